From an optimization exercise on the open Yosys and OpenROAD flow, aimed at a short achievable clock period and few clock cycles; shortcuts taken in it are not production practice. In this exercise RTL edits were held to simulation tests only and were not proved equivalent to the original. The runs stand in the order in which they began. Some may have run side by side, so a run need not build on the results above it, and the first need not be the original design. Not every run is shown, and edits may drop behaviour that the tests do not exercise.

$ cat flow/run.sh
#!/bin/bash
# synth_recipe.tcl (not shown) runs the flow's synth.tcl, then flattens the netlist and writes it again
# the make line also repeats each setting of config.mk as NAME=value (left out here)
make -C /OpenROAD-flow-scripts/flow DESIGN_CONFIG=/design/flow/config.mk WORK_HOME=/design/flow/orfs CLKGATE_MAP_FILE= SYNTH_SCRIPT=/design/flow/synth_recipe.tcl finish
$ cat flow/config.mk
export PLATFORM = sky130hd
export DESIGN_NAME = cpu
export DESIGN_NICKNAME = cpu
export VERILOG_FILES = /design/flow/design.v
export SDC_FILE = /design/flow/constraint.sdc
export NUM_CORES = 4
export LEC_CHECK = 0
export CAP_MARGIN = 20
export CELL_PAD_IN_SITES_GLOBAL_PLACEMENT = 2
export CORE_MARGIN = 2
export CORE_UTILIZATION = 25
export PLACE_DENSITY = 0.4
export SLEW_MARGIN = 20
$ cat flow/constraint.sdc
create_clock -name core_clock -period 11.0 [get_ports {clk}]
set_input_delay 2.2000 -clock core_clock [delete_from_list [all_inputs] [get_ports {clk}]]
set_output_delay 2.2000 -clock core_clock [all_outputs]
set_load 0.01 [all_outputs]
$ cat flow/design.v
module alu(
    input [5:0]  i_mnemonic,
    input [31:0] i_src1,
    input [31:0] i_src2,
    output logic [31:0] o_ALUout
);
    always_comb begin
        unique case (i_mnemonic)
            6'b000001, 6'b001011: begin
                o_ALUout = i_src1 + i_src2;
            end
            6'b000010: begin
                o_ALUout = i_src1 - i_src2;
            end
            6'b000011, 6'b010001: begin
                o_ALUout = i_src1 << i_src2[4:0];
            end
            6'b000100, 6'b001100: begin
                o_ALUout = ($signed(i_src1) < $signed(i_src2)) ? 32'b1 : 32'b0;
            end
            6'b000101, 6'b001101: begin
                o_ALUout = ($unsigned(i_src1) < $unsigned(i_src2)) ? 32'b1 : 32'b0;
            end
            6'b000110, 6'b001110: begin
                o_ALUout = i_src1 ^ i_src2;
            end
            6'b000111, 6'b010010: begin
                o_ALUout = i_src1 >> i_src2[4:0];
            end
            6'b001000, 6'b010011: begin
                o_ALUout = $signed(i_src1) >>> i_src2[4:0];
            end
            6'b001001, 6'b001111: begin
                o_ALUout = i_src1 | i_src2;
            end
            6'b001010, 6'b010000: begin
                o_ALUout = i_src1 & i_src2;
            end
            6'b011111: begin
                o_ALUout = i_src1 + 32'd4;
            end
            6'b011110: begin
                o_ALUout = i_src1 + 32'd4;
            end
            6'b010100, 6'b010101, 6'b010110, 6'b011000, 6'b010111: begin
                o_ALUout = i_src1 + i_src2;
            end
            6'b011001, 6'b011010, 6'b011011: begin
                o_ALUout = i_src1 + i_src2;
            end
            6'b011101: begin
                o_ALUout = i_src1 + i_src2;
            end
            6'b011100: begin
                o_ALUout = i_src2;
            end
            default: begin
                o_ALUout = 32'b0;
            end
        endcase
    end
endmodule
module bju(
    input [5:0]  i_mnemonic,
    input [31:0] i_src1,
    input [31:0] i_src2,
    input [31:0] i_fw_rs1_data,
    input [31:0] i_imm,
    input [31:0] i_pc,
    output logic o_branch,
    output logic [31:0] o_branch_addr
);
    always_comb begin
        unique case (i_mnemonic)
            6'b100000: begin
                o_branch = (i_src1 == i_src2) ? 1'b1 : 1'b0;
                o_branch_addr = i_pc + i_imm;
            end
            6'b100001: begin
                o_branch = (i_src1 != i_src2) ? 1'b1 : 1'b0;
                o_branch_addr = i_pc + i_imm;
            end
            6'b100010: begin
                o_branch = ($signed(i_src1) < $signed(i_src2)) ? 1'b1 : 1'b0;
                o_branch_addr = i_pc + i_imm;
            end
            6'b100011: begin
                o_branch = ($signed(i_src1) >= $signed(i_src2)) ? 1'b1: 1'b0;
                o_branch_addr = i_pc + i_imm;
            end
            6'b100100: begin
                o_branch = ($unsigned(i_src1) < $unsigned(i_src2)) ? 1'b1 : 1'b0;
                o_branch_addr = i_pc + i_imm;
            end
            6'b100101: begin
                o_branch = ($unsigned(i_src1) >= $unsigned(i_src2)) ? 1'b1 : 1'b0;
                o_branch_addr = i_pc + i_imm;
            end 
            6'b011110: begin
                o_branch = 1'b1;
                o_branch_addr = i_pc + i_imm;
            end
            6'b011111: begin
                o_branch = 1'b1;
                o_branch_addr = i_imm + i_fw_rs1_data;
            end
            default: begin
                o_branch = 1'b0;
                o_branch_addr = 32'b0;
            end
        endcase
    end
endmodule
module forward(
    input           [ 4:0]  i_wb_rd_addr,
    input           [31:0]  i_wb_rd_data,
    input                   i_wb_rd_wr,
    input           [ 4:0]  i_mem_rd_addr,
    input           [31:0]  i_mem_rd_data,
    input                   i_mem_rd_wr,
    input           [ 4:0]  i_rs1_addr,
    input           [31:0]  i_rs1_data,
    input           [ 4:0]  i_rs2_addr,
    input           [31:0]  i_rs2_data,
    output  logic           forward_detect,
    output  logic   [31:0]  o_rs1_data,
    output  logic   [31:0]  o_rs2_data
);
    always_comb begin
        if (i_mem_rd_wr && (i_mem_rd_addr == i_rs1_addr) && i_rs1_addr != 5'b0) begin
            o_rs1_data = i_mem_rd_data;
        end else if (i_wb_rd_wr && (i_wb_rd_addr == i_rs1_addr) && i_rs1_addr != 5'b0) begin
            o_rs1_data = i_wb_rd_data;
        end else begin
            o_rs1_data = i_rs1_data;
        end
    end
    always_comb begin
        if (i_mem_rd_wr && (i_mem_rd_addr == i_rs2_addr) && i_rs2_addr != 5'b0) begin
            o_rs2_data = i_mem_rd_data;
        end else if (i_wb_rd_wr && (i_wb_rd_addr == i_rs2_addr) && i_rs2_addr != 5'b0) begin
            o_rs2_data = i_wb_rd_data;
        end else begin
            o_rs2_data = i_rs2_data;
        end
    end
endmodule
module id_ex(
    input                   clk,
    input                   rst,
    input           [ 5:0]  i_mnemonic,
    input           [31:0]  i_rs1_data,
    input           [31:0]  i_rs2_data,
    input           [ 4:0]  i_rd_addr,
    input                   i_rd_wr,
    input           [31:0]  i_imm,
    input                   i_ALUsrc1,
    input                   i_ALUsrc2,
    input           [31:0]  i_pc,
    input           [ 4:0]  i_rs1_addr,
    input           [ 4:0]  i_rs2_addr,
    input                   i_flush,
    input                   i_DM_OE,
    input                   i_ex_stall,
    output  logic   [ 5:0]  o_mnemonic,
    output  logic   [31:0]  o_rs1_data,
    output  logic   [31:0]  o_rs2_data,
    output  logic   [ 4:0]  o_rd_addr,
    output  logic           o_rd_wr,
    output  logic   [31:0]  o_imm,
    output  logic           o_ALUsrc1,
    output  logic           o_ALUsrc2,
    output  logic   [31:0]  o_pc,
    output  logic   [ 4:0]  o_rs1_addr,
    output  logic   [ 4:0]  o_rs2_addr,
    output  logic           o_DM_OE
);
    always_ff @(posedge clk, posedge rst) begin
        if (rst) begin
            o_mnemonic  <= 'd0;
            o_rs1_data  <= 'd0;
            o_rs2_data  <= 'd0;
            o_rd_addr   <= 'd0;
            o_rd_wr     <= 'd0;
            o_imm       <= 'd0;
            o_ALUsrc1   <= 'd0;
            o_ALUsrc2   <= 'd0;
            o_pc        <= 'd0;
            o_rs1_addr  <= 'd0;
            o_rs2_addr  <= 'd0;
            o_DM_OE     <= 'd0;
        end else if (i_flush || i_ex_stall) begin
            o_mnemonic  <= 'd0;
            o_rs1_data  <= 'd0;
            o_rs2_data  <= 'd0;
            o_rd_addr   <= 'd0;
            o_rd_wr     <= 'd0;
            o_imm       <= 'd0;
            o_ALUsrc1   <= 'd0;
            o_ALUsrc2   <= 'd0;
            o_pc        <= 'd0;
            o_rs1_addr  <= 'd0;
            o_rs2_addr  <= 'd0;
            o_DM_OE     <= 'd0;
        end else begin
            o_mnemonic  <= i_mnemonic;
            o_rs1_data  <= i_rs1_data;
            o_rs2_data  <= i_rs2_data;
            o_rd_addr   <= i_rd_addr;
            o_rd_wr     <= i_rd_wr;
            o_imm       <= i_imm;
            o_ALUsrc1   <= i_ALUsrc1;
            o_ALUsrc2   <= i_ALUsrc2;
            o_pc        <= i_pc;
            o_rs1_addr  <= i_rs1_addr;
            o_rs2_addr  <= i_rs2_addr;
            o_DM_OE     <= i_DM_OE;
        end
    end
endmodule
module exu(
    input                   clk,
    input                   rst,
    input           [ 4:0]  i_wb_rd_addr,
    input           [31:0]  i_wb_rd_data,
    input                   i_wb_rd_wr,
    input           [ 4:0]  i_mem_rd_addr,
    input           [31:0]  i_mem_rd_data,
    input                   i_mem_rd_wr,
    input           [ 5:0]  i_mnemonic,
    input           [31:0]  i_rs1_data,
    input           [31:0]  i_rs2_data,
    input           [ 4:0]  i_rd_addr,
    input                   i_rd_wr,
    input           [31:0]  i_imm,
    input                   i_ALUsrc1,
    input                   i_ALUsrc2,
    input           [31:0]  i_pc,
    input           [ 4:0]  i_rs1_addr,
    input           [ 4:0]  i_rs2_addr,
    input                   i_flush,
    input                   i_DM_OE,
    output  logic   [ 5:0]  o_mnemonic,
    output  logic   [ 4:0]  o_rd_addr,
    output  logic   [31:0]  o_ALUout,
    output  logic           o_rd_wr,
    output  logic   [31:0]  o_rs2_data,
    output  logic           o_flush,
    output  logic   [31:0]  o_branch_addr,
    output  logic           o_ex_stall
);
    logic [5:0] mnemonic;
    logic [31:0] rs1_data, rs2_data;
    logic [4:0] rd_addr, rs1_addr, rs2_addr;
    logic rd_wr, ALUsrc1, ALUsrc2;
    logic [31:0] imm;
    logic [31:0] ALUout;
    logic [31:0] src1, src2;
    logic [31:0] pc;
    logic branch, DM_OE;
    logic [31:0] fw_rs1_data, fw_rs2_data;
    logic [63:0] rdinst, rdcycle;
    id_ex id_ex0(
        .clk            (clk            ),
        .rst            (rst            ),
        .i_mnemonic     (i_mnemonic     ),
        .i_rs1_data     (i_rs1_data     ),
        .i_rs2_data     (i_rs2_data     ),
        .i_rd_addr      (i_rd_addr      ),
        .i_rd_wr        (i_rd_wr        ),
        .i_imm          (i_imm          ),
        .i_ALUsrc1      (i_ALUsrc1      ),
        .i_ALUsrc2      (i_ALUsrc2      ),
        .i_pc           (i_pc           ),
        .i_rs1_addr     (i_rs1_addr     ),
        .i_rs2_addr     (i_rs2_addr     ),
        .i_flush        (i_flush        ),
        .i_DM_OE        (i_DM_OE        ),
        .i_ex_stall     (o_ex_stall     ),
        .o_mnemonic     (mnemonic       ),
        .o_rs1_data     (rs1_data       ),
        .o_rs2_data     (rs2_data       ),
        .o_rd_addr      (rd_addr        ),
        .o_rd_wr        (rd_wr          ),
        .o_imm          (imm            ),
        .o_ALUsrc1      (ALUsrc1        ),
        .o_ALUsrc2      (ALUsrc2        ),
        .o_pc           (pc             ),
        .o_rs1_addr     (rs1_addr       ),
        .o_rs2_addr     (rs2_addr       ),
        .o_DM_OE        (DM_OE          )
    );
    forward forward0(   
        .i_wb_rd_addr   (i_wb_rd_addr   ),
        .i_wb_rd_data   (i_wb_rd_data   ),
        .i_wb_rd_wr     (i_wb_rd_wr     ),
        .i_mem_rd_addr  (i_mem_rd_addr  ),
        .i_mem_rd_data  (i_mem_rd_data  ),
        .i_mem_rd_wr    (i_mem_rd_wr    ),
        .i_rs1_addr     (rs1_addr       ),
        .i_rs1_data     (rs1_data       ),
        .i_rs2_addr     (rs2_addr       ),
        .i_rs2_data     (rs2_data       ),
        .o_rs1_data     (fw_rs1_data    ),
        .o_rs2_data     (fw_rs2_data    )
    );
    assign src1 = ALUsrc1 ? fw_rs1_data : pc;
    assign src2 = ALUsrc2 ? fw_rs2_data : imm;
    alu alu0(
        .i_mnemonic     (mnemonic       ),
        .i_src1         (src1           ),
        .i_src2         (src2           ),
        .o_ALUout       (ALUout         )
    );
    bju bju0(
        .i_mnemonic     (mnemonic       ),
        .i_src1         (src1           ),
        .i_src2         (src2           ),
        .i_fw_rs1_data  (fw_rs1_data    ),
        .i_imm          (imm            ),
        .i_pc           (pc             ),
        .o_branch       (branch         ),
        .o_branch_addr  (o_branch_addr  )
    );
    assign o_mnemonic   = mnemonic;
    assign o_rd_addr    = rd_addr;
    assign o_rd_wr      = rd_wr;
    assign o_rs2_data   = fw_rs2_data;
    assign o_ALUout     = ALUout;
    assign o_flush      = branch;
    always_comb begin
        if (DM_OE) begin
            o_ex_stall = (i_rs1_addr == rd_addr) || (i_rs2_addr == rd_addr);
        end else begin
            o_ex_stall = 1'b0;
        end
    end
endmodule
module if_id(
    input                   clk,
    input                   rst,
    input           [31:0]  i_pc,
    input           [31:0]  i_inst,
    output  logic   [31:0]  o_pc,
    output  logic   [31:0]  o_inst
);
    always_ff @(posedge clk, posedge rst) begin
        if (rst) begin
            o_pc <= 'd0;
        end else begin
            o_pc <= i_pc;
        end
    end
    assign o_inst = i_inst;
endmodule
module regs(
    input                   clk,
    input                   rst,
    input                   i_rd_wr,
    input           [ 4:0]  i_rd_addr,
    input           [ 4:0]  i_rs1_addr,
    input           [ 4:0]  i_rs2_addr,
    input           [31:0]  i_rd_data,
    output  logic   [31:0]  o_rs1_data,
    output  logic   [31:0]  o_rs2_data
);
    logic [31:0] rf [0:31];
    always_ff @(posedge clk, posedge rst) begin
        if (rst) begin
            for (int i = 0; i < 32; i++) begin
                rf[i] <= 'd0;
            end
        end else if (i_rd_wr) begin
            rf[i_rd_addr] <= i_rd_data;
        end else begin
            rf[i_rd_addr] <= rf[i_rd_addr];
        end
    end
    always_comb begin
        if (i_rs1_addr == 5'b0) begin
            o_rs1_data = 'd0;
        end else if (i_rd_wr && i_rd_addr == i_rs1_addr) begin
            o_rs1_data = i_rd_data;
        end else begin
            o_rs1_data = rf[i_rs1_addr];
        end
    end
    always_comb begin
        if (i_rs2_addr == 5'b0) begin
            o_rs2_data = 32'b0;
        end else if (i_rd_wr && i_rd_addr == i_rs2_addr) begin
            o_rs2_data = i_rd_data;
        end else begin
            o_rs2_data = rf[i_rs2_addr];
        end
    end
endmodule
module control(
    input           [31:0]  clk,
    input           [31:0]  i_inst,
    output  logic           o_rd_wr,
    output  logic   [31:0]  o_imm,
    output  logic           o_ALUsrc1,
    output  logic           o_ALUsrc2,
    output  logic   [ 5:0]  o_mnemonic,
    output  logic           o_DM_OE,
    output  logic   [ 4:0]  o_rd_addr,
    output  logic   [ 4:0]  o_rs1_addr,
    output  logic   [ 4:0]  o_rs2_addr
);
    logic [6:0] opcode;
    logic [2:0] funct3;
    assign opcode = i_inst[6:0];
    assign funct3 = i_inst[14:12];
    assign o_rd_addr  = i_inst[11:7];
    assign o_rs1_addr = i_inst[19:15];
    assign o_rs2_addr = i_inst[24:20];
    always_comb begin
        unique case (opcode)
            7'b0110011: begin
                o_rd_wr     = 1'b1;
                o_imm       = 32'b0;
                o_ALUsrc1   = 1'b1;
                o_ALUsrc2   = 1'b1;
                o_DM_OE     = 1'b0;
                unique case (funct3)
                    3'b000: o_mnemonic = i_inst[30] ? 6'b000010 : 6'b000001;
                    3'b001: o_mnemonic = 6'b000011;
                    3'b010: o_mnemonic = 6'b000100;
                    3'b011: o_mnemonic = 6'b000101;
                    3'b100: o_mnemonic = 6'b000110;
                    3'b101: o_mnemonic = i_inst[30] ? 6'b001000 : 6'b000111; 
                    3'b110: o_mnemonic = 6'b001001;
                    3'b111: o_mnemonic = 6'b001010;
                    default:o_mnemonic = 6'b000000;
                endcase
            end
            7'b0010011: begin
                o_rd_wr     = 1'b1;
                o_imm       = signed'(i_inst[31:20]);
                o_ALUsrc1   = 1'b1;
                o_ALUsrc2   = 1'b0;
                o_DM_OE     = 1'b0;
                unique case (funct3)
                    3'b000: o_mnemonic = 6'b001011;
                    3'b010: o_mnemonic = 6'b001100;
                    3'b011: o_mnemonic = 6'b001101;
                    3'b100: o_mnemonic = 6'b001110;
                    3'b110: o_mnemonic = 6'b001111;
                    3'b111: o_mnemonic = 6'b010000;
                    3'b001: o_mnemonic = 6'b010001;
                    3'b101: o_mnemonic = i_inst[30] ? 6'b010011 : 6'b010010; 
                    default:o_mnemonic = 6'b000000;
                endcase
            end
            7'b0000011: begin
                o_rd_wr     = 1'b1;
                o_imm       = signed'(i_inst[31:20]);
                o_ALUsrc1   = 1'b1;
                o_ALUsrc2   = 1'b0;
                o_DM_OE     = 1'b1;
                unique case (funct3)
                    3'b000: o_mnemonic = 6'b010100;
                    3'b001: o_mnemonic = 6'b010101;
                    3'b010: o_mnemonic = 6'b010110;
                    3'b100: o_mnemonic = 6'b010111;
                    3'b101: o_mnemonic = 6'b011000;
                    default:o_mnemonic = 6'b000000;
                endcase
            end
            7'b0100011: begin
                o_rd_wr     = 1'b0;
                o_imm       = signed'({i_inst[31:25], i_inst[11:7]});
                o_ALUsrc1   = 1'b1;
                o_ALUsrc2   = 1'b0;
                o_DM_OE     = 1'b0;
                unique case (funct3)
                    3'b000: o_mnemonic = 6'b011001;
                    3'b001: o_mnemonic = 6'b011010;
                    3'b010: o_mnemonic = 6'b011011;
                    default:o_mnemonic = 6'b000000;
                endcase
            end
            7'b0110111: begin
                o_rd_wr     = 1'b1;
                o_imm       = {i_inst[31:12], 12'b0};
                o_mnemonic  = 6'b011100;
                o_ALUsrc1   = 1'b0;
                o_ALUsrc2   = 1'b0;
                o_DM_OE     = 1'b0;
            end
            7'b0010111: begin
                o_rd_wr     = 1'b1;
                o_imm       = {i_inst[31:12], 12'b0};
                o_mnemonic  = 6'b011101;
                o_ALUsrc1   = 1'b0;
                o_ALUsrc2   = 1'b0;
                o_DM_OE     = 1'b0;
            end
            7'b1101111: begin
                o_rd_wr     = 1'b1;
                o_imm       = signed'({i_inst[31], i_inst[19:12], i_inst[20], i_inst[30:21], 1'b0});
                o_mnemonic  = 6'b011110;
                o_ALUsrc1   = 1'b0;
                o_ALUsrc2   = 1'b0;
                o_DM_OE     = 1'b0;
            end
            7'b1100111: begin
                o_rd_wr     = 1'b1;
                o_imm       = signed'({i_inst[31:20]});
                o_mnemonic  = 6'b011111;
                o_ALUsrc1   = 1'b0;
                o_ALUsrc2   = 1'b0;
                o_DM_OE     = 1'b0;
            end
            7'b1100011: begin
                o_rd_wr     = 1'b0;
                o_imm       = signed'({i_inst[31], i_inst[7], i_inst[30:25], i_inst[11:8], 1'b0});
                o_ALUsrc1   = 1'b1;
                o_ALUsrc2   = 1'b1;
                o_DM_OE     = 1'b0;
                unique case (funct3)
                    3'b000: o_mnemonic = 6'b100000;
                    3'b001: o_mnemonic = 6'b100001;
                    3'b100: o_mnemonic = 6'b100010;
                    3'b101: o_mnemonic = 6'b100011;
                    3'b110: o_mnemonic = 6'b100100;
                    3'b111: o_mnemonic = 6'b100101;
                    default:o_mnemonic = 6'b000000;
                endcase
            end
            default: begin
                o_mnemonic  = 6'b000000;
                o_rd_wr     = 1'b0;
                o_imm       = 32'b0;
                o_ALUsrc1   = 1'b0;
                o_ALUsrc2   = 1'b0;
                o_DM_OE     = 1'b0;
            end
        endcase
    end
endmodule
module idu(
    input                   clk,
    input                   rst,
    input           [31:0]  i_pc,
    input           [31:0]  i_inst,
    input           [31:0]  i_rd_data,
    input           [ 4:0]  i_rd_addr,
    input                   i_rd_wr,
    output  logic   [ 5:0]  o_mnemonic,
    output  logic   [31:0]  o_rs1_data,
    output  logic   [31:0]  o_rs2_data,
    output  logic   [ 4:0]  o_rd_addr,
    output  logic   [ 4:0]  o_rs1_addr,
    output  logic   [ 4:0]  o_rs2_addr,
    output  logic           o_rd_wr,
    output  logic   [31:0]  o_imm,
    output  logic           o_ALUsrc1,
    output  logic           o_ALUsrc2,
    output  logic           o_DM_OE,
    output  logic   [31:0]  o_pc
);
    logic [31:0] inst;
    if_id if_id0(
        .clk            (clk        ),
        .rst            (rst        ),
        .i_pc           (i_pc       ),
        .i_inst         (i_inst     ),
        .o_pc           (o_pc       ),
        .o_inst         (inst       )
    );
    control control0(
        .i_inst         (inst       ),
        .o_rd_wr        (o_rd_wr    ),
        .o_imm          (o_imm      ),
        .o_ALUsrc1      (o_ALUsrc1  ),
        .o_ALUsrc2      (o_ALUsrc2  ),
        .o_mnemonic     (o_mnemonic ),
        .o_DM_OE        (o_DM_OE    ),
        .o_rd_addr      (o_rd_addr  ),
        .o_rs1_addr     (o_rs1_addr ),
        .o_rs2_addr     (o_rs2_addr )
    );
    regs regs0(
        .clk            (clk        ),
        .rst            (rst        ),
        .i_rd_wr        (i_rd_wr    ),
        .i_rd_addr      (i_rd_addr  ),
        .i_rd_data      (i_rd_data  ),
        .i_rs1_addr     (o_rs1_addr ),
        .i_rs2_addr     (o_rs2_addr ),
        .o_rs1_data     (o_rs1_data ),
        .o_rs2_data     (o_rs2_data )
    );
endmodule
module ifu(
    input                   clk,
    input                   rst,
    input           [31:0]  i_inst,
    input           [31:0]  i_branch_addr,
    input                   i_flush,
    input                   i_ex_stall,
    output  logic   [31:0]  o_IM_addr,
    output  logic   [31:0]  o_inst
);
    logic [31:0] pc;
    always_ff @(posedge clk, posedge rst) begin
        if (rst) begin
            pc <= 'd0;
        end else begin
            if (i_flush == 'd1) begin
                pc <= i_branch_addr + 'd4;
            end else if (i_ex_stall == 1'd1) begin
                pc <= pc;
            end else begin
                pc <= pc + 'd4;
            end
        end
    end
    assign o_inst   = i_inst;
    always_comb begin
        if (i_flush == 1'b1) begin
            o_IM_addr = i_branch_addr;
        end else if (i_ex_stall) begin
            o_IM_addr = pc -'d4;
        end else begin
            o_IM_addr = pc;
        end
    end
endmodule
module ex_mem(
    input                   clk,
    input                   rst,
    input                   i_rd_wr,
    input           [ 4:0]  i_rd_addr,
    input           [ 5:0]  i_mnemonic,
    input           [31:0]  i_ALUout,
    input           [31:0]  i_rs2_data,
    output  logic           o_rd_wr,
    output  logic   [ 4:0]  o_rd_addr,
    output  logic   [ 5:0]  o_mnemonic,
    output  logic   [31:0]  o_ALUout,
    output  logic   [31:0]  o_rs2_data
);
    always_ff @(posedge clk, posedge rst) begin
        if (rst) begin
            o_rd_wr     <= 'd0;
            o_rd_addr   <= 'd0;
            o_mnemonic  <= 'd0;
            o_ALUout    <= 'd0;
            o_rs2_data  <= 'd0;
        end else begin
            o_rd_wr     <= i_rd_wr;
            o_rd_addr   <= i_rd_addr;
            o_mnemonic  <= i_mnemonic;
            o_ALUout    <= i_ALUout;
            o_rs2_data  <= i_rs2_data;
        end
    end
endmodule
module store(
    input           [ 5:0]  i_mnemonic,
    input           [31:0]  i_ALUout,
    input           [31:0]  i_rs2_data,
    output  logic           o_DM_CS,
    output  logic   [ 3:0]  o_DM_WEB,
    output  logic   [31:0]  o_DM_addr,
    output  logic   [31:0]  o_DM_DI
);
    assign o_DM_addr = i_ALUout;
    always_comb begin
        unique case (i_mnemonic) 
            6'b011011: begin
                o_DM_CS     = 1'b1;
                o_DM_DI     = i_rs2_data;
                o_DM_WEB    = 4'b0000;
            end
            6'b011001: begin
                o_DM_CS     = 1'b1;
                o_DM_DI     = {4{i_rs2_data[7:0]}};
                unique case (i_ALUout[1:0])
                    2'b00: o_DM_WEB = 4'b1110;
                    2'b01: o_DM_WEB = 4'b1101;
                    2'b10: o_DM_WEB = 4'b1011;
                    2'b11: o_DM_WEB = 4'b0111;
                endcase
            end
            6'b011010: begin
                o_DM_CS     = 1'b1;
                o_DM_DI     = {2{i_rs2_data[15:0]}};
                o_DM_WEB    = i_ALUout[1] ? 4'b0011 : 4'b1100;
            end
            6'b010110, 6'b010100, 6'b010111, 6'b010101, 6'b011000: begin
                o_DM_CS     = 1'b1;
                o_DM_DI     = 32'b0;
                o_DM_WEB    = 4'b1111;
            end
            default: begin
                o_DM_CS     = 1'b0;
                o_DM_DI     = 32'b0;
                o_DM_WEB    = 4'b1111;
            end
        endcase
    end
endmodule
module memu(
    input                   clk,
    input                   rst,
    input           [ 5:0]  i_mnemonic,
    input           [ 4:0]  i_rd_addr,
    input           [31:0]  i_ALUout,
    input                   i_rd_wr,
    input           [31:0]  i_rs2_data,
    output  logic   [ 5:0]  o_mnemonic,
    output  logic   [ 4:0]  o_rd_addr,
    output  logic   [31:0]  o_ALUout,
    output  logic           o_rd_wr,
    output  logic           o_DM_CS,
    output  logic   [ 3:0]  o_DM_WEB,
    output  logic   [31:0]  o_DM_addr,
    output  logic   [31:0]  o_DM_DI
);
    logic [5:0] mnemonic;
    logic [31:0] rs2_data;
    logic [31:0] ALUout;
    ex_mem ex_mem0(
        .clk        (clk        ),
        .rst        (rst        ),
        .i_mnemonic (i_mnemonic ),
        .i_rd_addr  (i_rd_addr  ),
        .i_ALUout   (i_ALUout   ),
        .i_rd_wr    (i_rd_wr    ),
        .i_rs2_data (i_rs2_data ),
        .o_mnemonic (mnemonic   ),
        .o_rd_addr  (o_rd_addr  ),
        .o_ALUout   (ALUout     ),
        .o_rd_wr    (o_rd_wr    ),
        .o_rs2_data (rs2_data   )
    );
    store store0(
        .i_mnemonic (mnemonic   ),
        .i_ALUout   (ALUout     ),
        .i_rs2_data (rs2_data   ),
        .o_DM_CS    (o_DM_CS    ),
        .o_DM_WEB   (o_DM_WEB   ),
        .o_DM_addr  (o_DM_addr  ),
        .o_DM_DI    (o_DM_DI    )
    );
    assign o_ALUout   = ALUout;
    assign o_mnemonic = mnemonic;
endmodule
module mem_wb(
    input                   clk,
    input                   rst,
    input           [ 5:0]  i_mnemonic,
    input           [ 4:0]  i_rd_addr,
    input           [31:0]  i_ALUout,
    input                   i_rd_wr,
    output  logic   [ 5:0]  o_mnemonic,
    output  logic   [ 4:0]  o_rd_addr,
    output  logic   [31:0]  o_ALUout,
    output  logic           o_rd_wr
);
    always_ff @(posedge clk, posedge rst) begin
        if (rst) begin
            o_rd_addr   <= 'd0;
            o_ALUout    <= 'd0;
            o_rd_wr     <= 'd0;
            o_mnemonic  <= 'd0;
        end else begin
            o_rd_addr   <= i_rd_addr;
            o_ALUout    <= i_ALUout;
            o_rd_wr     <= i_rd_wr;
            o_mnemonic  <= i_mnemonic;
        end
    end
endmodule
module load(
    input           [ 5:0]  i_mnemonic,
    input           [31:0]  i_ALUout,
    input           [31:0]  i_DM_DI,
    output  logic   [31:0]  o_rd_data,
    output  logic           o_DM_OE
);
    always_comb begin
        unique case (i_mnemonic)
            6'b010110: begin
                o_DM_OE     = 1'b1;
                o_rd_data   = i_DM_DI;
            end
            6'b010101: begin
                o_DM_OE     = 1'b1;
                o_rd_data   = i_ALUout[1] ? signed'(i_DM_DI[31:16]) : signed'(i_DM_DI[15:0]);
            end
            6'b010100: begin
                o_DM_OE = 1'b1;
                unique case (i_ALUout[1:0])
                    2'b00: o_rd_data = signed'(i_DM_DI[ 7: 0]);
                    2'b01: o_rd_data = signed'(i_DM_DI[15: 8]);
                    2'b10: o_rd_data = signed'(i_DM_DI[23:16]);
                    2'b11: o_rd_data = signed'(i_DM_DI[31:24]);
                endcase
            end
            6'b011000: begin
                o_DM_OE = 1'b1;
                o_rd_data = i_ALUout[1] ? i_DM_DI[31:16] : i_DM_DI[15:0];
            end
            6'b010111: begin
                o_DM_OE = 1'b1;
                unique case (i_ALUout[1:0])
                    2'b00: o_rd_data = i_DM_DI[ 7: 0];
                    2'b01: o_rd_data = i_DM_DI[15: 8];
                    2'b10: o_rd_data = i_DM_DI[23:16];
                    2'b11: o_rd_data = i_DM_DI[31:24];
                endcase
            end
            default: begin
                o_DM_OE = 1'b0;
                o_rd_data = i_ALUout;
            end
        endcase
    end
endmodule
module wbu(
    input                   clk,
    input                   rst,
    input           [ 5:0]  i_mnemonic,
    input           [ 4:0]  i_rd_addr,
    input           [31:0]  i_ALUout,
    input                   i_rd_wr,
    input           [31:0]  i_DM_DI,
    output  logic   [ 4:0]  o_rd_addr,
    output  logic   [31:0]  o_rd_data,
    output  logic           o_rd_wr,
    output  logic           o_DM_OE
);
    logic load_inst;
    logic [31:0] ALUout;
    logic [5:0] mnemonic;
    mem_wb mem_wb0(
        .clk        (clk        ),
        .rst        (rst        ),
        .i_rd_addr  (i_rd_addr  ),
        .i_ALUout   (i_ALUout   ),
        .i_rd_wr    (i_rd_wr    ),
        .i_mnemonic (i_mnemonic ),
        .o_rd_addr  (o_rd_addr  ),
        .o_ALUout   (ALUout     ),
        .o_rd_wr    (o_rd_wr    ),
        .o_mnemonic (mnemonic   )
    );
    load load0(
        .i_mnemonic (mnemonic   ),
        .i_ALUout   (ALUout     ),
        .i_DM_DI    (i_DM_DI    ),
        .o_rd_data  (o_rd_data  ),
        .o_DM_OE    (o_DM_OE    )
    );
endmodule
module cpu(
    input clk,
    input rst,
    input [31:0] i_IM_inst,
    input [31:0] i_DM_DI,
    output logic [31:0] o_IM_addr,
    output logic        o_DM_CS,
    output logic [3:0]  o_DM_WEB,
    output logic [31:0] o_DM_addr,
    output logic [31:0] o_DM_DI
);
    logic [31:0] if_inst;
    logic [5:0]  id_mnemonic;
    logic [31:0] id_pc, id_rs1_data, id_rs2_data, id_imm;
    logic [4:0]  id_rd_addr, id_rs1_addr, id_rs2_addr;
    logic        id_rd_wr, id_ALUsrc1, id_ALUsrc2, id_DM_OE;
    logic [5:0]  ex_mnemonic;
    logic [4:0]  ex_rd_addr;
    logic [31:0] ex_ALUout, ex_rs2_data, ex_branch_addr;
    logic        ex_rd_wr, ex_flush, ex_stall;
    logic [4:0]  mem_rd_addr;
    logic [31:0] mem_ALUout;
    logic        mem_rd_wr;
    logic [5:0]  mem_mnemonic;
    logic [4:0]  wb_rd_addr;
    logic [31:0] wb_rd_data;
    logic        wb_rd_wr;
    ifu ifu0(
        .clk(clk),
        .rst(rst),
        .i_inst(i_IM_inst),
        .i_flush(ex_flush),
        .i_branch_addr(ex_branch_addr),
        .i_ex_stall(ex_stall),
        .o_inst(if_inst),
        .o_IM_addr(o_IM_addr)
    );
    idu idu0(
        .clk(clk),
        .rst(rst),
        .i_pc(o_IM_addr),
        .i_inst(if_inst),
        .i_rd_data(wb_rd_data),
        .i_rd_addr(wb_rd_addr),
        .i_rd_wr(wb_rd_wr),
        .o_mnemonic(id_mnemonic),
        .o_rs1_data(id_rs1_data),
        .o_rs2_data(id_rs2_data),
        .o_rd_addr(id_rd_addr),
        .o_rd_wr(id_rd_wr),
        .o_imm(id_imm),
        .o_ALUsrc1(id_ALUsrc1),
        .o_ALUsrc2(id_ALUsrc2),
        .o_pc(id_pc),
        .o_rs1_addr(id_rs1_addr),
        .o_rs2_addr(id_rs2_addr),
        .o_DM_OE(id_DM_OE)
    );
    exu exu0(
        .clk(clk),
        .rst(rst),
        .i_wb_rd_addr(wb_rd_addr),
        .i_wb_rd_data(wb_rd_data),
        .i_wb_rd_wr(wb_rd_wr),
        .i_mem_rd_addr(mem_rd_addr),
        .i_mem_rd_data(mem_ALUout),
        .i_mem_rd_wr(mem_rd_wr),
        .i_mnemonic(id_mnemonic),
        .i_rs1_data(id_rs1_data),
        .i_rs2_data(id_rs2_data),
        .i_rd_addr(id_rd_addr),
        .i_rd_wr(id_rd_wr),
        .i_imm(id_imm),
        .i_ALUsrc1(id_ALUsrc1),
        .i_ALUsrc2(id_ALUsrc2),
        .i_pc(id_pc),
        .i_rs1_addr(id_rs1_addr),
        .i_rs2_addr(id_rs2_addr),
        .i_flush(ex_flush),
        .i_DM_OE(id_DM_OE),
        .o_mnemonic(ex_mnemonic),
        .o_rd_addr(ex_rd_addr),
        .o_ALUout(ex_ALUout),
        .o_rd_wr(ex_rd_wr),
        .o_rs2_data(ex_rs2_data),
        .o_flush(ex_flush),
        .o_branch_addr(ex_branch_addr),
        .o_ex_stall(ex_stall)
    );
    memu memu0(
        .clk(clk),
        .rst(rst),
        .i_mnemonic(ex_mnemonic),
        .i_rd_addr(ex_rd_addr),
        .i_ALUout(ex_ALUout),
        .i_rd_wr(ex_rd_wr),
        .i_rs2_data(ex_rs2_data),
        .o_mnemonic(mem_mnemonic),
        .o_rd_addr(mem_rd_addr),
        .o_ALUout(mem_ALUout),
        .o_rd_wr(mem_rd_wr),
        .o_DM_CS(o_DM_CS),
        .o_DM_WEB(o_DM_WEB),
        .o_DM_addr(o_DM_addr),
        .o_DM_DI(o_DM_DI)
    );
    wbu wbu0(
        .clk(clk),
        .rst(rst),
        .i_mnemonic(mem_mnemonic),
        .i_rd_addr(mem_rd_addr),
        .i_ALUout(mem_ALUout),
        .i_rd_wr(mem_rd_wr),
        .i_DM_DI(i_DM_DI),
        .o_rd_addr(wb_rd_addr),
        .o_rd_data(wb_rd_data),
        .o_rd_wr(wb_rd_wr),
        .o_DM_OE()
    );
endmodule
==> results of run 1 <==
==> sequential cells by signal (all words and copies together) (netlist names), 6 cells and up <==
name                      count
memu0.ex_mem0.o_ALUout       32
wbu0.mem_wb0.o_ALUout        32
exu0.id_ex0.o_imm            32
exu0.id_ex0.o_mnemonic        6
ifu0.pc                      32
wbu0.mem_wb0.o_mnemonic       6
memu0.ex_mem0.o_rs2_data     32
idu0.if_id0.o_pc             32
exu0.id_ex0.o_pc             32
memu0.ex_mem0.o_mnemonic      6
idu0.regs0.rf              1024
exu0.id_ex0.o_rs1_data       32
exu0.id_ex0.o_rs2_data       32
==> cell type report <==
| cell class | count | share of cell area [%] |
|---|---|---|
| Clock inverter | 66 | 0.873 |
| Timing Repair Buffer | 735 | 6.65 |
| Clock buffer | 270 | 5.62 |
| Tap cell | 4346 | 5.53 |
| Inverter | 135 | 0.522 |
| Sequential cell | 1361 | 34.7 |
| Multi-Input combinational cell | 7245 | 46.1 |
| Antenna cell | 30 | 0.0764 |
==> worst max-delay path, stage by stage <==
cell	delay [ns]
clkdlybuf4s50_1	0.51
mux4_2	0.70
a221oi_2	0.49
nor2_1	0.20
mux2i_1	0.17
o21ai_0	0.11
mux2i_1	0.54
inv_1	0.10
ha_1	0.34
nor4bb_1	0.32
buf_4	0.20
nand4_1	0.15
nor4_2	0.25
buf_4	0.15
xnor2_1	0.05
o31ai_1	0.27
o21ai_1	0.14
mux2_2	0.42
nand2_4	0.14
buf_12	0.18
buf_4	0.18
nand2_1	0.08
nand2_1	0.10
clkdlybuf4s50_1	0.56
==> per-stage QoR <==
stage | instances | area [um^2]
6_report | 14188 | 98300
5_1_grt | 14162 | 98200
4_1_cts | 14158 | 98100
3_5_place_dp | 13822 | 91800
3_3_place_gp | 13821 | 91700
2_1_floorplan | 9652 | 82200
==> layout by cell type (no fill, tap or decap), types with 31 or more instances in the layout <==
master	Yosys	routed
a211oi_1	70	70
a21o_1	72	72
a21oi_1	1298	1260
a21oi_2	0	36
a221oi_1	353	349
a222oi_1	65	65
a22o_1	311	311
a22oi_1	724	724
a31oi_1	41	41
and2_1	32	32
and3_1	80	80
buf_12	0	48
buf_4	2	521
clkbuf_1	830	35
clkbuf_16	0	192
clkbuf_8	0	43
clkdlybuf4s50_1	0	166
dfrtp_1	1361	1357
ha_1	131	131
inv_1	118	116
mux2i_1	172	170
nand2_1	525	521
nand2b_1	39	39
nand3_1	161	160
nand4_1	253	253
nor2_1	1479	1388
nor2_4	0	90
nor3_1	190	178
nor4_1	54	43
o211ai_1	31	31
o21ai_0	393	389
o21ai_1	32	31
o221ai_1	33	33
o22ai_1	47	47
o32ai_1	36	36
xnor2_1	137	137
xor2_1	47	47
==> worst paths after layout <==
kind | to | startpoint | cells after the start
max in group asynchronous | idu0.regs0.rf[16][16]$_DFFE_PP0N_ | rst | 4
setup / recovery | o_IM_addr[0] | i_DM_DI[7] | 24
min in group asynchronous | wbu0.mem_wb0.o_ALUout[5]$_DFF_PP0_ | rst | 2
setup reg to reg | ifu0.pc[30]$_DFFE_PP0P_ | wbu0.mem_wb0.o_mnemonic[1]$_DFF_PP0_ | 30
hold reg to reg | memu0.ex_mem0.o_rd_wr$_DFF_PP0_ | exu0.id_ex0.o_rd_wr$_DFF_PP0_ | 0
hold / removal | memu0.ex_mem0.o_rd_wr$_DFF_PP0_ | exu0.id_ex0.o_rd_wr$_DFF_PP0_ | 0
==> cells by family (layout without fill, tap and decap cells) <==
logic type,after synthesis,after routing
mux,204,204
fa+ha+maj,134,134
other cells,0,30
flops,1361,1361
buf+inv,1046,1206
compound gates,3758,3758
xor+xnor,184,184
simple gates,2965,2965
==> metal layers <==
layer / global-route usage [%] / vias to the layer above
li1: - / 36323
met1: 46.2 / 46767
met3: 8.47 / 1675
met4: 21.0 / 10
met2: 56.9 / 5671
met5: 0 / -
==> cell usage after synthesis (all sizes together) (15+ instances only) <==
cell and instances:
nor2 1479, dfrtp 1361, a21oi 1298, clkbuf 830
a22oi 724, nand2 525, o21ai 426, a221oi 367
a22o 311, nand4 253, nor3 191, mux2i 172
nand3 163, xnor2 137, inv 133, ha 131
buf 81, and3 80, a21o 72, a211oi 70
a222oi 65, nor4 55, o22ai 47, xor2 47
a31oi 44, nand2b 39, o32ai 36, o221ai 33
and2 32, o211ai 31, or3 30, nor2b 26
mux2 23, a211o 21, o21a 20, o31ai 20
a311oi 19, a31o 19, a2111oi 18, a221o 18
o21bai 18, or2 17, nor3b 15
==> flow_results.xml, run 1 <==
<?xml version="1.0" encoding="UTF-8"?>
<metrics>
  <group name="run_status">
    <metric name="status" unit="">complete, no violations</metric>
  </group>
  <group name="clock_tree">
    <metric name="clock_insertion_delay_worst_skew" unit="ns">0.95</metric>
    <metric name="cts_repair_resizes" unit="">0</metric>
    <metric name="root_cell_of_the_clock_tree" unit="">clkbuf_16</metric>
    <metric name="cts_post_setup_buffers_inserted" unit="">0</metric>
    <metric name="cts_max_path_buffers" unit="">4</metric>
    <metric name="cts_buf_count" unit="">188</metric>
    <metric name="tritoncts" unit="">done</metric>
    <metric name="cts.hold.buffers_added" unit="">0</metric>
    <metric name="worst_setup_hold_path_clk_slew" unit="ns">0.05</metric>
    <metric name="cts_max_level" unit="">4</metric>
    <metric name="clock_sinks" unit="">1361</metric>
  </group>
  <group name="routing">
    <metric name="wirelength_met1" unit="um">256000</metric>
    <metric name="highest_metal_used" unit="">met5</metric>
    <metric name="ant_nets" unit="">0</metric>
    <metric name="drt_first_pass_iters" unit="">9</metric>
    <metric name="detailroute.via_count" unit="">90446</metric>
    <metric name="wl_per_cell" unit="um">44.2</metric>
    <metric name="drt_first_iter_violations" unit="">12160</metric>
    <metric name="detail_route.vias_per_cell" unit="">6.37</metric>
    <metric name="residual_drc_count" unit="">0</metric>
    <metric name="met2RoutedLength" unit="um">279000</metric>
    <metric name="met3_routed_length" unit="um">50600</metric>
    <metric name="wirelength" unit="um">628000</metric>
  </group>
  <group name="global_route">
    <metric name="grt_pass1_vias" unit="">85221</metric>
    <metric name="gr_overflow_total" unit="">0</metric>
    <metric name="track_usage" unit="%">36.5</metric>
    <metric name="grt_max_degree" unit="">146</metric>
    <metric name="number_of_antenna_violations_at_the_first_check_in_global_routing" unit="">43</metric>
    <metric name="wire_length_of_the_first_global_routing_pass" unit="um">830000</metric>
  </group>
  <group name="cells_and_area">
    <metric name="areaGrowthSynthToFinish" unit="%">19.5</metric>
    <metric name="multiInputGateArea" unit="um^2">45300</metric>
    <metric name="post_route_cells_drive_above_1_share" unit="%">11.9</metric>
    <metric name="finished_core_util" unit="%">30.0</metric>
    <metric name="layout.nets" unit="">9866</metric>
    <metric name="layout.filler_cells" unit="">34814</metric>
    <metric name="seq_area" unit="um^2">34100</metric>
  </group>
  <group name="timing">
    <metric name="hold_viol" unit="">0</metric>
    <metric name="setup_total_negative_slack" unit="ns">0</metric>
    <metric name="slew_viols_final" unit="">0</metric>
    <metric name="slew-limit-headroom" unit="%">9.73</metric>
    <metric name="ratio_of_final_minimum_period_to_clock_period" unit="%">98.0</metric>
    <metric name="clock.fmax" unit="GHz">0.0927</metric>
    <metric name="hold_ws" unit="ns">0.355</metric>
    <metric name="grt_setup_unrepaired" unit="">false</metric>
    <metric name="report.final.setup_viol" unit="">0</metric>
    <metric name="setup_ws" unit="ns">0.217</metric>
    <metric name="period_needed" unit="ns">10.78</metric>
    <metric name="timing.clock.skew" unit="ns">0.111</metric>
    <metric name="max_slew.worst_pin.slew" unit="ns">1.35</metric>
  </group>
  <group name="synthesis">
    <metric name="synth_top_area_cell" unit="">dfrtp_1</metric>
    <metric name="yosys_register_bits" unit="">1361</metric>
    <metric name="ys_async_sr_fraction" unit="%">100</metric>
    <metric name="post_synthesis_sequential_area_ratio" unit="%">41.4</metric>
    <metric name="synth_top_area_share" unit="%">41.4</metric>
    <metric name="synth_enable_flop_cells" unit="">0</metric>
    <metric name="synthesis.area" unit="um^2">82200</metric>
    <metric name="dominant_combinational_cell_family_by_area_after_synthesis" unit="">compound AO/OA/AOI/OAI gates</metric>
    <metric name="synthesis.area_per_instance" unit="um^2">8.52</metric>
    <metric name="post_synth_xor_area_fraction" unit="%">1.96</metric>
    <metric name="synthSimpleGateAreaFrac" unit="%">16.2</metric>
    <metric name="synth_cell_types" unit="">103</metric>
    <metric name="synth-compound-area-share" unit="%">30.9</metric>
    <metric name="postSynthCellCount" unit="">9652</metric>
    <metric name="synth_mux_area_share" unit="%">2.66</metric>
    <metric name="ys.warnings.count" unit="">14</metric>
    <metric name="post_synth_fa_ha_maj_area_fraction" unit="%">2.07</metric>
    <metric name="synth.area.top_cells" unit="">dfrtp_1 (41%), a21oi_1 (7.9%), nor2_1 (6.8%), a22oi_1 (6.6%), clkbuf_1 (3.8%)</metric>
    <metric name="synthFlopType" unit="">dfrtp_1</metric>
  </group>
  <group name="die">
    <metric name="design.core.area" unit="um^2">327000</metric>
    <metric name="fp.dieArea" unit="um^2">333000</metric>
    <metric name="num_rows" unit="">210</metric>
    <metric name="floorplan.initialDensity" unit="%">25.1</metric>
    <metric name="floorplan.die.width" unit="um">577</metric>
    <metric name="y_dimension_of_the_die" unit="um">577</metric>
    <metric name="boundaryPins" unit="">167</metric>
  </group>
  <group name="setup_path">
    <metric name="crit_required" unit="ns">8.80</metric>
    <metric name="crit_arrival" unit="ns">8.58</metric>
    <metric name="reg2reg_setup_slack" unit="ns">2.27</metric>
    <metric name="timing.critical_path.to_type" unit="">output pin</metric>
    <metric name="start_kind" unit="">primary input</metric>
    <metric name="setup.worst_path.class" unit="">primary input to output pin</metric>
    <metric name="timing.critical_path.fanout_max" unit="">27</metric>
  </group>
  <group name="placement">
    <metric name="count_of_port_buffers_added_during_placement" unit="">166</metric>
    <metric name="pre_cts_slack" unit="ns">0.111</metric>
    <metric name="dp.final_hpwl" unit="um">415000</metric>
    <metric name="gpl.final_weighted_congestion" unit="">0.924</metric>
  </group>
  <group name="hold_path">
    <metric name="min-delay-path-class" unit="">flop to flop</metric>
  </group>
  <group name="run">
    <metric name="max-cap-violations" unit="">0</metric>
  </group>
</metrics>
Testbench counts, summed over its fixed seeds: cycles 338,767.
Power of run 1 is not shown: the default activity estimate is doubtful for this run.
==> run 2: changes to the inputs <==
==> flow/design.v (replaced) <==
module cpu(
    input clk,
    input rst,
    input [31:0] i_IM_inst,
    input [31:0] i_DM_DI,
    output logic [31:0] o_IM_addr,
    output logic        o_DM_CS,
    output logic [3:0]  o_DM_WEB,
    output logic [31:0] o_DM_addr,
    output logic [31:0] o_DM_DI
);
    localparam BI = 3;
    localparam NB = 1 << BI;
    logic        stall, redirect;
    logic [31:2] redirect_pc;
    logic [31:2] pc_f;
    assign o_IM_addr = {pc_f, 2'b00};
    logic              btb_v   [NB];
    logic [1:0]        btb_ctr [NB];
    logic [31:2+BI]    btb_tag [NB];
    logic [31:2]       btb_tgt [NB];
    logic [BI-1:0] f_idx;
    logic          f_hit, f_pred;
    logic [1:0]    f_ctr;
    logic [31:2]   f_next;
    assign f_idx  = pc_f[2+BI-1:2];
    assign f_hit  = btb_v[f_idx] && (btb_tag[f_idx] == pc_f[31:2+BI]);
    assign f_ctr  = btb_ctr[f_idx];
    assign f_pred = f_hit && f_ctr[1];
    assign f_next = f_pred ? btb_tgt[f_idx] : pc_f + 30'd1;
    logic        d_valid, d_pred, d_hit, d_use_skid;
    logic [1:0]  d_ctr;
    logic [31:2] d_pc;
    logic [31:0] d_skid;
    logic [31:0] d_inst;
    always_ff @(posedge clk, posedge rst) begin
        if (rst) begin
            pc_f       <= '0;
            d_valid    <= 1'b0;
            d_use_skid <= 1'b0;
        end else if (redirect) begin
            pc_f       <= redirect_pc;
            d_valid    <= 1'b0;
            d_use_skid <= 1'b0;
        end else if (stall) begin
            d_use_skid <= 1'b1;
        end else begin
            pc_f       <= f_next;
            d_valid    <= 1'b1;
            d_use_skid <= 1'b0;
        end
    end
    always_ff @(posedge clk) begin
        if (stall) d_skid <= d_inst;
        if (!stall && !redirect) begin
            d_pc   <= pc_f;
            d_pred <= f_pred;
            d_hit  <= f_hit;
            d_ctr  <= f_ctr;
        end
    end
    assign d_inst = d_use_skid ? d_skid : i_IM_inst;
    logic [6:0] d_op;
    logic [4:0] d_rd, d_rs1, d_rs2;
    logic [2:0] d_f3;
    assign d_op  = d_inst[6:0];
    assign d_rd  = d_inst[11:7];
    assign d_f3  = d_inst[14:12];
    assign d_rs1 = d_inst[19:15];
    assign d_rs2 = d_inst[24:20];
    logic d_is_op, d_is_opi, d_is_ld, d_is_st, d_is_br, d_is_jal, d_is_jalr, d_is_lui, d_is_auipc;
    assign d_is_op    = d_op == 7'b0110011;
    assign d_is_opi   = d_op == 7'b0010011;
    assign d_is_ld    = d_op == 7'b0000011;
    assign d_is_st    = d_op == 7'b0100011;
    assign d_is_br    = d_op == 7'b1100011;
    assign d_is_jal   = d_op == 7'b1101111;
    assign d_is_jalr  = d_op == 7'b1100111;
    assign d_is_lui   = d_op == 7'b0110111;
    assign d_is_auipc = d_op == 7'b0010111;
    logic [31:0] d_imm;
    always_comb begin
        if (d_is_st)
            d_imm = {{20{d_inst[31]}}, d_inst[31:25], d_inst[11:7]};
        else if (d_is_br)
            d_imm = {{19{d_inst[31]}}, d_inst[31], d_inst[7], d_inst[30:25], d_inst[11:8], 1'b0};
        else if (d_is_lui || d_is_auipc)
            d_imm = {d_inst[31:12], 12'b0};
        else if (d_is_jal)
            d_imm = {{11{d_inst[31]}}, d_inst[31], d_inst[19:12], d_inst[20], d_inst[30:21], 1'b0};
        else
            d_imm = {{20{d_inst[31]}}, d_inst[31:20]};
    end
    logic d_alu;       
    assign d_alu = d_is_op || d_is_opi;
    logic d_wr, d_use1, d_use2;
    assign d_wr   = (d_rd != 5'd0) && (d_alu || d_is_ld || d_is_lui || d_is_auipc || d_is_jal || d_is_jalr);
    assign d_use1 = d_alu || d_is_ld || d_is_st || d_is_br || d_is_jalr;
    assign d_use2 = d_is_op || d_is_st || d_is_br;
    logic d_sel_add, d_sel_slt, d_sel_sltu, d_sel_xor, d_sel_or, d_sel_and, d_sel_sll, d_sel_sr, d_sel_imm, d_sel_link;
    assign d_sel_add  = (d_alu && d_f3 == 3'b000) || d_is_auipc;
    assign d_sel_slt  = d_alu && d_f3 == 3'b010;
    assign d_sel_sltu = d_alu && d_f3 == 3'b011;
    assign d_sel_xor  = d_alu && d_f3 == 3'b100;
    assign d_sel_or   = d_alu && d_f3 == 3'b110;
    assign d_sel_and  = d_alu && d_f3 == 3'b111;
    assign d_sel_sll  = d_alu && d_f3 == 3'b001;
    assign d_sel_sr   = d_alu && d_f3 == 3'b101;
    assign d_sel_imm  = d_is_lui;
    assign d_sel_link = d_is_jal || d_is_jalr;
    logic [31:0] rf [1:31];
    logic        w_wr;
    logic [4:0]  w_rd;
    logic [31:0] wb_data;
    logic [31:0] d_rs1v, d_rs2v;
    always_comb begin
        if (d_rs1 == 5'd0)                 d_rs1v = 32'd0;
        else if (w_wr && w_rd == d_rs1)    d_rs1v = wb_data;
        else                               d_rs1v = rf[d_rs1];
        if (d_rs2 == 5'd0)                 d_rs2v = 32'd0;
        else if (w_wr && w_rd == d_rs2)    d_rs2v = wb_data;
        else                               d_rs2v = rf[d_rs2];
    end
    always_ff @(posedge clk, posedge rst) begin
        if (rst) begin
            for (int i = 1; i < 32; i++) rf[i] <= 32'd0;
        end else if (w_wr) begin
            rf[w_rd] <= wb_data;
        end
    end
    logic        e_valid;
    logic [31:2] e_pc;
    logic [31:0] e_imm, e_rs1v, e_rs2v;
    logic [4:0]  e_rs1, e_rs2, e_rd;
    logic [2:0]  e_f3;
    logic        e_wr, e_use1, e_use2, e_is_ld, e_is_st, e_is_br, e_is_jal, e_is_jalr;
    logic        e_a_pc, e_b_imm, e_sub, e_sra, e_pred, e_hit;
    logic [1:0]  e_ctr;
    logic        e_sel_add, e_sel_slt, e_sel_sltu, e_sel_xor, e_sel_or, e_sel_and, e_sel_sll, e_sel_sr, e_sel_imm, e_sel_link;
    logic        m_wr, m_ld;
    logic [4:0]  m_rd;
    logic [31:0] m_res;
    logic        w_ld;
    logic [31:0] w_res;
    logic m_fw1, m_fw2, w_fw1, w_fw2;
    assign m_fw1 = m_wr && m_rd == e_rs1;
    assign m_fw2 = m_wr && m_rd == e_rs2;
    assign w_fw1 = w_wr && w_rd == e_rs1;
    assign w_fw2 = w_wr && w_rd == e_rs2;
    logic haz1, haz2;
    assign haz1  = e_use1 && (m_fw1 ? m_ld : (w_fw1 && w_ld));
    assign haz2  = e_use2 && (m_fw2 ? m_ld : (w_fw2 && w_ld));
    assign stall = e_valid && (haz1 || haz2);
    logic [31:0] a_fw, b_fw;
    assign a_fw = m_fw1 ? m_res : w_fw1 ? w_res : e_rs1v;
    assign b_fw = m_fw2 ? m_res : w_fw2 ? w_res : e_rs2v;
    logic [31:0] op_a, op_b, sum;
    assign op_a = e_a_pc  ? {e_pc, 2'b00} : a_fw;
    assign op_b = e_b_imm ? e_imm : b_fw;
    assign sum  = op_a + (e_sub ? ~op_b : op_b) + {31'd0, e_sub};
    logic eq, lt, ltu;
    assign eq  = a_fw == op_b;
    assign lt  = $signed(a_fw) < $signed(op_b);
    assign ltu = a_fw < op_b;
    logic [31:0] sll_r, sr_r;
    assign sll_r = a_fw << op_b[4:0];
    assign sr_r  = 32'($signed({e_sra & a_fw[31], a_fw}) >>> op_b[4:0]);
    logic [31:2] e_pc4, e_tgt;
    assign e_pc4 = e_pc + 30'd1;
    assign e_tgt = e_pc + e_imm[31:2];
    logic [31:0] res;
    assign res = ({32{e_sel_add }} & sum)
               | ({32{e_sel_slt }} & {31'd0, lt})
               | ({32{e_sel_sltu}} & {31'd0, ltu})
               | ({32{e_sel_xor }} & (a_fw ^ op_b))
               | ({32{e_sel_or  }} & (a_fw | op_b))
               | ({32{e_sel_and }} & (a_fw & op_b))
               | ({32{e_sel_sll }} & sll_r)
               | ({32{e_sel_sr  }} & sr_r)
               | ({32{e_sel_imm }} & e_imm)
               | ({32{e_sel_link}} & {e_pc4, 2'b00})
               | ({32{e_is_ld | e_is_st}} & sum);
    logic cond, taken;
    assign cond  = e_f3[2] ? (e_f3[1] ? ltu : lt) : eq;
    assign taken = e_is_jal || (e_is_br && (cond ^ e_f3[0]));
    assign redirect = e_valid && !stall &&
                      (e_is_jalr || (taken != e_pred));
    assign redirect_pc = e_is_jalr ? sum[31:2] : taken ? e_tgt : e_pc4;
    logic e_go;        
    assign e_go = e_valid && !stall;
    always_ff @(posedge clk, posedge rst) begin
        if (rst) begin
            e_valid <= 1'b0;
        end else if (redirect) begin
            e_valid <= 1'b0;
        end else if (!stall) begin
            e_valid <= d_valid;
        end
    end
    always_ff @(posedge clk) begin
        if (!stall) begin
            e_pc       <= d_pc;
            e_imm      <= d_imm;
            e_rs1v     <= d_rs1v;
            e_rs2v     <= d_rs2v;
            e_rs1      <= d_rs1;
            e_rs2      <= d_rs2;
            e_rd       <= d_rd;
            e_f3       <= d_f3;
            e_wr       <= d_wr;
            e_use1     <= d_use1;
            e_use2     <= d_use2;
            e_is_ld    <= d_is_ld;
            e_is_st    <= d_is_st;
            e_is_br    <= d_is_br;
            e_is_jal   <= d_is_jal;
            e_is_jalr  <= d_is_jalr;
            e_a_pc     <= d_is_auipc;
            e_b_imm    <= !(d_is_op || d_is_br);
            e_sub      <= d_is_op && d_f3 == 3'b000 && d_inst[30];
            e_sra      <= d_inst[30];
            e_pred     <= d_pred;
            e_hit      <= d_hit;
            e_ctr      <= d_ctr;
            e_sel_add  <= d_sel_add;
            e_sel_slt  <= d_sel_slt;
            e_sel_sltu <= d_sel_sltu;
            e_sel_xor  <= d_sel_xor;
            e_sel_or   <= d_sel_or;
            e_sel_and  <= d_sel_and;
            e_sel_sll  <= d_sel_sll;
            e_sel_sr   <= d_sel_sr;
            e_sel_imm  <= d_sel_imm;
            e_sel_link <= d_sel_link;
        end else begin
            if (m_fw1) begin
                if (!m_ld) e_rs1v <= m_res;
            end else if (w_fw1) begin
                e_rs1v <= wb_data;
            end
            if (m_fw2) begin
                if (!m_ld) e_rs2v <= m_res;
            end else if (w_fw2) begin
                e_rs2v <= wb_data;
            end
        end
    end
    logic [BI-1:0] e_idx;
    assign e_idx = e_pc[2+BI-1:2];
    always_ff @(posedge clk, posedge rst) begin
        if (rst) begin
            for (int i = 0; i < NB; i++) begin
                btb_v[i]   <= 1'b0;
                btb_ctr[i] <= 2'b00;
            end
        end else if (e_go && (e_is_br || e_is_jal)) begin
            if (e_hit) begin
                if (taken && e_ctr != 2'b11)       btb_ctr[e_idx] <= e_ctr + 2'd1;
                else if (!taken && e_ctr != 2'b00) btb_ctr[e_idx] <= e_ctr - 2'd1;
            end else if (taken) begin
                btb_v[e_idx]   <= 1'b1;
                btb_ctr[e_idx] <= 2'b10;
            end
        end
    end
    always_ff @(posedge clk) begin
        if (e_go && (e_is_br || e_is_jal) && !e_hit && taken) begin
            btb_tag[e_idx] <= e_pc[31:2+BI];
            btb_tgt[e_idx] <= e_tgt;
        end
    end
    logic [2:0]  m_f3;
    logic [3:0]  e_web;
    logic [31:0] e_sdata;
    always_comb begin
        case (e_f3[1:0])
            2'b00:   e_web = ~(4'b0001 << sum[1:0]);
            2'b01:   e_web = sum[1] ? 4'b0011 : 4'b1100;
            default: e_web = 4'b0000;
        endcase
        case (e_f3[1:0])
            2'b00:   e_sdata = {4{b_fw[7:0]}};
            2'b01:   e_sdata = {2{b_fw[15:0]}};
            default: e_sdata = b_fw;
        endcase
    end
    always_ff @(posedge clk, posedge rst) begin
        if (rst) begin
            m_wr     <= 1'b0;
            o_DM_CS  <= 1'b0;
            o_DM_WEB <= 4'hf;
        end else begin
            m_wr     <= e_go && e_wr;
            o_DM_CS  <= e_go && (e_is_ld || e_is_st);
            o_DM_WEB <= (e_go && e_is_st) ? e_web : 4'hf;
        end
    end
    always_ff @(posedge clk) begin
        m_ld    <= e_is_ld;
        m_rd    <= e_rd;
        m_res   <= res;
        m_f3    <= e_f3;
        o_DM_DI <= e_sdata;
    end
    assign o_DM_addr = m_res;
    logic [2:0] w_f3;
    always_ff @(posedge clk, posedge rst) begin
        if (rst) w_wr <= 1'b0;
        else     w_wr <= m_wr;
    end
    always_ff @(posedge clk) begin
        w_ld  <= m_ld;
        w_rd  <= m_rd;
        w_res <= m_res;
        w_f3  <= m_f3;
    end
    logic [31:0] ld_sh, ld_val;
    assign ld_sh = i_DM_DI >> {w_res[1:0], 3'b000};
    always_comb begin
        case (w_f3)
            3'b000:  ld_val = {{24{ld_sh[7]}}, ld_sh[7:0]};
            3'b001:  ld_val = {{16{ld_sh[15]}}, ld_sh[15:0]};
            3'b100:  ld_val = {24'd0, ld_sh[7:0]};
            3'b101:  ld_val = {16'd0, ld_sh[15:0]};
            default: ld_val = i_DM_DI;
        endcase
    end
    assign wb_data = w_ld ? ld_val : w_res;
endmodule
==> flow_results.xml, run 2 <==
<?xml version="1.0" encoding="UTF-8"?>
<metrics>
  <group name="synthesis">
    <metric name="synth_enable_flop_cells" unit="">692</metric>
    <metric name="synth_most_common_cell" unit="">nand2_1</metric>
    <metric name="synth_top_area_share" unit="%">28.3</metric>
    <metric name="postSynthCellCount" unit="">9047</metric>
    <metric name="yosys_register_bits" unit="">1862</metric>
    <metric name="synth.area.top_cells" unit="">dfrtp_1 (28%), edfxtp_1 (22%), o21ai_0 (6.9%), nand2_1 (6.0%), a22oi_1 (3.8%)</metric>
    <metric name="post_synthesis_sequential_area_ratio" unit="%">53.2</metric>
    <metric name="synthFlopType" unit="">dfrtp_1</metric>
    <metric name="synthesis.area" unit="um^2">93100</metric>
    <metric name="synthesis.area_per_instance" unit="um^2">10.3</metric>
    <metric name="ys_async_sr_fraction" unit="%">56.7</metric>
    <metric name="synth.cells.most_frequent" unit="">nand2_1 (1493), o21ai_0 (1275), dfrtp_1 (1052)</metric>
    <metric name="ys.warnings.count" unit="">4</metric>
    <metric name="synth_cell_types" unit="">92</metric>
    <metric name="synth_top_area_cell" unit="">dfrtp_1</metric>
  </group>
  <group name="setup_path">
    <metric name="timing.critical_path.to_type" unit="">flop</metric>
    <metric name="critical_path.max_stage_delay" unit="ns">0.90</metric>
    <metric name="crit_required" unit="ns">11.84</metric>
    <metric name="setup.worst_path.class" unit="">flop to flop</metric>
    <metric name="timing.critical_path.cells" unit="">xnor2_1, and4_1, a22oi_2, a221o_1, mux2i_2, buf_4, ha_1, nor4b_1, a31oi_1, a21boi_0, o41ai_1, and3_1, a21oi_1, or4_1, a31oi_4, buf_4, o211a_2, clkinv_2, a32o_1, a211oi_1</metric>
    <metric name="start_kind" unit="">flop</metric>
    <metric name="timing.critical_path.fanout_max" unit="">45</metric>
    <metric name="critical_r2r_capture" unit="">pc_f[8]$_DFFE_PP0N_</metric>
    <metric name="worst_path_most_repeated_cell" unit="">buf_4</metric>
    <metric name="critical-path-slowest-cell" unit="">clkinv_2</metric>
    <metric name="timing.rr.start" unit="">w_rd[3]$_DFF_P_</metric>
    <metric name="reg2reg_setup_slack" unit="ns">2.35</metric>
    <metric name="timing.reg2reg.worst_path_depth" unit="">20</metric>
    <metric name="crit_arrival" unit="ns">9.49</metric>
  </group>
  <group name="global_route">
    <metric name="grt_most_used_layer" unit="">met2</metric>
    <metric name="grt_pass1_vias" unit="">78655</metric>
    <metric name="grt_use_met1" unit="%">41.8</metric>
    <metric name="globalRouteMet3Util" unit="%">4.30</metric>
    <metric name="wire_length_of_the_first_global_routing_pass" unit="um">804000</metric>
    <metric name="track_usage" unit="%">31.6</metric>
    <metric name="gr_overflow_total" unit="">0</metric>
    <metric name="globalRouteMet2Util" unit="%">51.4</metric>
    <metric name="number_of_antenna_violations_at_the_first_check_in_global_routing" unit="">69</metric>
    <metric name="grt_max_degree" unit="">118</metric>
  </group>
  <group name="clock_tree">
    <metric name="root_cell_of_the_clock_tree" unit="">clkbuf_16</metric>
    <metric name="cts_post_setup_buffers_inserted" unit="">0</metric>
    <metric name="cts.hold.buffers_added" unit="">0</metric>
    <metric name="clock_insertion_delay_worst_skew" unit="ns">1.00</metric>
    <metric name="clock_sinks" unit="">1862</metric>
    <metric name="cts_repair_resizes" unit="">0</metric>
    <metric name="cts_max_level" unit="">4</metric>
    <metric name="cts_max_path_buffers" unit="">4</metric>
    <metric name="tritoncts" unit="">done</metric>
    <metric name="worst_setup_hold_path_clk_slew" unit="ns">0.06</metric>
    <metric name="cts_buf_count" unit="">238</metric>
  </group>
  <group name="die">
    <metric name="floorplan.initialDensity" unit="%">25.1</metric>
    <metric name="floorplan.die.width" unit="um">614</metric>
    <metric name="fp.dieArea" unit="um^2">377000</metric>
    <metric name="boundaryPins" unit="">167</metric>
    <metric name="y_dimension_of_the_die" unit="um">614</metric>
    <metric name="num_rows" unit="">224</metric>
    <metric name="design.core.area" unit="um^2">371000</metric>
  </group>
  <group name="routing">
    <metric name="residual_drc_count" unit="">0</metric>
    <metric name="ant_nets" unit="">0</metric>
    <metric name="detailroute.via_count" unit="">81233</metric>
    <metric name="wl_per_cell" unit="um">43.1</metric>
    <metric name="drt_first_pass_iters" unit="">10</metric>
    <metric name="detail_route.vias_per_cell" unit="">5.70</metric>
    <metric name="drt_first_iter_violations" unit="">9597</metric>
    <metric name="wirelength" unit="um">614000</metric>
  </group>
  <group name="placement">
    <metric name="dp.cells" unit="">13793</metric>
    <metric name="count_of_port_buffers_added_during_placement" unit="">164</metric>
    <metric name="gpl.final_weighted_congestion" unit="">0.913</metric>
    <metric name="dp.final_hpwl" unit="um">401000</metric>
  </group>
  <group name="cells_and_area">
    <metric name="post_route_cells_drive_above_1_share" unit="%">12.8</metric>
    <metric name="areaGrowthSynthToFinish" unit="%">18.8</metric>
    <metric name="max_flop_register" unit="">rf</metric>
    <metric name="layout.filler_cells" unit="">38563</metric>
    <metric name="layout.nets" unit="">9299</metric>
    <metric name="layout_commonest_cell" unit="">nand2_1</metric>
    <metric name="finished_core_util" unit="%">29.8</metric>
    <metric name="flip_flop_count_of_the_largest_register_after_layout" unit="">992</metric>
    <metric name="post_layout_nonfiller_instances" unit="">14244</metric>
    <metric name="largestRegisters" unit="">rf x992, btb_tgt x240, btb_tag x216</metric>
    <metric name="layout_common_cells" unit="">nand2_1 (1470), o21ai_0 (1264), dfrtp_1 (1048)</metric>
  </group>
  <group name="timing">
    <metric name="timing.clock.skew" unit="ns">0.136</metric>
    <metric name="slew-limit-headroom" unit="%">4.56</metric>
    <metric name="hold_viol" unit="">0</metric>
    <metric name="period_needed" unit="ns">8.65</metric>
    <metric name="grt_setup_unrepaired" unit="">false</metric>
    <metric name="setup_total_negative_slack" unit="ns">0</metric>
    <metric name="report.final.setup_viol" unit="">0</metric>
    <metric name="slew_viols_final" unit="">0</metric>
    <metric name="max_slew.worst_pin.slew" unit="ns">1.42</metric>
    <metric name="ratio_of_final_minimum_period_to_clock_period" unit="%">78.6</metric>
    <metric name="clock.fmax" unit="GHz">0.116</metric>
  </group>
  <group name="hold_path">
    <metric name="holdPathEnd" unit="">w_f3[1]$_DFF_P_</metric>
    <metric name="min-delay-path-class" unit="">flop to flop</metric>
    <metric name="hold_path_depth" unit="">0</metric>
    <metric name="hp-start" unit="">m_f3[1]$_DFF_P_</metric>
  </group>
  <group name="run">
    <metric name="max-cap-violations" unit="">0</metric>
  </group>
  <group name="run_status">
    <metric name="status" unit="">complete, no violations</metric>
  </group>
</metrics>
## run 2: area by class of cell
type | instances | area (um^2) | share of cell area (%)
sequential | 1862 | 49500 | 44.8
clock buffer | 341 | 6850 | 6.19
tap | 4972 | 6220 | 5.63
inverter | 164 | 626 | 0.566
timing repair buffer | 519 | 4800 | 4.34
antenna | 15 | 37.5 | 0.0339
clock inverter | 91 | 1050 | 0.948
multi-input combinational | 6280 | 41500 | 37.5
## run 2: worst max-delay path by stage
stage	cells past startpoint	slack, ns	to	startpoint
after CTS	20	2.78	pc_f[8]$_DFFE_PP0N_	w_rd[3]$_DFF_P_
after detailed placement	19	2.77	btb_tgt[0][29]$_DFFE_PP_	w_rd[2]$_DFF_P_
after floorplan	1	-5.76	btb_ctr[0][0]$_DFFE_PP0P_	rst
final	20	2.35	pc_f[8]$_DFFE_PP0N_	w_rd[3]$_DFF_P_
after global placement	19	2.79	btb_tgt[2][29]$_DFFE_PP_	w_rd[2]$_DFF_P_
after global routing	20	1.86	pc_f[8]$_DFFE_PP0N_	w_rd[3]$_DFF_P_
## run 2: stage by stage
| stage | instance area [um^2] | hold slack [ns] | setup slack (ns) |
|---|---|---|---|
| finish | 111000 | 0.327 | 2.35 |
| global route | 111000 | 0.338 | 1.86 |
| CTS | 110000 | 0.328 | 2.78 |
| detailed placement | 103000 | 0.317 | 2.77 |
| global placement | 102000 | 0.312 | 2.79 |
| floorplan | 93100 | 0.310 | -5.76 |
## run 2: layer usage
metal | wire, um | vias to the layer above
li1 | - | 33982
met1 | 264000 | 42585
met2 | 285000 | 3651
met3 | 32900 | 1011
met4 | 31200 | 4
met5 | 20 | -
## run 2: cells by family (layout without fill, tap and decap cells)
group,Yosys count,count (layout),share of synthesized area [%]
xor+xnor,182,182,1.71
mux,442,442,6.48
compound gates,3023,3023,21.1
simple gates,2463,2463,11.5
flops,1862,1862,53.2
other cells,1,17,0.00403
buf+inv,906,1115,3.72
fa+ha+maj,168,168,2.27
## run 2: critical path, delay by kind of cell (launching register included)
kind | cells | cell delay [ns]
muxes | 1 | 0.11
xor gates and xnor gates | 1 | 0.15
DFF | 1 | 0.84
AOI/OAI and AO/OA | 10 | 4.00
adders and majority gates | 1 | 0.34
buffers and inverters | 3 | 1.41
and+or+nand+nor | 4 | 1.61
Testbench counts for the RTL of run 2, summed over its fixed seeds: cycles 317,963.
Power of run 2 is not shown: the default activity estimate is doubtful for this run.
==> run 3: changes to the inputs <==
--- a/flow/design.v
+++ b/flow/design.v
@@ -1 +1,30 @@
+module ks_add #(parameter int W = 32) (
+    input  [W-1:0] a,
+    input  [W-1:0] b,
+    input          cin,
+    output [W-1:0] s,
+    output         cout
+);
+    localparam int N = W + 1;
+    localparam int L = (N > 32) ? 6 : (N > 16) ? 5 : (N > 8) ? 4 : (N > 4) ? 3 : 2;
+    logic [(L+1)*N-1:0] g, p;
+    assign g[N-1:0] = {a & b, cin};
+    assign p[N-1:0] = {a ^ b, 1'b0};
+    genvar l, i;
+    generate
+        for (l = 0; l < L; l++) begin : lv
+            for (i = 0; i < N; i++) begin : bt
+                if (i >= (1 << l)) begin : pre
+                    assign g[(l+1)*N+i] = g[l*N+i] | (p[l*N+i] & g[l*N+i-(1<<l)]);
+                    assign p[(l+1)*N+i] = p[l*N+i] & p[l*N+i-(1<<l)];
+                end else begin : pass
+                    assign g[(l+1)*N+i] = g[l*N+i];
+                    assign p[(l+1)*N+i] = p[l*N+i];
+                end
+            end
+        end
+    endgenerate
+    assign s    = p[N-1:1] ^ g[L*N+N-2:L*N];
+    assign cout = g[L*N+N-1];
+endmodule
 module cpu(
@@ -13,4 +42,6 @@
     localparam NB = 1 << BI;
-    logic        stall, redirect;
+    logic        stall, redirect, e_go;
     logic [31:2] redirect_pc;
+    logic        m_jalr;
+    logic [31:2] m_jtgt;
     logic [31:2] pc_f;
@@ -24,3 +55,3 @@
     logic [1:0]    f_ctr;
-    logic [31:2]   f_next;
+    logic [31:2]   f_inc, f_next;
     assign f_idx  = pc_f[2+BI-1:2];
@@ -29,3 +60,4 @@
     assign f_pred = f_hit && f_ctr[1];
-    assign f_next = f_pred ? btb_tgt[f_idx] : pc_f + 30'd1;
+    ks_add #(30) f_add (.a(pc_f), .b(30'd0), .cin(1'b1), .s(f_inc), .cout());
+    assign f_next = f_pred ? btb_tgt[f_idx] : f_inc;
     logic        d_valid, d_pred, d_hit, d_use_skid;
@@ -40,2 +72,6 @@
             d_use_skid <= 1'b0;
+        end else if (m_jalr) begin
+            pc_f       <= m_jtgt;
+            d_valid    <= 1'b0;
+            d_use_skid <= 1'b0;
         end else if (redirect) begin
@@ -54,3 +90,3 @@
         if (stall) d_skid <= d_inst;
-        if (!stall && !redirect) begin
+        if (!stall) begin
             d_pc   <= pc_f;
@@ -99,13 +135,2 @@
     assign d_use2 = d_is_op || d_is_st || d_is_br;
-    logic d_sel_add, d_sel_slt, d_sel_sltu, d_sel_xor, d_sel_or, d_sel_and, d_sel_sll, d_sel_sr, d_sel_imm, d_sel_link;
-    assign d_sel_add  = (d_alu && d_f3 == 3'b000) || d_is_auipc;
-    assign d_sel_slt  = d_alu && d_f3 == 3'b010;
-    assign d_sel_sltu = d_alu && d_f3 == 3'b011;
-    assign d_sel_xor  = d_alu && d_f3 == 3'b100;
-    assign d_sel_or   = d_alu && d_f3 == 3'b110;
-    assign d_sel_and  = d_alu && d_f3 == 3'b111;
-    assign d_sel_sll  = d_alu && d_f3 == 3'b001;
-    assign d_sel_sr   = d_alu && d_f3 == 3'b101;
-    assign d_sel_imm  = d_is_lui;
-    assign d_sel_link = d_is_jal || d_is_jalr;
     logic [31:0] rf [1:31];
@@ -114,11 +139,2 @@
     logic [31:0] wb_data;
-    logic [31:0] d_rs1v, d_rs2v;
-    always_comb begin
-        if (d_rs1 == 5'd0)                 d_rs1v = 32'd0;
-        else if (w_wr && w_rd == d_rs1)    d_rs1v = wb_data;
-        else                               d_rs1v = rf[d_rs1];
-        if (d_rs2 == 5'd0)                 d_rs2v = 32'd0;
-        else if (w_wr && w_rd == d_rs2)    d_rs2v = wb_data;
-        else                               d_rs2v = rf[d_rs2];
-    end
     always_ff @(posedge clk, posedge rst) begin
@@ -130,36 +146,38 @@
     end
-    logic        e_valid;
+    logic        e_valid, e_wr, e_is_ld;
+    logic [4:0]  e_rd;
+    logic        m_wr, m_ld;
+    logic [4:0]  m_rd;
+    logic d_sm1, d_sw1, d_sx1, d_sm2, d_sw2, d_sx2;
+    assign d_sm1 = e_valid && e_wr && e_rd == d_rs1;
+    assign d_sw1 = !d_sm1 && m_wr && m_rd == d_rs1;
+    assign d_sx1 = !d_sm1 && !d_sw1 && w_wr && w_rd == d_rs1;
+    assign d_sm2 = e_valid && e_wr && e_rd == d_rs2;
+    assign d_sw2 = !d_sm2 && m_wr && m_rd == d_rs2;
+    assign d_sx2 = !d_sm2 && !d_sw2 && w_wr && w_rd == d_rs2;
     logic [31:2] e_pc;
     logic [31:0] e_imm, e_rs1v, e_rs2v;
-    logic [4:0]  e_rs1, e_rs2, e_rd;
     logic [2:0]  e_f3;
-    logic        e_wr, e_use1, e_use2, e_is_ld, e_is_st, e_is_br, e_is_jal, e_is_jalr;
-    logic        e_a_pc, e_b_imm, e_sub, e_sra, e_pred, e_hit;
+    logic        e_is_st, e_is_br, e_is_jal, e_is_jalr;
+    logic        e_a_pc, e_b_imm, e_sub, e_sra, e_pred, e_hit, e_brx, e_omis;
     logic [1:0]  e_ctr;
     logic        e_sel_add, e_sel_slt, e_sel_sltu, e_sel_xor, e_sel_or, e_sel_and, e_sel_sll, e_sel_sr, e_sel_imm, e_sel_link;
-    logic        m_wr, m_ld;
-    logic [4:0]  m_rd;
-    logic [31:0] m_res;
+    logic        e_sm1, e_sw1, e_sx1, e_sr1, e_hm1, e_hw1;
+    logic        e_sm2, e_sw2, e_sx2, e_sr2, e_hm2, e_hw2;
+    logic [31:0] m_res, w_res, x_res;
     logic        w_ld;
-    logic [31:0] w_res;
-    logic m_fw1, m_fw2, w_fw1, w_fw2;
-    assign m_fw1 = m_wr && m_rd == e_rs1;
-    assign m_fw2 = m_wr && m_rd == e_rs2;
-    assign w_fw1 = w_wr && w_rd == e_rs1;
-    assign w_fw2 = w_wr && w_rd == e_rs2;
-    logic haz1, haz2;
-    assign haz1  = e_use1 && (m_fw1 ? m_ld : (w_fw1 && w_ld));
-    assign haz2  = e_use2 && (m_fw2 ? m_ld : (w_fw2 && w_ld));
-    assign stall = e_valid && (haz1 || haz2);
+    assign stall = e_valid && (e_hm1 || e_hw1 || e_hm2 || e_hw2);
+    assign e_go  = e_valid && !stall;
     logic [31:0] a_fw, b_fw;
-    assign a_fw = m_fw1 ? m_res : w_fw1 ? w_res : e_rs1v;
-    assign b_fw = m_fw2 ? m_res : w_fw2 ? w_res : e_rs2v;
+    assign a_fw = ({32{e_sm1}} & m_res) | ({32{e_sw1}} & w_res) | ({32{e_sx1}} & x_res) | ({32{e_sr1}} & e_rs1v);
+    assign b_fw = ({32{e_sm2}} & m_res) | ({32{e_sw2}} & w_res) | ({32{e_sx2}} & x_res) | ({32{e_sr2}} & e_rs2v);
     logic [31:0] op_a, op_b, sum;
+    logic        cout;
     assign op_a = e_a_pc  ? {e_pc, 2'b00} : a_fw;
     assign op_b = e_b_imm ? e_imm : b_fw;
-    assign sum  = op_a + (e_sub ? ~op_b : op_b) + {31'd0, e_sub};
+    ks_add #(32) e_add (.a(op_a), .b(e_sub ? ~op_b : op_b), .cin(e_sub), .s(sum), .cout(cout));
     logic eq, lt, ltu;
     assign eq  = a_fw == op_b;
-    assign lt  = $signed(a_fw) < $signed(op_b);
-    assign ltu = a_fw < op_b;
+    assign ltu = !cout;
+    assign lt  = ltu ^ a_fw[31] ^ op_b[31];
     logic [31:0] sll_r, sr_r;
@@ -168,4 +186,4 @@
     logic [31:2] e_pc4, e_tgt;
-    assign e_pc4 = e_pc + 30'd1;
-    assign e_tgt = e_pc + e_imm[31:2];
+    ks_add #(30) e_inc (.a(e_pc), .b(30'd0), .cin(1'b1), .s(e_pc4), .cout());
+    ks_add #(30) e_tad (.a(e_pc), .b(e_imm[31:2]), .cin(1'b0), .s(e_tgt), .cout());
     logic [31:0] res;
@@ -180,4 +198,3 @@
                | ({32{e_sel_imm }} & e_imm)
-               | ({32{e_sel_link}} & {e_pc4, 2'b00})
-               | ({32{e_is_ld | e_is_st}} & sum);
+               | ({32{e_sel_link}} & {e_pc4, 2'b00});
     logic cond, taken;
@@ -185,7 +202,4 @@
     assign taken = e_is_jal || (e_is_br && (cond ^ e_f3[0]));
-    assign redirect = e_valid && !stall &&
-                      (e_is_jalr || (taken != e_pred));
-    assign redirect_pc = e_is_jalr ? sum[31:2] : taken ? e_tgt : e_pc4;
-    logic e_go;        
-    assign e_go = e_valid && !stall;
+    assign redirect    = e_go && (e_is_br ? (cond ^ e_brx) : e_omis);
+    assign redirect_pc = e_pred ? e_pc4 : e_tgt;
     always_ff @(posedge clk, posedge rst) begin
@@ -193,3 +207,3 @@
             e_valid <= 1'b0;
-        end else if (redirect) begin
+        end else if (m_jalr || redirect) begin
             e_valid <= 1'b0;
@@ -203,6 +217,4 @@
             e_imm      <= d_imm;
-            e_rs1v     <= d_rs1v;
-            e_rs2v     <= d_rs2v;
-            e_rs1      <= d_rs1;
-            e_rs2      <= d_rs2;
+            e_rs1v     <= (d_rs1 == 5'd0) ? 32'd0 : rf[d_rs1];
+            e_rs2v     <= (d_rs2 == 5'd0) ? 32'd0 : rf[d_rs2];
             e_rd       <= d_rd;
@@ -210,4 +222,2 @@
             e_wr       <= d_wr;
-            e_use1     <= d_use1;
-            e_use2     <= d_use2;
             e_is_ld    <= d_is_ld;
@@ -219,32 +229,65 @@
             e_b_imm    <= !(d_is_op || d_is_br);
-            e_sub      <= d_is_op && d_f3 == 3'b000 && d_inst[30];
+            e_sub      <= d_is_br || (d_alu && (d_f3 == 3'b010 || d_f3 == 3'b011))
+                          || (d_is_op && d_f3 == 3'b000 && d_inst[30]);
             e_sra      <= d_inst[30];
             e_pred     <= d_pred;
+            e_brx      <= d_pred ^ d_f3[0];
+            e_omis     <= d_is_jalr || (d_is_jal ? !d_pred : d_pred);
             e_hit      <= d_hit;
             e_ctr      <= d_ctr;
-            e_sel_add  <= d_sel_add;
-            e_sel_slt  <= d_sel_slt;
-            e_sel_sltu <= d_sel_sltu;
-            e_sel_xor  <= d_sel_xor;
-            e_sel_or   <= d_sel_or;
-            e_sel_and  <= d_sel_and;
-            e_sel_sll  <= d_sel_sll;
-            e_sel_sr   <= d_sel_sr;
-            e_sel_imm  <= d_sel_imm;
-            e_sel_link <= d_sel_link;
+            e_sel_add  <= (d_alu && d_f3 == 3'b000) || d_is_auipc || d_is_ld || d_is_st;
+            e_sel_slt  <= d_alu && d_f3 == 3'b010;
+            e_sel_sltu <= d_alu && d_f3 == 3'b011;
+            e_sel_xor  <= d_alu && d_f3 == 3'b100;
+            e_sel_or   <= d_alu && d_f3 == 3'b110;
+            e_sel_and  <= d_alu && d_f3 == 3'b111;
+            e_sel_sll  <= d_alu && d_f3 == 3'b001;
+            e_sel_sr   <= d_alu && d_f3 == 3'b101;
+            e_sel_imm  <= d_is_lui;
+            e_sel_link <= d_is_jal || d_is_jalr;
+            e_sm1      <= d_sm1;
+            e_sw1      <= d_sw1;
+            e_sx1      <= d_sx1;
+            e_sr1      <= !(d_sm1 || d_sw1 || d_sx1);
+            e_hm1      <= d_use1 && d_sm1 && e_is_ld;
+            e_hw1      <= d_use1 && d_sw1 && m_ld;
+            e_sm2      <= d_sm2;
+            e_sw2      <= d_sw2;
+            e_sx2      <= d_sx2;
+            e_sr2      <= !(d_sm2 || d_sw2 || d_sx2);
+            e_hm2      <= d_use2 && d_sm2 && e_is_ld;
+            e_hw2      <= d_use2 && d_sw2 && m_ld;
         end else begin
-            if (m_fw1) begin
-                if (!m_ld) e_rs1v <= m_res;
-            end else if (w_fw1) begin
-                e_rs1v <= wb_data;
-            end
-            if (m_fw2) begin
-                if (!m_ld) e_rs2v <= m_res;
-            end else if (w_fw2) begin
-                e_rs2v <= wb_data;
-            end
+            if (!e_hm1) e_rs1v <= e_sw1 ? wb_data : a_fw;
+            if (!e_hm2) e_rs2v <= e_sw2 ? wb_data : b_fw;
+            e_sm1 <= 1'b0;
+            e_sx1 <= 1'b0;
+            e_sw1 <= e_hm1;
+            e_hw1 <= e_hm1;
+            e_hm1 <= 1'b0;
+            e_sr1 <= !e_hm1;
+            e_sm2 <= 1'b0;
+            e_sx2 <= 1'b0;
+            e_sw2 <= e_hm2;
+            e_hw2 <= e_hm2;
+            e_hm2 <= 1'b0;
+            e_sr2 <= !e_hm2;
         end
     end
-    logic [BI-1:0] e_idx;
-    assign e_idx = e_pc[2+BI-1:2];
+    logic          u_go, u_hit, u_taken;
+    logic [1:0]    u_ctr;
+    logic [31:2]   u_pc, u_tgt;
+    logic [BI-1:0] u_idx;
+    assign u_idx = u_pc[2+BI-1:2];
+    always_ff @(posedge clk, posedge rst) begin
+        if (rst) u_go <= 1'b0;
+        else     u_go <= e_go && (e_is_br || e_is_jal);
+    end
+    always_ff @(posedge clk) begin
+        u_hit   <= e_hit;
+        u_taken <= taken;
+        u_ctr   <= e_ctr;
+        u_pc    <= e_pc;
+        u_tgt   <= e_tgt;
+    end
     always_ff @(posedge clk, posedge rst) begin
@@ -255,9 +298,9 @@
             end
-        end else if (e_go && (e_is_br || e_is_jal)) begin
-            if (e_hit) begin
-                if (taken && e_ctr != 2'b11)       btb_ctr[e_idx] <= e_ctr + 2'd1;
-                else if (!taken && e_ctr != 2'b00) btb_ctr[e_idx] <= e_ctr - 2'd1;
-            end else if (taken) begin
-                btb_v[e_idx]   <= 1'b1;
-                btb_ctr[e_idx] <= 2'b10;
+        end else if (u_go) begin
+            if (u_hit) begin
+                if (u_taken && u_ctr != 2'b11)       btb_ctr[u_idx] <= u_ctr + 2'd1;
+                else if (!u_taken && u_ctr != 2'b00) btb_ctr[u_idx] <= u_ctr - 2'd1;
+            end else if (u_taken) begin
+                btb_v[u_idx]   <= 1'b1;
+                btb_ctr[u_idx] <= 2'b10;
             end
@@ -266,5 +309,5 @@
     always_ff @(posedge clk) begin
-        if (e_go && (e_is_br || e_is_jal) && !e_hit && taken) begin
-            btb_tag[e_idx] <= e_pc[31:2+BI];
-            btb_tgt[e_idx] <= e_tgt;
+        if (u_go && !u_hit && u_taken) begin
+            btb_tag[u_idx] <= u_pc[31:2+BI];
+            btb_tgt[u_idx] <= u_tgt;
         end
@@ -289,2 +332,3 @@
             m_wr     <= 1'b0;
+            m_jalr   <= 1'b0;
             o_DM_CS  <= 1'b0;
@@ -293,2 +337,3 @@
             m_wr     <= e_go && e_wr;
+            m_jalr   <= e_go && e_is_jalr;
             o_DM_CS  <= e_go && (e_is_ld || e_is_st);
@@ -302,5 +347,6 @@
         m_f3    <= e_f3;
+        m_jtgt  <= sum[31:2];
         o_DM_DI <= e_sdata;
+        if (e_go && (e_is_ld || e_is_st)) o_DM_addr <= sum;
     end
-    assign o_DM_addr = m_res;
     logic [2:0] w_f3;
@@ -315,2 +361,3 @@
         w_f3  <= m_f3;
+        x_res <= wb_data;
     end
==> flow/flow/run.sh (new file) <==
#!/bin/bash
# The standard layout, with timing repair aiming 6.8 ns below the clock
# period (the clock, constraints and synthesis are the standard ones).
bash standard.sh SETUP_SLACK_MARGIN=6.8 finish > flow.log 2>&1
==> flow/standard.sh (new file) <==
#!/bin/bash
# synth_recipe.tcl (not shown) runs the flow's synth.tcl, then flattens the netlist and writes it again
# the make line also repeats each setting of config.mk as NAME=value (left out here)
make -C /OpenROAD-flow-scripts/flow DESIGN_CONFIG=/design/flow/config.mk WORK_HOME=/design/flow/orfs CLKGATE_MAP_FILE= SYNTH_SCRIPT=/design/flow/synth_recipe.tcl "${@:-finish}"
--- a/flow/config.mk
+++ b/flow/config.mk
@@ -7,2 +7,3 @@
 export LEC_CHECK = 0
+export ABC_CLOCK_PERIOD_IN_PS = 4000
 export CAP_MARGIN = 20
@@ -10,4 +11,4 @@
 export CORE_MARGIN = 2
-export CORE_UTILIZATION = 25
-export PLACE_DENSITY = 0.4
+export CORE_UTILIZATION = 40
+export PLACE_DENSITY = 0.55
 export SLEW_MARGIN = 20
removed: flow/run.sh
==> flow_results.xml, run 3 <==
<?xml version="1.0" encoding="UTF-8"?>
<metrics>
  <group name="timing">
    <metric name="ratio_of_final_minimum_period_to_clock_period" unit="%">46.8</metric>
    <metric name="clock.fmax" unit="GHz">0.194</metric>
    <metric name="report.final.setup_viol" unit="">0</metric>
    <metric name="grt_setup_unrepaired" unit="">true</metric>
    <metric name="max_slew.worst_pin.slew" unit="ns">1.22</metric>
    <metric name="hold_viol" unit="">0</metric>
    <metric name="slew-limit-headroom" unit="%">18.5</metric>
    <metric name="timing.clock.skew" unit="ns">0.127</metric>
    <metric name="period_needed" unit="ns">5.15</metric>
    <metric name="slew_viols_final" unit="">0</metric>
    <metric name="setup_ws" unit="ns">5.85</metric>
    <metric name="setup_total_negative_slack" unit="ns">0</metric>
  </group>
  <group name="cells_and_area">
    <metric name="areaGrowthSynthToFinish" unit="%">23.3</metric>
    <metric name="layout_commonest_cell" unit="">nand2_1</metric>
    <metric name="flip_flop_count_of_the_largest_register_after_layout" unit="">992</metric>
    <metric name="post_route_cells_drive_above_1_share" unit="%">19.0</metric>
    <metric name="max_flop_register" unit="">rf</metric>
    <metric name="layout.nets" unit="">9786</metric>
    <metric name="layout_common_cells" unit="">nand2_1 (1385), o21ai_0 (1231), dfrtp_1 (1035)</metric>
    <metric name="post_layout_nonfiller_instances" unit="">12979</metric>
    <metric name="largestRegisters" unit="">rf x992, btb_tgt x240, btb_tag x216</metric>
  </group>
  <group name="clock_tree">
    <metric name="cts_buf_count" unit="">216</metric>
    <metric name="cts_max_path_buffers" unit="">3</metric>
    <metric name="root_cell_of_the_clock_tree" unit="">clkbuf_16</metric>
    <metric name="clock_sinks" unit="">2024</metric>
    <metric name="worst_setup_hold_path_clk_slew" unit="ns">0.06</metric>
    <metric name="clock_insertion_delay_worst_skew" unit="ns">0.97</metric>
    <metric name="tritoncts" unit="">done</metric>
    <metric name="cts_max_level" unit="">4</metric>
  </group>
  <group name="global_route">
    <metric name="grt_max_degree" unit="">156</metric>
    <metric name="gr_overflow_total" unit="">0</metric>
    <metric name="number_of_antenna_violations_at_the_first_check_in_global_routing" unit="">48</metric>
    <metric name="track_usage" unit="%">42.3</metric>
    <metric name="grt_pass1_vias" unit="">80796</metric>
    <metric name="wire_length_of_the_first_global_routing_pass" unit="um">710000</metric>
  </group>
  <group name="die">
    <metric name="floorplan.die.width" unit="um">495</metric>
    <metric name="fp.dieArea" unit="um^2">245000</metric>
    <metric name="num_rows" unit="">180</metric>
    <metric name="design.core.area" unit="um^2">240000</metric>
    <metric name="y_dimension_of_the_die" unit="um">495</metric>
    <metric name="boundaryPins" unit="">167</metric>
    <metric name="floorplan.initialDensity" unit="%">40.1</metric>
  </group>
  <group name="synthesis">
    <metric name="synth_top_area_share" unit="%">27.4</metric>
    <metric name="synth.area.top_cells" unit="">dfrtp_1 (27%), edfxtp_1 (22%), o21ai_0 (6.7%), nand2_1 (5.7%), dfxtp_1 (5.2%)</metric>
    <metric name="post_synth_fa_ha_maj_area_fraction" unit="%">1.75</metric>
    <metric name="postSynthCellCount" unit="">9248</metric>
    <metric name="synth_mux_area_share" unit="%">5.79</metric>
    <metric name="synth_cell_types" unit="">92</metric>
    <metric name="synth_most_common_cell" unit="">nand2_1</metric>
    <metric name="synth-compound-area-share" unit="%">20.9</metric>
    <metric name="ys_async_sr_fraction" unit="%">52.3</metric>
    <metric name="synth_top_area_cell" unit="">dfrtp_1</metric>
    <metric name="synth_enable_flop_cells" unit="">714</metric>
    <metric name="synth.cells.most_frequent" unit="">nand2_1 (1471), o21ai_0 (1291), dfrtp_1 (1054)</metric>
    <metric name="synthesis.area_per_instance" unit="um^2">10.4</metric>
    <metric name="post_synthesis_sequential_area_ratio" unit="%">55.0</metric>
    <metric name="synthesis.area" unit="um^2">96200</metric>
    <metric name="yosys_register_bits" unit="">2024</metric>
    <metric name="dominant_combinational_cell_family_by_area_after_synthesis" unit="">compound AO/OA/AOI/OAI gates</metric>
    <metric name="synthFlopType" unit="">dfrtp_1</metric>
    <metric name="synthSimpleGateAreaFrac" unit="%">11.1</metric>
    <metric name="post_synth_xor_area_fraction" unit="%">1.79</metric>
    <metric name="ys.warnings.count" unit="">4</metric>
  </group>
  <group name="hold_path">
    <metric name="min-delay-path-class" unit="">flop to flop</metric>
  </group>
  <group name="routing">
    <metric name="residual_drc_count" unit="">0</metric>
    <metric name="drt_first_pass_iters" unit="">9</metric>
    <metric name="wirelength" unit="um">539000</metric>
    <metric name="detailroute.via_count" unit="">86972</metric>
    <metric name="wl_per_cell" unit="um">41.5</metric>
    <metric name="ant_nets" unit="">0</metric>
    <metric name="detail_route.vias_per_cell" unit="">6.70</metric>
    <metric name="drt_first_iter_violations" unit="">13731</metric>
  </group>
  <group name="setup_path">
    <metric name="crit_required" unit="ns">11.78</metric>
    <metric name="crit_arrival" unit="ns">5.93</metric>
    <metric name="critical_path.max_stage_delay" unit="ns">0.48</metric>
    <metric name="crit_family" unit="">simple AND/OR/NAND/NOR gates</metric>
    <metric name="timing.critical_path.fanout_max" unit="">32</metric>
    <metric name="setup.worst_path.class" unit="">flop to flop</metric>
    <metric name="worst_path_most_repeated_cell" unit="">buf_12</metric>
    <metric name="critical-path-slowest-cell" unit="">a2111o_1</metric>
    <metric name="critical_path_buf_inv_count" unit="">3</metric>
    <metric name="start_kind" unit="">flop</metric>
    <metric name="timing.critical_path.to_type" unit="">flop</metric>
    <metric name="timing.critical_path.cells" unit="">buf_4, a22oi_1, nand2_2, mux2_2, ha_1, and4_1, and2_2, o311ai_4, buf_12, a2111o_1, and4b_1, or3_4, buf_12, or4_4, o221ai_2, a221oi_1</metric>
  </group>
  <group name="run">
    <metric name="max-cap-violations" unit="">0</metric>
  </group>
  <group name="placement">
    <metric name="dp.cells" unit="">12163</metric>
    <metric name="dp.final_hpwl" unit="um">344000</metric>
    <metric name="gpl.final_weighted_congestion" unit="">1.00</metric>
    <metric name="pre_cts_slack" unit="ns">3.76</metric>
    <metric name="count_of_port_buffers_added_during_placement" unit="">164</metric>
  </group>
  <group name="run_status">
    <metric name="status" unit="">complete, no violations</metric>
  </group>
</metrics>
-- run 3: changes by cell type in the layout (fill, tap and decap cells not counted), moves of 48 or more --
| cell | previous run | this run |
|---|---|---|
| mux2_2 | 123 | 75 |
| dfxtp_1 | 113 | 246 |
| buf_4 | 321 | 457 |
| ha_1 | 166 | 115 |
| buf_12 | 23 | 102 |
| buf_6 | 1 | 76 |
| nand2_1 | 1470 | 1385 |
-- run 3: worst paths after layout --
path,startpoint,slack [ns],cells after the start,end
worst max-delay path,e_sr1$_DFF_P_,5.85,16,pc_f[15]$_DFFE_PP0N_
worst min-delay path,m_f3[1]$_DFF_P_,0.33,0,w_f3[1]$_DFF_P_
worst max register to register,e_sr1$_DFF_P_,5.85,16,pc_f[15]$_DFFE_PP0N_
worst min register to register,m_f3[1]$_DFF_P_,0.33,0,w_f3[1]$_DFF_P_
max in group asynchronous,rst,7.03,5,rf[9][22]$_DFFE_PP0P_
min in group asynchronous,rst,1.86,3,pc_f[10]$_DFFE_PP0N_
-- run 3: area by class of cell --
type                       count  area (um^2)
inverter                     159          631
tap                         3185         3990
timing repair buffer         869         9610
clock buffer                 325         6390
antenna                       22         55.1
sequential                  2024        53000
multi-input combinational   6314        43800
fill                       21818       121000
clock inverter                79         1180
timing repair inverter         2         15.0
-- run 3: metrics by stage --
| step | hold slack, ns | util [%] | area (um^2) |
|---|---|---|---|
| global placement | 0.312 | 42.7 | 103000 |
| detailed placement | 0.313 | 42.8 | 103000 |
| CTS | 0.327 | 48.1 | 115000 |
| floorplan | 0.310 | - | 96300 |
| finish | 0.326 | 49.5 | 119000 |
| global route | 0.331 | 49.5 | 119000 |
-- run 3: what timing repair did --
action,in CTS,in global routing
pin swaps,140,172
hold buffers,0,0
setup endpoints to repair,545,382
gates cloned,22,27
gates resized for setup,653,356
setup buffers,212,128
endpoints found under the hold margin,0,0
-- run 3: metal layers --
metal  part of all wire [%]  vias up  global-route usage [%]
met1                     38    43359                    53.3
met3                     10     2020                    9.66
met5                  0.035        -                       0
met2                     43     6272                    64.1
met4                    9.1       30                    29.9
li1                       -    35291                       -
-- run 3: kinds of logic after synthesis --
logic type,after synthesis
adders and majority gates,134
and+or+nand+nor,2472
xor gates and xnor gates,197
muxes,408
buffers and inverters,915
DFF,2024
other,1
AOI/OAI and AO/OA,3097
Testbench counts for the RTL of run 3, summed over its fixed seeds: cycles 318,971.
Power of run 3 is not shown: the default activity estimate is doubtful for this run.
==> run 4: changes to the inputs <==
==> flow/design.v (replaced) <==
module ks_add #(parameter int W = 32) (
    input  [W-1:0] a,
    input  [W-1:0] b,
    input          cin,
    output [W-1:0] s,
    output         cout
);
    localparam int N = W + 1;
    localparam int L = (N > 32) ? 6 : (N > 16) ? 5 : (N > 8) ? 4 : (N > 4) ? 3 : 2;
    logic [(L+1)*N-1:0] g, p;
    assign g[N-1:0] = {a & b, cin};
    assign p[N-1:0] = {a ^ b, 1'b0};
    genvar l, i;
    generate
        for (l = 0; l < L; l++) begin : lv
            for (i = 0; i < N; i++) begin : bt
                if (i >= (1 << l)) begin : pre
                    assign g[(l+1)*N+i] = g[l*N+i] | (p[l*N+i] & g[l*N+i-(1<<l)]);
                    assign p[(l+1)*N+i] = p[l*N+i] & p[l*N+i-(1<<l)];
                end else begin : pass
                    assign g[(l+1)*N+i] = g[l*N+i];
                    assign p[(l+1)*N+i] = p[l*N+i];
                end
            end
        end
    endgenerate
    assign s    = p[N-1:1] ^ g[L*N+N-2:L*N];
    assign cout = g[L*N+N-1];
endmodule
module cpu(
    input clk,
    input rst,
    input [31:0] i_IM_inst,
    input [31:0] i_DM_DI,
    output logic [31:0] o_IM_addr,
    output logic        o_DM_CS,
    output logic [3:0]  o_DM_WEB,
    output logic [31:0] o_DM_addr,
    output logic [31:0] o_DM_DI
);
    localparam BI = 3;
    localparam NB = 1 << BI;
    logic        stall, redirect;
    logic [31:2] redirect_pc;
    logic        m_jalr;
    logic [31:2] m_jtgt;
    logic [31:2] pc_f;
    assign o_IM_addr = {pc_f, 2'b00};
    logic              btb_v   [NB];
    logic [1:0]        btb_ctr [NB];
    logic [31:2+BI]    btb_tag [NB];
    logic [31:2]       btb_tgt [NB];
    logic [NB-1:0] f_sel;
    logic          f_hit, f_pred;
    logic [1:0]    f_ctr;
    logic [31:2]   f_tgt, f_inc, f_next;
    always_comb begin
        f_hit = 1'b0;
        f_ctr = 2'b00;
        f_tgt = '0;
        for (int i = 0; i < NB; i++) begin
            f_sel[i] = btb_v[i] && pc_f[2+BI-1:2] == i[BI-1:0] && btb_tag[i] == pc_f[31:2+BI];
            f_hit    = f_hit | f_sel[i];
            f_ctr    = f_ctr | ({2{f_sel[i]}} & btb_ctr[i]);
            f_tgt    = f_tgt | ({30{f_sel[i]}} & btb_tgt[i]);
        end
    end
    assign f_pred = f_hit && f_ctr[1];
    ks_add #(30) f_add (.a(pc_f), .b(30'd0), .cin(1'b1), .s(f_inc), .cout());
    assign f_next = f_pred ? f_tgt : f_inc;
    logic        d_valid, d_pred, d_hit, d_use_skid;
    logic [1:0]  d_ctr;
    logic [31:2] d_pc;
    logic [31:0] d_skid;
    logic [31:0] d_inst;
    always_ff @(posedge clk) begin
        if (rst)           pc_f <= '0;
        else if (redirect) pc_f <= redirect_pc;
        else if (m_jalr)   pc_f <= m_jtgt;
        else if (!stall)   pc_f <= f_next;
    end
    always_ff @(posedge clk, posedge rst) begin
        if (rst) begin
            d_valid    <= 1'b0;
            d_use_skid <= 1'b0;
        end else begin
            d_valid    <= !redirect && !m_jalr && (d_valid || !stall);
            d_use_skid <= stall && !redirect;
        end
    end
    always_ff @(posedge clk) begin
        d_skid <= d_inst;
        if (!stall) begin
            d_pc   <= pc_f;
            d_pred <= f_pred;
            d_hit  <= f_hit;
            d_ctr  <= f_ctr;
        end
    end
    assign d_inst = d_use_skid ? d_skid : i_IM_inst;
    logic [6:0] d_op;
    logic [4:0] d_rd, d_rs1, d_rs2;
    logic [2:0] d_f3;
    assign d_op  = d_inst[6:0];
    assign d_rd  = d_inst[11:7];
    assign d_f3  = d_inst[14:12];
    assign d_rs1 = d_inst[19:15];
    assign d_rs2 = d_inst[24:20];
    logic d_is_op, d_is_opi, d_is_ld, d_is_st, d_is_br, d_is_jal, d_is_jalr, d_is_lui, d_is_auipc;
    assign d_is_op    = d_op == 7'b0110011;
    assign d_is_opi   = d_op == 7'b0010011;
    assign d_is_ld    = d_op == 7'b0000011;
    assign d_is_st    = d_op == 7'b0100011;
    assign d_is_br    = d_op == 7'b1100011;
    assign d_is_jal   = d_op == 7'b1101111;
    assign d_is_jalr  = d_op == 7'b1100111;
    assign d_is_lui   = d_op == 7'b0110111;
    assign d_is_auipc = d_op == 7'b0010111;
    logic [31:0] d_imm;
    always_comb begin
        if (d_is_st)
            d_imm = {{20{d_inst[31]}}, d_inst[31:25], d_inst[11:7]};
        else if (d_is_br)
            d_imm = {{19{d_inst[31]}}, d_inst[31], d_inst[7], d_inst[30:25], d_inst[11:8], 1'b0};
        else if (d_is_lui || d_is_auipc)
            d_imm = {d_inst[31:12], 12'b0};
        else if (d_is_jal)
            d_imm = {{11{d_inst[31]}}, d_inst[31], d_inst[19:12], d_inst[20], d_inst[30:21], 1'b0};
        else
            d_imm = {{20{d_inst[31]}}, d_inst[31:20]};
    end
    logic d_alu;       
    assign d_alu = d_is_op || d_is_opi;
    logic d_wr, d_use1, d_use2, d_bimm;
    assign d_wr   = (d_rd != 5'd0) && (d_alu || d_is_ld || d_is_lui || d_is_auipc || d_is_jal || d_is_jalr);
    assign d_use1 = d_alu || d_is_ld || d_is_st || d_is_br || d_is_jalr;
    assign d_use2 = d_is_op || d_is_st || d_is_br;
    assign d_bimm = !(d_is_op || d_is_br);
    logic [31:0] rf [1:31];
    logic [31:1] rf_ok;
    logic        w_wr;
    logic [4:0]  w_rd;
    logic [31:0] wb_data;
    always_ff @(posedge clk) begin
        if (w_wr) rf[w_rd] <= wb_data;
    end
    always_ff @(posedge clk, posedge rst) begin
        if (rst)       rf_ok <= '0;
        else if (w_wr) rf_ok[w_rd] <= 1'b1;
    end
    logic [31:0] rfz;
    assign rfz = {rf_ok, 1'b0};
    logic        e_valid, e_wr, e_is_ld;
    logic [4:0]  e_rd;
    logic        m_wr, m_ld;
    logic [4:0]  m_rd;
    logic [31:0] res, m_res, w_res;
    logic        w_ld;
    logic d_sm1, d_sw1, d_sx1, d_sm2, d_sw2, d_sx2;
    assign d_sm1 = e_valid && e_wr && e_rd == d_rs1;
    assign d_sw1 = !d_sm1 && m_wr && m_rd == d_rs1;
    assign d_sx1 = !d_sm1 && !d_sw1 && w_wr && w_rd == d_rs1;
    assign d_sm2 = e_valid && e_wr && e_rd == d_rs2;
    assign d_sw2 = !d_sm2 && m_wr && m_rd == d_rs2;
    assign d_sx2 = !d_sm2 && !d_sw2 && w_wr && w_rd == d_rs2;
    assign stall = d_valid && ((d_use1 && ((d_sm1 && e_is_ld) || (d_sw1 && m_ld)))
                            || (d_use2 && ((d_sm2 && e_is_ld) || (d_sw2 && m_ld))));
    logic [31:0] d_fw1, d_fw2;
    always_comb begin
        if (d_sm1)             d_fw1 = res;
        else if (d_sw1)        d_fw1 = m_res;
        else if (d_sx1)        d_fw1 = wb_data;
        else if (!rfz[d_rs1])  d_fw1 = 32'd0;
        else                   d_fw1 = rf[d_rs1];
        if (d_sm2)             d_fw2 = res;
        else if (d_sw2)        d_fw2 = m_res;
        else if (d_sx2)        d_fw2 = wb_data;
        else if (!rfz[d_rs2])  d_fw2 = 32'd0;
        else                   d_fw2 = rf[d_rs2];
    end
    logic [31:2] e_pc;
    logic [31:0] e_imm, e_a, e_b, e_sd;    
    logic [2:0]  e_f3;
    logic        e_is_st, e_is_br, e_is_jal, e_is_jalr;
    logic        e_a_pc, e_sub, e_sra, e_pred, e_hit, e_brx, e_omis;
    logic [1:0]  e_ctr;
    logic        e_sel_add, e_sel_slt, e_sel_sltu, e_sel_xor, e_sel_or, e_sel_and, e_sel_sll, e_sel_sr, e_sel_imm, e_sel_link;
    logic [31:0] sum, diff;
    logic        dcout;
    ks_add #(32) e_add (.a(e_a), .b(e_b),  .cin(1'b0), .s(sum),  .cout());
    ks_add #(32) e_sbb (.a(e_a), .b(~e_b), .cin(1'b1), .s(diff), .cout(dcout));
    logic eq, lt, ltu;
    assign eq  = e_a == e_b;
    assign ltu = !dcout;
    assign lt  = ltu ^ e_a[31] ^ e_b[31];
    logic [31:0] sll_r, sr_r;
    assign sll_r = e_a << e_b[4:0];
    assign sr_r  = 32'($signed({e_sra & e_a[31], e_a}) >>> e_b[4:0]);
    logic [31:2] e_pc4, e_tgt;
    ks_add #(30) e_inc (.a(e_pc), .b(30'd0), .cin(1'b1), .s(e_pc4), .cout());
    ks_add #(30) e_tad (.a(e_pc), .b(e_imm[31:2]), .cin(1'b0), .s(e_tgt), .cout());
    assign res = ({32{e_sel_add }} & sum)
               | ({32{e_sub     }} & diff)
               | ({32{e_a_pc    }} & {e_tgt, 2'b00})
               | ({32{e_sel_slt }} & {31'd0, lt})
               | ({32{e_sel_sltu}} & {31'd0, ltu})
               | ({32{e_sel_xor }} & (e_a ^ e_b))
               | ({32{e_sel_or  }} & (e_a | e_b))
               | ({32{e_sel_and }} & (e_a & e_b))
               | ({32{e_sel_sll }} & sll_r)
               | ({32{e_sel_sr  }} & sr_r)
               | ({32{e_sel_imm }} & e_b)
               | ({32{e_sel_link}} & {e_pc4, 2'b00});
    logic cond, taken;
    assign cond  = e_f3[2] ? (e_f3[1] ? ltu : lt) : eq;
    assign taken = e_is_jal || (e_is_br && (cond ^ e_f3[0]));
    assign redirect    = e_valid && (e_is_br ? (cond ^ e_brx) : e_omis);
    assign redirect_pc = e_pred ? e_pc4 : e_tgt;
    always_ff @(posedge clk, posedge rst) begin
        if (rst) e_valid <= 1'b0;
        else     e_valid <= d_valid && !stall && !redirect && !m_jalr;
    end
    always_ff @(posedge clk) begin
        e_pc       <= d_pc;
        e_imm      <= d_imm;
        e_a        <= d_fw1;
        e_b        <= d_bimm ? d_imm : d_fw2;
        e_sd       <= d_fw2;
        e_rd       <= d_rd;
        e_f3       <= d_f3;
        e_wr       <= d_wr;
        e_is_ld    <= d_is_ld;
        e_is_st    <= d_is_st;
        e_is_br    <= d_is_br;
        e_is_jal   <= d_is_jal;
        e_is_jalr  <= d_is_jalr;
        e_a_pc     <= d_is_auipc;
        e_sub      <= d_is_op && d_f3 == 3'b000 && d_inst[30];
        e_sra      <= d_inst[30];
        e_pred     <= d_pred;
        e_brx      <= d_pred ^ d_f3[0];
        e_omis     <= d_is_jalr || (d_is_jal ? !d_pred : d_pred);
        e_hit      <= d_hit;
        e_ctr      <= d_ctr;
        e_sel_add  <= (d_is_opi && d_f3 == 3'b000) || (d_is_op && d_f3 == 3'b000 && !d_inst[30])
                      || d_is_ld || d_is_st;
        e_sel_slt  <= d_alu && d_f3 == 3'b010;
        e_sel_sltu <= d_alu && d_f3 == 3'b011;
        e_sel_xor  <= d_alu && d_f3 == 3'b100;
        e_sel_or   <= d_alu && d_f3 == 3'b110;
        e_sel_and  <= d_alu && d_f3 == 3'b111;
        e_sel_sll  <= d_alu && d_f3 == 3'b001;
        e_sel_sr   <= d_alu && d_f3 == 3'b101;
        e_sel_imm  <= d_is_lui;
        e_sel_link <= d_is_jal || d_is_jalr;
    end
    logic          u_go, u_hit, u_taken;
    logic [1:0]    u_ctr;
    logic [31:2]   u_pc, u_tgt;
    logic [BI-1:0] u_idx;
    assign u_idx = u_pc[2+BI-1:2];
    always_ff @(posedge clk, posedge rst) begin
        if (rst) u_go <= 1'b0;
        else     u_go <= e_valid && (e_is_br || e_is_jal);
    end
    always_ff @(posedge clk) begin
        u_hit   <= e_hit;
        u_taken <= taken;
        u_ctr   <= e_ctr;
        u_pc    <= e_pc;
        u_tgt   <= e_tgt;
    end
    always_ff @(posedge clk, posedge rst) begin
        if (rst) begin
            for (int i = 0; i < NB; i++) begin
                btb_v[i]   <= 1'b0;
                btb_ctr[i] <= 2'b00;
            end
        end else if (u_go) begin
            if (u_hit) begin
                if (u_taken && u_ctr != 2'b11)       btb_ctr[u_idx] <= u_ctr + 2'd1;
                else if (!u_taken && u_ctr != 2'b00) btb_ctr[u_idx] <= u_ctr - 2'd1;
            end else if (u_taken) begin
                btb_v[u_idx]   <= 1'b1;
                btb_ctr[u_idx] <= 2'b10;
            end
        end
    end
    always_ff @(posedge clk) begin
        if (u_go && !u_hit && u_taken) begin
            btb_tag[u_idx] <= u_pc[31:2+BI];
            btb_tgt[u_idx] <= u_tgt;
        end
    end
    logic [2:0]  m_f3;
    logic [3:0]  e_web;
    logic [31:0] e_sdata;
    always_comb begin
        case (e_f3[1:0])
            2'b00:   e_web = ~(4'b0001 << sum[1:0]);
            2'b01:   e_web = sum[1] ? 4'b0011 : 4'b1100;
            default: e_web = 4'b0000;
        endcase
        case (e_f3[1:0])
            2'b00:   e_sdata = {4{e_sd[7:0]}};
            2'b01:   e_sdata = {2{e_sd[15:0]}};
            default: e_sdata = e_sd;
        endcase
    end
    always_ff @(posedge clk, posedge rst) begin
        if (rst) begin
            m_wr    <= 1'b0;
            m_jalr  <= 1'b0;
            o_DM_CS <= 1'b0;
        end else begin
            m_wr    <= e_valid && e_wr;
            m_jalr  <= e_valid && e_is_jalr;
            o_DM_CS <= e_valid && (e_is_ld || e_is_st);
        end
    end
    always_ff @(posedge clk) begin
        o_DM_WEB  <= (e_valid && e_is_st) ? e_web : 4'hf;
        m_ld      <= e_is_ld;
        m_rd      <= e_rd;
        m_res     <= res;
        m_f3      <= e_f3;
        m_jtgt    <= sum[31:2];
        o_DM_DI   <= e_sdata;
        o_DM_addr <= sum;
    end
    logic [2:0] w_f3;
    always_ff @(posedge clk, posedge rst) begin
        if (rst) w_wr <= 1'b0;
        else     w_wr <= m_wr;
    end
    always_ff @(posedge clk) begin
        w_ld  <= m_ld;
        w_rd  <= m_rd;
        w_res <= m_res;
        w_f3  <= m_f3;
    end
    logic [31:0] ld_sh, ld_val;
    assign ld_sh = i_DM_DI >> {w_res[1:0], 3'b000};
    always_comb begin
        case (w_f3)
            3'b000:  ld_val = {{24{ld_sh[7]}}, ld_sh[7:0]};
            3'b001:  ld_val = {{16{ld_sh[15]}}, ld_sh[15:0]};
            3'b100:  ld_val = {24'd0, ld_sh[7:0]};
            3'b101:  ld_val = {16'd0, ld_sh[15:0]};
            default: ld_val = i_DM_DI;
        endcase
    end
    assign wb_data = w_ld ? ld_val : w_res;
endmodule
==> flow/flow/run.sh (replaced) <==
#!/bin/bash
# The standard layout (standard synthesis, clock and constraints), with
# timing repair asked to leave 7 ns of setup slack at the design's period.
bash standard.sh SETUP_SLACK_MARGIN=7 finish > flow.log 2>&1
--- a/flow/config.mk
+++ b/flow/config.mk
@@ -11,4 +11,4 @@
 export CORE_MARGIN = 2
-export CORE_UTILIZATION = 40
-export PLACE_DENSITY = 0.55
+export CORE_UTILIZATION = 30
+export PLACE_DENSITY = 0.5
 export SLEW_MARGIN = 20
==> flow_results.xml, run 4 <==
<?xml version="1.0" encoding="UTF-8"?>
<metrics>
  <group name="run_status">
    <metric name="status" unit="">complete, no violations</metric>
  </group>
  <group name="cells_and_area">
    <metric name="post_route_cells_drive_above_1_share" unit="%">20.6</metric>
    <metric name="post_layout_nonfiller_instances" unit="">14694</metric>
    <metric name="flip_flop_count_of_the_largest_register_after_layout" unit="">992</metric>
    <metric name="areaGrowthSynthToFinish" unit="%">29.5</metric>
    <metric name="layout.nets" unit="">10350</metric>
    <metric name="layout_commonest_cell" unit="">nand2_1</metric>
    <metric name="layout_common_cells" unit="">nand2_1 (2248), edfxtp_1 (1482), nand3_1 (974)</metric>
    <metric name="max_flop_register" unit="">rf</metric>
    <metric name="largestRegisters" unit="">rf x992, btb_tgt x240, btb_tag x216</metric>
    <metric name="layout.filler_cells" unit="">31775</metric>
  </group>
  <group name="timing">
    <metric name="hold_viol" unit="">0</metric>
    <metric name="report.final.setup_viol" unit="">0</metric>
    <metric name="grt_setup_unrepaired" unit="">true</metric>
    <metric name="timing.clock.skew" unit="ns">0.0952</metric>
    <metric name="slew-limit-headroom" unit="%">14.8</metric>
    <metric name="setup_ws" unit="ns">6.62</metric>
    <metric name="max_slew.worst_pin.slew" unit="ns">1.26</metric>
    <metric name="slew_viols_final" unit="">0</metric>
    <metric name="setup_total_negative_slack" unit="ns">0</metric>
    <metric name="ratio_of_final_minimum_period_to_clock_period" unit="%">39.8</metric>
    <metric name="clock.fmax" unit="GHz">0.228</metric>
    <metric name="period_needed" unit="ns">4.38</metric>
  </group>
  <group name="routing">
    <metric name="detailroute.via_count" unit="">85229</metric>
    <metric name="drt_first_iter_violations" unit="">8835</metric>
    <metric name="residual_drc_count" unit="">0</metric>
    <metric name="drt_first_pass_iters" unit="">7</metric>
    <metric name="wirelength_met1" unit="um">233000</metric>
    <metric name="ant_nets" unit="">0</metric>
    <metric name="wl_per_cell" unit="um">38.9</metric>
    <metric name="detail_route.vias_per_cell" unit="">5.80</metric>
    <metric name="highest_metal_used" unit="">met5</metric>
    <metric name="met3_routed_length" unit="um">33700</metric>
    <metric name="wirelength" unit="um">572000</metric>
    <metric name="met2RoutedLength" unit="um">274000</metric>
  </group>
  <group name="die">
    <metric name="design.core.area" unit="um^2">327000</metric>
    <metric name="floorplan.initialDensity" unit="%">30.1</metric>
    <metric name="y_dimension_of_the_die" unit="um">577</metric>
    <metric name="floorplan.die.width" unit="um">577</metric>
    <metric name="boundaryPins" unit="">167</metric>
    <metric name="num_rows" unit="">210</metric>
    <metric name="fp.dieArea" unit="um^2">333000</metric>
  </group>
  <group name="clock_tree">
    <metric name="cts_max_level" unit="">4</metric>
    <metric name="root_cell_of_the_clock_tree" unit="">clkbuf_16</metric>
    <metric name="cts.hold.buffers_added" unit="">0</metric>
    <metric name="clock_sinks" unit="">2000</metric>
    <metric name="clock_insertion_delay_worst_skew" unit="ns">1.00</metric>
    <metric name="tritoncts" unit="">done</metric>
    <metric name="worst_setup_hold_path_clk_slew" unit="ns">0.06</metric>
    <metric name="cts_buf_count" unit="">242</metric>
    <metric name="cts_max_path_buffers" unit="">4</metric>
  </group>
  <group name="global_route">
    <metric name="number_of_antenna_violations_at_the_first_check_in_global_routing" unit="">47</metric>
    <metric name="gr_overflow_total" unit="">0</metric>
    <metric name="wire_length_of_the_first_global_routing_pass" unit="um">749000</metric>
    <metric name="grt_max_degree" unit="">69</metric>
    <metric name="track_usage" unit="%">32.9</metric>
    <metric name="grt_pass1_vias" unit="">81517</metric>
  </group>
  <group name="synthesis">
    <metric name="ys.warnings.count" unit="">3</metric>
    <metric name="synth.cells.most_frequent" unit="">nand2_1 (2283), edfxtp_1 (1482), nand3_1 (1002)</metric>
    <metric name="synthFlopType" unit="">edfxtp_1</metric>
    <metric name="synthesis.area_per_instance" unit="um^2">10.3</metric>
    <metric name="synth_top_area_share" unit="%">45.2</metric>
    <metric name="yosys_register_bits" unit="">2000</metric>
    <metric name="synth_cell_types" unit="">104</metric>
    <metric name="ys_async_sr_fraction" unit="%">3.15</metric>
    <metric name="synth_most_common_cell" unit="">nand2_1</metric>
    <metric name="synthesis.area" unit="um^2">98400</metric>
    <metric name="synth_enable_flop_cells" unit="">1482</metric>
    <metric name="synth.area.top_cells" unit="">edfxtp_1 (45%), dfxtp_1 (9.3%), nand2_1 (8.7%), nand3_1 (5.1%), a311oi_1 (3.0%)</metric>
    <metric name="synth_top_area_cell" unit="">edfxtp_1</metric>
    <metric name="post_synthesis_sequential_area_ratio" unit="%">56.1</metric>
    <metric name="postSynthCellCount" unit="">9597</metric>
  </group>
  <group name="hold_path">
    <metric name="min-delay-path-class" unit="">flop to flop</metric>
    <metric name="hold_path_depth" unit="">0</metric>
    <metric name="holdPathEnd" unit="">e_pc[8]$_DFF_P_</metric>
    <metric name="hp-start" unit="">d_pc[8]$_DFFE_PN_</metric>
  </group>
  <group name="setup_path">
    <metric name="timing.reg2reg.worst_path_depth" unit="">14</metric>
    <metric name="worst_path_most_repeated_cell" unit="">buf_6</metric>
    <metric name="timing.rr.start" unit="">e_a[10]$_DFF_P_</metric>
    <metric name="crit_arrival" unit="ns">5.18</metric>
    <metric name="timing.critical_path.to_type" unit="">flop</metric>
    <metric name="timing.critical_path.cells" unit="">buf_6, mux2i_4, buf_12, buf_16, inv_16, buf_6, bufbuf_16, nand2_1, and3_1, a311oi_1, a311oi_2, a21oi_1, a21o_2, a221oi_4, o31ai_2, mux2_2</metric>
    <metric name="setup.worst_path.class" unit="">primary input to flop</metric>
    <metric name="crit_family" unit="">compound AO/OA/AOI/OAI gates</metric>
    <metric name="critical-path-slowest-cell" unit="">a221oi_4</metric>
    <metric name="timing.critical_path.fanout_max" unit="">8</metric>
    <metric name="critical_path_buf_inv_count" unit="">6</metric>
    <metric name="crit_required" unit="ns">11.80</metric>
    <metric name="reg2reg_setup_slack" unit="ns">6.83</metric>
    <metric name="critical_r2r_capture" unit="">e_b[17]$_DFF_P_</metric>
    <metric name="start_kind" unit="">primary input</metric>
    <metric name="critical_path.max_stage_delay" unit="ns">0.36</metric>
  </group>
  <group name="placement">
    <metric name="dp.final_hpwl" unit="um">317000</metric>
    <metric name="dp.cells" unit="">13685</metric>
    <metric name="gpl.final_weighted_congestion" unit="">0.869</metric>
    <metric name="count_of_port_buffers_added_during_placement" unit="">164</metric>
    <metric name="pre_cts_slack" unit="ns">4.02</metric>
  </group>
  <group name="run">
    <metric name="max-cap-violations" unit="">0</metric>
  </group>
</metrics>
[run 4: worst max-delay path by stage]
| stage | start | end | slack [ns] | cells after the start |
|---|---|---|---|---|
| 5_1_grt | i_IM_inst[21] | e_b[6]$_DFF_P_ | 6.58 | 16 |
| 3_5_place_dp | i_IM_inst[19] | e_a[6]$_DFF_P_ | 4.02 | 12 |
| 2_1_floorplan | i_DM_DI[23] | e_a[19]$_DFF_P_ | 6.45 | 10 |
| 3_3_place_gp | i_IM_inst[20] | e_b[18]$_DFF_P_ | 4.01 | 14 |
| 4_1_cts | i_IM_inst[21] | e_b[2]$_DFF_P_ | 6.72 | 17 |
| 6_report | i_IM_inst[21] | e_b[6]$_DFF_P_ | 6.62 | 16 |
[run 4: layer usage]
layer,up-vias,global-route usage [%]
li1,36431,-
met1,44248,41.6
met2,3604,55.5
met3,934,4.50
met4,12,15.3
met5,-,0
[run 4: layout make-up]
| type | count | area [um^2] | area share (%) |
|---|---|---|---|
| diodes | 18 | 45.0 | 0.0354 |
| clock buffers | 330 | 6740 | 5.29 |
| clock inverters | 108 | 955 | 0.749 |
| inverters | 201 | 963 | 0.756 |
| multi-input cells | 6687 | 44000 | 34.6 |
| flip-flops and latches | 2000 | 55400 | 43.5 |
| well taps | 4346 | 5440 | 4.27 |
| repair buffers | 980 | 13500 | 10.6 |
| repair inverters | 24 | 328 | 0.257 |
[run 4: kinds of logic (layout without fill, tap and decap cells)]
family,after synthesis,count (layout),synth area share [%]
simple gates,4257,4259,19.0
flops,2000,2000,56.1
compound gates,1659,1660,12.3
buf+inv,914,1643,3.94
xor+xnor,362,362,3.22
mux,256,256,3.56
fa+ha+maj,148,148,1.90
other cells,1,20,0.00381
[run 4: worst register-to-register path, stage by stage (launching register included)]
cell and delay (ns):
dfxtp_2 0.38, buf_12 0.17, inv_1 0.08, ha_2 0.37
a21oi_1 0.24, o21ai_0 0.18, o21ai_1 0.32, o31ai_4 0.16
a221oi_4 0.52, buf_4 0.22, nor2_1 0.04, a211o_1 0.29
a221o_1 0.51, o21a_1 0.28, mux2_2 0.26
[run 4: repair_timing]
action                     4_1_cts  5_1_grt
buffers inserted               287      105
pin swaps                      203      191
resized for setup             1220      284
gates cloned                   127       34
setup endpoints to repair      624      239
[run 4: metrics by stage]
step / util (%) / area [um^2] / hold WS (ns)
6_report: 39.0 / 127000 / 0.320
5_1_grt: 39.0 / 127000 / 0.322
4_1_cts: 38.0 / 124000 / 0.310
3_5_place_dp: 32.4 / 106000 / 0.313
3_3_place_gp: 32.3 / 106000 / 0.314
2_1_floorplan: - / 99300 / 0.310
Testbench counts for the RTL of run 4, summed over its fixed seeds: cycles 318,971.
Power of run 4 is not shown: the default activity estimate is doubtful for this run.
==> run 5: changes to the inputs <==
--- a/flow/design.v
+++ b/flow/design.v
@@ -44,4 +44,2 @@
     logic [31:2] redirect_pc;
-    logic        m_jalr;
-    logic [31:2] m_jtgt;
     logic [31:2] pc_f;
@@ -72,3 +70,3 @@
     logic [1:0]  d_ctr;
-    logic [31:2] d_pc;
+    logic [31:2] d_pc, d_ptgt;
     logic [31:0] d_skid;
@@ -78,3 +76,2 @@
         else if (redirect) pc_f <= redirect_pc;
-        else if (m_jalr)   pc_f <= m_jtgt;
         else if (!stall)   pc_f <= f_next;
@@ -86,3 +83,3 @@
         end else begin
-            d_valid    <= !redirect && !m_jalr && (d_valid || !stall);
+            d_valid    <= !redirect && (d_valid || !stall);
             d_use_skid <= stall && !redirect;
@@ -95,2 +92,3 @@
             d_pred <= f_pred;
+            d_ptgt <= f_tgt;
             d_hit  <= f_hit;
@@ -140,7 +138,7 @@
     logic [31:1] rf_ok;
-    logic        w_wr;
-    logic [4:0]  w_rd;
-    logic [31:0] wb_data;
+    logic        w_wr, x_wr;
+    logic [4:0]  w_rd, x_rd;
+    logic [31:0] wb_data, x_res;
     always_ff @(posedge clk) begin
-        if (w_wr) rf[w_rd] <= wb_data;
+        if (x_wr) rf[x_rd] <= x_res;
     end
@@ -148,3 +146,3 @@
         if (rst)       rf_ok <= '0;
-        else if (w_wr) rf_ok[w_rd] <= 1'b1;
+        else if (x_wr) rf_ok[x_rd] <= 1'b1;
     end
@@ -158,3 +156,3 @@
     logic        w_ld;
-    logic d_sm1, d_sw1, d_sx1, d_sm2, d_sw2, d_sx2;
+    logic d_sm1, d_sw1, d_sx1, d_sy1, d_sm2, d_sw2, d_sx2, d_sy2;
     assign d_sm1 = e_valid && e_wr && e_rd == d_rs1;
@@ -165,17 +163,17 @@
     assign d_sx2 = !d_sm2 && !d_sw2 && w_wr && w_rd == d_rs2;
+    assign d_sy1 = !d_sm1 && !d_sw1 && !d_sx1 && x_wr && x_rd == d_rs1;
+    assign d_sy2 = !d_sm2 && !d_sw2 && !d_sx2 && x_wr && x_rd == d_rs2;
     assign stall = d_valid && ((d_use1 && ((d_sm1 && e_is_ld) || (d_sw1 && m_ld)))
                             || (d_use2 && ((d_sm2 && e_is_ld) || (d_sw2 && m_ld))));
-    logic [31:0] d_fw1, d_fw2;
-    always_comb begin
-        if (d_sm1)             d_fw1 = res;
-        else if (d_sw1)        d_fw1 = m_res;
-        else if (d_sx1)        d_fw1 = wb_data;
-        else if (!rfz[d_rs1])  d_fw1 = 32'd0;
-        else                   d_fw1 = rf[d_rs1];
-        if (d_sm2)             d_fw2 = res;
-        else if (d_sw2)        d_fw2 = m_res;
-        else if (d_sx2)        d_fw2 = wb_data;
-        else if (!rfz[d_rs2])  d_fw2 = 32'd0;
-        else                   d_fw2 = rf[d_rs2];
-    end
+    logic        d_sr1, d_sr2;
+    logic [31:0] d_fw1, d_fw2, d_opb;
+    assign d_sr1 = !(d_sm1 || d_sw1 || d_sx1 || d_sy1) && rfz[d_rs1];
+    assign d_sr2 = !(d_sm2 || d_sw2 || d_sx2 || d_sy2) && rfz[d_rs2];
+    assign d_fw1 = ({32{d_sm1}} & res) | ({32{d_sw1}} & m_res) | ({32{d_sx1}} & wb_data)
+                 | ({32{d_sy1}} & x_res) | ({32{d_sr1}} & rf[d_rs1]);
+    assign d_fw2 = ({32{d_sm2}} & res) | ({32{d_sw2}} & m_res) | ({32{d_sx2}} & wb_data)
+                 | ({32{d_sy2}} & x_res) | ({32{d_sr2}} & rf[d_rs2]);
+    assign d_opb = ({32{d_sm2 && !d_bimm}} & res) | ({32{d_sw2 && !d_bimm}} & m_res)
+                 | ({32{d_sx2 && !d_bimm}} & wb_data) | ({32{d_sy2 && !d_bimm}} & x_res)
+                 | ({32{d_sr2 && !d_bimm}} & rf[d_rs2]) | ({32{d_bimm}} & d_imm);
     logic [31:2] e_pc;
@@ -184,3 +182,5 @@
     logic        e_is_st, e_is_br, e_is_jal, e_is_jalr;
-    logic        e_a_pc, e_sub, e_sra, e_pred, e_hit, e_brx, e_omis;
+    logic        e_a_pc, e_sub, e_sra, e_pred, e_hit, e_omis;
+    logic        e_req, e_rne, e_rlt, e_rge, e_rltu, e_rgeu, e_rjalr;
+    logic [31:2] e_ptgt;
     logic [1:0]  e_ctr;
@@ -216,7 +216,16 @@
     assign taken = e_is_jal || (e_is_br && (cond ^ e_f3[0]));
-    assign redirect    = e_valid && (e_is_br ? (cond ^ e_brx) : e_omis);
-    assign redirect_pc = e_pred ? e_pc4 : e_tgt;
+    logic [31:0] jc, jk, jcy;
+    logic [1:0]  jlo;
+    logic        jalr_ok;
+    assign jlo     = e_a[1:0] + e_b[1:0];
+    assign jc      = {e_ptgt, jlo};
+    assign jk      = e_a ^ e_b ^ jc;
+    assign jcy     = (e_a & e_b) | ((e_a | e_b) & ~jc);
+    assign jalr_ok = e_pred && jk == {jcy[30:0], 1'b0};
+    assign redirect    = e_valid && ((e_req && eq) || (e_rne && !eq) || (e_rlt && lt) || (e_rge && !lt)
+                                     || (e_rltu && ltu) || (e_rgeu && !ltu) || (e_rjalr && !jalr_ok) || e_omis);
+    assign redirect_pc = e_is_jalr ? sum[31:2] : e_pred ? e_pc4 : e_tgt;
     always_ff @(posedge clk, posedge rst) begin
         if (rst) e_valid <= 1'b0;
-        else     e_valid <= d_valid && !stall && !redirect && !m_jalr;
+        else     e_valid <= d_valid && !stall && !redirect;
     end
@@ -226,3 +235,3 @@
         e_a        <= d_fw1;
-        e_b        <= d_bimm ? d_imm : d_fw2;
+        e_b        <= d_opb;
         e_sd       <= d_fw2;
@@ -240,4 +249,11 @@
         e_pred     <= d_pred;
-        e_brx      <= d_pred ^ d_f3[0];
-        e_omis     <= d_is_jalr || (d_is_jal ? !d_pred : d_pred);
+        e_ptgt     <= d_ptgt;
+        e_omis     <= !d_is_br && !d_is_jalr && (d_is_jal ? !d_pred : d_pred);
+        e_rjalr    <= d_is_jalr;
+        e_req      <= d_is_br && d_f3[2:1] == 2'b00 && (d_f3[0] == d_pred);
+        e_rne      <= d_is_br && d_f3[2:1] == 2'b00 && (d_f3[0] != d_pred);
+        e_rlt      <= d_is_br && d_f3[2:1] == 2'b10 && (d_f3[0] == d_pred);
+        e_rge      <= d_is_br && d_f3[2:1] == 2'b10 && (d_f3[0] != d_pred);
+        e_rltu     <= d_is_br && d_f3[2:1] == 2'b11 && (d_f3[0] == d_pred);
+        e_rgeu     <= d_is_br && d_f3[2:1] == 2'b11 && (d_f3[0] != d_pred);
         e_hit      <= d_hit;
@@ -256,3 +272,3 @@
     end
-    logic          u_go, u_hit, u_taken;
+    logic          u_go, u_hit, u_taken, u_jalr;
     logic [1:0]    u_ctr;
@@ -263,3 +279,3 @@
         if (rst) u_go <= 1'b0;
-        else     u_go <= e_valid && (e_is_br || e_is_jal);
+        else     u_go <= e_valid && (e_is_br || e_is_jal || e_is_jalr);
     end
@@ -267,6 +283,7 @@
         u_hit   <= e_hit;
-        u_taken <= taken;
+        u_taken <= taken || e_is_jalr;
+        u_jalr  <= e_is_jalr;
         u_ctr   <= e_ctr;
         u_pc    <= e_pc;
-        u_tgt   <= e_tgt;
+        u_tgt   <= e_is_jalr ? sum[31:2] : e_tgt;
     end
@@ -289,3 +306,3 @@
     always_ff @(posedge clk) begin
-        if (u_go && !u_hit && u_taken) begin
+        if (u_go && ((!u_hit && u_taken) || u_jalr)) begin
             btb_tag[u_idx] <= u_pc[31:2+BI];
@@ -312,3 +329,2 @@
             m_wr    <= 1'b0;
-            m_jalr  <= 1'b0;
             o_DM_CS <= 1'b0;
@@ -316,3 +332,2 @@
             m_wr    <= e_valid && e_wr;
-            m_jalr  <= e_valid && e_is_jalr;
             o_DM_CS <= e_valid && (e_is_ld || e_is_st);
@@ -326,3 +341,2 @@
         m_f3      <= e_f3;
-        m_jtgt    <= sum[31:2];
         o_DM_DI   <= e_sdata;
@@ -332,4 +346,9 @@
     always_ff @(posedge clk, posedge rst) begin
-        if (rst) w_wr <= 1'b0;
-        else     w_wr <= m_wr;
+        if (rst) begin
+            w_wr <= 1'b0;
+            x_wr <= 1'b0;
+        end else begin
+            w_wr <= m_wr;
+            x_wr <= w_wr;
+        end
     end
@@ -340,2 +359,4 @@
         w_f3  <= m_f3;
+        x_rd  <= w_rd;
+        x_res <= wb_data;
     end
==> flow/flow/run.sh (replaced) <==
#!/bin/bash
# The standard layout (standard synthesis, clock and constraints), with
# timing repair asked to leave 7 ns of setup slack at the design's period,
# and plain buffers (buf_4) rather than delay cells on the ports.
bash standard.sh SETUP_SLACK_MARGIN=7 "BUFFER_PORTS_ARGS=-buffer_cell sky130_fd_sc_hd__buf_4" finish > flow.log 2>&1
--- a/flow/config.mk
+++ b/flow/config.mk
@@ -7,3 +7,3 @@
 export LEC_CHECK = 0
-export ABC_CLOCK_PERIOD_IN_PS = 4000
+export ABC_CLOCK_PERIOD_IN_PS = 3000
 export CAP_MARGIN = 20
==> flow_results.xml, run 5 <==
<?xml version="1.0" encoding="UTF-8"?>
<metrics>
  <group name="setup_path">
    <metric name="timing.critical_path.cells" unit="">buf_4, mux2i_4, buf_12, inv_16, buf_16, buf_16, mux4_2, a211oi_1, a311oi_1, a31oi_2, o211ai_1, mux2_2</metric>
    <metric name="timing.reg2reg.worst_path_depth" unit="">14</metric>
    <metric name="crit_arrival" unit="ns">5.09</metric>
    <metric name="critical-path-slowest-cell" unit="">buf_16</metric>
    <metric name="worst_path_most_repeated_cell" unit="">buf_16</metric>
    <metric name="timing.critical_path.fanout_max" unit="">52</metric>
    <metric name="critical_path.max_stage_delay" unit="ns">0.37</metric>
    <metric name="setup.worst_path.class" unit="">primary input to flop</metric>
    <metric name="timing.critical_path.to_type" unit="">flop</metric>
    <metric name="start_kind" unit="">primary input</metric>
    <metric name="crit_required" unit="ns">11.80</metric>
  </group>
  <group name="timing">
    <metric name="report.final.setup_viol" unit="">0</metric>
    <metric name="grt_setup_unrepaired" unit="">true</metric>
    <metric name="setup_total_negative_slack" unit="ns">0</metric>
    <metric name="ratio_of_final_minimum_period_to_clock_period" unit="%">39.0</metric>
    <metric name="period_needed" unit="ns">4.29</metric>
    <metric name="hold_viol" unit="">0</metric>
    <metric name="slew_viols_final" unit="">0</metric>
    <metric name="timing.clock.skew" unit="ns">0.127</metric>
    <metric name="slew-limit-headroom" unit="%">10.6</metric>
    <metric name="clock.fmax" unit="GHz">0.233</metric>
    <metric name="max_slew.worst_pin.slew" unit="ns">1.33</metric>
  </group>
  <group name="cells_and_area">
    <metric name="post_route_cells_drive_above_1_share" unit="%">23.4</metric>
    <metric name="multiInputGateArea" unit="um^2">45200</metric>
    <metric name="layout_common_cells" unit="">nand2_1 (1554), edfxtp_1 (1512), nand3_1 (603)</metric>
    <metric name="max_flop_register" unit="">rf</metric>
    <metric name="areaGrowthSynthToFinish" unit="%">25.4</metric>
    <metric name="layout_commonest_cell" unit="">nand2_1</metric>
    <metric name="largestRegisters" unit="">rf x992, btb_tgt x240, btb_tag x216</metric>
    <metric name="layout.filler_cells" unit="">32788</metric>
    <metric name="seq_area" unit="um^2">57700</metric>
    <metric name="layout.nets" unit="">9615</metric>
    <metric name="flip_flop_count_of_the_largest_register_after_layout" unit="">992</metric>
  </group>
  <group name="die">
    <metric name="floorplan.initialDensity" unit="%">30.1</metric>
    <metric name="design.core.area" unit="um^2">340000</metric>
    <metric name="num_rows" unit="">214</metric>
    <metric name="floorplan.die.width" unit="um">588</metric>
    <metric name="fp.dieArea" unit="um^2">346000</metric>
    <metric name="y_dimension_of_the_die" unit="um">588</metric>
    <metric name="boundaryPins" unit="">167</metric>
  </group>
  <group name="synthesis">
    <metric name="synthFlopType" unit="">edfxtp_1</metric>
    <metric name="postSynthCellCount" unit="">8896</metric>
    <metric name="synthesis.area" unit="um^2">102000</metric>
    <metric name="synth_top_area_cell" unit="">edfxtp_1</metric>
    <metric name="post_synthesis_sequential_area_ratio" unit="%">56.2</metric>
    <metric name="synth.area.top_cells" unit="">edfxtp_1 (44%), dfxtp_1 (10%), mux4_2 (6.6%), nand2_1 (5.7%), nand3_1 (3.1%)</metric>
    <metric name="synth_top_area_share" unit="%">44.3</metric>
    <metric name="synth_enable_flop_cells" unit="">1512</metric>
    <metric name="ys.warnings.count" unit="">3</metric>
    <metric name="synth_most_common_cell" unit="">nand2_1</metric>
    <metric name="ys_async_sr_fraction" unit="%">3.00</metric>
    <metric name="synth_cell_types" unit="">104</metric>
    <metric name="synthesis.area_per_instance" unit="um^2">11.5</metric>
    <metric name="synth.cells.most_frequent" unit="">nand2_1 (1565), edfxtp_1 (1512), nand3_1 (627)</metric>
    <metric name="yosys_register_bits" unit="">2103</metric>
  </group>
  <group name="hold_path">
    <metric name="hold_path_depth" unit="">0</metric>
    <metric name="min-delay-path-class" unit="">flop to flop</metric>
  </group>
  <group name="clock_tree">
    <metric name="cts_buf_count" unit="">244</metric>
    <metric name="clock_sinks" unit="">2103</metric>
    <metric name="root_cell_of_the_clock_tree" unit="">clkbuf_16</metric>
    <metric name="clock_insertion_delay_worst_skew" unit="ns">1.00</metric>
    <metric name="tritoncts" unit="">done</metric>
    <metric name="worst_setup_hold_path_clk_slew" unit="ns">0.07</metric>
    <metric name="cts_max_level" unit="">4</metric>
    <metric name="cts_max_path_buffers" unit="">4</metric>
    <metric name="cts.hold.buffers_added" unit="">0</metric>
  </group>
  <group name="run_status">
    <metric name="status" unit="">complete, no violations</metric>
  </group>
  <group name="global_route">
    <metric name="track_usage" unit="%">31.2</metric>
    <metric name="number_of_antenna_violations_at_the_first_check_in_global_routing" unit="">47</metric>
    <metric name="gr_overflow_total" unit="">0</metric>
    <metric name="grt_max_degree" unit="">72</metric>
    <metric name="grt_pass1_vias" unit="">79585</metric>
    <metric name="wire_length_of_the_first_global_routing_pass" unit="um">739000</metric>
  </group>
  <group name="routing">
    <metric name="met2RoutedLength" unit="um">268000</metric>
    <metric name="highest_metal_used" unit="">met5</metric>
    <metric name="wl_per_cell" unit="um">39.6</metric>
    <metric name="drt_first_iter_violations" unit="">9948</metric>
    <metric name="wirelength_met1" unit="um">232000</metric>
    <metric name="ant_nets" unit="">0</metric>
    <metric name="met3_routed_length" unit="um">32500</metric>
    <metric name="residual_drc_count" unit="">0</metric>
    <metric name="detailroute.via_count" unit="">82676</metric>
    <metric name="drt_first_pass_iters" unit="">10</metric>
    <metric name="detail_route.vias_per_cell" unit="">5.84</metric>
    <metric name="wirelength" unit="um">561000</metric>
  </group>
  <group name="placement">
    <metric name="gpl.final_weighted_congestion" unit="">0.918</metric>
    <metric name="dp.final_hpwl" unit="um">342000</metric>
    <metric name="count_of_port_buffers_added_during_placement" unit="">164</metric>
  </group>
  <group name="run">
    <metric name="max-cap-violations" unit="">0</metric>
  </group>
</metrics>
[run 5: final cells by class]
type | count | area share (%)
repair inverters | 14 | 0.138
clock inverters | 124 | 0.807
clock buffers | 331 | 5.47
inverters | 228 | 0.821
multi-input cells | 5932 | 35.2
diodes | 39 | 0.0760
well taps | 4536 | 4.42
flip-flops and latches | 2103 | 44.9
repair buffers | 850 | 8.17
[run 5: kinds of logic after synthesis]
family          share of synthesized area [%]
flops                                    56.2
fa+ha+maj                                2.38
compound gates                           12.1
simple gates                             13.9
buf+inv                                  3.55
xor+xnor                                 3.46
other cells                           0.00366
mux                                      8.43
[run 5: layer usage]
layer | vias to the layer above | track usage [%]
met5 | - | 0
met4 | 14 | 13.8
met3 | 749 | 3.90
met2 | 3513 | 51.9
met1 | 43616 | 40.5
li1 | 34784 | -
[run 5: critical path, delay by kind of cell]
family,cells,cell delay [ns]
AOI/OAI and AO/OA,4,0.90
buffers and inverters,5,0.91
muxes,3,0.76
[run 5: metrics by stage]
step | hold slack, ns | util (%) | setup WS, ns | instances | instance area (um^2)
5_1_grt | 0.277 | 37.8 | 6.73 | 14147 | 128000
3_5_place_dp | 0.312 | 32.4 | 4.37 | 13302 | 110000
3_3_place_gp | 0.310 | 32.3 | 4.38 | 13294 | 110000
2_1_floorplan | 0.310 | - | 6.62 | 8897 | 103000
4_1_cts | 0.250 | 37.0 | 6.80 | 14003 | 126000
6_report | 0.255 | 37.8 | 6.71 | 14157 | 128000
[run 5: repair_timing]
action                                  CTS  global route
endpoints found under the setup margin  300           168
pin swaps                               118           113
endpoints found under the hold margin     0             0
buffers inserted                        165            96
cloned                                   81            18
resized for setup                       796           315
[run 5: final timing paths]
path | start | slack, ns | endpoint
setup / recovery | i_IM_inst[21] | 6.71 | e_b[7]$_DFF_P_
hold / removal | d_ptgt[11]$_DFFE_PN_ | 0.25 | e_ptgt[11]$_DFF_P_
setup reg to reg | e_b[15]$_DFF_P_ | 6.86 | e_b[26]$_DFF_P_
hold reg to reg | d_ptgt[11]$_DFFE_PN_ | 0.25 | e_ptgt[11]$_DFF_P_
max in group asynchronous | rst | 8.18 | rf_ok[21]$_DFFE_PP0P_
min in group asynchronous | rst | 1.48 | e_valid$_DFF_PP0_
Testbench counts for the RTL of run 5, summed over its fixed seeds: cycles 316,783.
Power of run 5 is not shown: the default activity estimate is doubtful for this run.
==> run 6: changes to the inputs <==
--- a/flow/design.v
+++ b/flow/design.v
@@ -71,2 +71,5 @@
     logic [31:2] d_pc, d_ptgt;
+    logic        dn_pred, dn_hit, ds_pred, ds_hit;
+    logic [1:0]  dn_ctr, ds_ctr;
+    logic [31:2] dn_pc, dn_ptgt, ds_pc, ds_ptgt;
     logic [31:0] d_skid;
@@ -89,11 +92,19 @@
         d_skid <= d_inst;
-        if (!stall) begin
-            d_pc   <= pc_f;
-            d_pred <= f_pred;
-            d_ptgt <= f_tgt;
-            d_hit  <= f_hit;
-            d_ctr  <= f_ctr;
-        end
+        dn_pc   <= pc_f;
+        dn_pred <= f_pred;
+        dn_ptgt <= f_tgt;
+        dn_hit  <= f_hit;
+        dn_ctr  <= f_ctr;
+        ds_pc   <= d_pc;
+        ds_pred <= d_pred;
+        ds_ptgt <= d_ptgt;
+        ds_hit  <= d_hit;
+        ds_ctr  <= d_ctr;
     end
     assign d_inst = d_use_skid ? d_skid : i_IM_inst;
+    assign d_pc   = d_use_skid ? ds_pc   : dn_pc;
+    assign d_pred = d_use_skid ? ds_pred : dn_pred;
+    assign d_ptgt = d_use_skid ? ds_ptgt : dn_ptgt;
+    assign d_hit  = d_use_skid ? ds_hit  : dn_hit;
+    assign d_ctr  = d_use_skid ? ds_ctr  : dn_ctr;
     logic [6:0] d_op;
@@ -165,4 +176,7 @@
     assign d_sy2 = !d_sm2 && !d_sw2 && !d_sx2 && x_wr && x_rd == d_rs2;
-    assign stall = d_valid && ((d_use1 && ((d_sm1 && e_is_ld) || (d_sw1 && m_ld)))
-                            || (d_use2 && ((d_sm2 && e_is_ld) || (d_sw2 && m_ld))));
+    logic e_ldw, m_ldw;
+    assign e_ldw = e_valid && e_wr && e_is_ld;
+    assign m_ldw = m_wr && m_ld;
+    assign stall = d_valid && ((d_use1 && ((e_ldw && e_rd == d_rs1) || (m_ldw && m_rd == d_rs1)))
+                            || (d_use2 && ((e_ldw && e_rd == d_rs2) || (m_ldw && m_rd == d_rs2))));
     logic        d_sr1, d_sr2;
==> flow_results.xml, run 6 <==
<?xml version="1.0" encoding="UTF-8"?>
<metrics>
  <group name="synthesis">
    <metric name="synthesis.area" unit="um^2">101000</metric>
    <metric name="ys_async_sr_fraction" unit="%">3.00</metric>
    <metric name="synth.cells.most_frequent" unit="">edfxtp_1 (1511), nand2_1 (1121), dfxtp_1 (529)</metric>
    <metric name="synth_enable_flop_cells" unit="">1511</metric>
    <metric name="synth.area.top_cells" unit="">edfxtp_1 (45%), dfxtp_1 (11%), mux4_2 (10%), nand2_1 (4.2%), xnor2_1 (2.4%)</metric>
    <metric name="synth_cell_types" unit="">105</metric>
    <metric name="synth_top_area_cell" unit="">edfxtp_1</metric>
    <metric name="synthFlopType" unit="">edfxtp_1</metric>
    <metric name="synthesis.area_per_instance" unit="um^2">12.6</metric>
    <metric name="yosys_register_bits" unit="">2103</metric>
    <metric name="synth_most_common_cell" unit="">edfxtp_1</metric>
    <metric name="post_synthesis_sequential_area_ratio" unit="%">57.2</metric>
    <metric name="postSynthCellCount" unit="">8009</metric>
    <metric name="ys.warnings.count" unit="">3</metric>
    <metric name="synth_top_area_share" unit="%">45.1</metric>
  </group>
  <group name="clock_tree">
    <metric name="cts_buf_count" unit="">262</metric>
    <metric name="tritoncts" unit="">done</metric>
    <metric name="clock_sinks" unit="">2103</metric>
    <metric name="cts_max_level" unit="">5</metric>
    <metric name="clock_insertion_delay_worst_skew" unit="ns">0.94</metric>
    <metric name="worst_setup_hold_path_clk_slew" unit="ns">0.05</metric>
    <metric name="cts_max_path_buffers" unit="">4</metric>
    <metric name="root_cell_of_the_clock_tree" unit="">clkbuf_16</metric>
  </group>
  <group name="die">
    <metric name="fp.dieArea" unit="um^2">340000</metric>
    <metric name="floorplan.initialDensity" unit="%">30.1</metric>
    <metric name="floorplan.die.width" unit="um">583</metric>
    <metric name="y_dimension_of_the_die" unit="um">583</metric>
    <metric name="boundaryPins" unit="">167</metric>
    <metric name="num_rows" unit="">212</metric>
    <metric name="design.core.area" unit="um^2">334000</metric>
  </group>
  <group name="cells_and_area">
    <metric name="max_flop_register" unit="">rf</metric>
    <metric name="layout_commonest_cell" unit="">edfxtp_1</metric>
    <metric name="seq_area" unit="um^2">57600</metric>
    <metric name="layout.nets" unit="">8797</metric>
    <metric name="layout_common_cells" unit="">edfxtp_1 (1511), nand2_1 (1099), buf_4 (553)</metric>
    <metric name="layout.filler_cells" unit="">31940</metric>
    <metric name="multiInputGateArea" unit="um^2">43400</metric>
    <metric name="post_route_cells_drive_above_1_share" unit="%">26.2</metric>
    <metric name="largestRegisters" unit="">rf x992, btb_tgt x240, btb_tag x216</metric>
    <metric name="flip_flop_count_of_the_largest_register_after_layout" unit="">992</metric>
    <metric name="areaGrowthSynthToFinish" unit="%">25.3</metric>
  </group>
  <group name="routing">
    <metric name="wl_per_cell" unit="um">39.3</metric>
    <metric name="ant_nets" unit="">0</metric>
    <metric name="met3_routed_length" unit="um">28300</metric>
    <metric name="drt_first_pass_iters" unit="">7</metric>
    <metric name="drt_first_iter_violations" unit="">7939</metric>
    <metric name="detailroute.via_count" unit="">75897</metric>
    <metric name="residual_drc_count" unit="">0</metric>
    <metric name="wirelength" unit="um">517000</metric>
    <metric name="met2RoutedLength" unit="um">255000</metric>
    <metric name="detail_route.vias_per_cell" unit="">5.76</metric>
    <metric name="highest_metal_used" unit="">met5</metric>
    <metric name="wirelength_met1" unit="um">210000</metric>
  </group>
  <group name="setup_path">
    <metric name="timing.critical_path.cells" unit="">buf_6, mux2i_4, buf_12, buf_16, xnor2_4, nor4_4, buf_4, buf_6, nand3_4, buf_12, and2_4, buf_12, a222oi_1, nand2_1, mux2_4</metric>
    <metric name="crit_arrival" unit="ns">5.00</metric>
    <metric name="critical-path-slowest-cell" unit="">a222oi_1</metric>
    <metric name="worst_path_most_repeated_cell" unit="">buf_12</metric>
    <metric name="crit_required" unit="ns">11.78</metric>
    <metric name="timing.critical_path.fanout_max" unit="">8</metric>
    <metric name="timing.critical_path.to_type" unit="">flop</metric>
    <metric name="start_kind" unit="">primary input</metric>
    <metric name="critical_path.max_stage_delay" unit="ns">0.51</metric>
    <metric name="setup.worst_path.class" unit="">primary input to flop</metric>
  </group>
  <group name="global_route">
    <metric name="wire_length_of_the_first_global_routing_pass" unit="um">682000</metric>
    <metric name="track_usage" unit="%">29.3</metric>
    <metric name="number_of_antenna_violations_at_the_first_check_in_global_routing" unit="">43</metric>
    <metric name="grt_pass1_vias" unit="">74394</metric>
    <metric name="grt_max_degree" unit="">73</metric>
    <metric name="gr_overflow_total" unit="">0</metric>
  </group>
  <group name="timing">
    <metric name="timing.clock.skew" unit="ns">0.0506</metric>
    <metric name="grt_setup_unrepaired" unit="">true</metric>
    <metric name="max_slew.worst_pin.slew" unit="ns">1.29</metric>
    <metric name="slew_viols_final" unit="">0</metric>
    <metric name="hold_viol" unit="">0</metric>
    <metric name="period_needed" unit="ns">4.22</metric>
    <metric name="setup_total_negative_slack" unit="ns">0</metric>
    <metric name="clock.fmax" unit="GHz">0.237</metric>
    <metric name="ratio_of_final_minimum_period_to_clock_period" unit="%">38.3</metric>
    <metric name="report.final.setup_viol" unit="">0</metric>
    <metric name="slew-limit-headroom" unit="%">13.7</metric>
  </group>
  <group name="placement">
    <metric name="count_of_port_buffers_added_during_placement" unit="">164</metric>
    <metric name="dp.final_hpwl" unit="um">314000</metric>
    <metric name="gpl.final_weighted_congestion" unit="">0.889</metric>
  </group>
  <group name="run">
    <metric name="max-cap-violations" unit="">0</metric>
  </group>
  <group name="hold_path">
    <metric name="min-delay-path-class" unit="">flop to flop</metric>
  </group>
  <group name="run_status">
    <metric name="status" unit="">complete, no violations</metric>
  </group>
</metrics>
[run 6: cell count changes in the layout (fill, tap and decap cells not counted), sizes merged, moves of 33 or more]
cell    before   now
a22oi      135    86
a311oi     274   223
a31oi       68    23
clkbuf     341   383
clkinv     106    73
mux4       302   445
nand2     1568  1121
nand3      628   339
nor4       114    73
xnor2      167   276
xor2       237   128
[run 6: kinds of logic (layout without fill, tap and decap cells)]
family                   Yosys count  after routing  share of synthesized area (%)
AO/OA/AOI/OAI                   1489           1489                           10.8
XOR/XNOR                         404            404                           3.52
adder cells (fa/ha/maj)          176            176                           2.42
buffers and inverters            796           1539                           3.30
flip-flops                      2103           2103                           57.2
multiplexers                     613            613                           11.8
other                              1             27                        0.00373
AND/OR/NAND/NOR                 2427           2428                           11.0
[run 6: worst max-delay path, delay by kind of cell]
family                    cells  cell delay, ns
AOI/OAI and AO/OA             1            0.51
buffers and inverters         7            1.00
and+or+nand+nor               4            0.74
xor gates and xnor gates      1            0.07
muxes                         2            0.44
[run 6: final timing paths]
kind	from	to	slack (ns)	depth (start not counted)
worst max-delay path	i_IM_inst[20]	e_b[3]$_DFF_P_	6.78	15
worst min-delay path	m_f3[1]$_DFF_P_	w_f3[1]$_DFF_P_	0.32	0
worst max register to register	e_a[23]$_DFF_P_	e_a[30]$_DFF_P_	6.87	15
worst min register to register	m_f3[1]$_DFF_P_	w_f3[1]$_DFF_P_	0.32	0
max in group asynchronous	rst	d_use_skid$_DFF_PP0_	8.10	3
min in group asynchronous	rst	btb_v[4]$_DFFE_PP0P_	1.65	2
[run 6: routing by layer]
layer | global-route usage, % | vias up
met5 | 0 | -
met3 | 3.55 | 749
met2 | 50.4 | 2896
met4 | 11.7 | 20
li1 | - | 31854
met1 | 37.5 | 40378
[run 6: cell type report]
type / count / share of cell area (%)
Sequential cell: 2103 / 45.7
Timing Repair Buffer: 814 / 7.67
Timing Repair inverter: 20 / 0.282
Clock inverter: 93 / 0.837
Clock buffer: 370 / 5.77
Antenna cell: 25 / 0.0496
Tap cell: 4387 / 4.35
Inverter: 242 / 0.901
Multi-Input combinational cell: 5112 / 34.4
[run 6: stage by stage]
step                hold slack (ns)  setup slack [ns]  util [%]  cell area (um^2)  instances
floorplan                     0.310              6.57         -            101000       8010
finish                        0.325              6.78      37.8            126000      13166
CTS                           0.321              6.87      37.1            124000      13050
global placement              0.314              4.17      32.3            108000      12293
global route                  0.329              6.72      37.8            126000      13148
detailed placement            0.314              4.18      32.4            108000      12297
[run 6: timing repair]
action	CTS	global route
buffers inserted	219	71
setup endpoints to repair	226	132
gates cloned	71	19
resized for setup	721	227
hold buffers	0	0
pin swaps	114	89
Testbench counts for the RTL of run 6, summed over its fixed seeds: cycles 316,783.
Power of run 6 is not shown: the default activity estimate is doubtful for this run.
==> run 7: changes to the inputs <==
--- a/flow/config.mk
+++ b/flow/config.mk
@@ -11,4 +11,4 @@
 export CORE_MARGIN = 2
-export CORE_UTILIZATION = 30
-export PLACE_DENSITY = 0.5
+export CORE_UTILIZATION = 45
+export PLACE_DENSITY = 0.62
 export SLEW_MARGIN = 20
==> flow_results.xml, run 7 <==
<?xml version="1.0" encoding="UTF-8"?>
<metrics>
  <group name="synthesis">
    <metric name="synth-compound-area-share" unit="%">10.8</metric>
    <metric name="synth_enable_flop_cells" unit="">1511</metric>
    <metric name="synth_top_area_cell" unit="">edfxtp_1</metric>
    <metric name="ys.warnings.count" unit="">3</metric>
    <metric name="post_synth_xor_area_fraction" unit="%">3.52</metric>
    <metric name="synth.area.top_cells" unit="">edfxtp_1 (45%), dfxtp_1 (11%), mux4_2 (10%), nand2_1 (4.2%), xnor2_1 (2.4%)</metric>
    <metric name="synth_mux_area_share" unit="%">11.8</metric>
    <metric name="synthSimpleGateAreaFrac" unit="%">11.0</metric>
    <metric name="synthesis.area_per_instance" unit="um^2">12.6</metric>
    <metric name="post_synth_fa_ha_maj_area_fraction" unit="%">2.42</metric>
    <metric name="synth_most_common_cell" unit="">edfxtp_1</metric>
    <metric name="synth_top_area_share" unit="%">45.1</metric>
    <metric name="synthFlopType" unit="">edfxtp_1</metric>
    <metric name="ys_async_sr_fraction" unit="%">3.00</metric>
    <metric name="synth_cell_types" unit="">105</metric>
    <metric name="postSynthCellCount" unit="">8009</metric>
    <metric name="synth.cells.most_frequent" unit="">edfxtp_1 (1511), nand2_1 (1121), dfxtp_1 (529)</metric>
    <metric name="post_synthesis_sequential_area_ratio" unit="%">57.2</metric>
    <metric name="yosys_register_bits" unit="">2103</metric>
    <metric name="dominant_combinational_cell_family_by_area_after_synthesis" unit="">multiplexers</metric>
    <metric name="synthesis.area" unit="um^2">101000</metric>
  </group>
  <group name="clock_tree">
    <metric name="cts_buf_count" unit="">218</metric>
    <metric name="cts_max_path_buffers" unit="">3</metric>
    <metric name="worst_setup_hold_path_clk_slew" unit="ns">0.06</metric>
    <metric name="clock_insertion_delay_worst_skew" unit="ns">0.90</metric>
    <metric name="root_cell_of_the_clock_tree" unit="">clkbuf_16</metric>
    <metric name="cts_max_level" unit="">4</metric>
    <metric name="clock_sinks" unit="">2103</metric>
    <metric name="tritoncts" unit="">done</metric>
    <metric name="cts.hold.buffers_added" unit="">0</metric>
  </group>
  <group name="run_status">
    <metric name="status" unit="">complete, no violations</metric>
  </group>
  <group name="routing">
    <metric name="met2RoutedLength" unit="um">209000</metric>
    <metric name="detail_route.vias_per_cell" unit="">6.61</metric>
    <metric name="wirelength_met1" unit="um">166000</metric>
    <metric name="wirelength" unit="um">448000</metric>
    <metric name="met3_routed_length" unit="um">40700</metric>
    <metric name="detailroute.via_count" unit="">76671</metric>
    <metric name="residual_drc_count" unit="">0</metric>
    <metric name="ant_nets" unit="">0</metric>
    <metric name="drt_first_pass_iters" unit="">10</metric>
    <metric name="highest_metal_used" unit="">met5</metric>
    <metric name="wl_per_cell" unit="um">38.6</metric>
    <metric name="drt_first_iter_violations" unit="">10335</metric>
  </group>
  <group name="cells_and_area">
    <metric name="layout_common_cells" unit="">edfxtp_1 (1511), nand2_1 (1110), buf_4 (519)</metric>
    <metric name="areaGrowthSynthToFinish" unit="%">20.6</metric>
    <metric name="max_flop_register" unit="">rf</metric>
    <metric name="layout.cell_area.non_filler" unit="um^2">121000</metric>
    <metric name="layout.filler_cells" unit="">18555</metric>
    <metric name="multiInputGateArea" unit="um^2">43000</metric>
    <metric name="seq_area" unit="um^2">57700</metric>
    <metric name="largestRegisters" unit="">rf x992, btb_tgt x240, btb_tag x216</metric>
    <metric name="layout.nets" unit="">8663</metric>
    <metric name="post_route_cells_drive_above_1_share" unit="%">24.6</metric>
    <metric name="flip_flop_count_of_the_largest_register_after_layout" unit="">992</metric>
    <metric name="layout_commonest_cell" unit="">edfxtp_1</metric>
  </group>
  <group name="global_route">
    <metric name="wire_length_of_the_first_global_routing_pass" unit="um">601000</metric>
    <metric name="number_of_antenna_violations_at_the_first_check_in_global_routing" unit="">40</metric>
    <metric name="gr_overflow_total" unit="">0</metric>
    <metric name="grt_max_degree" unit="">92</metric>
    <metric name="track_usage" unit="%">38.0</metric>
    <metric name="grt_pass1_vias" unit="">72825</metric>
  </group>
  <group name="timing">
    <metric name="hold_viol" unit="">0</metric>
    <metric name="report.final.setup_viol" unit="">0</metric>
    <metric name="period_needed" unit="ns">4.42</metric>
    <metric name="grt_setup_unrepaired" unit="">true</metric>
    <metric name="slew_viols_final" unit="">0</metric>
    <metric name="clock.fmax" unit="GHz">0.226</metric>
    <metric name="setup_total_negative_slack" unit="ns">0</metric>
    <metric name="slew-limit-headroom" unit="%">12.4</metric>
    <metric name="timing.clock.skew" unit="ns">0.0993</metric>
    <metric name="ratio_of_final_minimum_period_to_clock_period" unit="%">40.2</metric>
    <metric name="max_slew.worst_pin.slew" unit="ns">1.30</metric>
  </group>
  <group name="die">
    <metric name="floorplan.initialDensity" unit="%">45.2</metric>
    <metric name="boundaryPins" unit="">167</metric>
    <metric name="num_rows" unit="">173</metric>
    <metric name="design.core.area" unit="um^2">222000</metric>
    <metric name="fp.dieArea" unit="um^2">227000</metric>
    <metric name="y_dimension_of_the_die" unit="um">477</metric>
    <metric name="floorplan.die.width" unit="um">477</metric>
  </group>
  <group name="run">
    <metric name="max-cap-violations" unit="">0</metric>
  </group>
  <group name="setup_path">
    <metric name="timing.critical_path.cells" unit="">buf_6, mux2i_4, buf_12, xnor2_4, nor4_4, and3_4, buf_12, nor4b_4, buf_4, buf_12, a222oi_1, o211ai_1, mux2_4</metric>
    <metric name="critical_path.max_stage_delay" unit="ns">0.73</metric>
    <metric name="critical_r2r_capture" unit="">e_b[15]$_DFF_P_</metric>
    <metric name="timing.reg2reg.worst_path_depth" unit="">14</metric>
    <metric name="worst_path_most_repeated_cell" unit="">buf_12</metric>
    <metric name="timing.critical_path.to_type" unit="">flop</metric>
    <metric name="setup.worst_path.class" unit="">primary input to flop</metric>
    <metric name="crit_arrival" unit="ns">5.16</metric>
    <metric name="crit_family" unit="">compound AO/OA/AOI/OAI gates</metric>
    <metric name="critical-path-slowest-cell" unit="">a222oi_1</metric>
    <metric name="crit_required" unit="ns">11.74</metric>
    <metric name="critical_path_buf_inv_count" unit="">5</metric>
    <metric name="timing.critical_path.fanout_max" unit="">5</metric>
    <metric name="critPathLaunch" unit="">i_IM_inst[22]</metric>
    <metric name="start_kind" unit="">primary input</metric>
    <metric name="reg2reg_setup_slack" unit="ns">6.82</metric>
    <metric name="timing.rr.start" unit="">e_b[1]$_DFF_P_</metric>
  </group>
  <group name="hold_path">
    <metric name="min-delay-path-class" unit="">flop to flop</metric>
    <metric name="hold_path_depth" unit="">0</metric>
    <metric name="holdPathEnd" unit="">w_f3[2]$_DFF_P_</metric>
    <metric name="hp-start" unit="">m_f3[2]$_DFF_P_</metric>
  </group>
  <group name="placement">
    <metric name="count_of_port_buffers_added_during_placement" unit="">164</metric>
    <metric name="place_area" unit="um^2">106000</metric>
    <metric name="gpl.final_weighted_congestion" unit="">0.968</metric>
    <metric name="dp.final_hpwl" unit="um">275000</metric>
  </group>
</metrics>
==> run 7: kinds of logic after synthesis <==
| family | after synthesis |
|---|---|
| buffers and inverters | 796 |
| AOI/OAI and AO/OA | 1489 |
| muxes | 613 |
| other | 1 |
| xor gates and xnor gates | 404 |
| adders and majority gates | 176 |
| and+or+nand+nor | 2427 |
| DFF | 2103 |
==> run 7: layer usage <==
metal	vias to the layer above	track usage, %
met2	4603	61.1
met5	-	0
met4	24	21.8
met3	1171	7.14
met1	39263	48.3
li1	31610	-
==> run 7: area by class of cell <==
class / instances / area share, %
diodes: 15 / 0.0309
clock buffers: 295 / 4.99
clock inverters: 119 / 1.21
inverters: 242 / 0.920
multi-input cells: 5111 / 35.4
flip-flops and latches: 2103 / 47.5
well taps: 2975 / 3.07
repair buffers: 729 / 6.62
repair inverters: 16 / 0.177
==> run 7: worst max-delay path by stage <==
stage | cells after the start | end | slack (ns)
after floorplan | 13 | e_b[19]$_DFF_P_ | 6.57
after global placement | 11 | e_a[12]$_DFF_P_ | 3.78
after detailed placement | 11 | e_a[30]$_DFF_P_ | 4.29
after CTS | 13 | e_b[9]$_DFF_P_ | 6.78
after global routing | 13 | e_b[9]$_DFF_P_ | 6.64
final | 13 | e_b[9]$_DFF_P_ | 6.58
==> run 7: repair_timing <==
action,CTS,global route
pin swaps,73,88
setup endpoints to repair,195,133
setup buffers,148,90
resized for setup,627,225
cloned,49,15
==> run 7: worst register-to-register path, delay by kind of cell (launching register included) <==
kind	cells	cell delay [ns]
AO/OA/AOI/OAI	8	2.42
XOR/XNOR	1	0.21
adder cells (fa/ha/maj)	1	0.27
buffers and inverters	3	0.47
flip-flops	1	0.40
multiplexers	1	0.30
==> run 7: through the flow <==
step / std cells / hold WS [ns] / util [%] / worst slack (ns)
floorplan: 8010 / 0.310 / - / 6.57
global placement: 10857 / 0.315 / 47.6 / 3.78
detailed placement: 10874 / 0.317 / 47.8 / 4.29
CTS: 11485 / 0.333 / 53.6 / 6.78
global route: 11593 / 0.341 / 54.6 / 6.64
finish: 11605 / 0.332 / 54.6 / 6.58
Power of run 7 is not shown: the default activity estimate is doubtful for this run.
==> run 8: changes to the inputs <==
--- a/flow/design.v
+++ b/flow/design.v
@@ -68,9 +68,12 @@
     assign f_next = f_pred ? f_tgt : f_inc;
-    logic        d_valid, d_pred, d_hit, d_use_skid;
+    logic        i_valid, i_pred, i_hit, i_use_skid;
+    logic [1:0]  i_ctr;
+    logic [31:2] i_pc, i_ptgt;
+    logic [31:0] i_inst, i_skid;
+    logic        in_pred, in_hit, is_pred, is_hit;
+    logic [1:0]  in_ctr, is_ctr;
+    logic [31:2] in_pc, in_ptgt, is_pc, is_ptgt;
+    logic        d_valid, d_pred, d_hit;
     logic [1:0]  d_ctr;
     logic [31:2] d_pc, d_ptgt;
-    logic        dn_pred, dn_hit, ds_pred, ds_hit;
-    logic [1:0]  dn_ctr, ds_ctr;
-    logic [31:2] dn_pc, dn_ptgt, ds_pc, ds_ptgt;
-    logic [31:0] d_skid;
     logic [31:0] d_inst;
@@ -83,7 +86,9 @@
         if (rst) begin
+            i_valid    <= 1'b0;
+            i_use_skid <= 1'b0;
             d_valid    <= 1'b0;
-            d_use_skid <= 1'b0;
         end else begin
-            d_valid    <= !redirect && (d_valid || !stall);
-            d_use_skid <= stall && !redirect;
+            i_valid    <= !redirect && (i_valid || !stall);
+            i_use_skid <= stall && !redirect;
+            d_valid    <= !redirect && (stall ? d_valid : i_valid);
         end
@@ -91,20 +96,28 @@
     always_ff @(posedge clk) begin
-        d_skid <= d_inst;
-        dn_pc   <= pc_f;
-        dn_pred <= f_pred;
-        dn_ptgt <= f_tgt;
-        dn_hit  <= f_hit;
-        dn_ctr  <= f_ctr;
-        ds_pc   <= d_pc;
-        ds_pred <= d_pred;
-        ds_ptgt <= d_ptgt;
-        ds_hit  <= d_hit;
-        ds_ctr  <= d_ctr;
+        i_skid  <= i_inst;
+        in_pc   <= pc_f;
+        in_pred <= f_pred;
+        in_ptgt <= f_tgt;
+        in_hit  <= f_hit;
+        in_ctr  <= f_ctr;
+        is_pc   <= i_pc;
+        is_pred <= i_pred;
+        is_ptgt <= i_ptgt;
+        is_hit  <= i_hit;
+        is_ctr  <= i_ctr;
+        if (!stall) begin
+            d_inst <= i_inst;
+            d_pc   <= i_pc;
+            d_pred <= i_pred;
+            d_ptgt <= i_ptgt;
+            d_hit  <= i_hit;
+            d_ctr  <= i_ctr;
+        end
     end
-    assign d_inst = d_use_skid ? d_skid : i_IM_inst;
-    assign d_pc   = d_use_skid ? ds_pc   : dn_pc;
-    assign d_pred = d_use_skid ? ds_pred : dn_pred;
-    assign d_ptgt = d_use_skid ? ds_ptgt : dn_ptgt;
-    assign d_hit  = d_use_skid ? ds_hit  : dn_hit;
-    assign d_ctr  = d_use_skid ? ds_ctr  : dn_ctr;
+    assign i_inst = i_use_skid ? i_skid  : i_IM_inst;
+    assign i_pc   = i_use_skid ? is_pc   : in_pc;
+    assign i_pred = i_use_skid ? is_pred : in_pred;
+    assign i_ptgt = i_use_skid ? is_ptgt : in_ptgt;
+    assign i_hit  = i_use_skid ? is_hit  : in_hit;
+    assign i_ctr  = i_use_skid ? is_ctr  : in_ctr;
     logic [6:0] d_op;
--- a/flow/config.mk
+++ b/flow/config.mk
@@ -11,4 +11,4 @@
 export CORE_MARGIN = 2
-export CORE_UTILIZATION = 45
-export PLACE_DENSITY = 0.62
+export CORE_UTILIZATION = 30
+export PLACE_DENSITY = 0.5
 export SLEW_MARGIN = 20
==> flow_results.xml, run 8 <==
<?xml version="1.0" encoding="UTF-8"?>
<metrics>
  <group name="routing">
    <metric name="detailroute.via_count" unit="">67353</metric>
    <metric name="ant_nets" unit="">0</metric>
    <metric name="wl_per_cell" unit="um">36.1</metric>
    <metric name="detail_route.vias_per_cell" unit="">5.50</metric>
    <metric name="drt_first_pass_iters" unit="">9</metric>
    <metric name="drt_first_iter_violations" unit="">6483</metric>
    <metric name="residual_drc_count" unit="">0</metric>
    <metric name="wirelength" unit="um">443000</metric>
  </group>
  <group name="timing">
    <metric name="max_slew.worst_pin.slew" unit="ns">1.14</metric>
    <metric name="clock.fmax" unit="GHz">0.249</metric>
    <metric name="report.final.setup_viol" unit="">0</metric>
    <metric name="grt_setup_unrepaired" unit="">true</metric>
    <metric name="slew_viols_final" unit="">0</metric>
    <metric name="ratio_of_final_minimum_period_to_clock_period" unit="%">36.5</metric>
    <metric name="setup_total_negative_slack" unit="ns">0</metric>
    <metric name="hold_viol" unit="">0</metric>
    <metric name="hold_ws" unit="ns">0.323</metric>
    <metric name="timing.clock.skew" unit="ns">0.0533</metric>
    <metric name="slew-limit-headroom" unit="%">23.5</metric>
    <metric name="period_needed" unit="ns">4.02</metric>
  </group>
  <group name="setup_path">
    <metric name="critPathLaunch" unit="">e_b[12]$_DFF_P_</metric>
    <metric name="timing.reg2reg.worst_path_depth" unit="">13</metric>
    <metric name="critical_r2r_capture" unit="">e_b[30]$_DFF_P_</metric>
    <metric name="timing.critical_path.fanout_max" unit="">12</metric>
    <metric name="crit_required" unit="ns">11.79</metric>
    <metric name="timing.critical_path.to_type" unit="">flop</metric>
    <metric name="reg2reg_setup_slack" unit="ns">6.98</metric>
    <metric name="timing.rr.start" unit="">e_b[12]$_DFF_P_</metric>
    <metric name="crit_arrival" unit="ns">4.80</metric>
    <metric name="start_kind" unit="">flop</metric>
    <metric name="setup.worst_path.class" unit="">flop to flop</metric>
  </group>
  <group name="cells_and_area">
    <metric name="layout.nets" unit="">7686</metric>
    <metric name="post_route_cells_drive_above_1_share" unit="%">27.6</metric>
    <metric name="max_flop_register" unit="">rf</metric>
    <metric name="areaGrowthSynthToFinish" unit="%">18.8</metric>
    <metric name="layout_commonest_cell" unit="">edfxtp_1</metric>
    <metric name="layout.cell_area.non_filler" unit="um^2">123000</metric>
    <metric name="largestRegisters" unit="">rf x992, btb_tgt x240, btb_tag x216</metric>
    <metric name="flip_flop_count_of_the_largest_register_after_layout" unit="">992</metric>
    <metric name="layout_common_cells" unit="">edfxtp_1 (1544), mux4_2 (651), dfxtp_1 (605)</metric>
  </group>
  <group name="hold_path">
    <metric name="hp-start" unit="">e_hit$_DFF_P_</metric>
    <metric name="hold_path_depth" unit="">0</metric>
    <metric name="min-delay-path-class" unit="">flop to flop</metric>
    <metric name="holdPathEnd" unit="">u_hit$_DFF_P_</metric>
  </group>
  <group name="synthesis">
    <metric name="ys.warnings.count" unit="">3</metric>
    <metric name="synth.area.top_cells" unit="">edfxtp_1 (45%), mux4_2 (14%), dfxtp_1 (13%), xnor2_1 (2.4%), mux2_2 (2.0%)</metric>
    <metric name="post_synth_fa_ha_maj_area_fraction" unit="%">2.35</metric>
    <metric name="synth-compound-area-share" unit="%">8.46</metric>
    <metric name="synth_most_common_cell" unit="">edfxtp_1</metric>
    <metric name="synth_mux_area_share" unit="%">18.1</metric>
    <metric name="synth.cells.most_frequent" unit="">edfxtp_1 (1544), dfxtp_1 (676), mux4_2 (651)</metric>
    <metric name="synth_top_area_share" unit="%">44.7</metric>
    <metric name="synthSimpleGateAreaFrac" unit="%">5.90</metric>
    <metric name="post_synth_xor_area_fraction" unit="%">3.33</metric>
    <metric name="ys_async_sr_fraction" unit="%">2.80</metric>
    <metric name="synth_top_area_cell" unit="">edfxtp_1</metric>
    <metric name="synthesis.area" unit="um^2">104000</metric>
    <metric name="synth_enable_flop_cells" unit="">1544</metric>
    <metric name="synthesis.area_per_instance" unit="um^2">14.6</metric>
    <metric name="synthFlopType" unit="">edfxtp_1</metric>
    <metric name="dominant_combinational_cell_family_by_area_after_synthesis" unit="">multiplexers</metric>
    <metric name="post_synthesis_sequential_area_ratio" unit="%">59.3</metric>
    <metric name="synth_cell_types" unit="">98</metric>
    <metric name="yosys_register_bits" unit="">2284</metric>
    <metric name="postSynthCellCount" unit="">7127</metric>
  </group>
  <group name="die">
    <metric name="design.core.area" unit="um^2">344000</metric>
    <metric name="num_rows" unit="">215</metric>
    <metric name="floorplan.die.width" unit="um">592</metric>
    <metric name="floorplan.initialDensity" unit="%">30.2</metric>
    <metric name="fp.dieArea" unit="um^2">351000</metric>
    <metric name="y_dimension_of_the_die" unit="um">592</metric>
    <metric name="boundaryPins" unit="">167</metric>
  </group>
  <group name="global_route">
    <metric name="wire_length_of_the_first_global_routing_pass" unit="um">598000</metric>
    <metric name="track_usage" unit="%">24.8</metric>
    <metric name="grt_pass1_vias" unit="">67452</metric>
    <metric name="number_of_antenna_violations_at_the_first_check_in_global_routing" unit="">24</metric>
    <metric name="grt_max_degree" unit="">87</metric>
    <metric name="gr_overflow_total" unit="">0</metric>
  </group>
  <group name="clock_tree">
    <metric name="cts_buf_count" unit="">278</metric>
    <metric name="tritoncts" unit="">done</metric>
    <metric name="worst_setup_hold_path_clk_slew" unit="ns">0.06</metric>
    <metric name="cts_max_level" unit="">5</metric>
    <metric name="clock_sinks" unit="">2284</metric>
    <metric name="cts.hold.buffers_added" unit="">0</metric>
    <metric name="clock_insertion_delay_worst_skew" unit="ns">0.91</metric>
    <metric name="root_cell_of_the_clock_tree" unit="">clkbuf_16</metric>
    <metric name="cts_max_path_buffers" unit="">4</metric>
  </group>
  <group name="run_status">
    <metric name="status" unit="">complete, no violations</metric>
  </group>
  <group name="placement">
    <metric name="count_of_port_buffers_added_during_placement" unit="">164</metric>
    <metric name="place_area" unit="um^2">111000</metric>
    <metric name="gpl.final_weighted_congestion" unit="">0.891</metric>
    <metric name="dp.final_hpwl" unit="um">293000</metric>
  </group>
  <group name="run">
    <metric name="max-cap-violations" unit="">0</metric>
  </group>
</metrics>
[run 8: cell count changes after synthesis, sizes merged, moves of 46 or more]
| cell | previous run | this run |
|---|---|---|
| nand3 | 339 | 88 |
| dfxtp | 529 | 676 |
| and3 | 105 | 38 |
| buf | 237 | 159 |
| mux2 | 80 | 185 |
| mux2i | 88 | 198 |
| a311oi | 223 | 19 |
| a211oi | 89 | 32 |
| mux4 | 445 | 651 |
| o221ai | 11 | 57 |
| nand2 | 1121 | 362 |
[run 8: final cells by class]
cell class,instances,area [um^2]
diodes,23,57.6
clock buffers,360,7650
clock inverters,147,1260
fillers,32698,220000
inverters,215,836
multi-input cells,4149,41400
flip-flops and latches,2284,61700
well taps,4557,5700
repair buffers,516,4690
[run 8: layer usage]
metal | part of all wire, % | global-route usage [%] | vias to the layer above
met5 | 0.0016 | 0 | -
met4 | 3.9 | 8.48 | 2
met3 | 4.6 | 2.62 | 558
met2 | 50 | 43.0 | 2182
met1 | 42 | 32.2 | 35987
li1 | - | - | 28624
[run 8: how the worst max path moves through the flow]
| stage | endpoint | slack, ns | cells after the start |
|---|---|---|---|
| 2_1_floorplan | e_b[10]$_DFF_P_ | 6.90 | 10 |
| 3_3_place_gp | pc_f[31]$_SDFFE_PP0N_ | 5.59 | 11 |
| 3_5_place_dp | e_b[24]$_DFF_P_ | 5.52 | 14 |
| 4_1_cts | e_b[0]$_DFF_P_ | 6.95 | 7 |
| 5_1_grt | e_b[21]$_DFF_P_ | 6.98 | 13 |
| 6_report | e_b[30]$_DFF_P_ | 6.98 | 13 |
[run 8: logic make-up (layout without fill, tap and decap cells)]
group | after synthesis | count (layout)
AOI/OAI and AO/OA | 1235 | 1236
and+or+nand+nor | 1306 | 1306
other | 1 | 25
xor gates and xnor gates | 395 | 395
muxes | 1034 | 1034
adders and majority gates | 176 | 176
DFF | 2284 | 2284
buffers and inverters | 696 | 1238
[run 8: critical path: stages (launching register included)]
cell and delay (ns):
dfxtp_2 0.47, inv_1 0.15, ha_4 0.34, nor4_4 0.36
and3_4 0.25, nand2_1 0.07, o211a_4 0.29, buf_4 0.15
o22a_1 0.27, o211ai_1 0.45, mux2i_1 0.14, or4_4 0.48
a21o_1 0.22, mux2_2 0.26
[run 8: what timing repair did]
| action | in CTS | in global routing |
|---|---|---|
| endpoints found under the hold margin | 0 | 0 |
| resized for setup | 322 | 106 |
| pin swaps | 28 | 28 |
| setup buffers | 49 | 56 |
| gates cloned | 6 | 2 |
| endpoints found under the setup margin | 257 | 98 |
[run 8: through the flow]
step                std cells  setup slack, ns  utilization (%)
floorplan                7128             6.90                -
global placement        11608             5.59             32.4
detailed placement      11608             5.52             32.4
CTS                     12170             6.95             35.6
global route            12241             6.98             35.9
finish                  12251             6.98             35.9
Testbench counts for the RTL of run 8, summed over its fixed seeds: cycles 327,403.
Power of run 8 is not shown: the default activity estimate is doubtful for this run.
==> run 9: changes to the inputs <==
--- a/flow/design.v
+++ b/flow/design.v
@@ -44,4 +44,4 @@
     logic [31:2] redirect_pc;
-    logic [31:2] pc_f;
-    assign o_IM_addr = {pc_f, 2'b00};
+    logic [31:2] pc_f, pc_o;
+    assign o_IM_addr = {pc_o, 2'b00};
     logic              btb_v   [NB];
@@ -79,2 +79,31 @@
     logic [31:0] d_inst;
+    logic        e_valid, e_wr, e_is_ld;
+    logic [4:0]  e_rd;
+    logic        m_wr, m_ld;
+    logic [4:0]  m_rd;
+    logic        w_wr, x_wr;
+    logic [4:0]  w_rd, x_rd;
+    logic        d_wr;
+    logic [4:0]  d_rd;
+    logic [4:0]  i_rs1, i_rs2;
+    logic        p_m1, p_w1, p_x1, p_y1, p_m2, p_w2, p_x2, p_y2;
+    logic [31:1] i_oh1, i_oh2;
+    assign i_rs1 = i_inst[19:15];
+    assign i_rs2 = i_inst[24:20];
+    assign p_m1 = d_valid && d_wr && d_rd == i_rs1;
+    assign p_w1 = !p_m1 && e_valid && e_wr && e_rd == i_rs1;
+    assign p_x1 = !p_m1 && !p_w1 && m_wr && m_rd == i_rs1;
+    assign p_y1 = !p_m1 && !p_w1 && !p_x1 && w_wr && w_rd == i_rs1;
+    assign p_m2 = d_valid && d_wr && d_rd == i_rs2;
+    assign p_w2 = !p_m2 && e_valid && e_wr && e_rd == i_rs2;
+    assign p_x2 = !p_m2 && !p_w2 && m_wr && m_rd == i_rs2;
+    assign p_y2 = !p_m2 && !p_w2 && !p_x2 && w_wr && w_rd == i_rs2;
+    always_comb begin
+        for (int i = 1; i < 32; i++) begin
+            i_oh1[i] = i_rs1 == i[4:0];
+            i_oh2[i] = i_rs2 == i[4:0];
+        end
+    end
+    logic        d_sm1, d_sw1, d_sx1, d_sy1, d_sm2, d_sw2, d_sx2, d_sy2;
+    logic [31:1] d_oh1, d_oh2;
     always_ff @(posedge clk) begin
@@ -85,2 +114,7 @@
     always_ff @(posedge clk, posedge rst) begin
+        if (rst)           pc_o <= '0;
+        else if (redirect) pc_o <= redirect_pc;
+        else if (!stall)   pc_o <= f_next;
+    end
+    always_ff @(posedge clk, posedge rst) begin
         if (rst) begin
@@ -114,2 +148,21 @@
             d_ctr  <= i_ctr;
+            d_oh1  <= i_oh1;
+            d_oh2  <= i_oh2;
+            d_sm1  <= p_m1;
+            d_sw1  <= p_w1;
+            d_sx1  <= p_x1;
+            d_sy1  <= p_y1;
+            d_sm2  <= p_m2;
+            d_sw2  <= p_w2;
+            d_sx2  <= p_x2;
+            d_sy2  <= p_y2;
+        end else begin
+            d_sm1  <= 1'b0;
+            d_sw1  <= d_sm1;
+            d_sx1  <= d_sw1;
+            d_sy1  <= d_sx1;
+            d_sm2  <= 1'b0;
+            d_sw2  <= d_sm2;
+            d_sx2  <= d_sw2;
+            d_sy2  <= d_sx2;
         end
@@ -123,3 +176,3 @@
     logic [6:0] d_op;
-    logic [4:0] d_rd, d_rs1, d_rs2;
+    logic [4:0] d_rs1, d_rs2;
     logic [2:0] d_f3;
@@ -155,3 +208,3 @@
     assign d_alu = d_is_op || d_is_opi;
-    logic d_wr, d_use1, d_use2, d_bimm;
+    logic d_use1, d_use2, d_bimm;
     assign d_wr   = (d_rd != 5'd0) && (d_alu || d_is_ld || d_is_lui || d_is_auipc || d_is_jal || d_is_jalr);
@@ -162,4 +215,2 @@
     logic [31:1] rf_ok;
-    logic        w_wr, x_wr;
-    logic [4:0]  w_rd, x_rd;
     logic [31:0] wb_data, x_res;
@@ -172,37 +223,28 @@
     end
-    logic [31:0] rfz;
-    assign rfz = {rf_ok, 1'b0};
-    logic        e_valid, e_wr, e_is_ld;
-    logic [4:0]  e_rd;
-    logic        m_wr, m_ld;
-    logic [4:0]  m_rd;
     logic [31:0] res, m_res, w_res;
     logic        w_ld;
-    logic d_sm1, d_sw1, d_sx1, d_sy1, d_sm2, d_sw2, d_sx2, d_sy2;
-    assign d_sm1 = e_valid && e_wr && e_rd == d_rs1;
-    assign d_sw1 = !d_sm1 && m_wr && m_rd == d_rs1;
-    assign d_sx1 = !d_sm1 && !d_sw1 && w_wr && w_rd == d_rs1;
-    assign d_sm2 = e_valid && e_wr && e_rd == d_rs2;
-    assign d_sw2 = !d_sm2 && m_wr && m_rd == d_rs2;
-    assign d_sx2 = !d_sm2 && !d_sw2 && w_wr && w_rd == d_rs2;
-    assign d_sy1 = !d_sm1 && !d_sw1 && !d_sx1 && x_wr && x_rd == d_rs1;
-    assign d_sy2 = !d_sm2 && !d_sw2 && !d_sx2 && x_wr && x_rd == d_rs2;
-    logic e_ldw, m_ldw;
-    assign e_ldw = e_valid && e_wr && e_is_ld;
-    assign m_ldw = m_wr && m_ld;
-    assign stall = d_valid && ((d_use1 && ((e_ldw && e_rd == d_rs1) || (m_ldw && m_rd == d_rs1)))
-                            || (d_use2 && ((e_ldw && e_rd == d_rs2) || (m_ldw && m_rd == d_rs2))));
+    assign stall = d_valid && ((d_use1 && ((d_sm1 && e_is_ld) || (d_sw1 && m_ld)))
+                            || (d_use2 && ((d_sm2 && e_is_ld) || (d_sw2 && m_ld))));
     logic        d_sr1, d_sr2;
-    logic [31:0] d_fw1, d_fw2, d_opb;
-    assign d_sr1 = !(d_sm1 || d_sw1 || d_sx1 || d_sy1) && rfz[d_rs1];
-    assign d_sr2 = !(d_sm2 || d_sw2 || d_sx2 || d_sy2) && rfz[d_rs2];
+    logic [31:0] d_rf1, d_rf2, d_fw1, d_fw2, d_opb;
+    always_comb begin
+        d_rf1 = 32'd0;
+        d_rf2 = 32'd0;
+        for (int i = 1; i < 32; i++) begin
+            d_rf1 = d_rf1 | ({32{d_oh1[i] && rf_ok[i]}} & rf[i]);
+            d_rf2 = d_rf2 | ({32{d_oh2[i] && rf_ok[i]}} & rf[i]);
+        end
+    end
+    assign d_sr1 = !(d_sm1 || d_sw1 || d_sx1 || d_sy1);
+    assign d_sr2 = !(d_sm2 || d_sw2 || d_sx2 || d_sy2);
     assign d_fw1 = ({32{d_sm1}} & res) | ({32{d_sw1}} & m_res) | ({32{d_sx1}} & wb_data)
-                 | ({32{d_sy1}} & x_res) | ({32{d_sr1}} & rf[d_rs1]);
+                 | ({32{d_sy1}} & x_res) | ({32{d_sr1}} & d_rf1);
     assign d_fw2 = ({32{d_sm2}} & res) | ({32{d_sw2}} & m_res) | ({32{d_sx2}} & wb_data)
-                 | ({32{d_sy2}} & x_res) | ({32{d_sr2}} & rf[d_rs2]);
+                 | ({32{d_sy2}} & x_res) | ({32{d_sr2}} & d_rf2);
     assign d_opb = ({32{d_sm2 && !d_bimm}} & res) | ({32{d_sw2 && !d_bimm}} & m_res)
                  | ({32{d_sx2 && !d_bimm}} & wb_data) | ({32{d_sy2 && !d_bimm}} & x_res)
-                 | ({32{d_sr2 && !d_bimm}} & rf[d_rs2]) | ({32{d_bimm}} & d_imm);
+                 | ({32{d_sr2 && !d_bimm}} & d_rf2) | ({32{d_bimm}} & d_imm);
     logic [31:2] e_pc;
     logic [31:0] e_imm, e_a, e_b, e_sd;    
+    logic [31:0] e_ca, e_cb;               
     logic [2:0]  e_f3;
@@ -218,6 +260,10 @@
     ks_add #(32) e_sbb (.a(e_a), .b(~e_b), .cin(1'b1), .s(diff), .cout(dcout));
-    logic eq, lt, ltu;
-    assign eq  = e_a == e_b;
-    assign ltu = !dcout;
-    assign lt  = ltu ^ e_a[31] ^ e_b[31];
+    logic slt, sltu;
+    assign sltu = !dcout;
+    assign slt  = sltu ^ e_a[31] ^ e_b[31];
+    logic eq, lt, ltu, bcout;
+    ks_add #(32) e_cmp (.a(e_ca), .b(~e_cb), .cin(1'b1), .s(), .cout(bcout));
+    assign eq  = e_ca == e_cb;
+    assign ltu = !bcout;
+    assign lt  = ltu ^ e_ca[31] ^ e_cb[31];
     logic [31:0] sll_r, sr_r;
@@ -231,4 +277,4 @@
                | ({32{e_a_pc    }} & {e_tgt, 2'b00})
-               | ({32{e_sel_slt }} & {31'd0, lt})
-               | ({32{e_sel_sltu}} & {31'd0, ltu})
+               | ({32{e_sel_slt }} & {31'd0, slt})
+               | ({32{e_sel_sltu}} & {31'd0, sltu})
                | ({32{e_sel_xor }} & (e_a ^ e_b))
@@ -264,2 +310,4 @@
         e_sd       <= d_fw2;
+        e_ca       <= d_is_br ? d_fw1 : 32'd0;
+        e_cb       <= d_is_br ? d_fw2 : 32'd0;
         e_rd       <= d_rd;
==> flow/flow/run.sh (replaced) <==
#!/bin/bash
# The standard layout (standard synthesis, clock and constraints), with
# timing repair asked to leave 7.4 ns of setup slack at the design's period,
# and plain buffers (buf_4) rather than delay cells on the ports.
bash standard.sh SETUP_SLACK_MARGIN=7.4 "BUFFER_PORTS_ARGS=-buffer_cell sky130_fd_sc_hd__buf_4" finish > flow.log 2>&1
==> flow_results.xml, run 9 <==
<?xml version="1.0" encoding="UTF-8"?>
<metrics>
  <group name="synthesis">
    <metric name="synth_top_area_cell" unit="">edfxtp_1</metric>
    <metric name="ys.warnings.count" unit="">3</metric>
    <metric name="ys_async_sr_fraction" unit="%">3.86</metric>
    <metric name="yosys_register_bits" unit="">2438</metric>
    <metric name="synthFlopType" unit="">edfxtp_1</metric>
    <metric name="synth.area.top_cells" unit="">edfxtp_1 (46%), dfxtp_1 (14%), a221oi_1 (3.4%), a22o_1 (3.4%), xnor2_1 (2.6%)</metric>
    <metric name="synth_enable_flop_cells" unit="">1606</metric>
    <metric name="synth_cell_types" unit="">98</metric>
    <metric name="synth_most_common_cell" unit="">edfxtp_1</metric>
    <metric name="synth.cells.most_frequent" unit="">edfxtp_1 (1606), dfxtp_1 (738), nor2_1 (468)</metric>
    <metric name="post_synthesis_sequential_area_ratio" unit="%">61.8</metric>
    <metric name="postSynthCellCount" unit="">8308</metric>
    <metric name="synthesis.area_per_instance" unit="um^2">12.7</metric>
    <metric name="synthesis.area" unit="um^2">106000</metric>
    <metric name="synth_top_area_share" unit="%">45.6</metric>
  </group>
  <group name="setup_path">
    <metric name="timing.critical_path.cells" unit="">buf_12, fa_1, xor2_2, nand4_1, nor4_2, buf_4, nand4_1, a211oi_2, nand3b_1, buf_6, buf_6, buf_6, o31a_4, a211o_1, a31oi_1</metric>
    <metric name="critical_path.max_stage_delay" unit="ns">0.54</metric>
    <metric name="setup.worst_path.class" unit="">flop to flop</metric>
    <metric name="crit_arrival" unit="ns">4.79</metric>
    <metric name="critical_r2r_capture" unit="">pc_f[11]$_SDFFE_PP0N_</metric>
    <metric name="start_kind" unit="">flop</metric>
    <metric name="reg2reg_setup_slack" unit="ns">7.02</metric>
    <metric name="timing.critical_path.fanout_max" unit="">5</metric>
    <metric name="worst_path_most_repeated_cell" unit="">buf_6</metric>
    <metric name="crit_family" unit="">compound AO/OA/AOI/OAI gates</metric>
    <metric name="crit_required" unit="ns">11.81</metric>
    <metric name="critical_path_buf_inv_count" unit="">5</metric>
    <metric name="timing.rr.start" unit="">e_a[15]$_DFF_P_</metric>
    <metric name="timing.critical_path.to_type" unit="">flop</metric>
    <metric name="critical-path-slowest-cell" unit="">fa_1</metric>
    <metric name="timing.reg2reg.worst_path_depth" unit="">15</metric>
  </group>
  <group name="timing">
    <metric name="hold_viol" unit="">0</metric>
    <metric name="clock.fmax" unit="GHz">0.251</metric>
    <metric name="slew_viols_final" unit="">0</metric>
    <metric name="setup_total_negative_slack" unit="ns">0</metric>
    <metric name="max_slew.worst_pin.slew" unit="ns">1.20</metric>
    <metric name="grt_setup_unrepaired" unit="">true</metric>
    <metric name="report.final.setup_viol" unit="">0</metric>
    <metric name="slew-limit-headroom" unit="%">19.8</metric>
    <metric name="setup_ws" unit="ns">7.02</metric>
    <metric name="ratio_of_final_minimum_period_to_clock_period" unit="%">36.2</metric>
    <metric name="period_needed" unit="ns">3.98</metric>
    <metric name="hold_ws" unit="ns">0.323</metric>
    <metric name="timing.clock.skew" unit="ns">0.0547</metric>
  </group>
  <group name="clock_tree">
    <metric name="cts_max_level" unit="">5</metric>
    <metric name="tritoncts" unit="">done</metric>
    <metric name="cts_buf_count" unit="">289</metric>
    <metric name="cts_max_path_buffers" unit="">4</metric>
    <metric name="clock_sinks" unit="">2438</metric>
    <metric name="root_cell_of_the_clock_tree" unit="">clkbuf_16</metric>
    <metric name="clock_insertion_delay_worst_skew" unit="ns">0.94</metric>
    <metric name="cts.hold.buffers_added" unit="">0</metric>
    <metric name="worst_setup_hold_path_clk_slew" unit="ns">0.06</metric>
  </group>
  <group name="placement">
    <metric name="dp.final_hpwl" unit="um">384000</metric>
    <metric name="pre_cts_slack" unit="ns">5.66</metric>
    <metric name="gpl.final_weighted_congestion" unit="">0.913</metric>
    <metric name="count_of_port_buffers_added_during_placement" unit="">164</metric>
  </group>
  <group name="die">
    <metric name="fp.dieArea" unit="um^2">357000</metric>
    <metric name="floorplan.die.width" unit="um">598</metric>
    <metric name="num_rows" unit="">218</metric>
    <metric name="floorplan.initialDensity" unit="%">30.1</metric>
    <metric name="boundaryPins" unit="">167</metric>
    <metric name="design.core.area" unit="um^2">352000</metric>
    <metric name="y_dimension_of_the_die" unit="um">598</metric>
  </group>
  <group name="routing">
    <metric name="ant_nets" unit="">0</metric>
    <metric name="wirelength" unit="um">598000</metric>
    <metric name="drt_first_pass_iters" unit="">7</metric>
    <metric name="residual_drc_count" unit="">0</metric>
    <metric name="detail_route.vias_per_cell" unit="">6.12</metric>
    <metric name="detailroute.via_count" unit="">84269</metric>
    <metric name="drt_first_iter_violations" unit="">11982</metric>
    <metric name="wl_per_cell" unit="um">43.4</metric>
  </group>
  <group name="global_route">
    <metric name="grt_max_degree" unit="">116</metric>
    <metric name="number_of_antenna_violations_at_the_first_check_in_global_routing" unit="">47</metric>
    <metric name="gr_overflow_total" unit="">0</metric>
    <metric name="wire_length_of_the_first_global_routing_pass" unit="um">780000</metric>
    <metric name="grt_pass1_vias" unit="">81440</metric>
    <metric name="track_usage" unit="%">32.4</metric>
  </group>
  <group name="cells_and_area">
    <metric name="layout_commonest_cell" unit="">edfxtp_1</metric>
    <metric name="areaGrowthSynthToFinish" unit="%">25.4</metric>
    <metric name="layout_common_cells" unit="">edfxtp_1 (1606), dfxtp_1 (596), buf_4 (547)</metric>
    <metric name="flip_flop_count_of_the_largest_register_after_layout" unit="">992</metric>
    <metric name="largestRegisters" unit="">rf x992, btb_tgt x240, btb_tag x216</metric>
    <metric name="post_route_cells_drive_above_1_share" unit="%">25.7</metric>
    <metric name="layout.nets" unit="">9161</metric>
    <metric name="max_flop_register" unit="">rf</metric>
    <metric name="layout.filler_cells" unit="">33708</metric>
  </group>
  <group name="run">
    <metric name="max-cap-violations" unit="">0</metric>
  </group>
  <group name="hold_path">
    <metric name="holdPathEnd" unit="">e_pc[24]$_DFF_P_</metric>
    <metric name="hp-start" unit="">d_pc[24]$_DFFE_PN_</metric>
    <metric name="min-delay-path-class" unit="">flop to flop</metric>
    <metric name="hold_path_depth" unit="">0</metric>
  </group>
  <group name="run_status">
    <metric name="status" unit="">complete, no violations</metric>
  </group>
</metrics>
[run 9: cell count changes in the layout (fill, tap and decap cells not counted), sizes merged, moves of 62 or more]
cell    change
a221oi    +321
a22o      +368
a22oi     +251
and2      +108
buf       +313
dfxtp      +62
edfxtp     +62
mux2i     -122
mux4      -584
nand3     +135
nand4     +139
[run 9: repair_timing]
action / 4_1_cts / 5_1_grt
resized for setup: 931 / 334
buffers inserted: 196 / 137
pin swaps: 130 / 163
cloned: 23 / 3
hold endpoints to repair: 0 / 0
endpoints found under the setup margin: 522 / 283
[run 9: final cells by class]
class	instances	area, um^2	share of cell area (%)
inverters	266	1050	0.790
diodes	22	55.1	0.0415
clock inverters	154	1680	1.27
well taps	4620	5780	4.36
repair buffers	836	8790	6.62
clock buffers	372	7950	5.99
flip-flops and latches	2438	65700	49.5
multi-input cells	5056	41700	31.4
[run 9: cell families after synthesis]
| logic type | Yosys count | synth area share, % |
|---|---|---|
| DFF | 2438 | 61.8 |
| AOI/OAI and AO/OA | 2315 | 16.7 |
| and+or+nand+nor | 1805 | 8.43 |
| buffers and inverters | 818 | 3.02 |
| xor gates and xnor gates | 417 | 3.46 |
| muxes | 306 | 3.88 |
| adders and majority gates | 208 | 2.68 |
| other | 1 | 0.00355 |
[run 9: worst max-delay path by stage]
stage	from	endpoint	slack, ns	depth (start not counted)
final	e_a[15]$_DFF_P_	pc_f[11]$_SDFFE_PP0N_	7.02	15
after global routing	e_a[15]$_DFF_P_	pc_f[6]$_SDFFE_PP0N_	6.98	17
after CTS	e_a[15]$_DFF_P_	pc_f[6]$_SDFFE_PP0N_	7.07	17
after detailed placement	e_a[8]$_DFF_P_	e_b[22]$_DFF_P_	5.66	12
after global placement	e_a[8]$_DFF_P_	e_b[22]$_DFF_P_	5.67	12
after floorplan	i_DM_DI[31]	e_b[13]$_DFF_P_	6.80	9
[run 9: metal layers]
layer	global-route usage (%)	wire length [um]	up-vias
li1	-	-	33745
met1	40.7	233000	43946
met2	53.0	279000	5194
met3	5.50	46900	1360
met4	17.8	38400	24
met5	0	177	-
[run 9: through the flow]
stage          instances  util (%)  cell area, um^2
2_1_floorplan       8309         -           106000
3_3_place_gp       12854      32.4           114000
3_5_place_dp       12857      32.4           114000
4_1_cts            13602      36.9           130000
5_1_grt            13744      37.7           133000
6_report           13764      37.7           133000
Testbench counts for the RTL of run 9, summed over its fixed seeds: cycles 327,403.
Power of run 9 is not shown: the default activity estimate is doubtful for this run.
==> run 10: changes to the inputs <==
--- a/flow/design.v
+++ b/flow/design.v
@@ -42,4 +42,4 @@
     localparam NB = 1 << BI;
-    logic        stall, redirect;
-    logic [31:2] redirect_pc;
+    logic        stall, redirect, m_redir, kill, e_go;
+    logic [31:2] redirect_pc, m_jtgt;
     logic [31:2] pc_f, pc_o;
@@ -110,2 +110,3 @@
         if (rst)           pc_f <= '0;
+        else if (m_redir)  pc_f <= m_jtgt;
         else if (redirect) pc_f <= redirect_pc;
@@ -115,2 +116,3 @@
         if (rst)           pc_o <= '0;
+        else if (m_redir)  pc_o <= m_jtgt;
         else if (redirect) pc_o <= redirect_pc;
@@ -124,5 +126,5 @@
         end else begin
-            i_valid    <= !redirect && (i_valid || !stall);
-            i_use_skid <= stall && !redirect;
-            d_valid    <= !redirect && (stall ? d_valid : i_valid);
+            i_valid    <= !kill && (i_valid || !stall);
+            i_use_skid <= stall && !kill;
+            d_valid    <= !kill && (stall ? d_valid : i_valid);
         end
@@ -289,16 +291,21 @@
     assign taken = e_is_jal || (e_is_br && (cond ^ e_f3[0]));
-    logic [31:0] jc, jk, jcy;
-    logic [1:0]  jlo;
-    logic        jalr_ok;
-    assign jlo     = e_a[1:0] + e_b[1:0];
-    assign jc      = {e_ptgt, jlo};
-    assign jk      = e_a ^ e_b ^ jc;
-    assign jcy     = (e_a & e_b) | ((e_a | e_b) & ~jc);
-    assign jalr_ok = e_pred && jk == {jcy[30:0], 1'b0};
-    assign redirect    = e_valid && ((e_req && eq) || (e_rne && !eq) || (e_rlt && lt) || (e_rge && !lt)
-                                     || (e_rltu && ltu) || (e_rgeu && !ltu) || (e_rjalr && !jalr_ok) || e_omis);
+    logic        m_jchk;
+    logic [31:2] m_ptgt;
+    assign m_redir = m_jchk && m_jtgt != m_ptgt;
+    assign e_go    = e_valid && !m_redir;
+    assign kill    = redirect || m_redir;
+    assign redirect    = e_go && ((e_req && eq) || (e_rne && !eq) || (e_rlt && lt) || (e_rge && !lt)
+                                  || (e_rltu && ltu) || (e_rgeu && !ltu) || (e_rjalr && !e_pred) || e_omis);
     assign redirect_pc = e_is_jalr ? sum[31:2] : e_pred ? e_pc4 : e_tgt;
     always_ff @(posedge clk, posedge rst) begin
+        if (rst) m_jchk <= 1'b0;
+        else     m_jchk <= e_go && e_is_jalr && e_pred;
+    end
+    always_ff @(posedge clk) begin
+        m_jtgt <= sum[31:2];
+        m_ptgt <= e_ptgt;
+    end
+    always_ff @(posedge clk, posedge rst) begin
         if (rst) e_valid <= 1'b0;
-        else     e_valid <= d_valid && !stall && !redirect;
+        else     e_valid <= d_valid && !stall && !kill;
     end
@@ -354,3 +361,3 @@
         if (rst) u_go <= 1'b0;
-        else     u_go <= e_valid && (e_is_br || e_is_jal || e_is_jalr);
+        else     u_go <= e_go && (e_is_br || e_is_jal || e_is_jalr);
     end
@@ -406,4 +413,4 @@
         end else begin
-            m_wr    <= e_valid && e_wr;
-            o_DM_CS <= e_valid && (e_is_ld || e_is_st);
+            m_wr    <= e_go && e_wr;
+            o_DM_CS <= e_go && (e_is_ld || e_is_st);
         end
@@ -411,3 +418,3 @@
     always_ff @(posedge clk) begin
-        o_DM_WEB  <= (e_valid && e_is_st) ? e_web : 4'hf;
+        o_DM_WEB  <= (e_go && e_is_st) ? e_web : 4'hf;
         m_ld      <= e_is_ld;
==> flow_results.xml, run 10 <==
<?xml version="1.0" encoding="UTF-8"?>
<metrics>
  <group name="cells_and_area">
    <metric name="max_flop_register" unit="">rf</metric>
    <metric name="areaGrowthSynthToFinish" unit="%">24.9</metric>
    <metric name="layout_common_cells" unit="">edfxtp_1 (1606), dfxtp_1 (617), buf_4 (544)</metric>
    <metric name="post_route_cells_drive_above_1_share" unit="%">25.8</metric>
    <metric name="largestRegisters" unit="">rf x992, btb_tgt x240, btb_tag x216</metric>
    <metric name="layout.nets" unit="">8936</metric>
    <metric name="layout_commonest_cell" unit="">edfxtp_1</metric>
    <metric name="layout.cell_area.non_filler" unit="um^2">130000</metric>
    <metric name="layout.filler_cells" unit="">33132</metric>
    <metric name="finished_core_util" unit="%">37.6</metric>
    <metric name="flip_flop_count_of_the_largest_register_after_layout" unit="">992</metric>
  </group>
  <group name="die">
    <metric name="num_rows" unit="">216</metric>
    <metric name="floorplan.die.width" unit="um">593</metric>
    <metric name="y_dimension_of_the_die" unit="um">593</metric>
    <metric name="design.core.area" unit="um^2">346000</metric>
    <metric name="boundaryPins" unit="">167</metric>
    <metric name="fp.dieArea" unit="um^2">352000</metric>
    <metric name="floorplan.initialDensity" unit="%">30.1</metric>
  </group>
  <group name="run_status">
    <metric name="status" unit="">complete, no violations</metric>
  </group>
  <group name="synthesis">
    <metric name="ys.warnings.count" unit="">3</metric>
    <metric name="synth-compound-area-share" unit="%">16.3</metric>
    <metric name="synth_most_common_cell" unit="">edfxtp_1</metric>
    <metric name="yosys_register_bits" unit="">2469</metric>
    <metric name="synth_enable_flop_cells" unit="">1606</metric>
    <metric name="ys_async_sr_fraction" unit="%">3.85</metric>
    <metric name="post_synth_fa_ha_maj_area_fraction" unit="%">2.16</metric>
    <metric name="synthFlopType" unit="">edfxtp_1</metric>
    <metric name="postSynthCellCount" unit="">8119</metric>
    <metric name="synthSimpleGateAreaFrac" unit="%">8.02</metric>
    <metric name="synth.area.top_cells" unit="">edfxtp_1 (46%), dfxtp_1 (15%), a221oi_1 (3.6%), a22o_1 (3.3%), a22oi_1 (2.5%)</metric>
    <metric name="synthesis.area_per_instance" unit="um^2">12.8</metric>
    <metric name="synth_top_area_share" unit="%">46.3</metric>
    <metric name="post_synth_xor_area_fraction" unit="%">3.56</metric>
    <metric name="synth.cells.most_frequent" unit="">edfxtp_1 (1606), dfxtp_1 (768), nor2_1 (480)</metric>
    <metric name="synth_cell_types" unit="">95</metric>
    <metric name="synth_top_area_cell" unit="">edfxtp_1</metric>
    <metric name="dominant_combinational_cell_family_by_area_after_synthesis" unit="">compound AO/OA/AOI/OAI gates</metric>
    <metric name="post_synthesis_sequential_area_ratio" unit="%">63.3</metric>
    <metric name="synth_mux_area_share" unit="%">3.75</metric>
    <metric name="synthesis.area" unit="um^2">104000</metric>
  </group>
  <group name="clock_tree">
    <metric name="worst_setup_hold_path_clk_slew" unit="ns">0.06</metric>
    <metric name="cts.hold.buffers_added" unit="">0</metric>
    <metric name="cts_max_level" unit="">5</metric>
    <metric name="clock_insertion_delay_worst_skew" unit="ns">0.95</metric>
    <metric name="tritoncts" unit="">done</metric>
    <metric name="cts_max_path_buffers" unit="">4</metric>
    <metric name="cts_buf_count" unit="">289</metric>
    <metric name="root_cell_of_the_clock_tree" unit="">clkbuf_16</metric>
    <metric name="clock_sinks" unit="">2469</metric>
  </group>
  <group name="timing">
    <metric name="slew_viols_final" unit="">0</metric>
    <metric name="grt_setup_unrepaired" unit="">true</metric>
    <metric name="timing.clock.skew" unit="ns">0.0797</metric>
    <metric name="hold_viol" unit="">0</metric>
    <metric name="slew-limit-headroom" unit="%">19.3</metric>
    <metric name="max_slew.worst_pin.slew" unit="ns">1.21</metric>
    <metric name="setup_total_negative_slack" unit="ns">0</metric>
    <metric name="clock.fmax" unit="GHz">0.261</metric>
    <metric name="report.final.setup_viol" unit="">0</metric>
    <metric name="ratio_of_final_minimum_period_to_clock_period" unit="%">34.8</metric>
    <metric name="period_needed" unit="ns">3.83</metric>
  </group>
  <group name="routing">
    <metric name="detail_route.vias_per_cell" unit="">6.04</metric>
    <metric name="detailroute.via_count" unit="">81675</metric>
    <metric name="drt_first_pass_iters" unit="">9</metric>
    <metric name="residual_drc_count" unit="">0</metric>
    <metric name="wirelength" unit="um">589000</metric>
    <metric name="wl_per_cell" unit="um">43.6</metric>
    <metric name="ant_nets" unit="">0</metric>
    <metric name="drt_first_iter_violations" unit="">11355</metric>
  </group>
  <group name="setup_path">
    <metric name="crit_arrival" unit="ns">4.59</metric>
    <metric name="crit_required" unit="ns">11.76</metric>
    <metric name="timing.critical_path.cells" unit="">buf_12, inv_2, ha_4, a21o_1, a211oi_2, a21oi_2, o41ai_4, a31oi_4, xnor2_2, a221oi_2, o211ai_1, buf_4, a221o_1, mux2_4</metric>
    <metric name="timing.critical_path.fanout_max" unit="">8</metric>
    <metric name="timing.critical_path.to_type" unit="">flop</metric>
    <metric name="critical_path.max_stage_delay" unit="ns">0.60</metric>
    <metric name="setup.worst_path.class" unit="">flop to flop</metric>
    <metric name="start_kind" unit="">flop</metric>
    <metric name="critical-path-slowest-cell" unit="">o41ai_4</metric>
  </group>
  <group name="run">
    <metric name="max-cap-violations" unit="">0</metric>
  </group>
  <group name="global_route">
    <metric name="grt_pass1_vias" unit="">78804</metric>
    <metric name="gr_overflow_total" unit="">0</metric>
    <metric name="number_of_antenna_violations_at_the_first_check_in_global_routing" unit="">38</metric>
    <metric name="track_usage" unit="%">32.5</metric>
    <metric name="grt_max_degree" unit="">61</metric>
    <metric name="wire_length_of_the_first_global_routing_pass" unit="um">766000</metric>
  </group>
  <group name="placement">
    <metric name="place_area" unit="um^2">112000</metric>
    <metric name="gpl.final_weighted_congestion" unit="">0.882</metric>
    <metric name="count_of_port_buffers_added_during_placement" unit="">164</metric>
    <metric name="dp.final_hpwl" unit="um">375000</metric>
  </group>
  <group name="hold_path">
    <metric name="min-delay-path-class" unit="">flop to flop</metric>
  </group>
</metrics>
[run 10: area by class of cell]
class | count | area (um^2) | share of cell area, %
Inverter | 223 | 937 | 0.720
Tap cell | 4578 | 5730 | 4.40
Timing Repair Buffer | 824 | 8240 | 6.33
Clock buffer | 384 | 8090 | 6.21
Clock inverter | 139 | 1390 | 1.07
Antenna cell | 20 | 50.0 | 0.0384
Timing Repair inverter | 2 | 17.5 | 0.0135
Multi-Input combinational cell | 4882 | 39400 | 30.2
Sequential cell | 2469 | 66400 | 51.0
[run 10: path summary, 6_finish.rpt]
check                           cells after the start  slack, ns                   end               start
worst min-delay path                                0       0.31    m_ptgt[15]$_DFF_P_  e_ptgt[15]$_DFF_P_
worst max-delay path                               14       7.17       e_b[25]$_DFF_P_     e_a[10]$_DFF_P_
worst max register to register                     14       7.17       e_b[25]$_DFF_P_     e_a[10]$_DFF_P_
worst min register to register                      0       0.31    m_ptgt[15]$_DFF_P_  e_ptgt[15]$_DFF_P_
max in group asynchronous                           3       8.45  i_use_skid$_DFF_PP0_                 rst
min in group asynchronous                           3       1.82  btb_v[6]$_DFFE_PP0P_                 rst
[run 10: stage by stage]
| stage | hold WS [ns] | instances | setup slack (ns) |
|---|---|---|---|
| after CTS | 0.317 | 13395 | 7.16 |
| after global placement | 0.311 | 12632 | 5.19 |
| after floorplan | 0.310 | 8120 | 6.64 |
| after detailed placement | 0.312 | 12633 | 5.24 |
| final | 0.314 | 13521 | 7.17 |
| after global routing | 0.328 | 13509 | 7.10 |
[run 10: routing by layer]
layer,GRT usage (%),vias to the layer above,share of wire [%]
met5,0,-,0.024
met4,16.7,14,6.4
met3,6.31,1408,8.0
met2,52.5,4947,46
met1,41.3,42539,40
li1,-,32767,-
[run 10: timing repair]
item,4_1_cts,5_1_grt
endpoints found under the setup margin,514,279
endpoints found under the hold margin,0,0
gates cloned,17,5
pin swaps,144,170
buffers inserted,222,101
gates resized for setup,913,321
[run 10: cells by family (layout without fill, tap and decap cells)]
group | Yosys count | in the layout
AOI/OAI and AO/OA | 2249 | 2249
xor gates and xnor gates | 424 | 424
adders and majority gates | 179 | 179
buffers and inverters | 771 | 1572
DFF | 2469 | 2469
muxes | 291 | 291
other | 1 | 22
and+or+nand+nor | 1735 | 1737
[run 10: critical path, delay by kind of cell, from the launching register on]
| family | cells | cell delay [ns] |
|---|---|---|
| AO/OA/AOI/OAI | 8 | 2.19 |
| adder cells (fa/ha/maj) | 1 | 0.24 |
| buffers and inverters | 3 | 0.41 |
| multiplexers | 1 | 0.27 |
| flip-flops | 1 | 0.35 |
| XOR/XNOR | 1 | 0.18 |
Testbench counts for the RTL of run 10, summed over its fixed seeds: cycles 327,403.
Power of run 10 is not shown: the default activity estimate is doubtful for this run.
==> run 11: changes to the inputs <==
==> flow/flow/run.sh (replaced) <==
#!/bin/bash
# The standard layout (standard synthesis, clock and constraints), with
# timing repair asked to leave 7.7 ns of setup slack at the design's period,
# and plain buffers (buf_4) rather than delay cells on the ports.
bash standard.sh SETUP_SLACK_MARGIN=7.7 "BUFFER_PORTS_ARGS=-buffer_cell sky130_fd_sc_hd__buf_4" finish > flow.log 2>&1
==> flow_results.xml, run 11 <==
<?xml version="1.0" encoding="UTF-8"?>
<metrics>
  <group name="global_route">
    <metric name="wire_length_of_the_first_global_routing_pass" unit="um">777000</metric>
    <metric name="grt_max_degree" unit="">72</metric>
    <metric name="number_of_antenna_violations_at_the_first_check_in_global_routing" unit="">35</metric>
    <metric name="gr_overflow_total" unit="">0</metric>
    <metric name="track_usage" unit="%">33.0</metric>
    <metric name="grt_pass1_vias" unit="">79686</metric>
  </group>
  <group name="timing">
    <metric name="grt_setup_unrepaired" unit="">true</metric>
    <metric name="ratio_of_final_minimum_period_to_clock_period" unit="%">34.4</metric>
    <metric name="hold_viol" unit="">0</metric>
    <metric name="slew_viols_final" unit="">0</metric>
    <metric name="slew-limit-headroom" unit="%">19.2</metric>
    <metric name="setup_ws" unit="ns">7.22</metric>
    <metric name="report.final.setup_viol" unit="">0</metric>
    <metric name="clock.fmax" unit="GHz">0.264</metric>
    <metric name="timing.clock.skew" unit="ns">0.0639</metric>
    <metric name="max_slew.worst_pin.slew" unit="ns">1.21</metric>
    <metric name="period_needed" unit="ns">3.78</metric>
    <metric name="setup_total_negative_slack" unit="ns">0</metric>
  </group>
  <group name="routing">
    <metric name="detailroute.via_count" unit="">83744</metric>
    <metric name="residual_drc_count" unit="">0</metric>
    <metric name="wirelength" unit="um">600000</metric>
    <metric name="ant_nets" unit="">0</metric>
    <metric name="wl_per_cell" unit="um">43.4</metric>
    <metric name="drt_first_iter_violations" unit="">12067</metric>
    <metric name="detail_route.vias_per_cell" unit="">6.05</metric>
    <metric name="drt_first_pass_iters" unit="">10</metric>
  </group>
  <group name="setup_path">
    <metric name="crit_family" unit="">flip-flops</metric>
    <metric name="timing.critical_path.cells" unit="">buf_6</metric>
    <metric name="timing.critical_path.to_type" unit="">output pin</metric>
    <metric name="critical_path_buf_inv_count" unit="">1</metric>
    <metric name="setup.worst_path.class" unit="">flop to output pin</metric>
    <metric name="crit_required" unit="ns">8.80</metric>
    <metric name="start_kind" unit="">flop</metric>
    <metric name="crit_arrival" unit="ns">1.58</metric>
    <metric name="critical-path-slowest-cell" unit="">dfrtp_2</metric>
    <metric name="critical_path.max_stage_delay" unit="ns">0.49</metric>
    <metric name="timing.critical_path.fanout_max" unit="">1</metric>
  </group>
  <group name="synthesis">
    <metric name="ys.warnings.count" unit="">3</metric>
    <metric name="synthesis.area" unit="um^2">104000</metric>
    <metric name="synthesis.area_per_instance" unit="um^2">12.8</metric>
    <metric name="synth_top_area_cell" unit="">edfxtp_1</metric>
    <metric name="yosys_register_bits" unit="">2469</metric>
    <metric name="synth_enable_flop_cells" unit="">1606</metric>
    <metric name="synthFlopType" unit="">edfxtp_1</metric>
    <metric name="synth_most_common_cell" unit="">edfxtp_1</metric>
    <metric name="postSynthCellCount" unit="">8119</metric>
    <metric name="synth.area.top_cells" unit="">edfxtp_1 (46%), dfxtp_1 (15%), a221oi_1 (3.6%), a22o_1 (3.3%), a22oi_1 (2.5%)</metric>
    <metric name="ys_async_sr_fraction" unit="%">3.85</metric>
    <metric name="synth_top_area_share" unit="%">46.3</metric>
    <metric name="synth_cell_types" unit="">95</metric>
    <metric name="post_synthesis_sequential_area_ratio" unit="%">63.3</metric>
    <metric name="synth.cells.most_frequent" unit="">edfxtp_1 (1606), dfxtp_1 (768), nor2_1 (480)</metric>
  </group>
  <group name="clock_tree">
    <metric name="clock_insertion_delay_worst_skew" unit="ns">0.93</metric>
    <metric name="clock_sinks" unit="">2469</metric>
    <metric name="tritoncts" unit="">done</metric>
    <metric name="cts_max_level" unit="">5</metric>
    <metric name="cts_buf_count" unit="">296</metric>
    <metric name="worst_setup_hold_path_clk_slew" unit="ns">0.06</metric>
    <metric name="root_cell_of_the_clock_tree" unit="">clkbuf_16</metric>
    <metric name="cts_max_path_buffers" unit="">4</metric>
  </group>
  <group name="placement">
    <metric name="dp.final_hpwl" unit="um">375000</metric>
    <metric name="count_of_port_buffers_added_during_placement" unit="">164</metric>
    <metric name="pre_cts_slack" unit="ns">5.42</metric>
    <metric name="gpl.final_weighted_congestion" unit="">0.891</metric>
  </group>
  <group name="cells_and_area">
    <metric name="max_flop_register" unit="">rf</metric>
    <metric name="areaGrowthSynthToFinish" unit="%">31.1</metric>
    <metric name="layout_commonest_cell" unit="">edfxtp_1</metric>
    <metric name="post_route_cells_drive_above_1_share" unit="%">31.5</metric>
    <metric name="finished_core_util" unit="%">39.5</metric>
    <metric name="flip_flop_count_of_the_largest_register_after_layout" unit="">992</metric>
    <metric name="layout_common_cells" unit="">edfxtp_1 (1606), buf_4 (695), dfxtp_1 (592)</metric>
    <metric name="layout.nets" unit="">9242</metric>
    <metric name="largestRegisters" unit="">rf x992, btb_tgt x240, btb_tag x216</metric>
  </group>
  <group name="die">
    <metric name="floorplan.die.width" unit="um">593</metric>
    <metric name="y_dimension_of_the_die" unit="um">593</metric>
    <metric name="num_rows" unit="">216</metric>
    <metric name="boundaryPins" unit="">167</metric>
    <metric name="floorplan.initialDensity" unit="%">30.1</metric>
    <metric name="fp.dieArea" unit="um^2">352000</metric>
    <metric name="design.core.area" unit="um^2">346000</metric>
  </group>
  <group name="run_status">
    <metric name="status" unit="">complete, no violations</metric>
  </group>
  <group name="hold_path">
    <metric name="min-delay-path-class" unit="">flop to flop</metric>
  </group>
  <group name="run">
    <metric name="max-cap-violations" unit="">0</metric>
  </group>
</metrics>
[run 11: cell counts after synthesis]
Identical to the previous run, type by type.
[run 11: worst paths after layout]
check | from | cells after the start | end | slack [ns]
max | o_DM_CS$_DFF_PP0_ | 1 | o_DM_CS | 7.22
min | e_hit$_DFF_P_ | 0 | u_hit$_DFF_P_ | 0.32
max reg2reg | e_b[0]$_DFF_P_ | 12 | e_b[20]$_DFF_P_ | 7.26
min reg2reg | e_hit$_DFF_P_ | 0 | u_hit$_DFF_P_ | 0.32
max in group asynchronous | rst | 4 | rf_ok[13]$_DFFE_PP0P_ | 8.31
min in group asynchronous | rst | 2 | btb_ctr[3][1]$_DFFE_PP0P_ | 1.73
[run 11: cell type report]
class	instances	area (um^2)
clock inverter	114	1050
multi-input combinational	4881	41700
timing repair buffer	1120	12100
fill	32790	209000
inverter	223	963
sequential	2469	66400
tap	4578	5730
clock buffer	417	8550
timing repair inverter	6	73.8
antenna	24	60.1
[run 11: metrics by stage]
stage	std cells	cell area, um^2	hold WS, ns
final	13832	137000	0.325
after global routing	13812	137000	0.328
after CTS	13592	132000	0.325
after detailed placement	12623	112000	0.312
after global placement	12621	112000	0.311
after floorplan	8120	105000	0.310
[run 11: cell families (layout without fill, tap and decap cells)]
kind of cell	count (synthesis)	count (layout)	synth area share [%]
fa+ha+maj	179	179	2.16
xor+xnor	424	424	3.56
other cells	1	26	0.00360
compound gates	2249	2249	16.3
buf+inv	771	1880	2.91
mux	291	291	3.75
flops	2469	2469	63.3
simple gates	1735	1736	8.02
[run 11: per-layer routing]
metal  vias up  wire length (um)  track usage [%]
li1      33408                 -                -
met1     43667            239000             42.7
met2      5245            271000             52.6
met3      1414             49000             6.06
met4        10             40000             17.4
met5         -                58                0
[run 11: worst reg2reg max path, stage by stage, from the launching register on]
cell and delay [ns]:
dfxtp_4 0.47, buf_16 0.15, buf_12 0.11, mux2i_2 0.37, mux2_2 0.28, nand2_1 0.06, o211ai_1 0.13, o21ai_1 0.15
o21ai_0 0.65, nand3_1 0.16, a221o_2 0.45, a221o_1 0.38, mux2_2 0.27
[run 11: timing repair]
item	CTS	global route
gates resized for setup	1458	493
endpoints found under the setup margin	971	411
pin swaps	295	256
hold buffers	0	0
setup buffers	407	207
gates cloned	31	8
Power of run 11 is not shown: the default activity estimate is doubtful for this run.
==> run 12: changes to the inputs <==
==> flow/flow/run.sh (replaced) <==
#!/bin/bash
# The standard layout (standard synthesis, clock and constraints), with
# timing repair asked to leave 8.0 ns of setup slack at the design's period,
# and plain buffers (buf_4) rather than delay cells on the ports.
bash standard.sh SETUP_SLACK_MARGIN=8.0 "BUFFER_PORTS_ARGS=-buffer_cell sky130_fd_sc_hd__buf_4" finish > flow.log 2>&1
==> flow_results.xml, run 12 <==
<?xml version="1.0" encoding="UTF-8"?>
<metrics>
  <group name="run_status">
    <metric name="status" unit="">complete, no violations</metric>
  </group>
  <group name="cells_and_area">
    <metric name="post_route_cells_drive_above_1_share" unit="%">33.3</metric>
    <metric name="layout_commonest_cell" unit="">edfxtp_1</metric>
    <metric name="seq_area" unit="um^2">66400</metric>
    <metric name="post_layout_nonfiller_instances" unit="">13974</metric>
    <metric name="layout.filler_cells" unit="">32654</metric>
    <metric name="layout.nets" unit="">9360</metric>
    <metric name="layout_common_cells" unit="">edfxtp_1 (1606), buf_4 (676), dfxtp_1 (603)</metric>
    <metric name="max_flop_register" unit="">rf</metric>
    <metric name="flip_flop_count_of_the_largest_register_after_layout" unit="">992</metric>
    <metric name="multiInputGateArea" unit="um^2">42200</metric>
    <metric name="largestRegisters" unit="">rf x992, btb_tgt x240, btb_tag x216</metric>
    <metric name="areaGrowthSynthToFinish" unit="%">33.2</metric>
  </group>
  <group name="hold_path">
    <metric name="hold_path_depth" unit="">0</metric>
    <metric name="min-delay-path-class" unit="">flop to flop</metric>
  </group>
  <group name="timing">
    <metric name="ratio_of_final_minimum_period_to_clock_period" unit="%">35.3</metric>
    <metric name="report.final.setup_viol" unit="">0</metric>
    <metric name="slew-limit-headroom" unit="%">21.1</metric>
    <metric name="period_needed" unit="ns">3.88</metric>
    <metric name="max_slew.worst_pin.slew" unit="ns">1.18</metric>
    <metric name="hold_viol" unit="">0</metric>
    <metric name="timing.clock.skew" unit="ns">0.0623</metric>
    <metric name="grt_setup_unrepaired" unit="">true</metric>
    <metric name="clock.fmax" unit="GHz">0.258</metric>
    <metric name="setup_total_negative_slack" unit="ns">0</metric>
    <metric name="slew_viols_final" unit="">0</metric>
  </group>
  <group name="global_route">
    <metric name="wire_length_of_the_first_global_routing_pass" unit="um">780000</metric>
    <metric name="number_of_antenna_violations_at_the_first_check_in_global_routing" unit="">60</metric>
    <metric name="track_usage" unit="%">33.1</metric>
    <metric name="gr_overflow_total" unit="">0</metric>
    <metric name="grt_max_degree" unit="">69</metric>
    <metric name="grt_pass1_vias" unit="">80849</metric>
  </group>
  <group name="routing">
    <metric name="residual_drc_count" unit="">0</metric>
    <metric name="drt_first_iter_violations" unit="">12421</metric>
    <metric name="wirelength" unit="um">600000</metric>
    <metric name="drt_first_pass_iters" unit="">9</metric>
    <metric name="detailroute.via_count" unit="">84825</metric>
    <metric name="detail_route.vias_per_cell" unit="">6.07</metric>
    <metric name="ant_nets" unit="">0</metric>
    <metric name="wl_per_cell" unit="um">43.0</metric>
  </group>
  <group name="synthesis">
    <metric name="synth_most_common_cell" unit="">edfxtp_1</metric>
    <metric name="synth_top_area_share" unit="%">46.3</metric>
    <metric name="synth_top_area_cell" unit="">edfxtp_1</metric>
    <metric name="post_synthesis_sequential_area_ratio" unit="%">63.3</metric>
    <metric name="synthesis.area_per_instance" unit="um^2">12.8</metric>
    <metric name="synth.cells.most_frequent" unit="">edfxtp_1 (1606), dfxtp_1 (768), nor2_1 (480)</metric>
    <metric name="ys.warnings.count" unit="">3</metric>
    <metric name="synth-compound-area-share" unit="%">16.3</metric>
    <metric name="post_synth_xor_area_fraction" unit="%">3.56</metric>
    <metric name="postSynthCellCount" unit="">8119</metric>
    <metric name="synth_mux_area_share" unit="%">3.75</metric>
    <metric name="synth.area.top_cells" unit="">edfxtp_1 (46%), dfxtp_1 (15%), a221oi_1 (3.6%), a22o_1 (3.3%), a22oi_1 (2.5%)</metric>
    <metric name="synthFlopType" unit="">edfxtp_1</metric>
    <metric name="synthesis.area" unit="um^2">104000</metric>
    <metric name="yosys_register_bits" unit="">2469</metric>
    <metric name="dominant_combinational_cell_family_by_area_after_synthesis" unit="">compound AO/OA/AOI/OAI gates</metric>
    <metric name="synth_enable_flop_cells" unit="">1606</metric>
    <metric name="synthSimpleGateAreaFrac" unit="%">8.02</metric>
    <metric name="synth_cell_types" unit="">95</metric>
    <metric name="post_synth_fa_ha_maj_area_fraction" unit="%">2.16</metric>
    <metric name="ys_async_sr_fraction" unit="%">3.85</metric>
  </group>
  <group name="run">
    <metric name="max-cap-violations" unit="">0</metric>
  </group>
  <group name="setup_path">
    <metric name="setup.worst_path.class" unit="">flop to flop</metric>
    <metric name="timing.critical_path.fanout_max" unit="">4</metric>
    <metric name="crit_arrival" unit="ns">4.67</metric>
    <metric name="crit_required" unit="ns">11.79</metric>
    <metric name="timing.reg2reg.worst_path_depth" unit="">16</metric>
    <metric name="timing.critical_path.to_type" unit="">flop</metric>
    <metric name="start_kind" unit="">flop</metric>
  </group>
  <group name="die">
    <metric name="y_dimension_of_the_die" unit="um">593</metric>
    <metric name="floorplan.die.width" unit="um">593</metric>
    <metric name="num_rows" unit="">216</metric>
    <metric name="boundaryPins" unit="">167</metric>
    <metric name="fp.dieArea" unit="um^2">352000</metric>
    <metric name="design.core.area" unit="um^2">346000</metric>
    <metric name="floorplan.initialDensity" unit="%">30.1</metric>
  </group>
  <group name="clock_tree">
    <metric name="root_cell_of_the_clock_tree" unit="">clkbuf_16</metric>
    <metric name="cts_max_level" unit="">5</metric>
    <metric name="cts_max_path_buffers" unit="">4</metric>
    <metric name="worst_setup_hold_path_clk_slew" unit="ns">0.06</metric>
    <metric name="tritoncts" unit="">done</metric>
    <metric name="clock_insertion_delay_worst_skew" unit="ns">0.96</metric>
    <metric name="clock_sinks" unit="">2469</metric>
    <metric name="cts_buf_count" unit="">292</metric>
  </group>
  <group name="placement">
    <metric name="count_of_port_buffers_added_during_placement" unit="">164</metric>
    <metric name="gpl.final_weighted_congestion" unit="">0.878</metric>
    <metric name="dp.cells" unit="">12601</metric>
    <metric name="dp.final_hpwl" unit="um">369000</metric>
  </group>
</metrics>
## run 12: cell types whose count changed in the layout (fill, tap and decap cells not counted), moves of 15 or more
cell       delta
buf_12       +18
o21ai_0      -16
buf_6       +103
buf_4        -19
nand2_2      +39
nand2_1      -50
o21ai_2      +17
inv_1        -15
and2_2       -15
and2_4       +22
diode_2      +18
clkbuf_16    -15
## run 12: cell families after synthesis
kind of cell,Yosys count
adder cells (fa/ha/maj),179
flip-flops,2469
buffers and inverters,771
other,1
multiplexers,291
AO/OA/AOI/OAI,2249
AND/OR/NAND/NOR,1735
XOR/XNOR,424
## run 12: final timing paths
kind / startpoint / end / slack, ns
worst max-delay path: e_b[0]$_DFF_P_ / e_b[20]$_DFF_P_ / 7.12
min in group asynchronous: rst / pc_o[8]$_DFFE_PP0P_ / 1.58
max in group asynchronous: rst / rf_ok[1]$_DFFE_PP0P_ / 8.16
worst min register to register: e_ptgt[24]$_DFF_P_ / m_ptgt[24]$_DFF_P_ / 0.32
worst max register to register: e_b[0]$_DFF_P_ / e_b[20]$_DFF_P_ / 7.12
worst min-delay path: e_ptgt[24]$_DFF_P_ / m_ptgt[24]$_DFF_P_ / 0.32
## run 12: repair_timing
item | in CTS | in global routing
hold buffers | 0 | 0
cloned | 49 | 6
resized for setup | 1749 | 407
setup buffers | 596 | 146
endpoints found under the setup margin | 1531 | 646
pin swaps | 367 | 243
## run 12: worst max-delay path, cell delays in order (launching register included)
cell and delay [ns]:
dfxtp_4 0.36, buf_16 0.14, ha_4 0.16, fa_2 0.43, a211oi_4 0.24, o211ai_1 0.10
buf_4 0.17, a21oi_4 0.20, o211ai_1 0.11, buf_4 0.18, a21o_1 0.20, mux2i_1 0.13
nand2_1 0.07, nand3_1 0.09, a221o_2 0.44, a221o_1 0.42, mux2_4 0.29
## run 12: metrics by stage
stage,worst slack [ns],cell area [um^2],util (%),hold slack (ns)
6_report,7.12,139000,40.1,0.324
5_1_grt,7.04,139000,40.1,0.315
4_1_cts,7.07,136000,39.2,0.322
3_5_place_dp,5.57,112000,32.5,0.312
3_3_place_gp,5.51,112000,32.5,0.311
2_1_floorplan,6.64,105000,-,0.310
## run 12: cell type report
cell class,count,area share [%]
clock inverter,148,1.10
sequential,2469,47.8
tap,4578,4.13
timing repair inverter,18,0.174
multi-input combinational,4883,30.4
inverter,223,0.729
clock buffer,385,5.87
timing repair buffer,1228,9.71
antenna,42,0.0757
## run 12: layer usage
metal | vias up | track usage, % | wire [um]
met5 | - | 0.0271 | 38
met4 | 6 | 17.8 | 38800
met3 | 1396 | 5.77 | 48000
met2 | 5421 | 52.8 | 274000
met1 | 44280 | 42.8 | 239000
li1 | 33722 | - | -
Power of run 12 is not shown: the default activity estimate is doubtful for this run.
==> run 13: changes to the inputs <==
==> flow/flow/run.sh (replaced) <==
#!/bin/bash
# The standard layout (standard synthesis, clock and constraints), with
# timing repair asked to leave 7.7 ns of setup slack at the design's period,
# and plain buffers (buf_4) rather than delay cells on the ports.
bash standard.sh SETUP_SLACK_MARGIN=7.7 "BUFFER_PORTS_ARGS=-buffer_cell sky130_fd_sc_hd__buf_4" finish > flow.log 2>&1
--- a/flow/config.mk
+++ b/flow/config.mk
@@ -7,3 +7,3 @@
 export LEC_CHECK = 0
-export ABC_CLOCK_PERIOD_IN_PS = 3000
+export ABC_CLOCK_PERIOD_IN_PS = 2000
 export CAP_MARGIN = 20
==> flow_results.xml, run 13 <==
<?xml version="1.0" encoding="UTF-8"?>
<metrics>
  <group name="setup_path">
    <metric name="cp_num_cells" unit="">1</metric>
    <metric name="critical_r2r_capture" unit="">e_b[20]$_DFF_P_</metric>
    <metric name="crit_arrival" unit="ns">1.58</metric>
    <metric name="critPathLaunch" unit="">o_DM_CS$_DFF_PP0_</metric>
    <metric name="critical_path.max_stage_delay" unit="ns">0.49</metric>
    <metric name="start_kind" unit="">flop</metric>
    <metric name="timing.reg2reg.worst_path_depth" unit="">12</metric>
    <metric name="timing.rr.start" unit="">e_b[0]$_DFF_P_</metric>
    <metric name="setup.worst_path.class" unit="">flop to output pin</metric>
    <metric name="crit_family" unit="">flip-flops</metric>
    <metric name="timing.critical_path.cells" unit="">buf_6</metric>
    <metric name="critical-path-slowest-cell" unit="">dfrtp_2</metric>
    <metric name="crit_required" unit="ns">8.80</metric>
    <metric name="timing.critical_path.to_type" unit="">output pin</metric>
    <metric name="timing.critical_path.to" unit="">o_DM_CS</metric>
    <metric name="timing.critical_path.fanout_max" unit="">1</metric>
    <metric name="critical_path_buf_inv_count" unit="">1</metric>
    <metric name="reg2reg_setup_slack" unit="ns">7.26</metric>
  </group>
  <group name="cells_and_area">
    <metric name="layout_common_cells" unit="">edfxtp_1 (1606), buf_4 (695), dfxtp_1 (592)</metric>
    <metric name="layout_commonest_cell" unit="">edfxtp_1</metric>
    <metric name="layout.filler_cells" unit="">32790</metric>
    <metric name="max_flop_register" unit="">rf</metric>
    <metric name="layout.nets" unit="">9242</metric>
    <metric name="largestRegisters" unit="">rf x992, btb_tgt x240, btb_tag x216</metric>
    <metric name="areaGrowthSynthToFinish" unit="%">31.1</metric>
    <metric name="flip_flop_count_of_the_largest_register_after_layout" unit="">992</metric>
    <metric name="post_route_cells_drive_above_1_share" unit="%">31.5</metric>
  </group>
  <group name="clock_tree">
    <metric name="cts_max_path_buffers" unit="">4</metric>
    <metric name="root_cell_of_the_clock_tree" unit="">clkbuf_16</metric>
    <metric name="worst_setup_hold_path_clk_slew" unit="ns">0.06</metric>
    <metric name="clock_insertion_delay_worst_skew" unit="ns">0.93</metric>
    <metric name="cts_max_level" unit="">5</metric>
    <metric name="cts.hold.buffers_added" unit="">0</metric>
    <metric name="clock_sinks" unit="">2469</metric>
    <metric name="cts_buf_count" unit="">296</metric>
    <metric name="tritoncts" unit="">done</metric>
  </group>
  <group name="timing">
    <metric name="slew-limit-headroom" unit="%">19.2</metric>
    <metric name="hold_viol" unit="">0</metric>
    <metric name="setup_total_negative_slack" unit="ns">0</metric>
    <metric name="timing.clock.skew" unit="ns">0.0639</metric>
    <metric name="report.final.setup_viol" unit="">0</metric>
    <metric name="period_needed" unit="ns">3.78</metric>
    <metric name="grt_setup_unrepaired" unit="">true</metric>
    <metric name="max_slew.worst_pin.slew" unit="ns">1.21</metric>
    <metric name="clock.fmax" unit="GHz">0.264</metric>
    <metric name="ratio_of_final_minimum_period_to_clock_period" unit="%">34.4</metric>
    <metric name="slew_viols_final" unit="">0</metric>
  </group>
  <group name="routing">
    <metric name="ant_nets" unit="">0</metric>
    <metric name="residual_drc_count" unit="">0</metric>
    <metric name="drt_first_iter_violations" unit="">12067</metric>
    <metric name="detail_route.vias_per_cell" unit="">6.05</metric>
    <metric name="detailroute.via_count" unit="">83744</metric>
    <metric name="wirelength" unit="um">600000</metric>
    <metric name="wl_per_cell" unit="um">43.4</metric>
    <metric name="drt_first_pass_iters" unit="">10</metric>
  </group>
  <group name="hold_path">
    <metric name="min-delay-path-class" unit="">flop to flop</metric>
  </group>
  <group name="global_route">
    <metric name="track_usage" unit="%">33.0</metric>
    <metric name="number_of_antenna_violations_at_the_first_check_in_global_routing" unit="">35</metric>
    <metric name="wire_length_of_the_first_global_routing_pass" unit="um">777000</metric>
    <metric name="gr_overflow_total" unit="">0</metric>
    <metric name="grt_pass1_vias" unit="">79686</metric>
    <metric name="grt_max_degree" unit="">72</metric>
  </group>
  <group name="synthesis">
    <metric name="synthFlopType" unit="">edfxtp_1</metric>
    <metric name="ys.warnings.count" unit="">3</metric>
    <metric name="yosys_register_bits" unit="">2469</metric>
    <metric name="synth_most_common_cell" unit="">edfxtp_1</metric>
    <metric name="synthesis.area" unit="um^2">104000</metric>
    <metric name="synth.area.top_cells" unit="">edfxtp_1 (46%), dfxtp_1 (15%), a221oi_1 (3.6%), a22o_1 (3.3%), a22oi_1 (2.5%)</metric>
    <metric name="ys_async_sr_fraction" unit="%">3.85</metric>
    <metric name="synth.cells.most_frequent" unit="">edfxtp_1 (1606), dfxtp_1 (768), nor2_1 (480)</metric>
    <metric name="synth_top_area_cell" unit="">edfxtp_1</metric>
    <metric name="post_synthesis_sequential_area_ratio" unit="%">63.3</metric>
    <metric name="synth_top_area_share" unit="%">46.3</metric>
    <metric name="synth_cell_types" unit="">95</metric>
    <metric name="postSynthCellCount" unit="">8119</metric>
    <metric name="synthesis.area_per_instance" unit="um^2">12.8</metric>
    <metric name="synth_enable_flop_cells" unit="">1606</metric>
  </group>
  <group name="die">
    <metric name="floorplan.die.width" unit="um">593</metric>
    <metric name="floorplan.initialDensity" unit="%">30.1</metric>
    <metric name="y_dimension_of_the_die" unit="um">593</metric>
    <metric name="fp.dieArea" unit="um^2">352000</metric>
    <metric name="boundaryPins" unit="">167</metric>
    <metric name="design.core.area" unit="um^2">346000</metric>
    <metric name="num_rows" unit="">216</metric>
  </group>
  <group name="placement">
    <metric name="gpl.final_weighted_congestion" unit="">0.891</metric>
    <metric name="count_of_port_buffers_added_during_placement" unit="">164</metric>
    <metric name="dp.final_hpwl" unit="um">375000</metric>
  </group>
  <group name="run">
    <metric name="max-cap-violations" unit="">0</metric>
  </group>
  <group name="run_status">
    <metric name="status" unit="">complete, no violations</metric>
  </group>
</metrics>
## run 13: changes by cell type in the layout (fill, tap and decap cells not counted), sizes merged
cell      previous run  this run
bufinv              24        14
diode               42        24
inv                237       224
clkinvlp            18        13
buf               1210      1101
bufbuf              16        12
nor2               482       481
clkinv             110        92
clkbuf             387       424
nor2b               34        33
## run 13: cell type report
cell class                 count  area (um^2)  share of cell area, %
sequential                  2469        66400                   48.6
inverter                     223          963                  0.705
antenna                       24         60.1                 0.0440
tap                         4578         5730                   4.19
timing repair buffer        1120        12100                   8.84
clock inverter               114         1050                  0.769
multi-input combinational   4881        41700                   30.5
timing repair inverter         6         73.8                 0.0540
clock buffer                 417         8550                   6.26
## run 13: cells by family (layout without fill, tap and decap cells)
family / count (synthesis) / count (layout) / synth area share, %
other: 1 / 26 / 0.00360
and+or+nand+nor: 1735 / 1736 / 8.02
AOI/OAI and AO/OA: 2249 / 2249 / 16.3
buffers and inverters: 771 / 1880 / 2.91
adders and majority gates: 179 / 179 / 2.16
xor gates and xnor gates: 424 / 424 / 3.56
DFF: 2469 / 2469 / 63.3
muxes: 291 / 291 / 3.75
## run 13: through the flow
step	instance area (um^2)	cells	setup slack (ns)	hold WS, ns	util, %
3_3_place_gp	112000	12621	5.51	0.311	32.5
6_report	137000	13832	7.22	0.325	39.5
3_5_place_dp	112000	12623	5.42	0.312	32.5
2_1_floorplan	105000	8120	6.64	0.310	-
5_1_grt	137000	13812	7.20	0.328	39.5
4_1_cts	132000	13592	7.16	0.325	38.3
## run 13: timing repair
| action | in CTS | in global routing |
|---|---|---|
| gates resized for setup | 1458 | 493 |
| endpoints found under the setup margin | 971 | 411 |
| cloned | 31 | 8 |
| pin swaps | 295 | 256 |
| buffers inserted | 407 | 207 |
## run 13: routing by layer
metal	routed length (um)	global-route usage (%)
met5	58	0
met3	49000	6.06
met2	271000	52.6
met4	40000	17.4
met1	239000	42.7
## run 13: how the worst min path moves through the flow
| stage | cells after the start | from | to | slack [ns] |
|---|---|---|---|---|
| 5_1_grt | 0 | d_pc[15]$_DFFE_PN_ | e_pc[15]$_DFF_P_ | 0.33 |
| 4_1_cts | 0 | e_ptgt[21]$_DFF_P_ | m_ptgt[21]$_DFF_P_ | 0.32 |
| 6_report | 0 | e_hit$_DFF_P_ | u_hit$_DFF_P_ | 0.32 |
| 2_1_floorplan | 0 | e_ptgt[10]$_DFF_P_ | m_ptgt[10]$_DFF_P_ | 0.31 |
| 3_3_place_gp | 0 | e_ptgt[3]$_DFF_P_ | m_ptgt[3]$_DFF_P_ | 0.31 |
| 3_5_place_dp | 0 | e_ptgt[17]$_DFF_P_ | m_ptgt[17]$_DFF_P_ | 0.31 |
Power of run 13 is not shown: the default activity estimate is doubtful for this run.
==> run 14: changes to the inputs <==
--- a/flow/design.v
+++ b/flow/design.v
@@ -48,2 +48,6 @@
     logic [1:0]        btb_ctr [NB];
+    logic              btb_pt  [NB];       
+    logic [3:0]        btb_cur [NB];       
+    logic [3:0]        btb_trip[NB];       
+    logic              btb_conf[NB];       
     logic [31:2+BI]    btb_tag [NB];
@@ -51,3 +55,3 @@
     logic [NB-1:0] f_sel;
-    logic          f_hit, f_pred;
+    logic          f_hit, f_pred, f_pt;
     logic [1:0]    f_ctr;
@@ -57,2 +61,3 @@
         f_ctr = 2'b00;
+        f_pt  = 1'b0;
         f_tgt = '0;
@@ -62,2 +67,3 @@
             f_ctr    = f_ctr | ({2{f_sel[i]}} & btb_ctr[i]);
+            f_pt     = f_pt | (f_sel[i] && btb_pt[i]);
             f_tgt    = f_tgt | ({30{f_sel[i]}} & btb_tgt[i]);
@@ -65,3 +71,3 @@
     end
-    assign f_pred = f_hit && f_ctr[1];
+    assign f_pred = f_pt;
     ks_add #(30) f_add (.a(pc_f), .b(30'd0), .cin(1'b1), .s(f_inc), .cout());
@@ -371,2 +377,23 @@
     end
+    logic [1:0] u_ctr_n;
+    logic [3:0] u_cur, u_trip, u_cur_n, u_trip_n;
+    logic       u_conf, u_conf_n;
+    always_comb begin
+        u_cur  = btb_cur[u_idx];
+        u_trip = btb_trip[u_idx];
+        u_conf = btb_conf[u_idx];
+        if (u_taken)
+            u_ctr_n = (u_ctr == 2'b11) ? 2'b11 : u_ctr + 2'd1;
+        else
+            u_ctr_n = (u_ctr == 2'b00) ? 2'b00 : u_ctr - 2'd1;
+        if (u_taken) begin
+            u_cur_n  = (u_cur == 4'd15) ? 4'd15 : u_cur + 4'd1;
+            u_trip_n = u_trip;
+            u_conf_n = u_conf;
+        end else begin
+            u_cur_n  = 4'd0;
+            u_trip_n = u_cur;
+            u_conf_n = u_cur == u_trip && u_cur != 4'd15;
+        end
+    end
     always_ff @(posedge clk, posedge rst) begin
@@ -374,4 +401,8 @@
             for (int i = 0; i < NB; i++) begin
-                btb_v[i]   <= 1'b0;
-                btb_ctr[i] <= 2'b00;
+                btb_v[i]    <= 1'b0;
+                btb_ctr[i]  <= 2'b00;
+                btb_pt[i]   <= 1'b0;
+                btb_cur[i]  <= 4'd0;
+                btb_trip[i] <= 4'd0;
+                btb_conf[i] <= 1'b0;
             end
@@ -379,7 +410,14 @@
             if (u_hit) begin
-                if (u_taken && u_ctr != 2'b11)       btb_ctr[u_idx] <= u_ctr + 2'd1;
-                else if (!u_taken && u_ctr != 2'b00) btb_ctr[u_idx] <= u_ctr - 2'd1;
+                btb_ctr[u_idx]  <= u_ctr_n;
+                btb_cur[u_idx]  <= u_cur_n;
+                btb_trip[u_idx] <= u_trip_n;
+                btb_conf[u_idx] <= u_conf_n;
+                btb_pt[u_idx]   <= u_ctr_n[1] && !(u_conf_n && u_cur_n == u_trip_n);
             end else if (u_taken) begin
-                btb_v[u_idx]   <= 1'b1;
-                btb_ctr[u_idx] <= 2'b10;
+                btb_v[u_idx]    <= 1'b1;
+                btb_ctr[u_idx]  <= 2'b10;
+                btb_cur[u_idx]  <= 4'd1;
+                btb_trip[u_idx] <= 4'd0;
+                btb_conf[u_idx] <= 1'b0;
+                btb_pt[u_idx]   <= 1'b1;
             end
--- a/flow/config.mk
+++ b/flow/config.mk
@@ -7,3 +7,3 @@
 export LEC_CHECK = 0
-export ABC_CLOCK_PERIOD_IN_PS = 2000
+export ABC_CLOCK_PERIOD_IN_PS = 3000
 export CAP_MARGIN = 20
==> flow_results.xml, run 14 <==
<?xml version="1.0" encoding="UTF-8"?>
<metrics>
  <group name="run_status">
    <metric name="status" unit="">complete, no violations</metric>
  </group>
  <group name="die">
    <metric name="y_dimension_of_the_die" unit="um">613</metric>
    <metric name="boundaryPins" unit="">167</metric>
    <metric name="floorplan.die.width" unit="um">613</metric>
    <metric name="num_rows" unit="">223</metric>
    <metric name="fp.dieArea" unit="um^2">376000</metric>
    <metric name="design.core.area" unit="um^2">369000</metric>
    <metric name="floorplan.initialDensity" unit="%">30.1</metric>
  </group>
  <group name="placement">
    <metric name="dp.final_hpwl" unit="um">415000</metric>
    <metric name="pre_cts_slack" unit="ns">5.44</metric>
    <metric name="count_of_port_buffers_added_during_placement" unit="">164</metric>
    <metric name="gpl.final_weighted_congestion" unit="">0.902</metric>
    <metric name="dp.cells" unit="">13862</metric>
  </group>
  <group name="setup_path">
    <metric name="crit_required" unit="ns">11.78</metric>
    <metric name="reg2reg_setup_slack" unit="ns">7.20</metric>
    <metric name="critical_path_buf_inv_count" unit="">1</metric>
    <metric name="crit_arrival" unit="ns">4.68</metric>
    <metric name="crit_family" unit="">multiplexers</metric>
    <metric name="timing.critical_path.to_type" unit="">flop</metric>
    <metric name="critical_r2r_capture" unit="">e_b[14]$_DFF_P_</metric>
    <metric name="start_kind" unit="">primary input</metric>
    <metric name="critical_path.max_stage_delay" unit="ns">0.50</metric>
    <metric name="timing.critical_path.cells" unit="">buf_6, mux4_2, a31o_4, a21oi_4, a21oi_4, mux2_4, a221oi_4, nor4bb_4, a22oi_2, mux2_4</metric>
    <metric name="timing.critical_path.fanout_max" unit="">3</metric>
    <metric name="cp_num_cells" unit="">10</metric>
    <metric name="timing.reg2reg.worst_path_depth" unit="">10</metric>
    <metric name="critical-path-slowest-cell" unit="">mux4_2</metric>
    <metric name="setup.worst_path.class" unit="">primary input to flop</metric>
    <metric name="timing.rr.start" unit="">rf_ok[29]$_DFFE_PP0P_</metric>
  </group>
  <group name="clock_tree">
    <metric name="clock_insertion_delay_worst_skew" unit="ns">0.96</metric>
    <metric name="cts.hold.buffers_added" unit="">0</metric>
    <metric name="worst_setup_hold_path_clk_slew" unit="ns">0.06</metric>
    <metric name="clock_sinks" unit="">2549</metric>
    <metric name="cts_max_level" unit="">5</metric>
    <metric name="cts_buf_count" unit="">305</metric>
    <metric name="cts_max_path_buffers" unit="">4</metric>
    <metric name="root_cell_of_the_clock_tree" unit="">clkbuf_16</metric>
    <metric name="tritoncts" unit="">done</metric>
  </group>
  <group name="routing">
    <metric name="met2RoutedLength" unit="um">277000</metric>
    <metric name="drt_first_iter_violations" unit="">13870</metric>
    <metric name="ant_nets" unit="">0</metric>
    <metric name="wirelength" unit="um">649000</metric>
    <metric name="wirelength_met1" unit="um">275000</metric>
    <metric name="drt_first_pass_iters" unit="">8</metric>
    <metric name="highest_metal_used" unit="">met5</metric>
    <metric name="wl_per_cell" unit="um">42.8</metric>
    <metric name="residual_drc_count" unit="">0</metric>
    <metric name="met3_routed_length" unit="um">61700</metric>
    <metric name="detail_route.vias_per_cell" unit="">6.14</metric>
    <metric name="detailroute.via_count" unit="">93265</metric>
  </group>
  <group name="timing">
    <metric name="slew_viols_final" unit="">0</metric>
    <metric name="hold_ws" unit="ns">0.272</metric>
    <metric name="timing.clock.skew" unit="ns">0.0823</metric>
    <metric name="period_needed" unit="ns">3.90</metric>
    <metric name="hold_viol" unit="">0</metric>
    <metric name="setup_ws" unit="ns">7.10</metric>
    <metric name="slew-limit-headroom" unit="%">16.9</metric>
    <metric name="report.final.setup_viol" unit="">0</metric>
    <metric name="grt_setup_unrepaired" unit="">true</metric>
    <metric name="setup_total_negative_slack" unit="ns">0</metric>
    <metric name="max_slew.worst_pin.slew" unit="ns">1.25</metric>
    <metric name="ratio_of_final_minimum_period_to_clock_period" unit="%">35.5</metric>
    <metric name="clock.fmax" unit="GHz">0.256</metric>
  </group>
  <group name="synthesis">
    <metric name="synthFlopType" unit="">edfxtp_1</metric>
    <metric name="ys_async_sr_fraction" unit="%">6.87</metric>
    <metric name="synthesis.area_per_instance" unit="um^2">12.4</metric>
    <metric name="yosys_register_bits" unit="">2549</metric>
    <metric name="postSynthCellCount" unit="">8998</metric>
    <metric name="synthesis.area" unit="um^2">111000</metric>
    <metric name="synth_enable_flop_cells" unit="">1606</metric>
    <metric name="synth_top_area_cell" unit="">edfxtp_1</metric>
    <metric name="synth_cell_types" unit="">110</metric>
    <metric name="synth.cells.most_frequent" unit="">edfxtp_1 (1606), dfxtp_1 (768), nand2_1 (577)</metric>
    <metric name="ys.warnings.count" unit="">7</metric>
    <metric name="synth.area.top_cells" unit="">edfxtp_1 (43%), dfxtp_1 (14%), dfrtp_1 (3.9%), a22o_1 (3.3%), a221oi_1 (3.2%)</metric>
    <metric name="post_synthesis_sequential_area_ratio" unit="%">61.1</metric>
    <metric name="synth_top_area_share" unit="%">43.4</metric>
    <metric name="synth_most_common_cell" unit="">edfxtp_1</metric>
  </group>
  <group name="cells_and_area">
    <metric name="layout_common_cells" unit="">edfxtp_1 (1606), buf_4 (740), dfxtp_1 (591)</metric>
    <metric name="max_flop_register" unit="">rf</metric>
    <metric name="post_route_cells_drive_above_1_share" unit="%">31.6</metric>
    <metric name="layout.nets" unit="">10196</metric>
    <metric name="layout_commonest_cell" unit="">edfxtp_1</metric>
    <metric name="largestRegisters" unit="">rf x992, btb_tgt x240, btb_tag x216</metric>
    <metric name="areaGrowthSynthToFinish" unit="%">31.8</metric>
    <metric name="post_layout_nonfiller_instances" unit="">15181</metric>
    <metric name="flip_flop_count_of_the_largest_register_after_layout" unit="">992</metric>
  </group>
  <group name="global_route">
    <metric name="wire_length_of_the_first_global_routing_pass" unit="um">848000</metric>
    <metric name="grt_max_degree" unit="">67</metric>
    <metric name="gr_overflow_total" unit="">0</metric>
    <metric name="number_of_antenna_violations_at_the_first_check_in_global_routing" unit="">62</metric>
    <metric name="grt_pass1_vias" unit="">88647</metric>
    <metric name="track_usage" unit="%">33.4</metric>
  </group>
  <group name="run">
    <metric name="max-cap-violations" unit="">0</metric>
  </group>
  <group name="hold_path">
    <metric name="hp-start" unit="">d_pc[25]$_DFFE_PN_</metric>
    <metric name="hold_path_depth" unit="">0</metric>
    <metric name="min-delay-path-class" unit="">flop to flop</metric>
    <metric name="holdPathEnd" unit="">e_pc[25]$_DFF_P_</metric>
  </group>
</metrics>
## run 14: metal layers
| layer | global-route usage, % | vias to the layer above |
|---|---|---|
| li1 | - | 37119 |
| met1 | 46.5 | 48973 |
| met2 | 49.5 | 5885 |
| met3 | 7.35 | 1254 |
| met4 | 15.3 | 34 |
| met5 | 0.258 | - |
## run 14: how the worst max path moves through the flow
stage	startpoint	slack (ns)	end
final	i_DM_DI[31]	7.10	e_b[14]$_DFF_P_
after detailed placement	e_b[1]$_DFF_P_	5.44	e_b[9]$_DFF_P_
after global routing	i_DM_DI[31]	7.06	e_b[14]$_DFF_P_
after CTS	i_DM_DI[31]	7.12	e_b[14]$_DFF_P_
after global placement	e_b[1]$_DFF_P_	5.39	e_b[9]$_DFF_P_
after floorplan	i_DM_DI[31]	6.69	e_b[14]$_DFF_P_
## run 14: cells by family after synthesis
| kind of cell | Yosys count | share of synthesized area, % |
|---|---|---|
| other | 1 | 0.00337 |
| xor gates and xnor gates | 404 | 3.18 |
| muxes | 321 | 3.97 |
| buffers and inverters | 884 | 3.13 |
| and+or+nand+nor | 2176 | 9.70 |
| adders and majority gates | 182 | 2.06 |
| AOI/OAI and AO/OA | 2481 | 16.8 |
| DFF | 2549 | 61.1 |
## run 14: area by class of cell
class	instances	area (um^2)
Clock buffer	411	8400
Multi-Input combinational cell	5567	47300
Timing Repair inverter	1	8.76
Timing Repair Buffer	1252	13600
Fill cell	34996	222000
Tap cell	4950	6190
Clock inverter	146	1420
Sequential cell	2549	68400
Antenna cell	31	77.6
Inverter	274	1160
## run 14: stage by stage
stage	cell area, um^2	utilization (%)
global route	146000	39.7
CTS	142000	38.6
floorplan	112000	-
global placement	120000	32.5
finish	147000	39.7
detailed placement	120000	32.5
## run 14: worst reg2reg max path, delay by kind of cell (launching register included)
| kind | cells | cell delay [ns] |
|---|---|---|
| and+or+nand+nor | 4 | 1.42 |
| AOI/OAI and AO/OA | 3 | 0.78 |
| buffers and inverters | 2 | 0.71 |
| DFF | 1 | 0.45 |
| muxes | 1 | 0.31 |
## run 14: repair_timing
action,in CTS,in global routing
pin swaps,316,277
buffers inserted,505,187
gates resized for setup,1666,537
cloned,32,5
endpoints found under the setup margin,1100,399
Testbench counts for the RTL of run 14, summed over its fixed seeds: cycles 323,908.
Power of run 14 is not shown: the default activity estimate is doubtful for this run.
==> run 15: changes to the inputs <==
--- a/flow/design.v
+++ b/flow/design.v
@@ -232,3 +232,2 @@
     logic [31:0] res, m_res, w_res;
-    logic        w_ld;
     assign stall = d_valid && ((d_use1 && ((d_sm1 && e_is_ld) || (d_sw1 && m_ld)))
@@ -464,3 +463,28 @@
     end
-    logic [2:0] w_f3;
+    logic       m_isb, m_ish, m_isw, m_sx;
+    logic [1:0] m_a;
+    logic [3:0] w_b0, w_sg;
+    logic [1:0] w_b1;
+    logic       w_b1sg, w_hw, w_hsg, w_nl;
+    assign m_isb = m_f3[1:0] == 2'b00;
+    assign m_ish = m_f3[1:0] == 2'b01;
+    assign m_isw = !m_isb && !m_ish;
+    assign m_sx  = !m_f3[2];
+    assign m_a   = m_res[1:0];
+    always_ff @(posedge clk) begin
+        w_nl    <= !m_ld;
+        w_b0[0] <= m_ld && (m_isw || (m_isb && m_a == 2'd0) || (m_ish && !m_a[1]));
+        w_b0[1] <= m_ld && m_isb && m_a == 2'd1;
+        w_b0[2] <= m_ld && ((m_isb && m_a == 2'd2) || (m_ish && m_a[1]));
+        w_b0[3] <= m_ld && m_isb && m_a == 2'd3;
+        w_b1[0] <= m_ld && (m_isw || (m_ish && !m_a[1]));
+        w_b1[1] <= m_ld && m_ish && m_a[1];
+        w_b1sg  <= m_ld && m_isb && m_sx;
+        w_hw    <= m_ld && m_isw;
+        w_hsg   <= m_ld && !m_isw && m_sx;
+        w_sg[0] <= m_isb && m_a == 2'd0;
+        w_sg[1] <= (m_isb && m_a == 2'd1) || (m_ish && !m_a[1]);
+        w_sg[2] <= m_isb && m_a == 2'd2;
+        w_sg[3] <= (m_isb && m_a == 2'd3) || (m_ish && m_a[1]);
+    end
     always_ff @(posedge clk, posedge rst) begin
@@ -475,6 +499,4 @@
     always_ff @(posedge clk) begin
-        w_ld  <= m_ld;
         w_rd  <= m_rd;
         w_res <= m_res;
-        w_f3  <= m_f3;
         x_rd  <= w_rd;
@@ -482,14 +504,11 @@
     end
-    logic [31:0] ld_sh, ld_val;
-    assign ld_sh = i_DM_DI >> {w_res[1:0], 3'b000};
-    always_comb begin
-        case (w_f3)
-            3'b000:  ld_val = {{24{ld_sh[7]}}, ld_sh[7:0]};
-            3'b001:  ld_val = {{16{ld_sh[15]}}, ld_sh[15:0]};
-            3'b100:  ld_val = {24'd0, ld_sh[7:0]};
-            3'b101:  ld_val = {16'd0, ld_sh[15:0]};
-            default: ld_val = i_DM_DI;
-        endcase
-    end
-    assign wb_data = w_ld ? ld_val : w_res;
+    logic       sg;
+    assign sg = (w_sg[0] & i_DM_DI[7]) | (w_sg[1] & i_DM_DI[15]) | (w_sg[2] & i_DM_DI[23]) | (w_sg[3] & i_DM_DI[31]);
+    assign wb_data[7:0]   = ({8{w_b0[0]}} & i_DM_DI[7:0]) | ({8{w_b0[1]}} & i_DM_DI[15:8])
+                          | ({8{w_b0[2]}} & i_DM_DI[23:16]) | ({8{w_b0[3]}} & i_DM_DI[31:24])
+                          | ({8{w_nl}} & w_res[7:0]);
+    assign wb_data[15:8]  = ({8{w_b1[0]}} & i_DM_DI[15:8]) | ({8{w_b1[1]}} & i_DM_DI[31:24])
+                          | ({8{w_b1sg && sg}}) | ({8{w_nl}} & w_res[15:8]);
+    assign wb_data[31:16] = ({16{w_hw}} & i_DM_DI[31:16]) | ({16{w_hsg && sg}})
+                          | ({16{w_nl}} & w_res[31:16]);
 endmodule
==> flow_results.xml, run 15 <==
<?xml version="1.0" encoding="UTF-8"?>
<metrics>
  <group name="synthesis">
    <metric name="synth_mux_area_share" unit="%">3.78</metric>
    <metric name="synth-compound-area-share" unit="%">16.5</metric>
    <metric name="synthFlopType" unit="">edfxtp_1</metric>
    <metric name="synthSimpleGateAreaFrac" unit="%">7.88</metric>
    <metric name="dominant_combinational_cell_family_by_area_after_synthesis" unit="">compound AO/OA/AOI/OAI gates</metric>
    <metric name="synth.area.top_cells" unit="">edfxtp_1 (45%), dfxtp_1 (14%), dfrtp_1 (4.1%), a221oi_1 (3.9%), a22o_1 (3.6%)</metric>
    <metric name="ys_async_sr_fraction" unit="%">6.84</metric>
    <metric name="synthesis.area" unit="um^2">108000</metric>
    <metric name="postSynthCellCount" unit="">8347</metric>
    <metric name="ys.warnings.count" unit="">7</metric>
    <metric name="synth_cell_types" unit="">102</metric>
    <metric name="synth.cells.most_frequent" unit="">edfxtp_1 (1606), dfxtp_1 (778), nand2_1 (526)</metric>
    <metric name="synthesis.area_per_instance" unit="um^2">12.9</metric>
    <metric name="yosys_register_bits" unit="">2559</metric>
    <metric name="synth_most_common_cell" unit="">edfxtp_1</metric>
    <metric name="post_synth_fa_ha_maj_area_fraction" unit="%">2.12</metric>
    <metric name="post_synth_xor_area_fraction" unit="%">3.51</metric>
    <metric name="synth_top_area_share" unit="%">44.8</metric>
    <metric name="synth_enable_flop_cells" unit="">1606</metric>
    <metric name="synth_top_area_cell" unit="">edfxtp_1</metric>
    <metric name="post_synthesis_sequential_area_ratio" unit="%">63.4</metric>
  </group>
  <group name="global_route">
    <metric name="grt_max_degree" unit="">113</metric>
    <metric name="number_of_antenna_violations_at_the_first_check_in_global_routing" unit="">51</metric>
    <metric name="track_usage" unit="%">30.8</metric>
    <metric name="gr_overflow_total" unit="">0</metric>
    <metric name="wire_length_of_the_first_global_routing_pass" unit="um">760000</metric>
    <metric name="grt_pass1_vias" unit="">80436</metric>
  </group>
  <group name="cells_and_area">
    <metric name="post_layout_nonfiller_instances" unit="">14017</metric>
    <metric name="flip_flop_count_of_the_largest_register_after_layout" unit="">992</metric>
    <metric name="layout_common_cells" unit="">edfxtp_1 (1606), dfxtp_1 (635), buf_4 (582)</metric>
    <metric name="layout_commonest_cell" unit="">edfxtp_1</metric>
    <metric name="post_route_cells_drive_above_1_share" unit="%">27.6</metric>
    <metric name="max_flop_register" unit="">rf</metric>
    <metric name="largestRegisters" unit="">rf x992, btb_tgt x240, btb_tag x216</metric>
    <metric name="areaGrowthSynthToFinish" unit="%">26.5</metric>
    <metric name="layout.nets" unit="">9243</metric>
  </group>
  <group name="die">
    <metric name="design.core.area" unit="um^2">356000</metric>
    <metric name="floorplan.initialDensity" unit="%">30.2</metric>
    <metric name="floorplan.die.width" unit="um">603</metric>
    <metric name="y_dimension_of_the_die" unit="um">603</metric>
    <metric name="boundaryPins" unit="">167</metric>
    <metric name="fp.dieArea" unit="um^2">363000</metric>
    <metric name="num_rows" unit="">219</metric>
  </group>
  <group name="timing">
    <metric name="clock.fmax" unit="GHz">0.261</metric>
    <metric name="slew-limit-headroom" unit="%">17.6</metric>
    <metric name="grt_setup_unrepaired" unit="">true</metric>
    <metric name="slew_viols_final" unit="">0</metric>
    <metric name="hold_ws" unit="ns">0.307</metric>
    <metric name="setup_total_negative_slack" unit="ns">0</metric>
    <metric name="ratio_of_final_minimum_period_to_clock_period" unit="%">34.8</metric>
    <metric name="report.final.setup_viol" unit="">0</metric>
    <metric name="max_slew.worst_pin.slew" unit="ns">1.24</metric>
    <metric name="period_needed" unit="ns">3.83</metric>
    <metric name="timing.clock.skew" unit="ns">0.0770</metric>
    <metric name="hold_viol" unit="">0</metric>
  </group>
  <group name="run">
    <metric name="max-cap-violations" unit="">0</metric>
  </group>
  <group name="setup_path">
    <metric name="critical_path.max_stage_delay" unit="ns">0.43</metric>
    <metric name="timing.critical_path.cells" unit="">buf_12, clkinv_16, ha_4, o21ba_4, o2111ai_4, a211oi_4, or3_4, a21oi_4, a41oi_4, buf_6, a221o_1, a211oi_4, buf_12, o221ai_4, mux2_4</metric>
    <metric name="critical_path_buf_inv_count" unit="">4</metric>
    <metric name="timing.critical_path.to_type" unit="">flop</metric>
    <metric name="timing.critical_path.fanout_max" unit="">5</metric>
    <metric name="timing.rr.start" unit="">e_b[1]$_DFF_P_</metric>
    <metric name="critical-path-slowest-cell" unit="">or3_4</metric>
    <metric name="setup.worst_path.class" unit="">flop to flop</metric>
    <metric name="crit_family" unit="">compound AO/OA/AOI/OAI gates</metric>
    <metric name="start_kind" unit="">flop</metric>
    <metric name="crit_required" unit="ns">11.76</metric>
    <metric name="critPathLaunch" unit="">e_b[1]$_DFF_P_</metric>
    <metric name="crit_arrival" unit="ns">4.59</metric>
  </group>
  <group name="routing">
    <metric name="wirelength" unit="um">579000</metric>
    <metric name="ant_nets" unit="">0</metric>
    <metric name="drt_first_pass_iters" unit="">10</metric>
    <metric name="wl_per_cell" unit="um">41.3</metric>
    <metric name="drt_first_iter_violations" unit="">13251</metric>
    <metric name="detailroute.via_count" unit="">84281</metric>
    <metric name="detail_route.vias_per_cell" unit="">6.01</metric>
    <metric name="residual_drc_count" unit="">0</metric>
  </group>
  <group name="clock_tree">
    <metric name="clock_insertion_delay_worst_skew" unit="ns">0.95</metric>
    <metric name="root_cell_of_the_clock_tree" unit="">clkbuf_16</metric>
    <metric name="cts_max_level" unit="">5</metric>
    <metric name="clock_sinks" unit="">2559</metric>
    <metric name="tritoncts" unit="">done</metric>
    <metric name="cts_max_path_buffers" unit="">4</metric>
    <metric name="worst_setup_hold_path_clk_slew" unit="ns">0.07</metric>
    <metric name="cts.hold.buffers_added" unit="">0</metric>
    <metric name="cts_buf_count" unit="">306</metric>
  </group>
  <group name="placement">
    <metric name="dp.final_hpwl" unit="um">363000</metric>
    <metric name="dp.cells" unit="">12963</metric>
    <metric name="gpl.final_weighted_congestion" unit="">0.883</metric>
    <metric name="count_of_port_buffers_added_during_placement" unit="">164</metric>
  </group>
  <group name="hold_path">
    <metric name="min-delay-path-class" unit="">flop to flop</metric>
    <metric name="hp-start" unit="">d_pc[6]$_DFFE_PN_</metric>
  </group>
  <group name="run_status">
    <metric name="status" unit="">complete, no violations</metric>
  </group>
</metrics>
[run 15: cell types whose count changed after synthesis, moves of 53 or more]
cell / delta
a21oi_1: -55
a221oi_1: +70
a222oi_1: +78
a22oi_1: -146
inv_1: -70
nand3_1: -86
nand4_1: -76
nor3_1: -57
o21ai_0: -53
[run 15: final cells by class]
type                    instances  area (um^2)
inverters                     209          947
flip-flops and latches       2559        68500
repair inverters               10          163
multi-input cells            5009        41500
clock buffers                 419         8610
repair buffers                902         8790
diodes                         15         37.5
clock inverters               143         1550
well taps                    4751         5940
fillers                     33990       220000
[run 15: worst reg2reg max path, stage by stage, from the launching register on]
cell,delay [ns]
dfxtp_4,0.36
buf_12,0.15
clkinv_16,0.08
ha_4,0.28
o21ba_4,0.22
o2111ai_4,0.25
a211oi_4,0.14
or3_4,0.44
a21oi_4,0.25
a41oi_4,0.19
buf_6,0.17
a221o_1,0.33
a211oi_4,0.25
buf_12,0.17
o221ai_4,0.12
mux2_4,0.29
[run 15: layer usage]
layer	vias up	part of all wire [%]	track usage [%]
li1	33918	-	-
met1	44120	43	43.3
met2	5173	43	46.0
met3	1066	9.0	6.58
met4	4	4.5	11.9
met5	-	0.0043	0
[run 15: through the flow]
step / worst slack [ns] / utilization, % / area, um^2
4_1_cts: 7.16 / 37.4 / 133000
3_5_place_dp: 5.37 / 32.4 / 115000
5_1_grt: 7.12 / 38.2 / 136000
3_3_place_gp: 5.34 / 32.3 / 115000
2_1_floorplan: 5.06 / - / 108000
6_report: 7.17 / 38.2 / 136000
[run 15: repair_timing]
action,CTS,global route
setup endpoints to repair,1145,592
gates cloned,24,4
setup buffers,315,133
pin swaps,231,175
resized for setup,1159,336
[run 15: logic make-up (layout without fill, tap and decap cells)]
group	after synthesis	in the layout
flops	2559	2559
compound gates	2297	2297
simple gates	1776	1780
buf+inv	784	1683
xor+xnor	431	431
mux	318	318
fa+ha+maj	181	181
other cells	1	17
[run 15: worst paths after layout]
check,slack (ns),endpoint,cells past startpoint
min in group asynchronous,1.52,pc_o[12]$_DFFE_PP0P_,2
hold reg to reg,0.31,e_pc[6]$_DFF_P_,0
hold / removal,0.31,e_pc[6]$_DFF_P_,0
setup / recovery,7.17,e_b[27]$_DFF_P_,15
max in group asynchronous,7.90,btb_ctr[3][1]$_DFFE_PP0P_,4
setup reg to reg,7.17,e_b[27]$_DFF_P_,15
Testbench counts for the RTL of run 15, summed over its fixed seeds: cycles 323,908.
Power of run 15 is not shown: the default activity estimate is doubtful for this run.
==> run 16: changes to the inputs <==
--- a/flow/design.v
+++ b/flow/design.v
@@ -48,6 +48,2 @@
     logic [1:0]        btb_ctr [NB];
-    logic              btb_pt  [NB];       
-    logic [3:0]        btb_cur [NB];       
-    logic [3:0]        btb_trip[NB];       
-    logic              btb_conf[NB];       
     logic [31:2+BI]    btb_tag [NB];
@@ -55,3 +51,3 @@
     logic [NB-1:0] f_sel;
-    logic          f_hit, f_pred, f_pt;
+    logic          f_hit, f_pred;
     logic [1:0]    f_ctr;
@@ -61,3 +57,2 @@
         f_ctr = 2'b00;
-        f_pt  = 1'b0;
         f_tgt = '0;
@@ -67,3 +62,2 @@
             f_ctr    = f_ctr | ({2{f_sel[i]}} & btb_ctr[i]);
-            f_pt     = f_pt | (f_sel[i] && btb_pt[i]);
             f_tgt    = f_tgt | ({30{f_sel[i]}} & btb_tgt[i]);
@@ -71,3 +65,3 @@
     end
-    assign f_pred = f_pt;
+    assign f_pred = f_hit && f_ctr[1];
     ks_add #(30) f_add (.a(pc_f), .b(30'd0), .cin(1'b1), .s(f_inc), .cout());
@@ -376,23 +370,2 @@
     end
-    logic [1:0] u_ctr_n;
-    logic [3:0] u_cur, u_trip, u_cur_n, u_trip_n;
-    logic       u_conf, u_conf_n;
-    always_comb begin
-        u_cur  = btb_cur[u_idx];
-        u_trip = btb_trip[u_idx];
-        u_conf = btb_conf[u_idx];
-        if (u_taken)
-            u_ctr_n = (u_ctr == 2'b11) ? 2'b11 : u_ctr + 2'd1;
-        else
-            u_ctr_n = (u_ctr == 2'b00) ? 2'b00 : u_ctr - 2'd1;
-        if (u_taken) begin
-            u_cur_n  = (u_cur == 4'd15) ? 4'd15 : u_cur + 4'd1;
-            u_trip_n = u_trip;
-            u_conf_n = u_conf;
-        end else begin
-            u_cur_n  = 4'd0;
-            u_trip_n = u_cur;
-            u_conf_n = u_cur == u_trip && u_cur != 4'd15;
-        end
-    end
     always_ff @(posedge clk, posedge rst) begin
@@ -400,8 +373,4 @@
             for (int i = 0; i < NB; i++) begin
-                btb_v[i]    <= 1'b0;
-                btb_ctr[i]  <= 2'b00;
-                btb_pt[i]   <= 1'b0;
-                btb_cur[i]  <= 4'd0;
-                btb_trip[i] <= 4'd0;
-                btb_conf[i] <= 1'b0;
+                btb_v[i]   <= 1'b0;
+                btb_ctr[i] <= 2'b00;
             end
@@ -409,14 +378,7 @@
             if (u_hit) begin
-                btb_ctr[u_idx]  <= u_ctr_n;
-                btb_cur[u_idx]  <= u_cur_n;
-                btb_trip[u_idx] <= u_trip_n;
-                btb_conf[u_idx] <= u_conf_n;
-                btb_pt[u_idx]   <= u_ctr_n[1] && !(u_conf_n && u_cur_n == u_trip_n);
+                if (u_taken && u_ctr != 2'b11)       btb_ctr[u_idx] <= u_ctr + 2'd1;
+                else if (!u_taken && u_ctr != 2'b00) btb_ctr[u_idx] <= u_ctr - 2'd1;
             end else if (u_taken) begin
-                btb_v[u_idx]    <= 1'b1;
-                btb_ctr[u_idx]  <= 2'b10;
-                btb_cur[u_idx]  <= 4'd1;
-                btb_trip[u_idx] <= 4'd0;
-                btb_conf[u_idx] <= 1'b0;
-                btb_pt[u_idx]   <= 1'b1;
+                btb_v[u_idx]   <= 1'b1;
+                btb_ctr[u_idx] <= 2'b10;
             end
==> flow_results.xml, run 16 <==
<?xml version="1.0" encoding="UTF-8"?>
<metrics>
  <group name="run_status">
    <metric name="status" unit="">complete, no violations</metric>
  </group>
  <group name="die">
    <metric name="y_dimension_of_the_die" unit="um">595</metric>
    <metric name="boundaryPins" unit="">167</metric>
    <metric name="floorplan.die.width" unit="um">595</metric>
    <metric name="floorplan.initialDensity" unit="%">30.2</metric>
    <metric name="fp.dieArea" unit="um^2">354000</metric>
    <metric name="design.core.area" unit="um^2">347000</metric>
    <metric name="num_rows" unit="">216</metric>
  </group>
  <group name="setup_path">
    <metric name="critical-path-slowest-cell" unit="">a311o_2</metric>
    <metric name="critical_path_buf_inv_count" unit="">4</metric>
    <metric name="critical_path.max_stage_delay" unit="ns">0.43</metric>
    <metric name="timing.critical_path.cells" unit="">buf_16, ha_4, fa_2, a211oi_2, o21bai_2, o211ai_1, buf_4, a21oi_4, a311o_2, buf_6, a211oi_4, xnor2_4, a211oi_4, buf_6, o21ai_4, mux2_2</metric>
    <metric name="start_kind" unit="">flop</metric>
    <metric name="critPathLaunch" unit="">e_b[0]$_DFF_P_</metric>
    <metric name="setup.worst_path.class" unit="">flop to flop</metric>
    <metric name="crit_required" unit="ns">11.77</metric>
    <metric name="timing.rr.start" unit="">e_b[0]$_DFF_P_</metric>
    <metric name="crit_family" unit="">compound AO/OA/AOI/OAI gates</metric>
    <metric name="timing.critical_path.fanout_max" unit="">4</metric>
    <metric name="crit_arrival" unit="ns">4.57</metric>
    <metric name="timing.critical_path.to_type" unit="">flop</metric>
  </group>
  <group name="cells_and_area">
    <metric name="areaGrowthSynthToFinish" unit="%">26.7</metric>
    <metric name="layout_commonest_cell" unit="">edfxtp_1</metric>
    <metric name="layout_common_cells" unit="">edfxtp_1 (1606), dfxtp_1 (617), buf_4 (603)</metric>
    <metric name="largestRegisters" unit="">rf x992, btb_tgt x240, btb_tag x216</metric>
    <metric name="max_flop_register" unit="">rf</metric>
    <metric name="post_route_cells_drive_above_1_share" unit="%">28.8</metric>
    <metric name="layout.nets" unit="">8930</metric>
    <metric name="flip_flop_count_of_the_largest_register_after_layout" unit="">992</metric>
  </group>
  <group name="global_route">
    <metric name="grt_pass1_vias" unit="">79817</metric>
    <metric name="number_of_antenna_violations_at_the_first_check_in_global_routing" unit="">46</metric>
    <metric name="grt_max_degree" unit="">67</metric>
    <metric name="wire_length_of_the_first_global_routing_pass" unit="um">764000</metric>
    <metric name="track_usage" unit="%">31.9</metric>
    <metric name="gr_overflow_total" unit="">0</metric>
  </group>
  <group name="synthesis">
    <metric name="postSynthCellCount" unit="">8025</metric>
    <metric name="synth.area.top_cells" unit="">edfxtp_1 (46%), dfxtp_1 (15%), a221oi_1 (3.8%), a22o_1 (3.7%), xnor2_1 (2.8%)</metric>
    <metric name="synth_cell_types" unit="">102</metric>
    <metric name="ys.warnings.count" unit="">3</metric>
    <metric name="post_synthesis_sequential_area_ratio" unit="%">63.2</metric>
    <metric name="yosys_register_bits" unit="">2479</metric>
    <metric name="synth_top_area_share" unit="%">46.1</metric>
    <metric name="synth_enable_flop_cells" unit="">1606</metric>
    <metric name="synthesis.area_per_instance" unit="um^2">13.0</metric>
    <metric name="synthFlopType" unit="">edfxtp_1</metric>
    <metric name="synth.cells.most_frequent" unit="">edfxtp_1 (1606), dfxtp_1 (778), a221oi_1 (460)</metric>
    <metric name="synthesis.area" unit="um^2">105000</metric>
    <metric name="ys_async_sr_fraction" unit="%">3.83</metric>
    <metric name="synth_most_common_cell" unit="">edfxtp_1</metric>
    <metric name="synth_top_area_cell" unit="">edfxtp_1</metric>
  </group>
  <group name="timing">
    <metric name="report.final.setup_viol" unit="">0</metric>
    <metric name="slew_viols_final" unit="">0</metric>
    <metric name="ratio_of_final_minimum_period_to_clock_period" unit="%">34.6</metric>
    <metric name="hold_viol" unit="">0</metric>
    <metric name="slew-limit-headroom" unit="%">20.0</metric>
    <metric name="setup_total_negative_slack" unit="ns">0</metric>
    <metric name="period_needed" unit="ns">3.80</metric>
    <metric name="max_slew.worst_pin.slew" unit="ns">1.20</metric>
    <metric name="clock.fmax" unit="GHz">0.263</metric>
    <metric name="grt_setup_unrepaired" unit="">true</metric>
    <metric name="timing.clock.skew" unit="ns">0.0760</metric>
  </group>
  <group name="clock_tree">
    <metric name="worst_setup_hold_path_clk_slew" unit="ns">0.06</metric>
    <metric name="cts_max_path_buffers" unit="">4</metric>
    <metric name="root_cell_of_the_clock_tree" unit="">clkbuf_16</metric>
    <metric name="cts_max_level" unit="">5</metric>
    <metric name="clock_insertion_delay_worst_skew" unit="ns">0.93</metric>
    <metric name="cts_buf_count" unit="">292</metric>
    <metric name="clock_sinks" unit="">2479</metric>
    <metric name="cts.hold.buffers_added" unit="">0</metric>
    <metric name="tritoncts" unit="">done</metric>
  </group>
  <group name="routing">
    <metric name="detailroute.via_count" unit="">82339</metric>
    <metric name="detail_route.vias_per_cell" unit="">6.09</metric>
    <metric name="drt_first_iter_violations" unit="">11758</metric>
    <metric name="wirelength" unit="um">584000</metric>
    <metric name="drt_first_pass_iters" unit="">9</metric>
    <metric name="residual_drc_count" unit="">0</metric>
    <metric name="wl_per_cell" unit="um">43.2</metric>
    <metric name="ant_nets" unit="">0</metric>
  </group>
  <group name="placement">
    <metric name="count_of_port_buffers_added_during_placement" unit="">164</metric>
    <metric name="gpl.final_weighted_congestion" unit="">0.905</metric>
    <metric name="dp.final_hpwl" unit="um">371000</metric>
  </group>
  <group name="hold_path">
    <metric name="hp-start" unit="">d_pc[26]$_DFFE_PN_</metric>
    <metric name="min-delay-path-class" unit="">flop to flop</metric>
  </group>
  <group name="run">
    <metric name="max-cap-violations" unit="">0</metric>
  </group>
</metrics>
[run 16: cell count changes after synthesis, moves of 23 or more]
cell and delta:
dfrtp_1 -80, xnor2_1 +44, mux2_2 -23, clkbuf_1 -35, nand2_1 -103, xor2_1 -50
nand4_1 +28, o21ai_0 -79, a21oi_1 -35, a22oi_1 +30, nor2_1 -37
[run 16: cell type report]
| type | instances | area [um^2] |
|---|---|---|
| antenna | 20 | 50.0 |
| clock buffer | 378 | 8060 |
| clock inverter | 156 | 1540 |
| fill | 33054 | 214000 |
| inverter | 207 | 898 |
| multi-input combinational | 4784 | 40700 |
| sequential | 2479 | 66600 |
| tap | 4578 | 5730 |
| timing repair buffer | 911 | 8940 |
| timing repair inverter | 10 | 151 |
[run 16: per-stage QoR]
stage,cells,utilization [%],cell area [um^2],hold WS [ns],setup WS (ns)
floorplan,8026,-,105000,0.310,7.05
global placement,12488,32.4,112000,0.311,5.02
detailed placement,12491,32.4,112000,0.312,5.56
CTS,13373,37.5,130000,0.303,7.16
global route,13512,38.2,133000,0.316,7.13
finish,13523,38.2,133000,0.316,7.20
[run 16: worst paths after layout]
check	endpoint	slack, ns	cells after the start
setup / recovery	e_b[30]$_DFF_P_	7.20	16
hold / removal	e_pc[26]$_DFF_P_	0.32	0
setup reg to reg	e_b[30]$_DFF_P_	7.20	16
hold reg to reg	e_pc[26]$_DFF_P_	0.32	0
max in group asynchronous	rf_ok[1]$_DFFE_PP0P_	8.06	3
min in group asynchronous	pc_o[9]$_DFFE_PP0P_	1.76	2
[run 16: cells by family (layout without fill, tap and decap cells)]
logic type / count (synthesis) / count (layout) / synth area share (%)
AO/OA/AOI/OAI: 2192 / 2192 / 16.5
XOR/XNOR: 425 / 425 / 3.56
adder cells (fa/ha/maj): 179 / 179 / 2.15
buffers and inverters: 771 / 1662 / 2.93
flip-flops: 2479 / 2479 / 63.2
multiplexers: 287 / 287 / 3.75
other: 1 / 22 / 0.00358
AND/OR/NAND/NOR: 1691 / 1699 / 7.90
[run 16: worst reg2reg max path, cell delays in order, from the launching register on]
cell      delay [ns]
dfxtp_4         0.40
buf_16          0.16
ha_4            0.16
fa_2            0.35
a211oi_2        0.22
o21bai_2        0.12
o211ai_1        0.17
buf_4           0.18
a21oi_4         0.07
a311o_2         0.43
buf_6           0.15
a211oi_4        0.30
xnor2_4         0.18
a211oi_4        0.24
buf_6           0.18
o21ai_4         0.09
mux2_2          0.29
[run 16: timing repair]
item / in CTS / in global routing
pin swaps: 270 / 169
hold endpoints to repair: 0 / 0
endpoints found under the setup margin: 1119 / 439
gates resized for setup: 1156 / 328
setup buffers: 317 / 124
cloned: 31 / 6
[run 16: routing by layer]
layer  vias up  global-route usage (%)  wire length (um)
li1      32970                       -                 -
met1     43065                    40.4            231000
met2      4911                    51.7            272000
met3      1379                    5.75             45400
met4        14                    16.7             36000
met5         -                       0               100
Testbench counts for the RTL of run 16, summed over its fixed seeds: cycles 327,403.
Power of run 16 is not shown: the default activity estimate is doubtful for this run.
==> run 17: changes to the inputs <==
--- a/flow/design.v
+++ b/flow/design.v
@@ -48,2 +48,6 @@
     logic [1:0]        btb_ctr [NB];
+    logic              btb_pt  [NB];       
+    logic [3:0]        btb_cur [NB];       
+    logic [3:0]        btb_trip[NB];       
+    logic              btb_conf[NB];       
     logic [31:2+BI]    btb_tag [NB];
@@ -51,3 +55,3 @@
     logic [NB-1:0] f_sel;
-    logic          f_hit, f_pred;
+    logic          f_hit, f_pred, f_pt;
     logic [1:0]    f_ctr;
@@ -57,2 +61,3 @@
         f_ctr = 2'b00;
+        f_pt  = 1'b0;
         f_tgt = '0;
@@ -62,2 +67,3 @@
             f_ctr    = f_ctr | ({2{f_sel[i]}} & btb_ctr[i]);
+            f_pt     = f_pt | (f_sel[i] && btb_pt[i]);
             f_tgt    = f_tgt | ({30{f_sel[i]}} & btb_tgt[i]);
@@ -65,3 +71,3 @@
     end
-    assign f_pred = f_hit && f_ctr[1];
+    assign f_pred = f_pt;
     ks_add #(30) f_add (.a(pc_f), .b(30'd0), .cin(1'b1), .s(f_inc), .cout());
@@ -303,4 +309,6 @@
     always_ff @(posedge clk) begin
-        m_jtgt <= sum[31:2];
-        m_ptgt <= e_ptgt;
+        if (e_is_jalr) begin
+            m_jtgt <= sum[31:2];
+            m_ptgt <= e_ptgt;
+        end
     end
@@ -370,2 +378,23 @@
     end
+    logic [1:0] u_ctr_n;
+    logic [3:0] u_cur, u_trip, u_cur_n, u_trip_n;
+    logic       u_conf, u_conf_n;
+    always_comb begin
+        u_cur  = btb_cur[u_idx];
+        u_trip = btb_trip[u_idx];
+        u_conf = btb_conf[u_idx];
+        if (u_taken)
+            u_ctr_n = (u_ctr == 2'b11) ? 2'b11 : u_ctr + 2'd1;
+        else
+            u_ctr_n = (u_ctr == 2'b00) ? 2'b00 : u_ctr - 2'd1;
+        if (u_taken) begin
+            u_cur_n  = (u_cur == 4'd15) ? 4'd15 : u_cur + 4'd1;
+            u_trip_n = u_trip;
+            u_conf_n = u_conf;
+        end else begin
+            u_cur_n  = 4'd0;
+            u_trip_n = u_cur;
+            u_conf_n = u_cur == u_trip && u_cur != 4'd15;
+        end
+    end
     always_ff @(posedge clk, posedge rst) begin
@@ -373,4 +402,8 @@
             for (int i = 0; i < NB; i++) begin
-                btb_v[i]   <= 1'b0;
-                btb_ctr[i] <= 2'b00;
+                btb_v[i]    <= 1'b0;
+                btb_ctr[i]  <= 2'b00;
+                btb_pt[i]   <= 1'b0;
+                btb_cur[i]  <= 4'd0;
+                btb_trip[i] <= 4'd0;
+                btb_conf[i] <= 1'b0;
             end
@@ -378,7 +411,14 @@
             if (u_hit) begin
-                if (u_taken && u_ctr != 2'b11)       btb_ctr[u_idx] <= u_ctr + 2'd1;
-                else if (!u_taken && u_ctr != 2'b00) btb_ctr[u_idx] <= u_ctr - 2'd1;
+                btb_ctr[u_idx]  <= u_ctr_n;
+                btb_cur[u_idx]  <= u_cur_n;
+                btb_trip[u_idx] <= u_trip_n;
+                btb_conf[u_idx] <= u_conf_n;
+                btb_pt[u_idx]   <= u_ctr_n[1] && !(u_conf_n && u_cur_n == u_trip_n);
             end else if (u_taken) begin
-                btb_v[u_idx]   <= 1'b1;
-                btb_ctr[u_idx] <= 2'b10;
+                btb_v[u_idx]    <= 1'b1;
+                btb_ctr[u_idx]  <= 2'b10;
+                btb_cur[u_idx]  <= 4'd1;
+                btb_trip[u_idx] <= 4'd0;
+                btb_conf[u_idx] <= 1'b0;
+                btb_pt[u_idx]   <= 1'b1;
             end
==> flow_results.xml, run 17 <==
<?xml version="1.0" encoding="UTF-8"?>
<metrics>
  <group name="synthesis">
    <metric name="synth_most_common_cell" unit="">edfxtp_1</metric>
    <metric name="synthFlopType" unit="">edfxtp_1</metric>
    <metric name="synth_top_area_share" unit="%">45.7</metric>
    <metric name="synthesis.area_per_instance" unit="um^2">13.0</metric>
    <metric name="synth_top_area_cell" unit="">edfxtp_1</metric>
    <metric name="synthesis.area" unit="um^2">110000</metric>
    <metric name="postSynthCellCount" unit="">8430</metric>
    <metric name="post_synthesis_sequential_area_ratio" unit="%">63.3</metric>
    <metric name="ys.warnings.count" unit="">7</metric>
    <metric name="ys_async_sr_fraction" unit="%">6.76</metric>
    <metric name="synth_enable_flop_cells" unit="">1666</metric>
    <metric name="synth.area.top_cells" unit="">edfxtp_1 (46%), dfxtp_1 (14%), dfrtp_1 (4.0%), a221oi_1 (3.7%), a22o_1 (3.5%)</metric>
    <metric name="synth_cell_types" unit="">105</metric>
    <metric name="yosys_register_bits" unit="">2589</metric>
    <metric name="synth.cells.most_frequent" unit="">edfxtp_1 (1666), dfxtp_1 (748), nand2_1 (522)</metric>
  </group>
  <group name="cells_and_area">
    <metric name="areaGrowthSynthToFinish" unit="%">27.8</metric>
    <metric name="post_route_cells_drive_above_1_share" unit="%">29.8</metric>
    <metric name="layout.nets" unit="">9386</metric>
    <metric name="max_flop_register" unit="">rf</metric>
    <metric name="largestRegisters" unit="">rf x992, btb_tgt x240, btb_tag x216</metric>
    <metric name="layout.filler_cells" unit="">34460</metric>
    <metric name="layout.cell_area.non_filler" unit="um^2">140000</metric>
    <metric name="layout_common_cells" unit="">edfxtp_1 (1666), buf_4 (638), dfxtp_1 (600)</metric>
    <metric name="finished_core_util" unit="%">38.6</metric>
    <metric name="flip_flop_count_of_the_largest_register_after_layout" unit="">992</metric>
    <metric name="layout_commonest_cell" unit="">edfxtp_1</metric>
  </group>
  <group name="routing">
    <metric name="drt_first_pass_iters" unit="">9</metric>
    <metric name="wirelength" unit="um">594000</metric>
    <metric name="drt_first_iter_violations" unit="">12867</metric>
    <metric name="residual_drc_count" unit="">0</metric>
    <metric name="detail_route.vias_per_cell" unit="">6.04</metric>
    <metric name="ant_nets" unit="">0</metric>
    <metric name="wl_per_cell" unit="um">41.8</metric>
    <metric name="detailroute.via_count" unit="">85871</metric>
  </group>
  <group name="timing">
    <metric name="timing.clock.skew" unit="ns">0.0864</metric>
    <metric name="slew_viols_final" unit="">0</metric>
    <metric name="max_slew.worst_pin.slew" unit="ns">1.22</metric>
    <metric name="report.final.setup_viol" unit="">0</metric>
    <metric name="slew-limit-headroom" unit="%">18.8</metric>
    <metric name="period_needed" unit="ns">3.76</metric>
    <metric name="setup_total_negative_slack" unit="ns">0</metric>
    <metric name="ratio_of_final_minimum_period_to_clock_period" unit="%">34.2</metric>
    <metric name="clock.fmax" unit="GHz">0.266</metric>
    <metric name="hold_viol" unit="">0</metric>
    <metric name="grt_setup_unrepaired" unit="">true</metric>
  </group>
  <group name="die">
    <metric name="fp.dieArea" unit="um^2">370000</metric>
    <metric name="floorplan.initialDensity" unit="%">30.2</metric>
    <metric name="boundaryPins" unit="">167</metric>
    <metric name="y_dimension_of_the_die" unit="um">608</metric>
    <metric name="num_rows" unit="">221</metric>
    <metric name="design.core.area" unit="um^2">363000</metric>
    <metric name="floorplan.die.width" unit="um">608</metric>
  </group>
  <group name="run">
    <metric name="max-cap-violations" unit="">0</metric>
  </group>
  <group name="setup_path">
    <metric name="timing.critical_path.fanout_max" unit="">2</metric>
    <metric name="crit_arrival" unit="ns">1.56</metric>
    <metric name="start_kind" unit="">flop</metric>
    <metric name="critical_path.max_stage_delay" unit="ns">0.49</metric>
    <metric name="timing.critical_path.cells" unit="">buf_6</metric>
    <metric name="crit_required" unit="ns">8.80</metric>
    <metric name="critical-path-slowest-cell" unit="">dfrtp_2</metric>
    <metric name="setup.worst_path.class" unit="">flop to output pin</metric>
    <metric name="reg2reg_setup_slack" unit="ns">7.42</metric>
    <metric name="timing.critical_path.to_type" unit="">output pin</metric>
    <metric name="critical_path_buf_inv_count" unit="">1</metric>
    <metric name="crit_family" unit="">flip-flops</metric>
  </group>
  <group name="clock_tree">
    <metric name="clock_sinks" unit="">2589</metric>
    <metric name="worst_setup_hold_path_clk_slew" unit="ns">0.06</metric>
    <metric name="cts_buf_count" unit="">306</metric>
    <metric name="cts_max_level" unit="">5</metric>
    <metric name="clock_insertion_delay_worst_skew" unit="ns">0.96</metric>
    <metric name="root_cell_of_the_clock_tree" unit="">clkbuf_16</metric>
    <metric name="cts_max_path_buffers" unit="">4</metric>
    <metric name="tritoncts" unit="">done</metric>
  </group>
  <group name="global_route">
    <metric name="track_usage" unit="%">31.0</metric>
    <metric name="grt_pass1_vias" unit="">83175</metric>
    <metric name="wire_length_of_the_first_global_routing_pass" unit="um">783000</metric>
    <metric name="number_of_antenna_violations_at_the_first_check_in_global_routing" unit="">32</metric>
    <metric name="gr_overflow_total" unit="">0</metric>
    <metric name="grt_max_degree" unit="">81</metric>
  </group>
  <group name="run_status">
    <metric name="status" unit="">complete, no violations</metric>
  </group>
  <group name="hold_path">
    <metric name="min-delay-path-class" unit="">flop to flop</metric>
  </group>
  <group name="placement">
    <metric name="dp.final_hpwl" unit="um">383000</metric>
    <metric name="place_area" unit="um^2">118000</metric>
    <metric name="count_of_port_buffers_added_during_placement" unit="">164</metric>
    <metric name="gpl.final_weighted_congestion" unit="">0.917</metric>
  </group>
</metrics>
## run 17: changes by cell type in the layout (fill, tap and decap cells not counted), moves of 17 or more
| cell | change |
|---|---|
| o21a_1 | +19 |
| o21ai_0 | +62 |
| dfxtp_1 | -17 |
| mux2i_1 | +17 |
| nand4_1 | -17 |
| nand3_1 | -27 |
| xnor2_1 | -19 |
| o21ai_2 | +26 |
| nand2_1 | +93 |
| buf_8 | +18 |
| edfxtp_1 | +60 |
| a21oi_2 | +22 |
| buf_4 | +35 |
| dfrtp_1 | +77 |
## run 17: worst paths after layout
kind / start / end / depth (start not counted)
worst max-delay path: pc_o[12]$_DFFE_PP0P_ / o_IM_addr[12] / 1
worst min-delay path: d_pc[30]$_DFFE_PN_ / e_pc[30]$_DFF_P_ / 0
worst max register to register: e_b[0]$_DFF_P_ / e_cb[15]$_SDFF_PN0_ / 14
worst min register to register: d_pc[30]$_DFFE_PN_ / e_pc[30]$_DFF_P_ / 0
max in group asynchronous: rst / btb_pt[3]$_DFFE_PP0P_ / 4
min in group asynchronous: rst / pc_o[19]$_DFFE_PP0P_ / 2
## run 17: what timing repair did
action,CTS,global route
resized for setup,1268,445
cloned,26,2
pin swaps,221,254
buffers inserted,338,140
hold endpoints to repair,0,0
setup endpoints to repair,1263,472
hold buffers,0,0
## run 17: stage by stage
stage | hold WS (ns) | cells | worst slack [ns]
floorplan | 0.310 | 8431 | 6.89
global placement | 0.313 | 13113 | 5.47
detailed placement | 0.312 | 13120 | 5.79
CTS | 0.325 | 14044 | 7.18
global route | 0.338 | 14193 | 7.21
finish | 0.313 | 14209 | 7.24
## run 17: logic make-up after synthesis
family                     after synthesis  share of synthesized area, %
AOI/OAI and AO/OA                     2333                          16.5
xor gates and xnor gates               432                          3.45
adders and majority gates              181                          2.08
buffers and inverters                  816                          3.02
DFF                                   2589                          63.3
muxes                                  294                          3.70
other                                    1                       0.00342
and+or+nand+nor                       1784                          7.88
## run 17: cell type report
| class | instances | area, um^2 | share of cell area [%] |
|---|---|---|---|
| Timing Repair inverter | 3 | 31.3 | 0.0223 |
| Clock inverter | 155 | 1710 | 1.22 |
| Clock buffer | 405 | 8430 | 6.02 |
| Antenna cell | 23 | 57.6 | 0.0411 |
| Sequential cell | 2589 | 69700 | 49.8 |
| Tap cell | 4794 | 6000 | 4.28 |
| Inverter | 218 | 953 | 0.681 |
| Timing Repair Buffer | 994 | 10000 | 7.15 |
| Multi-Input combinational cell | 5028 | 43200 | 30.8 |
## run 17: per-layer routing
metal	vias to the layer above	GRT usage [%]	part of all wire, %
met3	1268	5.52	8.1
li1	34481	-	-
met5	-	0	0.0062
met4	6	15.6	5.9
met2	5095	48.2	45
met1	45021	41.5	41
Testbench counts for the RTL of run 17, summed over its fixed seeds: cycles 323,908.
Power of run 17 is not shown: the default activity estimate is doubtful for this run.
==> run 18: changes to the inputs <==
--- a/flow/config.mk
+++ b/flow/config.mk
@@ -11,4 +11,4 @@
 export CORE_MARGIN = 2
-export CORE_UTILIZATION = 30
-export PLACE_DENSITY = 0.5
+export CORE_UTILIZATION = 25
+export PLACE_DENSITY = 0.45
 export SLEW_MARGIN = 20
==> flow_results.xml, run 18 <==
<?xml version="1.0" encoding="UTF-8"?>
<metrics>
  <group name="setup_path">
    <metric name="critical-path-slowest-cell" unit="">dfrtp_2</metric>
    <metric name="critical_path.max_stage_delay" unit="ns">0.51</metric>
    <metric name="setup.worst_path.class" unit="">flop to output pin</metric>
    <metric name="critical_path_buf_inv_count" unit="">1</metric>
    <metric name="crit_required" unit="ns">8.80</metric>
    <metric name="timing.critical_path.to_type" unit="">output pin</metric>
    <metric name="crit_family" unit="">flip-flops</metric>
    <metric name="timing.critical_path.fanout_max" unit="">2</metric>
    <metric name="critPathLaunch" unit="">pc_o[25]$_DFFE_PP0P_</metric>
    <metric name="start_kind" unit="">flop</metric>
    <metric name="critical_r2r_capture" unit="">e_b[14]$_DFF_P_</metric>
    <metric name="cp_num_cells" unit="">1</metric>
    <metric name="timing.critical_path.to" unit="">o_IM_addr[25]</metric>
    <metric name="timing.critical_path.cells" unit="">buf_6</metric>
    <metric name="timing.reg2reg.worst_path_depth" unit="">15</metric>
    <metric name="crit_arrival" unit="ns">1.64</metric>
    <metric name="reg2reg_setup_slack" unit="ns">7.23</metric>
    <metric name="timing.rr.start" unit="">e_b[0]$_DFF_P_</metric>
  </group>
  <group name="die">
    <metric name="boundaryPins" unit="">167</metric>
    <metric name="num_rows" unit="">243</metric>
    <metric name="design.core.area" unit="um^2">437000</metric>
    <metric name="floorplan.initialDensity" unit="%">25.1</metric>
    <metric name="fp.dieArea" unit="um^2">444000</metric>
    <metric name="y_dimension_of_the_die" unit="um">666</metric>
    <metric name="floorplan.die.width" unit="um">666</metric>
  </group>
  <group name="timing">
    <metric name="report.final.setup_viol" unit="">0</metric>
    <metric name="slew-limit-headroom" unit="%">14.8</metric>
    <metric name="slew_viols_final" unit="">0</metric>
    <metric name="setup_total_negative_slack" unit="ns">0</metric>
    <metric name="grt_setup_unrepaired" unit="">true</metric>
    <metric name="clock.fmax" unit="GHz">0.261</metric>
    <metric name="ratio_of_final_minimum_period_to_clock_period" unit="%">34.9</metric>
    <metric name="max_slew.worst_pin.slew" unit="ns">1.27</metric>
    <metric name="hold_ws" unit="ns">0.326</metric>
    <metric name="timing.clock.skew" unit="ns">0.0825</metric>
    <metric name="period_needed" unit="ns">3.84</metric>
    <metric name="hold_viol" unit="">0</metric>
  </group>
  <group name="cells_and_area">
    <metric name="finished_core_util" unit="%">32.4</metric>
    <metric name="flip_flop_count_of_the_largest_register_after_layout" unit="">992</metric>
    <metric name="largestRegisters" unit="">rf x992, btb_tgt x240, btb_tag x216</metric>
    <metric name="layout.nets" unit="">9373</metric>
    <metric name="multiInputGateArea" unit="um^2">43100</metric>
    <metric name="layout_common_cells" unit="">edfxtp_1 (1666), buf_4 (597), dfxtp_1 (579)</metric>
    <metric name="layout.filler_cells" unit="">43193</metric>
    <metric name="max_flop_register" unit="">rf</metric>
    <metric name="seq_area" unit="um^2">69800</metric>
    <metric name="layout_commonest_cell" unit="">edfxtp_1</metric>
    <metric name="areaGrowthSynthToFinish" unit="%">29.2</metric>
    <metric name="post_route_cells_drive_above_1_share" unit="%">30.0</metric>
    <metric name="layout.cell_area.non_filler" unit="um^2">142000</metric>
  </group>
  <group name="placement">
    <metric name="count_of_port_buffers_added_during_placement" unit="">164</metric>
    <metric name="gpl.final_weighted_congestion" unit="">0.883</metric>
    <metric name="place_area" unit="um^2">119000</metric>
    <metric name="dp.final_hpwl" unit="um">409000</metric>
  </group>
  <group name="synthesis">
    <metric name="post_synth_fa_ha_maj_area_fraction" unit="%">2.08</metric>
    <metric name="synth.area.top_cells" unit="">edfxtp_1 (46%), dfxtp_1 (14%), dfrtp_1 (4.0%), a221oi_1 (3.7%), a22o_1 (3.5%)</metric>
    <metric name="synthesis.area" unit="um^2">110000</metric>
    <metric name="ys.warnings.count" unit="">7</metric>
    <metric name="ys_async_sr_fraction" unit="%">6.76</metric>
    <metric name="synth-compound-area-share" unit="%">16.5</metric>
    <metric name="post_synthesis_sequential_area_ratio" unit="%">63.3</metric>
    <metric name="synth_cell_types" unit="">105</metric>
    <metric name="yosys_register_bits" unit="">2589</metric>
    <metric name="synthesis.area_per_instance" unit="um^2">13.0</metric>
    <metric name="synthFlopType" unit="">edfxtp_1</metric>
    <metric name="post_synth_xor_area_fraction" unit="%">3.45</metric>
    <metric name="postSynthCellCount" unit="">8430</metric>
    <metric name="synth.cells.most_frequent" unit="">edfxtp_1 (1666), dfxtp_1 (748), nand2_1 (522)</metric>
    <metric name="synth_top_area_cell" unit="">edfxtp_1</metric>
    <metric name="synth_top_area_share" unit="%">45.7</metric>
    <metric name="synthSimpleGateAreaFrac" unit="%">7.88</metric>
    <metric name="dominant_combinational_cell_family_by_area_after_synthesis" unit="">compound AO/OA/AOI/OAI gates</metric>
    <metric name="synth_mux_area_share" unit="%">3.70</metric>
    <metric name="synth_most_common_cell" unit="">edfxtp_1</metric>
    <metric name="synth_enable_flop_cells" unit="">1666</metric>
  </group>
  <group name="hold_path">
    <metric name="min-delay-path-class" unit="">flop to flop</metric>
    <metric name="hp-start" unit="">e_ctr[0]$_DFF_P_</metric>
  </group>
  <group name="clock_tree">
    <metric name="cts_max_path_buffers" unit="">4</metric>
    <metric name="root_cell_of_the_clock_tree" unit="">clkbuf_16</metric>
    <metric name="cts_max_level" unit="">5</metric>
    <metric name="clock_insertion_delay_worst_skew" unit="ns">0.98</metric>
    <metric name="clock_sinks" unit="">2589</metric>
    <metric name="cts_buf_count" unit="">308</metric>
    <metric name="tritoncts" unit="">done</metric>
    <metric name="worst_setup_hold_path_clk_slew" unit="ns">0.06</metric>
  </group>
  <group name="run_status">
    <metric name="status" unit="">complete, no violations</metric>
  </group>
  <group name="routing">
    <metric name="drt_first_pass_iters" unit="">9</metric>
    <metric name="wirelength" unit="um">627000</metric>
    <metric name="detail_route.vias_per_cell" unit="">5.65</metric>
    <metric name="residual_drc_count" unit="">0</metric>
    <metric name="wl_per_cell" unit="um">41.4</metric>
    <metric name="ant_nets" unit="">0</metric>
    <metric name="detailroute.via_count" unit="">85632</metric>
    <metric name="drt_first_iter_violations" unit="">11595</metric>
  </group>
  <group name="run">
    <metric name="max-cap-violations" unit="">0</metric>
  </group>
  <group name="global_route">
    <metric name="grt_max_degree" unit="">136</metric>
    <metric name="track_usage" unit="%">27.3</metric>
    <metric name="wire_length_of_the_first_global_routing_pass" unit="um">819000</metric>
    <metric name="gr_overflow_total" unit="">0</metric>
    <metric name="number_of_antenna_violations_at_the_first_check_in_global_routing" unit="">56</metric>
    <metric name="grt_pass1_vias" unit="">83269</metric>
  </group>
</metrics>
==> run 18: cell counts after synthesis <==
No cell type changed its count.
==> run 18: worst min-delay path by stage <==
stage,slack (ns),depth (start not counted),to
floorplan,0.31,0,u_ctr[0]$_DFF_P_
global route,0.33,0,u_hit$_DFF_P_
CTS,0.33,0,u_ctr[0]$_DFF_P_
detailed placement,0.32,0,u_hit$_DFF_P_
global placement,0.31,0,u_hit$_DFF_P_
finish,0.33,0,u_ctr[0]$_DFF_P_
==> run 18: metrics by stage <==
step           instances  setup slack [ns]
6_report           15150              7.16
3_5_place_dp       14102              5.56
3_3_place_gp       14093              5.01
2_1_floorplan       8431              6.89
4_1_cts            15007              7.06
5_1_grt            15142              7.13
==> run 18: layout make-up <==
cell class / instances / area share, %
Clock inverter: 141 / 1.11
Multi-Input combinational cell: 5027 / 30.5
Clock buffer: 425 / 6.11
Tap cell: 5757 / 5.09
Timing Repair Buffer: 982 / 7.24
Timing Repair inverter: 1 / 0.00619
Sequential cell: 2589 / 49.3
Antenna cell: 10 / 0.0177
Inverter: 218 / 0.666
==> run 18: what timing repair did <==
| item | 4_1_cts | 5_1_grt |
|---|---|---|
| endpoints found under the setup margin | 1189 | 459 |
| hold buffers | 0 | 0 |
| setup buffers | 311 | 131 |
| resized for setup | 1345 | 388 |
| cloned | 28 | 2 |
| pin swaps | 254 | 217 |
==> run 18: per-layer routing <==
metal / up-vias / routed length, um / track usage, %
li1: 34491 / - / -
met2: 4538 / 279000 / 42.7
met4: 12 / 35300 / 12.6
met3: 1156 / 45800 / 4.45
met5: - / 92 / 0
met1: 45435 / 266000 / 36.9
==> run 18: kinds of logic (layout without fill, tap and decap cells) <==
kind of cell,Yosys count,count (layout)
AND/OR/NAND/NOR,1784,1785
flip-flops,2589,2589
buffers and inverters,816,1767
AO/OA/AOI/OAI,2333,2333
multiplexers,294,294
adder cells (fa/ha/maj),181,181
other,1,12
XOR/XNOR,432,432
Power of run 18 is not shown: the default activity estimate is doubtful for this run.
==> run 19: changes to the inputs <==
==> flow/flow/run.sh (replaced) <==
#!/bin/bash
# The standard layout (standard synthesis, clock and constraints), with
# timing repair asked to leave 7.85 ns of setup slack at the design's period,
# and plain buffers (buf_4) rather than delay cells on the ports.
bash standard.sh SETUP_SLACK_MARGIN=7.85 "BUFFER_PORTS_ARGS=-buffer_cell sky130_fd_sc_hd__buf_4" finish > flow.log 2>&1
--- a/flow/config.mk
+++ b/flow/config.mk
@@ -11,4 +11,4 @@
 export CORE_MARGIN = 2
-export CORE_UTILIZATION = 25
-export PLACE_DENSITY = 0.45
+export CORE_UTILIZATION = 30
+export PLACE_DENSITY = 0.5
 export SLEW_MARGIN = 20
==> flow_results.xml, run 19 <==
<?xml version="1.0" encoding="UTF-8"?>
<metrics>
  <group name="routing">
    <metric name="drt_first_pass_iters" unit="">10</metric>
    <metric name="wirelength" unit="um">603000</metric>
    <metric name="detailroute.via_count" unit="">86707</metric>
    <metric name="detail_route.vias_per_cell" unit="">6.06</metric>
    <metric name="drt_first_iter_violations" unit="">13200</metric>
    <metric name="ant_nets" unit="">0</metric>
    <metric name="wl_per_cell" unit="um">42.1</metric>
    <metric name="residual_drc_count" unit="">0</metric>
  </group>
  <group name="setup_path">
    <metric name="critical_path.max_stage_delay" unit="ns">0.51</metric>
    <metric name="critical_path_buf_inv_count" unit="">1</metric>
    <metric name="crit_family" unit="">flip-flops</metric>
    <metric name="reg2reg_setup_slack" unit="ns">7.37</metric>
    <metric name="timing.rr.start" unit="">e_b[0]$_DFF_P_</metric>
    <metric name="timing.reg2reg.worst_path_depth" unit="">16</metric>
    <metric name="setup.worst_path.class" unit="">flop to output pin</metric>
    <metric name="timing.critical_path.fanout_max" unit="">2</metric>
    <metric name="critical_r2r_capture" unit="">pc_f[20]$_SDFFE_PP0P_</metric>
    <metric name="crit_required" unit="ns">8.80</metric>
    <metric name="critical-path-slowest-cell" unit="">dfrtp_2</metric>
    <metric name="crit_arrival" unit="ns">1.59</metric>
    <metric name="timing.critical_path.cells" unit="">buf_6</metric>
    <metric name="start_kind" unit="">flop</metric>
    <metric name="timing.critical_path.to_type" unit="">output pin</metric>
  </group>
  <group name="clock_tree">
    <metric name="clock_insertion_delay_worst_skew" unit="ns">0.98</metric>
    <metric name="cts.hold.buffers_added" unit="">0</metric>
    <metric name="root_cell_of_the_clock_tree" unit="">clkbuf_16</metric>
    <metric name="clock_sinks" unit="">2589</metric>
    <metric name="cts_buf_count" unit="">307</metric>
    <metric name="worst_setup_hold_path_clk_slew" unit="ns">0.06</metric>
    <metric name="tritoncts" unit="">done</metric>
    <metric name="cts_max_level" unit="">5</metric>
    <metric name="cts_max_path_buffers" unit="">4</metric>
  </group>
  <group name="synthesis">
    <metric name="ys_async_sr_fraction" unit="%">6.76</metric>
    <metric name="synth_most_common_cell" unit="">edfxtp_1</metric>
    <metric name="postSynthCellCount" unit="">8430</metric>
    <metric name="synth_cell_types" unit="">105</metric>
    <metric name="synth_top_area_cell" unit="">edfxtp_1</metric>
    <metric name="yosys_register_bits" unit="">2589</metric>
    <metric name="post_synthesis_sequential_area_ratio" unit="%">63.3</metric>
    <metric name="synthesis.area_per_instance" unit="um^2">13.0</metric>
    <metric name="synth.cells.most_frequent" unit="">edfxtp_1 (1666), dfxtp_1 (748), nand2_1 (522)</metric>
    <metric name="synth.area.top_cells" unit="">edfxtp_1 (46%), dfxtp_1 (14%), dfrtp_1 (4.0%), a221oi_1 (3.7%), a22o_1 (3.5%)</metric>
    <metric name="synth_top_area_share" unit="%">45.7</metric>
    <metric name="synthesis.area" unit="um^2">110000</metric>
    <metric name="synthFlopType" unit="">edfxtp_1</metric>
    <metric name="ys.warnings.count" unit="">7</metric>
    <metric name="synth_enable_flop_cells" unit="">1666</metric>
  </group>
  <group name="placement">
    <metric name="count_of_port_buffers_added_during_placement" unit="">164</metric>
    <metric name="gpl.final_weighted_congestion" unit="">0.937</metric>
    <metric name="dp.final_hpwl" unit="um">380000</metric>
  </group>
  <group name="die">
    <metric name="num_rows" unit="">221</metric>
    <metric name="floorplan.die.width" unit="um">608</metric>
    <metric name="fp.dieArea" unit="um^2">370000</metric>
    <metric name="y_dimension_of_the_die" unit="um">608</metric>
    <metric name="boundaryPins" unit="">167</metric>
    <metric name="design.core.area" unit="um^2">363000</metric>
    <metric name="floorplan.initialDensity" unit="%">30.2</metric>
  </group>
  <group name="timing">
    <metric name="slew-limit-headroom" unit="%">12.4</metric>
    <metric name="setup_total_negative_slack" unit="ns">0</metric>
    <metric name="clock.fmax" unit="GHz">0.264</metric>
    <metric name="period_needed" unit="ns">3.79</metric>
    <metric name="timing.clock.skew" unit="ns">0.102</metric>
    <metric name="report.final.setup_viol" unit="">0</metric>
    <metric name="grt_setup_unrepaired" unit="">true</metric>
    <metric name="slew_viols_final" unit="">0</metric>
    <metric name="ratio_of_final_minimum_period_to_clock_period" unit="%">34.5</metric>
    <metric name="hold_viol" unit="">0</metric>
    <metric name="max_slew.worst_pin.slew" unit="ns">1.31</metric>
  </group>
  <group name="hold_path">
    <metric name="min-delay-path-class" unit="">flop to flop</metric>
    <metric name="holdPathEnd" unit="">u_ctr[1]$_DFF_P_</metric>
    <metric name="hp-start" unit="">e_ctr[1]$_DFF_P_</metric>
    <metric name="hold_path_depth" unit="">0</metric>
  </group>
  <group name="global_route">
    <metric name="grt_pass1_vias" unit="">83534</metric>
    <metric name="track_usage" unit="%">31.4</metric>
    <metric name="grt_max_degree" unit="">129</metric>
    <metric name="gr_overflow_total" unit="">0</metric>
    <metric name="number_of_antenna_violations_at_the_first_check_in_global_routing" unit="">51</metric>
    <metric name="wire_length_of_the_first_global_routing_pass" unit="um">792000</metric>
  </group>
  <group name="run">
    <metric name="max-cap-violations" unit="">0</metric>
  </group>
  <group name="cells_and_area">
    <metric name="layout.nets" unit="">9463</metric>
    <metric name="largestRegisters" unit="">rf x992, btb_tgt x240, btb_tag x216</metric>
    <metric name="layout_commonest_cell" unit="">edfxtp_1</metric>
    <metric name="areaGrowthSynthToFinish" unit="%">29.0</metric>
    <metric name="layout.filler_cells" unit="">34291</metric>
    <metric name="multiInputGateArea" unit="um^2">43500</metric>
    <metric name="max_flop_register" unit="">rf</metric>
    <metric name="post_route_cells_drive_above_1_share" unit="%">30.7</metric>
    <metric name="seq_area" unit="um^2">69700</metric>
    <metric name="layout_common_cells" unit="">edfxtp_1 (1666), buf_4 (635), dfxtp_1 (601)</metric>
    <metric name="flip_flop_count_of_the_largest_register_after_layout" unit="">992</metric>
  </group>
  <group name="run_status">
    <metric name="status" unit="">complete, no violations</metric>
  </group>
</metrics>
[run 19: cell counts after synthesis]
No cell type changed its count.
[run 19: metrics by stage]
stage                     worst slack [ns]  hold WS (ns)  utilization, %  cell area, um^2  instances
after CTS                             7.14         0.320            38.0           138000      14096
final                                 7.21         0.324            38.9           141000      14303
after global placement                4.83         0.315            32.4           118000      13112
after detailed placement              5.62         0.312            32.4           118000      13120
after floorplan                       7.05         0.310               -           110000       8431
after global routing                  7.18         0.326            38.9           141000      14290
[run 19: metal layers]
metal / global-route usage [%] / vias up / wire length [um]
met3: 7.12 / 1257 / 57100
li1: - / 34659 / -
met2: 48.7 / 5404 / 267000
met4: 13.6 / 28 / 31500
met5: 0.245 / - / 308
met1: 42.1 / 45359 / 247000
[run 19: worst max-delay path by stage]
stage	startpoint	cells after the start	to
CTS	pc_o[9]$_DFFE_PP0P_	1	o_IM_addr[9]
global route	pc_o[9]$_DFFE_PP0P_	1	o_IM_addr[9]
detailed placement	e_b[3]$_DFF_P_	13	e_b[25]$_DFF_P_
global placement	e_b[3]$_DFF_P_	12	e_b[12]$_DFF_P_
finish	pc_o[9]$_DFFE_PP0P_	1	o_IM_addr[9]
floorplan	i_DM_DI[7]	10	e_b[23]$_DFF_P_
[run 19: cells by family after synthesis]
kind of cell / synth area share, %
AND/OR/NAND/NOR: 7.88
flip-flops: 63.3
other: 0.00342
adder cells (fa/ha/maj): 2.08
buffers and inverters: 3.02
XOR/XNOR: 3.45
AO/OA/AOI/OAI: 16.5
multiplexers: 3.70
[run 19: final cells by class]
class,count,area share [%]
timing repair inverter,3,0.0239
multi-input combinational,5032,30.8
timing repair buffer,1066,7.96
clock buffer,430,6.07
antenna,44,0.0779
tap,4794,4.24
inverter,218,0.682
clock inverter,127,0.858
sequential,2589,49.3
[run 19: what timing repair did]
action                     in CTS  in global routing
setup endpoints to repair    1302                551
cloned                         41                  2
pin swaps                     290                278
buffers inserted              378                159
gates resized for setup      1412                426
Power of run 19 is not shown: the default activity estimate is doubtful for this run.
==> run 20: changes to the inputs <==
==> flow/flow/run.sh (replaced) <==
#!/bin/bash
# The standard layout (standard synthesis, clock and constraints), with
# timing repair asked to leave 7.7 ns of setup slack at the design's period,
# and plain buffers (buf_4) rather than delay cells on the ports.
bash standard.sh SETUP_SLACK_MARGIN=7.7 "BUFFER_PORTS_ARGS=-buffer_cell sky130_fd_sc_hd__buf_4" finish > flow.log 2>&1
--- a/flow/config.mk
+++ b/flow/config.mk
@@ -11,4 +11,4 @@
 export CORE_MARGIN = 2
-export CORE_UTILIZATION = 30
-export PLACE_DENSITY = 0.5
+export CORE_UTILIZATION = 33
+export PLACE_DENSITY = 0.52
 export SLEW_MARGIN = 20
==> flow_results.xml, run 20 <==
<?xml version="1.0" encoding="UTF-8"?>
<metrics>
  <group name="run_status">
    <metric name="status" unit="">complete, no violations</metric>
  </group>
  <group name="cells_and_area">
    <metric name="max_flop_register" unit="">rf</metric>
    <metric name="flip_flop_count_of_the_largest_register_after_layout" unit="">992</metric>
    <metric name="areaGrowthSynthToFinish" unit="%">27.6</metric>
    <metric name="post_route_cells_drive_above_1_share" unit="%">29.9</metric>
    <metric name="largestRegisters" unit="">rf x992, btb_tgt x240, btb_tag x216</metric>
    <metric name="layout_commonest_cell" unit="">edfxtp_1</metric>
    <metric name="layout.nets" unit="">9442</metric>
    <metric name="layout.filler_cells" unit="">30629</metric>
    <metric name="layout_common_cells" unit="">edfxtp_1 (1666), buf_4 (671), dfxtp_1 (576)</metric>
  </group>
  <group name="synthesis">
    <metric name="synth.cells.most_frequent" unit="">edfxtp_1 (1666), dfxtp_1 (748), nand2_1 (522)</metric>
    <metric name="ys_async_sr_fraction" unit="%">6.76</metric>
    <metric name="synth_enable_flop_cells" unit="">1666</metric>
    <metric name="synth.area.top_cells" unit="">edfxtp_1 (46%), dfxtp_1 (14%), dfrtp_1 (4.0%), a221oi_1 (3.7%), a22o_1 (3.5%)</metric>
    <metric name="yosys_register_bits" unit="">2589</metric>
    <metric name="synth_top_area_share" unit="%">45.7</metric>
    <metric name="synthesis.area_per_instance" unit="um^2">13.0</metric>
    <metric name="synthesis.area" unit="um^2">110000</metric>
    <metric name="synthFlopType" unit="">edfxtp_1</metric>
    <metric name="synth_top_area_cell" unit="">edfxtp_1</metric>
    <metric name="synth_most_common_cell" unit="">edfxtp_1</metric>
    <metric name="ys.warnings.count" unit="">7</metric>
    <metric name="post_synthesis_sequential_area_ratio" unit="%">63.3</metric>
    <metric name="postSynthCellCount" unit="">8430</metric>
    <metric name="synth_cell_types" unit="">105</metric>
  </group>
  <group name="timing">
    <metric name="slew-limit-headroom" unit="%">17.5</metric>
    <metric name="setup_total_negative_slack" unit="ns">0</metric>
    <metric name="hold_viol" unit="">0</metric>
    <metric name="hold_ws" unit="ns">0.310</metric>
    <metric name="max_slew.worst_pin.slew" unit="ns">1.24</metric>
    <metric name="ratio_of_final_minimum_period_to_clock_period" unit="%">34.4</metric>
    <metric name="setup_ws" unit="ns">7.22</metric>
    <metric name="slew_viols_final" unit="">0</metric>
    <metric name="grt_setup_unrepaired" unit="">true</metric>
    <metric name="period_needed" unit="ns">3.78</metric>
    <metric name="report.final.setup_viol" unit="">0</metric>
    <metric name="clock.fmax" unit="GHz">0.264</metric>
    <metric name="timing.clock.skew" unit="ns">0.0861</metric>
  </group>
  <group name="global_route">
    <metric name="globalRouteMet3Util" unit="%">8.41</metric>
    <metric name="grt_pass1_vias" unit="">83082</metric>
    <metric name="gr_overflow_total" unit="">0</metric>
    <metric name="number_of_antenna_violations_at_the_first_check_in_global_routing" unit="">56</metric>
    <metric name="grt_max_degree" unit="">80</metric>
    <metric name="wire_length_of_the_first_global_routing_pass" unit="um">779000</metric>
    <metric name="grt_use_met1" unit="%">45.8</metric>
    <metric name="globalRouteMet2Util" unit="%">51.6</metric>
    <metric name="grt_most_used_layer" unit="">met2</metric>
    <metric name="track_usage" unit="%">34.1</metric>
  </group>
  <group name="setup_path">
    <metric name="crit_arrival" unit="ns">1.58</metric>
    <metric name="crit_required" unit="ns">8.80</metric>
    <metric name="critical_path.max_stage_delay" unit="ns">0.48</metric>
    <metric name="critical-path-slowest-cell" unit="">dfrtp_2</metric>
    <metric name="timing.critical_path.cells" unit="">buf_6</metric>
    <metric name="critical_path_buf_inv_count" unit="">1</metric>
    <metric name="setup.worst_path.class" unit="">flop to output pin</metric>
    <metric name="timing.critical_path.fanout_max" unit="">2</metric>
    <metric name="crit_family" unit="">flip-flops</metric>
    <metric name="critPathLaunch" unit="">pc_o[26]$_DFFE_PP0P_</metric>
    <metric name="start_kind" unit="">flop</metric>
    <metric name="timing.critical_path.to_type" unit="">output pin</metric>
    <metric name="timing.rr.start" unit="">e_b[0]$_DFF_P_</metric>
  </group>
  <group name="clock_tree">
    <metric name="cts_max_level" unit="">5</metric>
    <metric name="clock_insertion_delay_worst_skew" unit="ns">0.97</metric>
    <metric name="tritoncts" unit="">done</metric>
    <metric name="worst_setup_hold_path_clk_slew" unit="ns">0.06</metric>
    <metric name="clock_sinks" unit="">2589</metric>
    <metric name="cts_buf_count" unit="">305</metric>
    <metric name="root_cell_of_the_clock_tree" unit="">clkbuf_16</metric>
    <metric name="cts_max_path_buffers" unit="">4</metric>
    <metric name="cts.hold.buffers_added" unit="">0</metric>
  </group>
  <group name="die">
    <metric name="y_dimension_of_the_die" unit="um">580</metric>
    <metric name="floorplan.die.width" unit="um">580</metric>
    <metric name="floorplan.initialDensity" unit="%">33.2</metric>
    <metric name="design.core.area" unit="um^2">331000</metric>
    <metric name="boundaryPins" unit="">167</metric>
    <metric name="fp.dieArea" unit="um^2">337000</metric>
    <metric name="num_rows" unit="">211</metric>
  </group>
  <group name="hold_path">
    <metric name="min-delay-path-class" unit="">flop to flop</metric>
    <metric name="hp-start" unit="">d_pc[18]$_DFFE_PN_</metric>
  </group>
  <group name="routing">
    <metric name="ant_nets" unit="">0</metric>
    <metric name="detailroute.via_count" unit="">87240</metric>
    <metric name="drt_first_pass_iters" unit="">10</metric>
    <metric name="detail_route.vias_per_cell" unit="">6.31</metric>
    <metric name="residual_drc_count" unit="">0</metric>
    <metric name="wl_per_cell" unit="um">43.0</metric>
    <metric name="wirelength" unit="um">595000</metric>
    <metric name="drt_first_iter_violations" unit="">13000</metric>
  </group>
  <group name="placement">
    <metric name="dp.final_hpwl" unit="um">373000</metric>
    <metric name="pre_cts_slack" unit="ns">5.73</metric>
    <metric name="gpl.final_weighted_congestion" unit="">0.932</metric>
    <metric name="count_of_port_buffers_added_during_placement" unit="">164</metric>
  </group>
  <group name="run">
    <metric name="max-cap-violations" unit="">0</metric>
  </group>
</metrics>
## run 20: cell counts after synthesis
No cell type changed its count.
## run 20: metal layers
metal / part of all wire, % / up-vias
li1: - / 34615
met1: 41 / 45574
met2: 44 / 5732
met3: 9.6 / 1301
met4: 5.5 / 18
met5: 0.019 / -
## run 20: timing repair
| action | CTS | global route |
|---|---|---|
| setup endpoints to repair | 1335 | 512 |
| setup buffers | 409 | 159 |
| gates resized for setup | 1328 | 428 |
| cloned | 29 | 5 |
| pin swaps | 278 | 282 |
## run 20: through the flow
step | utilization [%] | cells | area [um^2]
after detailed placement | 35.3 | 12651 | 117000
after floorplan | - | 8431 | 110000
after global routing | 42.3 | 13807 | 140000
after global placement | 35.3 | 12648 | 117000
final | 42.3 | 13829 | 140000
after CTS | 41.2 | 13638 | 136000
## run 20: cell type report
| type | count | area (um^2) | area share, % |
|---|---|---|---|
| multi-input cells | 5030 | 43100 | 30.8 |
| clock buffers | 432 | 8630 | 6.18 |
| inverters | 218 | 978 | 0.700 |
| clock inverters | 117 | 1100 | 0.789 |
| diodes | 25 | 62.6 | 0.0447 |
| repair buffers | 1049 | 10700 | 7.62 |
| flip-flops and latches | 2589 | 69800 | 49.9 |
| repair inverters | 3 | 33.8 | 0.0242 |
| well taps | 4366 | 5460 | 3.91 |
## run 20: final timing paths
path	slack, ns	endpoint	depth (start not counted)
worst max-delay path	7.22	o_IM_addr[26]	1
worst min-delay path	0.31	e_pc[18]$_DFF_P_	0
worst max register to register	7.28	e_cb[18]$_SDFF_PN0_	15
worst min register to register	0.31	e_pc[18]$_DFF_P_	0
max in group asynchronous	7.91	btb_trip[2][3]$_DFFE_PP0P_	4
min in group asynchronous	1.60	pc_o[6]$_DFFE_PP0P_	2
## run 20: cells by family after synthesis
| logic type | count (synthesis) | share of synthesized area [%] |
|---|---|---|
| flip-flops | 2589 | 63.3 |
| AO/OA/AOI/OAI | 2333 | 16.5 |
| AND/OR/NAND/NOR | 1784 | 7.88 |
| buffers and inverters | 816 | 3.02 |
| XOR/XNOR | 432 | 3.45 |
| multiplexers | 294 | 3.70 |
| adder cells (fa/ha/maj) | 181 | 2.08 |
| other | 1 | 0.00342 |
Power of run 20 is not shown: the default activity estimate is doubtful for this run.
==> run 21: changes to the inputs <==
--- a/flow/design.v
+++ b/flow/design.v
@@ -114,3 +114,3 @@
     logic [31:1] d_oh1, d_oh2;
-    always_ff @(posedge clk) begin
+    always_ff @(posedge clk, posedge rst) begin
         if (rst)           pc_f <= '0;
@@ -120,3 +120,3 @@
     end
-    always_ff @(posedge clk, posedge rst) begin
+    always_ff @(posedge clk) begin
         if (rst)           pc_o <= '0;
--- a/flow/config.mk
+++ b/flow/config.mk
@@ -11,4 +11,4 @@
 export CORE_MARGIN = 2
-export CORE_UTILIZATION = 33
-export PLACE_DENSITY = 0.52
+export CORE_UTILIZATION = 30
+export PLACE_DENSITY = 0.5
 export SLEW_MARGIN = 20
==> flow_results.xml, run 21 <==
<?xml version="1.0" encoding="UTF-8"?>
<metrics>
  <group name="synthesis">
    <metric name="synth_top_area_share" unit="%">45.6</metric>
    <metric name="synthFlopType" unit="">edfxtp_1</metric>
    <metric name="synth_enable_flop_cells" unit="">1666</metric>
    <metric name="synth-compound-area-share" unit="%">16.4</metric>
    <metric name="ys.warnings.count" unit="">7</metric>
    <metric name="synth_cell_types" unit="">120</metric>
    <metric name="synthesis.area_per_instance" unit="um^2">13.0</metric>
    <metric name="synth_most_common_cell" unit="">edfxtp_1</metric>
    <metric name="synthSimpleGateAreaFrac" unit="%">7.97</metric>
    <metric name="yosys_register_bits" unit="">2589</metric>
    <metric name="synthesis.area" unit="um^2">110000</metric>
    <metric name="post_synthesis_sequential_area_ratio" unit="%">63.2</metric>
    <metric name="synth.area.top_cells" unit="">edfxtp_1 (46%), dfxtp_1 (14%), dfrtp_1 (4.0%), a221oi_1 (3.4%), a22o_1 (3.3%)</metric>
    <metric name="postSynthCellCount" unit="">8450</metric>
    <metric name="ys_async_sr_fraction" unit="%">6.76</metric>
    <metric name="dominant_combinational_cell_family_by_area_after_synthesis" unit="">compound AO/OA/AOI/OAI gates</metric>
    <metric name="post_synth_xor_area_fraction" unit="%">3.37</metric>
    <metric name="synth_top_area_cell" unit="">edfxtp_1</metric>
    <metric name="synth_mux_area_share" unit="%">3.93</metric>
    <metric name="synth.cells.most_frequent" unit="">edfxtp_1 (1666), dfxtp_1 (748), nand2_1 (528)</metric>
    <metric name="post_synth_fa_ha_maj_area_fraction" unit="%">2.08</metric>
  </group>
  <group name="hold_path">
    <metric name="holdPathEnd" unit="">u_ctr[0]$_DFF_P_</metric>
    <metric name="min-delay-path-class" unit="">flop to flop</metric>
    <metric name="hp-start" unit="">e_ctr[0]$_DFF_P_</metric>
    <metric name="hold_path_depth" unit="">0</metric>
  </group>
  <group name="setup_path">
    <metric name="timing.rr.start" unit="">e_b[0]$_DFF_P_</metric>
    <metric name="start_kind" unit="">flop</metric>
    <metric name="critical_r2r_capture" unit="">e_b[26]$_DFF_P_</metric>
    <metric name="crit_arrival" unit="ns">4.48</metric>
    <metric name="timing.reg2reg.worst_path_depth" unit="">13</metric>
    <metric name="crit_required" unit="ns">11.77</metric>
    <metric name="timing.critical_path.fanout_max" unit="">7</metric>
    <metric name="timing.critical_path.to_type" unit="">flop</metric>
    <metric name="setup.worst_path.class" unit="">flop to flop</metric>
    <metric name="reg2reg_setup_slack" unit="ns">7.29</metric>
  </group>
  <group name="routing">
    <metric name="highest_metal_used" unit="">met5</metric>
    <metric name="detailroute.via_count" unit="">85814</metric>
    <metric name="residual_drc_count" unit="">0</metric>
    <metric name="ant_nets" unit="">0</metric>
    <metric name="wirelength" unit="um">591000</metric>
    <metric name="detail_route.vias_per_cell" unit="">6.07</metric>
    <metric name="drt_first_pass_iters" unit="">10</metric>
    <metric name="met2RoutedLength" unit="um">258000</metric>
    <metric name="met3_routed_length" unit="um">56500</metric>
    <metric name="drt_first_iter_violations" unit="">13219</metric>
    <metric name="wirelength_met1" unit="um">246000</metric>
    <metric name="wl_per_cell" unit="um">41.9</metric>
  </group>
  <group name="die">
    <metric name="boundaryPins" unit="">167</metric>
    <metric name="floorplan.die.width" unit="um">609</metric>
    <metric name="fp.dieArea" unit="um^2">371000</metric>
    <metric name="floorplan.initialDensity" unit="%">30.1</metric>
    <metric name="y_dimension_of_the_die" unit="um">609</metric>
    <metric name="num_rows" unit="">222</metric>
    <metric name="design.core.area" unit="um^2">365000</metric>
  </group>
  <group name="global_route">
    <metric name="grt_pass1_vias" unit="">82918</metric>
    <metric name="wire_length_of_the_first_global_routing_pass" unit="um">778000</metric>
    <metric name="grt_max_degree" unit="">110</metric>
    <metric name="gr_overflow_total" unit="">0</metric>
    <metric name="number_of_antenna_violations_at_the_first_check_in_global_routing" unit="">62</metric>
    <metric name="track_usage" unit="%">30.8</metric>
  </group>
  <group name="clock_tree">
    <metric name="clock_insertion_delay_worst_skew" unit="ns">0.97</metric>
    <metric name="clock_sinks" unit="">2589</metric>
    <metric name="worst_setup_hold_path_clk_slew" unit="ns">0.06</metric>
    <metric name="cts_max_path_buffers" unit="">4</metric>
    <metric name="cts_max_level" unit="">5</metric>
    <metric name="tritoncts" unit="">done</metric>
    <metric name="root_cell_of_the_clock_tree" unit="">clkbuf_16</metric>
    <metric name="cts_buf_count" unit="">309</metric>
  </group>
  <group name="placement">
    <metric name="count_of_port_buffers_added_during_placement" unit="">164</metric>
    <metric name="dp.final_hpwl" unit="um">378000</metric>
    <metric name="place_area" unit="um^2">118000</metric>
    <metric name="dp.cells" unit="">13147</metric>
    <metric name="gpl.final_weighted_congestion" unit="">0.923</metric>
  </group>
  <group name="cells_and_area">
    <metric name="layout.nets" unit="">9286</metric>
    <metric name="layout.filler_cells" unit="">34908</metric>
    <metric name="max_flop_register" unit="">rf</metric>
    <metric name="layout.cell_area.non_filler" unit="um^2">139000</metric>
    <metric name="post_layout_nonfiller_instances" unit="">14127</metric>
    <metric name="largestRegisters" unit="">rf x992, btb_tgt x240, btb_tag x216</metric>
    <metric name="layout_commonest_cell" unit="">edfxtp_1</metric>
    <metric name="areaGrowthSynthToFinish" unit="%">26.4</metric>
    <metric name="layout_common_cells" unit="">edfxtp_1 (1666), dfxtp_1 (572), buf_4 (534)</metric>
    <metric name="post_route_cells_drive_above_1_share" unit="%">28.0</metric>
    <metric name="flip_flop_count_of_the_largest_register_after_layout" unit="">992</metric>
  </group>
  <group name="timing">
    <metric name="report.final.setup_viol" unit="">0</metric>
    <metric name="clock.fmax" unit="GHz">0.269</metric>
    <metric name="setup_total_negative_slack" unit="ns">0</metric>
    <metric name="ratio_of_final_minimum_period_to_clock_period" unit="%">33.8</metric>
    <metric name="timing.clock.skew" unit="ns">0.124</metric>
    <metric name="max_slew.worst_pin.slew" unit="ns">1.32</metric>
    <metric name="period_needed" unit="ns">3.71</metric>
    <metric name="hold_viol" unit="">0</metric>
    <metric name="slew-limit-headroom" unit="%">11.6</metric>
    <metric name="grt_setup_unrepaired" unit="">true</metric>
    <metric name="slew_viols_final" unit="">0</metric>
  </group>
  <group name="run_status">
    <metric name="status" unit="">complete, no violations</metric>
  </group>
  <group name="run">
    <metric name="max-cap-violations" unit="">0</metric>
  </group>
</metrics>
run 21: layout make-up:
cell class / count / area, um^2 / area share, %
timing repair buffer: 864 / 8940 / 6.44
clock buffer: 407 / 8600 / 6.20
multi-input combinational: 5058 / 42500 / 30.7
sequential: 2589 / 69800 / 50.3
clock inverter: 158 / 1860 / 1.34
tap: 4816 / 6030 / 4.34
antenna: 17 / 42.5 / 0.0307
inverter: 218 / 898 / 0.648
run 21: how the worst max path moves through the flow:
stage,startpoint,end,slack [ns],depth (start not counted)
floorplan,u_pc[2]$_DFF_P_,btb_tag[1][0]$_DFFE_PP_,6.92,5
global placement,e_b[2]$_DFF_P_,e_b[15]$_DFF_P_,5.63,12
detailed placement,e_b[0]$_DFF_P_,e_b[26]$_DFF_P_,5.97,10
CTS,pc_o[15]$_SDFFE_PP0P_,o_IM_addr[15],7.27,1
global route,e_pc[2]$_DFF_P_,e_b[28]$_DFF_P_,7.24,17
finish,e_b[0]$_DFF_P_,e_b[26]$_DFF_P_,7.29,13
run 21: worst max-delay path, stage by stage (launching register included):
cell	delay, ns
dfxtp_4	0.40
buf_12	0.12
buf_12	0.12
buf_16	0.13
mux4_2	0.55
mux4_2	0.55
nand2b_4	0.16
o211ai_1	0.37
o311ai_2	0.30
a211oi_4	0.34
o21ai_4	0.15
a21boi_4	0.17
buf_12	0.14
a21oi_1	0.06
run 21: what timing repair did:
action | in CTS | in global routing
setup buffers | 263 | 100
gates resized for setup | 1274 | 295
endpoints found under the setup margin | 1037 | 484
endpoints found under the hold margin | 0 | 0
pin swaps | 227 | 153
hold buffers | 0 | 0
gates cloned | 31 | 4
run 21: cell families after synthesis:
kind of cell	after synthesis
AO/OA/AOI/OAI	2320
XOR/XNOR	423
adder cells (fa/ha/maj)	182
buffers and inverters	804
flip-flops	2589
multiplexers	316
other	1
AND/OR/NAND/NOR	1815
run 21: stage by stage:
step | setup slack (ns) | hold slack [ns] | util, %
detailed placement | 5.97 | 0.316 | 32.2
finish | 7.29 | 0.327 | 38.0
CTS | 7.27 | 0.330 | 37.4
floorplan | 6.92 | 0.310 | -
global route | 7.24 | 0.334 | 38.0
global placement | 5.63 | 0.317 | 32.2
run 21: per-layer routing:
metal | GRT usage [%] | vias to the layer above
li1 | - | 34296
met1 | 41.9 | 44729
met2 | 46.8 | 5556
met3 | 6.96 | 1223
met4 | 13.5 | 10
met5 | 0 | -
Testbench counts for the RTL of run 21, summed over its fixed seeds: cycles 323,908.
Power of run 21 is not shown: the default activity estimate is doubtful for this run.

[port drivers added, routing unchanged]
Ports are ideal in the flow. The routed layouts listed here were re-timed in OpenROAD. Step 1, drivers: a clkbuf_16 drives clk and a buf_2 each remaining input, both assumed. Step 2 adds t to the input delays and takes it off the output delays; t is the mean of the earliest and latest rising clock arrival at the registers after step 1. Input paths then give back, and output paths get back, about the clock's delay inside the block. a / b / c = ideal / step 1 / step 2; a / b = the first two.
run	t, ns	slack for setup (ns)	worst register clock-pin slew, ns	worst data-port slew with drivers (ns)	cell pins on the clock port's net
run 1	0.996	0.217 / 0.182 / 0.182	0.07 / 0.07	0.11	1
run 2	1.037	2.352 / 2.352 / 2.352	0.07 / 0.07	0.15	1
run 3	1.017	5.852 / 5.852 / 5.518	0.07 / 0.07	0.31	1
run 4	1.053	6.622 / 6.693 / 5.640	0.07 / 0.07	0.04	1
run 5	1.044	6.712 / 6.787 / 5.743	0.08 / 0.08	0.04	1
run 6	1.022	6.784 / 6.866 / 5.846	0.06 / 0.06	0.12	1
run 7	0.943	6.577 / 6.634 / 5.691	0.07 / 0.07	0.07	1
run 8	0.988	6.984 / 6.984 / 6.155	0.07 / 0.07	0.08	1
run 9	1.023	7.018 / 7.018 / 6.341	0.07 / 0.07	0.10	1
run 10	1.017	7.172 / 7.132 / 6.380	0.07 / 0.07	0.07	1
run 11	1.032	7.217 / 7.091 / 6.474	0.07 / 0.07	0.11	1
run 12	1.026	7.120 / 7.093 / 6.466	0.07 / 0.07	0.07	1
run 13	1.032	7.217 / 7.091 / 6.474	0.07 / 0.07	0.11	1
run 14	1.032	7.097 / 7.059 / 6.143	0.07 / 0.07	0.10	1
run 15	1.014	7.170 / 7.107 / 6.462	0.07 / 0.07	0.07	1
run 16	0.994	7.195 / 7.150 / 6.561	0.07 / 0.07	0.13	1
run 17	1.026	7.242 / 7.133 / 6.565	0.08 / 0.08	0.11	1
run 18	1.070	7.164 / 7.045 / 6.454	0.07 / 0.07	0.09	1
run 19	1.047	7.207 / 7.090 / 6.578	0.07 / 0.07	0.09	1
run 20	1.049	7.218 / 7.094 / 6.508	0.07 / 0.07	0.06	1
run 21	1.018	7.287 / 7.218 / 6.540	0.08 / 0.08	0.07	1
After both steps every run listed still meets setup and hold. The setup slack of run 4, which loses most, moves by +0.071 ns with the drivers and by -0.982 ns with both steps.
